This design comes from an exercise in tuning for small area, a short achievable clock period and few clock cycles on the open sky130 flow, not from production work.
Where RTL was checked, it was by simulation tests only, not by an equivalence proof against the original.
The runs stand in the order in which they began. Some may have run side by side, so a run need not build on the results above it, and the first need not be the original design.
Some runs may be left out. An edit can pass the tests and still lose a function that they never use.
No functional check of the RTL was part of runs 2 to 12, 17, 18, 22 to 24, 27, 31, 32 and 36 to 39.
Power figures rest on the tool's default switching activity, not on a simulated workload.

`flow/config.mk`:
```
export PLATFORM = sky130hd
export DESIGN_NAME = Div
export DESIGN_NICKNAME = Div
export VERILOG_FILES = /design/flow/design.v
export SDC_FILE = /design/flow/constraint.sdc
export NUM_CORES = 4
export LEC_CHECK = 0
export CAP_MARGIN = 20
export CORE_MARGIN = 2
export CORE_UTILIZATION = 40
export SLEW_MARGIN = 20
```
`flow/constraint.sdc`:
```
create_clock -name core_clock -period 6.0 [get_ports {clk}]
set_input_delay 1.2000 -clock core_clock [delete_from_list [all_inputs] [get_ports {clk}]]
set_output_delay 1.2000 -clock core_clock [all_outputs]
set_load 0.01 [all_outputs]
```
`flow/design.v`:
```
module Div (
    input wire clk,                     
    input wire reset_total,            
    input wire reset_local,            
    input wire [31:0] dividend_in,     
    input wire [31:0] divisor_in,      
    output reg zero_division_flag,     
    output reg [31:0] remainder_out,   
    output reg [31:0] quotient_out,    
    output wire done                   
);
    reg [31:0] reg_abs_divisor;        
    reg [31:0] reg_abs_dividend;       
    reg [31:0] reg_quotient_calc;      
    reg [31:0] reg_remainder_calc;     
    reg [5:0] current_bit_index;       
    always @ (posedge clk) begin
        if (reset_total == 1'b1 || reset_local == 1'b1) begin
            remainder_out = 32'b0;             
            quotient_out = 32'b0;              
            zero_division_flag = 1'b0;         
            current_bit_index = 6'd32;         
            reg_quotient_calc = 32'b0;         
            reg_remainder_calc = 32'b0;        
            if (divisor_in == 32'b0) begin
                zero_division_flag = 1'b1;     
            end else begin
                if (divisor_in[31] == 1'b1) begin  
                    reg_abs_divisor = ~divisor_in + 1'b1;  
                end else begin
                    reg_abs_divisor = divisor_in;          
                end
                if (dividend_in[31] == 1'b1) begin  
                    reg_abs_dividend = ~dividend_in + 1'b1;  
                end else begin
                    reg_abs_dividend = dividend_in;          
                end
            end
        end
        else if (current_bit_index != 6'd0 && !zero_division_flag) begin
            reg_remainder_calc = reg_remainder_calc << 1;
            reg_remainder_calc[0] = reg_abs_dividend[current_bit_index - 1];
            if (reg_remainder_calc >= reg_abs_divisor) begin
                reg_remainder_calc = reg_remainder_calc - reg_abs_divisor;
                reg_quotient_calc[current_bit_index - 1] = 1'b1;  
            end
            current_bit_index = current_bit_index - 1'b1;  
            if (current_bit_index == 6'd0) begin
                if (dividend_in[31] != divisor_in[31]) begin  
                    quotient_out = -reg_quotient_calc;           
                end else begin
                    quotient_out = reg_quotient_calc;            
                end
                if (dividend_in[31] == 1'b1) begin
                    remainder_out = -reg_remainder_calc;  
                end else begin
                    remainder_out = reg_remainder_calc;   
                end
            end
        end
    end
    assign done = (current_bit_index == 6'd0) || zero_division_flag;
endmodule
```
`flow/run.sh`:
```
#!/bin/bash
# synth_recipe.tcl (not shown) runs the flow's synth.tcl, then flattens the netlist and writes it again
# the make line also repeats each setting of config.mk as NAME=value (left out here)
make -C /OpenROAD-flow-scripts/flow DESIGN_CONFIG=/design/flow/config.mk WORK_HOME=/design/flow/orfs CLKGATE_MAP_FILE= SYNTH_SCRIPT=/design/flow/synth_recipe.tcl finish
```
==> results by group, run 1 <==
Detailed routing
  • Drt via density: 5.663
  • Drt wl/cell: 18.22 µm
  • Via count: 12270
  • # DRC: 0
  • Final WL: 39470 µm
  • Antenna Nets Post-Route: 0
  • DRT Pass-1 Iters: 5
  • DRT iter0 DRCs: 1063

Worst setup path
  • CP Launch Type: register
  • Worst path bufs/invs: 4
  • CP peak stage delay: 0.62 ns
  • CP Launch Point: current_bit_index[0]$_SDFFE_PP0P_
  • CP top delay family: compound AO/OA/AOI/OAI gates
  • CP Capture Type: register
  • Worst endpoint data arrival time: 5.94 ns
  • Flop2flop setup slack: 0.36 ns
  • Critical-path maximum fanout: 37
  • Reg2reg path depth: 22
  • CP Cell Sequence: inv_1, ha_2, xor2_1, buf_4, mux2i_1, mux2i_1, o211ai_1, ha_2, inv_1, fa_1, a211oi_2, or3_4, a21o_1, and3_2, a21o_1, buf_4, a32oi_1, or4_4, nand4b_4, o21ai_1, xnor2_1, o21ai_1
  • Worst r2r dst: remainder_out[30]$_SDFFE_PP0P_
  • Setup crit end: remainder_out[30]$_SDFFE_PP0P_
  • Crit path kind: register to register
  • CP max stage cell: or4_4
  • R2R Path Start: current_bit_index[0]$_SDFFE_PP0P_
  • CP Depth: 22
  • WP data required: 6.30 ns

STA
  • Worst-Margin Slew: 1.004 ns
  • FMAX: 177.4 MHz
  • Slew HR: 33.04%
  • Worst hold slack: 0.4515 ns
  • Worst Clk Skew: 0.01237 ns
  • Tcrit/Tclk final: 93.97%
  • Final Hold Fails: 0
  • Final setup margin: 0.3620 ns
  • Slew Viols, Final: 0
  • Setup_tns: 0 ns
  • Min cycle time layout: 5.638 ns
  • Final setup vio count: 0
  • RSZ-0062 raised after global routing: no

Layout
  • Design Area, Final: 15900 µm²
  • Layout fillers: 3149
  • FF+latch area: 4617 µm²
  • Synthesis-to-layout area growth: 19.61%
  • Nets: 1826
  • Multi-input logic area: 8177 µm²
  • Non-Filler Instances: 2166
  • Post-layout util: 48.74%
  • Share of cells above drive strength 1: 8.125%

Placed design
  • GPL Wtd Cong: 0.8846
  • Number of I/O port buffers: 132
  • HPWL after DPL: 30160 µm
  • Post-DP Area: 15260 µm²
  • Setup Slack @ Placement: 0.1202 ns
  • Placed Cells: 2133

Job
  • Total of max-cap violations: 0

Logic synthesis
  • Top cells by area, synth: dfxtp_1 20%, edfxtp_1 15%, xnor2_1 6.5%
  • Post-synth top area cell: dfxtp_1
  • Yosys top cell area share: 20.03%
  • Syn_nets: 1705
  • Most frequent cell after synthesis: nand2_1
  • Post-synthesis sequential area ratio: 34.72%
  • #FFs+latches synth: 198
  • Post-synthesis area per instance: 8.365 µm²
  • Mapped Cells: 1589
  • Post-synth EDFFs: 65
  • Netlist cell types: 91
  • Synth Warn #: 1
  • Netlist Area Pre-Place: 13290 µm²
  • Ys flop type: dfxtp_1
  • Post-synth ARST share: 0%
  • Commonest cells post-synth: 166 x nand2_1, 156 x nor2_1, 133 x dfxtp_1

Power
  • Total power: 3.862 mW
  • Worst VDD drop: 218.5 µV
  • Pwr per Cell Area: 242.9 nW/µm²
  • Leakage: 5.721 nW

Floorplanning
  • Starting Density: 40.75%
  • Die Area: 34700 µm²
  • Core Area: 32620 µm²
  • I/O pin count: 133
  • Die Ht: 186.3 µm
  • Site Rows: 66
  • Die X-Extent: 186.3 µm

GRT
  • Initial antenna violation count: 2
  • First-pass GRT wire length: 62070 µm
  • Busiest metal layer after global routing: met1
  • Overflow after GRT: 0
  • Vias in the first global route: 11190
  • Met3 Usage GRT: 3.349%
  • GR Layer Usage met1: 35.12%
  • Total GRT Usage: 22.90%
  • Largest net degree at the start of global routing: 84
  • Met2 Use GR: 33.34%

Clocking
  • Cts bufs inserted: 17
  • Root Driver: clkbuf_16
  • Clk pin slew, worst setup/hold paths: 0.08 ns
  • Clock Tree Buf Depth: 2
  • Max H-tree Level: 4
  • CTS tree: yes
  • Total clock sinks: 198
  • Post-CTS setup buffers: 0
  • Worst skew pair latency: 0.45 ns

Hold path
  • Hold WC Path Type: register to register

Outcome
  • Status: finished clean
-- timing repair --
item,CTS,global route
gates resized for setup,0,8
hold buffers,0,0
endpoints found under the setup margin,0,35
-- cell families (layout without fill, tap and decap cells) --
group                      after synthesis  in the layout  share of synthesized area [%]
other                                    0              1                              0
xor gates and xnor gates               142            142                          9.470
DFF                                    198            198                          34.72
buffers and inverters                  145            279                          4.453
adders and majority gates               49             49                          4.669
and+or+nand+nor                        545            545                          20.00
muxes                                   34             34                          3.332
AOI/OAI and AO/OA                      476            476                          23.36
-- flip-flops by register name, summed over array words and instances, names as in the netlist --
signal / count
reg_abs_divisor: 32
remainder_out: 32
reg_remainder_calc: 31
zero_division_flag: 1
reg_abs_dividend: 32
quotient_out: 32
reg_quotient_calc: 32
current_bit_index: 6
-- how the worst min path moves through the flow --
stage | from | to | slack, ns | cells after the start
2_1_floorplan | reg_quotient_calc[13]$_SDFFE_PP0P_ | reg_quotient_calc[13]$_SDFFE_PP0P_ | 0.45 | 2
3_3_place_gp | remainder_out[29]$_SDFFE_PP0P_ | remainder_out[29]$_SDFFE_PP0P_ | 0.44 | 2
3_5_place_dp | remainder_out[27]$_SDFFE_PP0P_ | remainder_out[27]$_SDFFE_PP0P_ | 0.44 | 2
4_1_cts | remainder_out[28]$_SDFFE_PP0P_ | remainder_out[28]$_SDFFE_PP0P_ | 0.45 | 2
5_1_grt | remainder_out[28]$_SDFFE_PP0P_ | remainder_out[28]$_SDFFE_PP0P_ | 0.47 | 2
6_report | quotient_out[19]$_SDFFE_PP0P_ | quotient_out[19]$_SDFFE_PP0P_ | 0.45 | 2
-- layer usage --
layer	share of wire [%]	vias up
met5	0.030	-
met4	1.4	2
met3	6.6	37
met2	41	403
met1	51	5743
li1	-	6080
-- where the power goes --
part,switching [mW],internal [mW]
logic,0.707,0.453
registers,0.0393,1.46
clock network,0.629,0.570
-- placed cells by master (no fill, tap or decap), types with 17 or more instances in the layout --
| cell | n |
|---|---|
| nor4_1 | 19 |
| or3_1 | 29 |
| a21oi_1 | 127 |
| xnor2_1 | 98 |
| nand2_1 | 166 |
| o21ai_1 | 20 |
| a211oi_1 | 44 |
| a31oi_1 | 17 |
| o21ai_0 | 110 |
| nand3_1 | 27 |
| buf_4 | 53 |
| nor3_1 | 32 |
| dfxtp_1 | 131 |
| xor2_1 | 42 |
| ha_1 | 44 |
| nor2_1 | 153 |
| o31ai_1 | 21 |
| clkdlybuf4s50_1 | 131 |
| clkbuf_16 | 17 |
| mux2i_1 | 23 |
| edfxtp_1 | 65 |
| inv_1 | 60 |
-- area by class of cell --
cell class / count / area share [%]
timing repair buffer: 185 / 10.78
sequential: 198 / 29.04
multi-input combinational: 1246 / 51.43
tap: 442 / 3.479
clock inverter: 15 / 1.110
antenna: 1 / 0.01574
inverter: 62 / 1.464
clock buffer: 17 / 2.676
-- tightest hold or removal path: stages (launching register included) --
cell	delay [ns]
dfxtp_1	0.31
nand2_1	0.05
a21oi_1	0.05
Testbench counts, summed over its fixed seeds: cycles 105,600.
==> run 2, diff against run 1 <==
==> flow/design.v (replaced) <==
module Div (
    input wire clk,
    input wire reset_total,
    input wire reset_local,
    input wire [31:0] dividend_in,
    input wire [31:0] divisor_in,
    output reg zero_division_flag,
    output wire [31:0] remainder_out,
    output wire [31:0] quotient_out,
    output wire done
);
    function [5:0] clz32;
        input [31:0] x;
        integer i;
        begin
            clz32 = 6'd32;
            for (i = 0; i < 32; i = i + 1)
                if (x[i]) clz32 = 6'd31 - i[5:0];
        end
    endfunction
    wire        sa = dividend_in[31];
    wire        sb = divisor_in[31];
    wire        bz = (divisor_in == 32'd0);
    wire [5:0]  ca = clz32(dividend_in ^ {32{sa}});
    wire [5:0]  cb = clz32(divisor_in ^ {32{sb}});
    wire [6:0]  s  = {1'b0, cb} - {1'b0, ca} + {6'd0, sa};
    wire        trivial = s[6];            
    wire [31:0] abs_a = (dividend_in ^ {32{sa}}) + {31'd0, sa};
    wire [32:0] d_init = {sb, divisor_in} << s[5:0];
    reg  [31:0] r;       
    reg  [31:0] q;       
    reg  [32:0] d;       
    reg  [5:0]  cnt;     
    reg         run;
    reg         sr;      
    reg         sq;      
    reg         neg_d;   
    wire [32:0] t = {1'b0, r} + (neg_d ? d : ~d) + {32'd0, ~neg_d};
    wire        ge = ~t[32];
    always @(posedge clk) begin
        if (reset_total) begin
            run <= 1'b0;
        end else if (reset_local) begin
            run <= ~trivial & ~bz;
            cnt <= s[5:0];
            d <= d_init;
            r <= bz ? 32'd0 : abs_a;
            q <= 32'd0;
            sr <= sa;
            sq <= sa ^ sb;
            neg_d <= sb;
            zero_division_flag <= bz;
        end else if (run) begin
            if (ge) r <= t[31:0];
            q <= {q[30:0], ge};
            d <= {d[32], d[32:1]};
            cnt <= cnt - 6'd1;
            if (cnt == 6'd0) run <= 1'b0;
        end
    end
    assign done = ~run;
    assign quotient_out  = (q ^ {32{sq}}) + {31'd0, sq};
    assign remainder_out = (r ^ {32{sr}}) + {31'd0, sr};
endmodule
==> results by group, run 2 <==
GRT
  • First-pass GRT wire length: 58830 µm
  • Initial antenna violation count: 0
  • Total GRT Usage: 21.78%
  • Vias in the first global route: 11320
  • Largest net degree at the start of global routing: 86
  • Overflow after GRT: 0

Power
  • Pwr per Cell Area: 288.6 nW/µm²
  • Sw frac: 40.29%
  • Worst VDD drop: 161.5 µV
  • Psw: 1.865 mW
  • Total power: 4.630 mW
  • Logic pwr share: 62.2%
  • Flop pwr share: 23.5%
  • Power Internal: 2.764 mW
  • Clock Power Share: 14.3%
  • Leakage: 6.128 nW

Clocking
  • CTS tree: yes
  • Total clock sinks: 108
  • Cts bufs inserted: 9
  • Hold Buf Count CTS: 0
  • Max H-tree Level: 3
  • Clock Tree Buf Depth: 2
  • Root Driver: clkbuf_16
  • Clk pin slew, worst setup/hold paths: 0.07 ns
  • Worst skew pair latency: 0.36 ns

STA
  • Final setup vio count: 0
  • Slew Viols, Final: 0
  • Worst Clk Skew: 0.009604 ns
  • Final Hold Fails: 0
  • Final setup margin: 0.2316 ns
  • Slew HR: 41.66%
  • Worst hold slack: 0.5697 ns
  • Setup_tns: 0 ns
  • Min cycle time layout: 5.768 ns
  • Tcrit/Tclk final: 96.14%
  • Worst-Margin Slew: 0.8733 ns
  • FMAX: 173.4 MHz

Logic synthesis
  • Mux cell area share after synthesis: 6.203%
  • Post-Synth XOR/XNOR Area: 13.90%
  • Ys flop type: edfxtp_1
  • Post-synth EDFFs: 107
  • Main combinational cell family by area after synthesis: compound AO/OA/AOI/OAI gates
  • Post-synth top area cell: edfxtp_1
  • Post-synth ARST share: 0%
  • Post-synthesis sequential area ratio: 25.40%
  • Synth Area in Simple Gates: 21.35%
  • Syn_nets: 1728
  • Most frequent cell after synthesis: nand2_1
  • Netlist Area Pre-Place: 12730 µm²
  • Post-synthesis compound-gate area fraction: 22.02%
  • Post-synthesis area per instance: 7.916 µm²
  • Mapped Cells: 1608
  • Netlist cell types: 75
  • Yosys top cell area share: 25.24%
  • Post-Synth Adder-Cell Area: 5.328%
  • #FFs+latches synth: 108
  • Commonest cells post-synth: 158 x nand2_1, 143 x xnor2_1, 127 x nor2_1
  • Top cells by area, synth: edfxtp_1 25%, xnor2_1 9.8%, ha_1 5.0%
  • Synth Warn #: 1

Layout
  • Share of cells above drive strength 1: 15.25%
  • Synthesis-to-layout area growth: 26.05%
  • Max reg flops: 33
  • Most frequent cells in the layout: 155 x nand2_1, 141 x xnor2_1, 136 x buf_4
  • Non-Filler Instances: 2199
  • Largest Register: d
  • Design Area, Final: 16040 µm²
  • Largest registers: d x33, q x32, r x32
  • Nets: 1912
  • Post-layout util: 50.98%
  • Antenna Cells: 0
  • Commonest non-fill, non-tap cell in the layout: nand2_1

Placed design
  • Number of I/O port buffers: 132
  • Placed Cells: 2179
  • GPL Wtd Cong: 0.9153
  • HPWL after DPL: 28580 µm
  • Post-DP Area: 15350 µm²
  • Setup Slack @ Placement: -0.6217 ns

Worst setup path
  • Worst r2r dst: r[2]$_DFFE_PP_
  • WP data required: 6.12 ns
  • CP Launch Point: divisor_in[31]
  • Flop2flop setup slack: 1.52 ns
  • Reg2reg path depth: 15
  • R2R Path Start: neg_d$_DFFE_PP_
  • CP max stage cell: fa_1
  • Worst endpoint data arrival time: 5.89 ns
  • Crit path kind: primary input to register
  • CP peak stage delay: 0.55 ns
  • CP Capture Type: register
  • CP Launch Type: primary input
  • Critical-path maximum fanout: 6
  • Top cell by count, worst path: a221oi_2

Detailed routing
  • Drt wl/cell: 16.71 µm
  • # DRC: 0
  • Drt via density: 5.601
  • DRT iter0 DRCs: 875
  • Antenna Nets Post-Route: 0
  • Final WL: 36750 µm
  • Via count: 12320
  • DRT Pass-1 Iters: 11

Floorplanning
  • Core Area: 31470 µm²
  • I/O pin count: 133
  • Die Ht: 182.4 µm
  • Die Area: 33260 µm²
  • Site Rows: 65
  • Die X-Extent: 182.4 µm
  • Starting Density: 40.44%

Outcome
  • Status: finished clean

Job
  • Total of max-cap violations: 0

Hold path
  • Hold path start: q[0]$_SDFFCE_PP0P_
  • Hold Path End: q[1]$_SDFFCE_PP0P_
  • Hold path cells: 2
  • Hold WC Path Type: register to register
run 2: changes by cell type after synthesis, sizes merged, moves of 36 or more:
cell    change
xnor2      +44
o22ai      +71
dfxtp     -132
edfxtp     +42
a211oi     -36
nand2b     +36
run 2: per-layer routing:
metal / up-vias / global-route usage (%) / routed length (µm)
met4: 0 / 4.452 / 482
met2: 344 / 35.85 / 16950
met1: 5779 / 31.07 / 17430
met5: - / 0 / 0
li1: 6160 / - / -
met3: 33 / 2.235 / 1885
run 2: critical path: cells and delay by family:
| kind | cells | cell delay (ns) |
|---|---|---|
| compound gates | 11 | 1.68 |
| mux | 2 | 0.61 |
| buf+inv | 5 | 0.66 |
| fa+ha+maj | 3 | 1.01 |
| simple gates | 7 | 0.70 |
run 2: worst max path at each step:
| stage | end | slack (ns) | cells after the start |
|---|---|---|---|
| after floorplan | d[23]$_DFFE_PP_ | 0.02 | 28 |
| after global placement | d[31]$_DFFE_PP_ | -0.57 | 28 |
| after detailed placement | d[29]$_DFFE_PP_ | -0.62 | 27 |
| after CTS | d[32]$_DFFE_PP_ | 0.01 | 30 |
| after global routing | d[32]$_DFFE_PP_ | -0.03 | 29 |
| final | d[32]$_DFFE_PP_ | 0.23 | 28 |
run 2: timing repair:
action / CTS / global route
pin swaps: 28 / 45
endpoints found under the setup margin: 24 / 34
gates resized for setup: 51 / 53
cloned: 1 / 0
setup buffers: 2 / 1
run 2: kinds of logic after synthesis:
family | count (synthesis)
AOI/OAI and AO/OA | 444
adders and majority gates | 53
muxes | 58
DFF | 108
and+or+nand+nor | 550
buffers and inverters | 193
xor gates and xnor gates | 202
run 2: layout make-up:
cell class	count	area, µm²
fillers	3041	15430
well taps	402	503.0
multi-input cells	1307	9081
inverters	85	319.1
flip-flops and latches	108	3233
clock buffers	9	225.2
repair buffers	281	2585
clock inverters	7	97.59
run 2: power by group through the flow:
stage | Sequential, mW | Combinational [mW] | Clock [mW]
finish | 1.09 | 2.88 | 0.661
global route | 1.10 | 3.14 | 0.695
CTS | 1.09 | 2.81 | 0.670
detailed placement | 1.10 | 2.70 | 0
global placement | 1.10 | 2.67 | 0
floorplan | 1.06 | 1.68 | 0
==> run 3, diff against run 2 <==
--- a/flow/design.v
+++ b/flow/design.v
@@ -25,40 +25,49 @@
     wire [5:0]  cb = clz32(divisor_in ^ {32{sb}});
     wire [6:0]  s  = {1'b0, cb} - {1'b0, ca} + {6'd0, sa};
     wire        trivial = s[6];            
-    wire [31:0] abs_a = (dividend_in ^ {32{sa}}) + {31'd0, sa};
-    wire [32:0] d_init = {sb, divisor_in} << s[5:0];
     reg  [31:0] r;       
     reg  [31:0] q;       
     reg  [32:0] d;       
     reg  [5:0]  cnt;     
-    reg         run;
+    reg         run;     
+    reg         p2;      
     reg         sr;      
     reg         sq;      
-    reg         neg_d;   
-    wire [32:0] t = {1'b0, r} + (neg_d ? d : ~d) + {32'd0, ~neg_d};
-    wire        ge = ~t[32];
+    wire [32:0] t = {r[31], r} + d + {32'd0, ~sq};
+    wire        ge = sr ? (t[32] | (t == 33'd0)) : ~t[32];
+    wire [32:0] d_sh = d << cnt;
+    wire [32:0] d_fill = ~({33{1'b1}} << cnt);    
     always @(posedge clk) begin
         if (reset_total) begin
             run <= 1'b0;
+            p2 <= 1'b0;
         end else if (reset_local) begin
             run <= ~trivial & ~bz;
+            p2 <= ~trivial & ~bz;
             cnt <= s[5:0];
-            d <= d_init;
-            r <= bz ? 32'd0 : abs_a;
+            d <= {sb, divisor_in} ^ {33{~(sa ^ sb)}};
+            r <= bz ? 32'd0 : dividend_in;
             q <= 32'd0;
             sr <= sa;
             sq <= sa ^ sb;
-            neg_d <= sb;
             zero_division_flag <= bz;
+        end else if (p2) begin
+            p2 <= 1'b0;
+            d <= d_sh | (d_fill & {33{~sq}});
+            if (!ge) run <= 1'b0;
+            if (sq & ge) begin
+                r <= t[31:0];
+                q <= 32'hffffffff;
+            end
         end else if (run) begin
             if (ge) r <= t[31:0];
-            q <= {q[30:0], ge};
+            q <= {q[30:0], ge ^ sq};
             d <= {d[32], d[32:1]};
             cnt <= cnt - 6'd1;
             if (cnt == 6'd0) run <= 1'b0;
         end
     end
     assign done = ~run;
-    assign quotient_out  = (q ^ {32{sq}}) + {31'd0, sq};
-    assign remainder_out = (r ^ {32{sr}}) + {31'd0, sr};
+    assign quotient_out  = q;
+    assign remainder_out = r;
 endmodule
--- a/flow/config.mk
+++ b/flow/config.mk
@@ -5,6 +5,7 @@
 export SDC_FILE = /design/flow/constraint.sdc
 export NUM_CORES = 4
 export LEC_CHECK = 0
+export ABC_AREA = 1
 export CAP_MARGIN = 20
 export CORE_MARGIN = 2
 export CORE_UTILIZATION = 40
==> results by group, run 3 <==
Detailed routing
  • DRT Pass-1 Iters: 7
  • Drt via density: 5.557
  • Final WL: 38130 µm
  • Via count: 10650
  • # DRC: 0
  • DRT iter0 DRCs: 1015
  • Antenna Nets Post-Route: 0
  • Drt wl/cell: 19.90 µm

Worst setup path
  • Critical-path maximum fanout: 3
  • Flop2flop setup slack: 1.04 ns
  • CP top delay family: simple AND/OR/NAND/NOR gates
  • CP max stage cell: clkdlybuf4s50_1
  • Worst r2r dst: r[0]$_DFFE_PP_
  • Reg2reg path depth: 29
  • CP Capture Type: register
  • Top cell by count, worst path: nand2_1
  • WP data required: 6.32 ns
  • CP peak stage delay: 0.45 ns
  • Crit path kind: primary input to register
  • R2R Path Start: sq$_DFFE_PP_
  • Worst endpoint data arrival time: 5.79 ns
  • CP Depth: 45
  • CP Launch Type: primary input
  • Worst path bufs/invs: 8

GRT
  • First-pass GRT wire length: 57750 µm
  • Initial antenna violation count: 0
  • Overflow after GRT: 0
  • Largest net degree at the start of global routing: 73
  • Total GRT Usage: 28.03%
  • Vias in the first global route: 9737

Outcome
  • Status: finished clean

Hold path
  • Hold path cells: 2
  • Hold path start: run$_SDFFE_PP0P_
  • Hold Path End: run$_SDFFE_PP0P_
  • Hold WC Path Type: register to register

STA
  • Worst Clk Skew: 0.01448 ns
  • Final setup vio count: 0
  • Tcrit/Tclk final: 91.26%
  • Final setup margin: 0.5245 ns
  • RSZ-0062 raised after global routing: no
  • Worst-Margin Slew: 0.9530 ns
  • Final Hold Fails: 0
  • Slew Viols, Final: 0
  • Setup_tns: 0 ns
  • FMAX: 182.6 MHz
  • Min cycle time layout: 5.475 ns
  • Slew HR: 36.40%

Floorplanning
  • Core Area: 25840 µm²
  • Die X-Extent: 165.4 µm
  • Die Ht: 165.4 µm
  • Starting Density: 40.33%
  • Site Rows: 59
  • I/O pin count: 133
  • Die Area: 27360 µm²

Layout
  • Antenna Cells: 0
  • Synthesis-to-layout area growth: 18.89%
  • Most frequent cells in the layout: 353 x nand2_1, 204 x nor2_1, 155 x o21ai_0
  • Share of cells above drive strength 1: 4.364%
  • Largest registers: d x32, q x32, r x32
  • Nets: 1695
  • Commonest non-fill, non-tap cell in the layout: nand2_1

Logic synthesis
  • #FFs+latches synth: 108
  • Yosys top cell area share: 30.55%
  • Synth Warn #: 1
  • Top cells by area, synth: edfxtp_1 31%, nand2_1 13%, o21ai_0 7.4%
  • Commonest cells post-synth: 353 x nand2_1, 206 x nor2_1, 155 x o21ai_0
  • Mapped Cells: 1479
  • Post-synth ARST share: 0%
  • Ys flop type: edfxtp_1
  • Netlist cell types: 56
  • Post-synthesis area per instance: 7.045 µm²
  • Netlist Area Pre-Place: 10420 µm²
  • Most frequent cell after synthesis: nand2_1
  • Syn_nets: 1598
  • Post-synthesis sequential area ratio: 30.93%
  • Post-synth EDFFs: 106
  • Post-synth top area cell: edfxtp_1

Placed design
  • HPWL after DPL: 29900 µm
  • Number of I/O port buffers: 132
  • Setup Slack @ Placement: 0.1695 ns
  • GPL Wtd Cong: 1.007

Clocking
  • Total clock sinks: 108
  • Root Driver: clkbuf_16
  • CTS tree: yes
  • Clk pin slew, worst setup/hold paths: 0.09 ns
  • Max H-tree Level: 3
  • Worst skew pair latency: 0.38 ns
  • Clock Tree Buf Depth: 2
  • Cts bufs inserted: 9
  • Hold Buf Count CTS: 0

Power
  • Pwr per Cell Area: 282.5 nW/µm²
  • Leakage: 5.141 nW
  • Worst VDD drop: 157.7 µV

Job
  • Total of max-cap violations: 0
==> run 3: cell types whose count changed after synthesis, moves of 29 or more <==
| cell | change |
|---|---|
| a21oi_1 | -45 |
| clkbuf_1 | -29 |
| inv_1 | +62 |
| nand2_1 | +195 |
| nand2b_1 | -47 |
| nor2_1 | +79 |
| nor2b_1 | -39 |
| o21ai_0 | +77 |
| o22ai_1 | -61 |
| xnor2_1 | -79 |
| xor2_1 | -35 |
==> run 3: logic make-up (layout without fill, tap and decap cells) <==
kind of cell             Yosys count  count (layout)  share of synthesized area, %
AND/OR/NAND/NOR                  649             649                         25.13
AO/OA/AOI/OAI                    351             351                         20.70
buffers and inverters            220             322                         8.141
flip-flops                       108             108                         30.93
XOR/XNOR                          91              91                         7.865
adder cells (fa/ha/maj)           52              52                         6.460
multiplexers                       8               8                        0.7685
==> run 3: cell type report <==
class | instances | area, µm²
Clock inverter | 7 | 91.34
Multi-Input combinational cell | 1151 | 6370
Tap cell | 335 | 419.2
Clock buffer | 9 | 225.2
Inverter | 154 | 578.1
Timing Repair Buffer | 152 | 1481
Sequential cell | 108 | 3223
Fill cell | 2677 | 13450
==> run 3: through the flow <==
stage / std cells / power (mW) / hold WS (ns) / cell area [µm²] / utilization, %
global route: 1916 / 3.721 / 0.5853 / 12390 / 47.95
floorplan: 1479 / 2.217 / 0.4967 / 10420 / -
CTS: 1915 / 3.481 / 0.5532 / 12360 / 47.82
finish: 1916 / 3.500 / 0.5584 / 12390 / 47.95
global placement: 1899 / 2.817 / 0.5236 / 12040 / 46.60
detailed placement: 1899 / 2.818 / 0.5375 / 12040 / 46.60
==> run 3: layer usage <==
layer | global-route usage, % | part of all wire (%) | wire, µm | up-vias
li1 | - | - | - | 5203
met1 | 40.22 | 46 | 17470 | 5004
met2 | 45.27 | 46 | 17480 | 388
met3 | 2.747 | 6.1 | 2323 | 52
met4 | 7.288 | 2.3 | 861 | 0
met5 | 0 | 0 | 0 | -
==> run 3: report_power, final <==
part	internal, mW	switching [mW]
clock network	0.304	0.357
logic	0.651	1.10
registers	0.982	0.101
total	1.94	1.56
==> run 3: worst reg2reg max path: cells and delay by family (launching register included) <==
family                     cells  cell delay [ns]
DFF                            1             0.41
buffers and inverters          5             0.75
AOI/OAI and AO/OA              4             0.96
adders and majority gates      3             0.82
xor gates and xnor gates       1             0.09
and+or+nand+nor               16             1.60
==> run 3: repair_timing <==
| item | in CTS | in global routing |
|---|---|---|
| setup buffers | 0 | 0 |
| endpoints found under the setup margin | 0 | 1 |
| resized for setup | 0 | 2 |
==> run 3: worst max path at each step <==
| stage | startpoint | to |
|---|---|---|
| 6_report | dividend_in[4] | run$_SDFFE_PP0P_ |
| 5_1_grt | divisor_in[2] | run$_SDFFE_PP0P_ |
| 4_1_cts | divisor_in[0] | run$_SDFFE_PP0P_ |
| 3_5_place_dp | divisor_in[0] | run$_SDFFE_PP0P_ |
| 3_3_place_gp | divisor_in[0] | run$_SDFFE_PP0P_ |
| 2_1_floorplan | sq$_DFFE_PP_ | r[0]$_DFFE_PP_ |
==> run 4, diff against run 3 <==
==> flow/design.v (replaced) <==
module Div (
    input wire clk,
    input wire reset_total,
    input wire reset_local,
    input wire [31:0] dividend_in,
    input wire [31:0] divisor_in,
    output reg zero_division_flag,
    output wire [31:0] remainder_out,
    output wire [31:0] quotient_out,
    output wire done
);
    function [6:0] lzc32;
        input [31:0] x;
        reg [15:0] v1; reg [15:0] c1;
        reg [7:0]  v2; reg [15:0] c2;
        reg [3:0]  v3; reg [11:0] c3;
        reg [1:0]  v4; reg [7:0]  c4;
        reg        v5; reg [4:0]  c5;
        integer k;
        begin
            for (k = 0; k < 16; k = k + 1) begin
                v1[k] = x[31-2*k] | x[30-2*k];
                c1[k] = ~x[31-2*k];
            end
            for (k = 0; k < 8; k = k + 1) begin
                v2[k] = v1[2*k] | v1[2*k+1];
                c2[2*k+:2] = v1[2*k] ? {1'b0, c1[2*k]} : {1'b1, c1[2*k+1]};
            end
            for (k = 0; k < 4; k = k + 1) begin
                v3[k] = v2[2*k] | v2[2*k+1];
                c3[3*k+:3] = v2[2*k] ? {1'b0, c2[4*k+:2]} : {1'b1, c2[4*k+2+:2]};
            end
            for (k = 0; k < 2; k = k + 1) begin
                v4[k] = v3[2*k] | v3[2*k+1];
                c4[4*k+:4] = v3[2*k] ? {1'b0, c3[6*k+:3]} : {1'b1, c3[6*k+3+:3]};
            end
            v5 = v4[0] | v4[1];
            c5 = v4[0] ? {1'b0, c4[3:0]} : {1'b1, c4[7:4]};
            lzc32 = {v5, ~v5, c5 & {5{v5}}};    
        end
    endfunction
    wire        sa = dividend_in[31];
    wire        sb = divisor_in[31];
    wire [6:0]  la = lzc32(dividend_in ^ {32{sa}});
    wire [6:0]  lb = lzc32(divisor_in ^ {32{sb}});
    wire        bz = ~sb & ~lb[6];
    wire [6:0]  s  = {1'b0, lb[5:0]} - {1'b0, la[5:0]} + {6'b0, sa};
    wire        trivial = s[6];            
    wire [4:0]  s0 = s[5] ? 5'd31 : s[4:0];
    reg  [31:0] r;       
    reg  [31:0] q;       
    reg  [32:0] d;       
    reg  [4:0]  cnt;     
    reg         run;     
    reg         p2;      
    reg         sr;      
    reg         sq;      
    wire [32:0] t = {r[31], r} + d + {32'd0, ~sq};
    wire        ge = sr ? (t[32] | (t == 33'd0)) : ~t[32];
    reg  [32:0] d_sh;
    integer i;
    always @* begin
        d_sh = d;
        for (i = 0; i < 5; i = i + 1)
            if (cnt[i]) d_sh = (d_sh << (1 << i)) | (~({33{1'b1}} << (1 << i)) & {33{~sq}});
    end
    always @(posedge clk) begin
        if (reset_total) begin
            run <= 1'b0;
            p2 <= 1'b0;
        end else if (reset_local) begin
            run <= ~trivial & ~bz;
            p2 <= ~trivial & ~bz;
            cnt <= s0;
            d <= {sb, divisor_in} ^ {33{~(sa ^ sb)}};
            r <= bz ? 32'd0 : dividend_in;
            q <= 32'd0;
            sr <= sa;
            sq <= sa ^ sb;
            zero_division_flag <= bz;
        end else if (p2) begin
            p2 <= 1'b0;
            d <= d_sh;
            if (!ge) run <= 1'b0;
            if (sq & ge) begin
                r <= t[31:0];
                q <= 32'hffffffff;
            end
        end else if (run) begin
            if (ge) r <= t[31:0];
            q <= {q[30:0], ge ^ sq};
            d <= {d[32], d[32:1]};
            cnt <= cnt - 5'd1;
            if (cnt == 5'd0) run <= 1'b0;
        end
    end
    assign done = ~run;
    assign quotient_out  = q;
    assign remainder_out = r;
endmodule
--- a/flow/config.mk
+++ b/flow/config.mk
@@ -5,8 +5,8 @@
 export SDC_FILE = /design/flow/constraint.sdc
 export NUM_CORES = 4
 export LEC_CHECK = 0
-export ABC_AREA = 1
 export CAP_MARGIN = 20
 export CORE_MARGIN = 2
 export CORE_UTILIZATION = 40
+export SETUP_SLACK_MARGIN = 2.5
 export SLEW_MARGIN = 20
==> results by group, run 4 <==
Outcome
  • Status: finished clean

STA
  • Slew HR: 31.70%
  • Setup_tns: 0 ns
  • FMAX: 211.2 MHz
  • RSZ-0062 raised after global routing: yes
  • Worst Clk Skew: 0.009658 ns
  • Min cycle time layout: 4.735 ns
  • Worst-Margin Slew: 1.024 ns
  • Final Hold Fails: 0
  • Slew Viols, Final: 0
  • Final setup vio count: 0
  • Tcrit/Tclk final: 78.92%

Logic synthesis
  • Netlist cell types: 81
  • Post-synth EDFFs: 105
  • Synth Warn #: 1
  • Mapped Cells: 1227
  • Post-synthesis sequential area ratio: 31.28%
  • Ys flop type: edfxtp_1
  • Top cells by area, synth: edfxtp_1 31%, nand2_1 5.7%, nor2_1 5.7%
  • #FFs+latches synth: 107
  • Post-synth top area cell: edfxtp_1
  • Netlist Area Pre-Place: 10210 µm²
  • Post-synthesis area per instance: 8.320 µm²
  • Post-synth ARST share: 0%
  • Syn_nets: 1343
  • Yosys top cell area share: 30.89%
  • Commonest cells post-synth: 156 x nand2_1, 156 x nor2_1, 111 x o21ai_0

GRT
  • Initial antenna violation count: 0
  • Overflow after GRT: 0
  • Vias in the first global route: 9718
  • Largest net degree at the start of global routing: 73
  • Total GRT Usage: 26.36%
  • First-pass GRT wire length: 54960 µm

Floorplanning
  • Die Area: 26820 µm²
  • Die X-Extent: 163.8 µm
  • Die Ht: 163.8 µm
  • I/O pin count: 133
  • Core Area: 25110 µm²
  • Site Rows: 58
  • Starting Density: 40.66%

Clocking
  • Hold Buf Count CTS: 0
  • Worst skew pair latency: 0.38 ns
  • Clk pin slew, worst setup/hold paths: 0.09 ns
  • Clock Tree Buf Depth: 2
  • Max H-tree Level: 3
  • Root Driver: clkbuf_16
  • CTS tree: yes
  • Cts bufs inserted: 9
  • Total clock sinks: 107

Layout
  • Most frequent cells in the layout: 150 x nand2_1, 146 x nor2_1, 105 x edfxtp_1
  • Max reg flops: 33
  • Post-layout util: 55.61%
  • Largest Register: d
  • Synthesis-to-layout area growth: 36.78%
  • Share of cells above drive strength 1: 22.92%
  • Non-Filler Instances: 1735
  • Commonest non-fill, non-tap cell in the layout: nand2_1
  • Largest registers: d x33, q x32, r x32
  • Antenna Cells: 0
  • Nets: 1516

Detailed routing
  • Antenna Nets Post-Route: 0
  • Final WL: 36350 µm
  • Via count: 10460
  • Drt wl/cell: 20.95 µm
  • Drt via density: 6.027
  • DRT iter0 DRCs: 1281
  • DRT Pass-1 Iters: 6
  • # DRC: 0

Worst setup path
  • CP Cell Sequence: fa_2, fa_2, a21o_1, a221oi_4, buf_6, o31a_1, buf_4, xor2_4, o21ai_0, nand4bb_2, nor4b_4, and4_4, o21a_4, ha_4, o21a_4, buf_6, o31a_4, buf_12, buf_12
  • CP Launch Point: r[0]$_DFFE_PP_
  • R2R Path Start: r[0]$_DFFE_PP_
  • WP data required: 6.10 ns
  • CP peak stage delay: 0.44 ns
  • CP Launch Type: register
  • CP max stage cell: fa_2
  • Critical-path maximum fanout: 7
  • CP Capture Type: register
  • Worst endpoint data arrival time: 4.83 ns
  • Crit path kind: register to register

Power
  • Worst VDD drop: 150.2 µV
  • Leakage: 5.304 nW
  • Pwr per Cell Area: 248.3 nW/µm²

Hold path
  • Hold WC Path Type: register to register
  • Hold path start: q[21]$_SDFFCE_PP0P_

Placed design
  • Number of I/O port buffers: 132
  • Placed Cells: 1626
  • HPWL after DPL: 25110 µm
  • GPL Wtd Cong: 0.9763

Job
  • Total of max-cap violations: 0
## run 4: report_power, final
part | total (mW) | internal, mW | switching [mW]
combinational | 1.76 | 0.815 | 0.948
sequential | 1.05 | 0.949 | 0.105
clock | 0.649 | 0.305 | 0.345
total | 3.47 | 2.07 | 1.40
## run 4: worst paths after layout
| check | endpoint | cells after the start | slack (ns) |
|---|---|---|---|
| min reg2reg | q[22]$_SDFFCE_PP0P_ | 2 | 0.58 |
| max reg2reg | r[27]$_DFFE_PP_ | 19 | 1.26 |
| min | q[22]$_SDFFCE_PP0P_ | 2 | 0.58 |
| max | r[27]$_DFFE_PP_ | 19 | 1.26 |
## run 4: through the flow
stage	power, mW	worst slack (ns)	instance area (µm²)	hold slack [ns]
after floorplan	1.985	1.078	10330	0.6015
after global routing	3.643	1.177	13960	0.6090
final	3.467	1.265	13960	0.5754
after global placement	2.439	0.5617	11860	0.5388
after detailed placement	2.451	0.4279	11860	0.5574
after CTS	3.280	1.328	13150	0.5800
## run 4: what timing repair did
action                                  in CTS  in global routing
hold endpoints to repair                     0                  0
endpoints found under the setup margin     113                125
pin swaps                                   35                 64
resized for setup                          157                194
buffers inserted                            57                 25
gates cloned                                 8                  2
## run 4: final cells by class
cell class | count | area [µm²]
Clock buffer | 9 | 225.2
Inverter | 30 | 112.6
Multi-Input combinational cell | 1012 | 7392
Clock inverter | 7 | 86.33
Sequential cell | 107 | 3194
Fill cell | 2283 | 11150
Timing Repair Buffer | 240 | 2540
Tap cell | 330 | 412.9
## run 4: cell families after synthesis
| kind of cell | synth area share [%] |
|---|---|
| flip-flops | 31.28 |
| multiplexers | 9.021 |
| AO/OA/AOI/OAI | 22.82 |
| AND/OR/NAND/NOR | 20.76 |
| buffers and inverters | 4.228 |
| adder cells (fa/ha/maj) | 6.226 |
| XOR/XNOR | 5.662 |
## run 4: layer usage
| layer | part of all wire, % | GRT usage [%] | vias to the layer above |
|---|---|---|---|
| li1 | - | - | 4939 |
| met1 | 43 | 36.97 | 4935 |
| met2 | 46 | 41.18 | 518 |
| met3 | 7.6 | 3.965 | 65 |
| met4 | 2.9 | 9.729 | 0 |
| met5 | 0 | 0 | - |
## run 4: critical path: cells and delay by family, from the launching register on
family	cells	cell delay [ns]
compound gates	7	1.29
fa+ha+maj	3	0.97
simple gates	3	0.92
buf+inv	5	0.65
flops	1	0.43
xor+xnor	1	0.19
==> run 5, diff against run 4 <==
--- a/flow/config.mk
+++ b/flow/config.mk
@@ -8,5 +8,5 @@
 export CAP_MARGIN = 20
 export CORE_MARGIN = 2
 export CORE_UTILIZATION = 40
-export SETUP_SLACK_MARGIN = 2.5
+export SETUP_SLACK_MARGIN = 3.5
 export SLEW_MARGIN = 20
==> results by group, run 5 <==
GRT
  • Largest net degree at the start of global routing: 86
  • First-pass GRT wire length: 55210 µm
  • Total GRT Usage: 26.71%
  • Initial antenna violation count: 0
  • Vias in the first global route: 9623
  • Overflow after GRT: 0

Layout
  • Most frequent cells in the layout: 150 x nor2_1, 145 x nand2_1, 105 x edfxtp_1
  • Design Area, Final: 14570 µm²
  • Synthesis-to-layout area growth: 42.73%
  • Max reg flops: 33
  • Share of cells above drive strength 1: 26.90%
  • Largest Register: d
  • Largest registers: d x33, q x32, r x32
  • Antenna Cells: 0
  • Nets: 1535
  • Commonest non-fill, non-tap cell in the layout: nor2_1

Power
  • Power Internal: 2.105 mW
  • Flop pwr share: 29.5%
  • Leakage: 5.897 nW
  • Clock Power Share: 18.1%
  • Worst VDD drop: 134.1 µV
  • Sw frac: 40.37%
  • Logic pwr share: 52.4%
  • Psw: 1.425 mW
  • Pwr per Cell Area: 242.3 nW/µm²

Clocking
  • Max H-tree Level: 3
  • Clock Tree Buf Depth: 2
  • Root Driver: clkbuf_16
  • Clk pin slew, worst setup/hold paths: 0.09 ns
  • CTS tree: yes
  • Total clock sinks: 107
  • Worst skew pair latency: 0.38 ns
  • Cts bufs inserted: 9

Logic synthesis
  • Post-synth EDFFs: 105
  • Post-synth top area cell: edfxtp_1
  • Netlist Area Pre-Place: 10210 µm²
  • Post-synthesis area per instance: 8.320 µm²
  • Ys flop type: edfxtp_1
  • Syn_nets: 1343
  • Synth Warn #: 1
  • Netlist cell types: 81
  • Mapped Cells: 1227
  • Post-synth ARST share: 0%
  • #FFs+latches synth: 107
  • Commonest cells post-synth: 156 x nand2_1, 156 x nor2_1, 111 x o21ai_0
  • Top cells by area, synth: edfxtp_1 31%, nand2_1 5.7%, nor2_1 5.7%
  • Yosys top cell area share: 30.89%
  • Post-synthesis sequential area ratio: 31.28%

Detailed routing
  • DRT iter0 DRCs: 1235
  • Drt via density: 6.038
  • Final WL: 37000 µm
  • Via count: 10590
  • # DRC: 0
  • Antenna Nets Post-Route: 0
  • DRT Pass-1 Iters: 5
  • Drt wl/cell: 21.10 µm

Worst setup path
  • CP max stage cell: or4_1
  • CP top delay family: compound AO/OA/AOI/OAI gates
  • CP Capture Type: register
  • WP data required: 6.28 ns
  • CP Cell Sequence: buf_8, or4_1, nor2_1, a31oi_2, and2_4, a221o_1, nand2_1, nand2_1, nand3_1, o31a_1, o32ai_4, ha_4, inv_2, ha_4, fa_2, a21o_1, a21oi_2, o21bai_1, a21oi_1, xnor2_1, a21oi_1, a221oi_2
  • CP peak stage delay: 0.50 ns
  • Crit path kind: primary input to register
  • Worst endpoint data arrival time: 4.91 ns
  • Worst r2r dst: r[26]$_DFFE_PP_
  • Critical-path maximum fanout: 5
  • Reg2reg path depth: 16
  • Worst path bufs/invs: 2
  • R2R Path Start: d[4]$_DFFE_PP_
  • CP Launch Type: primary input
  • Flop2flop setup slack: 1.45 ns

STA
  • Setup_tns: 0 ns
  • Worst Clk Skew: 0.009859 ns
  • FMAX: 216.0 MHz
  • Final Hold Fails: 0
  • Tcrit/Tclk final: 77.15%
  • Final setup vio count: 0
  • Slew Viols, Final: 0
  • Worst-Margin Slew: 0.8854 ns
  • RSZ-0062 raised after global routing: yes
  • Slew HR: 40.91%
  • Min cycle time layout: 4.629 ns

Hold path
  • Hold Path End: q[4]$_SDFFCE_PP0P_
  • Hold WC Path Type: register to register
  • Hold path cells: 2
  • Hold path start: q[3]$_SDFFCE_PP0P_

Placed design
  • GPL Wtd Cong: 0.9515
  • Number of I/O port buffers: 132
  • HPWL after DPL: 25260 µm
  • Post-DP Area: 12040 µm²

Floorplanning
  • Die Area: 26820 µm²
  • Die Ht: 163.8 µm
  • Core Area: 25110 µm²
  • Die X-Extent: 163.8 µm
  • Site Rows: 58
  • Starting Density: 40.66%
  • I/O pin count: 133

Job
  • Total of max-cap violations: 0

Outcome
  • Status: finished clean
==> run 5: cell counts after synthesis <==
Identical to the previous run, type by type.
==> run 5: routing by layer <==
metal	up-vias	share of wire (%)	global-route usage (%)
met4	0	3.1	9.211
li1	4981	-	-
met5	-	0	0
met3	72	6.7	4.444
met1	5091	44	37.56
met2	447	46	41.63
==> run 5: logic make-up (layout without fill, tap and decap cells) <==
family / count (synthesis) / after routing / share of synthesized area (%)
AOI/OAI and AO/OA: 372 / 373 / 22.82
DFF: 107 / 107 / 31.28
muxes: 59 / 59 / 9.021
buffers and inverters: 110 / 305 / 4.228
and+or+nand+nor: 464 / 465 / 20.76
adders and majority gates: 49 / 49 / 6.226
xor gates and xnor gates: 66 / 66 / 5.662
==> run 5: worst max path at each step <==
stage,startpoint,to,depth (start not counted)
after floorplan,sq$_DFFE_PP_,r[0]$_DFFE_PP_,15
after global placement,dividend_in[31],run$_SDFFE_PP0P_,21
after detailed placement,dividend_in[31],run$_SDFFE_PP0P_,21
after CTS,dividend_in[5],run$_SDFFE_PP0P_,22
after global routing,dividend_in[7],run$_SDFFE_PP0P_,22
final,dividend_in[7],run$_SDFFE_PP0P_,22
==> run 5: timing repair <==
action                                  4_1_cts  5_1_grt
cloned                                       15        2
buffers inserted                             61       34
pin swaps                                    41       41
gates resized for setup                     254      175
endpoints found under the hold margin         0        0
endpoints found under the setup margin      235      165
hold buffers                                  0        0
==> run 5: stage by stage <==
step	power, mW	setup slack (ns)	cells	hold slack [ns]	util (%)
after floorplan	2.018	1.078	1227	0.6015	-
after global placement	2.470	0.5518	1626	0.5444	47.96
after detailed placement	2.476	0.4341	1626	0.5506	47.96
after CTS	3.330	1.344	1718	0.5699	54.58
after global routing	3.714	1.214	1754	0.6019	58.03
final	3.531	1.371	1754	0.5645	58.03
==> run 5: power by group through the flow <==
stage,Clock [mW],Combinational [mW],Sequential (mW)
floorplan,0,0.979,1.04
global placement,0,1.40,1.07
detailed placement,0,1.41,1.07
CTS,0.648,1.64,1.04
global route,0.675,1.99,1.05
finish,0.639,1.85,1.04
==> run 5: worst min-delay path, cell delays in order (launching register included) <==
cell and delay, ns:
edfxtp_1 0.35, nor2_1 0.04, nor2_1 0.07
==> run 5: final cells by class <==
cell class	count	area [µm²]
fillers	2274	10540
multi-input cells	1012	7655
flip-flops and latches	107	3194
repair buffers	258	2867
well taps	330	412.9
clock buffers	9	225.2
inverters	30	127.6
clock inverters	7	83.83
repair inverters	1	5.005
==> run 6, diff against run 5 <==
==> flow/flow/run.sh (new file) <==
#!/bin/bash
# Standard layout (standard.sh), with two synthesis choices changed:
# adders keep Yosys's default carry-lookahead mapping instead of the Kogge-Stone
# extra map, and are not turned into half/full adder cells, so ABC maps them.
set -euo pipefail
export ADDER_MAP_FILE=
export SYNTH_OPERATIONS_ARGS=-nordff
bash standard.sh > flow_make.log 2>&1
==> flow/standard.sh (new file) <==
#!/bin/bash
# synth_recipe.tcl (not shown) runs the flow's synth.tcl, then flattens the netlist and writes it again
# the make line also repeats each setting of config.mk as NAME=value (left out here)
make -C /OpenROAD-flow-scripts/flow DESIGN_CONFIG=/design/flow/config.mk WORK_HOME=/design/flow/orfs CLKGATE_MAP_FILE= SYNTH_SCRIPT=/design/flow/synth_recipe.tcl "${@:-finish}"
--- a/flow/config.mk
+++ b/flow/config.mk
@@ -5,8 +5,8 @@
 export SDC_FILE = /design/flow/constraint.sdc
 export NUM_CORES = 4
 export LEC_CHECK = 0
+export ABC_AREA = 1
 export CAP_MARGIN = 20
 export CORE_MARGIN = 2
 export CORE_UTILIZATION = 40
-export SETUP_SLACK_MARGIN = 3.5
 export SLEW_MARGIN = 20
removed: flow/run.sh
==> results by group, run 6 <==
Power
  • Power Internal: 1.684 mW
  • Total power: 2.870 mW
  • Leakage: 5.232 nW
  • Flop pwr share: 36.5%
  • Pwr per Cell Area: 244.9 nW/µm²
  • Logic pwr share: 41.5%
  • Sw frac: 41.33%
  • Psw: 1.186 mW
  • Clock Power Share: 22.0%
  • Worst VDD drop: 203.4 µV

STA
  • Tcrit/Tclk final: 72.10%
  • Final Hold Fails: 0
  • Setup_tns: 0 ns
  • Worst hold slack: 0.5344 ns
  • RSZ-0062 raised after global routing: no
  • Worst Clk Skew: 0.02072 ns
  • Min cycle time layout: 4.326 ns
  • Worst-Margin Slew: 1.053 ns
  • Final setup vio count: 0
  • FMAX: 231.2 MHz
  • Slew HR: 29.71%
  • Slew Viols, Final: 0

Logic synthesis
  • Yosys top cell area share: 31.98%
  • Ys flop type: edfxtp_1
  • Netlist Area Pre-Place: 9858 µm²
  • Syn_nets: 1592
  • Post-synth ARST share: 0%
  • Post-synthesis sequential area ratio: 32.39%
  • Top cells by area, synth: edfxtp_1 32%, nand2_1 17%, nor2_1 8.0%
  • Post-synthesis area per instance: 6.464 µm²
  • Post-synth top area cell: edfxtp_1
  • Post-synth EDFFs: 105
  • Commonest cells post-synth: 445 x nand2_1, 209 x nor2_1, 154 x o21ai_0
  • #FFs+latches synth: 107
  • Netlist cell types: 55
  • Most frequent cell after synthesis: nand2_1
  • Mapped Cells: 1525
  • Synth Warn #: 1

GRT
  • Vias in the first global route: 9411
  • Overflow after GRT: 0
  • Largest net degree at the start of global routing: 80
  • First-pass GRT wire length: 51430 µm
  • Initial antenna violation count: 0
  • Total GRT Usage: 25.57%

Job
  • Total of max-cap violations: 0

Detailed routing
  • Final WL: 33450 µm
  • # DRC: 0
  • Drt wl/cell: 17.23 µm
  • Via count: 10330
  • Antenna Nets Post-Route: 0
  • DRT Pass-1 Iters: 6
  • DRT iter0 DRCs: 960
  • Drt via density: 5.320

Worst setup path
  • Critical-path maximum fanout: 32
  • Crit path kind: register to register
  • CP Cell Sequence: or2_2, nand2_1, nor2_1, a21oi_1, nor2_1, nor2_1, nand2_2, nand2_1, nand2_1, nand2_1, nand2_1, nand2_1, nand2_1, nor2_1, nand3_1, nor2_1, nand3_1, nand2_1, nand3_1, nand2_1, nand2_1, nor2_4
  • WP data required: 5.99 ns
  • Top cell by count, worst path: nand2_1
  • CP peak stage delay: 0.72 ns
  • CP Launch Type: register
  • CP top delay family: simple AND/OR/NAND/NOR gates
  • CP max stage cell: nor2_4
  • Worst endpoint data arrival time: 4.32 ns
  • CP Capture Type: register
  • Worst path bufs/invs: 0

Layout
  • Commonest non-fill, non-tap cell in the layout: nand2_1
  • Non-Filler Instances: 1942
  • Share of cells above drive strength 1: 6.304%
  • Synthesis-to-layout area growth: 18.87%
  • Largest Register: d
  • Nets: 1680
  • Most frequent cells in the layout: 445 x nand2_1, 207 x nor2_1, 154 x o21ai_0
  • Design Area, Final: 11720 µm²
  • Antenna Cells: 0
  • Max reg flops: 33
  • Largest registers: d x33, q x32, r x32

Floorplanning
  • Die Area: 25920 µm²
  • Die Ht: 161.0 µm
  • Starting Density: 40.66%
  • Site Rows: 57
  • Core Area: 24250 µm²
  • Die X-Extent: 161.0 µm
  • I/O pin count: 133

Placed design
  • GPL Wtd Cong: 0.9306
  • Placed Cells: 1925
  • HPWL after DPL: 25870 µm
  • Number of I/O port buffers: 132
  • Post-DP Area: 11370 µm²

Clocking
  • Worst skew pair latency: 0.37 ns
  • Cts bufs inserted: 9
  • Total clock sinks: 107
  • Clock Tree Buf Depth: 2
  • Hold Buf Count CTS: 0
  • Post-CTS setup buffers: 0
  • CTS tree: yes
  • Max H-tree Level: 3
  • Post-cts gate resize count: 0
  • Clk pin slew, worst setup/hold paths: 0.08 ns
  • Root Driver: clkbuf_16

Outcome
  • Status: finished clean

Hold path
  • Hold WC Path Type: register to register
-- run 6: cell types whose count changed after synthesis, sizes merged, moves of 46 or more --
cell   before  now
ha         46    0
inv        29  159
nand2     156  463
nand3      33  100
nor2      157  223
o21ai     112  166
-- run 6: worst paths after layout --
check                                       from                to  slack [ns]  cells after the start
worst min register to register  run$_SDFFE_PP0P_  run$_SDFFE_PP0P_        0.53                      2
worst min-delay path            run$_SDFFE_PP0P_  run$_SDFFE_PP0P_        0.53                      2
worst max register to register   d[11]$_DFFE_PP_   r[29]$_DFFE_PP_        1.67                     22
worst max-delay path             d[11]$_DFFE_PP_   r[29]$_DFFE_PP_        1.67                     22
-- run 6: final cells by class --
cell class	instances	area, µm²
Timing Repair Buffer	146	1431
Tap cell	324	405.4
Clock buffer	9	225.2
Clock inverter	7	91.34
Fill cell	2535	12530
Multi-Input combinational cell	1184	5753
Sequential cell	107	3193
Inverter	165	619.3
-- run 6: power groups by stage --
stage | clock [mW] | combinational (mW) | sequential [mW]
after floorplan | 0 | 0.777 | 1.04
after global placement | 0 | 1.16 | 1.06
after detailed placement | 0 | 1.17 | 1.06
after CTS | 0.639 | 1.17 | 1.05
after global routing | 0.662 | 1.33 | 1.06
final | 0.630 | 1.19 | 1.05
-- run 6: tightest hold or removal path: cells and delay by family (launching register included) --
family          cells  cell delay [ns]
compound gates      1             0.05
flops               1             0.35
simple gates        1             0.09
-- run 6: metrics by stage --
stage               util [%]  setup slack (ns)
floorplan                  -             1.678
CTS                    48.21             1.652
detailed placement     46.91             1.375
global placement       46.91             1.536
finish                 48.33             1.674
global route           48.33             1.271
-- run 6: layer usage --
| metal | up-vias | wire length, µm | track usage, % |
|---|---|---|---|
| li1 | 5173 | - | - |
| met1 | 4688 | 15480 | 36.83 |
| met2 | 416 | 14470 | 39.25 |
| met3 | 54 | 2240 | 3.287 |
| met4 | 0 | 1257 | 9.659 |
| met5 | - | 0 | 0 |
-- run 6: kinds of logic (layout without fill, tap and decap cells) --
logic type	Yosys count	count (layout)	synth area share, %
multiplexers	12	12	1.231
XOR/XNOR	55	55	5.115
flip-flops	107	107	32.39
buffers and inverters	234	327	9.468
AO/OA/AOI/OAI	300	300	16.96
AND/OR/NAND/NOR	817	817	34.84
==> run 7, diff against run 6 <==
--- a/flow/design.v
+++ b/flow/design.v
@@ -41,28 +41,30 @@
     endfunction
     wire        sa = dividend_in[31];
     wire        sb = divisor_in[31];
-    wire [6:0]  la = lzc32(dividend_in ^ {32{sa}});
+    wire [6:0]  la = lzc32(sa ? {~dividend_in[30:0], 1'b1} : dividend_in);
     wire [6:0]  lb = lzc32(divisor_in ^ {32{sb}});
     wire        bz = ~sb & ~lb[6];
-    wire [6:0]  s  = {1'b0, lb[5:0]} - {1'b0, la[5:0]} + {6'b0, sa};
-    wire        trivial = s[6];            
-    wire [4:0]  s0 = s[5] ? 5'd31 : s[4:0];
+    wire        trivial = la[5:0] > lb[5:0];    
     reg  [31:0] r;       
     reg  [31:0] q;       
     reg  [32:0] d;       
     reg  [4:0]  cnt;     
+    reg  [5:0]  za;      
+    reg  [5:0]  zb;
     reg         run;     
     reg         p2;      
     reg         sr;      
     reg         sq;      
     wire [32:0] t = {r[31], r} + d + {32'd0, ~sq};
     wire        ge = sr ? (t[32] | (t == 33'd0)) : ~t[32];
+    wire [5:0]  sd = zb - za;
+    wire [4:0]  s = sd[5] ? 5'd31 : sd[4:0];
     reg  [32:0] d_sh;
     integer i;
     always @* begin
         d_sh = d;
         for (i = 0; i < 5; i = i + 1)
-            if (cnt[i]) d_sh = (d_sh << (1 << i)) | (~({33{1'b1}} << (1 << i)) & {33{~sq}});
+            if (s[i]) d_sh = (d_sh << (1 << i)) | (~({33{1'b1}} << (1 << i)) & {33{~sq}});
     end
     always @(posedge clk) begin
         if (reset_total) begin
@@ -71,7 +73,8 @@
         end else if (reset_local) begin
             run <= ~trivial & ~bz;
             p2 <= ~trivial & ~bz;
-            cnt <= s0;
+            za <= la[5:0];
+            zb <= lb[5:0];
             d <= {sb, divisor_in} ^ {33{~(sa ^ sb)}};
             r <= bz ? 32'd0 : dividend_in;
             q <= 32'd0;
@@ -81,6 +84,7 @@
         end else if (p2) begin
             p2 <= 1'b0;
             d <= d_sh;
+            cnt <= s;
             if (!ge) run <= 1'b0;
             if (sq & ge) begin
                 r <= t[31:0];
--- a/flow/config.mk
+++ b/flow/config.mk
@@ -9,4 +9,5 @@
 export CAP_MARGIN = 20
 export CORE_MARGIN = 2
 export CORE_UTILIZATION = 40
+export SETUP_SLACK_MARGIN = 2.0
 export SLEW_MARGIN = 20
==> results by group, run 7 <==
Detailed routing
  • Drt via density: 5.362
  • Final WL: 34830 µm
  • Drt wl/cell: 17.06 µm
  • # DRC: 0
  • DRT iter0 DRCs: 911
  • Via count: 10950
  • DRT Pass-1 Iters: 6
  • Antenna Nets Post-Route: 0

Logic synthesis
  • Yosys top cell area share: 34.18%
  • #FFs+latches synth: 119
  • Ys flop type: edfxtp_1
  • Post-synthesis sequential area ratio: 34.57%
  • Mapped Cells: 1594
  • Post-synth top area cell: edfxtp_1
  • Top cells by area, synth: edfxtp_1 34%, nand2_1 18%, nand3_1 7.8%
  • Syn_nets: 1661
  • Netlist Area Pre-Place: 10280 µm²
  • Post-synth EDFFs: 117
  • Most frequent cell after synthesis: nand2_1
  • Commonest cells post-synth: 492 x nand2_1, 207 x nor2_1, 170 x inv_1
  • Netlist cell types: 49
  • Post-synthesis area per instance: 6.449 µm²
  • Post-synth ARST share: 0%
  • Synth Warn #: 1

Layout
  • Multi-input logic area: 5806 µm²
  • Most frequent cells in the layout: 491 x nand2_1, 203 x nor2_1, 170 x inv_1
  • Max reg flops: 33
  • Antenna Cells: 0
  • Synthesis-to-layout area growth: 22.05%
  • FF+latch area: 3553 µm²
  • Post-layout util: 49.83%
  • Nets: 1766
  • Commonest non-fill, non-tap cell in the layout: nand2_1
  • Design Area, Final: 12550 µm²
  • Layout fillers: 2513
  • Share of cells above drive strength 1: 6.075%
  • Largest registers: d x33, q x32, r x32
  • Largest Register: d

GRT
  • Initial antenna violation count: 0
  • Largest net degree at the start of global routing: 59
  • Met2 Use GR: 41.71%
  • Vias in the first global route: 10020
  • First-pass GRT wire length: 53880 µm
  • Total GRT Usage: 25.95%
  • GR Layer Usage met1: 36.85%
  • Overflow after GRT: 0
  • Busiest metal layer after global routing: met2
  • Met3 Usage GRT: 3.005%

Worst setup path
  • R2R Path Start: d[11]$_DFFE_PP_
  • WP data required: 6.13 ns
  • CP Capture Type: register
  • Worst endpoint data arrival time: 3.87 ns
  • Crit path kind: register to register
  • CP Launch Point: d[11]$_DFFE_PP_
  • CP Launch Type: register
  • Critical-path maximum fanout: 16

Power
  • Psw: 1.483 mW
  • Sw frac: 40.55%
  • Flop pwr share: 30.9%
  • Leakage: 5.753 nW
  • Power Internal: 2.174 mW
  • Pwr per Cell Area: 291.4 nW/µm²
  • Clock Power Share: 28.6%
  • Worst VDD drop: 150.6 µV
  • Logic pwr share: 40.5%
  • Total power: 3.657 mW

Placed design
  • Number of I/O port buffers: 132
  • GPL Wtd Cong: 0.9145
  • Post-DP Area: 11800 µm²
  • HPWL after DPL: 26170 µm

Clocking
  • CTS tree: yes
  • Max H-tree Level: 4
  • Total clock sinks: 119
  • Worst skew pair latency: 0.43 ns
  • Clock Tree Buf Depth: 2
  • Root Driver: clkbuf_16
  • Clk pin slew, worst setup/hold paths: 0.06 ns
  • Cts bufs inserted: 17

Floorplanning
  • Die Area: 27000 µm²
  • I/O pin count: 133
  • Die Ht: 164.3 µm
  • Die X-Extent: 164.3 µm
  • Site Rows: 58
  • Core Area: 25180 µm²
  • Starting Density: 40.82%

STA
  • Min cycle time layout: 3.736 ns
  • Worst-Margin Slew: 0.8511 ns
  • Worst hold slack: 0.5525 ns
  • Slew Viols, Final: 0
  • Slew HR: 43.19%
  • RSZ-0062 raised after global routing: yes
  • Final setup vio count: 0
  • Setup_tns: 0 ns
  • Worst Clk Skew: 0.01238 ns
  • Final Hold Fails: 0
  • Tcrit/Tclk final: 62.26%
  • FMAX: 267.7 MHz

Hold path
  • Hold path start: run$_SDFFE_PP0P_
  • Hold WC Path Type: register to register

Outcome
  • Status: finished clean

Job
  • Total of max-cap violations: 0
==> run 7: changes by cell type after synthesis, moves of 18 or more <==
cell and delta:
a21oi_1 +25, buf_2 +18, clkbuf_1 -20, inv_1 +21, nand2_1 +47, nand3_1 +64, o21ai_0 -67
==> run 7: worst max-delay path: stages (launching register included) <==
cell	delay, ns
edfxtp_1	0.51
or2_1	0.27
nand2_1	0.12
nor2_1	0.08
a21oi_1	0.27
nor2_1	0.09
nor2_2	0.14
nand2_4	0.11
xor2_1	0.20
nor2_1	0.12
nand3_1	0.16
nor2_1	0.16
nand3_1	0.09
nor2_1	0.12
nand3_1	0.10
nand2_1	0.16
nand3_4	0.16
nand2_1	0.10
nand2_1	0.08
nor2_4	0.18
clkbuf_16	0.23
==> run 7: power groups by stage <==
stage	Sequential, mW	Clock, mW	Combinational, mW
finish	1.13	1.05	1.48
global route	1.14	1.09	1.66
CTS	1.13	1.06	1.45
detailed placement	1.14	0	1.44
global placement	1.14	0	1.43
floorplan	1.13	0	1.01
==> run 7: stage by stage <==
step / setup WS (ns) / cells
2_1_floorplan: 2.095 / 1594
3_3_place_gp: 1.386 / 2002
3_5_place_dp: 1.250 / 2002
4_1_cts: 1.940 / 2035
5_1_grt: 1.943 / 2042
6_report: 2.265 / 2042
==> run 7: worst paths after layout <==
| path | slack, ns | to | cells after the start |
|---|---|---|---|
| worst min-delay path | 0.55 | run$_SDFFE_PP0P_ | 2 |
| worst max register to register | 2.26 | r[0]$_DFFE_PP_ | 20 |
| worst min register to register | 0.55 | run$_SDFFE_PP0P_ | 2 |
| worst max-delay path | 2.26 | r[0]$_DFFE_PP_ | 20 |
==> run 7: cells by family (layout without fill, tap and decap cells) <==
logic type / after synthesis / after routing / share of synthesized area (%)
and+or+nand+nor: 915 / 915 / 37.27
AOI/OAI and AO/OA: 274 / 275 / 14.93
buffers and inverters: 245 / 362 / 9.737
DFF: 119 / 119 / 34.57
xor gates and xnor gates: 41 / 41 / 3.493
==> run 7: area by class of cell <==
type	instances	share of cell area [%]
clock buffer	17	3.391
timing repair buffer	151	12.01
inverter	179	5.355
clock inverter	15	1.366
multi-input combinational	1231	46.27
sequential	119	28.32
tap	330	3.291
==> run 7: repair_timing <==
action | 4_1_cts | 5_1_grt
pin swaps | 0 | 2
endpoints found under the setup margin | 58 | 109
gates cloned | 1 | 1
hold buffers | 0 | 0
buffers inserted | 0 | 6
gates resized for setup | 3 | 12
==> run 7: metal layers <==
layer | vias up | part of all wire [%]
li1 | 5459 | -
met1 | 5065 | 46
met2 | 381 | 46
met3 | 45 | 6.4
met4 | 0 | 2.0
met5 | - | 0
==> run 8, diff against run 7 <==
--- a/flow/design.v
+++ b/flow/design.v
@@ -41,30 +41,28 @@
     endfunction
     wire        sa = dividend_in[31];
     wire        sb = divisor_in[31];
-    wire [6:0]  la = lzc32(sa ? {~dividend_in[30:0], 1'b1} : dividend_in);
+    wire [6:0]  la = lzc32(dividend_in ^ {32{sa}});
     wire [6:0]  lb = lzc32(divisor_in ^ {32{sb}});
     wire        bz = ~sb & ~lb[6];
-    wire        trivial = la[5:0] > lb[5:0];    
+    wire [6:0]  s  = {1'b0, lb[5:0]} - {1'b0, la[5:0]} + {6'b0, sa};
+    wire        trivial = s[6];            
+    wire [4:0]  s0 = s[5] ? 5'd31 : s[4:0];
     reg  [31:0] r;       
     reg  [31:0] q;       
     reg  [32:0] d;       
     reg  [4:0]  cnt;     
-    reg  [5:0]  za;      
-    reg  [5:0]  zb;
     reg         run;     
     reg         p2;      
     reg         sr;      
     reg         sq;      
     wire [32:0] t = {r[31], r} + d + {32'd0, ~sq};
     wire        ge = sr ? (t[32] | (t == 33'd0)) : ~t[32];
-    wire [5:0]  sd = zb - za;
-    wire [4:0]  s = sd[5] ? 5'd31 : sd[4:0];
     reg  [32:0] d_sh;
     integer i;
     always @* begin
         d_sh = d;
         for (i = 0; i < 5; i = i + 1)
-            if (s[i]) d_sh = (d_sh << (1 << i)) | (~({33{1'b1}} << (1 << i)) & {33{~sq}});
+            if (cnt[i]) d_sh = (d_sh << (1 << i)) | (~({33{1'b1}} << (1 << i)) & {33{~sq}});
     end
     always @(posedge clk) begin
         if (reset_total) begin
@@ -73,8 +71,7 @@
         end else if (reset_local) begin
             run <= ~trivial & ~bz;
             p2 <= ~trivial & ~bz;
-            za <= la[5:0];
-            zb <= lb[5:0];
+            cnt <= s0;
             d <= {sb, divisor_in} ^ {33{~(sa ^ sb)}};
             r <= bz ? 32'd0 : dividend_in;
             q <= 32'd0;
@@ -84,7 +81,6 @@
         end else if (p2) begin
             p2 <= 1'b0;
             d <= d_sh;
-            cnt <= s;
             if (!ge) run <= 1'b0;
             if (sq & ge) begin
                 r <= t[31:0];
==> results by group, run 8 <==
Detailed routing
  • Antenna Nets Post-Route: 0
  • Drt wl/cell: 17.24 µm
  • Via count: 10460
  • Final WL: 33860 µm
  • Drt via density: 5.327
  • DRT iter0 DRCs: 900
  • # DRC: 0
  • DRT Pass-1 Iters: 7

Floorplanning
  • Core Area: 24250 µm²
  • Starting Density: 40.66%
  • Site Rows: 57
  • Die Ht: 161.0 µm
  • I/O pin count: 133
  • Die X-Extent: 161.0 µm
  • Die Area: 25920 µm²

Power
  • Worst VDD drop: 146.0 µV
  • Pwr per Cell Area: 240.4 nW/µm²
  • Leakage: 5.490 nW
  • Total power: 2.925 mW

Logic synthesis
  • Netlist cell types: 55
  • Post-synth ARST share: 0%
  • Synth Warn #: 1
  • Syn_nets: 1592
  • Yosys top cell area share: 31.98%
  • Post-synthesis sequential area ratio: 32.39%
  • #FFs+latches synth: 107
  • Post-synthesis area per instance: 6.464 µm²
  • Ys flop type: edfxtp_1
  • Mapped Cells: 1525
  • Commonest cells post-synth: 445 x nand2_1, 209 x nor2_1, 154 x o21ai_0
  • Post-synth top area cell: edfxtp_1
  • Netlist Area Pre-Place: 9858 µm²
  • Most frequent cell after synthesis: nand2_1
  • Top cells by area, synth: edfxtp_1 32%, nand2_1 17%, nor2_1 8.0%
  • Post-synth EDFFs: 105

Layout
  • Largest registers: d x33, q x32, r x32
  • Design Area, Final: 12170 µm²
  • Post-layout util: 50.19%
  • Max reg flops: 33
  • Most frequent cells in the layout: 439 x nand2_1, 193 x nor2_1, 152 x o21ai_0
  • Antenna Cells: 0
  • Synthesis-to-layout area growth: 23.44%
  • Largest Register: d
  • Commonest non-fill, non-tap cell in the layout: nand2_1
  • Nets: 1702
  • Share of cells above drive strength 1: 9.817%

STA
  • RSZ-0062 raised after global routing: no
  • Setup_tns: 0 ns
  • Final Hold Fails: 0
  • Slew HR: 29.70%
  • Worst-Margin Slew: 1.053 ns
  • FMAX: 263.4 MHz
  • Slew Viols, Final: 0
  • Tcrit/Tclk final: 63.26%
  • Worst Clk Skew: 0.01753 ns
  • Final setup vio count: 0
  • Min cycle time layout: 3.796 ns

Worst setup path
  • Worst endpoint data arrival time: 3.91 ns
  • Reg2reg path depth: 22
  • CP Capture Type: register
  • R2R Path Start: d[9]$_DFFE_PP_
  • Worst r2r dst: r[28]$_DFFE_PP_
  • Flop2flop setup slack: 2.28 ns
  • Crit path kind: primary input to register
  • CP Launch Type: primary input
  • WP data required: 6.12 ns
  • Critical-path maximum fanout: 4

Clocking
  • Max H-tree Level: 3
  • Hold Buf Count CTS: 0
  • Total clock sinks: 107
  • Worst skew pair latency: 0.37 ns
  • Clk pin slew, worst setup/hold paths: 0.08 ns
  • Cts bufs inserted: 9
  • Clock Tree Buf Depth: 2
  • Root Driver: clkbuf_16
  • CTS tree: yes

Hold path
  • Hold path cells: 2
  • Hold path start: run$_SDFFE_PP0P_
  • Hold WC Path Type: register to register
  • Hold Path End: run$_SDFFE_PP0P_

GRT
  • Vias in the first global route: 9414
  • First-pass GRT wire length: 52040 µm
  • Initial antenna violation count: 0
  • Total GRT Usage: 25.78%
  • Overflow after GRT: 0
  • Largest net degree at the start of global routing: 48

Outcome
  • Status: finished clean

Job
  • Total of max-cap violations: 0

Placed design
  • HPWL after DPL: 25920 µm
  • GPL Wtd Cong: 0.9516
  • Number of I/O port buffers: 132
  • Post-DP Area: 11370 µm²
## run 8: cell count changes in the layout (fill, tap and decap cells not counted), moves of 10 or more
| cell | previous run | this run |
|---|---|---|
| o21ai_1 | 18 | 8 |
| nand2_2 | 11 | 23 |
| nor2_2 | 7 | 22 |
| edfxtp_1 | 117 | 105 |
| inv_1 | 170 | 148 |
| o21ai_0 | 86 | 152 |
| o22ai_1 | 25 | 11 |
| a21oi_1 | 92 | 65 |
| nand3_1 | 161 | 95 |
| nand2_1 | 491 | 439 |
| nor2_1 | 203 | 193 |
| buf_4 | 16 | 28 |
| mux2i_1 | 0 | 11 |
## run 8: worst max-delay path, cell delays in order
cell             delay [ns]
clkdlybuf4s50_1        0.47
xor2_2                 0.22
nor2_2                 0.15
nand2_2                0.11
nor2_4                 0.16
inv_2                  0.05
nor2_2                 0.13
nand2_1                0.12
clkinv_1               0.12
nor2_4                 0.06
nor2_2                 0.11
inv_2                  0.07
nand3b_4               0.08
inv_1                  0.08
a21boi_4               0.17
nand2_2                0.08
nand2_2                0.09
nand2_2                0.05
nand2_2                0.07
and2_4                 0.15
nand2_1                0.05
o21ai_1                0.07
inv_1                  0.05
## run 8: power by group
group	internal (mW)	total (mW)	switching [mW]
logic	0.472	1.25	0.777
clock network	0.302	0.630	0.328
registers	0.946	1.05	0.101
## run 8: stage by stage
| step | instances | hold slack [ns] | setup WS, ns |
|---|---|---|---|
| after floorplan | 1525 | 0.4777 | 2.298 |
| after global placement | 1925 | 0.5121 | 1.523 |
| after detailed placement | 1925 | 0.5194 | 1.383 |
| after CTS | 1946 | 0.5324 | 1.644 |
| after global routing | 1964 | 0.5653 | 1.962 |
| final | 1964 | 0.5564 | 2.204 |
## run 8: worst max path at each step
stage / startpoint / cells after the start / slack [ns] / end
floorplan: r[2]$_DFFE_PP_ / 25 / 2.30 / q[0]$_SDFFCE_PP0P_
detailed placement: divisor_in[31] / 13 / 1.38 / r[23]$_DFFE_PP_
CTS: d[11]$_DFFE_PP_ / 20 / 1.64 / q[30]$_SDFFCE_PP0P_
finish: dividend_in[14] / 23 / 2.20 / cnt[0]$_DFFE_PP_
global placement: divisor_in[31] / 13 / 1.52 / r[23]$_DFFE_PP_
global route: dividend_in[12] / 25 / 1.96 / cnt[4]$_DFFE_PP_
## run 8: final cells by class
cell class | instances | area, µm²
timing repair buffer | 166 | 1680
clock inverter | 7 | 93.84
tap | 324 | 405.4
clock buffer | 9 | 225.2
fill | 2470 | 12080
inverter | 165 | 626.9
multi-input combinational | 1185 | 5939
timing repair inverter | 1 | 5.005
sequential | 107 | 3193
## run 8: cell families (layout without fill, tap and decap cells)
logic type             Yosys count  in the layout  share of synthesized area (%)
XOR/XNOR                        55             55                          5.115
flip-flops                     107            107                          32.39
AND/OR/NAND/NOR                817            818                          34.84
buffers and inverters          234            348                          9.468
AO/OA/AOI/OAI                  300            300                          16.96
multiplexers                    12             12                          1.231
## run 8: per-layer routing
layer	global-route usage [%]	share of wire, %
met3	3.647	7.6
met5	0	0
met2	40.48	44
met4	9.659	3.5
met1	36.21	45
## run 8: what timing repair did
action	CTS	global route
gates resized for setup	2	61
endpoints found under the setup margin	85	86
hold endpoints to repair	0	0
gates cloned	1	2
setup buffers	4	15
pin swaps	0	12
==> run 9, diff against run 8 <==
--- a/flow/design.v
+++ b/flow/design.v
@@ -41,55 +41,70 @@
     endfunction
     wire        sa = dividend_in[31];
     wire        sb = divisor_in[31];
-    wire [6:0]  la = lzc32(dividend_in ^ {32{sa}});
+    wire [6:0]  la = lzc32(sa ? {~dividend_in[30:0], 1'b1} : dividend_in);
     wire [6:0]  lb = lzc32(divisor_in ^ {32{sb}});
     wire        bz = ~sb & ~lb[6];
-    wire [6:0]  s  = {1'b0, lb[5:0]} - {1'b0, la[5:0]} + {6'b0, sa};
-    wire        trivial = s[6];            
-    wire [4:0]  s0 = s[5] ? 5'd31 : s[4:0];
+    wire        trivial = la[5:0] > lb[5:0];    
     reg  [31:0] r;       
     reg  [31:0] q;       
     reg  [32:0] d;       
     reg  [4:0]  cnt;     
+    reg  [5:0]  za;      
+    reg  [5:0]  zb;
     reg         run;     
     reg         p2;      
     reg         sr;      
     reg         sq;      
-    wire [32:0] t = {r[31], r} + d + {32'd0, ~sq};
-    wire        ge = sr ? (t[32] | (t == 33'd0)) : ~t[32];
+    wire [32:0] rx = {r[31], r};
+    wire        ci = ~sq;
+    wire [32:0] t = rx + d + {32'd0, ci};
+    wire [32:0] hs = rx ^ d;
+    wire        tz = &(hs ~^ {rx[31:0] | d[31:0], ci});
+    wire        ge = sr ? (t[32] | tz) : ~t[32];
+    wire [5:0]  sd = zb - za;
+    wire [4:0]  s = sd[5] ? 5'd31 : sd[4:0];
     reg  [32:0] d_sh;
     integer i;
     always @* begin
         d_sh = d;
         for (i = 0; i < 5; i = i + 1)
-            if (cnt[i]) d_sh = (d_sh << (1 << i)) | (~({33{1'b1}} << (1 << i)) & {33{~sq}});
+            if (s[i]) d_sh = (d_sh << (1 << i)) | (~({33{1'b1}} << (1 << i)) & {33{~sq}});
     end
+    wire        start = reset_local & ~reset_total;
+    wire        go = ~trivial & ~bz;
+    wire        step = run & ~p2;
+    wire        take = ~reset_local & run & ge & (~p2 | sq);
+    wire        keep = ~reset_local & ~take;
+    wire [31:0] r_start = dividend_in & {32{~bz}};
+    wire [31:0] r_nx = ({32{take}} & t[31:0]) | ({32{keep}} & r) |
+                       ({32{reset_local}} & r_start);
     always @(posedge clk) begin
+        r <= r_nx;
+        if (reset_local)
+            d <= {sb, divisor_in} ^ {33{~(sa ^ sb)}};
+        else if (p2)
+            d <= d_sh;
+        else
+            d <= {d[32], d[32:1]};
         if (reset_total) begin
             run <= 1'b0;
             p2 <= 1'b0;
         end else if (reset_local) begin
-            run <= ~trivial & ~bz;
-            p2 <= ~trivial & ~bz;
-            cnt <= s0;
-            d <= {sb, divisor_in} ^ {33{~(sa ^ sb)}};
-            r <= bz ? 32'd0 : dividend_in;
+            run <= go;
+            p2 <= go;
+            za <= la[5:0];
+            zb <= lb[5:0];
             q <= 32'd0;
             sr <= sa;
             sq <= sa ^ sb;
             zero_division_flag <= bz;
         end else if (p2) begin
             p2 <= 1'b0;
-            d <= d_sh;
+            cnt <= s;
             if (!ge) run <= 1'b0;
-            if (sq & ge) begin
-                r <= t[31:0];
-                q <= 32'hffffffff;
-            end
+            q <= {32{sq & ge}};
         end else if (run) begin
-            if (ge) r <= t[31:0];
             q <= {q[30:0], ge ^ sq};
-            d <= {d[32], d[32:1]};
             cnt <= cnt - 5'd1;
             if (cnt == 5'd0) run <= 1'b0;
         end
==> results by group, run 9 <==
Logic synthesis
  • Top cells by area, synth: nand2_1 22%, edfxtp_1 15%, dfxtp_1 12%
  • Post-synthesis area per instance: 6.153 µm²
  • Synth Area in Simple Gates: 43.94%
  • Netlist cell types: 50
  • Mapped Cells: 1704
  • Post-synth top area cell: nand2_1
  • Netlist Area Pre-Place: 10490 µm²
  • Synth Warn #: 1
  • Post-synth ARST share: 0%
  • Mux cell area share after synthesis: 0%
  • Post-Synth Adder-Cell Area: 0%
  • Post-synthesis sequential area ratio: 27.88%
  • Commonest cells post-synth: 621 x nand2_1, 228 x nand3_1, 153 x inv_1
  • Main combinational cell family by area after synthesis: simple AND/OR/NAND/NOR gates
  • Ys flop type: dfxtp_1
  • #FFs+latches synth: 119
  • Post-synth EDFFs: 54
  • Post-synthesis compound-gate area fraction: 10.06%
  • Yosys top cell area share: 22.23%
  • Most frequent cell after synthesis: nand2_1
  • Post-Synth XOR/XNOR Area: 8.962%
  • Syn_nets: 1771

Worst setup path
  • CP max stage cell: clkinv_1
  • WP data required: 6.37 ns
  • Worst endpoint data arrival time: 4.01 ns
  • CP Capture Type: register
  • CP Cell Sequence: clkdlybuf4s50_1, buf_4, clkinv_1, nand2_1, nor2_1, a21boi_4, buf_4, nor2_1, buf_4, nand2_1, nand3_1
  • Critical-path maximum fanout: 36
  • CP peak stage delay: 0.68 ns
  • Crit path kind: primary input to register
  • CP Launch Type: primary input
  • Top cell by count, worst path: buf_4

Clocking
  • Total clock sinks: 119
  • Hold Buf Count CTS: 0
  • Worst skew pair latency: 0.44 ns
  • CTS tree: yes
  • Clock Tree Buf Depth: 2
  • Cts bufs inserted: 17
  • Root Driver: clkbuf_16
  • Max H-tree Level: 4
  • Clk pin slew, worst setup/hold paths: 0.07 ns

STA
  • Final Hold Fails: 0
  • Setup_tns: 0 ns
  • Worst Clk Skew: 0.01354 ns
  • Final setup vio count: 0
  • Slew Viols, Final: 0
  • Final setup margin: 2.361 ns
  • FMAX: 274.8 MHz
  • Slew HR: 48.73%
  • Worst-Margin Slew: 0.7690 ns
  • Min cycle time layout: 3.639 ns
  • RSZ-0062 raised after global routing: no
  • Tcrit/Tclk final: 60.65%

Placed design
  • GPL Wtd Cong: 0.9049
  • HPWL after DPL: 27480 µm
  • Number of I/O port buffers: 132
  • Setup Slack @ Placement: 1.802 ns

Layout
  • Multi-input logic area: 6633 µm²
  • Layout fillers: 2727
  • Largest registers: d x33, q x32, r x32
  • Post-layout util: 48.89%
  • Largest Register: d
  • Nets: 1869
  • Synthesis-to-layout area growth: 20.82%
  • Max reg flops: 33
  • Most frequent cells in the layout: 621 x nand2_1, 227 x nand3_1, 151 x inv_1
  • Share of cells above drive strength 1: 7.218%
  • FF+latch area: 2923 µm²
  • Antenna Cells: 0
  • Commonest non-fill, non-tap cell in the layout: nand2_1

Detailed routing
  • Final WL: 36500 µm
  • Antenna Nets Post-Route: 0
  • Drt via density: 5.307
  • Drt wl/cell: 16.98 µm
  • DRT iter0 DRCs: 1070
  • Via count: 11410
  • # DRC: 0
  • DRT Pass-1 Iters: 5

Power
  • Leakage: 6.062 nW
  • Worst VDD drop: 156.6 µV
  • Total power: 3.997 mW
  • Pwr per Cell Area: 315.5 nW/µm²

GRT
  • Initial antenna violation count: 0
  • First-pass GRT wire length: 56590 µm
  • Met2 Use GR: 41.48%
  • Met3 Usage GRT: 3.670%
  • GR Layer Usage met1: 36.15%
  • Vias in the first global route: 10610
  • Busiest metal layer after global routing: met2
  • Total GRT Usage: 25.87%
  • Overflow after GRT: 0
  • Largest net degree at the start of global routing: 57

Floorplanning
  • Die X-Extent: 165.9 µm
  • Core Area: 25910 µm²
  • Die Ht: 165.9 µm
  • I/O pin count: 133
  • Starting Density: 40.47%
  • Die Area: 27520 µm²
  • Site Rows: 59

Hold path
  • Hold WC Path Type: register to register

Outcome
  • Status: finished clean

Job
  • Total of max-cap violations: 0
==> run 9: area by class of cell <==
class	count	area share (%)
clock buffer	17	3.358
clock inverter	15	1.452
inverter	165	4.938
multi-input combinational	1353	52.36
sequential	119	23.07
tap	335	3.309
timing repair buffer	145	11.46
timing repair inverter	1	0.05926
==> run 9: cells by family after synthesis <==
family	after synthesis
AO/OA/AOI/OAI	178
XOR/XNOR	103
buffers and inverters	234
flip-flops	119
AND/OR/NAND/NOR	1070
==> run 9: what timing repair did <==
item,in CTS,in global routing
buffers inserted,0,0
endpoints found under the setup margin,0,26
gates resized for setup,0,4
==> run 9: path summary, 6_finish.rpt <==
kind | start | to | slack [ns] | cells after the start
max | reset_local | r[14]$_DFF_P_ | 2.36 | 11
min | run$_SDFFE_PP0P_ | run$_SDFFE_PP0P_ | 0.49 | 2
max reg2reg | zb[1]$_DFFE_PP_ | d[32]$_DFFE_PP_ | 2.38 | 21
min reg2reg | run$_SDFFE_PP0P_ | run$_SDFFE_PP0P_ | 0.49 | 2
==> run 9: power by group <==
group	switching, mW	internal (mW)	total, mW
registers	0.152	0.966	1.12
clock network	0.461	0.630	1.09
logic	1.14	0.645	1.79
total	1.76	2.24	4.00
==> run 9: critical path: cells and delay by family <==
| kind | cells | cell delay, ns |
|---|---|---|
| buffers and inverters | 5 | 1.97 |
| AO/OA/AOI/OAI | 1 | 0.14 |
| AND/OR/NAND/NOR | 5 | 0.64 |
==> run 9: per-stage QoR <==
| step | hold WS, ns | std cells | area (µm²) |
|---|---|---|---|
| 2_1_floorplan | 0.4504 | 1704 | 10490 |
| 3_3_place_gp | 0.4806 | 2113 | 11980 |
| 3_5_place_dp | 0.4859 | 2113 | 11980 |
| 4_1_cts | 0.4963 | 2145 | 12580 |
| 5_1_grt | 0.5173 | 2150 | 12670 |
| 6_report | 0.4921 | 2150 | 12670 |
==> run 9: routing by layer <==
layer,up-vias,wire (µm)
met5,-,0
li1,5717,-
met2,426,16400
met1,5205,16620
met4,0,905
met3,62,2581
==> run 10, diff against run 9 <==
--- a/flow/config.mk
+++ b/flow/config.mk
@@ -9,5 +9,5 @@
 export CAP_MARGIN = 20
 export CORE_MARGIN = 2
 export CORE_UTILIZATION = 40
-export SETUP_SLACK_MARGIN = 2.0
+export SETUP_SLACK_MARGIN = 2.6
 export SLEW_MARGIN = 20
==> results by group, run 10 <==
STA
  • Slew HR: 39.66%
  • Worst Clk Skew: 0.01471 ns
  • Worst-Margin Slew: 0.8998 ns
  • RSZ-0062 raised after global routing: yes
  • Min cycle time layout: 3.392 ns
  • Final Hold Fails: 0
  • FMAX: 294.9 MHz
  • Tcrit/Tclk final: 56.53%
  • Slew Viols, Final: 0
  • Final setup vio count: 0
  • Setup_tns: 0 ns

Layout
  • Multi-input logic area: 6726 µm²
  • FF+latch area: 2923 µm²
  • Post-layout util: 49.68%
  • Most frequent cells in the layout: 616 x nand2_1, 226 x nand3_1, 151 x inv_1
  • Max reg flops: 33
  • Nets: 1880
  • Layout fillers: 2626
  • Share of cells above drive strength 1: 8.817%
  • Largest registers: d x33, q x32, r x32
  • Synthesis-to-layout area growth: 22.78%
  • Antenna Cells: 0
  • Commonest non-fill, non-tap cell in the layout: nand2_1
  • Largest Register: d

Worst setup path
  • CP max stage cell: a21boi_2
  • Top cell by count, worst path: nand3_1
  • CP top delay family: buffers and inverters
  • Worst endpoint data arrival time: 3.75 ns
  • CP Depth: 8
  • CP Capture Type: register
  • CP Launch Type: primary input
  • Critical-path maximum fanout: 36
  • Crit path kind: primary input to register
  • CP peak stage delay: 0.79 ns
  • Flop2flop setup slack: 2.64 ns
  • WP data required: 6.36 ns
  • CP Cell Sequence: clkdlybuf4s50_1, buf_4, clkinv_2, nand2_1, nor2_1, a21boi_2, nand3_1, nand3_1
  • Worst r2r dst: r[26]$_DFF_P_
  • Setup crit end: r[26]$_DFF_P_
  • Worst path bufs/invs: 3
  • R2R Path Start: sq$_DFFE_PP_
  • Reg2reg path depth: 12
  • CP Launch Point: reset_local

Clocking
  • Max H-tree Level: 4
  • Hold Buf Count CTS: 0
  • Total clock sinks: 119
  • Root Driver: clkbuf_16
  • CTS tree: yes
  • Cts bufs inserted: 17
  • Clk pin slew, worst setup/hold paths: 0.07 ns
  • Clock Tree Buf Depth: 2
  • Worst skew pair latency: 0.42 ns

Logic synthesis
  • Post-synthesis area per instance: 6.153 µm²
  • Post-synth top area cell: nand2_1
  • Netlist cell types: 50
  • Netlist Area Pre-Place: 10490 µm²
  • Post-synth EDFFs: 54
  • Ys flop type: dfxtp_1
  • Syn_nets: 1771
  • Post-synth ARST share: 0%
  • Commonest cells post-synth: 621 x nand2_1, 228 x nand3_1, 153 x inv_1
  • #FFs+latches synth: 119
  • Post-synthesis sequential area ratio: 27.88%
  • Yosys top cell area share: 22.23%
  • Most frequent cell after synthesis: nand2_1
  • Synth Warn #: 1
  • Mapped Cells: 1704
  • Top cells by area, synth: nand2_1 22%, edfxtp_1 15%, dfxtp_1 12%

GRT
  • Largest net degree at the start of global routing: 57
  • Overflow after GRT: 0
  • Total GRT Usage: 25.99%
  • First-pass GRT wire length: 57190 µm
  • Vias in the first global route: 10610
  • Initial antenna violation count: 0

Detailed routing
  • DRT Pass-1 Iters: 10
  • Drt wl/cell: 17.35 µm
  • # DRC: 0
  • Final WL: 37480 µm
  • DRT iter0 DRCs: 1015
  • Via count: 11480
  • Antenna Nets Post-Route: 0
  • Drt via density: 5.311

Floorplanning
  • I/O pin count: 133
  • Die Area: 27520 µm²
  • Die Ht: 165.9 µm
  • Site Rows: 59
  • Starting Density: 40.47%
  • Core Area: 25910 µm²
  • Die X-Extent: 165.9 µm

Placed design
  • HPWL after DPL: 27480 µm
  • Number of I/O port buffers: 132
  • GPL Wtd Cong: 0.8987

Power
  • Pwr per Cell Area: 311.0 nW/µm²
  • Worst VDD drop: 174.9 µV
  • Total power: 4.004 mW
  • Leakage: 6.143 nW

Outcome
  • Status: finished clean

Hold path
  • Hold WC Path Type: register to register

Job
  • Total of max-cap violations: 0
==> run 10: cell count changes in the layout (fill, tap and decap cells not counted), moves of 3 or more <==
cell	previous run	this run
nand2_1	621	616
nand2_2	15	20
xnor2_1	37	32
xnor2_2	4	9
buf_12	0	4
clkinvlp_4	2	6
nor2_1	118	114
nor2_2	20	24
buf_4	12	15
==> run 10: per-stage QoR <==
| step | hold slack [ns] | area [µm²] | setup WS, ns | std cells |
|---|---|---|---|---|
| finish | 0.4890 | 12870 | 2.608 | 2161 |
| global route | 0.5010 | 12870 | 2.521 | 2161 |
| CTS | 0.4893 | 12640 | 2.613 | 2151 |
| detailed placement | 0.4781 | 11980 | 1.873 | 2113 |
| global placement | 0.4779 | 11980 | 1.884 | 2113 |
| floorplan | 0.4504 | 10490 | 2.749 | 1704 |
==> run 10: timing repair <==
item / in CTS / in global routing
gates cloned: 4 / 2
resized for setup: 13 / 23
endpoints found under the setup margin: 66 / 98
hold endpoints to repair: 0 / 0
buffers inserted: 2 / 8
pin swaps: 2 / 2
==> run 10: layout make-up <==
cell class              count  area share (%)
clock buffers              18           3.334
clock inverters            14           1.273
inverters                 165           4.957
multi-input cells        1354           52.25
flip-flops and latches    119           22.70
well taps                 335           3.256
repair buffers            154           12.13
repair inverters            2         0.09719
==> run 10: how the worst min path moves through the flow <==
stage | start | to | cells past startpoint
3_5_place_dp | run$_SDFFE_PP0P_ | run$_SDFFE_PP0P_ | 2
5_1_grt | run$_SDFFE_PP0P_ | run$_SDFFE_PP0P_ | 2
6_report | run$_SDFFE_PP0P_ | run$_SDFFE_PP0P_ | 2
4_1_cts | run$_SDFFE_PP0P_ | run$_SDFFE_PP0P_ | 2
2_1_floorplan | run$_SDFFE_PP0P_ | run$_SDFFE_PP0P_ | 2
3_3_place_gp | run$_SDFFE_PP0P_ | run$_SDFFE_PP0P_ | 2
==> run 10: worst register-to-register path: cells and delay by family (launching register included) <==
kind                   cells  cell delay (ns)
AND/OR/NAND/NOR            8             1.28
AO/OA/AOI/OAI              1             0.78
flip-flops                 1             0.57
XOR/XNOR                   1             0.19
buffers and inverters      2             0.50
==> run 10: cell families after synthesis <==
logic type | after synthesis | synth area share, %
compound gates | 178 | 10.06
flops | 119 | 27.88
simple gates | 1070 | 43.94
xor+xnor | 103 | 8.962
buf+inv | 234 | 9.165
==> run 10: per-layer routing <==
metal	wire [µm]	vias up	track usage (%)
li1	-	5752	-
met1	17470	5254	37.08
met2	16820	435	41.75
met3	2550	37	2.860
met4	644	0	7.183
met5	0	-	0
==> run 10: power breakdown <==
part / leakage [nW] / switching [mW] / internal [mW]
combinational: 4.80 / 1.16 / 0.670
clock: 0.281 / 0.432 / 0.624
sequential: 1.06 / 0.157 / 0.966
total: 6.14 / 1.74 / 2.26
==> run 11, diff against run 10 <==
--- a/flow/design.v
+++ b/flow/design.v
@@ -72,12 +72,9 @@
     end
     wire        start = reset_local & ~reset_total;
     wire        go = ~trivial & ~bz;
-    wire        step = run & ~p2;
-    wire        take = ~reset_local & run & ge & (~p2 | sq);
-    wire        keep = ~reset_local & ~take;
-    wire [31:0] r_start = dividend_in & {32{~bz}};
-    wire [31:0] r_nx = ({32{take}} & t[31:0]) | ({32{keep}} & r) |
-                       ({32{reset_local}} & r_start);
+    wire        take = run & ge & (~p2 | sq);
+    wire [31:0] r_it = ({32{take}} & t[31:0]) | ({32{~take}} & r);
+    wire [31:0] r_nx = reset_local ? dividend_in & {32{~bz}} : r_it;
     always @(posedge clk) begin
         r <= r_nx;
         if (reset_local)
--- a/flow/config.mk
+++ b/flow/config.mk
@@ -9,5 +9,5 @@
 export CAP_MARGIN = 20
 export CORE_MARGIN = 2
 export CORE_UTILIZATION = 40
-export SETUP_SLACK_MARGIN = 2.6
+export SETUP_SLACK_MARGIN = 3.2
 export SLEW_MARGIN = 20
==> results by group, run 11 <==
Logic synthesis
  • Yosys top cell area share: 24.01%
  • Post-synth ARST share: 0%
  • Post-synth top area cell: edfxtp_1
  • Post-synthesis sequential area ratio: 30.16%
  • Commonest cells post-synth: 653 x nand2_1, 192 x nand3_1, 149 x inv_1
  • Netlist cell types: 51
  • Post-synth EDFFs: 86
  • #FFs+latches synth: 119
  • Netlist Area Pre-Place: 10750 µm²
  • Syn_nets: 1731
  • Synth Warn #: 1
  • Ys flop type: edfxtp_1
  • Top cells by area, synth: edfxtp_1 24%, nand2_1 23%, nand3_1 8.9%
  • Most frequent cell after synthesis: nand2_1
  • Post-synthesis area per instance: 6.463 µm²
  • Mapped Cells: 1664

STA
  • Setup_tns: 0 ns
  • Worst-Margin Slew: 0.8767 ns
  • FMAX: 360.4 MHz
  • Final setup margin: 3.225 ns
  • RSZ-0062 raised after global routing: yes
  • Slew HR: 41.11%
  • Final Hold Fails: 0
  • Final setup vio count: 0
  • Slew Viols, Final: 0
  • Worst Clk Skew: 0.01216 ns
  • Min cycle time layout: 2.775 ns
  • Tcrit/Tclk final: 46.25%

Power
  • Leakage: 7.422 nW
  • Pwr per Cell Area: 284.0 nW/µm²
  • Worst VDD drop: 131.1 µV

GRT
  • Met3 Usage GRT: 3.526%
  • First-pass GRT wire length: 59690 µm
  • Largest net degree at the start of global routing: 55
  • Overflow after GRT: 0
  • Busiest metal layer after global routing: met2
  • GR Layer Usage met1: 36.81%
  • Initial antenna violation count: 0
  • Total GRT Usage: 27.12%
  • Met2 Use GR: 44.48%
  • Vias in the first global route: 10880

Placed design
  • Number of I/O port buffers: 132
  • Setup Slack @ Placement: 1.937 ns
  • HPWL after DPL: 26680 µm
  • GPL Wtd Cong: 0.9317

Worst setup path
  • Crit path kind: primary input to register
  • Reg2reg path depth: 18
  • WP data required: 6.32 ns
  • Setup crit end: run$_SDFFE_PP0P_
  • Worst endpoint data arrival time: 3.09 ns
  • Critical-path maximum fanout: 8
  • CP Capture Type: register
  • Flop2flop setup slack: 3.28 ns
  • CP Launch Point: divisor_in[31]
  • CP Launch Type: primary input

Layout
  • Multi-input logic area: 7611 µm²
  • Nets: 1971
  • FF+latch area: 3259 µm²
  • Share of cells above drive strength 1: 24.78%
  • Synthesis-to-layout area growth: 42.64%
  • Post-layout util: 57.56%
  • Antenna Cells: 0
  • Commonest non-fill, non-tap cell in the layout: nand2_1
  • Most frequent cells in the layout: 595 x nand2_1, 178 x nand3_1, 126 x inv_1
  • Layout fillers: 2444

Clocking
  • Cts bufs inserted: 17
  • Root Driver: clkbuf_16
  • Total clock sinks: 119
  • Max H-tree Level: 4
  • Clock Tree Buf Depth: 2
  • CTS tree: yes
  • Hold Buf Count CTS: 0
  • Worst skew pair latency: 0.42 ns
  • Clk pin slew, worst setup/hold paths: 0.06 ns

Detailed routing
  • Drt via density: 5.406
  • Final WL: 41670 µm
  • DRT Pass-1 Iters: 9
  • Via count: 12210
  • Drt wl/cell: 18.45 µm
  • DRT iter0 DRCs: 1225
  • # DRC: 0
  • Antenna Nets Post-Route: 0

Job
  • Total of max-cap violations: 0

Floorplanning
  • Core Area: 26650 µm²
  • Site Rows: 60
  • Die X-Extent: 168.0 µm
  • Die Area: 28210 µm²
  • Starting Density: 40.35%
  • Die Ht: 168.0 µm
  • I/O pin count: 133

Hold path
  • Hold WC Path Type: register to register

Outcome
  • Status: finished clean
==> run 11: changes by cell type after synthesis, moves of 10 or more <==
cell / delta
nand3_1: -36
edfxtp_1: +32
nand4_1: +10
dfxtp_1: -32
nand2_1: +32
o211ai_1: -13
==> run 11: cells by family (layout without fill, tap and decap cells) <==
| logic type | after synthesis | in the layout | synth area share [%] |
|---|---|---|---|
| and+or+nand+nor | 1050 | 1056 | 42.11 |
| xor gates and xnor gates | 115 | 115 | 10.45 |
| DFF | 119 | 119 | 30.16 |
| buffers and inverters | 229 | 475 | 9.133 |
| AOI/OAI and AO/OA | 151 | 152 | 8.156 |
==> run 11: worst min-delay path by stage <==
stage	from	endpoint	slack, ns	cells after the start
final	q[28]$_SDFFCE_PP0P_	q[29]$_SDFFCE_PP0P_	0.54	2
after global routing	q[1]$_SDFFCE_PP0P_	q[2]$_SDFFCE_PP0P_	0.57	2
after CTS	q[28]$_SDFFCE_PP0P_	q[29]$_SDFFCE_PP0P_	0.55	2
after detailed placement	q[0]$_SDFFCE_PP0P_	q[1]$_SDFFCE_PP0P_	0.53	2
after global placement	q[27]$_SDFFCE_PP0P_	q[28]$_SDFFCE_PP0P_	0.53	2
after floorplan	d[5]$_DFF_P_	d[4]$_DFF_P_	0.51	2
==> run 11: critical path: stages <==
cell and delay, ns:
buf_16 0.14, buf_12 0.13, xnor2_4 0.15, nand4_1 0.17
nor2_2 0.15, buf_4 0.14, nand3_4 0.10, nand2_4 0.13
o21a_1 0.18, nand2_1 0.07, nand2_1 0.06, nand2_1 0.05
nand2_1 0.05, nand2_1 0.06, nand2_2 0.10, nand2_2 0.05
nor2_1 0.09, nor2_1 0.05
==> run 11: repair_timing <==
| item | in CTS | in global routing |
|---|---|---|
| endpoints found under the setup margin | 178 | 148 |
| cloned | 11 | 9 |
| resized for setup | 191 | 213 |
| pin swaps | 61 | 106 |
| setup buffers | 52 | 74 |
==> run 11: per-layer routing <==
metal,routed length [µm],share of wire [%]
met1,17560,42
met3,3061,7.3
met4,1547,3.7
met2,19500,47
met5,0,0
==> run 11: through the flow <==
stage | hold WS [ns] | power (mW) | instances | area, µm²
after global routing | 0.5711 | 4.585 | 2258 | 15340
after detailed placement | 0.5331 | 2.809 | 2080 | 12340
final | 0.5438 | 4.357 | 2258 | 15340
after floorplan | 0.5081 | 2.316 | 1664 | 10920
after global placement | 0.5260 | 2.810 | 2080 | 12340
after CTS | 0.5466 | 4.063 | 2175 | 14050
==> run 11: cell type report <==
class | count | area share [%]
repair buffers | 278 | 17.72
multi-input cells | 1323 | 49.62
inverters | 163 | 4.445
repair inverters | 2 | 0.1060
well taps | 341 | 2.781
flip-flops and latches | 119 | 21.25
clock buffers | 18 | 2.798
clock inverters | 14 | 1.289
==> run 11: power breakdown <==
| group | switching [mW] | internal [mW] |
|---|---|---|
| logic | 1.29 | 0.817 |
| registers | 0.135 | 1.00 |
| clock network | 0.413 | 0.699 |
==> run 12, diff against run 11 <==
--- a/flow/config.mk
+++ b/flow/config.mk
@@ -9,5 +9,5 @@
 export CAP_MARGIN = 20
 export CORE_MARGIN = 2
 export CORE_UTILIZATION = 40
-export SETUP_SLACK_MARGIN = 3.2
+export SETUP_SLACK_MARGIN = 2.6
 export SLEW_MARGIN = 20
==> results by group, run 12 <==
Layout
  • Post-layout util: 49.47%
  • FF+latch area: 3243 µm²
  • Commonest non-fill, non-tap cell in the layout: nand2_1
  • Layout fillers: 2698
  • Antenna Cells: 0
  • Synthesis-to-layout area growth: 22.61%
  • Share of cells above drive strength 1: 9.622%
  • Multi-input logic area: 6695 µm²
  • Nets: 1852
  • Most frequent cells in the layout: 645 x nand2_1, 192 x nand3_1, 148 x inv_1

Power
  • Leakage: 6.336 nW
  • Total power: 3.913 mW
  • Sw frac: 43.28%
  • Worst VDD drop: 144.6 µV
  • Psw: 1.694 mW
  • Pwr per Cell Area: 296.8 nW/µm²
  • Flop pwr share: 28.8%
  • Power Internal: 2.219 mW
  • Clock Power Share: 25.9%
  • Logic pwr share: 45.3%

Clocking
  • Max H-tree Level: 4
  • Cts bufs inserted: 17
  • Root Driver: clkbuf_16
  • Total clock sinks: 119
  • Clk pin slew, worst setup/hold paths: 0.06 ns
  • Worst skew pair latency: 0.43 ns
  • Clock Tree Buf Depth: 2
  • CTS tree: yes
  • Hold Buf Count CTS: 0

Detailed routing
  • Drt via density: 5.243
  • # DRC: 0
  • Via count: 11210
  • Final WL: 35820 µm
  • Drt wl/cell: 16.75 µm
  • DRT iter0 DRCs: 947
  • Antenna Nets Post-Route: 0
  • DRT Pass-1 Iters: 8

Placed design
  • Number of I/O port buffers: 132
  • Setup Slack @ Placement: 1.822 ns
  • GPL Wtd Cong: 0.9056
  • HPWL after DPL: 26510 µm

Worst setup path
  • CP Launch Type: register
  • CP max stage cell: edfxtp_1
  • WP data required: 6.18 ns
  • CP Cell Sequence: xnor2_1, nand2_1, nand2_1, nand2_1, nand2_1, nand2_1, nand2_2, nand2_8, nand3_4, buf_4, nand2_1, nand3_1, nand3_1, nand3_1, nand3_1, nand3_1, nand2_1
  • Critical-path maximum fanout: 24
  • Flop2flop setup slack: 2.74 ns
  • R2R Path Start: zb[1]$_DFFE_PP_
  • CP Launch Point: zb[1]$_DFFE_PP_
  • CP peak stage delay: 0.40 ns
  • CP Capture Type: register
  • Top cell by count, worst path: nand2_1
  • Crit path kind: register to register
  • Worst endpoint data arrival time: 3.44 ns

Logic synthesis
  • Commonest cells post-synth: 653 x nand2_1, 192 x nand3_1, 149 x inv_1
  • Netlist cell types: 51
  • Post-synthesis sequential area ratio: 30.16%
  • Synth Warn #: 1
  • Post-synth ARST share: 0%
  • #FFs+latches synth: 119
  • Top cells by area, synth: edfxtp_1 24%, nand2_1 23%, nand3_1 8.9%
  • Post-synth EDFFs: 86
  • Mapped Cells: 1664
  • Post-synth top area cell: edfxtp_1
  • Yosys top cell area share: 24.01%
  • Post-synthesis area per instance: 6.463 µm²
  • Netlist Area Pre-Place: 10750 µm²
  • Ys flop type: edfxtp_1
  • Most frequent cell after synthesis: nand2_1
  • Syn_nets: 1731

STA
  • Min cycle time layout: 3.263 ns
  • Worst Clk Skew: 0.01048 ns
  • Slew HR: 46.42%
  • Final setup vio count: 0
  • FMAX: 306.5 MHz
  • Final Hold Fails: 0
  • Slew Viols, Final: 0
  • Setup_tns: 0 ns
  • Worst-Margin Slew: 0.7976 ns
  • Final setup margin: 2.737 ns
  • Tcrit/Tclk final: 54.39%
  • RSZ-0062 raised after global routing: yes

Floorplanning
  • Die X-Extent: 168.0 µm
  • Starting Density: 40.35%
  • Die Ht: 168.0 µm
  • I/O pin count: 133
  • Die Area: 28210 µm²
  • Site Rows: 60
  • Core Area: 26650 µm²

GRT
  • Initial antenna violation count: 0
  • First-pass GRT wire length: 54580 µm
  • Vias in the first global route: 10270
  • Overflow after GRT: 0
  • Total GRT Usage: 24.74%
  • Largest net degree at the start of global routing: 55

Job
  • Total of max-cap violations: 0

Hold path
  • Hold path start: q[3]$_SDFFCE_PP0P_
  • Hold WC Path Type: register to register

Outcome
  • Status: finished clean
## run 12: power by group through the flow
stage / clock [mW] / sequential [mW] / combinational [mW]
floorplan: 0 / 1.10 / 1.20
global placement: 0 / 1.14 / 1.66
detailed placement: 0 / 1.14 / 1.66
CTS: 1.02 / 1.12 / 1.69
global route: 1.06 / 1.14 / 1.95
finish: 1.01 / 1.13 / 1.77
## run 12: path summary, 6_finish.rpt
kind / to / cells after the start
max: d[32]$_DFFE_PP_ / 17
min: q[4]$_SDFFCE_PP0P_ / 2
max reg2reg: d[32]$_DFFE_PP_ / 17
min reg2reg: q[4]$_SDFFCE_PP0P_ / 2
## run 12: what timing repair did
item,CTS,global route
setup buffers,1,18
endpoints found under the hold margin,0,0
setup endpoints to repair,69,100
pin swaps,2,6
cloned,3,1
resized for setup,12,38
## run 12: final cells by class
type / count / area share, %
Tap cell: 341 / 3.236
Multi-Input combinational cell: 1319 / 50.78
Timing Repair Buffer: 164 / 12.18
Clock buffer: 17 / 3.226
Clock inverter: 15 / 1.101
Inverter: 163 / 4.821
Timing Repair inverter: 1 / 0.05694
Sequential cell: 119 / 24.60
## run 12: worst max-delay path: cells and delay by family (launching register included)
family	cells	cell delay (ns)
simple gates	15	2.02
buf+inv	1	0.28
flops	1	0.40
xor+xnor	1	0.29
## run 12: metal layers
layer	routed length, µm	GRT usage, %
met3	2426	3.456
met1	16040	33.83
met5	0	0
met4	815	7.561
met2	16550	40.64
## run 12: metrics by stage
stage / hold slack [ns] / instances / area [µm²]
after floorplan: 0.5081 / 1664 / 10760
after global placement: 0.5268 / 2083 / 12230
after detailed placement: 0.5371 / 2083 / 12230
after CTS: 0.5514 / 2119 / 12870
after global routing: 0.5648 / 2139 / 13190
final: 0.5493 / 2139 / 13190
## run 12: logic make-up (layout without fill, tap and decap cells)
| family | Yosys count | after routing | share of synthesized area (%) |
|---|---|---|---|
| XOR/XNOR | 115 | 115 | 10.45 |
| AND/OR/NAND/NOR | 1050 | 1053 | 42.11 |
| AO/OA/AOI/OAI | 151 | 151 | 8.156 |
| flip-flops | 119 | 119 | 30.16 |
| buffers and inverters | 229 | 360 | 9.133 |
==> run 13, diff against run 12 <==
--- a/flow/design.v
+++ b/flow/design.v
@@ -41,16 +41,19 @@
     endfunction
     wire        sa = dividend_in[31];
     wire        sb = divisor_in[31];
+    wire        ca = sa & ~&(dividend_in[31:1] | ~dividend_in[30:0]);
     wire [6:0]  la = lzc32(sa ? {~dividend_in[30:0], 1'b1} : dividend_in);
     wire [6:0]  lb = lzc32(divisor_in ^ {32{sb}});
+    wire [4:0]  lb5 = lb[4:0] | {5{lb[5]}};
     wire        bz = ~sb & ~lb[6];
-    wire        trivial = la[5:0] > lb[5:0];    
+    wire [6:0]  cmp = {1'b0, la[5:0]} + {2'b11, ~lb5} + {6'd0, ca};
+    wire        trivial = ~cmp[6];
     reg  [31:0] r;       
     reg  [31:0] q;       
     reg  [32:0] d;       
-    reg  [4:0]  cnt;     
-    reg  [5:0]  za;      
-    reg  [5:0]  zb;
+    reg  [4:0]  za;      
+    reg  [4:0]  zb;      
+    reg         zc;      
     reg         run;     
     reg         p2;      
     reg         sr;      
@@ -61,8 +64,7 @@
     wire [32:0] hs = rx ^ d;
     wire        tz = &(hs ~^ {rx[31:0] | d[31:0], ci});
     wire        ge = sr ? (t[32] | tz) : ~t[32];
-    wire [5:0]  sd = zb - za;
-    wire [4:0]  s = sd[5] ? 5'd31 : sd[4:0];
+    wire [4:0]  s = zb + ~za + {4'd0, ~zc};
     reg  [32:0] d_sh;
     integer i;
     always @* begin
@@ -73,10 +75,11 @@
     wire        start = reset_local & ~reset_total;
     wire        go = ~trivial & ~bz;
     wire        take = run & ge & (~p2 | sq);
-    wire [31:0] r_it = ({32{take}} & t[31:0]) | ({32{~take}} & r);
-    wire [31:0] r_nx = reset_local ? dividend_in & {32{~bz}} : r_it;
     always @(posedge clk) begin
-        r <= r_nx;
+        if (reset_local)
+            r <= dividend_in & {32{~bz}};
+        else if (take)
+            r <= t[31:0];
         if (reset_local)
             d <= {sb, divisor_in} ^ {33{~(sa ^ sb)}};
         else if (p2)
@@ -89,21 +92,22 @@
         end else if (reset_local) begin
             run <= go;
             p2 <= go;
-            za <= la[5:0];
-            zb <= lb[5:0];
+            za <= la[4:0];
+            zb <= lb5;
+            zc <= ca;
             q <= 32'd0;
             sr <= sa;
             sq <= sa ^ sb;
             zero_division_flag <= bz;
         end else if (p2) begin
             p2 <= 1'b0;
-            cnt <= s;
+            za <= s;
             if (!ge) run <= 1'b0;
             q <= {32{sq & ge}};
         end else if (run) begin
             q <= {q[30:0], ge ^ sq};
-            cnt <= cnt - 5'd1;
-            if (cnt == 5'd0) run <= 1'b0;
+            za <= za - 5'd1;
+            if (za == 5'd0) run <= 1'b0;
         end
     end
     assign done = ~run;
==> results by group, run 13 <==
Outcome
  • Status: finished clean

Clocking
  • Max H-tree Level: 4
  • Clk pin slew, worst setup/hold paths: 0.07 ns
  • Clock Tree Buf Depth: 2
  • Cts bufs inserted: 17
  • Root Driver: clkbuf_16
  • CTS tree: yes
  • Worst skew pair latency: 0.44 ns
  • Total clock sinks: 113
  • Hold Buf Count CTS: 0

Logic synthesis
  • Ys flop type: edfxtp_1
  • Most frequent cell after synthesis: nand2_1
  • Post-synth ARST share: 0%
  • Yosys top cell area share: 23.28%
  • Syn_nets: 1737
  • Post-synth top area cell: edfxtp_1
  • Post-synth EDFFs: 80
  • Netlist cell types: 56
  • Post-synthesis area per instance: 6.178 µm²
  • Mapped Cells: 1670
  • Synth Warn #: 1
  • Post-synthesis sequential area ratio: 29.69%
  • Top cells by area, synth: edfxtp_1 23%, nand2_1 23%, inv_1 7.0%
  • Commonest cells post-synth: 624 x nand2_1, 192 x inv_1, 135 x o21ai_0
  • Netlist Area Pre-Place: 10320 µm²
  • #FFs+latches synth: 113

Layout
  • FF+latch area: 3063 µm²
  • Antenna Cells: 0
  • Max reg flops: 33
  • Largest Register: d
  • Synthesis-to-layout area growth: 20.79%
  • Nets: 1836
  • Commonest non-fill, non-tap cell in the layout: nand2_1
  • Post-layout util: 49.35%
  • Multi-input logic area: 6170 µm²
  • Share of cells above drive strength 1: 7.969%
  • Most frequent cells in the layout: 622 x nand2_1, 190 x inv_1, 133 x o21ai_0
  • Design Area, Final: 12460 µm²
  • Layout fillers: 2654
  • Largest registers: d x33, q x32, r x32

STA
  • Worst Clk Skew: 0.01830 ns
  • Final Hold Fails: 0
  • Setup_tns: 0 ns
  • Worst hold slack: 0.5456 ns
  • Slew Viols, Final: 0
  • RSZ-0062 raised after global routing: yes
  • Slew HR: 35.56%
  • Min cycle time layout: 3.361 ns
  • Final setup vio count: 0
  • Tcrit/Tclk final: 56.02%
  • FMAX: 297.5 MHz
  • Worst-Margin Slew: 0.9643 ns

GRT
  • Initial antenna violation count: 0
  • Total GRT Usage: 27.02%
  • Overflow after GRT: 0
  • First-pass GRT wire length: 55990 µm
  • Vias in the first global route: 10260
  • Largest net degree at the start of global routing: 49

Power
  • Worst VDD drop: 173.6 µV
  • Pwr per Cell Area: 330.2 nW/µm²
  • Total power: 4.114 mW
  • Leakage: 5.910 nW

Worst setup path
  • Reg2reg path depth: 12
  • Crit path kind: primary input to register
  • Worst path bufs/invs: 2
  • R2R Path Start: r[23]$_DFFE_PP_
  • CP top delay family: compound AO/OA/AOI/OAI gates
  • Critical-path maximum fanout: 7
  • Worst endpoint data arrival time: 3.72 ns
  • CP peak stage delay: 0.66 ns
  • CP Cell Sequence: clkdlybuf4s50_1, inv_1, nand2_1, o21ai_0, and2_1, nand2_1, nor2_8, o21ai_0, o22a_1, nand2_1, nand2_1, nand2_1, nand2_1, nor2_1, nor2_1
  • CP Capture Type: register
  • CP Launch Type: primary input
  • Top cell by count, worst path: nand2_1
  • Flop2flop setup slack: 2.77 ns
  • CP max stage cell: o21ai_0
  • WP data required: 6.36 ns
  • Worst r2r dst: r[10]$_DFFE_PP_

Floorplanning
  • Die X-Extent: 164.6 µm
  • Core Area: 25250 µm²
  • Starting Density: 40.85%
  • Die Area: 27090 µm²
  • Site Rows: 58
  • I/O pin count: 133
  • Die Ht: 164.6 µm

Detailed routing
  • Highest routed layer: met4
  • DRT Pass-1 Iters: 5
  • Drt via density: 5.332
  • Final WL: 36190 µm
  • Metal3 WL: 2578 µm
  • DRT iter0 DRCs: 863
  • Metal2 WL: 16330 µm
  • # DRC: 0
  • Via count: 11260
  • Antenna Nets Post-Route: 0
  • Wire length on met1: 16110 µm
  • Drt wl/cell: 17.14 µm

Placed design
  • HPWL after DPL: 27420 µm
  • GPL Wtd Cong: 0.9481
  • Post-DP Area: 11780 µm²
  • Number of I/O port buffers: 132

Hold path
  • Hold path start: q[2]$_SDFFCE_PP0P_
  • Hold path cells: 2
  • Hold Path End: q[3]$_SDFFCE_PP0P_
  • Hold WC Path Type: register to register

Job
  • Total of max-cap violations: 0
run 13: changes by cell type in the layout (fill, tap and decap cells not counted), sizes merged, moves of 9 or more:
cell / change
xor2: -42
nand3: -100
nand2: -26
or2: +18
nand4: -15
buf: -17
nor2: +9
xnor2: -30
o211ai: +35
inv: +42
a22oi: -11
o21ai: +112
run 13: per-stage QoR:
step,std cells,setup WS (ns)
floorplan,1670,2.943
global placement,2077,1.564
detailed placement,2077,1.491
CTS,2110,2.549
global route,2112,2.493
finish,2112,2.639
run 13: worst max path at each step:
stage / slack, ns / end / depth (start not counted) / startpoint
2_1_floorplan: 2.94 / q[0]$_SDFFCE_PP0P_ / 5 / reset_local
4_1_cts: 2.55 / run$_SDFFE_PP0P_ / 17 / divisor_in[23]
3_3_place_gp: 1.56 / run$_SDFFE_PP0P_ / 17 / divisor_in[31]
6_report: 2.64 / run$_SDFFE_PP0P_ / 15 / divisor_in[21]
3_5_place_dp: 1.49 / run$_SDFFE_PP0P_ / 18 / divisor_in[31]
5_1_grt: 2.49 / run$_SDFFE_PP0P_ / 18 / divisor_in[21]
run 13: worst register-to-register path, delay by kind of cell (launching register included):
family,cells,cell delay (ns)
compound gates,1,0.13
flops,1,0.41
xor+xnor,1,0.23
simple gates,9,1.59
buf+inv,1,0.45
run 13: per-layer routing:
layer  global-route usage, %  up-vias
met4                   9.842        0
met5                       0        -
met1                   36.13     5164
li1                        -     5627
met2                   43.72      414
met3                   4.872       57
run 13: final cells by class:
class                      instances  area share, %
clock inverter                    15          1.496
sequential                       113          24.58
tap                              330          3.313
clock buffer                      17          3.414
timing repair buffer             148          11.50
multi-input combinational       1288          49.51
inverter                         201          6.195
run 13: cell families after synthesis:
group                  count (synthesis)  share of synthesized area, %
XOR/XNOR                              42                         3.747
buffers and inverters                270                         11.34
multiplexers                           5                        0.4851
AO/OA/AOI/OAI                        298                         16.60
AND/OR/NAND/NOR                      942                         38.14
flip-flops                           113                         29.69
run 13: what timing repair did:
item / CTS / global route
setup buffers: 0 / 2
setup endpoints to repair: 70 / 61
cloned: 1 / 0
pin swaps: 0 / 0
endpoints found under the hold margin: 0 / 0
gates resized for setup: 8 / 13
run 13: where the power goes:
group          total, mW  internal (mW)  switching [mW]
clock               1.09          0.634           0.459
sequential          1.12          0.987           0.135
combinational       1.90          0.670            1.23
total               4.11           2.29            1.82
Testbench counts for the RTL of run 13, summed over its fixed seeds: cycles 22,792.
==> run 14, diff against run 13 <==
--- a/flow/config.mk
+++ b/flow/config.mk
@@ -9,5 +9,5 @@
 export CAP_MARGIN = 20
 export CORE_MARGIN = 2
 export CORE_UTILIZATION = 40
-export SETUP_SLACK_MARGIN = 2.6
+export SETUP_SLACK_MARGIN = 3.2
 export SLEW_MARGIN = 20
==> results by group, run 14 <==
Outcome
  • Status: finished clean

Floorplanning
  • I/O pin count: 133
  • Die Ht: 164.6 µm
  • Site Rows: 58
  • Die Area: 27090 µm²
  • Starting Density: 40.85%
  • Core Area: 25250 µm²
  • Die X-Extent: 164.6 µm

Hold path
  • Hold Path End: q[4]$_SDFFCE_PP0P_
  • Hold WC Path Type: register to register
  • Hold path start: q[3]$_SDFFCE_PP0P_
  • Hold path cells: 2

Worst setup path
  • Worst r2r dst: r[10]$_DFFE_PP_
  • Worst endpoint data arrival time: 3.24 ns
  • CP Capture Type: register
  • Flop2flop setup slack: 3.27 ns
  • R2R Path Start: r[25]$_DFFE_PP_
  • CP top delay family: simple AND/OR/NAND/NOR gates
  • WP data required: 6.37 ns
  • Critical-path maximum fanout: 7
  • CP max stage cell: nor2_4
  • Crit path kind: primary input to register
  • CP Cell Sequence: buf_12, buf_12, nand2_1, o22ai_4, nand4_1, nor2_4, nand2_4, o211ai_1, o22a_1, nand2_1, nand2_1, nand2_2, nand2_1, nor2_1, nor2_1
  • CP peak stage delay: 0.26 ns
  • CP Launch Type: primary input
  • Worst path bufs/invs: 2
  • Reg2reg path depth: 13
  • Top cell by count, worst path: nand2_1

Logic synthesis
  • Syn_nets: 1737
  • Post-Synth Adder-Cell Area: 0%
  • Ys flop type: edfxtp_1
  • Netlist cell types: 56
  • Post-synthesis area per instance: 6.178 µm²
  • Post-synthesis sequential area ratio: 29.69%
  • Post-Synth XOR/XNOR Area: 3.747%
  • Main combinational cell family by area after synthesis: simple AND/OR/NAND/NOR gates
  • Commonest cells post-synth: 624 x nand2_1, 192 x inv_1, 135 x o21ai_0
  • Post-synthesis compound-gate area fraction: 16.60%
  • Post-synth ARST share: 0%
  • Post-synth EDFFs: 80
  • Mapped Cells: 1670
  • Top cells by area, synth: edfxtp_1 23%, nand2_1 23%, inv_1 7.0%
  • Mux cell area share after synthesis: 0.4851%
  • Post-synth top area cell: edfxtp_1
  • Synth Warn #: 1
  • Synth Area in Simple Gates: 38.14%
  • #FFs+latches synth: 113
  • Netlist Area Pre-Place: 10320 µm²
  • Most frequent cell after synthesis: nand2_1
  • Yosys top cell area share: 23.28%

Layout
  • Max reg flops: 33
  • Commonest non-fill, non-tap cell in the layout: nand2_1
  • Nets: 1903
  • Antenna Cells: 0
  • Most frequent cells in the layout: 580 x nand2_1, 170 x inv_1, 112 x o21ai_0
  • Share of cells above drive strength 1: 19.69%
  • Largest registers: d x33, q x32, r x32
  • Largest Register: d
  • Synthesis-to-layout area growth: 34.66%

Clocking
  • Root Driver: clkbuf_16
  • Max H-tree Level: 4
  • Clk pin slew, worst setup/hold paths: 0.06 ns
  • Total clock sinks: 113
  • Worst skew pair latency: 0.43 ns
  • Cts bufs inserted: 17
  • Clock Tree Buf Depth: 2
  • CTS tree: yes

STA
  • Final setup vio count: 0
  • Slew Viols, Final: 0
  • Worst Clk Skew: 0.01219 ns
  • FMAX: 348.3 MHz
  • Setup_tns: 0 ns
  • RSZ-0062 raised after global routing: yes
  • Final Hold Fails: 0
  • Slew HR: 32.37%
  • Worst-Margin Slew: 1.011 ns
  • Tcrit/Tclk final: 47.85%
  • Min cycle time layout: 2.871 ns

GRT
  • Overflow after GRT: 0
  • Largest net degree at the start of global routing: 57
  • Initial antenna violation count: 0
  • Vias in the first global route: 10640
  • Total GRT Usage: 27.29%
  • First-pass GRT wire length: 56660 µm

Detailed routing
  • Wire length on met1: 16070 µm
  • Metal2 WL: 17750 µm
  • Highest routed layer: met4
  • Drt wl/cell: 17.70 µm
  • Antenna Nets Post-Route: 0
  • Final WL: 38570 µm
  • # DRC: 0
  • Metal3 WL: 2838 µm
  • DRT iter0 DRCs: 976
  • DRT Pass-1 Iters: 6
  • Via count: 11760
  • Drt via density: 5.395

Power
  • Total power: 4.340 mW
  • Pwr per Cell Area: 312.4 nW/µm²
  • Leakage: 6.664 nW
  • Worst VDD drop: 203.3 µV

Placed design
  • HPWL after DPL: 26700 µm
  • Number of I/O port buffers: 132
  • GPL Wtd Cong: 0.8891

Job
  • Total of max-cap violations: 0
run 14: tightest hold or removal path: stages (launching register included):
cell	delay, ns
edfxtp_1	0.34
nand2_1	0.05
nand2_1	0.05
run 14: cells by family (layout without fill, tap and decap cells):
family,Yosys count,after routing
mux,5,5
buf+inv,270,448
xor+xnor,42,43
flops,113,113
simple gates,942,942
compound gates,298,298
run 14: metal layers:
metal | GRT usage (%) | vias to the layer above
met4 | 13.64 | 0
li1 | - | 5767
met5 | 0 | -
met2 | 43.70 | 487
met1 | 35.34 | 5402
met3 | 4.997 | 99
run 14: worst max path at each step:
| stage | endpoint | startpoint | slack [ns] | cells past startpoint |
|---|---|---|---|---|
| global placement | run$_SDFFE_PP0P_ | divisor_in[31] | 1.84 | 18 |
| finish | run$_SDFFE_PP0P_ | dividend_in[31] | 3.13 | 15 |
| floorplan | run$_SDFFE_PP0P_ | dividend_in[31] | 3.12 | 22 |
| global route | run$_SDFFE_PP0P_ | divisor_in[31] | 3.09 | 22 |
| CTS | run$_SDFFE_PP0P_ | dividend_in[19] | 3.09 | 22 |
| detailed placement | run$_SDFFE_PP0P_ | divisor_in[31] | 1.78 | 18 |
run 14: layout make-up:
| type | instances | area [µm²] |
|---|---|---|
| well taps | 330 | 412.9 |
| inverters | 201 | 822.0 |
| multi-input cells | 1288 | 6771 |
| clock buffers | 17 | 425.4 |
| repair inverters | 5 | 52.55 |
| fillers | 2534 | 11360 |
| flip-flops and latches | 113 | 3070 |
| repair buffers | 210 | 2147 |
| clock inverters | 15 | 191.4 |
run 14: stage by stage:
step / cells / utilization (%) / hold slack (ns) / area, µm² / worst slack (ns)
floorplan: 1670 / - / 0.4879 / 10410 / 3.117
global placement: 2075 / 46.77 / 0.5283 / 11810 / 1.837
detailed placement: 2077 / 46.99 / 0.5367 / 11870 / 1.782
CTS: 2149 / 51.77 / 0.5512 / 13080 / 3.091
global route: 2179 / 55.01 / 0.5773 / 13890 / 3.095
finish: 2179 / 55.01 / 0.5471 / 13890 / 3.129
run 14: repair_timing:
action | 4_1_cts | 5_1_grt
setup buffers | 32 | 26
pin swaps | 33 | 70
hold buffers | 0 | 0
gates resized for setup | 129 | 230
setup endpoints to repair | 178 | 131
gates cloned | 8 | 4
run 14: power by group:
part           total [mW]  switching [mW]  internal (mW)
clock network        1.09           0.457          0.635
registers            1.14           0.148          0.988
logic                2.11            1.33          0.785
==> run 15, diff against run 14 <==
--- a/flow/config.mk
+++ b/flow/config.mk
@@ -9,5 +9,7 @@
 export CAP_MARGIN = 20
 export CORE_MARGIN = 2
 export CORE_UTILIZATION = 40
+export CTS_BUF_LIST = sky130_fd_sc_hd__clkbuf_4 sky130_fd_sc_hd__clkbuf_8
+export CTS_CLUSTER_SIZE = 20
 export SETUP_SLACK_MARGIN = 3.2
 export SLEW_MARGIN = 20
==> results by group, run 15 <==
Clocking
  • Clk pin slew, worst setup/hold paths: 0.09 ns
  • Root Driver: clkbuf_8
  • Cts bufs inserted: 17
  • Hold Buf Count CTS: 0
  • Total clock sinks: 113
  • Clock Tree Buf Depth: 2
  • Worst skew pair latency: 0.48 ns
  • CTS tree: yes
  • Max H-tree Level: 4

Layout
  • Max reg flops: 33
  • Largest registers: d x33, q x32, r x32
  • Layout fillers: 2577
  • Antenna Cells: 0
  • Nets: 1901
  • Commonest non-fill, non-tap cell in the layout: nand2_1
  • Synthesis-to-layout area growth: 32.04%
  • Most frequent cells in the layout: 588 x nand2_1, 172 x inv_1, 111 x o21ai_0
  • Largest Register: d
  • Share of cells above drive strength 1: 18.14%

Detailed routing
  • Via count: 11720
  • DRT iter0 DRCs: 904
  • DRT Pass-1 Iters: 5
  • Antenna Nets Post-Route: 0
  • # DRC: 0
  • Final WL: 38160 µm
  • Drt wl/cell: 17.53 µm
  • Drt via density: 5.384

Logic synthesis
  • Syn_nets: 1737
  • Post-synthesis sequential area ratio: 29.69%
  • Post-synthesis area per instance: 6.178 µm²
  • Yosys top cell area share: 23.28%
  • Mapped Cells: 1670
  • Netlist Area Pre-Place: 10320 µm²
  • Commonest cells post-synth: 624 x nand2_1, 192 x inv_1, 135 x o21ai_0
  • #FFs+latches synth: 113
  • Most frequent cell after synthesis: nand2_1
  • Synth Warn #: 1
  • Post-synth EDFFs: 80
  • Top cells by area, synth: edfxtp_1 23%, nand2_1 23%, inv_1 7.0%
  • Ys flop type: edfxtp_1
  • Post-synth ARST share: 0%
  • Netlist cell types: 56
  • Post-synth top area cell: edfxtp_1

GRT
  • Vias in the first global route: 10530
  • Met3 Usage GRT: 3.491%
  • GR Layer Usage met1: 35.97%
  • Busiest metal layer after global routing: met2
  • Total GRT Usage: 27.14%
  • Met2 Use GR: 44.20%
  • Initial antenna violation count: 0
  • First-pass GRT wire length: 56460 µm
  • Largest net degree at the start of global routing: 57
  • Overflow after GRT: 0

STA
  • Final setup margin: 3.165 ns
  • RSZ-0062 raised after global routing: yes
  • Setup_tns: 0 ns
  • Final setup vio count: 0
  • FMAX: 352.7 MHz
  • Worst-Margin Slew: 1.011 ns
  • Slew HR: 32.37%
  • Slew Viols, Final: 0
  • Tcrit/Tclk final: 47.26%
  • Min cycle time layout: 2.835 ns
  • Worst Clk Skew: 0.01939 ns
  • Final Hold Fails: 0

Worst setup path
  • Crit path kind: primary input to register
  • CP Launch Type: primary input
  • WP data required: 6.41 ns
  • Top cell by count, worst path: nand2_1
  • Worst endpoint data arrival time: 3.24 ns
  • CP Cell Sequence: buf_4, buf_12, nand2_1, o22ai_4, nand4_1, nor2_4, nand2_4, o211ai_1, o22a_1, nand2_1, nand2_1, nand2_2, nand2_1, nor2_1, nor2_1
  • CP Capture Type: register
  • CP peak stage delay: 0.24 ns
  • Critical-path maximum fanout: 14
  • CP max stage cell: nor2_4

Outcome
  • Status: finished clean

Power
  • Leakage: 6.587 nW
  • Worst VDD drop: 134.8 µV
  • Pwr per Cell Area: 298.2 nW/µm²

Placed design
  • GPL Wtd Cong: 0.8891
  • Number of I/O port buffers: 132
  • HPWL after DPL: 26700 µm
  • Setup Slack @ Placement: 1.782 ns

Hold path
  • Hold WC Path Type: register to register

Floorplanning
  • I/O pin count: 133
  • Site Rows: 58
  • Die Ht: 164.6 µm
  • Core Area: 25250 µm²
  • Die X-Extent: 164.6 µm
  • Die Area: 27090 µm²
  • Starting Density: 40.85%

Job
  • Total of max-cap violations: 0
==> run 15: through the flow <==
step / cells / util (%) / total power, mW / area [µm²] / hold slack, ns
2_1_floorplan: 1670 / - / 2.412 / 10410 / 0.4879
3_3_place_gp: 2075 / 46.77 / 2.965 / 11810 / 0.5283
3_5_place_dp: 2077 / 46.99 / 2.981 / 11870 / 0.5367
4_1_cts: 2139 / 50.56 / 3.859 / 12770 / 0.5536
5_1_grt: 2177 / 53.94 / 4.325 / 13620 / 0.5779
6_report: 2177 / 53.94 / 4.063 / 13620 / 0.5506
==> run 15: cells by family (layout without fill, tap and decap cells) <==
| logic type | after synthesis | after routing | share of synthesized area, % |
|---|---|---|---|
| muxes | 5 | 5 | 0.4851 |
| AOI/OAI and AO/OA | 298 | 298 | 16.60 |
| DFF | 113 | 113 | 29.69 |
| buffers and inverters | 270 | 446 | 11.34 |
| xor gates and xnor gates | 42 | 43 | 3.747 |
| and+or+nand+nor | 942 | 942 | 38.14 |
==> run 15: repair_timing <==
item / CTS / global route
pin swaps: 27 / 63
resized for setup: 108 / 194
setup buffers: 23 / 33
cloned: 7 / 5
setup endpoints to repair: 178 / 150
==> run 15: cell type report <==
cell class,instances,area (µm²),share of cell area (%)
inverters,201,802.0,5.887
multi-input cells,1288,6719,49.32
clock buffers,17,234.0,1.717
repair buffers,207,2151,15.79
well taps,330,412.9,3.031
clock inverters,15,191.4,1.405
repair inverters,6,45.04,0.3306
flip-flops and latches,113,3068,22.52
==> run 15: critical path, delay by kind of cell <==
family / cells / cell delay (ns)
simple gates: 10 / 1.03
compound gates: 3 / 0.64
buf+inv: 2 / 0.35
==> run 15: worst paths after layout <==
| path | startpoint | to | slack [ns] | cells past startpoint |
|---|---|---|---|---|
| max reg2reg | r[8]$_DFFE_PP_ | r[10]$_DFFE_PP_ | 3.26 | 12 |
| min reg2reg | q[2]$_SDFFCE_PP0P_ | q[3]$_SDFFCE_PP0P_ | 0.55 | 2 |
| min | q[2]$_SDFFCE_PP0P_ | q[3]$_SDFFCE_PP0P_ | 0.55 | 2 |
| max | dividend_in[31] | run$_SDFFE_PP0P_ | 3.16 | 15 |
==> run 15: layer usage <==
metal / wire [µm] / up-vias / part of all wire [%]
met4: 1955 / 0 / 5.1
met2: 17460 / 483 / 46
met3: 2712 / 107 / 7.1
met5: 0 / - / 0
li1: - / 5766 / -
met1: 16040 / 5364 / 42
==> run 15: power breakdown <==
part | total, mW | internal, mW | leakage, nW | switching, mW
Sequential | 1.13 | 0.986 | 1.06 | 0.146
Combinational | 2.11 | 0.788 | 5.32 | 1.32
Clock | 0.820 | 0.392 | 0.211 | 0.428
==> run 16, diff against run 15 <==
==> flow/flow/run.sh (replaced) <==
#!/bin/bash
# Standard layout (standard.sh) with these changes:
# - adders keep Yosys's default carry-lookahead mapping instead of the
#   Kogge-Stone extra map, and are not turned into half/full adder cells, so
#   ABC maps them;
# - the port buffers are the smallest buffer cell (repair_timing upsizes the
#   ones on critical paths).
set -euo pipefail
export ADDER_MAP_FILE=
export SYNTH_OPERATIONS_ARGS=-nordff
export BUFFER_PORTS_ARGS="-buffer_cell sky130_fd_sc_hd__buf_1"
bash standard.sh > flow_make.log 2>&1
==> results by group, run 16 <==
Worst setup path
  • Reg2reg path depth: 12
  • CP Launch Type: primary input
  • CP max stage cell: nor2_4
  • Crit path kind: primary input to register
  • CP Cell Sequence: buf_12, buf_12, buf_12, nand2_4, o22ai_4, nand2_2, nor2_4, nand2_4, nor2_4, nand2_1, nand2_2, nand2_1, nand2_1, inv_1, nand2_1, nand2_1, nand2_1, nand2_1, nand2_2, nand2_2, nor2_2, nor2_1
  • Top cell by count, worst path: nand2_1
  • CP peak stage delay: 0.20 ns
  • Critical-path maximum fanout: 7
  • Worst r2r dst: r[12]$_DFFE_PP_
  • R2R Path Start: d[24]$_DFF_P_
  • WP data required: 6.36 ns
  • Setup crit end: run$_SDFFE_PP0P_
  • CP Launch Point: dividend_in[31]
  • CP Capture Type: register
  • Flop2flop setup slack: 3.29 ns
  • Worst endpoint data arrival time: 3.13 ns

Layout
  • Most frequent cells in the layout: 582 x nand2_1, 185 x inv_1, 128 x buf_1
  • Synthesis-to-layout area growth: 24.86%
  • Largest Register: d
  • Antenna Cells: 0
  • Largest registers: d x33, q x32, r x32
  • Layout fillers: 2630
  • FF+latch area: 3074 µm²
  • Multi-input logic area: 6805 µm²
  • Nets: 1905
  • Post-layout util: 51.01%
  • Max reg flops: 33
  • Commonest non-fill, non-tap cell in the layout: nand2_1
  • Share of cells above drive strength 1: 18.58%

STA
  • FMAX: 360.6 MHz
  • Tcrit/Tclk final: 46.21%
  • Setup_tns: 0 ns
  • Worst Clk Skew: 0.01744 ns
  • Min cycle time layout: 2.773 ns
  • Final Hold Fails: 0
  • Worst-Margin Slew: 0.9276 ns
  • RSZ-0062 raised after global routing: yes
  • Slew Viols, Final: 0
  • Slew HR: 38.09%
  • Final setup vio count: 0

Outcome
  • Status: finished clean

Detailed routing
  • DRT iter0 DRCs: 1066
  • Antenna Nets Post-Route: 0
  • # DRC: 0
  • DRT Pass-1 Iters: 5
  • Via count: 11750
  • Drt wl/cell: 17.38 µm
  • Drt via density: 5.389
  • Final WL: 37910 µm

GRT
  • First-pass GRT wire length: 56190 µm
  • Vias in the first global route: 10410
  • Overflow after GRT: 0
  • Total GRT Usage: 27.17%
  • Initial antenna violation count: 0
  • Largest net degree at the start of global routing: 48

Power
  • Logic pwr share: 53.5%
  • Psw: 1.868 mW
  • Power Internal: 2.002 mW
  • Sw frac: 48.27%
  • Clock Power Share: 17.4%
  • Worst VDD drop: 119.5 µV
  • Flop pwr share: 29.0%
  • Leakage: 6.033 nW
  • Pwr per Cell Area: 300.4 nW/µm²

Logic synthesis
  • Yosys top cell area share: 23.28%
  • Post-synthesis sequential area ratio: 29.69%
  • #FFs+latches synth: 113
  • Mapped Cells: 1670
  • Ys flop type: edfxtp_1
  • Syn_nets: 1737
  • Netlist Area Pre-Place: 10320 µm²
  • Synth Warn #: 1
  • Post-synth top area cell: edfxtp_1
  • Post-synthesis area per instance: 6.178 µm²
  • Top cells by area, synth: edfxtp_1 23%, nand2_1 23%, inv_1 7.0%
  • Commonest cells post-synth: 624 x nand2_1, 192 x inv_1, 135 x o21ai_0
  • Most frequent cell after synthesis: nand2_1
  • Post-synth ARST share: 0%
  • Netlist cell types: 56
  • Post-synth EDFFs: 80

Floorplanning
  • Die Area: 27090 µm²
  • Starting Density: 40.85%
  • Site Rows: 58
  • Core Area: 25250 µm²
  • Die X-Extent: 164.6 µm
  • Die Ht: 164.6 µm
  • I/O pin count: 133

Clocking
  • Clk pin slew, worst setup/hold paths: 0.08 ns
  • Cts bufs inserted: 17
  • Worst skew pair latency: 0.46 ns
  • Clock Tree Buf Depth: 2
  • Max H-tree Level: 4
  • Root Driver: clkbuf_8
  • Total clock sinks: 113
  • CTS tree: yes

Hold path
  • Hold WC Path Type: register to register

Job
  • Total of max-cap violations: 0

Placed design
  • Number of I/O port buffers: 132
  • GPL Wtd Cong: 0.9536
  • HPWL after DPL: 26600 µm
## run 16: cell counts after synthesis
Identical to the previous run, type by type.
## run 16: through the flow
step / power, mW / area, µm² / hold WS (ns) / std cells / setup WS [ns]
finish: 3.870 / 12880 / 0.5487 / 2181 / 3.227
CTS: 3.647 / 11910 / 0.5493 / 2137 / 3.194
detailed placement: 2.879 / 11050 / 0.5307 / 2077 / 2.164
global placement: 2.864 / 10990 / 0.5231 / 2075 / 2.239
global route: 4.148 / 12880 / 0.5690 / 2181 / 3.114
floorplan: 2.412 / 10410 / 0.4879 / 1670 / 3.117
## run 16: logic make-up after synthesis
family                    share of synthesized area [%]
xor gates and xnor gates                          3.747
AOI/OAI and AO/OA                                 16.60
buffers and inverters                             11.34
muxes                                            0.4851
and+or+nand+nor                                   38.14
DFF                                               29.69
## run 16: metal layers
metal  up-vias  part of all wire (%)  GRT usage (%)
met5         -                     0              0
met3        77                   7.9          5.048
met1      5412                    42          35.94
met4         0                   4.4          12.89
met2       495                    46          42.85
li1       5770                     -              -
## run 16: how the worst min path moves through the flow
stage	start	to	slack, ns	cells past startpoint
floorplan	d[17]$_DFF_P_	d[16]$_DFF_P_	0.49	2
global placement	q[30]$_SDFFCE_PP0P_	q[31]$_SDFFCE_PP0P_	0.52	2
detailed placement	q[27]$_SDFFCE_PP0P_	q[28]$_SDFFCE_PP0P_	0.53	2
CTS	d[5]$_DFF_P_	d[4]$_DFF_P_	0.55	2
global route	q[22]$_SDFFCE_PP0P_	q[23]$_SDFFCE_PP0P_	0.57	2
finish	q[27]$_SDFFCE_PP0P_	q[28]$_SDFFCE_PP0P_	0.55	2
## run 16: power by group through the flow
stage / Sequential, mW / Clock [mW] / Combinational, mW
2_1_floorplan: 1.11 / 0 / 1.30
3_3_place_gp: 1.14 / 0 / 1.72
3_5_place_dp: 1.14 / 0 / 1.74
4_1_cts: 1.12 / 0.682 / 1.85
5_1_grt: 1.14 / 0.715 / 2.30
6_report: 1.12 / 0.675 / 2.07
## run 16: final cells by class
class	instances	share of cell area, %
clock inverters	14	0.8256
well taps	330	3.205
inverters	201	6.342
clock buffers	18	1.875
multi-input cells	1289	52.83
repair buffers	212	10.84
flip-flops and latches	113	23.86
repair inverters	4	0.2234
## run 16: worst max-delay path, delay by kind of cell
family,cells,cell delay (ns)
AO/OA/AOI/OAI,1,0.19
buffers and inverters,4,0.43
AND/OR/NAND/NOR,17,1.31
## run 16: what timing repair did
item / in CTS / in global routing
gates resized for setup: 66 / 178
pin swaps: 17 / 58
cloned: 8 / 3
buffers inserted: 20 / 41
hold buffers: 0 / 0
endpoints found under the setup margin: 155 / 132
==> run 17, diff against run 16 <==
--- a/flow/design.v
+++ b/flow/design.v
@@ -41,19 +41,18 @@
     endfunction
     wire        sa = dividend_in[31];
     wire        sb = divisor_in[31];
-    wire        ca = sa & ~&(dividend_in[31:1] | ~dividend_in[30:0]);
-    wire [6:0]  la = lzc32(sa ? {~dividend_in[30:0], 1'b1} : dividend_in);
-    wire [6:0]  lb = lzc32(divisor_in ^ {32{sb}});
+    wire        pw = sa & &(dividend_in[31:1] | ~dividend_in[30:0]);
+    wire [6:0]  la = lzc32({1'b0, dividend_in[31:1] ^ dividend_in[30:0]});
+    wire [6:0]  lb = lzc32({1'b0, divisor_in[31:1] ^ divisor_in[30:0]});
     wire [4:0]  lb5 = lb[4:0] | {5{lb[5]}};
     wire        bz = ~sb & ~lb[6];
-    wire [6:0]  cmp = {1'b0, la[5:0]} + {2'b11, ~lb5} + {6'd0, ca};
-    wire        trivial = ~cmp[6];
+    wire        trivial = (la[5:0] > {1'b0, lb5}) & ~pw;
+    wire [4:0]  za0 = la[4:0] - {4'd0, pw};    
     reg  [31:0] r;       
     reg  [31:0] q;       
     reg  [32:0] d;       
     reg  [4:0]  za;      
     reg  [4:0]  zb;      
-    reg         zc;      
     reg         run;     
     reg         p2;      
     reg         sr;      
@@ -64,7 +63,7 @@
     wire [32:0] hs = rx ^ d;
     wire        tz = &(hs ~^ {rx[31:0] | d[31:0], ci});
     wire        ge = sr ? (t[32] | tz) : ~t[32];
-    wire [4:0]  s = zb + ~za + {4'd0, ~zc};
+    wire [4:0]  s = zb - za;
     reg  [32:0] d_sh;
     integer i;
     always @* begin
@@ -92,9 +91,8 @@
         end else if (reset_local) begin
             run <= go;
             p2 <= go;
-            za <= la[4:0];
+            za <= za0;
             zb <= lb5;
-            zc <= ca;
             q <= 32'd0;
             sr <= sa;
             sq <= sa ^ sb;
--- a/flow/config.mk
+++ b/flow/config.mk
@@ -8,8 +8,8 @@
 export ABC_AREA = 1
 export CAP_MARGIN = 20
 export CORE_MARGIN = 2
-export CORE_UTILIZATION = 40
+export CORE_UTILIZATION = 75
 export CTS_BUF_LIST = sky130_fd_sc_hd__clkbuf_4 sky130_fd_sc_hd__clkbuf_8
-export CTS_CLUSTER_SIZE = 20
+export CTS_CLUSTER_SIZE = 12
 export SETUP_SLACK_MARGIN = 3.2
 export SLEW_MARGIN = 20
==> results by group, run 17 <==
Outcome
  • Status: did not finish
  • Halt Stage: 5_1_grt
  • Error: [ERROR GRT-0232] Routing congestion too high. Check the congestion heatmap in the GUI.

Floorplanning
  • Die X-Extent: 121.4 µm
  • Site Rows: 42
  • I/O pin count: 133
  • Die Ht: 121.4 µm
  • Starting Density: 77.42%

Logic synthesis
  • Post-synthesis area per instance: 6.188 µm²
  • Post-synthesis sequential area ratio: 29.35%
  • Top cells by area, synth: edfxtp_1 23%, nand2_1 21%, o21ai_0 7.2%
  • Post-synth EDFFs: 79
  • Commonest cells post-synth: 587 x nand2_1, 185 x inv_1, 148 x o21ai_0
  • Mapped Cells: 1670
  • #FFs+latches synth: 112
  • Ys flop type: edfxtp_1
  • Synth Warn #: 1
  • Yosys top cell area share: 22.96%
  • Netlist Area Pre-Place: 10330 µm²
  • Post-synth top area cell: edfxtp_1
  • Netlist cell types: 54
  • Syn_nets: 1737
  • Synth Area in Simple Gates: 39.01%
  • Post-synthesis compound-gate area fraction: 16.61%
  • Mux cell area share after synthesis: 0.6780%
  • Most frequent cell after synthesis: nand2_1
  • Post-Synth Adder-Cell Area: 0%
  • Main combinational cell family by area after synthesis: simple AND/OR/NAND/NOR gates
  • Post-synth ARST share: 0%
  • Post-Synth XOR/XNOR Area: 4.153%

STA
  • Last worst endpoint in the global-route repair_timing: za[3]$_DFFE_PP_/D
  • Worst_ep kind: register data pin

Placed design
  • Number of I/O port buffers: 132
  • HPWL after DPL: 25670 µm
  • GPL Wtd Cong: 1.040
  • Placed Cells: 1923

Clocking
  • Clock Tree Buf Depth: 2
  • Cts bufs inserted: 9
  • Root Driver: clkbuf_8
  • Max H-tree Level: 3
  • Total clock sinks: 112

GRT
  • Largest net degree at the start of global routing: 56
  • Total GRT Usage: 77.23%
  • Overflow after GRT: 10
## run 17: changes by cell type after synthesis, moves of 8 or more
cell / change
o21ai_0: +13
o21ai_1: -14
a21oi_1: +9
nor2_1: +8
nand3_1: +11
nand2_1: -37
nand2_2: +13
## run 17: worst max-delay path by stage
stage	startpoint	endpoint	slack, ns	cells after the start
3_5_place_dp	dividend_in[18]	za[3]$_DFFE_PP_	2.42	14
4_1_cts	divisor_in[31]	d[24]$_DFF_P_	3.18	7
2_1_floorplan	dividend_in[28]	za[3]$_DFFE_PP_	3.10	13
3_3_place_gp	dividend_in[18]	za[3]$_DFFE_PP_	2.60	14
## run 17: power by group through the flow
stage | combinational [mW] | clock [mW] | sequential, mW
4_1_cts | 1.68 | 0.498 | 1.10
3_5_place_dp | 1.61 | 0 | 1.12
2_1_floorplan | 1.23 | 0 | 1.09
3_3_place_gp | 1.56 | 0 | 1.12
## run 17: repair_timing
action | in CTS
cloned | 4
buffers inserted | 17
resized for setup | 69
hold buffers | 0
setup endpoints to repair | 137
pin swaps | 18
## run 17: layer usage
metal  track usage (%)  overflow
met1             78.81         1
met3             66.26         0
met4             68.03         5
met2             92.06         4
met5             35.66         0
## run 17: logic make-up after synthesis
| logic type | Yosys count |
|---|---|
| muxes | 7 |
| DFF | 112 |
| AOI/OAI and AO/OA | 299 |
| buffers and inverters | 255 |
| and+or+nand+nor | 951 |
| xor gates and xnor gates | 46 |
## run 17: metrics by stage
stage / power (mW) / cell area (µm²) / setup WS [ns]
after detailed placement: 2.736 / 10820 / 2.423
after CTS: 3.282 / 11370 / 3.176
after global placement: 2.677 / 10820 / 2.602
after floorplan: 2.319 / 10380 / 3.096
==> run 18, diff against run 17 <==
--- a/flow/config.mk
+++ b/flow/config.mk
@@ -8,8 +8,6 @@
 export ABC_AREA = 1
 export CAP_MARGIN = 20
 export CORE_MARGIN = 2
-export CORE_UTILIZATION = 75
-export CTS_BUF_LIST = sky130_fd_sc_hd__clkbuf_4 sky130_fd_sc_hd__clkbuf_8
-export CTS_CLUSTER_SIZE = 12
+export CORE_UTILIZATION = 65
 export SETUP_SLACK_MARGIN = 3.2
 export SLEW_MARGIN = 20
==> results by group, run 18 <==
Outcome
  • Status: finished clean

GRT
  • Overflow after GRT: 0
  • Vias in the first global route: 10800
  • First-pass GRT wire length: 54830 µm
  • Largest net degree at the start of global routing: 56
  • Initial antenna violation count: 0
  • Total GRT Usage: 42.10%

Worst setup path
  • Crit path kind: primary input to register
  • Reg2reg path depth: 13
  • CP Launch Point: dividend_in[27]
  • Flop2flop setup slack: 3.14 ns
  • Worst endpoint data arrival time: 3.01 ns
  • Worst r2r dst: d[7]$_DFF_P_
  • WP data required: 6.12 ns
  • Setup crit end: za[4]$_DFFE_PP_
  • Critical-path maximum fanout: 5
  • R2R Path Start: za[0]$_DFFE_PP_
  • CP Launch Type: primary input
  • CP Capture Type: register

STA
  • Worst hold slack: 0.5657 ns
  • Tcrit/Tclk final: 48.06%
  • Setup_tns: 0 ns
  • Slew Viols, Final: 0
  • Min cycle time layout: 2.884 ns
  • Slew HR: 44.64%
  • Final Hold Fails: 0
  • Final setup vio count: 0
  • Worst-Margin Slew: 0.8297 ns
  • RSZ-0062 raised after global routing: yes
  • FMAX: 346.8 MHz
  • Worst Clk Skew: 0.01869 ns

Layout
  • Most frequent cells in the layout: 556 x nand2_1, 159 x inv_1, 126 x o21ai_0
  • Commonest non-fill, non-tap cell in the layout: nand2_1
  • Non-Filler Instances: 2025
  • Design Area, Final: 12170 µm²
  • Largest Register: d
  • Max reg flops: 33
  • Nets: 1871
  • Layout fillers: 1240
  • Synthesis-to-layout area growth: 17.81%
  • Largest registers: d x33, q x32, r x32
  • Share of cells above drive strength 1: 16.92%
  • Antenna Cells: 0

Clocking
  • CTS tree: yes
  • Root Driver: clkbuf_16
  • Total clock sinks: 112
  • Worst skew pair latency: 0.38 ns
  • Clk pin slew, worst setup/hold paths: 0.10 ns
  • Hold Buf Count CTS: 0
  • Cts bufs inserted: 9
  • Max H-tree Level: 3
  • Clock Tree Buf Depth: 2

Logic synthesis
  • Syn_nets: 1737
  • #FFs+latches synth: 112
  • Post-synthesis sequential area ratio: 29.35%
  • Commonest cells post-synth: 587 x nand2_1, 185 x inv_1, 148 x o21ai_0
  • Top cells by area, synth: edfxtp_1 23%, nand2_1 21%, o21ai_0 7.2%
  • Synth Warn #: 1
  • Mapped Cells: 1670
  • Netlist Area Pre-Place: 10330 µm²
  • Netlist cell types: 54
  • Post-synth EDFFs: 79
  • Yosys top cell area share: 22.96%
  • Ys flop type: edfxtp_1
  • Post-synth ARST share: 0%
  • Post-synthesis area per instance: 6.188 µm²
  • Most frequent cell after synthesis: nand2_1
  • Post-synth top area cell: edfxtp_1

Floorplanning
  • Site Rows: 46
  • Starting Density: 65.77%
  • Core Area: 15710 µm²
  • Die Ht: 130.1 µm
  • I/O pin count: 133
  • Die X-Extent: 130.1 µm
  • Die Area: 16920 µm²

Detailed routing
  • DRT Pass-1 Iters: 8
  • Drt via density: 6.145
  • DRT iter0 DRCs: 1727
  • Drt wl/cell: 18.60 µm
  • # DRC: 0
  • Via count: 12440
  • Final WL: 37660 µm
  • Antenna Nets Post-Route: 0

Placed design
  • Number of I/O port buffers: 132
  • GPL Wtd Cong: 1.010
  • Post-DP Area: 10870 µm²
  • Placed Cells: 1964
  • HPWL after DPL: 26040 µm

Power
  • Leakage: 5.690 nW
  • Worst VDD drop: 171.4 µV
  • Pwr per Cell Area: 296.8 nW/µm²

Hold path
  • Hold WC Path Type: register to register
  • Hold path start: q[12]$_SDFFCE_PP0P_

Job
  • Total of max-cap violations: 0
## run 18: cell counts after synthesis
No cell type changed its count.
## run 18: through the flow
stage / setup slack, ns / power (mW) / util, %
6_report: 3.116 / 3.613 / 77.48
5_1_grt: 2.991 / 3.818 / 77.48
4_1_cts: 3.174 / 3.447 / 74.03
3_5_place_dp: 2.402 / 2.735 / 69.20
3_3_place_gp: 2.403 / 2.709 / 69.20
2_1_floorplan: 3.096 / 2.319 / -
## run 18: worst max-delay path, stage by stage
cell and delay, ns:
buf_8 0.10, or2_4 0.25, a21oi_4 0.15, nand2_2 0.08, nor2_4 0.18, inv_2 0.08
nor2_4 0.16, nand2_4 0.10, nand3_4 0.10, inv_2 0.07, nor2_2 0.13, nand2_2 0.07
xnor2_2 0.13, nand2_1 0.09, nand3_1 0.10
## run 18: area by class of cell
type / count / area [µm²] / area share [%]
multi-input cells: 1311 / 6827 / 56.07
flip-flops and latches: 112 / 3037 / 24.94
repair buffers: 173 / 937.1 / 7.698
inverters: 194 / 762.0 / 6.259
well taps: 216 / 270.3 / 2.220
clock buffers: 9 / 225.2 / 1.850
clock inverters: 7 / 93.84 / 0.7708
repair inverters: 3 / 22.52 / 0.1850
## run 18: metal layers
| metal | up-vias | part of all wire [%] | track usage, % |
|---|---|---|---|
| met1 | 5574 | 36 | 53.97 |
| li1 | 5749 | - | - |
| met2 | 941 | 45 | 67.23 |
| met5 | - | 0 | 0 |
| met3 | 180 | 13 | 7.257 |
| met4 | 0 | 6.0 | 24.35 |
## run 18: cells by family (layout without fill, tap and decap cells)
kind of cell,after synthesis,in the layout,share of synthesized area [%]
AND/OR/NAND/NOR,951,957,39.01
AO/OA/AOI/OAI,299,300,16.61
buffers and inverters,255,386,10.19
flip-flops,112,112,29.35
XOR/XNOR,46,47,4.153
multiplexers,7,7,0.6781
## run 18: power by group
| part | total (mW) | internal (mW) | switching [mW] |
|---|---|---|---|
| sequential | 1.12 | 0.973 | 0.146 |
| clock | 0.665 | 0.308 | 0.357 |
| combinational | 1.83 | 0.577 | 1.25 |
| total | 3.61 | 1.86 | 1.76 |
## run 18: repair_timing
item,CTS,global route
pin swaps,24,34
resized for setup,83,147
gates cloned,6,5
endpoints found under the setup margin,132,142
setup buffers,20,12
## run 18: how the worst min path moves through the flow
stage / cells past startpoint / end
after CTS: 2 / q[2]$_SDFFCE_PP0P_
after global routing: 2 / q[22]$_SDFFCE_PP0P_
final: 2 / q[13]$_SDFFCE_PP0P_
after detailed placement: 2 / q[2]$_SDFFCE_PP0P_
after global placement: 2 / q[12]$_SDFFCE_PP0P_
after floorplan: 2 / d[16]$_DFF_P_
==> run 19, diff against run 18 <==
--- a/flow/design.v
+++ b/flow/design.v
@@ -41,18 +41,19 @@
     endfunction
     wire        sa = dividend_in[31];
     wire        sb = divisor_in[31];
-    wire        pw = sa & &(dividend_in[31:1] | ~dividend_in[30:0]);
-    wire [6:0]  la = lzc32({1'b0, dividend_in[31:1] ^ dividend_in[30:0]});
-    wire [6:0]  lb = lzc32({1'b0, divisor_in[31:1] ^ divisor_in[30:0]});
+    wire        ca = sa & ~&(dividend_in[31:1] | ~dividend_in[30:0]);
+    wire [6:0]  la = lzc32(sa ? {~dividend_in[30:0], 1'b1} : dividend_in);
+    wire [6:0]  lb = lzc32(divisor_in ^ {32{sb}});
     wire [4:0]  lb5 = lb[4:0] | {5{lb[5]}};
     wire        bz = ~sb & ~lb[6];
-    wire        trivial = (la[5:0] > {1'b0, lb5}) & ~pw;
-    wire [4:0]  za0 = la[4:0] - {4'd0, pw};    
+    wire [6:0]  cmp = {1'b0, la[5:0]} + {2'b11, ~lb5} + {6'd0, ca};
+    wire        trivial = ~cmp[6];
     reg  [31:0] r;       
     reg  [31:0] q;       
     reg  [32:0] d;       
     reg  [4:0]  za;      
     reg  [4:0]  zb;      
+    reg         zc;      
     reg         run;     
     reg         p2;      
     reg         sr;      
@@ -63,7 +64,7 @@
     wire [32:0] hs = rx ^ d;
     wire        tz = &(hs ~^ {rx[31:0] | d[31:0], ci});
     wire        ge = sr ? (t[32] | tz) : ~t[32];
-    wire [4:0]  s = zb - za;
+    wire [4:0]  s = zb + ~za + {4'd0, ~zc};
     reg  [32:0] d_sh;
     integer i;
     always @* begin
@@ -91,8 +92,9 @@
         end else if (reset_local) begin
             run <= go;
             p2 <= go;
-            za <= za0;
+            za <= la[4:0];
             zb <= lb5;
+            zc <= ca;
             q <= 32'd0;
             sr <= sa;
             sq <= sa ^ sb;
--- a/flow/config.mk
+++ b/flow/config.mk
@@ -9,5 +9,7 @@
 export CAP_MARGIN = 20
 export CORE_MARGIN = 2
 export CORE_UTILIZATION = 65
+export CTS_BUF_LIST = sky130_fd_sc_hd__clkbuf_4 sky130_fd_sc_hd__clkbuf_8
+export CTS_CLUSTER_SIZE = 20
 export SETUP_SLACK_MARGIN = 3.2
 export SLEW_MARGIN = 20
==> results by group, run 19 <==
STA
  • FMAX: 361.6 MHz
  • Slew Viols, Final: 0
  • Final setup vio count: 0
  • Slew HR: 31.01%
  • Final Hold Fails: 0
  • Min cycle time layout: 2.765 ns
  • Setup_tns: 0 ns
  • RSZ-0062 raised after global routing: yes
  • Worst-Margin Slew: 1.035 ns
  • Worst Clk Skew: 0.01600 ns
  • Tcrit/Tclk final: 46.09%

Worst setup path
  • Flop2flop setup slack: 3.23 ns
  • CP max stage cell: edfxtp_1
  • Worst endpoint data arrival time: 2.95 ns
  • CP peak stage delay: 0.44 ns
  • Worst r2r dst: r[10]$_DFFE_PP_
  • Crit path kind: register to register
  • WP data required: 6.18 ns
  • R2R Path Start: r[15]$_DFFE_PP_
  • CP Capture Type: register
  • Critical-path maximum fanout: 11
  • CP Cell Sequence: nand2_1, inv_1, nor2_2, xor2_1, nand4_1, nor3_1, nand3_2, nor2_2, nor2_1, nand3_2, nand2_4, o21ai_4, buf_12, buf_12
  • Reg2reg path depth: 14
  • CP Launch Type: register

Detailed routing
  • DRT iter0 DRCs: 1604
  • Drt wl/cell: 16.75 µm
  • Final WL: 33910 µm
  • Antenna Nets Post-Route: 0
  • DRT Pass-1 Iters: 6
  • Drt via density: 5.896
  • # DRC: 0
  • Via count: 11930

Layout
  • Synthesis-to-layout area growth: 16.18%
  • Largest registers: d x33, q x32, r x32
  • Post-layout util: 76.29%
  • Most frequent cells in the layout: 610 x nand2_1, 189 x inv_1, 127 x buf_1
  • Share of cells above drive strength 1: 12.44%
  • Largest Register: d
  • Design Area, Final: 11990 µm²
  • Antenna Cells: 0
  • Layout fillers: 1314
  • Max reg flops: 33
  • Commonest non-fill, non-tap cell in the layout: nand2_1
  • Nets: 1862

GRT
  • Total GRT Usage: 38.72%
  • Largest net degree at the start of global routing: 49
  • First-pass GRT wire length: 50600 µm
  • Initial antenna violation count: 0
  • Vias in the first global route: 10050
  • Overflow after GRT: 0

Floorplanning
  • Core Area: 15710 µm²
  • I/O pin count: 133
  • Site Rows: 46
  • Die X-Extent: 130.0 µm
  • Die Ht: 130.0 µm
  • Die Area: 16900 µm²
  • Starting Density: 65.66%

Logic synthesis
  • Mapped Cells: 1670
  • Netlist cell types: 56
  • Most frequent cell after synthesis: nand2_1
  • Syn_nets: 1737
  • Post-synth top area cell: edfxtp_1
  • Ys flop type: edfxtp_1
  • Netlist Area Pre-Place: 10320 µm²
  • Synth Warn #: 1
  • Post-synth EDFFs: 80
  • Yosys top cell area share: 23.28%
  • Post-synthesis sequential area ratio: 29.69%
  • Post-synthesis area per instance: 6.178 µm²
  • Commonest cells post-synth: 624 x nand2_1, 192 x inv_1, 135 x o21ai_0
  • Top cells by area, synth: edfxtp_1 23%, nand2_1 23%, inv_1 7.0%
  • Post-synth ARST share: 0%
  • #FFs+latches synth: 113

Clocking
  • Worst skew pair latency: 0.47 ns
  • Root Driver: clkbuf_8
  • Max H-tree Level: 4
  • Clk pin slew, worst setup/hold paths: 0.08 ns
  • Cts bufs inserted: 17
  • Clock Tree Buf Depth: 2
  • CTS tree: yes
  • Total clock sinks: 113

Power
  • Total power: 3.799 mW
  • Worst VDD drop: 172.6 µV
  • Pwr per Cell Area: 317.0 nW/µm²
  • Leakage: 5.721 nW

Placed design
  • HPWL after DPL: 24510 µm
  • GPL Wtd Cong: 1.024
  • Post-DP Area: 10890 µm²
  • Number of I/O port buffers: 132

Outcome
  • Status: finished clean

Job
  • Total of max-cap violations: 0

Hold path
  • Hold path start: q[30]$_SDFFCE_PP0P_
  • Hold Path End: q[31]$_SDFFCE_PP0P_
  • Hold path cells: 2
  • Hold WC Path Type: register to register
-- run 19: cell types whose count changed after synthesis, moves of 5 or more --
cell and change:
o22ai_1 +5, nand2_1 +37, nand2_2 -13, inv_1 +7, or2_1 -7, nand3_1 -11
a21oi_1 -9, nor2_1 -8, o21ai_1 +14, clkbuf_1 -5, o21ai_0 -13
-- run 19: layer usage --
layer  track usage [%]  wire length, µm
met3             7.626             3821
met1             52.00            13140
met4             17.71             1639
met5                 0                0
met2             60.61            15310
-- run 19: cells by family (layout without fill, tap and decap cells) --
logic type | after synthesis | after routing | share of synthesized area, %
buf+inv | 270 | 405 | 11.34
flops | 113 | 113 | 29.69
mux | 5 | 5 | 0.4851
compound gates | 298 | 299 | 16.60
simple gates | 942 | 943 | 38.14
xor+xnor | 42 | 43 | 3.747
-- run 19: cell type report --
type / count / area (µm²) / area share, %
repair buffers: 171 / 980.9 / 8.184
clock buffers: 17 / 234.0 / 1.952
repair inverters: 1 / 11.26 / 0.09395
inverters: 201 / 795.8 / 6.639
well taps: 216 / 270.3 / 2.255
multi-input cells: 1290 / 6459 / 53.88
clock inverters: 15 / 165.2 / 1.378
flip-flops and latches: 113 / 3070 / 25.62
-- run 19: worst max-delay path by stage --
stage | from | endpoint | cells past startpoint
final | r[15]$_DFFE_PP_ | r[10]$_DFFE_PP_ | 14
after global routing | dividend_in[23] | run$_SDFFE_PP0P_ | 20
after CTS | dividend_in[31] | run$_SDFFE_PP0P_ | 21
after detailed placement | divisor_in[31] | run$_SDFFE_PP0P_ | 18
after global placement | divisor_in[31] | run$_SDFFE_PP0P_ | 18
after floorplan | dividend_in[31] | run$_SDFFE_PP0P_ | 22
-- run 19: worst max-delay path, delay by kind of cell, from the launching register on --
kind | cells | cell delay (ns)
buffers and inverters | 3 | 0.35
xor gates and xnor gates | 1 | 0.31
AOI/OAI and AO/OA | 1 | 0.18
and+or+nand+nor | 9 | 1.20
DFF | 1 | 0.44
-- run 19: timing repair --
action / 4_1_cts / 5_1_grt
endpoints found under the hold margin: 0 / 0
setup buffers: 6 / 16
gates cloned: 3 / 4
hold buffers: 0 / 0
pin swaps: 3 / 11
setup endpoints to repair: 162 / 132
gates resized for setup: 28 / 95
-- run 19: stage by stage --
step | setup slack [ns] | hold slack, ns | instances
2_1_floorplan | 3.117 | 0.4879 | 1670
3_3_place_gp | 1.996 | 0.5237 | 1962
3_5_place_dp | 1.888 | 0.5322 | 1963
4_1_cts | 3.163 | 0.5515 | 2004
5_1_grt | 3.096 | 0.5873 | 2024
6_report | 3.235 | 0.5510 | 2024
-- run 19: power breakdown --
part | total, mW | internal [mW] | switching [mW]
clock network | 0.759 | 0.348 | 0.411
registers | 1.13 | 0.987 | 0.142
logic | 1.91 | 0.640 | 1.27
total | 3.80 | 1.97 | 1.82
Testbench counts for the RTL of run 19, summed over its fixed seeds: cycles 22,792.
==> run 20, diff against run 19 <==
--- a/flow/config.mk
+++ b/flow/config.mk
@@ -11,5 +11,6 @@
 export CORE_UTILIZATION = 65
 export CTS_BUF_LIST = sky130_fd_sc_hd__clkbuf_4 sky130_fd_sc_hd__clkbuf_8
 export CTS_CLUSTER_SIZE = 20
+export PLACE_DENSITY = 0.75
 export SETUP_SLACK_MARGIN = 3.2
 export SLEW_MARGIN = 20
==> results by group, run 20 <==
Power
  • Sw frac: 48.03%
  • Leakage: 5.721 nW
  • Logic pwr share: 50.3%
  • Psw: 1.825 mW
  • Clock Power Share: 20.0%
  • Worst VDD drop: 172.6 µV
  • Flop pwr share: 29.7%
  • Pwr per Cell Area: 317.0 nW/µm²
  • Power Internal: 1.975 mW

STA
  • Worst Clk Skew: 0.01600 ns
  • Tcrit/Tclk final: 46.09%
  • Final setup vio count: 0
  • Slew Viols, Final: 0
  • Min cycle time layout: 2.765 ns
  • Worst-Margin Slew: 1.035 ns
  • Slew HR: 31.01%
  • RSZ-0062 raised after global routing: yes
  • FMAX: 361.6 MHz
  • Final Hold Fails: 0
  • Setup_tns: 0 ns

Hold path
  • Hold WC Path Type: register to register
  • Hold path cells: 2

Logic synthesis
  • Ys flop type: edfxtp_1
  • Yosys top cell area share: 23.28%
  • #FFs+latches synth: 113
  • Mapped Cells: 1670
  • Netlist cell types: 56
  • Post-synthesis area per instance: 6.178 µm²
  • Commonest cells post-synth: 624 x nand2_1, 192 x inv_1, 135 x o21ai_0
  • Top cells by area, synth: edfxtp_1 23%, nand2_1 23%, inv_1 7.0%
  • Post-synth top area cell: edfxtp_1
  • Netlist Area Pre-Place: 10320 µm²
  • Post-synth EDFFs: 80
  • Most frequent cell after synthesis: nand2_1
  • Syn_nets: 1737
  • Post-synthesis sequential area ratio: 29.69%
  • Synth Warn #: 1
  • Post-synth ARST share: 0%

Layout
  • Share of cells above drive strength 1: 12.44%
  • Most frequent cells in the layout: 610 x nand2_1, 189 x inv_1, 127 x buf_1
  • Commonest non-fill, non-tap cell in the layout: nand2_1
  • Non-Filler Instances: 2024
  • Max reg flops: 33
  • Largest Register: d
  • Synthesis-to-layout area growth: 16.18%
  • Post-layout util: 76.29%
  • Antenna Cells: 0
  • Nets: 1862
  • Layout fillers: 1314
  • Largest registers: d x33, q x32, r x32

Worst setup path
  • Critical-path maximum fanout: 11
  • CP Launch Point: r[15]$_DFFE_PP_
  • Worst endpoint data arrival time: 2.95 ns
  • CP Launch Type: register
  • Flop2flop setup slack: 3.23 ns
  • R2R Path Start: r[15]$_DFFE_PP_
  • WP data required: 6.18 ns
  • Worst r2r dst: r[10]$_DFFE_PP_
  • CP Capture Type: register
  • Crit path kind: register to register
  • Setup crit end: r[10]$_DFFE_PP_
  • Reg2reg path depth: 14

GRT
  • Overflow after GRT: 0
  • First-pass GRT wire length: 50600 µm
  • Vias in the first global route: 10050
  • Initial antenna violation count: 0
  • Total GRT Usage: 38.72%
  • Largest net degree at the start of global routing: 49

Clocking
  • Total clock sinks: 113
  • Max H-tree Level: 4
  • Clk pin slew, worst setup/hold paths: 0.08 ns
  • Cts bufs inserted: 17
  • Hold Buf Count CTS: 0
  • Worst skew pair latency: 0.47 ns
  • CTS tree: yes
  • Root Driver: clkbuf_8
  • Clock Tree Buf Depth: 2

Detailed routing
  • Via count: 11930
  • DRT iter0 DRCs: 1604
  • Drt via density: 5.896
  • Drt wl/cell: 16.75 µm
  • DRT Pass-1 Iters: 6
  • Final WL: 33910 µm
  • Antenna Nets Post-Route: 0
  • # DRC: 0

Job
  • Total of max-cap violations: 0

Floorplanning
  • Site Rows: 46
  • Die Ht: 130.0 µm
  • Die X-Extent: 130.0 µm
  • Core Area: 15710 µm²
  • I/O pin count: 133
  • Starting Density: 65.66%
  • Die Area: 16900 µm²

Placed design
  • Number of I/O port buffers: 132
  • HPWL after DPL: 24510 µm
  • GPL Wtd Cong: 1.024
  • Placed Cells: 1963

Outcome
  • Status: finished clean
## run 20: cell counts in the layout (fill, tap and decap cells not counted)
Identical to the previous run, type by type.
## run 20: per-stage QoR
step	worst slack (ns)	hold slack (ns)	total power [mW]	cell area [µm²]
2_1_floorplan	3.117	0.4879	2.412	10410
3_3_place_gp	1.996	0.5237	2.799	10860
3_5_place_dp	1.888	0.5322	2.829	10890
4_1_cts	3.163	0.5515	3.621	11480
5_1_grt	3.096	0.5873	4.026	11990
6_report	3.235	0.5510	3.799	11990
## run 20: timing repair
action,in CTS,in global routing
pin swaps,3,11
gates resized for setup,28,95
setup endpoints to repair,162,132
setup buffers,6,16
cloned,3,4
## run 20: routing by layer
layer / share of wire, % / GRT usage, %
met3: 11 / 7.626
met1: 39 / 52.00
met4: 4.8 / 17.71
met5: 0 / 0
met2: 45 / 60.61
## run 20: worst min-delay path by stage
stage / start / slack [ns] / to
floorplan: d[17]$_DFF_P_ / 0.49 / d[16]$_DFF_P_
global placement: q[30]$_SDFFCE_PP0P_ / 0.52 / q[31]$_SDFFCE_PP0P_
detailed placement: q[30]$_SDFFCE_PP0P_ / 0.53 / q[31]$_SDFFCE_PP0P_
CTS: q[30]$_SDFFCE_PP0P_ / 0.55 / q[31]$_SDFFCE_PP0P_
global route: q[13]$_SDFFCE_PP0P_ / 0.59 / q[14]$_SDFFCE_PP0P_
finish: q[30]$_SDFFCE_PP0P_ / 0.55 / q[31]$_SDFFCE_PP0P_
## run 20: layout make-up
cell class	instances	area, µm²	area share (%)
sequential	113	3070	25.62
timing repair inverter	1	11.26	0.09395
timing repair buffer	171	980.9	8.184
multi-input combinational	1290	6459	53.88
clock buffer	17	234.0	1.952
inverter	201	795.8	6.639
tap	216	270.3	2.255
clock inverter	15	165.2	1.378
## run 20: kinds of logic (layout without fill, tap and decap cells)
kind of cell	after synthesis	count (layout)	synth area share, %
flops	113	113	29.69
mux	5	5	0.4851
compound gates	298	299	16.60
buf+inv	270	405	11.34
simple gates	942	943	38.14
xor+xnor	42	43	3.747
## run 20: worst max-delay path, stage by stage (launching register included)
cell      delay, ns
edfxtp_1       0.44
nand2_1        0.09
inv_1          0.05
nor2_2         0.19
xor2_1         0.31
nand4_1        0.15
nor3_1         0.24
nand3_2        0.16
nor2_2         0.14
nor2_1         0.06
nand3_2        0.09
nand2_4        0.08
o21ai_4        0.18
buf_12         0.15
buf_12         0.15
## run 20: power groups by stage
stage / Clock, mW / Sequential (mW) / Combinational [mW]
after floorplan: 0 / 1.11 / 1.30
after global placement: 0 / 1.13 / 1.67
after detailed placement: 0 / 1.13 / 1.70
after CTS: 0.751 / 1.11 / 1.76
after global routing: 0.780 / 1.14 / 2.11
final: 0.759 / 1.13 / 1.91
==> run 21, diff against run 20 <==
--- a/flow/config.mk
+++ b/flow/config.mk
@@ -11,6 +11,5 @@
 export CORE_UTILIZATION = 65
 export CTS_BUF_LIST = sky130_fd_sc_hd__clkbuf_4 sky130_fd_sc_hd__clkbuf_8
 export CTS_CLUSTER_SIZE = 20
-export PLACE_DENSITY = 0.75
-export SETUP_SLACK_MARGIN = 3.2
+export SETUP_SLACK_MARGIN = 3.6
 export SLEW_MARGIN = 20
==> results by group, run 21 <==
Floorplanning
  • Starting Density: 65.66%
  • I/O pin count: 133
  • Die X-Extent: 130.0 µm
  • Die Ht: 130.0 µm
  • Site Rows: 46

Clocking
  • Total clock sinks: 113
  • Root Driver: clkbuf_8
  • Hold Buf Count CTS: 0
  • Clock Tree Buf Depth: 2
  • Max H-tree Level: 4
  • Cts bufs inserted: 17

Logic synthesis
  • Netlist Area Pre-Place: 10320 µm²
  • Synth Warn #: 1
  • Commonest cells post-synth: 624 x nand2_1, 192 x inv_1, 135 x o21ai_0
  • #FFs+latches synth: 113
  • Top cells by area, synth: edfxtp_1 23%, nand2_1 23%, inv_1 7.0%
  • Post-Synth Adder-Cell Area: 0%
  • Yosys top cell area share: 23.28%
  • Mapped Cells: 1670
  • Main combinational cell family by area after synthesis: simple AND/OR/NAND/NOR gates
  • Synth Area in Simple Gates: 38.14%
  • Most frequent cell after synthesis: nand2_1
  • Post-synth top area cell: edfxtp_1
  • Post-synth ARST share: 0%
  • Mux cell area share after synthesis: 0.4851%
  • Netlist cell types: 56
  • Ys flop type: edfxtp_1
  • Post-Synth XOR/XNOR Area: 3.747%
  • Post-synthesis compound-gate area fraction: 16.60%
  • Post-synthesis area per instance: 6.178 µm²
  • Post-synth EDFFs: 80
  • Syn_nets: 1737
  • Post-synthesis sequential area ratio: 29.69%

Placed design
  • Number of I/O port buffers: 132
  • GPL Wtd Cong: 1.003
  • HPWL after DPL: 25470 µm

STA
  • Worst_ep kind: register data pin
  • Last worst endpoint in the global-route repair_timing: run$_SDFFE_PP0P_/D

GRT
  • Largest net degree at the start of global routing: 49

Outcome
  • Halt Stage: 5_1_grt
  • Status: did not finish
  • Error: [ERROR DPL-0038] Utilization greater than 100%, impossible to legalize
run 21: cell counts after synthesis:
Identical to the previous run, type by type.
run 21: how the worst max path moves through the flow:
| stage | slack, ns | endpoint | cells after the start |
|---|---|---|---|
| floorplan | 3.12 | run$_SDFFE_PP0P_ | 22 |
| global placement | 1.99 | run$_SDFFE_PP0P_ | 18 |
| detailed placement | 1.88 | run$_SDFFE_PP0P_ | 18 |
| CTS | 3.43 | run$_SDFFE_PP0P_ | 21 |
run 21: timing repair:
| action | CTS |
|---|---|
| gates cloned | 20 |
| setup buffers | 92 |
| setup endpoints to repair | 180 |
| gates resized for setup | 329 |
| pin swaps | 71 |
run 21: power by group through the flow:
stage	logic [mW]	clock network (mW)	registers, mW
2_1_floorplan	1.33	0	1.11
3_3_place_gp	1.71	0	1.13
3_5_place_dp	1.73	0	1.13
4_1_cts	2.23	0.719	1.12
run 21: through the flow:
step                      utilization, %  power [mW]  instance area, µm²  worst slack, ns  instances
after floorplan                        -       2.440               10690            3.121       1670
after global placement             70.20       2.843               11030            1.985       1959
after detailed placement           70.20       2.869               11030            1.881       1959
after CTS                          87.08       4.067               13680            3.428       2103
run 21: kinds of logic after synthesis:
logic type / after synthesis
simple gates: 942
flops: 113
buf+inv: 270
mux: 5
xor+xnor: 42
compound gates: 298
==> run 22, diff against run 21 <==
--- a/flow/design.v
+++ b/flow/design.v
@@ -52,8 +52,6 @@
     reg  [31:0] q;       
     reg  [32:0] d;       
     reg  [4:0]  za;      
-    reg  [4:0]  zb;      
-    reg         zc;      
     reg         run;     
     reg         p2;      
     reg         sr;      
@@ -64,7 +62,7 @@
     wire [32:0] hs = rx ^ d;
     wire        tz = &(hs ~^ {rx[31:0] | d[31:0], ci});
     wire        ge = sr ? (t[32] | tz) : ~t[32];
-    wire [4:0]  s = zb + ~za + {4'd0, ~zc};
+    wire [4:0]  s = za;
     reg  [32:0] d_sh;
     integer i;
     always @* begin
@@ -92,16 +90,13 @@
         end else if (reset_local) begin
             run <= go;
             p2 <= go;
-            za <= la[4:0];
-            zb <= lb5;
-            zc <= ca;
+            za <= lb5 + ~la[4:0] + {4'd0, ~ca};    
             q <= 32'd0;
             sr <= sa;
             sq <= sa ^ sb;
             zero_division_flag <= bz;
         end else if (p2) begin
             p2 <= 1'b0;
-            za <= s;
             if (!ge) run <= 1'b0;
             q <= {32{sq & ge}};
         end else if (run) begin
--- a/flow/config.mk
+++ b/flow/config.mk
@@ -11,5 +11,5 @@
 export CORE_UTILIZATION = 65
 export CTS_BUF_LIST = sky130_fd_sc_hd__clkbuf_4 sky130_fd_sc_hd__clkbuf_8
 export CTS_CLUSTER_SIZE = 20
-export SETUP_SLACK_MARGIN = 3.6
+export SETUP_SLACK_MARGIN = 3.2
 export SLEW_MARGIN = 20
==> results by group, run 22 <==
Floorplanning
  • Core Area: 15260 µm²
  • Die Ht: 129.3 µm
  • Die X-Extent: 129.3 µm
  • Die Area: 16720 µm²
  • I/O pin count: 133
  • Starting Density: 66.90%
  • Site Rows: 45

Power
  • Leakage: 5.470 nW
  • Pwr per Cell Area: 257.5 nW/µm²
  • Worst VDD drop: 130.8 µV

Worst setup path
  • CP Cell Sequence: clkbuf_16, buf_12, inv_12, a21oi_2, nor2_1, nand2_2, nor2_4, nand2_4, nor2_4, nand3_2, nand2_2, nand2_2, nand2_4, nand3_4, nand3_4, nand2_1, o21ai_1, o21ai_1
  • R2R Path Start: r[10]$_DFFE_PP_
  • CP peak stage delay: 0.18 ns
  • CP Launch Type: primary input
  • CP max stage cell: nor2_1
  • CP Launch Point: dividend_in[31]
  • Top cell by count, worst path: nand2_2
  • CP Capture Type: register
  • Worst endpoint data arrival time: 3.13 ns
  • Critical-path maximum fanout: 7
  • Worst path bufs/invs: 3
  • CP top delay family: simple AND/OR/NAND/NOR gates
  • Crit path kind: primary input to register
  • WP data required: 6.15 ns

Hold path
  • Hold WC Path Type: register to register
  • Hold path start: d[23]$_DFF_P_

Detailed routing
  • DRT iter0 DRCs: 1485
  • DRT Pass-1 Iters: 6
  • Via count: 11600
  • Drt wl/cell: 17.31 µm
  • # DRC: 0
  • Final WL: 34120 µm
  • Antenna Nets Post-Route: 0
  • Drt via density: 5.883

Clocking
  • Clk pin slew, worst setup/hold paths: 0.12 ns
  • Hold Buf Count CTS: 0
  • CTS tree: yes
  • Cts bufs inserted: 9
  • Root Driver: clkbuf_8
  • Clock Tree Buf Depth: 2
  • Total clock sinks: 107
  • Worst skew pair latency: 0.41 ns
  • Max H-tree Level: 3

Layout
  • Design Area, Final: 11680 µm²
  • Non-Filler Instances: 1971
  • Largest registers: d x33, q x32, r x32
  • Commonest non-fill, non-tap cell in the layout: nand2_1
  • Antenna Cells: 0
  • Synthesis-to-layout area growth: 14.46%
  • Post-layout util: 76.57%
  • Largest Register: d
  • Nets: 1822
  • Share of cells above drive strength 1: 14.03%
  • Most frequent cells in the layout: 525 x nand2_1, 155 x inv_1, 151 x o21ai_0
  • Max reg flops: 33

STA
  • Worst Clk Skew: 0.01866 ns
  • Worst-Margin Slew: 0.9538 ns
  • Final setup vio count: 0
  • FMAX: 336.1 MHz
  • Setup_tns: 0 ns
  • Final Hold Fails: 0
  • Slew Viols, Final: 0
  • Tcrit/Tclk final: 49.59%
  • Min cycle time layout: 2.976 ns
  • Slew HR: 36.27%
  • RSZ-0062 raised after global routing: yes

Outcome
  • Status: finished clean

GRT
  • Largest net degree at the start of global routing: 51
  • Met3 Usage GRT: 8.464%
  • Busiest metal layer after global routing: met2
  • Total GRT Usage: 39.20%
  • Met2 Use GR: 57.89%
  • GR Layer Usage met1: 55.94%
  • Overflow after GRT: 0
  • Vias in the first global route: 9750
  • Initial antenna violation count: 0
  • First-pass GRT wire length: 50840 µm

Logic synthesis
  • Post-synth top area cell: edfxtp_1
  • Main combinational cell family by area after synthesis: simple AND/OR/NAND/NOR gates
  • Post-synth ARST share: 0%
  • Top cells by area, synth: edfxtp_1 22%, nand2_1 20%, o21ai_0 7.8%
  • Synth Area in Simple Gates: 37.53%
  • Ys flop type: edfxtp_1
  • Yosys top cell area share: 21.77%
  • Netlist Area Pre-Place: 10210 µm²
  • Post-synthesis area per instance: 6.247 µm²
  • Mux cell area share after synthesis: 0.7845%
  • #FFs+latches synth: 107
  • Most frequent cell after synthesis: nand2_1
  • Post-Synth XOR/XNOR Area: 4.290%
  • Post-synthesis compound-gate area fraction: 18.89%
  • Syn_nets: 1701
  • Post-synth EDFFs: 74
  • Netlist cell types: 57
  • Post-Synth Adder-Cell Area: 0%
  • Mapped Cells: 1634
  • Commonest cells post-synth: 549 x nand2_1, 160 x o21ai_0, 157 x inv_1
  • Post-synthesis sequential area ratio: 28.24%
  • Synth Warn #: 1

Placed design
  • HPWL after DPL: 24580 µm
  • Post-DP Area: 10730 µm²
  • Placed Cells: 1916
  • Number of I/O port buffers: 132
  • GPL Wtd Cong: 0.9690

Job
  • Total of max-cap violations: 0
-- run 22: stage by stage --
step	setup slack, ns	total power, mW	hold slack [ns]
finish	3.024	3.008	0.5551
global route	2.939	3.191	0.5746
CTS	3.111	2.835	0.5568
detailed placement	1.673	2.348	0.5350
global placement	1.797	2.320	0.5271
floorplan	3.040	1.998	0.4926
-- run 22: cell families (layout without fill, tap and decap cells) --
family	count (synthesis)	count (layout)
AOI/OAI and AO/OA	342	343
xor gates and xnor gates	50	50
DFF	107	107
buffers and inverters	249	374
muxes	8	8
and+or+nand+nor	878	878
-- run 22: worst paths after layout --
| path | slack, ns | end | cells past startpoint |
|---|---|---|---|
| setup / recovery | 3.02 | za[3]$_DFFE_PP_ | 18 |
| hold / removal | 0.56 | d[22]$_DFF_P_ | 2 |
| setup reg to reg | 3.09 | r[16]$_DFFE_PP_ | 16 |
| hold reg to reg | 0.56 | d[22]$_DFF_P_ | 2 |
-- run 22: final cells by class --
cell class	count	area, µm²
clock buffers	9	123.9
inverters	177	689.4
clock inverters	7	66.31
multi-input cells	1279	6616
well taps	211	264.0
fillers	1258	3575
repair buffers	180	1020
repair inverters	1	5.005
flip-flops and latches	107	2899
-- run 22: per-layer routing --
metal	vias up	wire, µm
li1	5592	-
met1	5203	13750
met4	0	1681
met2	688	14470
met5	-	0
met3	113	4215
-- run 22: repair_timing --
item                       in CTS  in global routing
gates resized for setup        37                 88
setup buffers                  18                 15
setup endpoints to repair      95                113
pin swaps                      23                 26
gates cloned                    4                  2
-- run 22: worst min-delay path: stages, from the launching register on --
cell,delay [ns]
dfxtp_2,0.38
nand2_1,0.07
nand3_1,0.07
-- run 22: power breakdown --
part | leakage (nW) | switching (mW) | internal [mW]
sequential | 1.01 | 0.127 | 0.930
combinational | 4.37 | 0.984 | 0.509
clock | 0.0969 | 0.296 | 0.162
total | 5.47 | 1.41 | 1.60
==> run 23, diff against run 22 <==
--- a/flow/design.v
+++ b/flow/design.v
@@ -52,8 +52,11 @@
     reg  [31:0] q;       
     reg  [32:0] d;       
     reg  [4:0]  za;      
+    reg  [4:0]  zb;      
+    reg         zc;      
     reg         run;     
     reg         p2;      
+    reg         fix;     
     reg         sr;      
     reg         sq;      
     wire [32:0] rx = {r[31], r};
@@ -62,7 +65,7 @@
     wire [32:0] hs = rx ^ d;
     wire        tz = &(hs ~^ {rx[31:0] | d[31:0], ci});
     wire        ge = sr ? (t[32] | tz) : ~t[32];
-    wire [4:0]  s = za;
+    wire [4:0]  s = zb + ~za + {4'd0, ~zc};
     reg  [32:0] d_sh;
     integer i;
     always @* begin
@@ -72,7 +75,7 @@
     end
     wire        start = reset_local & ~reset_total;
     wire        go = ~trivial & ~bz;
-    wire        take = run & ge & (~p2 | sq);
+    wire        take = run & ge & (~p2 | sq) & ~fix;
     always @(posedge clk) begin
         if (reset_local)
             r <= dividend_in & {32{~bz}};
@@ -87,18 +90,28 @@
         if (reset_total) begin
             run <= 1'b0;
             p2 <= 1'b0;
+            fix <= 1'b0;
         end else if (reset_local) begin
             run <= go;
             p2 <= go;
-            za <= lb5 + ~la[4:0] + {4'd0, ~ca};    
+            fix <= 1'b0;
+            za <= la[4:0];
+            zb <= lb5;
+            zc <= ca;
             q <= 32'd0;
             sr <= sa;
             sq <= sa ^ sb;
             zero_division_flag <= bz;
         end else if (p2) begin
             p2 <= 1'b0;
-            if (!ge) run <= 1'b0;
-            q <= {32{sq & ge}};
+            za <= s;
+            if (!ge & !sq) run <= 1'b0;
+            fix <= ~ge & sq;
+            q <= {32{sq}};
+        end else if (fix) begin
+            fix <= 1'b0;
+            run <= 1'b0;
+            q <= 32'd0;
         end else if (run) begin
             q <= {q[30:0], ge ^ sq};
             za <= za - 5'd1;
==> results by group, run 23 <==
Outcome
  • Status: finished clean

Layout
  • Max reg flops: 33
  • Largest Register: d
  • Nets: 1893
  • Layout fillers: 1239
  • Commonest non-fill, non-tap cell in the layout: nand2_1
  • Share of cells above drive strength 1: 14.19%
  • Most frequent cells in the layout: 624 x nand2_1, 165 x inv_1, 127 x buf_1
  • Largest registers: d x33, q x32, r x32
  • Antenna Cells: 0
  • Synthesis-to-layout area growth: 19.41%

Detailed routing
  • Antenna Nets Post-Route: 0
  • Drt via density: 6.022
  • DRT iter0 DRCs: 1802
  • Via count: 12380
  • Final WL: 36730 µm
  • DRT Pass-1 Iters: 8
  • Drt wl/cell: 17.87 µm
  • # DRC: 0

GRT
  • Vias in the first global route: 10430
  • First-pass GRT wire length: 52530 µm
  • Initial antenna violation count: 0
  • Overflow after GRT: 0
  • Largest net degree at the start of global routing: 50
  • Total GRT Usage: 40.45%

Hold path
  • Hold WC Path Type: register to register

Logic synthesis
  • Post-synthesis area per instance: 6.167 µm²
  • Commonest cells post-synth: 647 x nand2_1, 172 x inv_1, 142 x nor2_1
  • Post-synthesis sequential area ratio: 29.78%
  • Synth Warn #: 1
  • Mapped Cells: 1679
  • Post-synth ARST share: 0%
  • #FFs+latches synth: 114
  • Top cells by area, synth: nand2_1 23%, edfxtp_1 23%, dfxtp_1 6.6%
  • Ys flop type: edfxtp_1
  • Netlist Area Pre-Place: 10350 µm²
  • Syn_nets: 1746
  • Post-synth EDFFs: 80
  • Yosys top cell area share: 23.46%
  • Netlist cell types: 58
  • Post-synth top area cell: nand2_1
  • Most frequent cell after synthesis: nand2_1

Placed design
  • HPWL after DPL: 24960 µm
  • Number of I/O port buffers: 132
  • GPL Wtd Cong: 1.021

Worst setup path
  • Critical-path maximum fanout: 6
  • Worst endpoint data arrival time: 3.25 ns
  • Crit path kind: primary input to register
  • CP Launch Type: primary input
  • CP max stage cell: buf_1
  • WP data required: 6.40 ns
  • Worst path bufs/invs: 2
  • Top cell by count, worst path: nand2_1
  • CP Capture Type: register
  • CP top delay family: simple AND/OR/NAND/NOR gates
  • CP Cell Sequence: buf_1, nand2_1, nand2_1, o21ai_1, inv_1, nand3_2, nor2_4, nand2_2, o21ai_1, nor2_1, nor2_1, nand2_1, nand2_2, a21oi_2, a21oi_1
  • CP peak stage delay: 0.28 ns

Clocking
  • Worst skew pair latency: 0.48 ns
  • Hold Buf Count CTS: 0
  • Total clock sinks: 114
  • Cts bufs inserted: 17
  • CTS tree: yes
  • Clock Tree Buf Depth: 2
  • Root Driver: clkbuf_8
  • Max H-tree Level: 4
  • Clk pin slew, worst setup/hold paths: 0.09 ns

STA
  • Worst Clk Skew: 0.01560 ns
  • RSZ-0062 raised after global routing: yes
  • Tcrit/Tclk final: 47.39%
  • Slew HR: 45.11%
  • Final setup vio count: 0
  • Final Hold Fails: 0
  • Worst hold slack: 0.5449 ns
  • Min cycle time layout: 2.843 ns
  • Worst-Margin Slew: 0.8206 ns
  • Setup_tns: 0 ns
  • Slew Viols, Final: 0
  • FMAX: 351.7 MHz

Floorplanning
  • Die Ht: 130.2 µm
  • Die Area: 16950 µm²
  • Starting Density: 65.89%
  • Site Rows: 46
  • Core Area: 15710 µm²
  • Die X-Extent: 130.2 µm
  • I/O pin count: 133

Power
  • Pwr per Cell Area: 306.6 nW/µm²
  • Psw: 1.822 mW
  • Clock Power Share: 20.0%
  • Leakage: 5.842 nW
  • Sw frac: 48.07%
  • Logic pwr share: 50.3%
  • Power Internal: 1.968 mW
  • Worst VDD drop: 176.1 µV
  • Flop pwr share: 29.7%

Job
  • Total of max-cap violations: 0
run 23: what timing repair did:
item | in CTS | in global routing
gates resized for setup | 33 | 123
cloned | 5 | 7
buffers inserted | 7 | 33
pin swaps | 6 | 29
endpoints found under the setup margin | 147 | 175
run 23: per-layer routing:
| metal | track usage (%) | wire (µm) | vias up |
|---|---|---|---|
| met5 | 0 | 0 | - |
| met4 | 21.88 | 2687 | 0 |
| met2 | 62.58 | 15760 | 915 |
| li1 | - | - | 5769 |
| met3 | 9.717 | 4817 | 225 |
| met1 | 52.42 | 13470 | 5466 |
run 23: cells by family after synthesis:
family | share of synthesized area [%]
simple gates | 38.72
buf+inv | 10.07
compound gates | 16.97
mux | 0.6768
flops | 29.78
xor+xnor | 3.795
run 23: worst reg2reg max path, cell delays in order, from the launching register on:
cell and delay (ns):
edfxtp_1 0.42, inv_1 0.09, nand2_2 0.07, nand3b_2 0.12, nand2_4 0.11, clkbuf_16 0.19
o21ai_0 0.43, nand2_1 0.10, o21ai_0 0.08, inv_1 0.08, nand2_1 0.06, o21ai_0 0.11
mux2i_1 0.42, o21ai_1 0.13, nand2_1 0.11, nand3_1 0.07
run 23: cell type report:
class,count,area (µm²),area share (%)
Multi-Input combinational cell,1325,6763,54.70
Sequential cell,114,3090,25.00
Timing Repair Buffer,187,1116,9.027
Inverter,180,721.9,5.839
Tap cell,216,270.3,2.186
Clock buffer,17,234.0,1.893
Clock inverter,15,160.2,1.295
Timing Repair inverter,1,7.507,0.06072
run 23: path summary, 6_finish.rpt:
path                            start                  end  slack (ns)  cells after the start
setup / recovery       divisor_in[27]     run$_SDFFE_PP0P_        3.16                     15
hold reg to reg   q[23]$_SDFFCE_PP0P_  q[24]$_SDFFCE_PP0P_        0.54                      2
setup reg to reg      za[0]$_DFFE_PP_        d[13]$_DFF_P_        3.30                     15
hold / removal    q[23]$_SDFFCE_PP0P_  q[24]$_SDFFCE_PP0P_        0.54                      2
run 23: through the flow:
stage / cell area, µm² / power, mW / cells / utilization [%] / setup slack, ns
6_report: 12360 / 3.790 / 2055 / 78.68 / 3.157
5_1_grt: 12360 / 4.005 / 2055 / 78.68 / 3.038
4_1_cts: 11510 / 3.546 / 2015 / 73.27 / 3.040
3_5_place_dp: 10860 / 2.770 / 1971 / 69.14 / 1.810
3_3_place_gp: 10860 / 2.750 / 1971 / 69.14 / 1.942
2_1_floorplan: 10390 / 2.363 / 1679 / - / 3.089
run 23: power groups by stage:
stage	sequential, mW	combinational, mW	clock [mW]
after floorplan	1.11	1.25	0
after global placement	1.13	1.62	0
after detailed placement	1.13	1.64	0
after CTS	1.11	1.68	0.749
after global routing	1.13	2.09	0.780
final	1.13	1.91	0.759
==> run 24, diff against run 23 <==
--- a/flow/config.mk
+++ b/flow/config.mk
@@ -9,7 +9,5 @@
 export CAP_MARGIN = 20
 export CORE_MARGIN = 2
 export CORE_UTILIZATION = 65
-export CTS_BUF_LIST = sky130_fd_sc_hd__clkbuf_4 sky130_fd_sc_hd__clkbuf_8
-export CTS_CLUSTER_SIZE = 20
 export SETUP_SLACK_MARGIN = 3.2
 export SLEW_MARGIN = 20
==> results by group, run 24 <==
STA
  • Final Hold Fails: 0
  • RSZ-0062 raised after global routing: yes
  • Worst hold slack: 0.5407 ns
  • FMAX: 337.0 MHz
  • Slew Viols, Final: 0
  • Setup_tns: 0 ns
  • Slew HR: 41.92%
  • Worst-Margin Slew: 0.8683 ns
  • Worst Clk Skew: 0.01058 ns
  • Min cycle time layout: 2.968 ns
  • Tcrit/Tclk final: 49.46%
  • Final setup vio count: 0

Worst setup path
  • R2R Path Start: za[0]$_DFFE_PP_
  • Crit path kind: primary input to register
  • CP Capture Type: register
  • CP Launch Type: primary input
  • Reg2reg path depth: 13
  • Worst endpoint data arrival time: 3.24 ns
  • WP data required: 6.27 ns
  • Worst r2r dst: d[13]$_DFF_P_
  • Flop2flop setup slack: 3.28 ns
  • Critical-path maximum fanout: 6

Power
  • Psw: 1.866 mW
  • Flop pwr share: 27.6%
  • Worst VDD drop: 238.0 µV
  • Power Internal: 2.213 mW
  • Pwr per Cell Area: 322.2 nW/µm²
  • Leakage: 6.003 nW
  • Clock Power Share: 25.3%
  • Total power: 4.079 mW
  • Logic pwr share: 47.1%
  • Sw frac: 45.75%

Floorplanning
  • Starting Density: 65.89%
  • I/O pin count: 133
  • Die X-Extent: 130.2 µm
  • Site Rows: 46
  • Core Area: 15710 µm²
  • Die Area: 16950 µm²
  • Die Ht: 130.2 µm

GRT
  • Vias in the first global route: 10660
  • First-pass GRT wire length: 53350 µm
  • Overflow after GRT: 0
  • Largest net degree at the start of global routing: 50
  • Total GRT Usage: 40.95%
  • Initial antenna violation count: 0

Clocking
  • Total clock sinks: 114
  • Clock Tree Buf Depth: 2
  • CTS tree: yes
  • Max H-tree Level: 4
  • Hold Buf Count CTS: 0
  • Clk pin slew, worst setup/hold paths: 0.06 ns
  • Cts bufs inserted: 17
  • Root Driver: clkbuf_16
  • Worst skew pair latency: 0.43 ns

Layout
  • Synthesis-to-layout area growth: 22.26%
  • Share of cells above drive strength 1: 14.64%
  • Layout fillers: 1192
  • Commonest non-fill, non-tap cell in the layout: nand2_1
  • Most frequent cells in the layout: 625 x nand2_1, 164 x inv_1, 123 x buf_1
  • Nets: 1905
  • Largest Register: d
  • Max reg flops: 33
  • Post-layout util: 80.56%
  • Largest registers: d x33, q x32, r x32
  • Antenna Cells: 0
  • Multi-input logic area: 6724 µm²
  • Design Area, Final: 12660 µm²
  • FF+latch area: 3088 µm²

Logic synthesis
  • Post-Synth Adder-Cell Area: 0%
  • Mux cell area share after synthesis: 0.6767%
  • Yosys top cell area share: 23.46%
  • Synth Area in Simple Gates: 38.72%
  • Post-synth ARST share: 0%
  • Post-synth EDFFs: 80
  • Netlist cell types: 58
  • Most frequent cell after synthesis: nand2_1
  • Synth Warn #: 1
  • Top cells by area, synth: nand2_1 23%, edfxtp_1 23%, dfxtp_1 6.6%
  • Post-Synth XOR/XNOR Area: 3.795%
  • Post-synthesis sequential area ratio: 29.78%
  • #FFs+latches synth: 114
  • Post-synthesis compound-gate area fraction: 16.97%
  • Syn_nets: 1746
  • Main combinational cell family by area after synthesis: simple AND/OR/NAND/NOR gates
  • Mapped Cells: 1679
  • Ys flop type: edfxtp_1
  • Netlist Area Pre-Place: 10350 µm²
  • Post-synth top area cell: nand2_1
  • Post-synthesis area per instance: 6.167 µm²
  • Commonest cells post-synth: 647 x nand2_1, 172 x inv_1, 142 x nor2_1

Hold path
  • Hold path start: q[22]$_SDFFCE_PP0P_
  • Hold Path End: q[23]$_SDFFCE_PP0P_
  • Hold WC Path Type: register to register
  • Hold path cells: 2

Detailed routing
  • Final WL: 37590 µm
  • # DRC: 0
  • Via count: 12560
  • Drt wl/cell: 18.18 µm
  • DRT Pass-1 Iters: 9
  • DRT iter0 DRCs: 1824
  • Drt via density: 6.077
  • Antenna Nets Post-Route: 0

Placed design
  • Number of I/O port buffers: 132
  • GPL Wtd Cong: 1.021
  • Post-DP Area: 10860 µm²
  • HPWL after DPL: 24960 µm

Outcome
  • Status: finished clean

Job
  • Total of max-cap violations: 0
-- run 24: cell counts after synthesis --
No cell type changed its count.
-- run 24: per-layer routing --
metal,GRT usage (%),wire length (µm)
met1,53.41,13520
met2,62.89,16420
met3,7.913,5038
met4,25.24,2602
met5,0,0
-- run 24: worst max path at each step --
stage	start	end	slack (ns)	cells past startpoint
final	divisor_in[29]	run$_SDFFE_PP0P_	3.03	19
after global placement	dividend_in[31]	d[23]$_DFF_P_	1.94	7
after global routing	divisor_in[29]	run$_SDFFE_PP0P_	2.96	19
after detailed placement	dividend_in[31]	run$_SDFFE_PP0P_	1.81	20
after floorplan	divisor_in[31]	r[16]$_DFFE_PP_	3.09	13
after CTS	reset_local	zb[3]$_DFFE_PP_	3.00	4
-- run 24: kinds of logic (layout without fill, tap and decap cells) --
family,Yosys count,after routing
XOR/XNOR,41,42
multiplexers,7,7
AO/OA/AOI/OAI,303,304
buffers and inverters,246,412
flip-flops,114,114
AND/OR/NAND/NOR,968,972
-- run 24: power groups by stage --
| stage | clock [mW] | combinational [mW] | sequential [mW] |
|---|---|---|---|
| after global placement | 0 | 1.62 | 1.13 |
| after floorplan | 0 | 1.25 | 1.11 |
| after CTS | 1.02 | 1.69 | 1.11 |
| after global routing | 1.05 | 2.10 | 1.13 |
| final | 1.03 | 1.92 | 1.13 |
| after detailed placement | 0 | 1.64 | 1.13 |
-- run 24: per-stage QoR --
step | setup WS [ns] | cells
floorplan | 3.089 | 1679
global placement | 1.942 | 1971
detailed placement | 1.810 | 1971
CTS | 3.003 | 2017
global route | 2.957 | 2067
finish | 3.032 | 2067
-- run 24: cell type report --
type	count	share of cell area (%)
Tap cell	216	2.135
Timing Repair inverter	1	0.05931
Sequential cell	114	24.39
Inverter	180	5.703
Timing Repair Buffer	199	9.963
Clock inverter	15	1.265
Multi-Input combinational cell	1325	53.12
Clock buffer	17	3.361
-- run 24: repair_timing --
action / in CTS / in global routing
resized for setup: 41 / 123
setup endpoints to repair: 148 / 179
gates cloned: 5 / 9
pin swaps: 8 / 30
buffers inserted: 9 / 41
-- run 24: critical path, cell delays in order --
cell and delay (ns):
clkbuf_2 0.24, nand2_2 0.09, inv_2 0.06, nand2_2 0.06
a21oi_2 0.20, nand3_2 0.13, nor2_4 0.23, buf_4 0.14
nor2_1 0.04, nand2_1 0.11, nand2_2 0.08, nand2_1 0.07
nand2_1 0.05, nand2_1 0.07, nand2_1 0.05, nand2_1 0.08
nand2_2 0.09, a21oi_2 0.15, a21oi_1 0.08
==> run 25, diff against run 24 <==
--- a/flow/design.v
+++ b/flow/design.v
@@ -56,14 +56,11 @@
     reg         zc;      
     reg         run;     
     reg         p2;      
-    reg         fix;     
     reg         sr;      
     reg         sq;      
     wire [32:0] rx = {r[31], r};
-    wire        ci = ~sq;
-    wire [32:0] t = rx + d + {32'd0, ci};
-    wire [32:0] hs = rx ^ d;
-    wire        tz = &(hs ~^ {rx[31:0] | d[31:0], ci});
+    wire [32:0] t = rx + d + 33'd1;
+    wire        tz = &(rx ^ d);
     wire        ge = sr ? (t[32] | tz) : ~t[32];
     wire [4:0]  s = zb + ~za + {4'd0, ~zc};
     reg  [32:0] d_sh;
@@ -71,18 +68,18 @@
     always @* begin
         d_sh = d;
         for (i = 0; i < 5; i = i + 1)
-            if (s[i]) d_sh = (d_sh << (1 << i)) | (~({33{1'b1}} << (1 << i)) & {33{~sq}});
+            if (s[i]) d_sh = (d_sh << (1 << i)) | ~({33{1'b1}} << (1 << i));
     end
     wire        start = reset_local & ~reset_total;
     wire        go = ~trivial & ~bz;
-    wire        take = run & ge & (~p2 | sq) & ~fix;
+    wire        take = run & ge & (~p2 | sq);
     always @(posedge clk) begin
         if (reset_local)
             r <= dividend_in & {32{~bz}};
         else if (take)
             r <= t[31:0];
         if (reset_local)
-            d <= {sb, divisor_in} ^ {33{~(sa ^ sb)}};
+            d <= (sa ^ sb) ? {sb, divisor_in} - 33'd1 : ~{sb, divisor_in};
         else if (p2)
             d <= d_sh;
         else
@@ -90,11 +87,9 @@
         if (reset_total) begin
             run <= 1'b0;
             p2 <= 1'b0;
-            fix <= 1'b0;
         end else if (reset_local) begin
             run <= go;
             p2 <= go;
-            fix <= 1'b0;
             za <= la[4:0];
             zb <= lb5;
             zc <= ca;
@@ -105,13 +100,8 @@
         end else if (p2) begin
             p2 <= 1'b0;
             za <= s;
-            if (!ge & !sq) run <= 1'b0;
-            fix <= ~ge & sq;
-            q <= {32{sq}};
-        end else if (fix) begin
-            fix <= 1'b0;
-            run <= 1'b0;
-            q <= 32'd0;
+            if (!ge) run <= 1'b0;
+            q <= {32{sq & ge}};
         end else if (run) begin
             q <= {q[30:0], ge ^ sq};
             za <= za - 5'd1;
--- a/flow/config.mk
+++ b/flow/config.mk
@@ -9,5 +9,7 @@
 export CAP_MARGIN = 20
 export CORE_MARGIN = 2
 export CORE_UTILIZATION = 65
+export CTS_BUF_LIST = sky130_fd_sc_hd__clkbuf_4 sky130_fd_sc_hd__clkbuf_8
+export CTS_CLUSTER_SIZE = 20
 export SETUP_SLACK_MARGIN = 3.2
 export SLEW_MARGIN = 20
==> results by group, run 25 <==
Worst setup path
  • Worst endpoint data arrival time: 3.28 ns
  • Crit path kind: primary input to register
  • Worst path bufs/invs: 3
  • CP top delay family: simple AND/OR/NAND/NOR gates
  • Reg2reg path depth: 13
  • CP Cell Sequence: buf_1, buf_4, nor2_4, inv_1, nor2_1, o21ai_0, o211ai_1
  • Flop2flop setup slack: 3.26 ns
  • R2R Path Start: za[0]$_DFFE_PP_
  • WP data required: 6.37 ns
  • CP max stage cell: nor2_4
  • CP peak stage delay: 0.51 ns
  • CP Launch Type: primary input
  • Worst r2r dst: d[16]$_DFF_P_
  • CP Capture Type: register
  • Critical-path maximum fanout: 30

Logic synthesis
  • Netlist Area Pre-Place: 9997 µm²
  • Yosys top cell area share: 24.03%
  • Syn_nets: 1721
  • Post-synth top area cell: edfxtp_1
  • Most frequent cell after synthesis: nand2_1
  • Commonest cells post-synth: 632 x nand2_1, 171 x inv_1, 171 x o21ai_0
  • Post-synth ARST share: 0%
  • #FFs+latches synth: 113
  • Netlist cell types: 47
  • Post-synthesis sequential area ratio: 30.64%
  • Top cells by area, synth: edfxtp_1 24%, nand2_1 24%, o21ai_0 8.6%
  • Synth Warn #: 1
  • Ys flop type: edfxtp_1
  • Post-synthesis area per instance: 6.044 µm²
  • Post-synth EDFFs: 80
  • Mapped Cells: 1654

STA
  • Tcrit/Tclk final: 48.49%
  • Final setup vio count: 0
  • Slew HR: 45.56%
  • Final setup margin: 3.090 ns
  • Worst-Margin Slew: 0.8081 ns
  • Slew Viols, Final: 0
  • RSZ-0062 raised after global routing: yes
  • Worst Clk Skew: 0.01383 ns
  • Final Hold Fails: 0
  • FMAX: 343.7 MHz
  • Setup_tns: 0 ns
  • Min cycle time layout: 2.910 ns
  • Worst hold slack: 0.5539 ns

Job
  • Total of max-cap violations: 0

Layout
  • Post-layout util: 78.52%
  • Antenna Cells: 0
  • Most frequent cells in the layout: 612 x nand2_1, 164 x inv_1, 157 x o21ai_0
  • Largest Register: d
  • Nets: 1870
  • Synthesis-to-layout area growth: 18.51%
  • Non-Filler Instances: 2004
  • Layout fillers: 1199
  • Max reg flops: 33
  • Share of cells above drive strength 1: 12.22%
  • Largest registers: d x33, q x32, r x32
  • Commonest non-fill, non-tap cell in the layout: nand2_1

Detailed routing
  • Drt wl/cell: 17.62 µm
  • # DRC: 0
  • Antenna Nets Post-Route: 0
  • Drt via density: 6.067
  • DRT iter0 DRCs: 1769
  • DRT Pass-1 Iters: 6
  • Final WL: 35300 µm
  • Via count: 12160

GRT
  • Vias in the first global route: 9932
  • Total GRT Usage: 39.98%
  • First-pass GRT wire length: 50940 µm
  • Overflow after GRT: 0
  • Initial antenna violation count: 0
  • Largest net degree at the start of global routing: 54

Floorplanning
  • Die Ht: 128.0 µm
  • Site Rows: 45
  • Core Area: 15090 µm²
  • Starting Density: 66.25%
  • I/O pin count: 133
  • Die Area: 16390 µm²
  • Die X-Extent: 128.0 µm

Outcome
  • Status: finished clean

Power
  • Logic pwr share: 47.0%
  • Sw frac: 46.31%
  • Pwr per Cell Area: 302.0 nW/µm²
  • Psw: 1.657 mW
  • Flop pwr share: 32.2%
  • Leakage: 5.641 nW
  • Clock Power Share: 20.7%
  • Worst VDD drop: 241.5 µV
  • Power Internal: 1.921 mW

Clocking
  • Total clock sinks: 113
  • Worst skew pair latency: 0.46 ns
  • Clk pin slew, worst setup/hold paths: 0.08 ns
  • Hold Buf Count CTS: 0
  • Cts bufs inserted: 17
  • Clock Tree Buf Depth: 2
  • Max H-tree Level: 4
  • Root Driver: clkbuf_8
  • CTS tree: yes

Placed design
  • Number of I/O port buffers: 132
  • Setup Slack @ Placement: 1.795 ns
  • Placed Cells: 1921
  • GPL Wtd Cong: 1.021
  • HPWL after DPL: 23900 µm

Hold path
  • Hold Path End: q[13]$_SDFFCE_PP0P_
  • Hold path cells: 2
  • Hold WC Path Type: register to register
  • Hold path start: q[12]$_SDFFCE_PP0P_
==> run 25: cell count changes after synthesis, moves of 11 or more <==
cell       delta
nand2_1      -15
a21oi_1      +14
o21ai_0      +37
nand3_1      +15
or2_2        -21
nor2_1       +28
o21ai_1      -23
o211ai_1     -20
o2111ai_1    +11
==> run 25: power by group through the flow <==
| stage | Sequential [mW] | Clock, mW | Combinational (mW) |
|---|---|---|---|
| final | 1.15 | 0.742 | 1.68 |
| after detailed placement | 1.16 | 0 | 1.41 |
| after floorplan | 1.13 | 0 | 1.06 |
| after CTS | 1.14 | 0.734 | 1.48 |
| after global placement | 1.16 | 0 | 1.39 |
| after global routing | 1.16 | 0.768 | 1.86 |
==> run 25: timing repair <==
item                                    in CTS  in global routing
pin swaps                                    5                 28
cloned                                       3                  9
endpoints found under the hold margin        0                  0
gates resized for setup                     48                113
endpoints found under the setup margin     148                133
setup buffers                                6                 33
==> run 25: through the flow <==
step	area [µm²]	total power, mW
3_5_place_dp	10480	2.573
3_3_place_gp	10480	2.545
5_1_grt	11850	3.784
6_report	11850	3.578
2_1_floorplan	10030	2.189
4_1_cts	11140	3.352
==> run 25: logic make-up (layout without fill, tap and decap cells) <==
group	count (synthesis)	in the layout	synth area share, %
flip-flops	113	113	30.64
XOR/XNOR	26	26	2.541
AND/OR/NAND/NOR	971	975	39.57
AO/OA/AOI/OAI	303	305	17.03
multiplexers	1	1	0.1001
buffers and inverters	240	396	10.11
==> run 25: metal layers <==
metal / track usage [%] / up-vias / wire [µm]
met4: 16.55 / 0 / 1912
li1: - / 5692 / -
met2: 61.97 / 936 / 15100
met3: 9.057 / 177 / 4976
met5: 0 / - / 0
met1: 54.27 / 5354 / 13310
==> run 25: worst max-delay path by stage <==
stage | startpoint | end | slack, ns | cells past startpoint
after floorplan | divisor_in[1] | r[1]$_DFFE_PP_ | 3.18 | 11
after global placement | dividend_in[31] | d[26]$_DFF_P_ | 1.92 | 11
after detailed placement | dividend_in[31] | d[26]$_DFF_P_ | 1.79 | 11
after CTS | divisor_in[1] | d[31]$_DFFE_PP_ | 3.21 | 11
after global routing | dividend_in[31] | run$_SDFFE_PP0P_ | 3.08 | 19
final | reset_local | d[20]$_DFF_P_ | 3.09 | 7
==> run 25: worst min-delay path, cell delays in order (launching register included) <==
cell      delay (ns)
edfxtp_1        0.35
nand2_1         0.05
nand2_1         0.05
==> run 25: area by class of cell <==
cell class                 instances  area (µm²)  area share (%)
sequential                       113        3069           25.91
clock inverter                    15       158.9           1.341
timing repair inverter             3       22.52          0.1901
multi-input combinational       1307        6372           53.79
clock buffer                      17       234.0           1.975
tap                              188       235.2           1.985
timing repair buffer             180        1017           8.586
inverter                         181       738.2           6.231
Testbench counts for the RTL of run 25, summed over its fixed seeds: cycles 22,792.
==> run 26, diff against run 25 <==
--- a/flow/design.v
+++ b/flow/design.v
@@ -59,8 +59,10 @@
     reg         sr;      
     reg         sq;      
     wire [32:0] rx = {r[31], r};
-    wire [32:0] t = rx + d + 33'd1;
-    wire        tz = &(rx ^ d);
+    wire        ci = ~sq;
+    wire [32:0] t = rx + d + {32'd0, ci};
+    wire [32:0] hs = rx ^ d;
+    wire        tz = &(hs ~^ {rx[31:0] | d[31:0], ci});
     wire        ge = sr ? (t[32] | tz) : ~t[32];
     wire [4:0]  s = zb + ~za + {4'd0, ~zc};
     reg  [32:0] d_sh;
@@ -68,7 +70,7 @@
     always @* begin
         d_sh = d;
         for (i = 0; i < 5; i = i + 1)
-            if (s[i]) d_sh = (d_sh << (1 << i)) | ~({33{1'b1}} << (1 << i));
+            if (s[i]) d_sh = (d_sh << (1 << i)) | (~({33{1'b1}} << (1 << i)) & {33{~sq}});
     end
     wire        start = reset_local & ~reset_total;
     wire        go = ~trivial & ~bz;
@@ -79,7 +81,7 @@
         else if (take)
             r <= t[31:0];
         if (reset_local)
-            d <= (sa ^ sb) ? {sb, divisor_in} - 33'd1 : ~{sb, divisor_in};
+            d <= {sb, divisor_in} ^ {33{~(sa ^ sb)}};
         else if (p2)
             d <= d_sh;
         else
--- a/flow/config.mk
+++ b/flow/config.mk
@@ -8,8 +8,8 @@
 export ABC_AREA = 1
 export CAP_MARGIN = 20
 export CORE_MARGIN = 2
-export CORE_UTILIZATION = 65
+export CORE_UTILIZATION = 60
 export CTS_BUF_LIST = sky130_fd_sc_hd__clkbuf_4 sky130_fd_sc_hd__clkbuf_8
 export CTS_CLUSTER_SIZE = 20
-export SETUP_SLACK_MARGIN = 3.2
+export SETUP_SLACK_MARGIN = 3.4
 export SLEW_MARGIN = 20
==> results by group, run 26 <==
Logic synthesis
  • Post-synth EDFFs: 80
  • Synth Warn #: 1
  • Post-synth ARST share: 0%
  • Post-synth top area cell: edfxtp_1
  • Most frequent cell after synthesis: nand2_1
  • Post-synthesis area per instance: 6.178 µm²
  • Ys flop type: edfxtp_1
  • Netlist Area Pre-Place: 10320 µm²
  • Commonest cells post-synth: 624 x nand2_1, 192 x inv_1, 135 x o21ai_0
  • Post-synthesis sequential area ratio: 29.69%
  • Syn_nets: 1737
  • Netlist cell types: 56
  • #FFs+latches synth: 113
  • Yosys top cell area share: 23.28%
  • Top cells by area, synth: edfxtp_1 23%, nand2_1 23%, inv_1 7.0%
  • Mapped Cells: 1670

Floorplanning
  • I/O pin count: 133
  • Starting Density: 61.78%
  • Site Rows: 47
  • Die Area: 18260 µm²
  • Core Area: 16700 µm²
  • Die X-Extent: 135.1 µm
  • Die Ht: 135.1 µm

Clocking
  • Hold Buf Count CTS: 0
  • Clock Tree Buf Depth: 2
  • CTS tree: yes
  • Root Driver: clkbuf_8
  • Worst skew pair latency: 0.47 ns
  • Total clock sinks: 113
  • Clk pin slew, worst setup/hold paths: 0.08 ns
  • Max H-tree Level: 4
  • Cts bufs inserted: 17

Worst setup path
  • CP Launch Type: primary input
  • CP peak stage delay: 0.29 ns
  • CP Capture Type: register
  • CP max stage cell: a221o_1
  • Worst path bufs/invs: 5
  • CP Cell Sequence: buf_12, buf_16, buf_12, nand2_4, o21ai_2, nand2_1, nor2_2, nand3_2, nor2_4, nor2_4, nand2_2, nand2_4, buf_4, buf_4, a221o_1
  • Worst endpoint data arrival time: 3.10 ns
  • Crit path kind: primary input to register
  • Critical-path maximum fanout: 7
  • WP data required: 6.21 ns
  • CP top delay family: simple AND/OR/NAND/NOR gates

Layout
  • Max reg flops: 33
  • Synthesis-to-layout area growth: 34.48%
  • Commonest non-fill, non-tap cell in the layout: nand2_1
  • Share of cells above drive strength 1: 25.42%
  • Largest registers: d x33, q x32, r x32
  • Largest Register: d
  • Nets: 1958
  • Antenna Cells: 0
  • Post-layout util: 83.08%
  • Most frequent cells in the layout: 564 x nand2_1, 181 x inv_1, 127 x buf_1
  • Layout fillers: 1093

STA
  • Tcrit/Tclk final: 48.11%
  • Slew Viols, Final: 0
  • FMAX: 346.4 MHz
  • Slew HR: 34.96%
  • Final setup margin: 3.113 ns
  • Worst Clk Skew: 0.01616 ns
  • Final Hold Fails: 0
  • Setup_tns: 0 ns
  • Worst-Margin Slew: 0.9653 ns
  • Min cycle time layout: 2.887 ns
  • Final setup vio count: 0
  • RSZ-0062 raised after global routing: yes

Detailed routing
  • Final WL: 41510 µm
  • DRT Pass-1 Iters: 8
  • Antenna Nets Post-Route: 0
  • Drt wl/cell: 19.54 µm
  • Via count: 13080
  • # DRC: 0
  • DRT iter0 DRCs: 2023
  • Drt via density: 6.158

Power
  • Worst VDD drop: 188.1 µV
  • Leakage: 6.541 nW
  • Pwr per Cell Area: 320.4 nW/µm²

Job
  • Total of max-cap violations: 0

Hold path
  • Hold WC Path Type: register to register

GRT
  • Initial antenna violation count: 0
  • Overflow after GRT: 0
  • First-pass GRT wire length: 56300 µm
  • Vias in the first global route: 10910
  • Total GRT Usage: 40.10%
  • Largest net degree at the start of global routing: 49

Placed design
  • Number of I/O port buffers: 132
  • Setup Slack @ Placement: 2.200 ns
  • HPWL after DPL: 24510 µm
  • GPL Wtd Cong: 0.9789

Outcome
  • Status: finished clean
==> run 26: kinds of logic after synthesis <==
| kind of cell | after synthesis | synth area share [%] |
|---|---|---|
| AOI/OAI and AO/OA | 298 | 16.60 |
| muxes | 5 | 0.4851 |
| buffers and inverters | 270 | 11.34 |
| xor gates and xnor gates | 42 | 3.747 |
| and+or+nand+nor | 942 | 38.14 |
| DFF | 113 | 29.69 |
==> run 26: worst paths after layout <==
path | depth (start not counted) | from | slack, ns | endpoint
worst min register to register | 2 | q[21]$_SDFFCE_PP0P_ | 0.56 | q[22]$_SDFFCE_PP0P_
worst min-delay path | 2 | q[21]$_SDFFCE_PP0P_ | 0.56 | q[22]$_SDFFCE_PP0P_
worst max-delay path | 15 | dividend_in[31] | 3.11 | za[1]$_DFFE_PP_
worst max register to register | 14 | d[14]$_DFF_P_ | 3.26 | r[11]$_DFFE_PP_
==> run 26: repair_timing <==
action,4_1_cts,5_1_grt
pin swaps,42,64
resized for setup,143,243
cloned,10,5
buffers inserted,48,63
endpoints found under the setup margin,184,143
==> run 26: where the power goes <==
group | switching [mW] | internal [mW] | leakage (nW)
Clock | 0.402 | 0.426 | 0.222
Combinational | 1.56 | 0.917 | 5.26
Sequential | 0.157 | 0.989 | 1.06
Total | 2.11 | 2.33 | 6.54
==> run 26: area by class of cell <==
cell class	count	area [µm²]	area share (%)
Sequential cell	113	3080	22.20
Inverter	201	850.8	6.132
Timing Repair Buffer	264	1966	14.17
Timing Repair inverter	4	57.56	0.4148
Clock buffer	17	234.0	1.686
Clock inverter	15	198.9	1.434
Tap cell	220	275.3	1.984
Multi-Input combinational cell	1290	7212	51.98
==> run 26: metal layers <==
layer | up-vias | share of wire [%] | GRT usage, %
met5 | - | 0 | 0
met1 | 5867 | 34 | 50.67
met2 | 1040 | 45 | 64.75
li1 | 5873 | - | -
met3 | 300 | 13 | 8.866
met4 | 0 | 7.9 | 20.54
==> run 26: through the flow <==
stage          hold slack, ns  power (mW)  instances  instance area [µm²]
5_1_grt                0.5784       4.634       2124                13870
6_report               0.5594       4.446       2124                13870
3_3_place_gp           0.5260       2.817       1966                10900
4_1_cts                0.5551       3.845       2056                12430
2_1_floorplan          0.4879       2.422       1670                10490
3_5_place_dp           0.5337       2.839       1966                10900
==> run 26: worst min-delay path: stages, from the launching register on <==
cell,delay [ns]
edfxtp_1,0.35
nand2_1,0.06
nand2_1,0.06
Testbench counts for the RTL of run 26, summed over its fixed seeds: cycles 22,792.
==> run 27, diff against run 26 <==
--- a/flow/design.v
+++ b/flow/design.v
@@ -41,19 +41,18 @@
     endfunction
     wire        sa = dividend_in[31];
     wire        sb = divisor_in[31];
-    wire        ca = sa & ~&(dividend_in[31:1] | ~dividend_in[30:0]);
-    wire [6:0]  la = lzc32(sa ? {~dividend_in[30:0], 1'b1} : dividend_in);
-    wire [6:0]  lb = lzc32(divisor_in ^ {32{sb}});
+    wire        pw = sa & &(dividend_in[31:1] | ~dividend_in[30:0]);
+    wire [6:0]  la = lzc32({1'b0, dividend_in[31:1] ^ dividend_in[30:0]});
+    wire [6:0]  lb = lzc32({1'b0, divisor_in[31:1] ^ divisor_in[30:0]});
     wire [4:0]  lb5 = lb[4:0] | {5{lb[5]}};
     wire        bz = ~sb & ~lb[6];
-    wire [6:0]  cmp = {1'b0, la[5:0]} + {2'b11, ~lb5} + {6'd0, ca};
-    wire        trivial = ~cmp[6];
+    wire        trivial = (la[5:0] > {1'b0, lb5}) & ~pw;
+    wire [4:0]  za0 = la[4:0] - {4'd0, pw};    
     reg  [31:0] r;       
     reg  [31:0] q;       
     reg  [32:0] d;       
     reg  [4:0]  za;      
     reg  [4:0]  zb;      
-    reg         zc;      
     reg         run;     
     reg         p2;      
     reg         sr;      
@@ -64,7 +63,7 @@
     wire [32:0] hs = rx ^ d;
     wire        tz = &(hs ~^ {rx[31:0] | d[31:0], ci});
     wire        ge = sr ? (t[32] | tz) : ~t[32];
-    wire [4:0]  s = zb + ~za + {4'd0, ~zc};
+    wire [4:0]  s = zb - za;
     reg  [32:0] d_sh;
     integer i;
     always @* begin
@@ -92,9 +91,8 @@
         end else if (reset_local) begin
             run <= go;
             p2 <= go;
-            za <= la[4:0];
+            za <= za0;
             zb <= lb5;
-            zc <= ca;
             q <= 32'd0;
             sr <= sa;
             sq <= sa ^ sb;
--- a/flow/config.mk
+++ b/flow/config.mk
@@ -9,7 +9,5 @@
 export CAP_MARGIN = 20
 export CORE_MARGIN = 2
 export CORE_UTILIZATION = 60
-export CTS_BUF_LIST = sky130_fd_sc_hd__clkbuf_4 sky130_fd_sc_hd__clkbuf_8
-export CTS_CLUSTER_SIZE = 20
-export SETUP_SLACK_MARGIN = 3.4
+export SETUP_SLACK_MARGIN = 3.2
 export SLEW_MARGIN = 20
==> results by group, run 27 <==
STA
  • FMAX: 348.7 MHz
  • Slew HR: 37.17%
  • Setup_tns: 0 ns
  • Worst-Margin Slew: 0.9392 ns
  • Min cycle time layout: 2.868 ns
  • Final setup vio count: 0
  • Tcrit/Tclk final: 47.80%
  • Slew Viols, Final: 0
  • RSZ-0062 raised after global routing: yes
  • Final Hold Fails: 0
  • Worst Clk Skew: 0.01418 ns
  • Final setup margin: 3.132 ns

Floorplanning
  • Starting Density: 61.87%
  • Core Area: 16700 µm²
  • Die X-Extent: 135.2 µm
  • I/O pin count: 133
  • Site Rows: 47
  • Die Area: 18290 µm²
  • Die Ht: 135.2 µm

Worst setup path
  • CP Cell Sequence: clkbuf_2, inv_1, nand2_1, o21ai_1, nor2_2, nand2_2, nor2_4, nand2_1, inv_2, buf_4, nand2_4, inv_2, nor2_4, buf_4, nor2_1, nand2_1, xnor2_1, nand2_1, nand3_1
  • Worst r2r dst: d[7]$_DFF_P_
  • CP Launch Point: dividend_in[9]
  • CP Capture Type: register
  • Top cell by count, worst path: nand2_1
  • WP data required: 6.12 ns
  • R2R Path Start: zb[0]$_DFFE_PP_
  • CP max stage cell: nor2_2
  • Crit path kind: primary input to register
  • Flop2flop setup slack: 3.24 ns
  • CP peak stage delay: 0.15 ns
  • Critical-path maximum fanout: 4
  • CP Launch Type: primary input
  • Worst endpoint data arrival time: 2.99 ns
  • Reg2reg path depth: 14
  • Setup crit end: za[4]$_DFFE_PP_

Placed design
  • Post-DP Area: 10900 µm²
  • Setup Slack @ Placement: 2.487 ns
  • GPL Wtd Cong: 1.016
  • HPWL after DPL: 26390 µm
  • Number of I/O port buffers: 132

Layout
  • Synthesis-to-layout area growth: 17.68%
  • Nets: 1868
  • Max reg flops: 33
  • Largest registers: d x33, q x32, r x32
  • Largest Register: d
  • Design Area, Final: 12160 µm²
  • Most frequent cells in the layout: 566 x nand2_1, 165 x inv_1, 124 x o21ai_0
  • Layout fillers: 1487
  • Share of cells above drive strength 1: 16.00%
  • Commonest non-fill, non-tap cell in the layout: nand2_1

GRT
  • Largest net degree at the start of global routing: 56
  • Vias in the first global route: 10480
  • Total GRT Usage: 38.81%
  • Initial antenna violation count: 2
  • Overflow after GRT: 0
  • First-pass GRT wire length: 55160 µm

Detailed routing
  • Antenna Nets Post-Route: 0
  • Drt via density: 5.887
  • DRT Pass-1 Iters: 6
  • DRT iter0 DRCs: 1334
  • Final WL: 36660 µm
  • # DRC: 0
  • Via count: 11940
  • Drt wl/cell: 18.07 µm

Clocking
  • Total clock sinks: 112
  • Cts bufs inserted: 9
  • Root Driver: clkbuf_16
  • Clk pin slew, worst setup/hold paths: 0.09 ns
  • CTS tree: yes
  • Clock Tree Buf Depth: 2
  • Worst skew pair latency: 0.37 ns
  • Max H-tree Level: 3

Logic synthesis
  • Post-synth top area cell: edfxtp_1
  • Ys flop type: edfxtp_1
  • Post-synth EDFFs: 79
  • Post-synthesis sequential area ratio: 29.35%
  • #FFs+latches synth: 112
  • Yosys top cell area share: 22.96%
  • Netlist cell types: 54
  • Post-synth ARST share: 0%
  • Mapped Cells: 1670
  • Top cells by area, synth: edfxtp_1 23%, nand2_1 21%, o21ai_0 7.2%
  • Synth Warn #: 1
  • Most frequent cell after synthesis: nand2_1
  • Post-synthesis area per instance: 6.188 µm²
  • Syn_nets: 1737
  • Commonest cells post-synth: 587 x nand2_1, 185 x inv_1, 148 x o21ai_0
  • Netlist Area Pre-Place: 10330 µm²

Power
  • Leakage: 5.685 nW
  • Worst VDD drop: 256.6 µV
  • Pwr per Cell Area: 295.7 nW/µm²

Outcome
  • Status: finished clean

Job
  • Total of max-cap violations: 0

Hold path
  • Hold WC Path Type: register to register
[run 27: cell types whose count changed after synthesis, moves of 8 or more]
cell and delta:
nand2_1 -37, o21ai_1 -14, nand2_2 +13, o21ai_0 +13, nand3_1 +11, a21oi_1 +9
nor2_1 +8
[run 27: worst min path at each step]
stage                                endpoint  cells past startpoint           startpoint  slack [ns]
after floorplan                 d[16]$_DFF_P_                      2        d[17]$_DFF_P_        0.49
after global placement     q[7]$_SDFFCE_PP0P_                      2   q[6]$_SDFFCE_PP0P_        0.53
after detailed placement   q[1]$_SDFFCE_PP0P_                      2   q[0]$_SDFFCE_PP0P_        0.54
after CTS                 q[20]$_SDFFCE_PP0P_                      2  q[19]$_SDFFCE_PP0P_        0.56
after global routing       q[1]$_SDFFCE_PP0P_                      2   q[0]$_SDFFCE_PP0P_        0.59
final                     q[11]$_SDFFCE_PP0P_                      2  q[10]$_SDFFCE_PP0P_        0.56
[run 27: kinds of logic after synthesis]
group                  count (synthesis)  synth area share [%]
buffers and inverters                255                 10.19
multiplexers                           7                0.6781
AND/OR/NAND/NOR                      951                 39.01
flip-flops                           112                 29.35
AO/OA/AOI/OAI                        299                 16.61
XOR/XNOR                              46                 4.153
[run 27: critical path, delay by kind of cell]
family	cells	cell delay, ns
AO/OA/AOI/OAI	1	0.08
XOR/XNOR	1	0.12
buffers and inverters	6	0.66
AND/OR/NAND/NOR	11	0.92
[run 27: what timing repair did]
item	4_1_cts	5_1_grt
gates resized for setup	69	149
setup buffers	19	14
endpoints found under the setup margin	167	155
hold buffers	0	0
pin swaps	23	40
gates cloned	5	4
[run 27: through the flow]
step | total power [mW] | utilization, % | hold slack [ns] | std cells
5_1_grt | 3.821 | 72.78 | 0.5868 | 2026
3_5_place_dp | 2.748 | 65.25 | 0.5434 | 1968
3_3_place_gp | 2.720 | 65.09 | 0.5314 | 1967
6_report | 3.596 | 72.81 | 0.5636 | 2028
2_1_floorplan | 2.319 | - | 0.4905 | 1670
4_1_cts | 3.453 | 69.67 | 0.5641 | 2008
[run 27: report_power, final]
part	internal [mW]	total (mW)	switching, mW
sequential	0.973	1.12	0.146
clock	0.307	0.652	0.345
combinational	0.581	1.82	1.24
[run 27: cell type report]
type	count	area (µm²)	area share [%]
Clock buffer	9	225.2	1.852
Timing Repair Buffer	172	914.6	7.521
Tap cell	220	275.3	2.264
Timing Repair inverter	1	6.256	0.05145
Antenna cell	2	5.005	0.04116
Multi-Input combinational cell	1311	6833	56.19
Clock inverter	7	96.34	0.7923
Inverter	194	768.2	6.318
Sequential cell	112	3037	24.97
[run 27: routing by layer]
| metal | vias up | global-route usage (%) | share of wire (%) |
|---|---|---|---|
| met5 | - | 0 | 0 |
| li1 | 5741 | - | - |
| met2 | 699 | 62.32 | 46 |
| met4 | 0 | 12.33 | 3.8 |
| met3 | 110 | 7.520 | 12 |
| met1 | 5388 | 53.02 | 39 |
==> run 28, diff against run 27 <==
--- a/flow/design.v
+++ b/flow/design.v
@@ -41,35 +41,34 @@
     endfunction
     wire        sa = dividend_in[31];
     wire        sb = divisor_in[31];
-    wire        pw = sa & &(dividend_in[31:1] | ~dividend_in[30:0]);
-    wire [6:0]  la = lzc32({1'b0, dividend_in[31:1] ^ dividend_in[30:0]});
-    wire [6:0]  lb = lzc32({1'b0, divisor_in[31:1] ^ divisor_in[30:0]});
+    wire        ca = sa & ~&(dividend_in[31:1] | ~dividend_in[30:0]);
+    wire [6:0]  la = lzc32(sa ? {~dividend_in[30:0], 1'b1} : dividend_in);
+    wire [6:0]  lb = lzc32(divisor_in ^ {32{sb}});
     wire [4:0]  lb5 = lb[4:0] | {5{lb[5]}};
     wire        bz = ~sb & ~lb[6];
-    wire        trivial = (la[5:0] > {1'b0, lb5}) & ~pw;
-    wire [4:0]  za0 = la[4:0] - {4'd0, pw};    
+    wire [6:0]  cmp = {1'b0, la[5:0]} + {2'b11, ~lb5} + {6'd0, ca};
+    wire        trivial = ~cmp[6];
     reg  [31:0] r;       
     reg  [31:0] q;       
     reg  [32:0] d;       
     reg  [4:0]  za;      
     reg  [4:0]  zb;      
+    reg         zc;      
     reg         run;     
     reg         p2;      
     reg         sr;      
     reg         sq;      
     wire [32:0] rx = {r[31], r};
-    wire        ci = ~sq;
-    wire [32:0] t = rx + d + {32'd0, ci};
-    wire [32:0] hs = rx ^ d;
-    wire        tz = &(hs ~^ {rx[31:0] | d[31:0], ci});
+    wire [32:0] t = rx + d + 33'd1;
+    wire        tz = &(rx ^ d);
     wire        ge = sr ? (t[32] | tz) : ~t[32];
-    wire [4:0]  s = zb - za;
+    wire [4:0]  s = zb + ~za + {4'd0, ~zc};
     reg  [32:0] d_sh;
     integer i;
     always @* begin
         d_sh = d;
         for (i = 0; i < 5; i = i + 1)
-            if (s[i]) d_sh = (d_sh << (1 << i)) | (~({33{1'b1}} << (1 << i)) & {33{~sq}});
+            if (s[i]) d_sh = (d_sh << (1 << i)) | ~({33{1'b1}} << (1 << i));
     end
     wire        start = reset_local & ~reset_total;
     wire        go = ~trivial & ~bz;
@@ -80,7 +79,7 @@
         else if (take)
             r <= t[31:0];
         if (reset_local)
-            d <= {sb, divisor_in} ^ {33{~(sa ^ sb)}};
+            d <= (sa ^ sb) ? {sb, divisor_in} - 33'd1 : ~{sb, divisor_in};
         else if (p2)
             d <= d_sh;
         else
@@ -91,8 +90,9 @@
         end else if (reset_local) begin
             run <= go;
             p2 <= go;
-            za <= za0;
+            za <= la[4:0];
             zb <= lb5;
+            zc <= ca;
             q <= 32'd0;
             sr <= sa;
             sq <= sa ^ sb;
--- a/flow/config.mk
+++ b/flow/config.mk
@@ -9,5 +9,7 @@
 export CAP_MARGIN = 20
 export CORE_MARGIN = 2
 export CORE_UTILIZATION = 60
+export CTS_BUF_LIST = sky130_fd_sc_hd__clkbuf_4 sky130_fd_sc_hd__clkbuf_8
+export CTS_CLUSTER_SIZE = 20
 export SETUP_SLACK_MARGIN = 3.2
 export SLEW_MARGIN = 20
==> results by group, run 28 <==
Outcome
  • Status: finished clean

STA
  • Slew Viols, Final: 0
  • FMAX: 361.3 MHz
  • RSZ-0062 raised after global routing: yes
  • Tcrit/Tclk final: 46.13%
  • Worst-Margin Slew: 0.9010 ns
  • Final setup vio count: 0
  • Setup_tns: 0 ns
  • Worst Clk Skew: 0.02260 ns
  • Final Hold Fails: 0
  • Min cycle time layout: 2.768 ns
  • Final setup margin: 3.232 ns
  • Slew HR: 39.30%

GRT
  • Initial antenna violation count: 0
  • Vias in the first global route: 9914
  • Total GRT Usage: 37.63%
  • First-pass GRT wire length: 51920 µm
  • Largest net degree at the start of global routing: 51
  • Overflow after GRT: 0

Power
  • Worst VDD drop: 222.5 µV
  • Clock Power Share: 20.0%
  • Logic pwr share: 47.3%
  • Power Internal: 1.869 mW
  • Leakage: 5.636 nW
  • Pwr per Cell Area: 294.9 nW/µm²
  • Sw frac: 46.71%
  • Psw: 1.638 mW
  • Flop pwr share: 32.7%

Worst setup path
  • R2R Path Start: za[0]$_DFFE_PP_
  • CP max stage cell: nor2_2
  • CP Depth: 21
  • Crit path kind: primary input to register
  • Flop2flop setup slack: 3.31 ns
  • WP data required: 6.37 ns
  • CP Capture Type: register
  • Worst endpoint data arrival time: 3.13 ns
  • CP Cell Sequence: buf_6, buf_12, clkinvlp_4, nand3_2, nand2_1, nand2_2, inv_1, nand2_1, nor2_1, nor2_2, inv_1, nand2_1, nand2_1, nor2_1, nand2_1, nand2_1, nand2_1, nand2_2, nand3_1, nand2_1, inv_1
  • CP peak stage delay: 0.24 ns
  • Worst r2r dst: d[32]$_DFFE_PP_
  • CP Launch Type: primary input
  • Reg2reg path depth: 14
  • Top cell by count, worst path: nand2_1
  • Critical-path maximum fanout: 9
  • Worst path bufs/invs: 6
  • CP top delay family: simple AND/OR/NAND/NOR gates

Detailed routing
  • Metal3 WL: 3813 µm
  • DRT iter0 DRCs: 1405
  • Final WL: 34950 µm
  • Drt via density: 5.842
  • Wire length on met1: 14750 µm
  • # DRC: 0
  • Drt wl/cell: 17.22 µm
  • Via count: 11850
  • Metal2 WL: 15050 µm
  • Antenna Nets Post-Route: 0
  • Highest routed layer: met4
  • DRT Pass-1 Iters: 8

Layout
  • Most frequent cells in the layout: 610 x nand2_1, 163 x inv_1, 157 x o21ai_0
  • FF+latch area: 3068 µm²
  • Antenna Cells: 0
  • Synthesis-to-layout area growth: 19.00%
  • Share of cells above drive strength 1: 12.33%
  • Largest registers: d x33, q x32, r x32
  • Largest Register: d
  • Max reg flops: 33
  • Layout fillers: 1504
  • Commonest non-fill, non-tap cell in the layout: nand2_1
  • Nets: 1863
  • Multi-input logic area: 6386 µm²

Logic synthesis
  • Post-synth ARST share: 0%
  • Post-synth EDFFs: 80
  • Post-synthesis area per instance: 6.044 µm²
  • Mapped Cells: 1654
  • Most frequent cell after synthesis: nand2_1
  • Syn_nets: 1721
  • Post-synthesis sequential area ratio: 30.64%
  • Top cells by area, synth: edfxtp_1 24%, nand2_1 24%, o21ai_0 8.6%
  • Commonest cells post-synth: 632 x nand2_1, 171 x inv_1, 171 x o21ai_0
  • Netlist cell types: 47
  • Netlist Area Pre-Place: 9997 µm²
  • #FFs+latches synth: 113
  • Synth Warn #: 1
  • Yosys top cell area share: 24.03%
  • Post-synth top area cell: edfxtp_1
  • Ys flop type: edfxtp_1

Job
  • Total of max-cap violations: 0

Floorplanning
  • Core Area: 16410 µm²
  • Die Ht: 133.1 µm
  • I/O pin count: 133
  • Die Area: 17710 µm²
  • Starting Density: 60.93%
  • Die X-Extent: 133.1 µm
  • Site Rows: 47

Hold path
  • Hold WC Path Type: register to register
  • Hold path cells: 2
  • Hold Path End: d[1]$_DFF_P_
  • Hold path start: d[2]$_DFF_P_

Placed design
  • Number of I/O port buffers: 132
  • HPWL after DPL: 24470 µm
  • GPL Wtd Cong: 0.9701
  • Setup Slack @ Placement: 1.879 ns

Clocking
  • Clk pin slew, worst setup/hold paths: 0.08 ns
  • Worst skew pair latency: 0.47 ns
  • Max H-tree Level: 4
  • Root Driver: clkbuf_8
  • CTS tree: yes
  • Cts bufs inserted: 17
  • Hold Buf Count CTS: 0
  • Clock Tree Buf Depth: 2
  • Total clock sinks: 113
-- run 28: cell families (layout without fill, tap and decap cells) --
logic type	count (synthesis)	in the layout	synth area share, %
xor+xnor	26	26	2.541
buf+inv	240	390	10.11
compound gates	303	305	17.03
mux	1	1	0.1001
flops	113	113	30.64
simple gates	971	974	39.57
-- run 28: final cells by class --
cell class	count	share of cell area, %
clock buffers	17	1.967
clock inverters	15	1.104
inverters	181	6.195
multi-input cells	1306	53.68
flip-flops and latches	113	25.79
well taps	220	2.314
repair buffers	174	8.730
repair inverters	3	0.2209
-- run 28: power by group through the flow --
stage,Clock [mW],Combinational [mW],Sequential (mW)
5_1_grt,0.731,1.84,1.16
6_report,0.702,1.66,1.15
4_1_cts,0.701,1.48,1.14
3_5_place_dp,0,1.42,1.16
2_1_floorplan,0,1.06,1.13
3_3_place_gp,0,1.40,1.15
-- run 28: per-stage QoR --
stage | hold WS [ns] | cells | power (mW) | utilization, % | cell area, µm²
2_1_floorplan | 0.4789 | 1654 | 2.189 | - | 10030
3_3_place_gp | 0.5264 | 1953 | 2.556 | 64.12 | 10520
3_5_place_dp | 0.5331 | 1954 | 2.577 | 64.21 | 10540
4_1_cts | 0.5534 | 1998 | 3.318 | 68.25 | 11200
5_1_grt | 0.5657 | 2029 | 3.725 | 72.51 | 11900
6_report | 0.5231 | 2029 | 3.508 | 72.51 | 11900
-- run 28: worst max path at each step --
stage | startpoint | slack [ns] | to
2_1_floorplan | divisor_in[1] | 3.18 | r[1]$_DFFE_PP_
3_5_place_dp | dividend_in[31] | 1.88 | d[26]$_DFF_P_
6_report | divisor_in[31] | 3.23 | run$_SDFFE_PP0P_
3_3_place_gp | dividend_in[31] | 1.94 | d[26]$_DFF_P_
5_1_grt | dividend_in[31] | 3.14 | run$_SDFFE_PP0P_
4_1_cts | divisor_in[31] | 3.20 | run$_SDFFE_PP0P_
-- run 28: layer usage --
layer,GRT usage [%],vias to the layer above
met2,55.90,739
met4,15.77,0
met5,0,-
met1,54.22,5326
li1,-,5684
met3,6.360,105
-- run 28: tightest hold or removal path: stages (launching register included) --
cell	delay [ns]
dfxtp_2	0.36
a211oi_1	0.07
nand2_1	0.06
-- run 28: what timing repair did --
action,CTS,global route
cloned,4,10
gates resized for setup,41,133
endpoints found under the setup margin,148,129
pin swaps,7,30
setup buffers,8,21
Testbench counts for the RTL of run 28, summed over its fixed seeds: cycles 22,792.
==> run 29, diff against run 28 <==
--- a/flow/config.mk
+++ b/flow/config.mk
@@ -9,7 +9,5 @@
 export CAP_MARGIN = 20
 export CORE_MARGIN = 2
 export CORE_UTILIZATION = 60
-export CTS_BUF_LIST = sky130_fd_sc_hd__clkbuf_4 sky130_fd_sc_hd__clkbuf_8
-export CTS_CLUSTER_SIZE = 20
 export SETUP_SLACK_MARGIN = 3.2
 export SLEW_MARGIN = 20
==> results by group, run 29 <==
Floorplanning
  • Die X-Extent: 133.1 µm
  • Die Area: 17710 µm²
  • Site Rows: 47
  • I/O pin count: 133
  • Starting Density: 60.93%
  • Die Ht: 133.1 µm
  • Core Area: 16410 µm²

Detailed routing
  • Antenna Nets Post-Route: 0
  • Via count: 11870
  • Drt via density: 5.829
  • Metal2 WL: 15540 µm
  • DRT Pass-1 Iters: 6
  • Drt wl/cell: 17.55 µm
  • Highest routed layer: met4
  • # DRC: 0
  • Metal3 WL: 4174 µm
  • DRT iter0 DRCs: 1516
  • Final WL: 35750 µm
  • Wire length on met1: 14530 µm

Clocking
  • Max H-tree Level: 4
  • CTS tree: yes
  • Clock Tree Buf Depth: 2
  • Root Driver: clkbuf_16
  • Cts bufs inserted: 17
  • Total clock sinks: 113
  • Clk pin slew, worst setup/hold paths: 0.06 ns
  • Hold Buf Count CTS: 0
  • Worst skew pair latency: 0.44 ns

Logic synthesis
  • #FFs+latches synth: 113
  • Post-synthesis area per instance: 6.044 µm²
  • Post-synthesis sequential area ratio: 30.64%
  • Yosys top cell area share: 24.03%
  • Mapped Cells: 1654
  • Main combinational cell family by area after synthesis: simple AND/OR/NAND/NOR gates
  • Most frequent cell after synthesis: nand2_1
  • Netlist cell types: 47
  • Synth Warn #: 1
  • Post-synth ARST share: 0%
  • Commonest cells post-synth: 632 x nand2_1, 171 x inv_1, 171 x o21ai_0
  • Syn_nets: 1721
  • Post-synthesis compound-gate area fraction: 17.03%
  • Mux cell area share after synthesis: 0.1001%
  • Post-Synth Adder-Cell Area: 0%
  • Synth Area in Simple Gates: 39.57%
  • Ys flop type: edfxtp_1
  • Post-synth EDFFs: 80
  • Post-synth top area cell: edfxtp_1
  • Netlist Area Pre-Place: 9997 µm²
  • Top cells by area, synth: edfxtp_1 24%, nand2_1 24%, o21ai_0 8.6%
  • Post-Synth XOR/XNOR Area: 2.541%

STA
  • Worst hold slack: 0.5484 ns
  • FMAX: 358.5 MHz
  • RSZ-0062 raised after global routing: yes
  • Final setup vio count: 0
  • Tcrit/Tclk final: 46.49%
  • Slew Viols, Final: 0
  • Slew HR: 41.48%
  • Final Hold Fails: 0
  • Min cycle time layout: 2.789 ns
  • Worst-Margin Slew: 0.8686 ns
  • Setup_tns: 0 ns
  • Worst Clk Skew: 0.01267 ns

GRT
  • Overflow after GRT: 0
  • Largest net degree at the start of global routing: 51
  • Vias in the first global route: 10240
  • Total GRT Usage: 39.02%
  • Initial antenna violation count: 0
  • First-pass GRT wire length: 53750 µm

Worst setup path
  • Worst r2r dst: d[31]$_DFFE_PP_
  • CP Depth: 16
  • Flop2flop setup slack: 3.26 ns
  • CP top delay family: simple AND/OR/NAND/NOR gates
  • Critical-path maximum fanout: 7
  • CP max stage cell: nor3_4
  • CP peak stage delay: 0.30 ns
  • CP Cell Sequence: buf_6, nor2_4, nand2_2, nor2_4, nand4_1, nor2_4, buf_6, nand3_4, nor3_4, nor2_4, inv_8, a211oi_1, nand2_1, nand3_1, nand2_1, inv_1
  • R2R Path Start: za[0]$_DFFE_PP_
  • WP data required: 6.33 ns
  • Setup crit end: run$_SDFFE_PP0P_
  • CP Capture Type: register
  • Reg2reg path depth: 16
  • Top cell by count, worst path: nor2_4
  • CP Launch Point: divisor_in[1]
  • Crit path kind: primary input to register
  • Worst path bufs/invs: 4
  • Worst endpoint data arrival time: 3.12 ns
  • CP Launch Type: primary input

Layout
  • Non-Filler Instances: 2037
  • Antenna Cells: 0
  • Largest Register: d
  • Share of cells above drive strength 1: 12.49%
  • Largest registers: d x33, q x32, r x32
  • Max reg flops: 33
  • Synthesis-to-layout area growth: 20.99%
  • Post-layout util: 73.72%
  • Nets: 1871
  • Most frequent cells in the layout: 614 x nand2_1, 163 x inv_1, 150 x o21ai_0
  • Commonest non-fill, non-tap cell in the layout: nand2_1

Power
  • Total power: 3.794 mW
  • Clock Power Share: 26.1%
  • Psw: 1.688 mW
  • Pwr per Cell Area: 313.7 nW/µm²
  • Flop pwr share: 30.3%
  • Leakage: 5.735 nW
  • Power Internal: 2.106 mW
  • Worst VDD drop: 237.0 µV
  • Logic pwr share: 43.7%
  • Sw frac: 44.48%

Hold path
  • Hold WC Path Type: register to register
  • Hold path cells: 2

Job
  • Total of max-cap violations: 0

Placed design
  • Placed Cells: 1954
  • GPL Wtd Cong: 0.9701
  • HPWL after DPL: 24470 µm
  • Number of I/O port buffers: 132

Outcome
  • Status: finished clean
## run 29: layer usage
layer,vias up,track usage [%]
li1,5706,-
met1,5307,54.51
met2,753,59.44
met3,107,7.241
met4,0,16.55
met5,-,0
## run 29: kinds of logic (layout without fill, tap and decap cells)
family                    count (synthesis)  in the layout
DFF                                     113            113
AOI/OAI and AO/OA                       303            305
muxes                                     1              1
buffers and inverters                   240            398
and+or+nand+nor                         971            974
xor gates and xnor gates                 26             26
## run 29: final cells by class
class,count,area (µm²)
fillers,1466,4312
flip-flops and latches,113,3065
clock buffers,17,425.4
clock inverters,15,131.4
well taps,220,275.3
inverters,181,726.9
multi-input cells,1306,6376
repair buffers,182,1069
repair inverters,3,26.28
## run 29: worst min-delay path by stage
stage	startpoint	to	slack, ns
global placement	q[12]$_SDFFCE_PP0P_	q[13]$_SDFFCE_PP0P_	0.53
finish	q[11]$_SDFFCE_PP0P_	q[12]$_SDFFCE_PP0P_	0.55
floorplan	d[2]$_DFF_P_	d[1]$_DFF_P_	0.48
detailed placement	d[2]$_DFF_P_	d[1]$_DFF_P_	0.53
CTS	d[2]$_DFF_P_	d[1]$_DFF_P_	0.55
global route	q[9]$_SDFFCE_PP0P_	q[10]$_SDFFCE_PP0P_	0.57
## run 29: stage by stage
step	setup slack, ns	area, µm²
finish	3.211	12100
global route	3.109	12100
CTS	3.196	11640
detailed placement	1.879	10540
global placement	1.943	10520
floorplan	3.179	10030
## run 29: power groups by stage
stage	sequential (mW)	clock (mW)	combinational [mW]
2_1_floorplan	1.13	0	1.06
3_3_place_gp	1.15	0	1.40
3_5_place_dp	1.16	0	1.42
4_1_cts	1.14	0.980	1.50
5_1_grt	1.16	1.01	1.84
6_report	1.15	0.988	1.66
## run 29: repair_timing
action,4_1_cts,5_1_grt
pin swaps,16,25
setup buffers,30,9
endpoints found under the setup margin,150,126
gates resized for setup,64,109
cloned,7,5
## run 29: worst reg2reg max path, stage by stage, from the launching register on
cell        delay, ns
edfxtp_1         0.38
inv_1            0.07
nand2_2          0.10
nand3b_1         0.20
nand2_4          0.20
buf_12           0.19
clkinvlp_4       0.22
nand2_1          0.10
o21ai_0          0.12
nand2_1          0.08
o21ai_1          0.13
o21ai_1          0.24
nand2_1          0.07
o21ai_1          0.16
nand2_1          0.08
nand3_1          0.08
nand3_1          0.07
==> run 30, diff against run 29 <==
--- a/flow/config.mk
+++ b/flow/config.mk
@@ -9,5 +9,7 @@
 export CAP_MARGIN = 20
 export CORE_MARGIN = 2
 export CORE_UTILIZATION = 60
-export SETUP_SLACK_MARGIN = 3.2
+export CTS_BUF_LIST = sky130_fd_sc_hd__clkbuf_4 sky130_fd_sc_hd__clkbuf_8
+export CTS_CLUSTER_SIZE = 20
+export SETUP_SLACK_MARGIN = 3.0
 export SLEW_MARGIN = 20
==> results by group, run 30 <==
Outcome
  • Status: finished clean

Logic synthesis
  • Ys flop type: edfxtp_1
  • Top cells by area, synth: edfxtp_1 24%, nand2_1 24%, o21ai_0 8.6%
  • Mapped Cells: 1654
  • Commonest cells post-synth: 632 x nand2_1, 171 x inv_1, 171 x o21ai_0
  • Post-synth top area cell: edfxtp_1
  • Syn_nets: 1721
  • Netlist Area Pre-Place: 9997 µm²
  • Synth Warn #: 1
  • Netlist cell types: 47
  • Post-synthesis sequential area ratio: 30.64%
  • Post-synth EDFFs: 80
  • Post-synth ARST share: 0%
  • #FFs+latches synth: 113
  • Post-synthesis area per instance: 6.044 µm²
  • Yosys top cell area share: 24.03%
  • Most frequent cell after synthesis: nand2_1

Power
  • Pwr per Cell Area: 305.6 nW/µm²
  • Flop pwr share: 33.8%
  • Leakage: 5.362 nW
  • Psw: 1.585 mW
  • Sw frac: 46.48%
  • Worst VDD drop: 206.2 µV
  • Logic pwr share: 44.2%
  • Power Internal: 1.825 mW
  • Clock Power Share: 22.0%

Layout
  • Nets: 1828
  • FF+latch area: 3064 µm²
  • Antenna Cells: 0
  • Synthesis-to-layout area growth: 11.61%
  • Share of cells above drive strength 1: 6.652%
  • Most frequent cells in the layout: 631 x nand2_1, 170 x inv_1, 168 x o21ai_0
  • Multi-input logic area: 6023 µm²
  • Commonest non-fill, non-tap cell in the layout: nand2_1
  • Largest registers: d x33, q x32, r x32
  • Max reg flops: 33
  • Largest Register: d
  • Design Area, Final: 11160 µm²
  • Post-layout util: 68.01%
  • Layout fillers: 1572

Clocking
  • Root Driver: clkbuf_8
  • Hold Buf Count CTS: 0
  • Clk pin slew, worst setup/hold paths: 0.09 ns
  • Worst skew pair latency: 0.47 ns
  • Clock Tree Buf Depth: 2
  • Total clock sinks: 113
  • Cts bufs inserted: 17
  • CTS tree: yes
  • Max H-tree Level: 4

GRT
  • Vias in the first global route: 9812
  • Largest net degree at the start of global routing: 53
  • Overflow after GRT: 0
  • Initial antenna violation count: 0
  • First-pass GRT wire length: 50640 µm
  • Total GRT Usage: 36.76%

Detailed routing
  • DRT iter0 DRCs: 1135
  • Antenna Nets Post-Route: 0
  • # DRC: 0
  • Drt via density: 5.634
  • Drt wl/cell: 16.39 µm
  • Final WL: 32670 µm
  • DRT Pass-1 Iters: 8
  • Via count: 11240

STA
  • RSZ-0062 raised after global routing: yes
  • Slew HR: 47.11%
  • Final setup vio count: 0
  • Final Hold Fails: 0
  • Worst Clk Skew: 0.01412 ns
  • Setup_tns: 0 ns
  • Tcrit/Tclk final: 48.20%
  • Min cycle time layout: 2.892 ns
  • FMAX: 345.8 MHz
  • Worst-Margin Slew: 0.7904 ns
  • Slew Viols, Final: 0

Placed design
  • GPL Wtd Cong: 1.007
  • Post-DP Area: 10520 µm²
  • HPWL after DPL: 24950 µm
  • Number of I/O port buffers: 132

Worst setup path
  • CP top delay family: simple AND/OR/NAND/NOR gates
  • CP peak stage delay: 0.23 ns
  • Worst path bufs/invs: 3
  • Crit path kind: primary input to register
  • Critical-path maximum fanout: 25
  • CP Launch Type: primary input
  • CP max stage cell: clkbuf_4
  • Top cell by count, worst path: nand2_1
  • Worst endpoint data arrival time: 3.26 ns
  • CP Cell Sequence: clkbuf_4, buf_6, nor2_1, nand2_1, nand2_1, nand2_1, nor2_2, nand2_1, nor2_2, nor2_1, nand2_1, nand2_1, nand2_1, nor2_1, nand2_1, nand2_1, nand2_1, nand2_1, nand3_1, nand2_1, inv_1
  • WP data required: 6.36 ns
  • CP Capture Type: register

Floorplanning
  • Site Rows: 47
  • Die Ht: 133.1 µm
  • Core Area: 16410 µm²
  • Die X-Extent: 133.1 µm
  • I/O pin count: 133
  • Die Area: 17710 µm²
  • Starting Density: 60.93%

Hold path
  • Hold WC Path Type: register to register

Job
  • Total of max-cap violations: 0
## run 30: what timing repair did
item / in CTS / in global routing
resized for setup: 14 / 36
setup buffers: 0 / 6
pin swaps: 0 / 2
endpoints found under the setup margin: 98 / 87
## run 30: cell families (layout without fill, tap and decap cells)
| group | count (synthesis) | after routing | share of synthesized area, % |
|---|---|---|---|
| flip-flops | 113 | 113 | 30.64 |
| AO/OA/AOI/OAI | 303 | 303 | 17.03 |
| XOR/XNOR | 26 | 26 | 2.541 |
| AND/OR/NAND/NOR | 971 | 971 | 39.57 |
| multiplexers | 1 | 1 | 0.1001 |
| buffers and inverters | 240 | 360 | 10.11 |
## run 30: metrics by stage
step	hold slack (ns)	worst slack, ns	instances	total power, mW
floorplan	0.4789	3.025	1654	2.187
global placement	0.5239	2.213	1955	2.557
detailed placement	0.5370	2.156	1955	2.584
CTS	0.5600	3.001	1987	3.337
global route	0.5760	2.907	1994	3.644
finish	0.5559	3.108	1994	3.410
## run 30: worst min-delay path: cells and delay by family, from the launching register on
kind,cells,cell delay (ns)
DFF,1,0.35
and+or+nand+nor,2,0.10
## run 30: worst paths after layout
| check | startpoint | endpoint | slack, ns | depth (start not counted) |
|---|---|---|---|---|
| setup / recovery | dividend_in[31] | run$_SDFFE_PP0P_ | 3.11 | 21 |
| hold / removal | q[21]$_SDFFCE_PP0P_ | q[22]$_SDFFCE_PP0P_ | 0.56 | 2 |
| hold reg to reg | q[21]$_SDFFCE_PP0P_ | q[22]$_SDFFCE_PP0P_ | 0.56 | 2 |
| setup reg to reg | za[0]$_DFFE_PP_ | d[20]$_DFF_P_ | 3.16 | 15 |
## run 30: layer usage
metal / routed length, µm / GRT usage, % / vias to the layer above
li1: - / - / 5602
met1: 14040 / 51.20 / 5033
met2: 14490 / 56.97 / 530
met3: 3173 / 7.701 / 70
met4: 977 / 12.49 / 0
met5: 0 / 0 / -
## run 30: power groups by stage
stage                     logic [mW]  clock network, mW  registers [mW]
after floorplan                 1.06                  0            1.13
after global placement          1.40                  0            1.16
after detailed placement        1.42                  0            1.16
after CTS                       1.44              0.749            1.14
after global routing            1.70              0.784            1.16
final                           1.51              0.749            1.15
## run 30: final cells by class
type / count / share of cell area [%]
Tap cell: 220 / 2.467
Inverter: 181 / 6.537
Multi-Input combinational cell: 1301 / 53.98
Sequential cell: 113 / 27.46
Timing Repair Buffer: 147 / 5.954
Clock buffer: 17 / 2.097
Clock inverter: 15 / 1.503
==> run 31, diff against run 30 <==
--- a/flow/design.v
+++ b/flow/design.v
@@ -43,7 +43,7 @@
     wire        sb = divisor_in[31];
     wire        ca = sa & ~&(dividend_in[31:1] | ~dividend_in[30:0]);
     wire [6:0]  la = lzc32(sa ? {~dividend_in[30:0], 1'b1} : dividend_in);
-    wire [6:0]  lb = lzc32(divisor_in ^ {32{sb}});
+    wire [6:0]  lb = lzc32({1'b0, divisor_in[31:1] ^ divisor_in[30:0]});
     wire [4:0]  lb5 = lb[4:0] | {5{lb[5]}};
     wire        bz = ~sb & ~lb[6];
     wire [6:0]  cmp = {1'b0, la[5:0]} + {2'b11, ~lb5} + {6'd0, ca};
--- a/flow/config.mk
+++ b/flow/config.mk
@@ -11,5 +11,5 @@
 export CORE_UTILIZATION = 60
 export CTS_BUF_LIST = sky130_fd_sc_hd__clkbuf_4 sky130_fd_sc_hd__clkbuf_8
 export CTS_CLUSTER_SIZE = 20
-export SETUP_SLACK_MARGIN = 3.0
+export SETUP_SLACK_MARGIN = 3.2
 export SLEW_MARGIN = 20
==> results by group, run 31 <==
Logic synthesis
  • Post-synthesis area per instance: 6.180 µm²
  • Netlist cell types: 49
  • Syn_nets: 1693
  • Post-synth EDFFs: 80
  • Most frequent cell after synthesis: nand2_1
  • Post-synth top area cell: edfxtp_1
  • Synth Warn #: 1
  • Top cells by area, synth: edfxtp_1 24%, nand2_1 22%, o21ai_0 6.8%
  • #FFs+latches synth: 113
  • Yosys top cell area share: 23.91%
  • Netlist Area Pre-Place: 10050 µm²
  • Post-synthesis sequential area ratio: 30.48%
  • Ys flop type: edfxtp_1
  • Post-synth ARST share: 0%
  • Commonest cells post-synth: 602 x nand2_1, 165 x inv_1, 141 x nor2_1
  • Mapped Cells: 1626

Clocking
  • Max H-tree Level: 4
  • Clk pin slew, worst setup/hold paths: 0.08 ns
  • Worst skew pair latency: 0.45 ns
  • Root Driver: clkbuf_8
  • Cts bufs inserted: 17
  • CTS tree: yes
  • Clock Tree Buf Depth: 2
  • Total clock sinks: 113

Worst setup path
  • Crit path kind: primary input to register
  • CP top delay family: simple AND/OR/NAND/NOR gates
  • Flop2flop setup slack: 3.25 ns
  • Top cell by count, worst path: nor2_4
  • CP Capture Type: register
  • CP peak stage delay: 0.18 ns
  • WP data required: 6.31 ns
  • Worst endpoint data arrival time: 3.21 ns
  • CP max stage cell: buf_4
  • CP Cell Sequence: buf_8, nor2_4, nand2_2, inv_2, nand3_4, nor2_4, nand2_2, nor2_4, nand2_4, nor2_4, nand3_4, nor2_4, nand2_2, nor2_4, nand2_8, buf_4, o21ai_4, nand2_2, nand4_1
  • CP Launch Type: primary input
  • Worst path bufs/invs: 3
  • Critical-path maximum fanout: 6

Floorplanning
  • Core Area: 16470 µm²
  • Die X-Extent: 133.4 µm
  • Site Rows: 47
  • I/O pin count: 133
  • Die Ht: 133.4 µm
  • Die Area: 17800 µm²
  • Starting Density: 61.03%

STA
  • Final Hold Fails: 0
  • Slew HR: 37.26%
  • Slew Viols, Final: 0
  • FMAX: 345.2 MHz
  • Final setup vio count: 0
  • Min cycle time layout: 2.897 ns
  • RSZ-0062 raised after global routing: yes
  • Setup_tns: 0 ns
  • Worst Clk Skew: 0.01379 ns
  • Tcrit/Tclk final: 48.29%
  • Worst-Margin Slew: 0.9313 ns

GRT
  • Overflow after GRT: 0
  • First-pass GRT wire length: 52370 µm
  • Vias in the first global route: 10080
  • Total GRT Usage: 37.65%
  • Largest net degree at the start of global routing: 52
  • Initial antenna violation count: 0

Detailed routing
  • Via count: 11740
  • Antenna Nets Post-Route: 0
  • DRT Pass-1 Iters: 8
  • Final WL: 35010 µm
  • Drt wl/cell: 17.39 µm
  • DRT iter0 DRCs: 1681
  • # DRC: 0
  • Drt via density: 5.831

Layout
  • Largest registers: d x33, q x32, r x32
  • Commonest non-fill, non-tap cell in the layout: nand2_1
  • Max reg flops: 33
  • Layout fillers: 1421
  • Multi-input logic area: 6659 µm²
  • Antenna Cells: 0
  • Largest Register: d
  • Post-layout util: 73.64%
  • FF+latch area: 3074 µm²
  • Synthesis-to-layout area growth: 20.67%
  • Most frequent cells in the layout: 590 x nand2_1, 160 x inv_1, 125 x nor2_1
  • Nets: 1847
  • Share of cells above drive strength 1: 14.72%

Power
  • Worst VDD drop: 215.7 µV
  • Leakage: 5.629 nW
  • Pwr per Cell Area: 300.6 nW/µm²

Hold path
  • Hold WC Path Type: register to register

Job
  • Total of max-cap violations: 0

Placed design
  • GPL Wtd Cong: 0.9678
  • Number of I/O port buffers: 132
  • HPWL after DPL: 24300 µm

Outcome
  • Status: finished clean
run 31: changes by cell type after synthesis, sizes merged, moves of 4 or more:
cell	delta
nand2	-29
nor2	-25
o21ai	+11
nand3	-9
a21oi	+8
xnor2	+8
inv	-7
o211ai	+7
clkbuf	+5
nand3b	-4
o2111ai	-4
run 31: per-stage QoR:
stage	hold slack, ns	cells	power (mW)	worst slack, ns	instance area, µm²
2_1_floorplan	0.4827	1626	2.273	2.987	10090
3_3_place_gp	0.5279	1919	2.652	2.035	10580
3_5_place_dp	0.5341	1919	2.676	1.926	10580
4_1_cts	0.5483	1979	3.428	3.078	11490
5_1_grt	0.5668	2013	3.874	3.000	12130
6_report	0.5499	2013	3.645	3.103	12130
run 31: metal layers:
layer	global-route usage, %	vias up	part of all wire (%)
met3	6.697	107	11
met5	0	-	0
met2	59.56	700	45
li1	-	5671	-
met4	14.54	0	4.1
met1	51.57	5259	40
run 31: layout make-up:
class	count	area share (%)
timing repair inverter	1	0.06191
clock buffer	17	1.930
multi-input combinational	1285	54.92
tap	220	2.270
inverter	172	5.665
timing repair buffer	190	8.792
sequential	113	25.35
clock inverter	15	1.011
run 31: worst paths after layout:
path | startpoint | end | cells after the start
worst max-delay path | divisor_in[1] | d[31]$_DFFE_PP_ | 19
worst min-delay path | q[25]$_SDFFCE_PP0P_ | q[26]$_SDFFCE_PP0P_ | 2
worst max register to register | d[21]$_DFF_P_ | r[3]$_DFFE_PP_ | 12
worst min register to register | q[25]$_SDFFCE_PP0P_ | q[26]$_SDFFCE_PP0P_ | 2
run 31: cells by family after synthesis:
| logic type | synth area share, % |
|---|---|
| multiplexers | 0.3985 |
| XOR/XNOR | 3.673 |
| AND/OR/NAND/NOR | 37.26 |
| flip-flops | 30.48 |
| AO/OA/AOI/OAI | 18.49 |
| buffers and inverters | 9.700 |
run 31: repair_timing:
item,CTS,global route
buffers inserted,22,28
resized for setup,76,103
setup endpoints to repair,141,134
pin swaps,18,25
hold buffers,0,0
cloned,6,5
run 31: worst reg2reg max path, stage by stage, from the launching register on:
cell     delay, ns
dfxtp_1       0.47
nor2_1        0.12
nor2_1        0.22
nand2_1       0.12
nor2_1        0.18
nand2_1       0.12
nor2_2        0.22
a41oi_1       0.24
nand3_4       0.18
nand2_4       0.10
buf_12        0.14
o21ai_4       0.13
buf_4         0.21
run 31: power by group:
group          switching [mW]  internal (mW)  leakage [nW]
clock                   0.376          0.294         0.166
combinational            1.19          0.611          4.40
sequential              0.169           1.00          1.06
==> run 32, diff against run 31 <==
--- a/flow/design.v
+++ b/flow/design.v
@@ -41,13 +41,12 @@
     endfunction
     wire        sa = dividend_in[31];
     wire        sb = divisor_in[31];
-    wire        ca = sa & ~&(dividend_in[31:1] | ~dividend_in[30:0]);
-    wire [6:0]  la = lzc32(sa ? {~dividend_in[30:0], 1'b1} : dividend_in);
+    wire        pw = sa & &(dividend_in[31:1] | ~dividend_in[30:0]);
+    wire [6:0]  la = lzc32({1'b0, dividend_in[31:1] ^ dividend_in[30:0]});
     wire [6:0]  lb = lzc32({1'b0, divisor_in[31:1] ^ divisor_in[30:0]});
     wire [4:0]  lb5 = lb[4:0] | {5{lb[5]}};
     wire        bz = ~sb & ~lb[6];
-    wire [6:0]  cmp = {1'b0, la[5:0]} + {2'b11, ~lb5} + {6'd0, ca};
-    wire        trivial = ~cmp[6];
+    wire        trivial = (la[5:0] > {1'b0, lb5}) & ~pw;
     reg  [31:0] r;       
     reg  [31:0] q;       
     reg  [32:0] d;       
@@ -62,7 +61,7 @@
     wire [32:0] t = rx + d + 33'd1;
     wire        tz = &(rx ^ d);
     wire        ge = sr ? (t[32] | tz) : ~t[32];
-    wire [4:0]  s = zb + ~za + {4'd0, ~zc};
+    wire [4:0]  s = zb + ~za + {3'd0, zc, ~zc};
     reg  [32:0] d_sh;
     integer i;
     always @* begin
@@ -92,7 +91,7 @@
             p2 <= go;
             za <= la[4:0];
             zb <= lb5;
-            zc <= ca;
+            zc <= pw;
             q <= 32'd0;
             sr <= sa;
             sq <= sa ^ sb;
==> results by group, run 32 <==
Detailed routing
  • Via count: 11610
  • Antenna Nets Post-Route: 0
  • # DRC: 0
  • DRT Pass-1 Iters: 6
  • Drt wl/cell: 16.97 µm
  • DRT iter0 DRCs: 1254
  • Drt via density: 5.742
  • Final WL: 34320 µm

Logic synthesis
  • Syn_nets: 1703
  • Mapped Cells: 1636
  • Post-synth ARST share: 0%
  • Synth Warn #: 1
  • Most frequent cell after synthesis: nand2_1
  • Top cells by area, synth: edfxtp_1 24%, nand2_1 22%, o21ai_0 7.6%
  • Commonest cells post-synth: 599 x nand2_1, 182 x nor2_1, 173 x inv_1
  • Post-synthesis sequential area ratio: 30.29%
  • Post-synthesis area per instance: 6.181 µm²
  • Ys flop type: edfxtp_1
  • #FFs+latches synth: 113
  • Post-synth top area cell: edfxtp_1
  • Netlist cell types: 60
  • Post-synth EDFFs: 80
  • Yosys top cell area share: 23.76%
  • Netlist Area Pre-Place: 10110 µm²

STA
  • Final setup margin: 3.108 ns
  • Final Hold Fails: 0
  • Tcrit/Tclk final: 48.20%
  • FMAX: 345.8 MHz
  • RSZ-0062 raised after global routing: yes
  • Final setup vio count: 0
  • Worst-Margin Slew: 1.069 ns
  • Setup_tns: 0 ns
  • Slew Viols, Final: 0
  • Min cycle time layout: 2.892 ns
  • Worst Clk Skew: 0.01620 ns
  • Slew HR: 28.22%

GRT
  • Largest net degree at the start of global routing: 57
  • Total GRT Usage: 36.55%
  • Overflow after GRT: 0
  • First-pass GRT wire length: 50730 µm
  • Vias in the first global route: 9909
  • Initial antenna violation count: 0

Floorplanning
  • Core Area: 16520 µm²
  • Die Ht: 133.8 µm
  • Die X-Extent: 133.8 µm
  • I/O pin count: 133
  • Starting Density: 61.19%
  • Die Area: 17910 µm²
  • Site Rows: 47

Placed design
  • Setup Slack @ Placement: 2.186 ns
  • HPWL after DPL: 24210 µm
  • Placed Cells: 1937
  • GPL Wtd Cong: 0.9597
  • Number of I/O port buffers: 132
  • Post-DP Area: 10680 µm²

Layout
  • Multi-input logic area: 6560 µm²
  • Synthesis-to-layout area growth: 19.39%
  • Non-Filler Instances: 2022
  • FF+latch area: 3077 µm²
  • Share of cells above drive strength 1: 15.21%
  • Antenna Cells: 0
  • Largest Register: d
  • Design Area, Final: 12070 µm²
  • Commonest non-fill, non-tap cell in the layout: nand2_1
  • Max reg flops: 33
  • Layout fillers: 1458
  • Nets: 1856
  • Largest registers: d x33, q x32, r x32
  • Most frequent cells in the layout: 583 x nand2_1, 166 x inv_1, 154 x nor2_1

Worst setup path
  • CP Cell Sequence: buf_8, nor2_4, nand2_2, inv_2, nand3_4, nor2_4, inv_2, nor2_4, nand3_4, nor2_4, nand2_2, nor2_4, nand2_2, nor3_4, nor2_4, buf_6, nand2_2, o21ai_1
  • Crit path kind: primary input to register
  • CP peak stage delay: 0.28 ns
  • WP data required: 6.23 ns
  • Worst endpoint data arrival time: 3.12 ns
  • CP Launch Type: primary input
  • CP max stage cell: nor3_4
  • CP top delay family: simple AND/OR/NAND/NOR gates
  • Top cell by count, worst path: nor2_4
  • Critical-path maximum fanout: 6
  • Worst path bufs/invs: 4
  • CP Capture Type: register

Clocking
  • Root Driver: clkbuf_8
  • Clk pin slew, worst setup/hold paths: 0.08 ns
  • Total clock sinks: 113
  • Hold Buf Count CTS: 0
  • Clock Tree Buf Depth: 2
  • Max H-tree Level: 4
  • Cts bufs inserted: 17
  • Worst skew pair latency: 0.47 ns
  • CTS tree: yes

Power
  • Worst VDD drop: 205.1 µV
  • Total power: 3.867 mW
  • Leakage: 5.772 nW
  • Pwr per Cell Area: 320.3 nW/µm²

Hold path
  • Hold WC Path Type: register to register

Job
  • Total of max-cap violations: 0

Outcome
  • Status: finished clean
[run 32: routing by layer]
| metal | vias to the layer above | track usage (%) | routed length (µm) | part of all wire [%] |
|---|---|---|---|---|
| li1 | 5666 | - | - | - |
| met1 | 5237 | 48.86 | 13660 | 40 |
| met2 | 617 | 57.38 | 15650 | 46 |
| met3 | 90 | 8.957 | 3698 | 11 |
| met4 | 0 | 14.24 | 1308 | 3.8 |
| met5 | - | 0 | 0 | 0 |
[run 32: where the power goes]
part | leakage [nW] | switching, mW | internal, mW | total, mW
registers | 1.06 | 0.184 | 1.01 | 1.19
logic | 4.51 | 1.26 | 0.657 | 1.92
clock network | 0.205 | 0.405 | 0.348 | 0.753
total | 5.77 | 1.85 | 2.01 | 3.87
[run 32: cells by family after synthesis]
logic type	Yosys count	synth area share (%)
xor gates and xnor gates	37	3.390
muxes	1	0.09899
and+or+nand+nor	927	37.60
AOI/OAI and AO/OA	315	18.68
DFF	113	30.29
buffers and inverters	243	9.936
[run 32: worst register-to-register path, stage by stage, from the launching register on]
cell,delay [ns]
edfxtp_1,0.48
nand2_1,0.12
nand2_1,0.09
xor2_2,0.17
inv_2,0.06
nand2_2,0.13
or2_4,0.29
nand2_1,0.12
nand3_4,0.15
nand2_4,0.18
xor2_4,0.13
nor4_1,0.52
nand2_1,0.12
[run 32: through the flow]
stage          util (%)  hold WS, ns
4_1_cts           69.04       0.5489
6_report          73.06       0.5509
3_5_place_dp      64.62       0.5333
2_1_floorplan         -       0.4795
3_3_place_gp      64.62       0.5295
5_1_grt           73.06       0.5710
[run 32: layout make-up]
type                            instances  area share [%]
Clock inverter                         15           1.368
Timing Repair Buffer                  178           8.291
Sequential cell                       113           25.48
Timing Repair inverter                  3          0.2384
Tap cell                              220           2.280
Inverter                              187           6.063
Clock buffer                           17           1.938
Multi-Input combinational cell       1289           54.34
[run 32: final timing paths]
path                                    start               to  slack, ns  cells past startpoint
worst min-delay path            p2$_SDFF_PN0_  d[31]$_DFFE_PP_       0.55                      1
worst max-delay path            divisor_in[1]  r[23]$_DFFE_PP_       3.11                     18
worst max register to register   zc$_DFFE_PP_  d[31]$_DFFE_PP_       3.18                     12
worst min register to register  p2$_SDFF_PN0_  d[31]$_DFFE_PP_       0.55                      1
[run 32: what timing repair did]
action	4_1_cts	5_1_grt
gates resized for setup	47	140
setup endpoints to repair	174	128
cloned	6	7
pin swaps	4	34
setup buffers	13	27
==> run 33, diff against run 32 <==
--- a/flow/design.v
+++ b/flow/design.v
@@ -41,12 +41,13 @@
     endfunction
     wire        sa = dividend_in[31];
     wire        sb = divisor_in[31];
-    wire        pw = sa & &(dividend_in[31:1] | ~dividend_in[30:0]);
-    wire [6:0]  la = lzc32({1'b0, dividend_in[31:1] ^ dividend_in[30:0]});
-    wire [6:0]  lb = lzc32({1'b0, divisor_in[31:1] ^ divisor_in[30:0]});
+    wire        ca = sa & ~&(dividend_in[31:1] | ~dividend_in[30:0]);
+    wire [6:0]  la = lzc32(sa ? {~dividend_in[30:0], 1'b1} : dividend_in);
+    wire [6:0]  lb = lzc32(divisor_in ^ {32{sb}});
     wire [4:0]  lb5 = lb[4:0] | {5{lb[5]}};
     wire        bz = ~sb & ~lb[6];
-    wire        trivial = (la[5:0] > {1'b0, lb5}) & ~pw;
+    wire [6:0]  cmp = {1'b0, la[5:0]} + {2'b11, ~lb5} + {6'd0, ca};
+    wire        trivial = ~cmp[6];
     reg  [31:0] r;       
     reg  [31:0] q;       
     reg  [32:0] d;       
@@ -61,7 +62,7 @@
     wire [32:0] t = rx + d + 33'd1;
     wire        tz = &(rx ^ d);
     wire        ge = sr ? (t[32] | tz) : ~t[32];
-    wire [4:0]  s = zb + ~za + {3'd0, zc, ~zc};
+    wire [4:0]  s = zb + ~za + {4'd0, ~zc};
     reg  [32:0] d_sh;
     integer i;
     always @* begin
@@ -91,7 +92,7 @@
             p2 <= go;
             za <= la[4:0];
             zb <= lb5;
-            zc <= pw;
+            zc <= ca;
             q <= 32'd0;
             sr <= sa;
             sq <= sa ^ sb;
--- a/flow/config.mk
+++ b/flow/config.mk
@@ -11,5 +11,5 @@
 export CORE_UTILIZATION = 60
 export CTS_BUF_LIST = sky130_fd_sc_hd__clkbuf_4 sky130_fd_sc_hd__clkbuf_8
 export CTS_CLUSTER_SIZE = 20
-export SETUP_SLACK_MARGIN = 3.2
+export SETUP_SLACK_MARGIN = 2.8
 export SLEW_MARGIN = 20
==> results by group, run 33 <==
Outcome
  • Status: finished clean

Detailed routing
  • # DRC: 0
  • DRT iter0 DRCs: 1137
  • Antenna Nets Post-Route: 0
  • Via count: 11210
  • DRT Pass-1 Iters: 7
  • Drt wl/cell: 16.30 µm
  • Drt via density: 5.631
  • Final WL: 32460 µm

STA
  • Final setup margin: 2.969 ns
  • Worst hold slack: 0.5553 ns
  • Worst-Margin Slew: 0.9061 ns
  • FMAX: 329.9 MHz
  • Min cycle time layout: 3.031 ns
  • Worst Clk Skew: 0.01317 ns
  • Final Hold Fails: 0
  • RSZ-0062 raised after global routing: yes
  • Setup_tns: 0 ns
  • Slew Viols, Final: 0
  • Slew HR: 39.53%
  • Final setup vio count: 0
  • Tcrit/Tclk final: 50.51%

Logic synthesis
  • Post-synthesis area per instance: 6.044 µm²
  • Synth Warn #: 1
  • #FFs+latches synth: 113
  • Post-synth EDFFs: 80
  • Post-synthesis sequential area ratio: 30.64%
  • Post-Synth XOR/XNOR Area: 2.541%
  • Most frequent cell after synthesis: nand2_1
  • Syn_nets: 1721
  • Mux cell area share after synthesis: 0.1001%
  • Mapped Cells: 1654
  • Yosys top cell area share: 24.03%
  • Commonest cells post-synth: 632 x nand2_1, 171 x inv_1, 171 x o21ai_0
  • Post-synth ARST share: 0%
  • Post-Synth Adder-Cell Area: 0%
  • Ys flop type: edfxtp_1
  • Netlist Area Pre-Place: 9997 µm²
  • Top cells by area, synth: edfxtp_1 24%, nand2_1 24%, o21ai_0 8.6%
  • Post-synthesis compound-gate area fraction: 17.03%
  • Netlist cell types: 47
  • Main combinational cell family by area after synthesis: simple AND/OR/NAND/NOR gates
  • Synth Area in Simple Gates: 39.57%
  • Post-synth top area cell: edfxtp_1

Power
  • Sw frac: 46.55%
  • Clock Power Share: 22.2%
  • Worst VDD drop: 206.6 µV
  • Logic pwr share: 43.7%
  • Power Internal: 1.810 mW
  • Psw: 1.577 mW
  • Flop pwr share: 34.1%
  • Total power: 3.387 mW
  • Pwr per Cell Area: 306.9 nW/µm²
  • Leakage: 5.310 nW

Worst setup path
  • Flop2flop setup slack: 3.03 ns
  • CP Launch Type: primary input
  • Worst endpoint data arrival time: 3.41 ns
  • CP Capture Type: register
  • WP data required: 6.38 ns
  • Crit path kind: primary input to register
  • Critical-path maximum fanout: 18

Placed design
  • Number of I/O port buffers: 132
  • HPWL after DPL: 24950 µm
  • Post-DP Area: 10520 µm²
  • Setup Slack @ Placement: 2.156 ns
  • GPL Wtd Cong: 1.007
  • Placed Cells: 1955

GRT
  • Met3 Usage GRT: 7.778%
  • First-pass GRT wire length: 50680 µm
  • GR Layer Usage met1: 51.08%
  • Busiest metal layer after global routing: met2
  • Initial antenna violation count: 0
  • Met2 Use GR: 56.88%
  • Vias in the first global route: 9824
  • Largest net degree at the start of global routing: 53
  • Overflow after GRT: 0
  • Total GRT Usage: 36.78%

Clocking
  • Clock Tree Buf Depth: 2
  • Worst skew pair latency: 0.47 ns
  • Root Driver: clkbuf_8
  • Hold Buf Count CTS: 0
  • Max H-tree Level: 4
  • Clk pin slew, worst setup/hold paths: 0.09 ns
  • CTS tree: yes
  • Cts bufs inserted: 17
  • Total clock sinks: 113

Layout
  • Max reg flops: 33
  • Non-Filler Instances: 1991
  • Share of cells above drive strength 1: 5.985%
  • Commonest non-fill, non-tap cell in the layout: nand2_1
  • Nets: 1825
  • Synthesis-to-layout area growth: 10.41%
  • Design Area, Final: 11040 µm²
  • Most frequent cells in the layout: 631 x nand2_1, 170 x inv_1, 169 x o21ai_0
  • Post-layout util: 67.28%
  • Antenna Cells: 0
  • Largest registers: d x33, q x32, r x32
  • Largest Register: d

Job
  • Total of max-cap violations: 0

Floorplanning
  • Starting Density: 60.93%
  • Die Area: 17710 µm²
  • Core Area: 16410 µm²
  • Site Rows: 47
  • Die X-Extent: 133.1 µm
  • I/O pin count: 133
  • Die Ht: 133.1 µm

Hold path
  • Hold WC Path Type: register to register
==> run 33: changes by cell type in the layout (fill, tap and decap cells not counted), moves of 13 or more <==
cell      before  now
nand2_1      583  631
buf_1        100  130
o22ai_1        5   18
o21ai_0      131  169
clkbuf_2      20    0
buf_4         37    8
o22ai_2       16    0
nor2_1       154  167
o21ai_1       25   11
nor2_2        25   10
nand3_1       76  111
nor2_4        15    2
==> run 33: final timing paths <==
| kind | cells past startpoint | from | end |
|---|---|---|---|
| hold / removal | 2 | q[21]$_SDFFCE_PP0P_ | q[22]$_SDFFCE_PP0P_ |
| hold reg to reg | 2 | q[21]$_SDFFCE_PP0P_ | q[22]$_SDFFCE_PP0P_ |
| setup reg to reg | 16 | r[15]$_DFFE_PP_ | r[0]$_DFFE_PP_ |
| setup / recovery | 6 | reset_local | d[20]$_DFF_P_ |
==> run 33: routing by layer <==
metal | vias up | routed length [µm]
met5 | - | 0
met4 | 0 | 984
met3 | 68 | 2984
met2 | 520 | 14360
met1 | 5033 | 14140
li1 | 5590 | -
==> run 33: critical path, stage by stage <==
cell      delay [ns]
buf_1           0.29
nor2_2          0.81
inv_1           0.46
nor2_1          0.32
o21ai_0         0.21
o211ai_1        0.12
==> run 33: cell type report <==
cell class / count / area, µm²
multi-input cells: 1301 / 5977
fillers: 1594 / 5369
flip-flops and latches: 113 / 3063
inverters: 181 / 701.9
repair buffers: 144 / 619.3
well taps: 220 / 275.3
clock buffers: 17 / 234.0
clock inverters: 15 / 167.7
==> run 33: logic make-up (layout without fill, tap and decap cells) <==
group	count (synthesis)	in the layout
and+or+nand+nor	971	971
buffers and inverters	240	357
muxes	1	1
xor gates and xnor gates	26	26
DFF	113	113
AOI/OAI and AO/OA	303	303
==> run 33: power groups by stage <==
| stage | clock network [mW] | registers, mW | logic [mW] |
|---|---|---|---|
| 3_5_place_dp | 0 | 1.16 | 1.42 |
| 3_3_place_gp | 0 | 1.16 | 1.40 |
| 5_1_grt | 0.784 | 1.16 | 1.67 |
| 6_report | 0.753 | 1.15 | 1.48 |
| 4_1_cts | 0.749 | 1.14 | 1.43 |
| 2_1_floorplan | 0 | 1.13 | 1.06 |
==> run 33: timing repair <==
item,CTS,global route
buffers inserted,0,3
gates resized for setup,3,24
cloned,0,0
setup endpoints to repair,5,73
pin swaps,0,1
Testbench counts for the RTL of run 33, summed over its fixed seeds: cycles 22,792.
==> run 34, diff against run 33 <==
--- a/flow/config.mk
+++ b/flow/config.mk
@@ -8,8 +8,8 @@
 export ABC_AREA = 1
 export CAP_MARGIN = 20
 export CORE_MARGIN = 2
-export CORE_UTILIZATION = 60
+export CORE_UTILIZATION = 55
 export CTS_BUF_LIST = sky130_fd_sc_hd__clkbuf_4 sky130_fd_sc_hd__clkbuf_8
 export CTS_CLUSTER_SIZE = 20
-export SETUP_SLACK_MARGIN = 2.8
+export SETUP_SLACK_MARGIN = 3.0
 export SLEW_MARGIN = 20
==> results by group, run 34 <==
Clocking
  • Worst skew pair latency: 0.47 ns
  • Total clock sinks: 113
  • Clock Tree Buf Depth: 2
  • CTS tree: yes
  • Max H-tree Level: 4
  • Clk pin slew, worst setup/hold paths: 0.09 ns
  • Cts bufs inserted: 17
  • Root Driver: clkbuf_8
  • Hold Buf Count CTS: 0

STA
  • Worst Clk Skew: 0.01496 ns
  • Tcrit/Tclk final: 48.45%
  • Setup_tns: 0 ns
  • Slew HR: 42.22%
  • Final Hold Fails: 0
  • Worst hold slack: 0.5536 ns
  • Slew Viols, Final: 0
  • Min cycle time layout: 2.907 ns
  • Final setup vio count: 0
  • RSZ-0062 raised after global routing: no
  • Final setup margin: 3.093 ns
  • FMAX: 344.0 MHz
  • Worst-Margin Slew: 0.8636 ns

Logic synthesis
  • Commonest cells post-synth: 632 x nand2_1, 171 x inv_1, 171 x o21ai_0
  • #FFs+latches synth: 113
  • Post-synthesis sequential area ratio: 30.64%
  • Mapped Cells: 1654
  • Top cells by area, synth: edfxtp_1 24%, nand2_1 24%, o21ai_0 8.6%
  • Netlist Area Pre-Place: 9997 µm²
  • Synth Warn #: 1
  • Post-synthesis area per instance: 6.044 µm²
  • Most frequent cell after synthesis: nand2_1
  • Syn_nets: 1721
  • Post-synth EDFFs: 80
  • Ys flop type: edfxtp_1
  • Netlist cell types: 47
  • Post-synth top area cell: edfxtp_1
  • Post-synth ARST share: 0%
  • Yosys top cell area share: 24.03%

Floorplanning
  • Die Ht: 138.8 µm
  • Core Area: 17900 µm²
  • Die X-Extent: 138.8 µm
  • Starting Density: 55.84%
  • I/O pin count: 133
  • Site Rows: 49
  • Die Area: 19270 µm²

Detailed routing
  • DRT Pass-1 Iters: 6
  • # DRC: 0
  • Drt via density: 5.609
  • DRT iter0 DRCs: 1171
  • Antenna Nets Post-Route: 0
  • Final WL: 33570 µm
  • Drt wl/cell: 16.71 µm
  • Via count: 11270

Worst setup path
  • Top cell by count, worst path: nor2_2
  • Worst r2r dst: d[30]$_DFF_P_
  • WP data required: 6.32 ns
  • CP Depth: 11
  • Critical-path maximum fanout: 5
  • CP Cell Sequence: buf_1, nor2_2, nand2_1, nor2_2, nand4_1, nor2_4, nand3_2, nor3_4, o21ai_0, a31o_2, nand3_1
  • Flop2flop setup slack: 3.15 ns
  • Worst path bufs/invs: 1
  • CP peak stage delay: 0.34 ns
  • CP top delay family: simple AND/OR/NAND/NOR gates
  • Reg2reg path depth: 17
  • CP Launch Type: primary input
  • Crit path kind: primary input to register
  • Setup crit end: d[31]$_DFFE_PP_
  • R2R Path Start: zb[0]$_DFFE_PP_
  • Worst endpoint data arrival time: 3.23 ns
  • CP Launch Point: divisor_in[1]
  • CP max stage cell: a31o_2
  • CP Capture Type: register

Layout
  • Most frequent cells in the layout: 630 x nand2_1, 170 x inv_1, 165 x o21ai_0
  • Largest Register: d
  • Layout fillers: 1811
  • Share of cells above drive strength 1: 6.914%
  • Commonest non-fill, non-tap cell in the layout: nand2_1
  • Synthesis-to-layout area growth: 12.79%
  • Largest registers: d x33, q x32, r x32
  • Max reg flops: 33
  • Nets: 1833

GRT
  • Initial antenna violation count: 2
  • Largest net degree at the start of global routing: 48
  • First-pass GRT wire length: 52310 µm
  • Vias in the first global route: 10020
  • Overflow after GRT: 0
  • Total GRT Usage: 34.13%

Outcome
  • Status: finished clean

Power
  • Total power: 3.423 mW
  • Pwr per Cell Area: 303.6 nW/µm²
  • Worst VDD drop: 160.8 µV
  • Leakage: 5.405 nW

Placed design
  • Setup Slack @ Placement: 2.215 ns
  • HPWL after DPL: 25330 µm
  • Number of I/O port buffers: 132
  • GPL Wtd Cong: 0.9891

Hold path
  • Hold WC Path Type: register to register

Job
  • Total of max-cap violations: 0
## run 34: cell count changes in the layout (fill, tap and decap cells not counted), sizes merged
cell      change
buf           +3
diode         +1
bufinv        +1
clkinvlp      +2
clkinv        -3
nand2         +1
clkbuf        +3
inv           +1
## run 34: logic make-up (layout without fill, tap and decap cells)
logic type             after synthesis  count (layout)  synth area share, %
AND/OR/NAND/NOR                    971             972                39.57
AO/OA/AOI/OAI                      303             303                17.03
buffers and inverters              240             364                10.11
flip-flops                         113             113                30.64
XOR/XNOR                            26              26                2.541
multiplexers                         1               1               0.1001
other                                0               1                    0
## run 34: per-layer routing
metal	track usage [%]	wire, µm	vias up
met3	6.699	3359	48
met5	0	0	-
li1	-	-	5614
met1	47.96	14590	5052
met4	10.26	731	0
met2	53.51	14890	555
## run 34: worst register-to-register path, delay by kind of cell, from the launching register on
family,cells,cell delay [ns]
flip-flops,1,0.46
buffers and inverters,5,0.75
AND/OR/NAND/NOR,9,0.81
AO/OA/AOI/OAI,3,0.70
## run 34: repair_timing
item                       in CTS  in global routing
gates resized for setup         7                 52
gates cloned                    0                  4
setup buffers                   0                  7
setup endpoints to repair      63                 94
pin swaps                       1                  5
## run 34: area by class of cell
class / count / area (µm²) / share of cell area [%]
timing repair buffer: 150 / 733.2 / 6.502
clock buffer: 17 / 234.0 / 2.075
inverter: 181 / 725.7 / 6.436
sequential: 113 / 3064 / 27.17
timing repair inverter: 1 / 8.758 / 0.07767
tap: 229 / 286.5 / 2.541
antenna: 1 / 2.502 / 0.02219
multi-input combinational: 1302 / 6053 / 53.68
clock inverter: 15 / 167.7 / 1.487
## run 34: worst min path at each step
stage / slack, ns / start / endpoint / cells after the start
finish: 0.55 / q[1]$_SDFFCE_PP0P_ / q[2]$_SDFFCE_PP0P_ / 2
global route: 0.58 / q[14]$_SDFFCE_PP0P_ / q[15]$_SDFFCE_PP0P_ / 2
CTS: 0.55 / q[1]$_SDFFCE_PP0P_ / q[2]$_SDFFCE_PP0P_ / 2
detailed placement: 0.53 / q[3]$_SDFFCE_PP0P_ / q[4]$_SDFFCE_PP0P_ / 2
global placement: 0.52 / q[13]$_SDFFCE_PP0P_ / q[14]$_SDFFCE_PP0P_ / 2
floorplan: 0.48 / d[2]$_DFF_P_ / d[1]$_DFF_P_ / 2
## run 34: power by group
group	switching (mW)	leakage [nW]	internal (mW)
Clock	0.408	0.199	0.348
Combinational	1.03	4.15	0.486
Sequential	0.159	1.06	0.994
Total	1.60	5.41	1.83
## run 34: per-stage QoR
stage / instance area (µm²) / std cells / util [%]
after CTS: 10950 / 1996 / 61.18
after global routing: 11280 / 2009 / 62.99
after detailed placement: 10530 / 1964 / 58.83
final: 11280 / 2009 / 62.99
after global placement: 10530 / 1964 / 58.83
after floorplan: 10010 / 1654 / -
==> run 35, diff against run 34 <==
--- a/flow/design.v
+++ b/flow/design.v
@@ -70,7 +70,6 @@
         for (i = 0; i < 5; i = i + 1)
             if (s[i]) d_sh = (d_sh << (1 << i)) | ~({33{1'b1}} << (1 << i));
     end
-    wire        start = reset_local & ~reset_total;
     wire        go = ~trivial & ~bz;
     wire        take = run & ge & (~p2 | sq);
     always @(posedge clk) begin
--- a/flow/config.mk
+++ b/flow/config.mk
@@ -8,7 +8,7 @@
 export ABC_AREA = 1
 export CAP_MARGIN = 20
 export CORE_MARGIN = 2
-export CORE_UTILIZATION = 55
+export CORE_UTILIZATION = 60
 export CTS_BUF_LIST = sky130_fd_sc_hd__clkbuf_4 sky130_fd_sc_hd__clkbuf_8
 export CTS_CLUSTER_SIZE = 20
 export SETUP_SLACK_MARGIN = 3.0
==> results by group, run 35 <==
Placed design
  • HPWL after DPL: 24720 µm
  • Number of I/O port buffers: 132
  • Placed Cells: 1955
  • GPL Wtd Cong: 0.9957

Layout
  • Most frequent cells in the layout: 599 x nand2_1, 165 x inv_1, 161 x nor2_1
  • Share of cells above drive strength 1: 9.096%
  • Nets: 1835
  • Layout fillers: 1521
  • Max reg flops: 33
  • Largest Register: d
  • Synthesis-to-layout area growth: 12.45%
  • Commonest non-fill, non-tap cell in the layout: nand2_1
  • Largest registers: d x33, q x32, r x32
  • Non-Filler Instances: 2001
  • Antenna Cells: 0

Detailed routing
  • # DRC: 0
  • DRT iter0 DRCs: 1221
  • Via count: 11370
  • Drt via density: 5.684
  • Antenna Nets Post-Route: 0
  • Drt wl/cell: 16.34 µm
  • DRT Pass-1 Iters: 6
  • Final WL: 32690 µm

Floorplanning
  • I/O pin count: 133
  • Die X-Extent: 133.8 µm
  • Die Ht: 133.8 µm
  • Site Rows: 47
  • Starting Density: 61.13%
  • Die Area: 17890 µm²
  • Core Area: 16520 µm²

Clocking
  • Worst skew pair latency: 0.47 ns
  • CTS tree: yes
  • Root Driver: clkbuf_8
  • Max H-tree Level: 4
  • Clock Tree Buf Depth: 2
  • Total clock sinks: 113
  • Clk pin slew, worst setup/hold paths: 0.09 ns
  • Cts bufs inserted: 17
  • Hold Buf Count CTS: 0

Power
  • Pwr per Cell Area: 302.4 nW/µm²
  • Leakage: 5.392 nW
  • Worst VDD drop: 173.7 µV

Worst setup path
  • Worst r2r dst: q[9]$_SDFFCE_PP0P_
  • Reg2reg path depth: 18
  • CP Capture Type: register
  • R2R Path Start: r[15]$_DFFE_PP_
  • Top cell by count, worst path: nand2_1
  • CP peak stage delay: 0.46 ns
  • CP Launch Type: primary input
  • CP Cell Sequence: buf_1, buf_4, clkinvlp_4, nor2_2, bufinv_8, a211oi_1, nand2_1, nand3_1, nand2_1, inv_1
  • Crit path kind: primary input to register
  • WP data required: 6.42 ns
  • Worst endpoint data arrival time: 3.31 ns
  • CP max stage cell: clkinvlp_4
  • Flop2flop setup slack: 3.24 ns
  • Critical-path maximum fanout: 30

Logic synthesis
  • Post-synth ARST share: 0%
  • Syn_nets: 1721
  • Post-synth EDFFs: 80
  • Mapped Cells: 1654
  • Netlist Area Pre-Place: 10100 µm²
  • Post-synth top area cell: edfxtp_1
  • #FFs+latches synth: 113
  • Netlist cell types: 50
  • Post-synthesis sequential area ratio: 30.32%
  • Commonest cells post-synth: 603 x nand2_1, 167 x inv_1, 166 x o21ai_0
  • Ys flop type: edfxtp_1
  • Top cells by area, synth: edfxtp_1 24%, nand2_1 22%, o21ai_0 8.2%
  • Synth Warn #: 1
  • Yosys top cell area share: 23.78%
  • Most frequent cell after synthesis: nand2_1
  • Post-synthesis area per instance: 6.107 µm²

Hold path
  • Hold WC Path Type: register to register
  • Hold Path End: q[20]$_SDFFCE_PP0P_
  • Hold path start: q[19]$_SDFFCE_PP0P_
  • Hold path cells: 2

Job
  • Total of max-cap violations: 0

STA
  • Final Hold Fails: 0
  • Worst-Margin Slew: 0.6903 ns
  • RSZ-0062 raised after global routing: no
  • Tcrit/Tclk final: 48.17%
  • FMAX: 346.0 MHz
  • Slew Viols, Final: 0
  • Final setup vio count: 0
  • Worst Clk Skew: 0.01696 ns
  • Min cycle time layout: 2.890 ns
  • Setup_tns: 0 ns
  • Slew HR: 53.73%

GRT
  • Total GRT Usage: 36.24%
  • Largest net degree at the start of global routing: 53
  • Vias in the first global route: 9836
  • First-pass GRT wire length: 50720 µm
  • Overflow after GRT: 0
  • Initial antenna violation count: 0

Outcome
  • Status: finished clean
[run 35: layout make-up]
class	instances	area (µm²)	area share [%]
inverter	181	724.4	6.378
timing repair buffer	152	763.2	6.720
timing repair inverter	2	10.01	0.08813
tap	220	275.3	2.423
clock inverter	15	162.7	1.432
multi-input combinational	1301	6126	53.93
sequential	113	3063	26.97
clock buffer	17	234.0	2.060
[run 35: repair_timing]
| action | in CTS | in global routing |
|---|---|---|
| pin swaps | 0 | 7 |
| setup endpoints to repair | 77 | 87 |
| resized for setup | 12 | 44 |
| gates cloned | 1 | 2 |
| setup buffers | 1 | 9 |
[run 35: cells by family (layout without fill, tap and decap cells)]
group	Yosys count	after routing	synth area share (%)
XOR/XNOR	26	26	2.515
multiplexers	1	1	0.09910
AO/OA/AOI/OAI	303	303	16.86
AND/OR/NAND/NOR	971	971	40.28
flip-flops	113	113	30.32
buffers and inverters	240	367	9.922
[run 35: routing by layer]
metal	GRT usage, %	up-vias	part of all wire [%]
met1	50.37	5060	42
met4	12.88	0	3.1
met2	56.30	611	44
li1	-	5629	-
met3	7.154	73	11
met5	0	-	0
[run 35: per-stage QoR]
step / total power, mW / instance area (µm²) / setup slack (ns) / util (%) / hold WS, ns
6_report: 3.435 / 11360 / 3.110 / 68.74 / 0.5687
5_1_grt: 3.668 / 11360 / 3.014 / 68.74 / 0.5857
2_1_floorplan: 2.206 / 10120 / 3.025 / - / 0.4794
3_5_place_dp: 2.609 / 10630 / 1.925 / 64.35 / 0.5489
3_3_place_gp: 2.587 / 10630 / 2.011 / 64.35 / 0.5233
4_1_cts: 3.362 / 11080 / 3.054 / 67.03 / 0.5665
[run 35: report_power, final]
part	switching (mW)	total, mW	leakage [nW]	internal, mW
Clock	0.405	0.752	0.196	0.347
Sequential	0.162	1.16	1.06	0.994
Combinational	1.03	1.53	4.14	0.493
Total	1.60	3.43	5.39	1.83
[run 35: worst max path at each step]
stage                          startpoint  cells past startpoint                 end  slack, ns
after floorplan               reset_local                      4  q[0]$_SDFFCE_PP0P_       3.03
after global routing        divisor_in[1]                     18       d[15]$_DFF_P_       3.01
after global placement    dividend_in[31]                     11       d[26]$_DFF_P_       2.01
final                         reset_local                     10    run$_SDFFE_PP0P_       3.11
after CTS                  divisor_in[31]                     21    run$_SDFFE_PP0P_       3.05
after detailed placement  dividend_in[31]                     11       d[26]$_DFF_P_       1.92
[run 35: critical path, delay by kind of cell]
kind / cells / cell delay, ns
buffers and inverters: 5 / 1.23
AOI/OAI and AO/OA: 1 / 0.18
and+or+nand+nor: 4 / 0.67
Testbench counts for the RTL of run 35, summed over its fixed seeds: cycles 22,792.
==> run 36, diff against run 35 <==
--- a/flow/design.v
+++ b/flow/design.v
@@ -59,9 +59,13 @@
     reg         sr;      
     reg         sq;      
     wire [32:0] rx = {r[31], r};
+    wire [32:0] d2 = {d[32], d[32:1]};
     wire [32:0] t = rx + d + 33'd1;
     wire        tz = &(rx ^ d);
     wire        ge = sr ? (t[32] | tz) : ~t[32];
+    wire [32:0] t2 = rx + d2 + 33'd1;
+    wire        tz2 = &(rx ^ d2);
+    wire        ge2 = sr ? (t2[32] | tz2) : ~t2[32];
     wire [4:0]  s = zb + ~za + {4'd0, ~zc};
     reg  [32:0] d_sh;
     integer i;
@@ -71,18 +75,25 @@
             if (s[i]) d_sh = (d_sh << (1 << i)) | ~({33{1'b1}} << (1 << i));
     end
     wire        go = ~trivial & ~bz;
+    wire        step = run & ~p2;
+    wire        last = (za == 5'd0);
     wire        take = run & ge & (~p2 | sq);
+    wire        take2 = step & ~ge & ~last & ge2;
     always @(posedge clk) begin
         if (reset_local)
             r <= dividend_in & {32{~bz}};
         else if (take)
             r <= t[31:0];
+        else if (take2)
+            r <= t2[31:0];
         if (reset_local)
             d <= (sa ^ sb) ? {sb, divisor_in} - 33'd1 : ~{sb, divisor_in};
         else if (p2)
             d <= d_sh;
+        else if (ge)
+            d <= d2;
         else
-            d <= {d[32], d[32:1]};
+            d <= {{2{d[32]}}, d[32:2]};
         if (reset_total) begin
             run <= 1'b0;
             p2 <= 1'b0;
@@ -102,9 +113,15 @@
             if (!ge) run <= 1'b0;
             q <= {32{sq & ge}};
         end else if (run) begin
-            q <= {q[30:0], ge ^ sq};
-            za <= za - 5'd1;
-            if (za == 5'd0) run <= 1'b0;
+            if (ge | last) begin
+                q <= {q[30:0], ge ^ sq};
+                za <= za - 5'd1;
+                if (last) run <= 1'b0;
+            end else begin
+                q <= {q[29:0], sq, ge2 ^ sq};
+                za <= za - 5'd2;
+                if (za == 5'd1) run <= 1'b0;
+            end
         end
     end
     assign done = ~run;
--- a/flow/config.mk
+++ b/flow/config.mk
@@ -11,5 +11,5 @@
 export CORE_UTILIZATION = 60
 export CTS_BUF_LIST = sky130_fd_sc_hd__clkbuf_4 sky130_fd_sc_hd__clkbuf_8
 export CTS_CLUSTER_SIZE = 20
-export SETUP_SLACK_MARGIN = 3.0
+export SETUP_SLACK_MARGIN = 3.2
 export SLEW_MARGIN = 20
==> results by group, run 36 <==
Hold path
  • Hold WC Path Type: register to register

Clocking
  • Cts bufs inserted: 17
  • Worst skew pair latency: 0.47 ns
  • CTS tree: yes
  • Root Driver: clkbuf_8
  • Total clock sinks: 113
  • Max H-tree Level: 4
  • Hold Buf Count CTS: 0
  • Clk pin slew, worst setup/hold paths: 0.08 ns
  • Clock Tree Buf Depth: 2

Floorplanning
  • Die Ht: 146.5 µm
  • Starting Density: 60.64%
  • Die Area: 21480 µm²
  • Die X-Extent: 146.5 µm
  • I/O pin count: 133
  • Site Rows: 52
  • Core Area: 20100 µm²

Logic synthesis
  • Yosys top cell area share: 19.80%
  • #FFs+latches synth: 113
  • Top cells by area, synth: nand2_1 20%, edfxtp_1 20%, o21ai_0 8.8%
  • Post-synth EDFFs: 80
  • Post-synthesis sequential area ratio: 25.12%
  • Post-synthesis area per instance: 5.985 µm²
  • Synth Warn #: 1
  • Commonest cells post-synth: 643 x nand2_1, 235 x inv_1, 215 x o21ai_0
  • Syn_nets: 2104
  • Most frequent cell after synthesis: nand2_1
  • Netlist cell types: 59
  • Post-synth ARST share: 0%
  • Post-synth top area cell: nand2_1
  • Netlist Area Pre-Place: 12190 µm²
  • Mapped Cells: 2037
  • Ys flop type: edfxtp_1

Layout
  • Share of cells above drive strength 1: 22.66%
  • Nets: 2340
  • Post-layout util: 78.85%
  • Antenna Cells: 0
  • Synthesis-to-layout area growth: 30.03%
  • Largest Register: d
  • Max reg flops: 33
  • Commonest non-fill, non-tap cell in the layout: nand2_1
  • Design Area, Final: 15850 µm²
  • Largest registers: d x33, q x32, r x32
  • Most frequent cells in the layout: 573 x nand2_1, 222 x inv_1, 188 x o21ai_0

Detailed routing
  • Via count: 16050
  • DRT Pass-1 Iters: 10
  • Antenna Nets Post-Route: 0
  • Drt wl/cell: 19.99 µm
  • Final WL: 51100 µm
  • # DRC: 0
  • Drt via density: 6.280
  • DRT iter0 DRCs: 2343

Placed design
  • HPWL after DPL: 31600 µm
  • GPL Wtd Cong: 1.026
  • Post-DP Area: 12850 µm²
  • Number of I/O port buffers: 132

STA
  • Final Hold Fails: 0
  • FMAX: 336.2 MHz
  • Final setup vio count: 0
  • Min cycle time layout: 2.974 ns
  • RSZ-0062 raised after global routing: yes
  • Setup_tns: 0 ns
  • Worst Clk Skew: 0.02070 ns
  • Worst hold slack: 0.5680 ns
  • Tcrit/Tclk final: 49.57%
  • Worst-Margin Slew: 0.8621 ns
  • Slew Viols, Final: 0
  • Slew HR: 42.12%

Power
  • Worst VDD drop: 419.4 µV
  • Pwr per Cell Area: 546.9 nW/µm²
  • Leakage: 7.319 nW

Worst setup path
  • Critical-path maximum fanout: 8
  • CP Launch Type: register
  • Worst r2r dst: r[27]$_DFFE_PP_
  • CP Launch Point: r[26]$_DFFE_PP_
  • Reg2reg path depth: 16
  • CP Capture Type: register
  • CP max stage cell: edfxtp_1
  • Worst endpoint data arrival time: 3.15 ns
  • CP Cell Sequence: buf_4, nand2_2, inv_1, nor2_4, nand2_1, o21ai_0, inv_1, o21ai_0, a21oi_1, nand3b_1, nand2_1, nand2_2, nand3_4, o31ai_4, buf_12, buf_16
  • WP data required: 6.18 ns
  • R2R Path Start: r[26]$_DFFE_PP_
  • Setup crit end: r[27]$_DFFE_PP_
  • Flop2flop setup slack: 3.03 ns
  • CP peak stage delay: 0.46 ns
  • Crit path kind: register to register

GRT
  • Total GRT Usage: 41.40%
  • Initial antenna violation count: 0
  • Overflow after GRT: 0
  • Largest net degree at the start of global routing: 63
  • Vias in the first global route: 13580
  • First-pass GRT wire length: 70460 µm

Outcome
  • Status: finished clean

Job
  • Total of max-cap violations: 0
run 36: cell types whose count changed in the layout (fill, tap and decap cells not counted), sizes merged, moves of 8 or more:
cell,before,now
o21ai,183,285
o211ai,13,35
nor2,179,198
o22ai,18,26
nand2,650,662
a21oi,53,98
inv,186,266
xor2,14,31
buf,151,278
or2,9,22
xnor2,12,24
run 36: area by class of cell:
type | count | area, µm²
Inverter | 263 | 1081
Sequential cell | 113 | 3113
Fill cell | 1504 | 4252
Multi-Input combinational cell | 1592 | 8865
Timing Repair Buffer | 286 | 2057
Clock inverter | 15 | 165.2
Clock buffer | 17 | 234.0
Tap cell | 270 | 337.8
run 36: repair_timing:
| action | in CTS | in global routing |
|---|---|---|
| pin swaps | 40 | 81 |
| buffers inserted | 60 | 73 |
| setup endpoints to repair | 177 | 144 |
| cloned | 10 | 7 |
| resized for setup | 153 | 229 |
run 36: worst min-delay path by stage:
stage,from,to,cells after the start
after global placement,run$_SDFFE_PP0P_,run$_SDFFE_PP0P_,2
after global routing,run$_SDFFE_PP0P_,run$_SDFFE_PP0P_,2
after floorplan,run$_SDFFE_PP0P_,run$_SDFFE_PP0P_,2
after CTS,run$_SDFFE_PP0P_,run$_SDFFE_PP0P_,2
after detailed placement,run$_SDFFE_PP0P_,run$_SDFFE_PP0P_,2
final,run$_SDFFE_PP0P_,run$_SDFFE_PP0P_,2
run 36: logic make-up after synthesis:
| kind of cell | after synthesis | share of synthesized area (%) |
|---|---|---|
| flops | 113 | 25.12 |
| compound gates | 500 | 23.67 |
| mux | 2 | 0.1642 |
| buf+inv | 341 | 11.61 |
| simple gates | 1026 | 35.18 |
| xor+xnor | 55 | 4.259 |
run 36: where the power goes:
part           internal, mW  switching, mW  total [mW]
sequential             1.25          0.531        1.78
clock                 0.350          0.428       0.777
combinational          2.25           3.86        6.12
total                  3.85           4.82        8.67
run 36: routing by layer:
metal,GRT usage (%),vias up,share of wire (%)
met5,0,-,0
met4,20.83,0,7.3
met3,7.813,362,14
met2,65.68,1288,44
met1,54.24,7162,35
li1,-,7240,-
run 36: critical path: cells and delay by family (launching register included):
family / cells / cell delay [ns]
AO/OA/AOI/OAI: 4 / 0.83
buffers and inverters: 5 / 0.70
flip-flops: 1 / 0.46
AND/OR/NAND/NOR: 7 / 0.71
run 36: metrics by stage:
stage	total power, mW	worst slack [ns]	std cells
after floorplan	5.119	2.801	2037
after global placement	6.098	2.081	2374
after detailed placement	6.179	2.032	2374
after CTS	7.527	3.175	2476
after global routing	9.161	2.883	2556
final	8.670	3.026	2556
==> run 37, diff against run 36 <==
--- a/flow/config.mk
+++ b/flow/config.mk
@@ -11,5 +11,5 @@
 export CORE_UTILIZATION = 60
 export CTS_BUF_LIST = sky130_fd_sc_hd__clkbuf_4 sky130_fd_sc_hd__clkbuf_8
 export CTS_CLUSTER_SIZE = 20
-export SETUP_SLACK_MARGIN = 3.2
+export SETUP_SLACK_MARGIN = 3.0
 export SLEW_MARGIN = 20
==> results by group, run 37 <==
Clocking
  • Clock Tree Buf Depth: 2
  • Max H-tree Level: 4
  • Clk pin slew, worst setup/hold paths: 0.09 ns
  • Worst skew pair latency: 0.49 ns
  • Cts bufs inserted: 17
  • Root Driver: clkbuf_8
  • Total clock sinks: 113
  • CTS tree: yes
  • Hold Buf Count CTS: 0

GRT
  • First-pass GRT wire length: 68350 µm
  • Vias in the first global route: 13190
  • Met2 Use GR: 63.37%
  • Busiest metal layer after global routing: met2
  • GR Layer Usage met1: 52.51%
  • Overflow after GRT: 0
  • Total GRT Usage: 40.05%
  • Largest net degree at the start of global routing: 63
  • Initial antenna violation count: 0
  • Met3 Usage GRT: 7.469%

STA
  • FMAX: 335.6 MHz
  • Final setup vio count: 0
  • Worst Clk Skew: 0.01125 ns
  • Worst-Margin Slew: 0.8362 ns
  • Setup_tns: 0 ns
  • Slew Viols, Final: 0
  • Min cycle time layout: 2.980 ns
  • Tcrit/Tclk final: 49.67%
  • Slew HR: 44.05%
  • Final Hold Fails: 0
  • RSZ-0062 raised after global routing: yes

Floorplanning
  • Die Ht: 146.5 µm
  • Die Area: 21480 µm²
  • Die X-Extent: 146.5 µm
  • I/O pin count: 133
  • Core Area: 20100 µm²
  • Site Rows: 52
  • Starting Density: 60.64%

Logic synthesis
  • Post-synthesis sequential area ratio: 25.12%
  • Synth Warn #: 1
  • Syn_nets: 2104
  • Post-synth ARST share: 0%
  • Post-synthesis area per instance: 5.985 µm²
  • #FFs+latches synth: 113
  • Commonest cells post-synth: 643 x nand2_1, 235 x inv_1, 215 x o21ai_0
  • Post-synth top area cell: nand2_1
  • Netlist cell types: 59
  • Post-synth EDFFs: 80
  • Yosys top cell area share: 19.80%
  • Mapped Cells: 2037
  • Top cells by area, synth: nand2_1 20%, edfxtp_1 20%, o21ai_0 8.8%
  • Most frequent cell after synthesis: nand2_1
  • Ys flop type: edfxtp_1
  • Netlist Area Pre-Place: 12190 µm²

Placed design
  • GPL Wtd Cong: 1.010
  • Number of I/O port buffers: 132
  • HPWL after DPL: 31340 µm

Layout
  • Max reg flops: 33
  • Synthesis-to-layout area growth: 21.02%
  • Largest Register: d
  • Share of cells above drive strength 1: 16.36%
  • Commonest non-fill, non-tap cell in the layout: nand2_1
  • Most frequent cells in the layout: 607 x nand2_1, 229 x inv_1, 207 x o21ai_0
  • Largest registers: d x33, q x32, r x32
  • Post-layout util: 73.39%
  • Nets: 2285
  • Layout fillers: 1760

Detailed routing
  • Via count: 15150
  • Drt wl/cell: 18.56 µm
  • Antenna Nets Post-Route: 0
  • DRT iter0 DRCs: 1882
  • Final WL: 46430 µm
  • # DRC: 0
  • DRT Pass-1 Iters: 13
  • Drt via density: 6.055

Worst setup path
  • CP Capture Type: register
  • CP Launch Type: register
  • Reg2reg path depth: 15
  • WP data required: 6.22 ns
  • Worst endpoint data arrival time: 3.20 ns
  • Critical-path maximum fanout: 14
  • Crit path kind: register to register

Outcome
  • Status: finished clean

Hold path
  • Hold path cells: 2
  • Hold WC Path Type: register to register

Power
  • Worst VDD drop: 429.6 µV
  • Leakage: 6.856 nW
  • Pwr per Cell Area: 548.9 nW/µm²

Job
  • Total of max-cap violations: 0
## run 37: final timing paths
path | from | to | slack (ns)
max | r[4]$_DFFE_PP_ | r[10]$_DFFE_PP_ | 3.02
max reg2reg | r[4]$_DFFE_PP_ | r[10]$_DFFE_PP_ | 3.02
min | run$_SDFFE_PP0P_ | run$_SDFFE_PP0P_ | 0.56
min reg2reg | run$_SDFFE_PP0P_ | run$_SDFFE_PP0P_ | 0.56
## run 37: metrics by stage
| step | setup slack (ns) | instance area, µm² | hold WS (ns) | total power, mW | instances |
|---|---|---|---|---|---|
| final | 3.020 | 14750 | 0.5594 | 8.099 | 2502 |
| after global routing | 2.960 | 14750 | 0.5995 | 8.646 | 2501 |
| after CTS | 2.987 | 13690 | 0.5520 | 7.245 | 2431 |
| after detailed placement | 1.979 | 12810 | 0.5399 | 6.152 | 2374 |
| after global placement | 2.071 | 12810 | 0.5049 | 6.067 | 2374 |
| after floorplan | 2.801 | 12290 | 0.4933 | 5.106 | 2037 |
## run 37: cell type report
| cell class | count | area, µm² | share of cell area (%) |
|---|---|---|---|
| timing repair inverter | 1 | 5.005 | 0.03392 |
| inverter | 263 | 1052 | 7.132 |
| timing repair buffer | 231 | 1416 | 9.600 |
| tap | 270 | 337.8 | 2.290 |
| sequential | 113 | 3103 | 21.03 |
| clock inverter | 15 | 163.9 | 1.111 |
| antenna | 1 | 2.502 | 0.01696 |
| clock buffer | 17 | 234.0 | 1.586 |
| multi-input combinational | 1591 | 8439 | 57.20 |
## run 37: critical path, stage by stage (launching register included)
cell and delay [ns]:
edfxtp_1 0.48, nand2_1 0.12, inv_1 0.06, nor2_2 0.11, nand2_1 0.08, nor2_2 0.19
nand4_1 0.22, o31ai_4 0.37, nand2_4 0.11, nand2_8 0.11, nand2_4 0.14, nand2_8 0.13
inv_4 0.11, o31ai_4 0.09, buf_6 0.19, clkbuf_16 0.16
## run 37: power breakdown
part | switching (mW) | internal [mW]
logic | 3.55 | 2.02
clock network | 0.434 | 0.349
registers | 0.500 | 1.24
## run 37: kinds of logic (layout without fill, tap and decap cells)
group	count (synthesis)	after routing	synth area share, %
DFF	113	113	25.12
other	0	1	0
buffers and inverters	341	527	11.61
and+or+nand+nor	1026	1033	35.18
AOI/OAI and AO/OA	500	500	23.67
xor gates and xnor gates	55	56	4.259
muxes	2	2	0.1642
## run 37: repair_timing
action	CTS	global route
pin swaps	12	42
cloned	7	6
endpoints found under the setup margin	138	133
resized for setup	73	136
buffers inserted	18	63
## run 37: metal layers
| layer | vias to the layer above | share of wire [%] |
|---|---|---|
| met1 | 6832 | 39 |
| met4 | 0 | 6.1 |
| met2 | 984 | 44 |
| met3 | 227 | 11 |
| met5 | - | 0 |
| li1 | 7106 | - |
==> run 38, diff against run 37 <==
--- a/flow/config.mk
+++ b/flow/config.mk
@@ -11,5 +11,5 @@
 export CORE_UTILIZATION = 60
 export CTS_BUF_LIST = sky130_fd_sc_hd__clkbuf_4 sky130_fd_sc_hd__clkbuf_8
 export CTS_CLUSTER_SIZE = 20
-export SETUP_SLACK_MARGIN = 3.0
+export SETUP_SLACK_MARGIN = 2.5
 export SLEW_MARGIN = 20
==> results by group, run 38 <==
Logic synthesis
  • Post-synth EDFFs: 80
  • Top cells by area, synth: nand2_1 20%, edfxtp_1 20%, o21ai_0 8.8%
  • Syn_nets: 2104
  • Netlist Area Pre-Place: 12190 µm²
  • Ys flop type: edfxtp_1
  • Mapped Cells: 2037
  • #FFs+latches synth: 113
  • Most frequent cell after synthesis: nand2_1
  • Netlist cell types: 59
  • Post-synth top area cell: nand2_1
  • Post-synth ARST share: 0%
  • Synth Warn #: 1
  • Post-synthesis area per instance: 5.985 µm²
  • Yosys top cell area share: 19.80%
  • Post-synthesis sequential area ratio: 25.12%
  • Commonest cells post-synth: 643 x nand2_1, 235 x inv_1, 215 x o21ai_0

Layout
  • Layout fillers: 1934
  • Largest registers: d x33, q x32, r x32
  • Commonest non-fill, non-tap cell in the layout: nand2_1
  • Max reg flops: 33
  • Most frequent cells in the layout: 641 x nand2_1, 235 x inv_1, 215 x o21ai_0
  • Multi-input logic area: 7869 µm²
  • Nets: 2216
  • Largest Register: d
  • FF+latch area: 3063 µm²
  • Antenna Cells: 0
  • Share of cells above drive strength 1: 8.048%
  • Synthesis-to-layout area growth: 10.51%

Placed design
  • Number of I/O port buffers: 132
  • HPWL after DPL: 31530 µm
  • GPL Wtd Cong: 1.001

Worst setup path
  • CP Launch Type: register
  • Worst endpoint data arrival time: 3.57 ns
  • WP data required: 6.16 ns
  • Critical-path maximum fanout: 14
  • Crit path kind: register to register
  • CP Capture Type: register
  • Flop2flop setup slack: 2.60 ns

STA
  • Worst-Margin Slew: 0.9970 ns
  • Tcrit/Tclk final: 56.75%
  • Min cycle time layout: 3.405 ns
  • Final Hold Fails: 0
  • Final setup vio count: 0
  • Slew HR: 33.53%
  • RSZ-0062 raised after global routing: yes
  • Worst hold slack: 0.5568 ns
  • Worst Clk Skew: 0.01702 ns
  • Setup_tns: 0 ns
  • FMAX: 293.7 MHz
  • Slew Viols, Final: 0

Detailed routing
  • Final WL: 43670 µm
  • Drt via density: 6.001
  • Via count: 14600
  • DRT Pass-1 Iters: 7
  • # DRC: 0
  • Antenna Nets Post-Route: 0
  • Drt wl/cell: 17.96 µm
  • DRT iter0 DRCs: 1561

Clocking
  • Cts bufs inserted: 17
  • CTS tree: yes
  • Hold Buf Count CTS: 0
  • Worst skew pair latency: 0.46 ns
  • Clk pin slew, worst setup/hold paths: 0.09 ns
  • Total clock sinks: 113
  • Clock Tree Buf Depth: 2
  • Root Driver: clkbuf_8
  • Max H-tree Level: 4

Power
  • Clock Power Share: 10.5%
  • Pwr per Cell Area: 543.0 nW/µm²
  • Leakage: 6.348 nW
  • Worst VDD drop: 337.4 µV
  • Sw frac: 56.20%
  • Total power: 7.316 mW
  • Logic pwr share: 66.5%
  • Flop pwr share: 23.0%
  • Power Internal: 3.204 mW
  • Psw: 4.112 mW

Floorplanning
  • Starting Density: 60.64%
  • Die Ht: 146.5 µm
  • Die Area: 21480 µm²
  • Core Area: 20100 µm²
  • I/O pin count: 133
  • Site Rows: 52
  • Die X-Extent: 146.5 µm

GRT
  • GR Layer Usage met1: 51.71%
  • Busiest metal layer after global routing: met2
  • Total GRT Usage: 38.67%
  • Largest net degree at the start of global routing: 63
  • Overflow after GRT: 0
  • Met3 Usage GRT: 6.906%
  • Initial antenna violation count: 0
  • First-pass GRT wire length: 66530 µm
  • Met2 Use GR: 61.82%
  • Vias in the first global route: 12880

Outcome
  • Status: finished clean

Job
  • Total of max-cap violations: 0

Hold path
  • Hold WC Path Type: register to register
[run 38: cell counts after synthesis]
Identical to the previous run, type by type.
[run 38: critical path: stages (launching register included)]
cell	delay, ns
dfxtp_1	0.54
nor2_1	0.09
nor2_2	0.17
nand2_1	0.09
nor2_1	0.21
nand2_1	0.20
clkinv_1	0.09
nand2_2	0.07
nand2_4	0.11
nand3_2	0.09
nand2_1	0.09
nand2_2	0.19
nand2_8	0.19
nand2_4	0.16
nand2_8	0.18
inv_6	0.11
o31ai_4	0.08
buf_4	0.19
buf_6	0.20
[run 38: cells by family (layout without fill, tap and decap cells)]
logic type      count (synthesis)  count (layout)  share of synthesized area (%)
buf+inv                       341             461                          11.61
mux                             2               2                         0.1642
xor+xnor                       55              55                          4.259
compound gates                500             500                          23.67
simple gates                 1026            1031                          35.18
flops                         113             113                          25.12
[run 38: path summary, 6_finish.rpt]
kind                            cells past startpoint               end              from
worst min-delay path                                2  run$_SDFFE_PP0P_  run$_SDFFE_PP0P_
worst max-delay path                               18   r[30]$_DFFE_PP_     d[10]$_DFF_P_
worst min register to register                      2  run$_SDFFE_PP0P_  run$_SDFFE_PP0P_
worst max register to register                     18   r[30]$_DFFE_PP_     d[10]$_DFF_P_
[run 38: area by class of cell]
| type | instances | share of cell area (%) |
|---|---|---|
| Tap cell | 270 | 2.507 |
| Clock buffer | 17 | 1.737 |
| Sequential cell | 113 | 22.73 |
| Clock inverter | 15 | 1.189 |
| Multi-Input combinational cell | 1588 | 58.40 |
| Inverter | 263 | 7.420 |
| Timing Repair Buffer | 166 | 6.009 |
[run 38: power by group through the flow]
stage / Combinational [mW] / Clock [mW] / Sequential, mW
final: 4.86 / 0.770 / 1.68
after detailed placement: 4.46 / 0 / 1.68
after CTS: 4.59 / 0.766 / 1.66
after global placement: 4.38 / 0 / 1.67
after global routing: 5.39 / 0.799 / 1.71
after floorplan: 3.53 / 0 / 1.56
[run 38: metal layers]
layer / vias up / share of wire [%] / routed length (µm)
met5: - / 0 / 0
met3: 148 / 11 / 4811
met2: 907 / 45 / 19740
met1: 6575 / 40 / 17310
li1: 6965 / - / -
met4: 0 / 4.1 / 1805
[run 38: metrics by stage]
step                std cells  util, %  worst slack, ns  instance area, µm²
finish                   2432    67.02            2.595               13470
global route             2432    67.02            2.471               13470
CTS                      2411    65.72            2.513               13210
detailed placement       2376    63.42            1.964               12750
global placement         2376    63.42            2.038               12750
floorplan                2037        -            2.410               12200
[run 38: timing repair]
action | in CTS | in global routing
setup buffers | 0 | 16
resized for setup | 6 | 18
setup endpoints to repair | 58 | 73
cloned | 3 | 4
pin swaps | 2 | 6
==> run 39, diff against run 38 <==
--- a/flow/config.mk
+++ b/flow/config.mk
@@ -8,7 +8,7 @@
 export ABC_AREA = 1
 export CAP_MARGIN = 20
 export CORE_MARGIN = 2
-export CORE_UTILIZATION = 60
+export CORE_UTILIZATION = 50
 export CTS_BUF_LIST = sky130_fd_sc_hd__clkbuf_4 sky130_fd_sc_hd__clkbuf_8
 export CTS_CLUSTER_SIZE = 20
 export SETUP_SLACK_MARGIN = 2.5
==> results by group, run 39 <==
STA
  • Final Hold Fails: 0
  • Slew Viols, Final: 0
  • Setup_tns: 0 ns
  • FMAX: 296.5 MHz
  • Worst-Margin Slew: 1.082 ns
  • Tcrit/Tclk final: 56.21%
  • Worst Clk Skew: 0.02171 ns
  • RSZ-0062 raised after global routing: no
  • Slew HR: 27.33%
  • Min cycle time layout: 3.373 ns
  • Final setup vio count: 0

Power
  • Pwr per Cell Area: 539.1 nW/µm²
  • Worst VDD drop: 329.4 µV
  • Total power: 7.252 mW
  • Leakage: 6.293 nW

Detailed routing
  • Via count: 14090
  • Drt via density: 5.691
  • DRT Pass-1 Iters: 7
  • Final WL: 44020 µm
  • Antenna Nets Post-Route: 0
  • DRT iter0 DRCs: 1541
  • # DRC: 0
  • Drt wl/cell: 17.78 µm

Logic synthesis
  • Ys flop type: edfxtp_1
  • Synth Warn #: 1
  • Netlist cell types: 59
  • Synth Area in Simple Gates: 35.18%
  • Post-synth top area cell: nand2_1
  • Netlist Area Pre-Place: 12190 µm²
  • Mux cell area share after synthesis: 0.1642%
  • Mapped Cells: 2037
  • Post-synth ARST share: 0%
  • Main combinational cell family by area after synthesis: simple AND/OR/NAND/NOR gates
  • Post-Synth Adder-Cell Area: 0%
  • Post-synthesis sequential area ratio: 25.12%
  • Commonest cells post-synth: 643 x nand2_1, 235 x inv_1, 215 x o21ai_0
  • Post-Synth XOR/XNOR Area: 4.259%
  • Top cells by area, synth: nand2_1 20%, edfxtp_1 20%, o21ai_0 8.8%
  • Post-synth EDFFs: 80
  • Most frequent cell after synthesis: nand2_1
  • Syn_nets: 2104
  • Post-synthesis area per instance: 5.985 µm²
  • Yosys top cell area share: 19.80%
  • #FFs+latches synth: 113
  • Post-synthesis compound-gate area fraction: 23.67%

Layout
  • FF+latch area: 3065 µm²
  • Largest Register: d
  • Nets: 2206
  • Max reg flops: 33
  • Synthesis-to-layout area growth: 10.32%
  • Largest registers: d x33, q x32, r x32
  • Layout fillers: 2528
  • Share of cells above drive strength 1: 7.760%
  • Post-layout util: 55.80%
  • Commonest non-fill, non-tap cell in the layout: nand2_1
  • Antenna Cells: 0
  • Non-Filler Instances: 2476
  • Multi-input logic area: 7865 µm²
  • Most frequent cells in the layout: 641 x nand2_1, 235 x inv_1, 215 x o21ai_0

Floorplanning
  • Site Rows: 57
  • Starting Density: 50.58%
  • Die Area: 25650 µm²
  • I/O pin count: 133
  • Die X-Extent: 160.2 µm
  • Core Area: 24110 µm²
  • Die Ht: 160.2 µm

Worst setup path
  • CP max stage cell: dfxtp_1
  • CP Cell Sequence: inv_1, nand2_1, nand2_1, nor2_1, nand3_1, nor2_1, nand2_1, nand2_2, nand3_1, nand3b_1, nand2_1, nand2_1, nand3_2, o31ai_4, clkbuf_16
  • CP top delay family: simple AND/OR/NAND/NOR gates
  • Top cell by count, worst path: nand2_1
  • WP data required: 6.18 ns
  • Crit path kind: register to register
  • CP peak stage delay: 0.55 ns
  • Critical-path maximum fanout: 16
  • Worst endpoint data arrival time: 3.55 ns
  • CP Launch Type: register
  • Worst path bufs/invs: 2
  • CP Capture Type: register

Placed design
  • GPL Wtd Cong: 0.9863
  • HPWL after DPL: 32730 µm
  • Placed Cells: 2430
  • Number of I/O port buffers: 132

Clocking
  • Clk pin slew, worst setup/hold paths: 0.11 ns
  • CTS tree: yes
  • Cts bufs inserted: 17
  • Max H-tree Level: 4
  • Root Driver: clkbuf_8
  • Worst skew pair latency: 0.48 ns
  • Total clock sinks: 113
  • Clock Tree Buf Depth: 2

Outcome
  • Status: finished clean

GRT
  • First-pass GRT wire length: 67230 µm
  • Initial antenna violation count: 0
  • Total GRT Usage: 33.11%
  • Vias in the first global route: 12510
  • Largest net degree at the start of global routing: 63
  • Overflow after GRT: 0

Hold path
  • Hold WC Path Type: register to register

Job
  • Total of max-cap violations: 0
==> run 39: cell counts after synthesis <==
No cell type changed its count.
==> run 39: worst paths after layout <==
check                                         to  slack, ns             start  cells after the start
worst max-delay path             r[31]$_DFFE_PP_       2.63     d[12]$_DFF_P_                     15
worst min-delay path            run$_SDFFE_PP0P_       0.54  run$_SDFFE_PP0P_                      2
worst max register to register   r[31]$_DFFE_PP_       2.63     d[12]$_DFF_P_                     15
worst min register to register  run$_SDFFE_PP0P_       0.54  run$_SDFFE_PP0P_                      2
==> run 39: power by group <==
group / switching [mW] / internal (mW) / leakage [nW] / total (mW)
combinational: 3.16 / 1.61 / 5.03 / 4.77
sequential: 0.483 / 1.22 / 1.06 / 1.70
clock: 0.436 / 0.351 / 0.200 / 0.787
==> run 39: cells by family (layout without fill, tap and decap cells) <==
group                     Yosys count  count (layout)
and+or+nand+nor                  1026            1030
AOI/OAI and AO/OA                 500             500
buffers and inverters             341             452
DFF                               113             113
xor gates and xnor gates           55              55
muxes                               2               2
==> run 39: worst reg2reg max path, cell delays in order (launching register included) <==
cell and delay [ns]:
dfxtp_1 0.55, inv_1 0.23, nand2_1 0.12, nand2_1 0.08
nor2_1 0.16, nand3_1 0.13, nor2_1 0.37, nand2_1 0.12
nand2_2 0.19, nand3_1 0.10, nand3b_1 0.16, nand2_1 0.07
nand2_1 0.07, nand3_2 0.13, o31ai_4 0.34, clkbuf_16 0.28
==> run 39: layout make-up <==
| type | instances | share of cell area, % |
|---|---|---|
| inverter | 263 | 7.442 |
| multi-input combinational | 1587 | 58.47 |
| timing repair buffer | 157 | 5.312 |
| clock buffer | 17 | 1.740 |
| tap | 324 | 3.014 |
| clock inverter | 15 | 1.228 |
| sequential | 113 | 22.79 |
==> run 39: metrics by stage <==
| stage | worst slack, ns | hold WS (ns) | area (µm²) |
|---|---|---|---|
| after floorplan | 2.410 | 0.4933 | 12200 |
| after global placement | 2.020 | 0.5257 | 12820 |
| after detailed placement | 1.957 | 0.5194 | 12820 |
| after CTS | 2.508 | 0.5334 | 13290 |
| after global routing | 2.509 | 0.5720 | 13450 |
| final | 2.627 | 0.5402 | 13450 |
==> run 39: timing repair <==
item                                    4_1_cts  5_1_grt
pin swaps                                     2        5
buffers inserted                              0        9
gates cloned                                  3        2
endpoints found under the setup margin       68       99
hold buffers                                  0        0
resized for setup                             9       16
==> run 39: per-layer routing <==
layer | track usage [%] | part of all wire (%) | vias to the layer above
met4 | 13.60 | 3.9 | 0
met3 | 5.117 | 8.8 | 107
met5 | 0 | 0 | -
met2 | 52.72 | 45 | 651
met1 | 44.98 | 43 | 6394
li1 | - | - | 6938

-- port drivers added, routing unchanged --
The results above use ideal ports. As a check the final layouts listed here were re-extracted and re-timed, cells and wires unchanged. Step 1: set_driving_cell puts a clkbuf_16 on clk and a buf_2 on each other input, an assumption about the parent block. Step 2 times the ports against the registers' clock, not the clock port: input delays grow and output delays shrink by t, the midpoint of the rising clock arrivals with the driver on. Three values: ideal ports, drivers, drivers and shift; two values: the first two.
run	shift t [ns]	setup slack, ns	clock arrival spread, ns	worst register clock-pin slew, ns	cell pins on the clock port's net
run 1	0.496	0.362 / 0.362 / 0.362	0.012 / 0.013	0.09 / 0.09	1
run 2	0.400	0.232 / 0.254 / -0.146	0.014 / 0.014	0.08 / 0.08	1
run 3	0.412	0.525 / 0.544 / 0.132	0.014 / 0.015	0.09 / 0.09	1
run 4	0.418	1.265 / 1.265 / 0.943	0.010 / 0.010	0.09 / 0.09	1
run 5	0.421	1.371 / 1.376 / 0.955	0.010 / 0.010	0.09 / 0.09	1
run 6	0.410	1.674 / 1.674 / 1.430	0.021 / 0.021	0.09 / 0.09	1
run 7	0.464	2.265 / 2.254 / 1.790	0.012 / 0.012	0.07 / 0.07	1
run 8	0.411	2.204 / 2.225 / 1.814	0.018 / 0.018	0.09 / 0.09	1
run 9	0.476	2.361 / 2.368 / 1.892	0.015 / 0.015	0.07 / 0.07	1
run 10	0.462	2.608 / 2.622 / 2.161	0.015 / 0.015	0.07 / 0.07	1
run 11	0.468	3.225 / 2.967 / 2.499	0.012 / 0.013	0.06 / 0.06	1
run 12	0.474	2.737 / 2.737 / 2.335	0.011 / 0.010	0.06 / 0.06	1
run 13	0.477	2.639 / 2.666 / 2.189	0.019 / 0.018	0.08 / 0.08	1
run 14	0.474	3.129 / 3.110 / 2.636	0.013 / 0.012	0.07 / 0.07	1
run 15	0.509	3.165 / 3.176 / 2.668	0.019 / 0.020	0.10 / 0.10	1
run 16	0.497	3.227 / 3.207 / 2.709	0.017 / 0.017	0.09 / 0.09	1
run 18	0.415	3.116 / 3.120 / 2.705	0.019 / 0.019	0.10 / 0.10	1
run 19	0.503	3.235 / 3.235 / 2.762	0.017 / 0.016	0.09 / 0.09	1
run 20	0.503	3.235 / 3.235 / 2.762	0.017 / 0.016	0.09 / 0.09	1
run 22	0.433	3.024 / 2.994 / 2.561	0.019 / 0.018	0.12 / 0.12	1
run 23	0.514	3.157 / 3.154 / 2.640	0.016 / 0.016	0.09 / 0.09	1
run 24	0.474	3.032 / 3.058 / 2.584	0.011 / 0.011	0.07 / 0.07	1
run 25	0.492	3.090 / 3.109 / 2.617	0.014 / 0.014	0.08 / 0.08	1
run 26	0.512	3.113 / 3.099 / 2.587	0.017 / 0.016	0.09 / 0.09	1
run 27	0.413	3.132 / 3.145 / 2.731	0.014 / 0.015	0.09 / 0.09	1
run 28	0.499	3.232 / 3.223 / 2.723	0.023 / 0.023	0.09 / 0.09	1
run 29	0.479	3.211 / 3.229 / 2.750	0.013 / 0.012	0.06 / 0.06	1
run 30	0.504	3.108 / 3.123 / 2.619	0.014 / 0.015	0.09 / 0.09	1
run 31	0.486	3.103 / 3.107 / 2.621	0.014 / 0.014	0.09 / 0.09	1
run 32	0.502	3.108 / 3.109 / 2.606	0.017 / 0.017	0.09 / 0.09	1
run 33	0.512	2.969 / 2.989 / 2.477	0.013 / 0.013	0.09 / 0.09	1
run 34	0.499	3.093 / 3.113 / 2.613	0.015 / 0.015	0.09 / 0.09	1
run 35	0.504	3.110 / 3.128 / 2.624	0.017 / 0.017	0.09 / 0.09	1
run 36	0.508	3.026 / 3.026 / 2.645	0.020 / 0.021	0.10 / 0.10	1
run 37	0.534	3.020 / 3.020 / 2.532	0.011 / 0.011	0.09 / 0.09	1
run 38	0.495	2.595 / 2.595 / 2.250	0.017 / 0.017	0.10 / 0.10	1
run 39	0.514	2.627 / 2.627 / 2.201	0.022 / 0.022	0.11 / 0.11	1
Met with ideal ports but missed after step 2: setup timing in run 2. For run 11, which loses most, drivers alone change the setup slack by -0.258 ns; drivers and shift together by -0.726 ns.
